Source: an optimization exercise on an open RTL-to-GDS flow (aim: small area, a short achievable clock period and few clock cycles per item). Production flows keep margins and buffers that such runs may drop. RTL that was checked went through simulation tests only; none was proved equivalent to the original. The runs stand in the order in which they began. Some may have run side by side, so a run need not build on the results above it, and the first need not be the original design. The series may have gaps, and a smaller design here may also do less where the tests do not look. No functional check of the RTL was part of runs 3 to 9, 28 to 30 and 33 to 38. Power is estimated from default activity; no workload was simulated.

`design/flow/config.mk`:
```
export PLATFORM = sky130hd
export DESIGN_NAME = SHA
export DESIGN_NICKNAME = SHA
export VERILOG_FILES = /design/flow/design.v
export SDC_FILE = /design/flow/constraint.sdc
export NUM_CORES = 8
export LEC_CHECK = 0
export CAP_MARGIN = 20
export CORE_MARGIN = 2
export CORE_UTILIZATION = 25
export PLACE_DENSITY = 0.45
export SLEW_MARGIN = 20
```
`design/flow/constraint.sdc`:
```
create_clock -name core_clock -period 11.0 [get_ports {PCLK_IN}]
set_input_delay 2.2000 -clock core_clock [delete_from_list [all_inputs] [get_ports {PCLK_IN}]]
set_output_delay 2.2000 -clock core_clock [all_outputs]
set_load 0.01 [all_outputs]
```
`design/flow/design.v`:
```
module SHA(
	input logic PCLK_IN,
	input logic [4:0] PADDR_IN,
	input logic PRESETn_IN,
	input logic PSEL_IN,
	input logic PENABLE_IN,
	input logic PWRITE_IN,
	input logic [31:0] PWDATA_IN,
	output logic PREADY_OUT,
	output logic [31:0] PRDATA_OUT);
	logic [31:0] M [16];    
	logic [15:0] zf;        
	logic [31:0] S [16];    
	logic [31:0] H [5];     
	logic [31:0] a, b, c, d, e;
	logic [6:0] p;          
	logic ok;               
	wire rst = !PRESETn_IN;
	wire rdy = PREADY_OUT;
	wire we = PSEL_IN & !PENABLE_IN & PWRITE_IN & rdy;
	wire st = PSEL_IN & PENABLE_IN & rdy;
	wire [3:0] k = PADDR_IN[4] ? 4'd15 : PADDR_IN[3:0];
	wire hazard = we & ({3'd0, k} <= p);
	wire restart = rdy & (!ok | hazard | (!st & p[4]));
	wire last = !rdy & (p == 7'd80);
	function automatic logic [31:0] mnext(input logic [3:0] j);
		if (we && k == j) mnext = PWDATA_IN;
		else mnext = zf[j] ? 32'd0 : M[j];
	endfunction
	wire [6:0] p1 = p + 7'd1;
	wire [31:0] wrec = S[13] ^ S[8] ^ S[2] ^ S[0];
	wire [31:0] wnew = restart ? mnext(4'd0) :
	                   (p1 < 7'd16) ? mnext(p1[3:0]) : {wrec[30:0], wrec[31]};
	logic [31:0] f, K;
	always_comb begin
		if (p < 7'd20)      begin f = (b & c) | (~b & d);          K = 32'h5a827999; end
		else if (p < 7'd40) begin f = b ^ c ^ d;                   K = 32'h6ed9eba1; end
		else if (p < 7'd60) begin f = (b & c) | (b & d) | (c & d); K = 32'h8f1bbcdc; end
		else                begin f = b ^ c ^ d;                   K = 32'hca62c1d6; end
	end
	wire [31:0] T = {a[26:0], a[31:27]} + f + e + K + S[15];
	wire ring = !rdy & (p >= 7'd76) & (p <= 7'd80);
	wire [31:0] X = (p <= 7'd78) ? {a[1:0], a[31:2]} : a;
	wire [31:0] hsum = H[4] + X;
	always_ff @(posedge PCLK_IN) begin
		for (int j = 0; j < 16; j++)
			if (we && k == j) M[j] <= PWDATA_IN;
		if (rst) zf <= 16'hffff;
		else for (int j = 0; j < 16; j++)
			if (we && k == j) zf[j] <= 1'b0;
		for (int j = 0; j < 15; j++) S[j] <= S[j+1];
		S[15] <= wnew;
		if (restart) begin
			a <= H[0]; b <= H[1]; c <= H[2]; d <= H[3]; e <= H[4];
		end else begin
			a <= T; b <= a; c <= {b[1:0], b[31:2]}; d <= c; e <= d;
		end
		if (rst) begin
			PREADY_OUT <= 1'b1;
			p <= 7'd0;
			ok <= 1'b0;
		end else begin
			if (restart || last) p <= 7'd0;
			else p <= p1;
			if (last) ok <= 1'b0;
			else if (restart) ok <= 1'b1;
			if (rdy) PREADY_OUT <= !st;
			else PREADY_OUT <= last;
		end
		if (rst) begin
			H[0] <= 32'h67452301;
			H[1] <= 32'hefcdab89;
			H[2] <= 32'h98badcfe;
			H[3] <= 32'h10325476;
			H[4] <= 32'hc3d2e1f0;
		end else if (ring) begin
			H[0] <= hsum; H[1] <= H[0]; H[2] <= H[1]; H[3] <= H[2]; H[4] <= H[3];
		end
		case (PADDR_IN)
			5'd16: PRDATA_OUT <= H[0];
			5'd17: PRDATA_OUT <= H[1];
			5'd18: PRDATA_OUT <= H[2];
			5'd19: PRDATA_OUT <= H[3];
			5'd20: PRDATA_OUT <= H[4];
			default: PRDATA_OUT <= 32'd0;
		endcase
	end
endmodule
```
`design/flow/run.sh`:
```
#!/bin/bash
# synth_recipe.tcl (not shown) runs the flow's synth.tcl, then flattens the netlist and writes it again
# the make line also repeats each setting of config.mk as NAME=value (left out here)
make -C /OpenROAD-flow-scripts/flow DESIGN_CONFIG=/design/flow/config.mk WORK_HOME=/design/flow/orfs CLKGATE_MAP_FILE= SYNTH_SCRIPT=/design/flow/synth_recipe.tcl finish
```
==> notes.md, run 1 <==
commonest cells after routing, fill and taps aside dfxtp_1, nand2_1, edfxtp_1, inv_1, a22oi_1; chip height 460 um; clock sink count 1401; Crit path buffers/inverters 6; Max-Cap Viols 0; CTS tree yes; synthesized area 52000 sq um; Crit. End Element flip-flop; Req. time, crit path 11.64 ns; Initial DRT Pass Iterations 6; gr usage total 14.9%; routability cong. 0.848; first-pass GRT wire length 231000 um; final count of pins violating max slew 0; XOR/XNOR Fraction of Synth Area 2.88%; relative slew slack 33.6%; Fin Setup TNS 0 ns; highest clock rate 0.147 GHz; worst reg2reg path depth 23; Seq/Total Area, Yosys 63.8%; Overflow after GRT 0; FF-to-FF End a[29]; Crit. path cell count 23; Non-Filler Instances 7158; CP Max Fanout 29; leakage 0.0231 uW; Placed Cells 6882; CP cell instances and3_1 -> a21oi_4 -> nand2_2 -> buf_4 -> inv_1 -> nor2_4 -> inv_2 -> fa_1 -> inv_1 -> fa_1 -> inv_1 -> fa_1 -> inv_1 -> ha_1 -> a21o_1 -> a21o_1 -> a21oi_1 -> o2111ai_1 -> a211oi_1 -> o21ai_0 -> a31oi_1 -> xor2_1 -> o21ai_0; Clock transition at path regs 0.07 ns; Tcrit/Tclk final 61.8%; DRT Wirelength 159000 um; CTS resizes 0; Seq. cell area 33200 sq um; fin crit period 6.80 ns; clk latency of the worst-skew pair 0.80 ns; Initial Utilization 25.1%; CP Launch Type flip-flop; number of nets in the layout 4567; mux cell area share after synthesis 0.992%; Die X 460 um; Final setup viols 0; Worst VDD drop 0.161 mV; DP HPWL 96300 um; critical path launch point p[3]; Top delay family on crit path adder cells; # IOs 75; critical path type reg -> reg; share of post-route cells with drive strength above 1 9.96%; Syn Nets 4504; multi-input logic area 17300 sq um; vias in the first global route 32.5k; Seq cells post-synth 1401; PwrDens 257 nW/um^2; CP peak stage delay 0.59 ns; post-synthesis adder-cell area fraction 6.45%; synthesized instance count 4263; compound-gate portion of the synthesized area 13.0%; Hold Vio Cnt, Final 0; most common cell after layout, fill and taps aside dfxtp_1; CP most frequent cell inv_1; largest family of logic cells by synthesized area compound AO/OA/AOI/OAI gates; vias 32.8k; Avg Inst Size Synth 12.2 sq um; postcts setup bufs 0; number of vias per cell 4.59; WP data arrival 7.44 ns; FFs w/ async S/R, synth 0%; CTS root buffer clkbuf_16; DRC 0; Synth Warn # 4; initial antenna violation count 13; clk_skew 0.0365 ns; Routed Antenna Nets 0; core area 207000 sq um; largest net degree at the start of global routing 100; Yosys cell types 82; hold_sp S[4][0]; # hold bufs at CTS 0; TritonCTS Buffers 146; r2r setup slk 4.20 ns; Synth Area in Simple Gates 9.24%; die area 212000 sq um; RSZ-0062 raised after global routing no; Worst Hold Class reg -> reg; EDFF count, synth 512; Max Root-Sink Buffers 3; Buffers on Ports 74; status timing/DRC/antenna clean; Synth Flop Type dfxtp_1; DR iter-0 viols 2892; Tightest Pin Transition 0.994 ns; Crit-path slowest cell dfxtp_1; H-tree depth 4; launch point of the worst reg-to-reg path p[3]; Worst Setup EP a[29]; Layout fillers 21.1k; row count 167; routed len/inst 22.3 um; area delta synth->final 17.4%
synth_stat cells, types with 35 or more instances:
master / instances / share of area [%]
dfxtp_1: 889 / 34
nand2_1: 724 / 5.2
edfxtp_1: 512 / 30
inv_1: 245 / 1.8
a22oi_1: 216 / 3.1
o21ai_0: 154 / 1.5
clkbuf_1: 150 / 1.1
nand3_1: 128 / 1.2
fa_1: 115 / 4.4
nor2_1: 101 / 0.73
xor2_1: 89 / 1.5
ha_1: 84 / 2.0
xnor2_1: 82 / 1.4
a21oi_1: 79 / 0.76
a21boi_0: 64 / 0.92
a222oi_1: 64 / 1.2
buf_2: 44 / 0.42
a211oi_1: 38 / 0.55
nand4_1: 37 / 0.45
a21o_1: 36 / 0.52
a211o_1: 35 / 0.59
nor3b_1: 35 / 0.51
per-stage QoR:
stage	setup WS (ns)	hold slack (ns)	util [%]	area (sq um)	power (uW)
6_report	4.20	0.296	29.5	61000	15700
4_1_cts	4.26	0.303	29.5	61000	15800
3_5_place_dp	4.30	0.312	27.0	55900	10600
3_3_place_gp	4.48	0.310	27.0	55900	10600
2_1_floorplan	5.97	0.310	-	52000	9160
5_1_grt	3.70	0.303	29.5	61000	16600
registers in the layout (all words and copies together), names as in the netlist:
signal	count
b	32
S	512
e	32
ok	1
d	32
M	512
a	32
zf	16
PREADY_OUT	1
H	160
p	7
c	32
PRDATA_OUT	32
how the worst min path moves through the flow:
stage	cells after the start	slack [ns]	endpoint
after global placement	0	0.31	S[2][8]
final	0	0.30	S[3][0]
after CTS	0	0.30	S[3][0]
after detailed placement	0	0.31	S[0][23]
after global routing	0	0.30	S[3][0]
after floorplan	0	0.31	S[0][0]
per-layer routing:
metal / vias up / share of wire (%) / global-route usage [%]
li1: 15200 / - / -
met1: 16500 / 47 / 20.8
met2: 860 / 46 / 23.6
met3: 206 / 5.4 / 2.81
met4: 4 / 1.9 / 3.34
met5: - / 0.014 / 0
area by class of cell:
| type | count | area share, % |
|---|---|---|
| diodes | 5 | 0.0205 |
| inverters | 248 | 1.53 |
| multi-input cells | 2397 | 28.3 |
| repair buffers | 132 | 1.92 |
| clock buffers | 217 | 7.06 |
| well taps | 2704 | 5.54 |
| flip-flops and latches | 1401 | 54.4 |
| clock inverters | 54 | 1.26 |
where the power goes:
part	switching (uW)	internal (uW)	leakage (uW)
logic	2740	1760	0.00870
clock network	2160	2970	0.00247
registers	295	5740	0.0120
cells by family (layout without fill, tap and decap cells):
| kind of cell | count (synthesis) | after routing |
|---|---|---|
| flops | 1401 | 1401 |
| simple gates | 1110 | 1110 |
| compound gates | 874 | 874 |
| buf+inv | 465 | 651 |
| fa+ha+maj | 199 | 199 |
| xor+xnor | 171 | 171 |
| mux | 43 | 43 |
| other cells | 0 | 5 |
Testbench counts, summed over its fixed seeds: cycles 33,698, blocks 397.
==> run 2: changes to the inputs <==
--- a/design/flow/config.mk
+++ b/design/flow/config.mk
@@ -7,6 +7,8 @@
 export LEC_CHECK = 0
+export ABC_CLOCK_PERIOD_IN_PS = 2500
 export CAP_MARGIN = 20
 export CORE_MARGIN = 2
-export CORE_UTILIZATION = 25
-export PLACE_DENSITY = 0.45
+export CORE_UTILIZATION = 50
+export PLACE_DENSITY = 0.6
+export SETUP_SLACK_MARGIN = 5
 export SLEW_MARGIN = 20
==> notes.md, run 2 <==
status timing/DRC/antenna clean; most common cell after layout, fill and taps aside dfxtp_1; Layout fillers 8500 (-60%); top post-synthesis cells by count dfxtp_1, nand2_1, edfxtp_1; Synth Warn # 4 (unchanged); PwrDens 260 nW/um^2 (+1.3%); FFs w/ async S/R, synth 0% (unchanged); clock sink count 1401 (unchanged); WHS Path Cells 0 (unchanged); Placed Cells 5555 (-19%); EDFF count, synth 512 (unchanged); Req. time, crit path 11.61 ns (-0.03 ns); final count of pins violating max slew 0 (unchanged); clk latency of the worst-skew pair 0.77 ns (-0.03 ns); Crit. End Element flip-flop; Non-Filler Instances 5827 (-19%); clock network fraction of total power 31.7% (-1.1 points); largest net degree at the start of global routing 221 (+120%); worst reg2reg path depth 22 (-4.3%); Final setup viols 0 (unchanged); commonest cells after routing, fill and taps aside dfxtp_1, nand2_1, edfxtp_1, inv_1, a22oi_1; Syn Nets 4504 (unchanged); cell taking the most area after synthesis dfxtp_1; gr usage total 26.3% (+11 points); Seq/Total Area, Yosys 63.8% (unchanged); TritonCTS Buffers 142 (-2.7%); Buffers on Ports 74 (unchanged); first-pass GRT wire length 210000 um (-9.4%); CTS root buffer clkbuf_16; largest registers M (512), S (512), H (160); DRC 0 (unchanged); synthesized area 52000 sq um (unchanged); Yosys cell types 82 (unchanged); leakage 0.0230 uW (-0.50%); Routed Antenna Nets 0 (unchanged); Reg power frac 39.1% (+0.6 points); Max-Cap Viols 0 (unchanged); row count 118 (-29%); core area 103000 sq um (-50%); top-area cell type share of the netlist area 34.2% (unchanged); hold_sp S[6][23]; vias 33.3k (+1.5%); NetSw 5090 uW (-2.1%); Finished Cell Area 59200 sq um (-3.0%); r2r setup slk 5.40 ns (+1.19 ns); share of post-route cells with drive strength above 1 9.91% (-0.050 points); Core Util, Final 57.3% (+28 points); clk_skew 0.0401 ns (+0.00363 ns); Worst VDD drop 0.191 mV (+18%); setup slack at placement 4.52 ns (+0.225 ns); WP data arrival 6.22 ns (-1.22 ns); H-tree depth 4 (unchanged); DP HPWL 85000 um (-12%); area delta synth->final 13.9%; FF-to-FF End a[31]; relative slew slack 18.3% (-15 points); count leader, synth dfxtp_1; critical path type reg -> reg; Overflow after GRT 0 (unchanged); Tightest Pin Transition 1.23 ns (+0.231 ns); number of nets in the layout 4563 (-0.088%); hold endpoint S[5][23]; Sw Ratio 33.1% (-0.11 points); number of vias per cell 5.72 (+25%); chip height 326 um (-29%); Initial DRT Pass Iterations 7 (+1); DRT Wirelength 141000 um (-12%); die area 107000 sq um (-50%); P_int 10300 uW (-1.6%); Clock transition at path regs 0.06 ns (about the same); fin crit period 5.60 ns (-1.19 ns); Tcrit/Tclk final 50.9% (-11 points); launch point of the worst reg-to-reg path p[3]; Worst Hold Class reg -> reg; Hold Vio Cnt, Final 0 (unchanged); Avg Inst Size Synth 12.2 sq um (unchanged); worst setup margin 5.40 ns (+1.19 ns); placed cell areas 54300 sq um (-2.9%); highest clock rate 0.178 GHz (+21%); CP Max Fanout 29 (unchanged); Die X 326 um (-29%); DR iter-0 viols 3441 (+19%); Max Root-Sink Buffers 3 (unchanged); vias in the first global route 32.5k (+0.11%); routed len/inst 24.2 um (+8.5%); Seq cells post-synth 1401 (unchanged); synthesized instance count 4263 (unchanged); Synth area leaders dfxtp_1, edfxtp_1, nand2_1; initial antenna violation count 14 (+1); CP Launch Type flip-flop; Initial Utilization 50.3% (+25 points); CTS tree yes; # IOs 75 (unchanged); Fin Setup TNS 0 ns (unchanged); Gate power share 29.2% (+0.5 points); RSZ-0062 raised after global routing no; routability cong. 0.877 (+3.5%); Synth Flop Type dfxtp_1
## run 2: repair_timing
item / CTS / global route
pin swaps: 0 / 1
hold endpoints to repair: 0 / 0
hold buffers: 0 / 0
gates resized for setup: 7 / 8
setup buffers: 1 / 2
endpoints found under the setup margin: 14 / 18
## run 2: layout make-up
cell class | instances | area [sq um] | share of cell area (%)
inverters | 248 | 937 | 1.58
clock buffers | 203 | 4060 | 6.85
flip-flops and latches | 1401 | 33200 | 56.1
multi-input cells | 2397 | 17300 | 29.2
clock inverters | 60 | 753 | 1.27
repair buffers | 132 | 1220 | 2.06
diodes | 6 | 15.0 | 0.0254
well taps | 1380 | 1730 | 2.92
## run 2: logic make-up (layout without fill, tap and decap cells)
group / count (synthesis) / in the layout / share of synthesized area (%)
adder cells (fa/ha/maj): 199 / 199 / 6.45
flip-flops: 1401 / 1401 / 63.8
AND/OR/NAND/NOR: 1110 / 1110 / 9.24
XOR/XNOR: 171 / 171 / 2.88
buffers and inverters: 465 / 643 / 3.58
other: 0 / 6 / 0
multiplexers: 43 / 43 / 0.992
AO/OA/AOI/OAI: 874 / 874 / 13.0
## run 2: critical path, stage by stage (launching register included)
cell and delay, ns:
dfxtp_2 0.46, and3_1 0.31, a21oi_4 0.14, nand2_2 0.09, buf_8 0.23, clkinvlp_4 0.20
buf_4 0.22, a221oi_2 0.43, fa_1 0.48, fa_1 0.44, inv_1 0.07, ha_1 0.19
inv_1 0.08, fa_1 0.45, nor2b_1 0.12, o21ai_0 0.12, a21oi_1 0.22, o211a_2 0.31
a21oi_2 0.12, o41ai_1 0.38, a21oi_1 0.14, xnor2_1 0.14, o21ai_1 0.07
## run 2: worst max-delay path by stage
stage                end  slack (ns)  cells past startpoint         from
4_1_cts            a[31]        5.01                     22         p[2]
3_5_place_dp       a[26]        4.52                     22         p[3]
2_1_floorplan      a[29]        5.97                     24         p[3]
3_3_place_gp   S[15][31]        4.70                     15  PADDR_IN[4]
6_report           a[31]        5.40                     22         p[3]
5_1_grt            a[31]        5.00                     22         p[3]
## run 2: power groups by stage
| stage | registers (uW) | clock network (uW) | logic [uW] |
|---|---|---|---|
| CTS | 6020 | 4960 | 4410 |
| global placement | 6120 | 0 | 4330 |
| global route | 6050 | 5180 | 4980 |
| floorplan | 5990 | 0 | 3160 |
| detailed placement | 6120 | 0 | 4360 |
| finish | 6010 | 4880 | 4490 |
## run 2: stage by stage
stage / hold slack (ns) / power (uW)
floorplan: 0.310 / 9160
global placement: 0.310 / 10500
detailed placement: 0.312 / 10500
CTS: 0.287 / 15400
global route: 0.294 / 16200
finish: 0.298 / 15400
## run 2: routing by layer
metal / wire, um / global-route usage (%) / up-vias
li1: - / - / 15200
met4: 4010 / 8.72 / 4
met3: 9560 / 3.77 / 243
met5: 27 / 0 / -
met1: 63000 / 38.1 / 16600
met2: 64200 / 41.0 / 1275
==> run 3: changes to the inputs <==
--- a/design/flow/design.v
+++ b/design/flow/design.v
@@ -14,7 +14,8 @@
 	logic [31:0] H [5];     
-	logic [31:0] a, b, c, d, e;
+	logic [31:0] a, b, c, d, eK;
 	logic [6:0] p;          
+	logic [1:0] ph;         
 	logic ok;               
+	logic rdy;              
 	wire rst = !PRESETn_IN;
-	wire rdy = PREADY_OUT;
 	wire we = PSEL_IN & !PENABLE_IN & PWRITE_IN & rdy;
@@ -33,12 +34,24 @@
 	                   (p1 < 7'd16) ? mnext(p1[3:0]) : {wrec[30:0], wrec[31]};
-	logic [31:0] f, K;
+	logic fch, fmaj;        
+	wire [31:0] f = fch ? ((b & c) | (~b & d)) :
+	                fmaj ? ((b & c) | (b & d) | (c & d)) : (b ^ c ^ d);
+	wire [31:0] a5 = {a[26:0], a[31:27]};
+	wire [31:0] w = S[15];
+	wire [31:0] s1 = eK ^ w ^ a5;
+	wire [31:0] c1 = (eK & w) | (eK & a5) | (w & a5);
+	wire [31:0] c1s = {c1[30:0], 1'b0};
+	wire [31:0] s2 = s1 ^ c1s ^ f;
+	wire [31:0] c2 = (s1 & c1s) | (s1 & f) | (c1s & f);
+	wire [31:0] T = s2 + {c2[30:0], 1'b0};
+	logic [31:0] Kn;
 	always_comb begin
-		if (p < 7'd20)      begin f = (b & c) | (~b & d);          K = 32'h5a827999; end
-		else if (p < 7'd40) begin f = b ^ c ^ d;                   K = 32'h6ed9eba1; end
-		else if (p < 7'd60) begin f = (b & c) | (b & d) | (c & d); K = 32'h8f1bbcdc; end
-		else                begin f = b ^ c ^ d;                   K = 32'hca62c1d6; end
+		case (ph)
+			2'd0: Kn = (p == 7'd19) ? 32'h6ed9eba1 : 32'h5a827999;
+			2'd1: Kn = (p == 7'd39) ? 32'h8f1bbcdc : 32'h6ed9eba1;
+			default: Kn = (p == 7'd59) ? 32'hca62c1d6 : (ph == 2'd2) ? 32'h8f1bbcdc : 32'hca62c1d6;
+		endcase
 	end
-	wire [31:0] T = {a[26:0], a[31:27]} + f + e + K + S[15];
-	wire ring = !rdy & (p >= 7'd76) & (p <= 7'd80);
-	wire [31:0] X = (p <= 7'd78) ? {a[1:0], a[31:2]} : a;
+	wire [31:0] dK = d + Kn;
+	wire ring = !rdy & (p >= 7'd76);
+	wire [31:0] X = rdy ? 32'h5a827999 : (p <= 7'd78) ? {a[1:0], a[31:2]} : a;
 	wire [31:0] hsum = H[4] + X;
@@ -53,5 +66,5 @@
 		if (restart) begin
-			a <= H[0]; b <= H[1]; c <= H[2]; d <= H[3]; e <= H[4];
+			a <= H[0]; b <= H[1]; c <= H[2]; d <= H[3]; eK <= hsum;
 		end else begin
-			a <= T; b <= a; c <= {b[1:0], b[31:2]}; d <= c; e <= d;
+			a <= T; b <= a; c <= {b[1:0], b[31:2]}; d <= c; eK <= dK;
 		end
@@ -59,11 +72,30 @@
 			PREADY_OUT <= 1'b1;
+			rdy <= 1'b1;
 			p <= 7'd0;
+			ph <= 2'd0;
+			fch <= 1'b1;
+			fmaj <= 1'b0;
 			ok <= 1'b0;
 		end else begin
-			if (restart || last) p <= 7'd0;
-			else p <= p1;
+			if (restart || last) begin
+				p <= 7'd0;
+				ph <= 2'd0;
+				fch <= 1'b1;
+				fmaj <= 1'b0;
+			end else begin
+				if (p == 7'd19) fch <= 1'b0;
+				if (p == 7'd39) fmaj <= 1'b1;
+				if (p == 7'd59) fmaj <= 1'b0;
+				p <= p1;
+				if (p == 7'd19 || p == 7'd39 || p == 7'd59) ph <= ph + 2'd1;
+			end
 			if (last) ok <= 1'b0;
 			else if (restart) ok <= 1'b1;
-			if (rdy) PREADY_OUT <= !st;
-			else PREADY_OUT <= last;
+			if (rdy) begin
+				PREADY_OUT <= !(PSEL_IN & PENABLE_IN);
+				rdy <= !st;
+			end else begin
+				PREADY_OUT <= last;
+				rdy <= last;
+			end
 		end
==> notes.md, run 3 <==
Syn Nets 4795 (+6.5%); Sw Ratio 31.6% (-1.5 points); vias in the first global route 33.3k (+2.4%); Synth Flop Type dfxtp_1; Crit. End Element flip-flop; # IOs 75 (unchanged); relative slew slack 26.5% (+8.2 points); Max-Cap Viols 0 (unchanged); Die X 329 um (+0.72%); Fin Hold WS 0.316 ns (+0.0182 ns); number of nets in the layout 4838 (+6.0%); final count of pins violating max slew 0 (unchanged); RSZ-0062 raised after global routing no; top-area cell type share of the netlist area 33.9% (-0.34 points); row count 119 (+0.85%); status timing/DRC/antenna clean; leakage 0.0231 uW (+0.20%); Hold Vio Cnt, Final 0 (unchanged); Tcrit/Tclk final 49.6% (-1.3 points); top post-synthesis cells by count dfxtp_1, nand2_1, edfxtp_1; Final setup viols 0 (unchanged); cell taking the most area after synthesis dfxtp_1; count leader, synth dfxtp_1; DRC 0 (unchanged); postcts setup bufs 0 (-1); initial antenna violation count 3 (-11); clock sink count 1405 (+0.29%); Synth area leaders dfxtp_1, edfxtp_1, nand2_1; area delta synth->final 13.6%; Tightest Pin Transition 1.10 ns (-0.123 ns); CP Max Fanout 66 (+130%); TritonCTS Buffers 146 (+2.8%); clk_skew 0.0235 ns (-0.0166 ns); die area 108000 sq um (+1.4%); most common cell after layout, fill and taps aside dfxtp_1; Worst VDD drop 0.169 mV (-11%); H-tree depth 4 (unchanged); Initial Utilization 50.2% (-0.050 points); Routed Antenna Nets 0 (unchanged); CTS tree yes; NetSw 4640 uW (-8.9%); commonest cells after routing, fill and taps aside dfxtp_1, nand2_1, edfxtp_1, a21oi_1, nor2_1; DR iter-0 viols 3604 (+4.7%); Req. time, crit path 11.60 ns (about the same); Fin Setup TNS 0 ns (unchanged); Avg Inst Size Synth 11.6 sq um (-5.0%); highest clock rate 0.183 GHz (+2.7%); EDFF count, synth 512 (unchanged); vias 34.7k (+4.1%); core area 105000 sq um (+1.6%); Seq cells post-synth 1405 (+0.29%); largest net degree at the start of global routing 183 (-17%); Clock transition at path regs 0.06 ns (about the same); Reg power frac 41.7% (+2.6 points); Initial DRT Pass Iterations 5 (-2); Max Root-Sink Buffers 3 (unchanged); Yosys cell types 83 (+1.2%); CP Launch Type input pin; Overflow after GRT 0 (unchanged); routability cong. 0.871 (-0.74%); clock network fraction of total power 33.7% (+2.0 points); DRT Wirelength 144000 um (+2.1%); gr usage total 26.6% (+0.28 points); FFs w/ async S/R, synth 0% (unchanged); Synth Warn # 4 (unchanged); share of post-route cells with drive strength above 1 8.02% (-1.9 points); fin crit period 5.46 ns (-0.145 ns); largest registers M (512), S (512), H (160); DP HPWL 88200 um (+3.7%); first-pass GRT wire length 214000 um (+2.2%); total power 14700 uW (-4.5%); Worst Hold Class reg -> reg; CTS root buffer clkbuf_16; routed len/inst 23.5 um (-2.6%); synthesized instance count 4552 (+6.8%); # hold bufs at CTS 0 (unchanged); Seq/Total Area, Yosys 63.0% (-0.77 points); synthesized area 52700 sq um (+1.5%); clk latency of the worst-skew pair 0.77 ns (about the same); chip height 329 um (+0.72%); number of vias per cell 5.68 (-0.70%); WP data arrival 6.06 ns (-0.16 ns); critical path type in -> reg; PwrDens 245 nW/um^2 (-5.6%); Gate power share 24.6% (-4.6 points); P_int 10100 uW (-2.3%); Buffers on Ports 74 (unchanged); CTS resizes 0 (-7)
run 3: metal layers:
layer,global-route usage (%),share of wire (%),up-vias
li1,-,-,16100
met1,39.1,46,17200
met2,41.1,45,1264
met3,4.06,6.8,187
met4,7.31,2.1,4
met5,0,0.017,-
run 3: critical path: stages:
cell,delay [ns]
clkdlybuf4s50_1,0.50
nor2_1,0.26
inv_1,0.09
ha_1,0.30
nor2b_1,0.13
o21ai_0,0.15
nand2b_1,0.08
a21oi_1,0.13
o21ai_0,0.08
nand3_1,0.16
and2_4,0.41
buf_4,0.64
buf_4,0.66
o21ai_0,0.21
run 3: worst paths after layout:
check	slack, ns	startpoint	endpoint	cells after the start
max	5.54	PADDR_IN[1]	eK[12]	14
min reg2reg	0.32	S[12][7]	S[11][7]	0
min	0.32	S[12][7]	S[11][7]	0
max reg2reg	5.65	p[0]	eK[31]	19
run 3: power groups by stage:
stage	registers (uW)	logic, uW	clock network, uW
floorplan	6070	2620	0
global placement	6240	3540	0
detailed placement	6250	3580	0
CTS	6140	3610	5020
global route	6170	4060	5230
finish	6130	3620	4940
run 3: cells by family after synthesis:
family | Yosys count | synth area share (%)
XOR/XNOR | 190 | 3.16
adder cells (fa/ha/maj) | 201 | 6.14
buffers and inverters | 398 | 2.85
multiplexers | 135 | 2.73
AO/OA/AOI/OAI | 892 | 11.1
flip-flops | 1405 | 63.0
AND/OR/NAND/NOR | 1331 | 11.0
run 3: layout make-up:
| class | count | area (sq um) |
|---|---|---|
| Sequential cell | 1405 | 33300 |
| Tap cell | 1391 | 1740 |
| Clock buffer | 208 | 4150 |
| Fill cell | 8749 | 45100 |
| Inverter | 162 | 608 |
| Multi-Input combinational cell | 2749 | 18200 |
| Clock inverter | 60 | 749 |
| Timing Repair Buffer | 131 | 1170 |
| Antenna cell | 3 | 7.51 |
run 3: stage by stage:
| step | instances | area, sq um | utilization (%) | setup WS (ns) |
|---|---|---|---|---|
| finish | 6109 | 59900 | 57.1 | 5.54 |
| global placement | 5838 | 55000 | 52.4 | 4.91 |
| CTS | 6106 | 59900 | 57.1 | 5.64 |
| floorplan | 4552 | 52700 | - | 5.97 |
| detailed placement | 5838 | 55000 | 52.4 | 4.83 |
| global route | 6107 | 59900 | 57.1 | 5.29 |
==> run 4: changes to the inputs <==
==> design/flow/flow/run.sh (new file) <==
#!/bin/bash
# The standard layout, with repair_timing aiming for a larger setup slack.
set -euo pipefail
bash standard.sh SETUP_SLACK_MARGIN=7.5 finish > standard.log 2>&1
==> design/flow/standard.sh (new file) <==
#!/bin/bash
# synth_recipe.tcl (not shown) runs the flow's synth.tcl, then flattens the netlist and writes it again
# the make line also repeats each setting of config.mk as NAME=value (left out here)
make -C /OpenROAD-flow-scripts/flow DESIGN_CONFIG=/design/flow/config.mk WORK_HOME=/design/flow/orfs CLKGATE_MAP_FILE= SYNTH_SCRIPT=/design/flow/synth_recipe.tcl "${@:-finish}"
--- a/design/flow/config.mk
+++ b/design/flow/config.mk
@@ -7,3 +7,2 @@
 export LEC_CHECK = 0
-export ABC_CLOCK_PERIOD_IN_PS = 2500
 export CAP_MARGIN = 20
@@ -12,3 +11,2 @@
 export PLACE_DENSITY = 0.6
-export SETUP_SLACK_MARGIN = 5
 export SLEW_MARGIN = 20
removed: design/flow/run.sh
==> notes.md, run 4 <==
status timing/DRC/antenna clean; count leader, synth dfxtp_1; leakage 0.0257 uW (+11%); Synth Flop Type dfxtp_1; Avg Inst Size Synth 11.6 sq um (unchanged); Seq cells post-synth 1405 (unchanged); clk latency of the worst-skew pair 0.77 ns (about the same); Core Util, Final 63.1% (+6.0 points); number of vias per cell 5.89 (+3.6%); top-area cell type share of the netlist area 33.9% (unchanged); Seq/Total Area, Yosys 63.0% (unchanged); Req. time, crit path 11.70 ns (+0.10 ns); most common cell after layout, fill and taps aside dfxtp_1; WHS Path Cells 0 (unchanged); vias 37.4k (+7.9%); share of post-route cells with drive strength above 1 23.2% (+15 points); final count of pins violating max slew 0 (unchanged); FFs w/ async S/R, synth 0% (unchanged); RSZ-0062 raised after global routing yes; Final setup viols 0 (unchanged); clk_skew 0.0238 ns (+0.000306 ns); top post-synthesis cells by count dfxtp_1, nand2_1, edfxtp_1; Fin Hold WS 0.317 ns (+0.000295 ns); setup slack at placement 4.87 ns (+0.0403 ns); CP Max Fanout 4 (-94%); cell taking the most area after synthesis dfxtp_1; Tcrit/Tclk final 39.8% (-9.8 points); routability cong. 0.894 (+2.7%); relative slew slack 32.0% (+5.5 points); commonest cells after routing, fill and taps aside dfxtp_1, nand2_1, edfxtp_1, a21oi_1, a22oi_1; Yosys cell types 83 (unchanged); launch point of the worst reg-to-reg path c[1]; Clock transition at path regs 0.06 ns (about the same); CTS tree yes; synthesized area 52700 sq um (unchanged); synthesized instance count 4552 (unchanged); gr usage total 30.1% (+3.5 points); Synth area leaders dfxtp_1, edfxtp_1, nand2_1; DRC 0 (unchanged); Worst VDD drop 0.183 mV (+8.2%); FF-to-FF End a[15]; Tightest Pin Transition 1.02 ns (-0.0829 ns); largest net degree at the start of global routing 84 (-54%); Fin Setup TNS 0 ns (unchanged); DR iter-0 viols 3820 (+6.0%); H-tree depth 4 (unchanged); Routed Antenna Nets 0 (unchanged); Initial DRT Pass Iterations 6 (+1); worst setup margin 6.62 ns (+1.08 ns); Buffers on Ports 74 (unchanged); total power 16000 uW (+8.9%); Hold Vio Cnt, Final 0 (unchanged); worst reg2reg path depth 19 (unchanged); area delta synth->final 25.6%; hold_sp S[12][22]; Worst Hold Class reg -> reg; TritonCTS Buffers 145 (-0.68%); highest clock rate 0.228 GHz (+25%); fin crit period 4.38 ns (-1.08 ns); Die X 329 um (unchanged); Max-Cap Viols 0 (unchanged); Initial Utilization 50.2% (unchanged); hold endpoint S[11][22]; initial antenna violation count 7 (+4); die area 108000 sq um (unchanged); Overflow after GRT 0 (unchanged); critical path type reg -> reg; core area 105000 sq um (unchanged); first-pass GRT wire length 238000 um (+11%); r2r setup slk 6.62 ns (+0.97 ns); routed len/inst 26.1 um (+11%); Syn Nets 4795 (unchanged); clock sink count 1405 (unchanged); number of nets in the layout 5095 (+5.3%); DRT Wirelength 166000 um (+16%); DP HPWL 87500 um (-0.77%); vias in the first global route 35.7k (+7.3%); Synth Warn # 4 (unchanged); PwrDens 242 nW/um^2 (-1.5%); CTS root buffer clkbuf_16; chip height 329 um (unchanged); row count 119 (unchanged); CP Launch Type flip-flop; largest registers M (512), S (512), H (160); Crit. End Element flip-flop; # IOs 75 (unchanged); EDFF count, synth 512 (unchanged); Max Root-Sink Buffers 3 (unchanged); WP data arrival 5.08 ns (-0.98 ns)
run 4: cell counts after synthesis:
No cell type changed its count.
run 4: kinds of logic after synthesis:
group | share of synthesized area, %
flops | 63.0
simple gates | 11.0
compound gates | 11.1
buf+inv | 2.85
fa+ha+maj | 6.14
xor+xnor | 3.16
mux | 2.73
run 4: how the worst max path moves through the flow:
stage	to	slack, ns	startpoint
after floorplan	S[15][26]	6.74	PADDR_IN[2]
after global placement	a[15]	4.94	PADDR_IN[1]
after detailed placement	a[15]	4.87	PADDR_IN[1]
after CTS	a[29]	6.61	c[1]
after global routing	a[28]	6.48	d[9]
final	a[15]	6.62	c[1]
run 4: layout make-up:
cell class                      count  area (sq um)
Tap cell                         1391          1740
Sequential cell                  1405         33300
Antenna cell                        2          5.00
Inverter                          162           616
Clock buffer                      204          4260
Multi-Input combinational cell   2764         21100
Clock inverter                     60           637
Timing Repair Buffer              374          4580
Fill cell                        8077         38800
run 4: timing repair:
item,4_1_cts,5_1_grt
pin swaps,177,195
endpoints found under the setup margin,778,314
hold buffers,0,0
setup buffers,131,61
cloned,59,6
resized for setup,601,312
run 4: report_power, final:
group	leakage (uW)	internal, uW	total [uW]	switching, uW
Combinational	0.0112	2090	4810	2730
Sequential	0.0120	5780	6180	405
Clock	0.00241	2930	5010	2080
Total	0.0257	10800	16000	5210
run 4: critical path: stages, from the launching register on:
cell and delay (ns):
dfxtp_2 0.33, fa_1 0.54, mux2i_1 0.07, nor2_1 0.14
a21oi_2 0.05, fa_1 0.47, inv_2 0.08, ha_4 0.14
inv_2 0.04, fa_2 0.36, nand2b_4 0.17, a21oi_4 0.18
o41a_1 0.34, o21ai_0 0.17, a21oi_1 0.22, o21ai_0 0.10
nand2b_1 0.13, a21oi_1 0.10, or4b_2 0.61, nand4_1 0.09
run 4: metal layers:
layer	vias up	wire length (um)	share of wire, %	GRT usage [%]
met4	8	8330	5.0	13.4
met1	18600	69100	42	40.8
met2	1695	76200	46	47.3
met5	-	54	0.032	0
li1	16700	-	-	-
met3	453	12600	7.6	5.65
run 4: stage by stage:
step	instance area (sq um)	instances
after global routing	66200	6361
after detailed placement	55300	5839
after CTS	64300	6293
final	66200	6362
after global placement	55300	5839
after floorplan	53500	4552
==> run 5: changes to the inputs <==
==> design/flow/design.v (replaced) <==
module SHA(
	input logic PCLK_IN,
	input logic [4:0] PADDR_IN,
	input logic PRESETn_IN,
	input logic PSEL_IN,
	input logic PENABLE_IN,
	input logic PWRITE_IN,
	input logic [31:0] PWDATA_IN,
	output logic PREADY_OUT,
	output logic [31:0] PRDATA_OUT);
	localparam logic [31:0] K0 = 32'h5a827999, K1 = 32'h6ed9eba1,
	                        K2 = 32'h8f1bbcdc, K3 = 32'hca62c1d6;
	logic [31:0] M [16];    
	logic [15:0] zf;        
	logic [31:0] S [16];    
	logic [31:0] H [5];     
	logic [31:0] a, b, c, d, eKW;
	logic [6:0] p;          
	logic [15:0] oh;        
	logic [15:0] th;        
	logic sch;              
	logic [1:0] kn;         
	logic fch, fmaj;        
	logic ok;               
	logic rdy;              
	wire rst = !PRESETn_IN;
	wire we = PSEL_IN & !PENABLE_IN & PWRITE_IN & rdy;
	wire st = PSEL_IN & PENABLE_IN & rdy;
	wire [3:0] k = PADDR_IN[4] ? 4'd15 : PADDR_IN[3:0];
	wire hazard = we & th[k];
	wire w0 = we & (k == 4'd0);
	wire need = !ok | hazard | (p[4] & !st);
	wire ld = rdy & need & !w0;       
	wire inv = rdy & need & w0;       
	wire last = !rdy & (p == 7'd80);
	wire [31:0] f = fch ? ((b & c) | (~b & d)) :
	                fmaj ? ((b & c) | (b & d) | (c & d)) : (b ^ c ^ d);
	wire [31:0] a5 = {a[26:0], a[31:27]};
	wire [31:0] T = a5 + f + eKW;
	logic [31:0] msel;
	always_comb begin
		msel = 32'd0;
		for (int j = 0; j < 16; j++)
			if (oh[j] && !zf[j]) msel = msel | M[j];
	end
	wire [31:0] wrec = S[13] ^ S[8] ^ S[2] ^ S[0];
	wire [31:0] wn = sch ? {wrec[30:0], wrec[31]} : msel;
	wire [31:0] kv = (kn == 2'd0) ? K0 : (kn == 2'd1) ? K1 : (kn == 2'd2) ? K2 : K3;
	wire [31:0] eKWn = d + kv + wn;
	wire [31:0] m0 = zf[0] ? 32'd0 : M[0];
	wire [31:0] X = rdy ? K0 : (p <= 7'd78) ? {a[1:0], a[31:2]} : a;
	wire [31:0] Y = rdy ? m0 : 32'd0;
	wire [31:0] hsum = H[4] + X + Y;
	wire ring = !rdy & (p >= 7'd76);
	always_ff @(posedge PCLK_IN) begin
		for (int j = 0; j < 16; j++)
			if (we && k == j) M[j] <= PWDATA_IN;
		if (rst) zf <= 16'hffff;
		else for (int j = 0; j < 16; j++)
			if (we && k == j) zf[j] <= 1'b0;
		for (int j = 0; j < 15; j++) S[j] <= S[j+1];
		if (ld) begin
			S[15] <= m0;
			a <= H[0]; b <= H[1]; c <= H[2]; d <= H[3]; eKW <= hsum;
		end else begin
			S[15] <= wn;
			a <= T; b <= a; c <= {b[1:0], b[31:2]}; d <= c; eKW <= eKWn;
		end
		if (rst || ld || last) begin
			p <= 7'd0;
			oh <= 16'h0002;
			th <= 16'h0003;
			sch <= 1'b0;
			kn <= 2'd0;
			fch <= 1'b1;
			fmaj <= 1'b0;
		end else begin
			p <= p + 7'd1;
			oh <= {oh[14:0], 1'b0};
			th <= {th[14:0], 1'b1};
			sch <= sch | oh[15];
			if (p == 7'd18) kn <= 2'd1;
			if (p == 7'd38) kn <= 2'd2;
			if (p == 7'd58) kn <= 2'd3;
			fch <= (kn == 2'd0);
			fmaj <= (kn == 2'd2);
		end
		if (rst) begin
			PREADY_OUT <= 1'b1;
			rdy <= 1'b1;
			ok <= 1'b0;
		end else begin
			if (last || inv) ok <= 1'b0;
			else if (ld) ok <= 1'b1;
			if (rdy) begin
				PREADY_OUT <= !(PSEL_IN & PENABLE_IN);
				rdy <= !(PSEL_IN & PENABLE_IN);
			end else begin
				PREADY_OUT <= last;
				rdy <= last;
			end
		end
		if (rst) begin
			H[0] <= 32'h67452301;
			H[1] <= 32'hefcdab89;
			H[2] <= 32'h98badcfe;
			H[3] <= 32'h10325476;
			H[4] <= 32'hc3d2e1f0;
		end else if (ring) begin
			H[0] <= hsum; H[1] <= H[0]; H[2] <= H[1]; H[3] <= H[2]; H[4] <= H[3];
		end
		case (PADDR_IN)
			5'd16: PRDATA_OUT <= H[0];
			5'd17: PRDATA_OUT <= H[1];
			5'd18: PRDATA_OUT <= H[2];
			5'd19: PRDATA_OUT <= H[3];
			5'd20: PRDATA_OUT <= H[4];
			default: PRDATA_OUT <= 32'd0;
		endcase
	end
endmodule
==> notes.md, run 5 <==
status timing/DRC/antenna clean; Synth area leaders dfxtp_1, edfxtp_1, nand2_1; Top delay family on crit path compound AO/OA/AOI/OAI gates; CTS root buffer clkbuf_16; CP Max Fanout 15 (+11); Synth Flop Type dfxtp_1; Crit path buffers/inverters 6 (+4); DRC 0 (unchanged); Crit. End Element flip-flop; # IOs 75 (unchanged); clock sink count 1435 (+2.1%); WP data arrival 5.50 ns (+0.42 ns); area delta synth->final 28.8%; die area 109000 sq um (+0.75%); Fin Setup TNS 0 ns (unchanged); Finished Cell Area 68500 sq um (+3.4%); routed len/inst 26.7 um (+2.1%); cell taking the most area after synthesis dfxtp_1; Worst VDD drop 0.192 mV (+4.9%); CP peak stage delay 0.46 ns (-0.15 ns); Worst Hold Class reg -> reg; P_int 10500 uW (-2.3%); largest registers M (512), S (512), H (160); Syn Nets 4787 (-0.17%); H-tree depth 4 (unchanged); Hold Vio Cnt, Final 0 (unchanged); EDFF count, synth 512 (unchanged); CP Launch Type flip-flop; Crit-path slowest cell a211oi_2; largest net degree at the start of global routing 174 (+110%); Seq. cell area 33900 sq um (+1.9%); Clock transition at path regs 0.06 ns (about the same); number of vias per cell 5.90 (+0.25%); placed cell areas 55900 sq um (+0.99%); synthesized area 53100 sq um (+0.76%); Buffers on Ports 74 (unchanged); Seq cells post-synth 1435 (+2.1%); CP most frequent cell buf_4; Avg Inst Size Synth 11.8 sq um (+1.5%); vias 37.8k (+0.95%); multi-input logic area 21100 sq um (+0.14%); critical path type reg -> reg; clock network fraction of total power 32.7% (+1.4 points); clk latency of the worst-skew pair 0.77 ns (about the same); Sw Ratio 30.4% (-2.1 points); Max-Cap Viols 0 (unchanged); Yosys cell types 71 (-14%); Overflow after GRT 0 (unchanged); CP cell instances inv_4 -> ha_4 -> and4b_2 -> o31a_1 -> buf_4 -> buf_4 -> bufbuf_16 -> nand2_1 -> a21oi_1 -> fa_1 -> ha_1 -> nand4_1 -> nor2_2 -> nand2_1 -> a211oi_2 -> a211o_1 -> a41o_1 -> buf_4 -> buf_6 -> nor2_4 -> xor2_2 -> mux2i_1; NetSw 4610 uW (-11%); most common cell after layout, fill and taps aside dfxtp_1; count leader, synth dfxtp_1; Seq/Total Area, Yosys 63.7% (+0.66 points); Die X 330 um (+0.37%); Synth Warn # 4 (unchanged); relative slew slack 19.7% (-12 points); row count 119 (unchanged); highest clock rate 0.205 GHz (-10%); vias in the first global route 35.6k (-0.29%); DRT Wirelength 171000 um (+2.8%); clk_skew 0.0378 ns (+0.0140 ns); Initial DRT Pass Iterations 19 (+13); leakage 0.0271 uW (+5.7%); commonest cells after routing, fill and taps aside dfxtp_1, nand2_1, edfxtp_1, a22oi_1, inv_1; Initial Utilization 50.4% (+0.17 points); Layout fillers 7695 (-4.7%); RSZ-0062 raised after global routing yes; first-pass GRT wire length 242000 um (+1.3%); final count of pins violating max slew 0 (unchanged); routability cong. 0.912 (+2.0%); Req. time, crit path 11.63 ns (-0.07 ns); # hold bufs at CTS 0 (unchanged); Reg power frac 39.0% (+0.4 points); top post-synthesis cells by count dfxtp_1, nand2_1, edfxtp_1; PwrDens 221 nW/um^2 (-8.4%); Final setup viols 0 (unchanged); TritonCTS Buffers 145 (unchanged); number of nets in the layout 5160 (+1.3%); Routed Antenna Nets 0 (unchanged); Tightest Pin Transition 1.19 ns (+0.172 ns); share of post-route cells with drive strength above 1 25.7% (+2.5 points); DP HPWL 89500 um (+2.3%); CTS tree yes; top-area cell type share of the netlist area 34.8% (+0.88 points); FFs w/ async S/R, synth 0% (unchanged); Max Root-Sink Buffers 3 (unchanged); core area 105000 sq um (+0.43%); chip height 330 um (+0.37%); gr usage total 30.7% (+0.55 points); Gate power share 28.3% (-1.8 points); initial antenna violation count 10 (+3); Tcrit/Tclk final 44.4% (+4.6 points); fin crit period 4.88 ns (+0.501 ns); synthesized instance count 4517 (-0.77%); DR iter-0 viols 4264 (+12%)
run 5: metal layers:
metal | vias up | global-route usage [%] | wire [um]
met3 | 438 | 7.13 | 17500
met2 | 1896 | 46.6 | 76000
met5 | - | 0 | 55
met4 | 8 | 12.1 | 7800
met1 | 18800 | 42.7 | 69700
li1 | 16700 | - | -
run 5: final timing paths:
path              depth (start not counted)    start       to  slack, ns
hold reg to reg                           0  S[1][6]  S[0][6]       0.31
setup / recovery                         22     p[0]  eKW[28]       6.12
hold / removal                            0  S[1][6]  S[0][6]       0.31
setup reg to reg                         22     p[0]  eKW[28]       6.12
run 5: cell type report:
class	count	area share, %
well taps	1391	2.54
diodes	5	0.0183
clock buffers	210	6.19
inverters	197	1.09
flip-flops and latches	1435	49.6
multi-input cells	2674	30.8
repair buffers	437	8.86
clock inverters	57	0.885
run 5: repair_timing:
action                                  in CTS  in global routing
pin swaps                                  266                166
setup buffers                              166                 61
gates cloned                                72                  8
resized for setup                          834                314
endpoints found under the setup margin     821                468
run 5: logic make-up (layout without fill, tap and decap cells):
group,count (synthesis),count (layout),synth area share [%]
DFF,1435,1435,63.7
xor gates and xnor gates,177,177,2.93
other,0,5,0
and+or+nand+nor,1294,1294,10.5
muxes,63,63,1.28
AOI/OAI and AO/OA,911,912,11.8
buffers and inverters,409,901,2.94
adders and majority gates,228,228,6.91
run 5: per-stage QoR:
step,util [%],std cells,power [uW],hold WS (ns),setup slack (ns)
5_1_grt,64.9,6405,15700,0.313,6.00
4_1_cts,63.2,6332,14600,0.305,6.21
6_report,64.9,6406,15200,0.314,6.12
3_3_place_gp,53.0,5827,8600,0.310,4.65
3_5_place_dp,53.0,5827,8640,0.312,4.57
2_1_floorplan,-,4517,7960,0.310,6.62
run 5: power groups by stage:
stage | combinational, uW | clock [uW] | sequential, uW
CTS | 3680 | 5030 | 5890
detailed placement | 2640 | 0 | 6000
global route | 4560 | 5240 | 5920
finish | 4290 | 4960 | 5900
floorplan | 2050 | 0 | 5910
global placement | 2610 | 0 | 6000
==> run 6: changes to the inputs <==
==> design/flow/run.sh (new file) <==
#!/bin/bash
# synth_recipe.tcl (not shown) runs the flow's synth.tcl, then flattens the netlist and writes it again
# the make line also repeats each setting of config.mk as NAME=value (left out here)
make -C /OpenROAD-flow-scripts/flow DESIGN_CONFIG=/design/flow/config.mk WORK_HOME=/design/flow/orfs CLKGATE_MAP_FILE= SYNTH_SCRIPT=/design/flow/synth_recipe.tcl finish
--- a/design/flow/config.mk
+++ b/design/flow/config.mk
@@ -7,2 +7,3 @@
 export LEC_CHECK = 0
+export ABC_CLOCK_PERIOD_IN_PS = 2500
 export CAP_MARGIN = 20
@@ -11,2 +12,3 @@
 export PLACE_DENSITY = 0.6
+export SETUP_SLACK_MARGIN = 5
 export SLEW_MARGIN = 20
removed: design/flow/flow/run.sh
removed: design/flow/standard.sh
==> notes.md, run 6 <==
# IOs 75 (unchanged); relative slew slack 27.4% (+7.7 points); Synth area leaders dfxtp_1, edfxtp_1, nand2_1; H-tree depth 4 (unchanged); Seq cells post-synth 1435 (unchanged); Yosys cell types 71 (unchanged); Tcrit/Tclk final 53.0% (+8.7 points); TritonCTS Buffers 147 (+1.4%); CTS tree yes; vias 34.6k (-8.4%); status timing/DRC/antenna clean; first-pass GRT wire length 213000 um (-12%); largest registers M (512), S (512), H (160); Worst Hold Class reg -> reg; fin crit period 5.83 ns (+0.955 ns); Synth Warn # 4 (unchanged); CTS root buffer clkbuf_16; RSZ-0062 raised after global routing no; Max-Cap Viols 0 (unchanged); number of vias per cell 5.67 (-3.9%); Seq/Total Area, Yosys 63.7% (unchanged); critical path type reg -> reg; row count 119 (unchanged); DRT Wirelength 144000 um (-16%); chip height 330 um (unchanged); DP HPWL 89600 um (about the same); top-area cell type share of the netlist area 34.8% (unchanged); multi-input logic area 18000 sq um (-15%); commonest cells after routing, fill and taps aside dfxtp_1, nand2_1, edfxtp_1, a21oi_1, inv_1; Hold Vio Cnt, Final 0 (unchanged); largest net degree at the start of global routing 195 (+12%); highest clock rate 0.171 GHz (-16%); leakage 0.0239 uW (-12%); Avg Inst Size Synth 11.8 sq um (unchanged); total power 13600 uW (-10%); Final setup viols 0 (unchanged); Placed Cells 5831 (+0.069%); area delta synth->final 14.1%; Non-Filler Instances 6101 (-4.8%); vias in the first global route 32.5k (-8.8%); synthesized instance count 4517 (unchanged); clock sink count 1435 (unchanged); Clock transition at path regs 0.07 ns (about the same); CP Launch Type flip-flop; Syn Nets 4787 (unchanged); Overflow after GRT 0 (unchanged); Buffers on Ports 74 (unchanged); Seq. cell area 33900 sq um (-0.24%); Crit. End Element flip-flop; core area 105000 sq um (unchanged); EDFF count, synth 512 (unchanged); Initial DRT Pass Iterations 19 (unchanged); clk_skew 0.0222 ns (-0.0155 ns); synthesized area 53100 sq um (unchanged); top post-synthesis cells by count dfxtp_1, nand2_1, edfxtp_1; Fin Setup TNS 0 ns (unchanged); DR iter-0 viols 3570 (-16%); initial antenna violation count 5 (-5); Initial Utilization 50.4% (unchanged); Max Root-Sink Buffers 3 (unchanged); CP Max Fanout 44 (+29); most common cell after layout, fill and taps aside dfxtp_1; Tightest Pin Transition 1.08 ns (-0.114 ns); count leader, synth dfxtp_1; routability cong. 0.935 (+2.5%); number of nets in the layout 4860 (-5.8%); final count of pins violating max slew 0 (unchanged); DRC 0 (unchanged); PwrDens 224 nW/um^2 (+1.1%); Req. time, crit path 11.65 ns (+0.02 ns); Core Util, Final 57.5% (-7.4 points); routed len/inst 23.7 um (-11%); clk latency of the worst-skew pair 0.77 ns (about the same); share of post-route cells with drive strength above 1 8.41% (-17 points); FFs w/ async S/R, synth 0% (unchanged); Synth Flop Type dfxtp_1; cell taking the most area after synthesis dfxtp_1; Routed Antenna Nets 0 (unchanged); Layout fillers 8636 (+12%); Worst VDD drop 0.160 mV (-17%); Die X 330 um (unchanged); gr usage total 26.6% (-4.0 points); die area 109000 sq um (unchanged); WP data arrival 6.48 ns (+0.98 ns)
==> run 6: final timing paths <==
check	slack, ns	cells past startpoint	to	startpoint
setup / recovery	5.17	17	a[31]	fch
hold / removal	0.31	0	S[10][26]	S[11][26]
hold reg to reg	0.31	0	S[10][26]	S[11][26]
setup reg to reg	5.17	17	a[31]	fch
==> run 6: power by group <==
part	internal, uW	switching [uW]	total (uW)
clock network	2970	2130	5100
logic	1050	1540	2600
registers	5690	191	5880
==> run 6: area by class of cell <==
cell class / instances / area share [%]
multi-input combinational: 2673 / 29.7
clock buffer: 200 / 7.07
timing repair buffer: 136 / 2.02
sequential: 1435 / 55.8
clock inverter: 68 / 1.25
tap: 1391 / 2.87
antenna: 1 / 0.00413
inverter: 197 / 1.22
==> run 6: critical path, cell delays in order, from the launching register on <==
cell and delay (ns):
dfxtp_2 0.66, buf_4 0.53, nor2_1 0.10, a21oi_1 0.18, fa_1 0.44, inv_1 0.07, ha_1 0.20, inv_1 0.08
fa_1 0.47, nand2b_1 0.19, a211oi_1 0.54, o21ai_0 0.43, a21o_1 0.33, a21bo_2 0.27, a311oi_1 0.60, o31ai_1 0.28
mux2i_1 0.21, nand3_1 0.10
==> run 6: repair_timing <==
action / 4_1_cts / 5_1_grt
gates resized for setup: 0 / 2
setup buffers: 0 / 1
hold buffers: 0 / 0
endpoints found under the setup margin: 0 / 5
==> run 6: kinds of logic (layout without fill, tap and decap cells) <==
kind of cell | count (synthesis) | after routing | share of synthesized area [%]
mux | 63 | 63 | 1.28
flops | 1435 | 1435 | 63.7
compound gates | 911 | 911 | 11.8
simple gates | 1294 | 1294 | 10.5
buf+inv | 409 | 601 | 2.94
xor+xnor | 177 | 177 | 2.93
other cells | 0 | 1 | 0
fa+ha+maj | 228 | 228 | 6.91
==> run 6: metal layers <==
layer  global-route usage [%]  part of all wire, %
met3                     5.06                  7.8
met1                     37.7                   44
met2                     41.5                   46
met5                        0                0.028
met4                     8.45                  2.7
==> run 6: metrics by stage <==
stage / hold slack [ns] / area [sq um] / worst slack (ns)
after floorplan: 0.310 / 53100 / 5.69
after global placement: 0.310 / 55600 / 4.53
after detailed placement: 0.312 / 55600 / 4.38
after CTS: 0.310 / 60600 / 5.20
after global routing: 0.316 / 60600 / 5.01
final: 0.313 / 60600 / 5.17
==> run 7: changes to the inputs <==
--- a/design/flow/design.v
+++ b/design/flow/design.v
@@ -23,2 +23,4 @@
 	logic fch, fmaj;        
+	logic xrot;             
+	logic yen;              
 	logic ok;               
@@ -27,9 +29,7 @@
 	wire we = PSEL_IN & !PENABLE_IN & PWRITE_IN & rdy;
-	wire st = PSEL_IN & PENABLE_IN & rdy;
 	wire [3:0] k = PADDR_IN[4] ? 4'd15 : PADDR_IN[3:0];
-	wire hazard = we & th[k];
-	wire w0 = we & (k == 4'd0);
-	wire need = !ok | hazard | (p[4] & !st);
-	wire ld = rdy & need & !w0;       
-	wire inv = rdy & need & w0;       
+	logic [15:0] wk;        
+	always_comb for (int j = 0; j < 16; j++) wk[j] = we && k == j;
+	wire ld = rdy & (!ok | p[4]);     
+	wire hazard = we & (ld ? (k == 4'd0) : th[k]);
 	wire last = !rdy & (p == 7'd80);
@@ -39,15 +39,20 @@
 	wire [31:0] T = a5 + f + eKW;
+	wire [31:0] kv = (kn == 2'd0) ? K0 : (kn == 2'd1) ? K1 : (kn == 2'd2) ? K2 : K3;
+	wire [31:0] eKWn = d + kv + S[15];
 	logic [31:0] msel;
+	logic wsel;
 	always_comb begin
 		msel = 32'd0;
+		wsel = 1'b0;
 		for (int j = 0; j < 16; j++)
-			if (oh[j] && !zf[j]) msel = msel | M[j];
+			if (ld ? (j == 1) : oh[j]) begin
+				if (!zf[j]) msel = msel | M[j];
+				wsel = wsel | wk[j];
+			end
 	end
 	wire [31:0] wrec = S[13] ^ S[8] ^ S[2] ^ S[0];
-	wire [31:0] wn = sch ? {wrec[30:0], wrec[31]} : msel;
-	wire [31:0] kv = (kn == 2'd0) ? K0 : (kn == 2'd1) ? K1 : (kn == 2'd2) ? K2 : K3;
-	wire [31:0] eKWn = d + kv + wn;
+	wire [31:0] wn = wsel ? PWDATA_IN : (sch & !ld) ? {wrec[30:0], wrec[31]} : msel;
 	wire [31:0] m0 = zf[0] ? 32'd0 : M[0];
-	wire [31:0] X = rdy ? K0 : (p <= 7'd78) ? {a[1:0], a[31:2]} : a;
-	wire [31:0] Y = rdy ? m0 : 32'd0;
+	wire [31:0] X = rdy ? K0 : xrot ? {a[1:0], a[31:2]} : a;
+	wire [31:0] Y = yen ? M[0] : 32'd0;
 	wire [31:0] hsum = H[4] + X + Y;
@@ -56,12 +61,11 @@
 		for (int j = 0; j < 16; j++)
-			if (we && k == j) M[j] <= PWDATA_IN;
+			if (wk[j]) M[j] <= PWDATA_IN;
 		if (rst) zf <= 16'hffff;
-		else for (int j = 0; j < 16; j++)
-			if (we && k == j) zf[j] <= 1'b0;
-		for (int j = 0; j < 15; j++) S[j] <= S[j+1];
+		else zf <= zf & ~wk;
+		for (int j = 0; j < 14; j++) S[j] <= S[j+1];
+		S[14] <= ld ? m0 : S[15];
+		S[15] <= wn;
 		if (ld) begin
-			S[15] <= m0;
 			a <= H[0]; b <= H[1]; c <= H[2]; d <= H[3]; eKW <= hsum;
 		end else begin
-			S[15] <= wn;
 			a <= T; b <= a; c <= {b[1:0], b[31:2]}; d <= c; eKW <= eKWn;
@@ -70,3 +74,3 @@
 			p <= 7'd0;
-			oh <= 16'h0002;
+			oh <= 16'h0004;
 			th <= 16'h0003;
@@ -87,2 +91,4 @@
 		end
+		xrot <= (p <= 7'd77);
+		yen <= rdy_n & !zf_n0;
 		if (rst) begin
@@ -92,11 +98,6 @@
 		end else begin
-			if (last || inv) ok <= 1'b0;
+			if (last || hazard) ok <= 1'b0;
 			else if (ld) ok <= 1'b1;
-			if (rdy) begin
-				PREADY_OUT <= !(PSEL_IN & PENABLE_IN);
-				rdy <= !(PSEL_IN & PENABLE_IN);
-			end else begin
-				PREADY_OUT <= last;
-				rdy <= last;
-			end
+			PREADY_OUT <= rdy_n;
+			rdy <= rdy_n;
 		end
@@ -120,2 +121,4 @@
 	end
+	wire rdy_n = rst | (rdy ? !(PSEL_IN & PENABLE_IN) : last);
+	wire zf_n0 = rst | (zf[0] & !wk[0]);
 endmodule
==> design/flow/flow/run.sh (new file) <==
#!/bin/bash
# The standard layout, with repair_timing aiming for a larger setup slack.
set -euo pipefail
bash standard.sh SETUP_SLACK_MARGIN=7.5 finish > standard.log 2>&1
==> design/flow/standard.sh (new file) <==
#!/bin/bash
# synth_recipe.tcl (not shown) runs the flow's synth.tcl, then flattens the netlist and writes it again
# the make line also repeats each setting of config.mk as NAME=value (left out here)
make -C /OpenROAD-flow-scripts/flow DESIGN_CONFIG=/design/flow/config.mk WORK_HOME=/design/flow/orfs CLKGATE_MAP_FILE= SYNTH_SCRIPT=/design/flow/synth_recipe.tcl "${@:-finish}"
--- a/design/flow/config.mk
+++ b/design/flow/config.mk
@@ -7,3 +7,2 @@
 export LEC_CHECK = 0
-export ABC_CLOCK_PERIOD_IN_PS = 2500
 export CAP_MARGIN = 20
@@ -11,4 +10,5 @@
 export CORE_UTILIZATION = 50
+export GPL_TIMING_DRIVEN = 1
 export PLACE_DENSITY = 0.6
-export SETUP_SLACK_MARGIN = 5
 export SLEW_MARGIN = 20
+export TNS_END_PERCENT = 5
removed: design/flow/run.sh
==> notes.md, run 7 <==
status timing/DRC/antenna clean; synthesized area 54300 sq um (+2.3%); Tightest Pin Transition 0.999 ns (-0.0790 ns); Synth Flop Type dfxtp_1; relative slew slack 33.2% (+5.8 points); area delta synth->final 17.4%; Hold Vio Cnt, Final 0 (unchanged); commonest cells after routing, fill and taps aside dfxtp_1, nand2_1, edfxtp_1, inv_1, o21ai_0; DRC 0 (unchanged); Fin Setup TNS 0 ns (unchanged); Finished Cell Area 63800 sq um (+5.2%); Tcrit/Tclk final 39.1% (-14 points); clk latency of the worst-skew pair 0.78 ns (about the same); Max Root-Sink Buffers 3 (unchanged); clock sink count 1436 (+0.070%); Reg power frac 40.8% (-2.5 points); CP peak stage delay 0.50 ns (-0.16 ns); leakage 0.0250 uW (+4.4%); RSZ-0062 raised after global routing yes; PwrDens 230 nW/um^2 (+2.9%); Top delay family on crit path compound AO/OA/AOI/OAI gates; placed cell areas 56600 sq um (+1.8%); Yosys cell types 92 (+30%); Clock transition at path regs 0.06 ns (about the same); CTS root buffer clkbuf_16; Initial DRT Pass Iterations 8 (-11); # hold bufs at CTS 0 (unchanged); routability cong. 0.894 (-4.3%); Overflow after GRT 0 (unchanged); CP Max Fanout 5 (-89%); Core Util, Final 59.3% (+1.8 points); initial antenna violation count 7 (+2); mux cell area share after synthesis 1.89% (+0.61 points); Initial Utilization 50.6% (+0.14 points); Worst Hold Class reg -> reg; Synth area leaders dfxtp_1, edfxtp_1, nand2_1; TritonCTS Buffers 147 (unchanged); number of vias per cell 5.72 (+0.82%); count leader, synth dfxtp_1; cell taking the most area after synthesis dfxtp_1; die area 111000 sq um (+2.2%); core area 108000 sq um (+2.0%); Buffers on Ports 74 (unchanged); synthesized instance count 4674 (+3.5%); chip height 334 um (+1.1%); first-pass GRT wire length 227000 um (+6.5%); clock network fraction of total power 35.1% (-2.5 points); Seq cells post-synth 1436 (+0.070%); CP cell instances fa_1 -> mux2i_1 -> nor2_1 -> a21oi_1 -> fa_1 -> inv_1 -> ha_1 -> a211oi_2 -> o21ai_1 -> a31oi_4 -> o21ai_4 -> a221o_2 -> a221oi_4 -> o21bai_2 -> nand4b_1 -> o311ai_1; Syn Nets 4943 (+3.3%); CP most frequent cell fa_1; share of post-route cells with drive strength above 1 12.8% (+4.4 points); FFs w/ async S/R, synth 0% (unchanged); Max-Cap Viols 0 (unchanged); Crit. End Element flip-flop; Routed Antenna Nets 0 (unchanged); CP Launch Type flip-flop; largest family of logic cells by synthesized area compound AO/OA/AOI/OAI gates; row count 120 (+0.84%); Avg Inst Size Synth 11.6 sq um (-1.2%); Die X 334 um (+1.1%); fin crit period 4.30 ns (-1.53 ns); DRT Wirelength 155000 um (+7.4%); clk_skew 0.0461 ns (+0.0239 ns); total power 14700 uW (+8.3%); Crit path buffers/inverters 1 (-2); top-area cell type share of the netlist area 34.0% (-0.73 points); compound-gate portion of the synthesized area 12.4% (+0.58 points); Req. time, crit path 11.60 ns (-0.05 ns); CTS tree yes; worst setup margin 6.70 ns (+1.53 ns); Worst VDD drop 0.170 mV (+6.6%); # IOs 75 (unchanged); XOR/XNOR Fraction of Synth Area 2.98% (+0.050 points); vias 36.2k (+4.6%); multi-input logic area 19400 sq um (+7.5%); post-synthesis adder-cell area fraction 6.94% (+0.031 points); vias in the first global route 34.7k (+6.7%); Seq/Total Area, Yosys 62.3% (-1.4 points); routed len/inst 24.5 um (+3.6%); number of nets in the layout 5072 (+4.4%); EDFF count, synth 512 (unchanged); DP HPWL 91200 um (+1.9%); largest registers M (512), S (512), H (160); Crit-path slowest cell a221o_2; gr usage total 27.6% (+0.94 points); NetSw 4430 uW (+15%); highest clock rate 0.232 GHz (+36%); critical path type reg -> reg; top post-synthesis cells by count dfxtp_1, nand2_1, edfxtp_1; Layout fillers 8778 (+1.6%); Synth Area in Simple Gates 9.72% (-0.74 points); P_int 10300 uW (+5.7%); Final setup viols 0 (unchanged); Sw Ratio 30.1% (+1.7 points); Gate power share 24.0% (+4.9 points); Synth Warn # 4 (unchanged); H-tree depth 4 (unchanged); setup slack at placement 5.09 ns (+0.706 ns); largest net degree at the start of global routing 165 (-15%); WP data arrival 4.91 ns (-1.57 ns); DR iter-0 viols 3799 (+6.4%); most common cell after layout, fill and taps aside dfxtp_1; final count of pins violating max slew 0 (unchanged); Seq. cell area 33900 sq um (+0.12%)
-- run 7: cell count changes after synthesis, sizes merged, moves of 36 or more --
cell,previous run,this run
o21ai,145,251
inv,196,301
a21oi,197,132
xnor2,71,115
a22oi,195,152
nor2,170,127
nand3,152,114
a22o,32,68
xor2,106,70
-- run 7: layout make-up --
class                   instances  share of cell area, %
flip-flops and latches       1436                   53.1
multi-input cells            2702                   30.4
clock buffers                 213                   6.76
repair buffers                214                   3.84
well taps                    1403                   2.75
inverters                     301                   1.78
clock inverters                56                   1.33
repair inverters                1                0.00981
diodes                          1                0.00392
-- run 7: logic make-up after synthesis --
| kind of cell | after synthesis |
|---|---|
| simple gates | 1224 |
| xor+xnor | 185 |
| fa+ha+maj | 227 |
| flops | 1436 |
| buf+inv | 537 |
| mux | 95 |
| compound gates | 970 |
-- run 7: what timing repair did --
action                     in CTS  in global routing
setup buffers                  44                 24
setup endpoints to repair     755                457
pin swaps                      40                 44
gates cloned                   16                  3
gates resized for setup       166                 99
-- run 7: power groups by stage --
stage | clock network [uW] | logic, uW | registers (uW)
6_report | 5160 | 3530 | 6000
4_1_cts | 5240 | 3320 | 6000
3_5_place_dp | 0 | 3110 | 6110
3_3_place_gp | 0 | 3080 | 6110
2_1_floorplan | 0 | 2320 | 6040
5_1_grt | 5460 | 3880 | 6030
-- run 7: metrics by stage --
stage                     hold WS (ns)  std cells
after global routing             0.321       6326
after global placement           0.310       5970
after CTS                        0.318       6299
final                            0.317       6327
after floorplan                  0.310       4674
after detailed placement         0.312       5970
-- run 7: final timing paths --
check / start / endpoint / slack, ns / cells after the start
setup reg to reg: d[2] / a[30] / 6.70 / 16
setup / recovery: d[2] / a[30] / 6.70 / 16
hold / removal: S[10][13] / S[9][13] / 0.32 / 0
hold reg to reg: S[10][13] / S[9][13] / 0.32 / 0
-- run 7: per-layer routing --
| metal | part of all wire, % | up-vias | track usage (%) |
|---|---|---|---|
| li1 | - | 16600 | - |
| met1 | 45 | 17900 | 40.3 |
| met2 | 44 | 1403 | 41.7 |
| met3 | 8.0 | 249 | 4.69 |
| met4 | 3.1 | 10 | 8.94 |
| met5 | 0.041 | - | 0 |
==> run 8: changes to the inputs <==
==> design/flow/flow/run.sh (replaced) <==
#!/bin/bash
# The standard layout, with repair_timing aiming for a larger setup slack.
set -euo pipefail
bash standard.sh SETUP_SLACK_MARGIN=8.0 finish > standard.log 2>&1
==> notes.md, run 8 <==
cell taking the most area after synthesis dfxtp_1; row count 120 (unchanged); Tightest Pin Transition 1.01 ns (+0.0140 ns); Top delay family on crit path compound AO/OA/AOI/OAI gates; chip height 334 um (unchanged); vias 36.2k (+0.13%); final count of pins violating max slew 0 (unchanged); routability cong. 0.894 (unchanged); Seq. cell area 33900 sq um (about the same); vias in the first global route 34.8k (+0.36%); Initial DRT Pass Iterations 8 (unchanged); DRC 0 (unchanged); Syn Nets 4943 (unchanged); launch point of the worst reg-to-reg path b[2]; clock sink count 1436 (unchanged); DR iter-0 viols 3740 (-1.6%); Final setup viols 0 (unchanged); FFs w/ async S/R, synth 0% (unchanged); CTS tree yes; clock network fraction of total power 34.9% (-0.2 points); CP Launch Type flip-flop; area delta synth->final 18.3%; count leader, synth dfxtp_1; DRT Wirelength 155000 um (+0.22%); PwrDens 231 nW/um^2 (about the same); H-tree depth 4 (unchanged); Buffers on Ports 74 (unchanged); CP cell instances fa_1 -> mux2i_1 -> nor2_1 -> a21oi_1 -> fa_1 -> inv_1 -> ha_1 -> a211oi_2 -> o21ai_1 -> a31oi_4 -> o21ai_4 -> a221o_2 -> a221oi_4 -> buf_4 -> xnor2_1 -> a21oi_1; CP peak stage delay 0.57 ns (+0.07 ns); Die X 334 um (unchanged); Avg Inst Size Synth 11.6 sq um (unchanged); # IOs 75 (unchanged); commonest cells after routing, fill and taps aside dfxtp_1, nand2_1, edfxtp_1, inv_1, o21ai_0; Yosys cell types 92 (unchanged); worst setup margin 6.72 ns (+0.0290 ns); Synth area leaders dfxtp_1, edfxtp_1, nand2_1; WP data arrival 4.90 ns (about the same); leakage 0.0252 uW (+0.87%); Max-Cap Viols 0 (unchanged); critical path launch point b[2]; # hold bufs at CTS 0 (unchanged); Tcrit/Tclk final 38.9% (-0.26 points); Worst Hold Class reg -> reg; Synth Flop Type dfxtp_1; clk latency of the worst-skew pair 0.78 ns (about the same); Finished Cell Area 64300 sq um (+0.77%); TritonCTS Buffers 147 (unchanged); largest registers M (512), S (512), H (160); first-pass GRT wire length 228000 um (+0.40%); Seq/Total Area, Yosys 62.3% (unchanged); Clock transition at path regs 0.06 ns (about the same); highest clock rate 0.234 GHz (+0.68%); core area 108000 sq um (unchanged); status timing/DRC/antenna clean; share of post-route cells with drive strength above 1 13.7% (+0.93 points); fin crit period 4.28 ns (-0.0290 ns); placed cell areas 56600 sq um (unchanged); Layout fillers 8727 (-0.58%); largest net degree at the start of global routing 165 (unchanged); Crit path buffers/inverters 2 (+1); Fin Setup TNS 0 ns (unchanged); Initial Utilization 50.6% (unchanged); DP HPWL 91200 um (unchanged); critical path type reg -> reg; setup slack at placement 5.09 ns (unchanged); initial antenna violation count 7 (unchanged); number of nets in the layout 5089 (+0.34%); Seq cells post-synth 1436 (unchanged); top post-synthesis cells by count dfxtp_1, nand2_1, edfxtp_1; Req. time, crit path 11.62 ns (+0.02 ns); Worst VDD drop 0.172 mV (+0.74%); most common cell after layout, fill and taps aside dfxtp_1; Hold Vio Cnt, Final 0 (unchanged); CTS root buffer clkbuf_16; Gate power share 24.6% (+0.6 points); Fin Hold WS 0.317 ns (+0.000284 ns); CP Max Fanout 5 (unchanged); Sw Ratio 30.2% (+0.082 points); EDFF count, synth 512 (unchanged); die area 111000 sq um (unchanged); Core Util, Final 59.8% (+0.46 points); Routed Antenna Nets 0 (unchanged); clk_skew 0.0541 ns (+0.00795 ns); relative slew slack 32.3% (-0.94 points); Overflow after GRT 0 (unchanged); P_int 10300 uW (+0.71%); RSZ-0062 raised after global routing yes; hold_sp S[10][13]; synthesized instance count 4674 (unchanged); synthesized area 54300 sq um (unchanged); Reg power frac 40.5% (-0.3 points); Crit. End Element flip-flop; gr usage total 27.7% (+0.12 points); Crit-path slowest cell fa_1; routed len/inst 24.5 um (about the same); multi-input logic area 19600 sq um (+1.2%); Synth Warn # 4 (unchanged); top-area cell type share of the netlist area 34.0% (unchanged); NetSw 4480 uW (+1.1%); number of vias per cell 5.71 (-0.14%); Max Root-Sink Buffers 3 (unchanged)
-- run 8: final timing paths --
path                            endpoint  slack, ns  depth (start not counted)
worst min-delay path            S[9][13]       0.32                          0
worst max register to register     a[28]       6.72                         16
worst max-delay path               a[28]       6.72                         16
worst min register to register  S[9][13]       0.32                          0
-- run 8: layout make-up --
type / count / share of cell area (%)
Clock inverter: 56 / 1.32
Sequential cell: 1436 / 52.8
Tap cell: 1403 / 2.73
Clock buffer: 213 / 6.71
Inverter: 301 / 1.80
Antenna cell: 1 / 0.00389
Timing Repair Buffer: 232 / 4.16
Multi-Input combinational cell: 2702 / 30.5
-- run 8: cells by family after synthesis --
family | count (synthesis) | share of synthesized area, %
flops | 1436 | 62.3
simple gates | 1224 | 9.72
compound gates | 970 | 12.4
buf+inv | 537 | 3.79
fa+ha+maj | 227 | 6.94
xor+xnor | 185 | 2.98
mux | 95 | 1.89
-- run 8: power by group through the flow --
stage	registers (uW)	clock network, uW	logic (uW)
2_1_floorplan	6040	0	2320
3_3_place_gp	6110	0	3080
3_5_place_dp	6110	0	3110
4_1_cts	6000	5240	3360
5_1_grt	6030	5460	4010
6_report	6000	5170	3650
-- run 8: metal layers --
layer,vias to the layer above,global-route usage [%],wire (um)
met5,-,0,63
met3,273,4.76,13200
met2,1476,42.0,68400
met4,10,9.11,5340
li1,16600,-,-
met1,17800,40.4,68500
-- run 8: worst register-to-register path: cells and delay by family, from the launching register on --
family | cells | cell delay [ns]
AOI/OAI and AO/OA | 8 | 1.89
xor gates and xnor gates | 1 | 0.11
adders and majority gates | 3 | 1.41
buffers and inverters | 2 | 0.23
DFF | 1 | 0.34
muxes | 1 | 0.06
and+or+nand+nor | 1 | 0.09
-- run 8: timing repair --
| item | in CTS | in global routing |
|---|---|---|
| endpoints found under the hold margin | 0 | 0 |
| resized for setup | 221 | 120 |
| endpoints found under the setup margin | 838 | 828 |
| buffers inserted | 54 | 32 |
| pin swaps | 53 | 76 |
| cloned | 17 | 1 |
-- run 8: through the flow --
stage | power (uW) | instances
global placement | 9190 | 5970
floorplan | 8360 | 4674
global route | 15500 | 6343
CTS | 14600 | 6310
finish | 14800 | 6344
detailed placement | 9220 | 5970
==> run 9: changes to the inputs <==
==> design/flow/flow/run.sh (replaced) <==
#!/bin/bash
# The standard layout, with repair_timing aiming for a larger setup slack and
# a clock tree without dummy loads.
set -euo pipefail
bash standard.sh SETUP_SLACK_MARGIN=8.0 "CTS_ARGS=-sink_clustering_enable -repair_clock_nets -dont_use_dummy_load" finish > standard.log 2>&1
==> notes.md, run 9 <==
clock sink count 1436 (unchanged); Worst Hold Class reg -> reg; met1 GRT Util 39.6% (-0.80 points); top post-synthesis cells by count dfxtp_1, nand2_1, edfxtp_1; Final setup viols 0 (unchanged); DR iter-0 viols 3691 (-1.3%); Syn Nets 4943 (unchanged); Max-Cap Viols 0 (unchanged); most common cell after layout, fill and taps aside dfxtp_1; Worst VDD drop 0.169 mV (-1.5%); area delta synth->final 15.4%; DRT Wirelength 154000 um (-1.1%); H-tree depth 4 (unchanged); Seq cells post-synth 1436 (unchanged); routed len/inst 24.7 um (+0.78%); Fin Setup TNS 0 ns (unchanged); share of post-route cells with drive strength above 1 12.3% (-1.5 points); CP peak stage delay 0.47 ns (-0.10 ns); Crit-path slowest cell fa_1; CP Launch Type flip-flop; top-area cell type share of the netlist area 34.0% (unchanged); synthesized instance count 4674 (unchanged); largest registers M (512), S (512), H (160); compound-gate portion of the synthesized area 12.4% (unchanged); Seq/Total Area, Yosys 62.3% (unchanged); chip height 334 um (unchanged); fin crit period 4.22 ns (-0.0542 ns); Hold Vio Cnt, Final 0 (unchanged); Buffers on Ports 74 (unchanged); Synth Warn # 4 (unchanged); leakage 0.0244 uW (-3.0%); post-synthesis adder-cell area fraction 6.94% (unchanged); clk_skew 0.0886 ns (+0.0345 ns); initial antenna violation count 10 (+3); Core Util, Final 58.3% (-1.5 points); routability cong. 0.894 (unchanged); Routed Antenna Nets 0 (unchanged); number of vias per cell 5.76 (+0.83%); TritonCTS Buffers 147 (unchanged); Initial Utilization 50.6% (unchanged); critical path type reg -> reg; largest family of logic cells by synthesized area compound AO/OA/AOI/OAI gates; Clock transition at path regs 0.06 ns (about the same); cell taking the most area after synthesis dfxtp_1; vias 35.8k (-1.1%); CP Max Fanout 5 (unchanged); Overflow after GRT 0 (unchanged); Crit path buffers/inverters 2 (unchanged); EDFF count, synth 512 (unchanged); Crit. End Element flip-flop; DP HPWL 91200 um (unchanged); WP data arrival 4.84 ns (-0.06 ns); final count of pins violating max slew 0 (unchanged); # IOs 75 (unchanged); Yosys cell types 92 (unchanged); die area 111000 sq um (unchanged); largest net degree at the start of global routing 165 (unchanged); highest clock rate 0.237 GHz (+1.3%); Avg Inst Size Synth 11.6 sq um (unchanged); PwrDens 222 nW/um^2 (-3.8%); XOR/XNOR Fraction of Synth Area 2.98% (unchanged); M2 GR Usage 41.6% (-0.36 points); Max Root-Sink Buffers 3 (unchanged); grt peak-use layer met2; Top delay family on crit path compound AO/OA/AOI/OAI gates; clk latency of the worst-skew pair 0.78 ns (about the same); core area 108000 sq um (unchanged); FFs w/ async S/R, synth 0% (unchanged); commonest cells after routing, fill and taps aside dfxtp_1, nand2_1, edfxtp_1, inv_1, o21ai_0; Initial DRT Pass Iterations 6 (-2); Synth Flop Type dfxtp_1; number of nets in the layout 5091 (+0.039%); count leader, synth dfxtp_1; CP cell instances fa_1 -> mux2i_1 -> nor2_1 -> a21oi_2 -> fa_1 -> inv_2 -> ha_4 -> inv_2 -> fa_2 -> and2b_1 -> o2111ai_2 -> a21boi_2 -> a41oi_4 -> o211ai_1 -> and2_4 -> a41oi_4 -> a2111o_1 -> o211ai_1; gr usage total 27.4% (-0.26 points); Synth Area in Simple Gates 9.72% (unchanged); mux cell area share after synthesis 1.89% (unchanged); row count 120 (unchanged); status timing/DRC/antenna clean; vias in the first global route 34.6k (-0.57%); Req. time, crit path 11.62 ns (about the same); Tcrit/Tclk final 38.4% (-0.49 points); RSZ-0062 raised after global routing yes; Tightest Pin Transition 1.05 ns (+0.0412 ns); relative slew slack 29.7% (-2.5 points); first-pass GRT wire length 226000 um (-1.0%); synthesized area 54300 sq um (unchanged); CTS root buffer clkbuf_16; Synth area leaders dfxtp_1, edfxtp_1, nand2_1; grt met3 use 5.10% (+0.34 points); Die X 334 um (unchanged); DRC 0 (unchanged); CTS tree yes
[run 9: cell types whose count changed in the layout (fill, tap and decap cells not counted), moves of 8 or more]
cell	change
clkbuf_8	-28
clkinv_1	-8
clkbuf_1	-33
buf_4	+10
clkinv_16	-10
nand2_2	-20
bufinv_16	-10
clkinv_2	-17
nand2_1	+18
[run 9: final cells by class]
type	count	area (sq um)
diodes	1	2.50
clock buffers	147	3680
fillers	8865	44800
inverters	301	1160
multi-input cells	2702	19700
flip-flops and latches	1436	33900
well taps	1403	1760
repair buffers	234	2540
[run 9: worst paths after layout]
check	from	to	slack, ns	cells past startpoint
worst max-delay path	c[1]	a[29]	6.78	18
worst min-delay path	S[7][23]	S[6][23]	0.28	0
worst max register to register	c[1]	a[29]	6.78	18
worst min register to register	S[7][23]	S[6][23]	0.28	0
[run 9: power by group]
part | internal, uW | switching [uW]
logic | 1590 | 2160
registers | 5810 | 199
clock network | 2330 | 1830
total | 9730 | 4190
[run 9: cell families (layout without fill, tap and decap cells)]
kind of cell,Yosys count,count (layout)
flops,1436,1436
simple gates,1224,1224
compound gates,970,971
buf+inv,537,682
fa+ha+maj,227,227
xor+xnor,185,185
mux,95,95
other cells,0,1
[run 9: layer usage]
metal / part of all wire [%] / vias up
li1: - / 16500
met1: 44 / 17700
met2: 44 / 1371
met3: 8.0 / 248
met4: 3.1 / 12
met5: 0.052 / -
[run 9: metrics by stage]
stage / instance area (sq um) / total power [uW] / hold slack, ns / setup slack [ns] / std cells
2_1_floorplan: 54500 / 8360 / 0.310 / 6.38 / 4674
3_3_place_gp: 56600 / 9190 / 0.310 / 5.22 / 5970
3_5_place_dp: 56600 / 9220 / 0.312 / 5.09 / 5970
4_1_cts: 61900 / 13700 / 0.291 / 6.75 / 6184
5_1_grt: 62700 / 14600 / 0.293 / 6.55 / 6223
6_report: 62700 / 13900 / 0.285 / 6.78 / 6224
[run 9: timing repair]
action | in CTS | in global routing
endpoints found under the setup margin | 838 | 830
setup buffers | 54 | 38
hold buffers | 0 | 0
gates cloned | 13 | 1
gates resized for setup | 213 | 124
pin swaps | 58 | 78
==> run 10: changes to the inputs <==
--- a/design/flow/design.v
+++ b/design/flow/design.v
@@ -21,4 +21,5 @@
 	logic sch;              
+	logic [3:0] tgt;        
 	logic [1:0] kn;         
-	logic fch, fmaj;        
+	logic [31:0] F1, F0;    
 	logic xrot;             
@@ -26,3 +27,4 @@
 	logic ok;               
-	logic rdy;              
+	logic busy;             
+	wire rdy = !busy;
 	wire rst = !PRESETn_IN;
@@ -35,6 +37,10 @@
 	wire last = !rdy & (p == 7'd80);
-	wire [31:0] f = fch ? ((b & c) | (~b & d)) :
-	                fmaj ? ((b & c) | (b & d) | (c & d)) : (b ^ c ^ d);
+	logic [31:0] f;
+	always_comb for (int i = 0; i < 32; i++) f[i] = b[i] ? F1[i] : F0[i];
 	wire [31:0] a5 = {a[26:0], a[31:27]};
 	wire [31:0] T = a5 + f + eKW;
+	wire [31:0] cn = {b[1:0], b[31:2]};
+	wire [31:0] cxd = cn ^ c;
+	wire [31:0] F1n = (kn == 2'd0) ? cn : (kn == 2'd2) ? (cn | c) : ~cxd;
+	wire [31:0] F0n = (kn == 2'd0) ? c : (kn == 2'd2) ? (cn & c) : cxd;
 	wire [31:0] kv = (kn == 2'd0) ? K0 : (kn == 2'd1) ? K1 : (kn == 2'd2) ? K2 : K3;
@@ -42,12 +48,9 @@
 	logic [31:0] msel;
-	logic wsel;
 	always_comb begin
 		msel = 32'd0;
-		wsel = 1'b0;
 		for (int j = 0; j < 16; j++)
-			if (ld ? (j == 1) : oh[j]) begin
-				if (!zf[j]) msel = msel | M[j];
-				wsel = wsel | wk[j];
-			end
+			if ((ld ? (j == 1) : oh[j]) && !zf[j]) msel = msel | M[j];
 	end
+	wire [3:0] tw = ld ? 4'd1 : tgt;   
+	wire wsel = we & (ld | !sch) & (k == tw);
 	wire [31:0] wrec = S[13] ^ S[8] ^ S[2] ^ S[0];
@@ -69,4 +72,6 @@
 			a <= H[0]; b <= H[1]; c <= H[2]; d <= H[3]; eKW <= hsum;
+			F1 <= H[2]; F0 <= H[3];
 		end else begin
-			a <= T; b <= a; c <= {b[1:0], b[31:2]}; d <= c; eKW <= eKWn;
+			a <= T; b <= a; c <= cn; d <= c; eKW <= eKWn;
+			F1 <= F1n; F0 <= F0n;
 		end
@@ -75,2 +80,3 @@
 			oh <= 16'h0004;
+			tgt <= 4'd2;
 			th <= 16'h0003;
@@ -78,4 +84,2 @@
 			kn <= 2'd0;
-			fch <= 1'b1;
-			fmaj <= 1'b0;
 		end else begin
@@ -83,2 +87,3 @@
 			oh <= {oh[14:0], 1'b0};
+			tgt <= tgt + 4'd1;
 			th <= {th[14:0], 1'b1};
@@ -88,4 +93,2 @@
 			if (p == 7'd58) kn <= 2'd3;
-			fch <= (kn == 2'd0);
-			fmaj <= (kn == 2'd2);
 		end
@@ -95,3 +98,3 @@
 			PREADY_OUT <= 1'b1;
-			rdy <= 1'b1;
+			busy <= 1'b0;
 			ok <= 1'b0;
@@ -101,3 +104,3 @@
 			PREADY_OUT <= rdy_n;
-			rdy <= rdy_n;
+			busy <= !rdy_n;
 		end
==> design/flow/flow/run.sh (replaced) <==
#!/bin/bash
# The standard layout, with repair_timing aiming for a larger setup slack.
set -euo pipefail
bash standard.sh SETUP_SLACK_MARGIN=8.0 finish > standard.log 2>&1
==> notes.md, run 10 <==
Initial DRT Pass Iterations 5 (-1); initial antenna violation count 10 (unchanged); Yosys cell types 88 (-4.3%); Synth Warn # 4 (unchanged); core area 113000 sq um (+4.8%); Tightest Pin Transition 1.02 ns (-0.0382 ns); clk_skew 0.0428 ns (-0.0458 ns); vias 37.4k (+4.2%); chip height 341 um (+2.3%); PwrDens 221 nW/um^2 (-0.31%); area delta synth->final 16.6%; CTS tree yes; final count of pins violating max slew 0 (unchanged); Overflow after GRT 0 (unchanged); Worst Hold Class reg -> reg; clk latency of the worst-skew pair 0.77 ns (about the same); CP Max Fanout 3 (-2); synthesized area 56900 sq um (+4.7%); top post-synthesis cells by count dfxtp_1, nand2_1, edfxtp_1; Max-Cap Viols 0 (unchanged); DR iter-0 viols 3438 (-6.9%); Crit. End Element flip-flop; fin crit period 3.91 ns (-0.314 ns); RSZ-0062 raised after global routing yes; placed cell areas 59200 sq um (+4.6%); Seq/Total Area, Yosys 61.9% (-0.46 points); critical path type reg -> reg; Req. time, crit path 11.60 ns (-0.02 ns); most common cell after layout, fill and taps aside dfxtp_1; top-area cell type share of the netlist area 34.9% (+0.82 points); DRC 0 (unchanged); WP data arrival 4.51 ns (-0.33 ns); TritonCTS Buffers 150 (+2.0%); Buffers on Ports 74 (unchanged); number of vias per cell 5.60 (-2.7%); Hold Vio Cnt, Final 0 (unchanged); DRT Wirelength 155000 um (+0.51%); synthesized instance count 4932 (+5.5%); routability cong. 0.882 (-1.4%); share of post-route cells with drive strength above 1 13.4% (+1.2 points); row count 123 (+2.5%); commonest cells after routing, fill and taps aside dfxtp_1, nand2_1, edfxtp_1, inv_1, a21oi_1; number of nets in the layout 5350 (+5.1%); Finished Cell Area 66400 sq um (+5.8%); count leader, synth dfxtp_1; Routed Antenna Nets 0 (unchanged); Seq cells post-synth 1503 (+4.7%); Initial Utilization 50.5% (about the same); FFs w/ async S/R, synth 0% (unchanged); Avg Inst Size Synth 11.5 sq um (-0.75%); CTS root buffer clkbuf_16; H-tree depth 4 (unchanged); Fin Setup TNS 0 ns (unchanged); first-pass GRT wire length 229000 um (+1.4%); Tcrit/Tclk final 35.5% (-2.9 points); cell taking the most area after synthesis dfxtp_1; # IOs 75 (unchanged); relative slew slack 32.3% (+2.5 points); CP Launch Type flip-flop; leakage 0.0263 uW (+7.5%); highest clock rate 0.256 GHz (+8.0%); Max Root-Sink Buffers 3 (unchanged); clock sink count 1503 (+4.7%); gr usage total 26.3% (-1.1 points); Synth area leaders dfxtp_1, edfxtp_1, nand2_1; largest registers M (512), S (512), H (160); vias in the first global route 36.0k (+4.1%); EDFF count, synth 512 (unchanged); routed len/inst 23.2 um (-6.2%); die area 117000 sq um (+4.7%); DP HPWL 93300 um (+2.3%); Die X 341 um (+2.3%); status timing/DRC/antenna clean; # hold bufs at CTS 0 (unchanged); Final setup viols 0 (unchanged); Syn Nets 5233 (+5.9%); Worst VDD drop 0.184 mV (+9.0%); Clock transition at path regs 0.06 ns (about the same); Synth Flop Type dfxtp_1; largest net degree at the start of global routing 91 (-45%)
## run 10: cell count changes in the layout (fill, tap and decap cells not counted), moves of 32 or more
cell,before,now
and3_1,50,18
dfxtp_1,904,953
ha_1,74,132
nand2_1,775,678
a22oi_1,151,96
a221o_1,2,35
fa_1,119,86
o221ai_1,0,33
nand3b_1,2,34
and2_1,11,45
nor2_1,109,171
a21oi_1,116,217
## run 10: area by class of cell
class / count / area (sq um)
fillers: 9274 / 46300
flip-flops and latches: 1503 / 35300
clock inverters: 57 / 671
diodes: 3 / 7.51
inverters: 288 / 1090
clock buffers: 211 / 4310
well taps: 1500 / 1880
repair buffers: 227 / 2290
multi-input cells: 2879 / 20900
## run 10: metrics by stage
step	hold WS (ns)	utilization [%]	std cells	worst slack, ns	total power (uW)
2_1_floorplan	0.310	-	4932	6.67	8350
5_1_grt	0.306	58.9	6666	7.04	15300
3_5_place_dp	0.312	52.5	6299	5.68	9130
4_1_cts	0.299	58.5	6653	7.01	14400
6_report	0.293	58.9	6668	7.09	14700
3_3_place_gp	0.310	52.5	6299	5.67	9100
## run 10: report_power, final
part	leakage (uW)	switching (uW)	internal (uW)	total, uW
logic	0.0111	1860	1490	3340
clock network	0.00244	2190	2910	5100
registers	0.0127	261	5980	6240
## run 10: critical path: stages, from the launching register on
cell,delay (ns)
dfxtp_2,0.35
mux2_4,0.30
fa_1,0.48
ha_2,0.20
inv_2,0.04
fa_2,0.41
nor2b_4,0.16
o31ai_4,0.08
a211oi_2,0.29
o22a_2,0.24
nand4_1,0.23
a311oi_2,0.31
buf_4,0.18
a311oi_2,0.12
xor2_1,0.23
a21oi_1,0.09
## run 10: logic make-up after synthesis
group	synth area share, %
muxes	1.94
buffers and inverters	3.77
adders and majority gates	6.91
AOI/OAI and AO/OA	12.8
and+or+nand+nor	9.73
DFF	61.9
xor gates and xnor gates	2.94
## run 10: timing repair
item                                    in CTS  in global routing
endpoints found under the setup margin     740                839
gates cloned                                 6                  0
pin swaps                                   96                 48
setup buffers                               80                 12
gates resized for setup                    236                176
## run 10: worst paths after layout
path | start | end | depth (start not counted) | slack (ns)
worst min register to register | S[11][20] | S[10][20] | 0 | 0.29
worst min-delay path | S[11][20] | S[10][20] | 0 | 0.29
worst max-delay path | b[1] | a[27] | 15 | 7.09
worst max register to register | b[1] | a[27] | 15 | 7.09
## run 10: routing by layer
layer | up-vias | wire, um | GRT usage, %
met5 | - | 0 | 0
met1 | 18400 | 67700 | 36.5
li1 | 17500 | - | -
met4 | 0 | 5100 | 9.16
met3 | 268 | 11000 | 4.91
met2 | 1226 | 70700 | 41.4
Testbench counts for the RTL of run 10, summed over its fixed seeds: cycles 34,095, blocks 397.
==> run 11: changes to the inputs <==
==> design/flow/flow/run.sh (replaced) <==
#!/bin/bash
# The standard layout, with repair_timing aiming for a larger setup slack,
# a clock tree of larger sink clusters without dummy loads, and buf_2 port buffers.
set -euo pipefail
bash standard.sh SETUP_SLACK_MARGIN=8.0 \
  "CTS_ARGS=-sink_clustering_enable -repair_clock_nets -dont_use_dummy_load -sink_clustering_size 24 -sink_clustering_max_diameter 100" \
  "BUFFER_PORTS_ARGS=-buffer_cell sky130_fd_sc_hd__buf_2" \
  finish > standard.log 2>&1
==> notes.md, run 11 <==
met2 wire length 73200 um (+3.5%); first-pass GRT wire length 228000 um (-0.55%); count leader, synth dfxtp_1; leakage 0.0249 uW (-5.0%); final count of pins violating max slew 0 (unchanged); Overflow after GRT 0 (unchanged); Seq. cell area 35300 sq um (about the same); row count 123 (unchanged); Hold Vio Cnt, Final 0 (unchanged); Finished Cell Area 63300 sq um (-4.6%); Clock transition at path regs 0.10 ns (+0.04 ns); Initial Utilization 50.5% (unchanged); Final setup viols 0 (unchanged); status timing/DRC/antenna clean; TritonCTS Buffers 74 (-51%); Req. time, crit path 11.53 ns (-0.07 ns); highest clock rate 0.263 GHz (+2.6%); WL met3 10600 um (-3.4%); DRC 0 (unchanged); EDFF count, synth 512 (unchanged); clk latency of the worst-skew pair 0.69 ns (-0.08 ns); largest registers M (512), S (512), H (160); share of post-route cells with drive strength above 1 12.1% (-1.3 points); Crit. End Element flip-flop; CP Launch Type flip-flop; Avg Inst Size Synth 11.5 sq um (unchanged); synthesized area 56900 sq um (unchanged); Fin Setup TNS 0 ns (unchanged); wl on met1 68700 um (+1.4%); Syn Nets 5233 (unchanged); Max Root-Sink Buffers 3 (unchanged); Seq cells post-synth 1503 (unchanged); RSZ-0062 raised after global routing yes; commonest cells after routing, fill and taps aside dfxtp_1, nand2_1, edfxtp_1, inv_1, a21oi_1; clk_skew 0.0592 ns (+0.0165 ns); number of nets in the layout 5298 (-0.97%); DRT Wirelength 158000 um (+2.1%); Layout fillers 9528 (+2.7%); Synth Flop Type dfxtp_1; synthesized instance count 4932 (unchanged); highest metal used met5; vias 37.3k (-0.23%); clock sink count 1503 (unchanged); H-tree depth 3 (-1); Synth Warn # 4 (unchanged); WHS Path Cells 0 (unchanged); Routed Antenna Nets 0 (unchanged); WP data arrival 4.34 ns (-0.17 ns); die area 117000 sq um (unchanged); top post-synthesis cells by count dfxtp_1, nand2_1, edfxtp_1; CTS tree yes; Seq/Total Area, Yosys 61.9% (unchanged); number of vias per cell 5.74 (+2.4%); PwrDens 199 nW/um^2 (-9.8%); Buffers on Ports 74 (unchanged); cell taking the most area after synthesis dfxtp_1; multi-input logic area 21000 sq um (+0.86%); area delta synth->final 11.3%; routed len/inst 24.3 um (+4.8%); Synth area leaders dfxtp_1, edfxtp_1, nand2_1; critical path type reg -> reg; Tightest Pin Transition 1.23 ns (+0.210 ns); FFs w/ async S/R, synth 0% (unchanged); Die X 341 um (unchanged); vias in the first global route 35.1k (-2.5%); most common cell after layout, fill and taps aside dfxtp_1; Worst Hold Class reg -> reg; top-area cell type share of the netlist area 34.9% (unchanged); placed cell areas 58800 sq um (-0.58%); Tcrit/Tclk final 34.6% (-0.89 points); core area 113000 sq um (unchanged); routability cong. 0.899 (+2.0%); relative slew slack 17.2% (-15 points); Initial DRT Pass Iterations 6 (+1); Yosys cell types 88 (unchanged); fin crit period 3.81 ns (-0.0984 ns); gr usage total 26.1% (-0.20 points); initial antenna violation count 10 (unchanged); worst reg2reg path depth 15 (unchanged); CP Max Fanout 3 (unchanged); # IOs 75 (unchanged); DP HPWL 93000 um (-0.42%); largest net degree at the start of global routing 182 (+100%); DR iter-0 viols 3222 (-6.3%); CTS root buffer clkbuf_16; Max-Cap Viols 0 (unchanged); Worst VDD drop 0.149 mV (-19%); chip height 341 um (unchanged)
## run 11: cell count changes in the layout (fill, tap and decap cells not counted), sizes merged
cell and delta:
buf +64, bufbuf -2, bufinv -6, clkbuf -133, clkdlybuf4s15 -1, clkdlybuf4s50 -40
clkinv -43, clkinvlp -1, diode -2, dlygate4sd2 -2, inv -7, o311a +1
## run 11: repair_timing
item	4_1_cts	5_1_grt
pin swaps	79	77
setup endpoints to repair	802	848
hold buffers	0	0
cloned	2	8
buffers inserted	73	41
gates resized for setup	169	159
## run 11: cell type report
cell class	instances	share of cell area, %
Antenna cell	1	0.00395
Clock buffer	74	2.92
Inverter	288	1.72
Multi-Input combinational cell	2880	33.2
Sequential cell	1503	55.7
Tap cell	1500	2.96
Timing Repair Buffer	250	3.50
## run 11: final timing paths
| check | slack (ns) | endpoint | startpoint |
|---|---|---|---|
| max reg2reg | 7.19 | a[27] | b[1] |
| max | 7.19 | a[27] | b[1] |
| min reg2reg | 0.32 | S[10][11] | S[11][11] |
| min | 0.32 | S[10][11] | S[11][11] |
## run 11: cells by family (layout without fill, tap and decap cells)
group | Yosys count | after routing | share of synthesized area [%]
buffers and inverters | 551 | 612 | 3.77
other | 0 | 1 | 0
multiplexers | 102 | 102 | 1.94
AO/OA/AOI/OAI | 1080 | 1081 | 12.8
flip-flops | 1503 | 1503 | 61.9
adder cells (fa/ha/maj) | 259 | 259 | 6.91
XOR/XNOR | 191 | 191 | 2.94
AND/OR/NAND/NOR | 1246 | 1247 | 9.73
## run 11: per-layer routing
layer	global-route usage [%]	up-vias
met5	0	-
met2	41.8	1221
met4	7.59	4
met3	3.77	248
met1	37.0	18500
li1	-	17300
## run 11: worst max-delay path, cell delays in order, from the launching register on
cell and delay, ns:
dfxtp_4 0.36, mux2_4 0.30, fa_1 0.49, ha_2 0.18, inv_2 0.04, fa_2 0.38
nor2b_4 0.17, o31ai_4 0.10, a211oi_2 0.30, o22a_2 0.23, nand4_1 0.24, a311oi_2 0.30
buf_4 0.18, a311oi_4 0.10, xor2_1 0.21, a21oi_1 0.09
## run 11: power by group
part | total [uW] | internal, uW | switching (uW) | leakage (uW)
logic | 3500 | 1590 | 1910 | 0.0113
registers | 6240 | 5970 | 269 | 0.0127
clock network | 2880 | 1210 | 1680 | 0.000912
## run 11: per-stage QoR
stage                     setup slack, ns  utilization (%)  std cells  hold slack (ns)  power, uW
after CTS                            7.12             55.2       6446            0.303      12200
after global routing                 7.10             56.2       6495            0.316      13200
after floorplan                      6.67                -       4932            0.310       8350
after detailed placement             6.02             52.2       6297            0.312       9100
after global placement               6.10             52.2       6297            0.310       9080
final                                7.19             56.2       6496            0.317      12600
==> run 12: changes to the inputs <==
==> design/flow/flow/run.sh (replaced) <==
#!/bin/bash
# The standard layout with: the standard synthesis script, its logic mapped
# by a delay-oriented ABC script; repair_timing aiming for a larger setup slack;
# a clock tree of larger sink clusters without dummy loads; buf_2 port buffers.
set -euo pipefail
here=$PWD
{ head -1 synth_recipe.tcl; sed "s|@ABC_SCRIPT@|$here/flow/delay.abc|" flow/abc_override.tcl; tail -n +2 synth_recipe.tcl; } > my_synth.tcl
bash standard.sh SYNTH_SCRIPT=$here/my_synth.tcl SETUP_SLACK_MARGIN=8.0 \
  "CTS_ARGS=-sink_clustering_enable -repair_clock_nets -dont_use_dummy_load -sink_clustering_size 24 -sink_clustering_max_diameter 100" \
  "BUFFER_PORTS_ARGS=-buffer_cell sky130_fd_sc_hd__buf_2" \
  finish > standard.log 2>&1
==> design/flow/flow/abc_override.tcl (new file) <==
# Map the logic with a delay-oriented ABC script (structural hashing, then a
# delay-driven cut mapping) that keeps the adders' prefix structure, instead of
# ORFS's abc_speed.script. Only the combinational mapping changes.
proc abc {args} {
  set i [lsearch -exact $args -script]
  if {$i >= 0} { set args [lreplace $args $i [expr {$i + 1}] -script @ABC_SCRIPT@] }
  yosys abc {*}$args
}
==> design/flow/flow/delay.abc (new file) <==
strash; map -D 1000; topo; buffer -c; upsize -c; dnsize -c
==> notes.md, run 12 <==
share of post-route cells with drive strength above 1 16.8% (+4.7 points); Synth Flop Type dfxtp_1; routed len/inst 22.5 um (-7.2%); Avg Inst Size Synth 10.6 sq um (-8.1%); CTS tree yes; hold_sp S[1][16]; # IOs 75 (unchanged); launch point of the worst reg-to-reg path kn[1]; clock sink count 1503 (unchanged); synthesized area 59300 sq um (+4.3%); H-tree depth 3 (unchanged); critical path launch point PADDR_IN[4]; Tcrit/Tclk final 31.7% (-2.9 points); vias in the first global route 37.4k (+6.4%); CP most frequent cell nor2_4; top-area cell type share of the netlist area 33.4% (-1.4 points); Layout fillers 10.1k (+6.2%); largest net degree at the start of global routing 221 (+21%); DR iter-0 viols 3881 (+20%); CP Max Fanout 17 (+14); Die X 348 um (+2.1%); leakage 0.0266 uW (+6.9%); highest clock rate 0.286 GHz (+9.1%); relative slew slack 28.9% (+12 points); status timing/DRC/antenna clean; Hold Vio Cnt, Final 0 (unchanged); number of nets in the layout 5992 (+13%); most common cell after layout, fill and taps aside dfxtp_1; Crit-path slowest cell nor2_4; Final setup viols 0 (unchanged); Placed Cells 7030 (+12%); Crit. End Element flip-flop; CTS root buffer clkbuf_16; top post-synthesis cells by count dfxtp_1, inv_1, nand2_1; initial antenna violation count 3 (-7); Synth Warn # 4 (unchanged); hold endpoint S[0][16]; vias 40.0k (+7.2%); Yosys cell types 49 (-44%); Overflow after GRT 0 (unchanged); fin crit period 3.49 ns (-0.317 ns); gr usage total 26.4% (+0.31 points); TritonCTS Buffers 75 (+1.4%); Req. time, crit path 11.32 ns (-0.21 ns); Non-Filler Instances 7226 (+11%); r2r setup slk 7.57 ns (+0.38 ns); Crit path buffers/inverters 2 (unchanged); CP peak stage delay 0.63 ns (+0.14 ns); critical path type in -> reg; die area 121000 sq um (+4.2%); Routed Antenna Nets 0 (unchanged); Crit. path cell count 6 (-9); largest registers M (512), S (512), H (160); Seq/Total Area, Yosys 59.3% (-2.5 points); Initial Utilization 50.3% (-0.20 points); Fin Hold WS 0.293 ns (-0.0236 ns); WHS Path Cells 0 (unchanged); row count 126 (+2.4%); routability cong. 0.982 (+9.2%); worst reg2reg path depth 12 (-3); Max Root-Sink Buffers 3 (unchanged); core area 118000 sq um (+4.7%); cell taking the most area after synthesis dfxtp_1; FFs w/ async S/R, synth 0% (unchanged); Synth area leaders dfxtp_1, edfxtp_1, inv_1; CP Launch Type input pin; CP cell instances buf_2 -> nor2_4 -> inv_2 -> nor2_1 -> nand2_1 -> nor2_4; number of vias per cell 5.53 (-3.6%); EDFF count, synth 512 (unchanged); commonest cells after routing, fill and taps aside dfxtp_1, inv_1, nand2_1, edfxtp_1, o21ai_0; synthesized instance count 5596 (+13%); chip height 348 um (+2.1%); Initial DRT Pass Iterations 6 (unchanged); Buffers on Ports 74 (unchanged); final count of pins violating max slew 0 (unchanged); clk_skew 0.103 ns (+0.0433 ns); Worst VDD drop 0.161 mV (+7.9%); WP data arrival 3.81 ns (-0.53 ns); Fin Setup TNS 0 ns (unchanged); RSZ-0062 raised after global routing yes; Seq cells post-synth 1503 (unchanged); Top delay family on crit path simple AND/OR/NAND/NOR gates; FF-to-FF End eKW[24]; first-pass GRT wire length 241000 um (+6.1%); PwrDens 177 nW/um^2 (-11%); count leader, synth dfxtp_1; Clock transition at path regs 0.10 ns (about the same); DRT Wirelength 163000 um (+3.2%); DP HPWL 112000 um (+21%); Tightest Pin Transition 1.07 ns (-0.160 ns); DRC 0 (unchanged); clk latency of the worst-skew pair 0.69 ns (about the same); area delta synth->final 13.4%; Worst Hold Class reg -> reg; Max-Cap Viols 0 (unchanged); Syn Nets 5897 (+13%)
==> run 12: changes by cell type in the layout (fill, tap and decap cells not counted), moves of 58 or more <==
cell and change:
o21ai_0 +116, a22o_1 -65, xnor2_1 -58, a221oi_2 +88, a21boi_0 -67, o221ai_1 +99
a21oi_1 +67, a22oi_1 -64, inv_1 +486, nor2_1 +143, a221oi_1 -60, o211ai_1 +65
==> run 12: layout make-up <==
class	count	area [sq um]	area share, %
timing repair buffer	245	2250	3.34
sequential	1503	35300	52.4
clock buffer	75	1880	2.79
multi-input combinational	3028	22800	33.8
tap	1536	1920	2.86
antenna	1	2.50	0.00372
timing repair inverter	1	7.51	0.0112
inverter	837	3190	4.74
==> run 12: how the worst max path moves through the flow <==
stage,slack (ns),end
3_3_place_gp,5.90,S[15][9]
5_1_grt,7.44,eKW[29]
2_1_floorplan,6.50,M[10][0]
3_5_place_dp,5.90,S[15][9]
6_report,7.51,M[0][0]
4_1_cts,7.49,PRDATA_OUT[10]
==> run 12: per-layer routing <==
| metal | GRT usage [%] | part of all wire (%) | vias to the layer above |
|---|---|---|---|
| li1 | - | - | 19000 |
| met1 | 40.1 | 47 | 19500 |
| met2 | 39.0 | 43 | 1305 |
| met3 | 4.13 | 7.1 | 193 |
| met4 | 7.32 | 3.1 | 0 |
| met5 | 0 | 0 | - |
==> run 12: what timing repair did <==
item,4_1_cts,5_1_grt
hold buffers,0,0
pin swaps,104,93
resized for setup,509,233
endpoints found under the setup margin,902,912
cloned,11,2
setup buffers,67,40
==> run 12: logic make-up (layout without fill, tap and decap cells) <==
group	count (synthesis)	in the layout	synth area share, %
mux	73	73	1.30
compound gates	1236	1237	14.5
other cells	0	1	0
fa+ha+maj	259	259	6.63
xor+xnor	193	193	2.85
simple gates	1264	1266	8.42
buf+inv	1068	1158	6.94
flops	1503	1503	59.3
==> run 12: stage by stage <==
step                setup slack (ns)  util (%)  power (uW)  instance area [sq um]
detailed placement              5.90      52.0        8590                  61400
CTS                             7.49      56.0       11600                  66000
floorplan                       6.50         -        7710                  59500
global route                    7.44      57.1       12400                  67300
global placement                5.90      52.0        8580                  61400
finish                          7.51      57.1       11900                  67300
==> run 12: worst register-to-register path, stage by stage (launching register included) <==
cell	delay, ns
dfxtp_4	0.39
inv_2	0.07
ha_4	0.22
nor2_4	0.22
fa_1	0.49
ha_1	0.20
a21oi_1	0.28
and2_2	0.28
inv_1	0.09
a21oi_2	0.28
o221ai_1	0.27
xnor2_2	0.29
mux2i_1	0.12
==> run 12: report_power, final <==
part | switching, uW | internal (uW) | leakage (uW)
clock | 1680 | 1220 | 0.000924
combinational | 1920 | 1010 | 0.0131
sequential | 188 | 5910 | 0.0127
total | 3780 | 8140 | 0.0266
==> run 13: changes to the inputs <==
==> design/flow/flow/run.sh (replaced) <==
#!/bin/bash
# The standard layout, with repair_timing aiming for a larger setup slack,
# a clock tree of larger sink clusters without dummy loads, and buf_2 port buffers.
set -euo pipefail
bash standard.sh SETUP_SLACK_MARGIN=7.6 \
  "CTS_ARGS=-sink_clustering_enable -repair_clock_nets -dont_use_dummy_load -sink_clustering_size 24 -sink_clustering_max_diameter 100" \
  "BUFFER_PORTS_ARGS=-buffer_cell sky130_fd_sc_hd__buf_2" \
  finish > standard.log 2>&1
removed: design/flow/flow/abc_override.tcl
removed: design/flow/flow/delay.abc
==> notes.md, run 13 <==
status timing/DRC/antenna clean; clk_skew 0.0664 ns (-0.0361 ns); Initial Utilization 50.5% (+0.20 points); Syn Nets 5233 (-11%); H-tree depth 3 (unchanged); commonest cells after routing, fill and taps aside dfxtp_1, nand2_1, edfxtp_1, inv_1, a21oi_1; DP HPWL 93900 um (-16%); highest clock rate 0.259 GHz (-9.5%); row count 123 (-2.4%); Final setup viols 0 (unchanged); Max Root-Sink Buffers 3 (unchanged); clk latency of the worst-skew pair 0.69 ns (about the same); Synth Flop Type dfxtp_1; DRC 0 (unchanged); area delta synth->final 10.2%; vias in the first global route 35.2k (-5.8%); first-pass GRT wire length 228000 um (-5.7%); Clock transition at path regs 0.09 ns (about the same); CP Max Fanout 35 (+18); routed len/inst 23.9 um (+6.0%); Seq cells post-synth 1503 (unchanged); Seq/Total Area, Yosys 61.9% (+2.5 points); number of nets in the layout 5270 (-12%); CTS root buffer clkbuf_16; Req. time, crit path 11.51 ns (+0.19 ns); fin crit period 3.86 ns (+0.368 ns); EDFF count, synth 512 (unchanged); routability cong. 0.906 (-7.7%); RSZ-0062 raised after global routing yes; Crit. End Element flip-flop; clock sink count 1503 (unchanged); FFs w/ async S/R, synth 0% (unchanged); CTS tree yes; Worst VDD drop 0.158 mV (-1.8%); Routed Antenna Nets 0 (unchanged); synthesized area 56900 sq um (-4.1%); gr usage total 26.0% (-0.44 points); PwrDens 200 nW/um^2 (+13%); Worst Hold Class reg -> reg; top-area cell type share of the netlist area 34.9% (+1.4 points); most common cell after layout, fill and taps aside dfxtp_1; top post-synthesis cells by count dfxtp_1, nand2_1, edfxtp_1; Overflow after GRT 0 (unchanged); DR iter-0 viols 3574 (-7.9%); cell taking the most area after synthesis dfxtp_1; Max-Cap Viols 0 (unchanged); synthesized instance count 4932 (-12%); number of vias per cell 5.73 (+3.7%); largest registers M (512), S (512), H (160); Non-Filler Instances 6474 (-10%); TritonCTS Buffers 74 (-1.3%); final count of pins violating max slew 0 (unchanged); chip height 341 um (-2.0%); # IOs 75 (unchanged); Initial DRT Pass Iterations 8 (+2); leakage 0.0246 uW (-7.6%); Fin Setup TNS 0 ns (unchanged); critical path type in -> reg; vias 37.1k (-7.1%); die area 117000 sq um (-4.0%); Placed Cells 6299 (-10%); DRT Wirelength 155000 um (-5.1%); initial antenna violation count 13 (+10); relative slew slack 29.8% (+0.92 points); Avg Inst Size Synth 11.5 sq um (+8.8%); Hold Vio Cnt, Final 0 (unchanged); Synth area leaders dfxtp_1, edfxtp_1, nand2_1; Tcrit/Tclk final 35.1% (+3.3 points); largest net degree at the start of global routing 178 (-19%); Synth Warn # 4 (unchanged); Tightest Pin Transition 1.05 ns (-0.0138 ns); Die X 341 um (-2.0%); Buffers on Ports 74 (unchanged); share of post-route cells with drive strength above 1 11.1% (-5.7 points); WP data arrival 4.37 ns (+0.56 ns); count leader, synth dfxtp_1; Yosys cell types 88 (+80%); core area 113000 sq um (-4.5%); CP Launch Type input pin
run 13: cell count changes after synthesis, moves of 66 or more:
cell and change:
a21boi_0 +70, a21oi_1 -106, a221oi_2 -87, inv_1 -546, nor2_1 -191, o21ai_0 -164
o221ai_1 -101, xor2_1 -66
run 13: worst paths after layout:
path	from	end	slack [ns]	cells after the start
max	PADDR_IN[2]	PRDATA_OUT[23]	7.14	7
max reg2reg	b[1]	a[27]	7.19	14
min reg2reg	S[12][8]	S[11][8]	0.28	0
min	S[12][8]	S[11][8]	0.28	0
run 13: layout make-up:
class                      instances  area (sq um)
antenna                            7          17.5
clock buffer                      74          1850
fill                            9638         50000
inverter                         288          1080
multi-input combinational       2878         20800
sequential                      1503         35300
tap                             1500          1880
timing repair buffer             224          1780
run 13: logic make-up after synthesis:
kind of cell             Yosys count  share of synthesized area, %
buffers and inverters            551                          3.77
multiplexers                     102                          1.94
XOR/XNOR                         191                          2.94
AND/OR/NAND/NOR                 1246                          9.73
adder cells (fa/ha/maj)          259                          6.91
AO/OA/AOI/OAI                   1080                          12.8
flip-flops                      1503                          61.9
run 13: per-stage QoR:
step	total power (uW)	setup WS (ns)	instance area, sq um	hold slack [ns]	util (%)
after floorplan	8350	6.67	57100	0.310	-
after global placement	9090	6.29	58800	0.310	52.2
after detailed placement	9120	6.12	58800	0.312	52.2
after CTS	12100	7.11	61900	0.279	55.0
after global routing	13100	7.08	62700	0.289	55.6
final	12600	7.14	62700	0.278	55.7
run 13: worst max-delay path, stage by stage:
cell and delay (ns):
buf_2 0.23, buf_4 0.80, nor2_1 0.08, nand3_1 0.23, nor2_4 0.04, buf_4 0.32, a221o_1 0.44
run 13: routing by layer:
metal	up-vias	GRT usage (%)	wire length, um
met4	0	7.83	5290
met1	18300	37.8	68500
met2	1326	40.7	70100
met5	-	0	0
li1	17200	-	-
met3	238	3.28	10800
run 13: power by group:
part	switching, uW	leakage [uW]	internal [uW]
clock	1680	0.000912	1210
combinational	1890	0.0110	1540
sequential	270	0.0127	5970
run 13: timing repair:
action | 4_1_cts | 5_1_grt
pin swaps | 67 | 61
gates resized for setup | 157 | 95
setup endpoints to repair | 514 | 613
gates cloned | 1 | 2
buffers inserted | 62 | 26
hold buffers | 0 | 0
==> run 14: changes to the inputs <==
==> design/flow/flow/run.sh (replaced) <==
#!/bin/bash
# The standard layout with: the standard synthesis script, its logic mapped
# by a delay-oriented ABC script; repair_timing aiming for a larger setup slack;
# a clock tree of larger sink clusters without dummy loads; buf_2 port buffers.
set -euo pipefail
here=$PWD
{ head -1 synth_recipe.tcl; sed "s|@ABC_SCRIPT@|$here/flow/delay.abc|" flow/abc_override.tcl; tail -n +2 synth_recipe.tcl; } > my_synth.tcl
bash standard.sh SYNTH_SCRIPT=$here/my_synth.tcl SETUP_SLACK_MARGIN=8.0 \
  "CTS_ARGS=-sink_clustering_enable -repair_clock_nets -dont_use_dummy_load -sink_clustering_size 24 -sink_clustering_max_diameter 100" \
  "BUFFER_PORTS_ARGS=-buffer_cell sky130_fd_sc_hd__buf_2" \
  finish > standard.log 2>&1
==> design/flow/flow/abc_override.tcl (new file) <==
# Map the logic with a delay-oriented ABC script (structural hashing, then a
# delay-driven cut mapping) that keeps the adders' prefix structure, instead of
# ORFS's abc_speed.script. Only the combinational mapping changes.
proc abc {args} {
  set i [lsearch -exact $args -script]
  if {$i >= 0} { set args [lreplace $args $i [expr {$i + 1}] -script @ABC_SCRIPT@] }
  yosys abc {*}$args
}
==> design/flow/flow/delay.abc (new file) <==
strash; map -D 1000; topo; buffer -c; upsize -c; dnsize -c
--- a/design/flow/config.mk
+++ b/design/flow/config.mk
@@ -9,5 +9,5 @@
 export CORE_MARGIN = 2
-export CORE_UTILIZATION = 50
+export CORE_UTILIZATION = 65
 export GPL_TIMING_DRIVEN = 1
-export PLACE_DENSITY = 0.6
+export PLACE_DENSITY = 0.75
 export SLEW_MARGIN = 20
==> notes.md, run 14 <==
commonest cells after routing, fill and taps aside dfxtp_1, inv_1, nand2_1, edfxtp_1, o21ai_0; leakage 0.0268 uW (+8.9%); top-area cell type share of the netlist area 33.4% (-1.4 points); Tcrit/Tclk final 32.9% (-2.2 points); Synth Flop Type dfxtp_1; DR iter-0 viols 4951 (+39%); worst setup margin 7.38 ns (+0.240 ns); row count 110 (-11%); share of post-route cells with drive strength above 1 16.2% (+5.0 points); core area 90300 sq um (-20%); Avg Inst Size Synth 10.6 sq um (-8.1%); clk_skew 0.0636 ns (-0.00278 ns); relative slew slack 32.2% (+2.4 points); CTS root buffer clkbuf_16; DRT Wirelength 164000 um (+6.0%); Placed Cells 6678 (+6.0%); Routed Antenna Nets 0 (unchanged); largest registers M (512), S (512), H (160); status timing/DRC/antenna clean; Non-Filler Instances 6884 (+6.3%); Initial DRT Pass Iterations 8 (unchanged); setup slack at placement 5.98 ns (-0.142 ns); Sw Ratio 31.8% (+1.2 points); Yosys cell types 49 (-44%); # IOs 75 (unchanged); Seq/Total Area, Yosys 59.3% (-2.5 points); Max-Cap Viols 0 (unchanged); Synth Warn # 4 (unchanged); vias in the first global route 39.0k (+11%); clock sink count 1503 (unchanged); PwrDens 177 nW/um^2 (-12%); top post-synthesis cells by count dfxtp_1, inv_1, nand2_1; Die X 306 um (-10%); number of vias per cell 6.03 (+5.2%); area delta synth->final 12.9%; CP Max Fanout 21 (-40%); RSZ-0062 raised after global routing yes; first-pass GRT wire length 245000 um (+7.6%); Synth area leaders dfxtp_1, edfxtp_1, inv_1; TritonCTS Buffers 74 (unchanged); DP HPWL 110000 um (+17%); Hold Vio Cnt, Final 0 (unchanged); clk latency of the worst-skew pair 0.68 ns (about the same); synthesized instance count 5596 (+13%); clock network fraction of total power 24.2% (+1.2 points); Req. time, crit path 11.58 ns (+0.07 ns); highest clock rate 0.276 GHz (+6.6%); Layout fillers 6112 (-37%); count leader, synth dfxtp_1; Crit. End Element flip-flop; routability cong. 1.02 (+13%); Fin Setup TNS 0 ns (unchanged); fin crit period 3.62 ns (-0.240 ns); final count of pins violating max slew 0 (unchanged); Worst Hold Class reg -> reg; P_int 8090 uW (-7.2%); vias 41.5k (+12%); Worst VDD drop 0.158 mV (+0.32%); gr usage total 34.7% (+8.7 points); Seq cells post-synth 1503 (unchanged); FFs w/ async S/R, synth 0% (unchanged); number of nets in the layout 6010 (+14%); EDFF count, synth 512 (unchanged); Fin Hold WS 0.313 ns (+0.0356 ns); Overflow after GRT 0 (unchanged); Reg power frac 51.5% (+1.8 points); Tightest Pin Transition 1.02 ns (-0.0369 ns); Clock transition at path regs 0.09 ns (about the same); WP data arrival 4.20 ns (-0.17 ns); NetSw 3760 uW (-1.9%); CP Launch Type input pin; largest net degree at the start of global routing 103 (-42%); Gate power share 24.3% (-3.0 points); most common cell after layout, fill and taps aside dfxtp_1; Syn Nets 5897 (+13%); Initial Utilization 65.7% (+15 points); H-tree depth 3 (unchanged); cell taking the most area after synthesis dfxtp_1; Max Root-Sink Buffers 3 (unchanged); die area 93700 sq um (-20%); Final setup viols 0 (unchanged); chip height 306 um (-10%); initial antenna violation count 4 (-9); # hold bufs at CTS 0 (unchanged); routed len/inst 23.8 um (-0.33%); critical path type in -> reg; Buffers on Ports 74 (unchanged); DRC 0 (unchanged); synthesized area 59300 sq um (+4.3%); CTS tree yes
## run 14: layout make-up
type	count	area [sq um]	share of cell area, %
repair inverters	1	7.51	0.0112
repair buffers	264	2630	3.93
diodes	1	2.50	0.00374
clock buffers	74	1850	2.76
flip-flops and latches	1503	35300	52.7
inverters	837	3210	4.79
well taps	1176	1470	2.20
multi-input cells	3028	22500	33.6
## run 14: per-layer routing
metal	GRT usage, %	wire [um]
met5	0	27
met3	6.35	16800
met4	13.9	7790
met2	51.5	70500
met1	50.7	68800
## run 14: power by group through the flow
stage / clock network (uW) / registers (uW) / logic, uW
after floorplan: 0 / 6130 / 1590
after global placement: 0 / 6220 / 2310
after detailed placement: 0 / 6220 / 2340
after CTS: 2890 / 6090 / 2470
after global routing: 3070 / 6120 / 3080
final: 2870 / 6110 / 2880
## run 14: worst paths after layout
kind	start	to	slack (ns)	cells past startpoint
worst max-delay path	PADDR_IN[3]	PRDATA_OUT[1]	7.38	9
worst min-delay path	S[7][17]	S[6][17]	0.31	0
worst max register to register	xrot	H[0][26]	7.50	15
worst min register to register	S[7][17]	S[6][17]	0.31	0
## run 14: stage by stage
stage	cell area, sq um	utilization (%)	power (uW)
after CTS	66000	73.1	11500
after global routing	67000	74.2	12300
after global placement	61000	67.5	8530
after detailed placement	61000	67.5	8560
after floorplan	59500	-	7710
final	67000	74.2	11900
## run 14: cell families after synthesis
group           share of synthesized area [%]
xor+xnor                                 2.85
fa+ha+maj                                6.63
buf+inv                                  6.94
mux                                      1.30
compound gates                           14.5
flops                                    59.3
simple gates                             8.42
## run 14: worst max-delay path, cell delays in order
cell and delay (ns):
buf_6 0.10, nor2_1 0.24, inv_1 0.10, nor4_2 0.18, bufbuf_16 0.41, nor2_1 0.06
nand4_1 0.37, buf_4 0.30, o21a_1 0.22
## run 14: repair_timing
action	in CTS	in global routing
pin swaps	114	76
resized for setup	484	208
setup endpoints to repair	965	838
gates cloned	19	0
buffers inserted	83	29
==> run 15: changes to the inputs <==
==> design/flow/flow/abc_override.tcl (replaced) <==
# Map the logic with a delay-oriented ABC script (structural hashing, then a
# choice computation and a delay-driven cut mapping), instead of
# ORFS's abc_speed.script. Only the combinational mapping changes.
proc abc {args} {
  set i [lsearch -exact $args -script]
  if {$i >= 0} { set args [lreplace $args $i [expr {$i + 1}] -script @ABC_SCRIPT@] }
  yosys abc {*}$args
}
==> design/flow/flow/delay.abc (replaced) <==
strash; dch; map -D 1500; topo; buffer -c; upsize -c; dnsize -c
--- a/design/flow/config.mk
+++ b/design/flow/config.mk
@@ -9,5 +9,5 @@
 export CORE_MARGIN = 2
-export CORE_UTILIZATION = 65
+export CORE_UTILIZATION = 50
 export GPL_TIMING_DRIVEN = 1
-export PLACE_DENSITY = 0.75
+export PLACE_DENSITY = 0.6
 export SLEW_MARGIN = 20
==> notes.md, run 15 <==
status timing/DRC/antenna clean; hold_sp S[7][13]; # IOs 75 (unchanged); FF-to-FF End eKW[25]; Seq/Total Area, Yosys 62.7% (+3.4 points); Final setup viols 0 (unchanged); fin crit period 3.41 ns (-0.213 ns); CTS root buffer clkbuf_16; highest clock rate 0.294 GHz (+6.3%); Yosys cell types 52 (+6.1%); number of vias per cell 5.68 (-5.8%); final count of pins violating max slew 0 (unchanged); critical path type in -> reg; Seq cells post-synth 1503 (unchanged); routed len/inst 24.5 um (+3.0%); H-tree depth 3 (unchanged); vias 38.7k (-6.8%); synthesized instance count 5204 (-7.0%); Clock transition at path regs 0.09 ns (about the same); Crit. End Element flip-flop; clk_skew 0.0701 ns (+0.00651 ns); EDFF count, synth 512 (unchanged); Max Root-Sink Buffers 3 (unchanged); CP Launch Type input pin; CP Max Fanout 33 (+57%); Syn Nets 5505 (-6.6%); row count 122 (+11%); number of nets in the layout 5616 (-6.6%); Initial DRT Pass Iterations 12 (+4); gr usage total 28.3% (-6.4 points); area delta synth->final 13.4%; Routed Antenna Nets 0 (unchanged); hold endpoint S[6][13]; Worst VDD drop 0.178 mV (+13%); relative slew slack 35.5% (+3.2 points); commonest cells after routing, fill and taps aside dfxtp_1, nand2_1, o21ai_0, edfxtp_1, inv_1; DR iter-0 viols 3617 (-27%); most common cell after layout, fill and taps aside dfxtp_1; r2r setup slk 7.65 ns (+0.15 ns); leakage 0.0245 uW (-8.6%); PwrDens 198 nW/um^2 (+12%); chip height 339 um (+11%); Synth Warn # 4 (unchanged); DP HPWL 106000 um (-3.0%); Tcrit/Tclk final 31.0% (-1.9 points); Finished Cell Area 63600 sq um (-5.0%); DRT Wirelength 167000 um (+1.8%); launch point of the worst reg-to-reg path xrot; FFs w/ async S/R, synth 0% (unchanged); Avg Inst Size Synth 10.8 sq um (+1.7%); CTS tree yes; Buffers on Ports 74 (unchanged); synthesized area 56100 sq um (-5.4%); RSZ-0062 raised after global routing yes; Fin Setup TNS 0 ns (unchanged); initial antenna violation count 11 (+7); core area 111000 sq um (+23%); worst reg2reg path depth 18 (+3); TritonCTS Buffers 74 (unchanged); total power 12600 uW (+6.3%); WHS Path Cells 0 (unchanged); Synth Flop Type dfxtp_1; top post-synthesis cells by count dfxtp_1, nand2_1, o21ai_0; DRC 0 (unchanged); Worst Hold Class reg -> reg; Hold Vio Cnt, Final 0 (unchanged); clock sink count 1503 (unchanged); first-pass GRT wire length 242000 um (-1.0%); largest net degree at the start of global routing 103 (unchanged); CP cell instances buf_4 -> nor2_2 -> inv_2 -> nor2_2 -> inv_4 -> nor3_4 -> buf_4; WP data arrival 3.73 ns (-0.47 ns); Max-Cap Viols 0 (unchanged); Tightest Pin Transition 0.968 ns (-0.0474 ns); share of post-route cells with drive strength above 1 13.9% (-2.3 points); placed cell areas 58200 sq um (-4.5%); largest registers M (512), S (512), H (160); Die X 339 um (+11%); Crit path buffers/inverters 4 (unchanged); routability cong. 0.946 (-7.3%); vias in the first global route 36.7k (-5.8%); Crit-path slowest cell buf_4; Initial Utilization 50.6% (-15 points); Req. time, crit path 11.32 ns (-0.26 ns); count leader, synth dfxtp_1; die area 115000 sq um (+23%); cell taking the most area after synthesis dfxtp_1; top-area cell type share of the netlist area 35.4% (+1.9 points); Top delay family on crit path buffers and inverters; clk latency of the worst-skew pair 0.69 ns (about the same); CP peak stage delay 0.52 ns (+0.11 ns); Overflow after GRT 0 (unchanged); Synth area leaders dfxtp_1, edfxtp_1, o21ai_0
==> run 15: logic make-up (layout without fill, tap and decap cells) <==
kind of cell	after synthesis	count (layout)	synth area share [%]
DFF	1503	1503	62.7
AOI/OAI and AO/OA	1345	1345	13.9
and+or+nand+nor	1165	1166	8.33
buffers and inverters	742	850	5.02
adders and majority gates	259	259	7.01
xor gates and xnor gates	183	183	2.86
muxes	7	7	0.127
other	0	5	0
==> run 15: how the worst max path moves through the flow <==
stage / cells past startpoint / from / end / slack, ns
after floorplan: 5 / PENABLE_IN / M[11][0] / 6.96
after global placement: 10 / PENABLE_IN / S[15][16] / 5.36
after detailed placement: 10 / PENABLE_IN / S[15][29] / 5.24
after CTS: 1 / PRDATA_OUT[20] / PRDATA_OUT[20] / 7.57
after global routing: 18 / xrot / eKW[25] / 7.48
final: 7 / PADDR_IN[4] / M[1][17] / 7.59
==> run 15: power breakdown <==
part / leakage (uW) / switching (uW) / internal, uW
clock network: 0.000912 / 1680 / 1210
logic: 0.0109 / 2220 / 1300
registers: 0.0127 / 225 / 5970
total: 0.0245 / 4130 / 8480
==> run 15: layer usage <==
layer,track usage (%),vias up,share of wire [%]
met1,42.0,19100,45
met5,0,-,0.017
met3,4.00,240,7.6
li1,-,17900,-
met2,43.0,1421,44
met4,8.56,6,3.4
==> run 15: final cells by class <==
type | instances | area (sq um)
Inverter | 522 | 2060
Sequential cell | 1503 | 35300
Clock buffer | 74 | 1850
Timing Repair inverter | 7 | 111
Tap cell | 1488 | 1860
Multi-Input combinational cell | 2960 | 20200
Timing Repair Buffer | 247 | 2230
Antenna cell | 5 | 12.5
Fill cell | 9507 | 47400
==> run 15: stage by stage <==
step / utilization [%] / worst slack, ns / hold WS (ns) / cells
5_1_grt: 57.3 / 7.48 / 0.316 / 6803
3_5_place_dp: 52.5 / 5.24 / 0.312 / 6603
3_3_place_gp: 52.5 / 5.36 / 0.310 / 6603
4_1_cts: 55.7 / 7.57 / 0.312 / 6742
2_1_floorplan: - / 6.96 / 0.310 / 5204
6_report: 57.3 / 7.59 / 0.313 / 6806
==> run 15: timing repair <==
action	CTS	global route
pin swaps	59	96
gates cloned	12	3
hold buffers	0	0
endpoints found under the setup margin	939	891
resized for setup	285	367
buffers inserted	53	56
==> run 16: changes to the inputs <==
--- a/design/flow/design.v
+++ b/design/flow/design.v
@@ -18,4 +18,2 @@
 	logic [6:0] p;          
-	logic [15:0] oh;        
-	logic [15:0] th;        
 	logic sch;              
@@ -35,3 +33,3 @@
 	wire ld = rdy & (!ok | p[4]);     
-	wire hazard = we & (ld ? (k == 4'd0) : th[k]);
+	wire hazard = we & (ld ? (k == 4'd0) : (sch | (k < tgt)));
 	wire last = !rdy & (p == 7'd80);
@@ -47,2 +45,4 @@
 	wire [31:0] eKWn = d + kv + S[15];
+	wire [3:0] tw = ld ? 4'd1 : tgt;   
+	wire tv = ld | !sch;
 	logic [31:0] msel;
@@ -51,6 +51,5 @@
 		for (int j = 0; j < 16; j++)
-			if ((ld ? (j == 1) : oh[j]) && !zf[j]) msel = msel | M[j];
+			if (tv && tw == j && !zf[j]) msel = msel | M[j];
 	end
-	wire [3:0] tw = ld ? 4'd1 : tgt;   
-	wire wsel = we & (ld | !sch) & (k == tw);
+	wire wsel = we & tv & (k == tw);   
 	wire [31:0] wrec = S[13] ^ S[8] ^ S[2] ^ S[0];
@@ -79,5 +78,3 @@
 			p <= 7'd0;
-			oh <= 16'h0004;
 			tgt <= 4'd2;
-			th <= 16'h0003;
 			sch <= 1'b0;
@@ -86,6 +83,4 @@
 			p <= p + 7'd1;
-			oh <= {oh[14:0], 1'b0};
 			tgt <= tgt + 4'd1;
-			th <= {th[14:0], 1'b1};
-			sch <= sch | oh[15];
+			sch <= sch | (tgt == 4'd15);
 			if (p == 7'd18) kn <= 2'd1;
--- a/design/flow/flow/run.sh
+++ b/design/flow/flow/run.sh
@@ -7,3 +7,3 @@
 { head -1 synth_recipe.tcl; sed "s|@ABC_SCRIPT@|$here/flow/delay.abc|" flow/abc_override.tcl; tail -n +2 synth_recipe.tcl; } > my_synth.tcl
-bash standard.sh SYNTH_SCRIPT=$here/my_synth.tcl SETUP_SLACK_MARGIN=8.0 \
+bash standard.sh SYNTH_SCRIPT=$here/my_synth.tcl SETUP_SLACK_MARGIN=7.6 \
   "CTS_ARGS=-sink_clustering_enable -repair_clock_nets -dont_use_dummy_load -sink_clustering_size 24 -sink_clustering_max_diameter 100" \
==> notes.md, run 16 <==
status timing/DRC/antenna clean; fin crit period 3.57 ns (+0.168 ns); Worst Hold Class reg -> reg; Layout fillers 9529 (+0.23%); H-tree depth 3 (unchanged); Syn Nets 5443 (-1.1%); PwrDens 200 nW/um^2 (+0.78%); Seq/Total Area, Yosys 62.3% (-0.45 points); cell taking the most area after synthesis dfxtp_1; vias 38.1k (-1.5%); row count 122 (unchanged); Max-Cap Viols 0 (unchanged); area delta synth->final 10.8%; Worst VDD drop 0.193 mV (+8.5%); share of post-route cells with drive strength above 1 10.7% (-3.1 points); Final setup viols 0 (unchanged); routed len/inst 24.6 um (+0.12%); TritonCTS Buffers 73 (-1.4%); multi-input logic area 19300 sq um (-4.6%); largest net degree at the start of global routing 223 (+120%); synthesized instance count 5139 (-1.2%); Tcrit/Tclk final 32.5% (+1.5 points); WP data arrival 3.87 ns (+0.14 ns); # hold bufs at CTS 0 (unchanged); worst reg2reg path depth 18 (unchanged); Die X 338 um (-0.44%); Clock transition at path regs 0.09 ns (about the same); Initial Utilization 50.3% (-0.24 points); DR iter-0 viols 4263 (+18%); top-area cell type share of the netlist area 34.7% (-0.69 points); final count of pins violating max slew 0 (unchanged); clk_skew 0.0708 ns (+0.000672 ns); relative slew slack 25.3% (-10 points); number of vias per cell 5.68 (about the same); CP Max Fanout 33 (unchanged); DP HPWL 109000 um (+2.2%); Routed Antenna Nets 0 (unchanged); Non-Filler Instances 6705 (-1.5%); Buffers on Ports 74 (unchanged); gr usage total 28.6% (+0.34 points); clock sink count 1475 (-1.9%); critical path type in -> reg; Tightest Pin Transition 1.11 ns (+0.143 ns); Overflow after GRT 0 (unchanged); initial antenna violation count 11 (unchanged); chip height 338 um (-0.44%); vias in the first global route 35.6k (-3.0%); Seq cells post-synth 1475 (-1.9%); RSZ-0062 raised after global routing yes; r2r setup slk 7.44 ns (-0.21 ns); Max Root-Sink Buffers 3 (unchanged); # IOs 75 (unchanged); launch point of the worst reg-to-reg path b[1]; FF-to-FF End a[29]; Yosys cell types 53 (+1.9%); Seq. cell area 34700 sq um (-1.6%); DRC 0 (unchanged); CTS root buffer clkbuf_16; top post-synthesis cells by count dfxtp_1, nand2_1, inv_1; Fin Setup TNS 0 ns (unchanged); Synth Flop Type dfxtp_1; EDFF count, synth 512 (unchanged); Hold Vio Cnt, Final 0 (unchanged); first-pass GRT wire length 237000 um (-2.1%); Initial DRT Pass Iterations 6 (-6); largest registers M (512), S (512), H (160); most common cell after layout, fill and taps aside dfxtp_1; Req. time, crit path 11.30 ns (-0.02 ns); Placed Cells 6535 (-1.0%); WHS Path Cells 0 (unchanged); Crit. End Element flip-flop; CTS tree yes; synthesized area 55600 sq um (-0.88%); hold endpoint S[13][14]; FFs w/ async S/R, synth 0% (unchanged); leakage 0.0242 uW (-1.1%); Avg Inst Size Synth 10.8 sq um (+0.37%); count leader, synth dfxtp_1; core area 111000 sq um (-0.41%); Synth Warn # 4 (unchanged); DRT Wirelength 165000 um (-1.4%); hold_sp S[14][14]; CP Launch Type input pin; highest clock rate 0.280 GHz (-4.7%); routability cong. 0.956 (+1.1%); clk latency of the worst-skew pair 0.69 ns (about the same); commonest cells after routing, fill and taps aside dfxtp_1, nand2_1, edfxtp_1, inv_1, o21ai_0; Synth area leaders dfxtp_1, edfxtp_1, o21ai_0; number of nets in the layout 5520 (-1.7%); die area 114000 sq um (-0.87%)
## run 16: cell type report
type,count,area share [%]
timing repair inverter,1,0.0264
clock buffer,73,2.96
antenna,3,0.0122
multi-input combinational,2894,31.3
sequential,1475,56.3
tap,1488,3.02
inverter,547,3.42
timing repair buffer,224,2.99
## run 16: worst max-delay path by stage
stage | start | end | slack [ns]
6_report | PADDR_IN[4] | M[8][30] | 7.43
3_5_place_dp | busy | eKW[27] | 6.00
3_3_place_gp | xrot | eKW[30] | 6.08
5_1_grt | b[1] | a[29] | 7.31
4_1_cts | PADDR_IN[4] | PRDATA_OUT[30] | 7.28
2_1_floorplan | PADDR_IN[4] | M[0][0] | 6.95
## run 16: timing repair
item	CTS	global route
resized for setup	157	170
setup buffers	44	45
pin swaps	48	66
setup endpoints to repair	818	567
cloned	5	0
hold endpoints to repair	0	0
## run 16: kinds of logic after synthesis
logic type	synth area share, %
buffers and inverters	5.25
muxes	0.126
adders and majority gates	7.13
AOI/OAI and AO/OA	14.5
xor gates and xnor gates	2.55
DFF	62.3
and+or+nand+nor	8.13
## run 16: report_power, final
group | total [uW] | internal (uW) | switching, uW | leakage (uW)
logic | 3290 | 1240 | 2060 | 0.0109
clock network | 2850 | 1190 | 1660 | 0.000900
registers | 6170 | 5880 | 287 | 0.0124
total | 12300 | 8310 | 4000 | 0.0242
## run 16: critical path: stages
cell	delay, ns
buf_2	0.14
nor2_1	0.42
inv_1	0.14
nor2_1	0.15
inv_1	0.18
nor2_4	0.11
buf_4	0.50
## run 16: per-layer routing
| layer | GRT usage (%) | share of wire [%] | up-vias |
|---|---|---|---|
| met3 | 6.32 | 9.6 | 276 |
| met2 | 41.3 | 42 | 1625 |
| met1 | 42.0 | 44 | 18500 |
| met4 | 11.0 | 4.0 | 6 |
| li1 | - | - | 17700 |
| met5 | 0 | 0.025 | - |
## run 16: through the flow
stage / total power, uW / util (%) / setup WS [ns] / hold slack (ns) / area, sq um
final: 12300 / 55.8 / 7.43 / 0.291 / 61600
after global routing: 12900 / 55.8 / 7.31 / 0.303 / 61600
after CTS: 11900 / 54.9 / 7.28 / 0.292 / 60700
after detailed placement: 8970 / 52.2 / 6.00 / 0.312 / 57700
after global placement: 8960 / 52.2 / 6.08 / 0.310 / 57700
after floorplan: 8060 / - / 6.95 / 0.310 / 55700
Testbench counts for the RTL of run 16, summed over its fixed seeds: cycles 34,095, blocks 397.
==> run 17: changes to the inputs <==
--- a/design/flow/flow/run.sh
+++ b/design/flow/flow/run.sh
@@ -7,3 +7,3 @@
 { head -1 synth_recipe.tcl; sed "s|@ABC_SCRIPT@|$here/flow/delay.abc|" flow/abc_override.tcl; tail -n +2 synth_recipe.tcl; } > my_synth.tcl
-bash standard.sh SYNTH_SCRIPT=$here/my_synth.tcl SETUP_SLACK_MARGIN=7.6 \
+bash standard.sh SYNTH_SCRIPT=$here/my_synth.tcl SETUP_SLACK_MARGIN=8.0 \
   "CTS_ARGS=-sink_clustering_enable -repair_clock_nets -dont_use_dummy_load -sink_clustering_size 24 -sink_clustering_max_diameter 100" \
==> notes.md, run 17 <==
status timing/DRC/antenna clean; core area 111000 sq um (unchanged); Hold Vio Cnt, Final 0 (unchanged); CTS tree yes; Sw Ratio 32.8% (+0.29 points); hold endpoint S[13][14]; final count of pins violating max slew 0 (unchanged); PwrDens 200 nW/um^2 (+0.41%); Synth Flop Type dfxtp_1; Final setup viols 0 (unchanged); Yosys cell types 53 (unchanged); Buffers on Ports 74 (unchanged); first-pass GRT wire length 243000 um (+2.4%); DRC 0 (unchanged); leakage 0.0248 uW (+2.4%); Syn Nets 5443 (unchanged); routability cong. 0.956 (unchanged); critical path launch point b[1]; Fin Hold WS 0.291 ns (-0.000151 ns); Core Util, Final 57.4% (+1.7 points); Req. time, crit path 11.52 ns (+0.22 ns); EDFF count, synth 512 (unchanged); NetSw 4170 uW (+4.3%); Die X 338 um (unchanged); TritonCTS Buffers 73 (unchanged); worst reg2reg path depth 18 (unchanged); launch point of the worst reg-to-reg path b[1]; number of nets in the layout 5590 (+1.3%); Max Root-Sink Buffers 3 (unchanged); Synth Warn # 4 (unchanged); Max-Cap Viols 0 (unchanged); largest registers M (512), S (512), H (160); die area 114000 sq um (unchanged); count leader, synth dfxtp_1; Clock transition at path regs 0.10 ns (about the same); P_int 8550 uW (+2.9%); synthesized area 55600 sq um (unchanged); # IOs 75 (unchanged); clock sink count 1475 (unchanged); CTS root buffer clkbuf_16; routed len/inst 25.2 um (+2.6%); WP data arrival 4.04 ns (+0.17 ns); Seq/Total Area, Yosys 62.3% (unchanged); RSZ-0062 raised after global routing yes; Tcrit/Tclk final 31.9% (-0.55 points); total power 12700 uW (+3.4%); top post-synthesis cells by count dfxtp_1, nand2_1, inv_1; DRT Wirelength 171000 um (+3.7%); hold_sp S[14][14]; Avg Inst Size Synth 10.8 sq um (unchanged); DR iter-0 viols 4543 (+6.6%); clk_skew 0.0664 ns (-0.00442 ns); share of post-route cells with drive strength above 1 14.2% (+3.5 points); largest net degree at the start of global routing 223 (unchanged); Crit. End Element flip-flop; initial antenna violation count 11 (unchanged); Placed Cells 6535 (unchanged); area delta synth->final 14.1%; vias in the first global route 35.9k (+1.0%); CP Launch Type flip-flop; row count 122 (unchanged); Initial Utilization 50.3% (unchanged); DP HPWL 109000 um (unchanged); WHS Path Cells 0 (unchanged); cell taking the most area after synthesis dfxtp_1; FF-to-FF End a[29]; Gate power share 29.0% (+2.3 points); top-area cell type share of the netlist area 34.7% (unchanged); Worst VDD drop 0.202 mV (+4.6%); Worst Hold Class reg -> reg; gr usage total 29.2% (+0.61 points); Layout fillers 9305 (-2.4%); # hold bufs at CTS 0 (unchanged); Initial DRT Pass Iterations 6 (unchanged); synthesized instance count 5139 (unchanged); Synth area leaders dfxtp_1, edfxtp_1, o21ai_0; relative slew slack 26.0% (+0.71 points); Reg power frac 48.5% (-1.6 points); CP Max Fanout 3 (-91%); Seq cells post-synth 1475 (unchanged); critical path type reg -> reg; r2r setup slk 7.49 ns (+0.05 ns); most common cell after layout, fill and taps aside dfxtp_1; fin crit period 3.51 ns (-0.0601 ns); vias 39.1k (+2.5%); chip height 338 um (unchanged); Non-Filler Instances 6776 (+1.1%); highest clock rate 0.285 GHz (+1.7%); clock network fraction of total power 22.4% (-0.7 points); commonest cells after routing, fill and taps aside dfxtp_1, nand2_1, edfxtp_1, inv_1, o21ai_0; Tightest Pin Transition 1.10 ns (-0.0106 ns); H-tree depth 3 (unchanged); Fin Setup TNS 0 ns (unchanged); number of vias per cell 5.77 (+1.4%); FFs w/ async S/R, synth 0% (unchanged); Routed Antenna Nets 0 (unchanged); clk latency of the worst-skew pair 0.69 ns (about the same); Overflow after GRT 0 (unchanged)
-- run 17: routing by layer --
metal,routed length [um],track usage (%)
met4,6390,10.4
met3,15700,4.71
met2,72300,42.5
met5,54,0
met1,76200,44.1
-- run 17: repair_timing --
action	in CTS	in global routing
pin swaps	84	79
resized for setup	350	254
cloned	11	7
endpoints found under the setup margin	1027	820
buffers inserted	83	63
-- run 17: worst max path at each step --
stage          slack (ns)      end  cells past startpoint
5_1_grt              7.41    a[29]                     18
6_report             7.49    a[29]                     18
2_1_floorplan        6.95  M[0][0]                      5
4_1_cts              7.51    a[29]                     18
3_3_place_gp         6.08  eKW[30]                     19
3_5_place_dp         6.00  eKW[27]                     17
-- run 17: cells by family after synthesis --
logic type               count (synthesis)  synth area share, %
AO/OA/AOI/OAI                         1353                 14.5
AND/OR/NAND/NOR                       1110                 8.13
adder cells (fa/ha/maj)                262                 7.13
XOR/XNOR                               162                 2.55
buffers and inverters                  770                 5.25
flip-flops                            1475                 62.3
multiplexers                             7                0.126
-- run 17: cell type report --
| type | count | area, sq um | share of cell area, % |
|---|---|---|---|
| sequential | 1475 | 34700 | 54.7 |
| antenna | 4 | 10.0 | 0.0158 |
| clock buffer | 73 | 1830 | 2.88 |
| timing repair buffer | 293 | 2780 | 4.38 |
| multi-input combinational | 2895 | 20100 | 31.6 |
| inverter | 547 | 2160 | 3.40 |
| timing repair inverter | 1 | 30.0 | 0.0473 |
| tap | 1488 | 1860 | 2.93 |
-- run 17: worst max-delay path: stages, from the launching register on --
cell and delay, ns:
dfxtp_4 0.39, inv_4 0.05, nand2_2 0.05, nand2_2 0.05
fa_1 0.57, ha_4 0.15, inv_2 0.04, fa_2 0.39
o21ai_4 0.20, a31oi_4 0.15, o31ai_4 0.21, nand2_1 0.08
o211ai_1 0.22, and3_4 0.34, nand2_4 0.08, nor2_4 0.09
nor2_2 0.05, xor2_1 0.16, o21ai_1 0.09
-- run 17: power groups by stage --
stage | sequential, uW | combinational [uW] | clock [uW]
after floorplan | 6140 | 1920 | 0
after global placement | 6280 | 2680 | 0
after detailed placement | 6280 | 2690 | 0
after CTS | 6160 | 3000 | 2910
after global routing | 6200 | 4000 | 3090
final | 6180 | 3700 | 2850
-- run 17: stage by stage --
stage	setup slack (ns)	cell area, sq um
2_1_floorplan	6.95	55700
3_3_place_gp	6.08	57700
3_5_place_dp	6.00	57700
4_1_cts	7.51	61900
5_1_grt	7.41	63500
6_report	7.49	63500
==> run 18: changes to the inputs <==
--- a/design/flow/flow/run.sh
+++ b/design/flow/flow/run.sh
@@ -7,3 +7,3 @@
 { head -1 synth_recipe.tcl; sed "s|@ABC_SCRIPT@|$here/flow/delay.abc|" flow/abc_override.tcl; tail -n +2 synth_recipe.tcl; } > my_synth.tcl
-bash standard.sh SYNTH_SCRIPT=$here/my_synth.tcl SETUP_SLACK_MARGIN=8.0 \
+bash standard.sh SYNTH_SCRIPT=$here/my_synth.tcl SETUP_SLACK_MARGIN=7.6 \
   "CTS_ARGS=-sink_clustering_enable -repair_clock_nets -dont_use_dummy_load -sink_clustering_size 24 -sink_clustering_max_diameter 100" \
==> design/flow/flow/delay.abc (replaced) <==
strash; dch; map -D 1500
==> notes.md, run 18 <==
status timing/DRC/antenna clean; largest net degree at the start of global routing 97 (-57%); CP Max Fanout 30 (+27); EDFF count, synth 512 (unchanged); relative slew slack 34.9% (+8.9 points); CTS root buffer clkbuf_16; Clock transition at path regs 0.10 ns (about the same); clk latency of the worst-skew pair 0.67 ns (-0.02 ns); Finished Cell Area 61600 sq um (-3.0%); CTS tree yes; Tcrit/Tclk final 33.7% (+1.8 points); PwrDens 200 nW/um^2 (about the same); initial antenna violation count 8 (-3); FFs w/ async S/R, synth 0% (unchanged); routed len/inst 24.3 um (-3.5%); Max-Cap Viols 0 (unchanged); Yosys cell types 40 (-25%); DR iter-0 viols 4259 (-6.3%); Seq cells post-synth 1475 (unchanged); RSZ-0062 raised after global routing yes; Max Root-Sink Buffers 3 (unchanged); Fin Hold WS 0.296 ns (+0.00527 ns); Layout fillers 9221 (-0.90%); Die X 335 um (-0.77%); Crit. End Element flip-flop; Fin Setup TNS 0 ns (unchanged); share of post-route cells with drive strength above 1 11.7% (-2.5 points); count leader, synth dfxtp_1; final count of pins violating max slew 0 (unchanged); Worst VDD drop 0.159 mV (-21%); Req. time, crit path 11.53 ns (about the same); Seq/Total Area, Yosys 63.3% (+0.98 points); CP Launch Type input pin; DRT Wirelength 162000 um (-5.3%); number of nets in the layout 5537 (-0.95%); die area 112000 sq um (-1.5%); r2r setup slk 7.38 ns (-0.11 ns); critical path type in -> reg; WP data arrival 4.23 ns (+0.19 ns); commonest cells after routing, fill and taps aside dfxtp_1, nand2_1, edfxtp_1, clkinv_1, o21ai_0; top post-synthesis cells by count dfxtp_1, nand2_1, clkinv_1; number of vias per cell 5.73 (-0.65%); met1 GRT Util 42.8% (-1.3 points); gr usage total 28.6% (-0.69 points); H-tree depth 3 (unchanged); # IOs 75 (unchanged); Syn Nets 5220 (-4.1%); Buffers on Ports 74 (unchanged); Overflow after GRT 0 (unchanged); placed cell areas 57600 sq um (-0.15%); vias in the first global route 35.7k (-0.58%); cell taking the most area after synthesis dfxtp_1; Synth Warn # 4 (unchanged); DRC 0 (unchanged); Initial Utilization 50.4% (about the same); clk_skew 0.0533 ns (-0.0131 ns); routability cong. 0.906 (-5.3%); chip height 335 um (-0.77%); Synth Flop Type dfxtp_1; Avg Inst Size Synth 11.1 sq um (+2.9%); core area 109000 sq um (-1.6%); synthesized instance count 4916 (-4.3%); first-pass GRT wire length 237000 um (-2.5%); Synth area leaders dfxtp_1, edfxtp_1, o21ai_0; TritonCTS Buffers 72 (-1.4%); grt met3 use 3.97% (-0.74 points); total power 12300 uW (-3.0%); Worst Hold Class reg -> reg; # hold bufs at CTS 0 (unchanged); area delta synth->final 12.4%; synthesized area 54800 sq um (-1.5%); fin crit period 3.71 ns (+0.193 ns); largest registers M (512), S (512), H (160); M2 GR Usage 42.9% (+0.40 points); Hold Vio Cnt, Final 0 (unchanged); row count 121 (-0.82%); highest clock rate 0.270 GHz (-5.2%); DP HPWL 106000 um (-2.6%); Tightest Pin Transition 0.976 ns (-0.125 ns); vias 38.1k (-2.5%); Initial DRT Pass Iterations 6 (unchanged); top-area cell type share of the netlist area 35.2% (+0.54 points); most common cell after layout, fill and taps aside dfxtp_1; Routed Antenna Nets 0 (unchanged); leakage 0.0225 uW (-9.4%); clock sink count 1475 (unchanged); grt peak-use layer met2; Final setup viols 0 (unchanged)
[run 18: area by class of cell]
cell class	count	area [sq um]	share of cell area, %
Sequential cell	1475	34700	56.4
Tap cell	1414	1770	2.87
Clock buffer	72	1800	2.93
Antenna cell	4	10.0	0.0163
Timing Repair Buffer	242	1930	3.13
Timing Repair inverter	1	16.3	0.0264
Multi-Input combinational cell	2894	19200	31.1
Inverter	547	2150	3.49
[run 18: worst max-delay path, cell delays in order]
cell and delay, ns:
buf_2 0.13, clkinv_1 0.20, nor4_2 0.37, buf_6 0.44
clkinv_1 0.39, o211ai_1 0.45
[run 18: through the flow]
step                      setup slack [ns]  util (%)  instances
after global routing                  7.26      56.6       6647
after detailed placement              5.96      53.0       6467
final                                 7.29      56.6       6649
after global placement                6.06      53.0       6467
after floorplan                       1.79         -       4916
after CTS                             7.16      56.1       6611
[run 18: kinds of logic after synthesis]
| kind of cell | after synthesis | synth area share [%] |
|---|---|---|
| xor gates and xnor gates | 162 | 2.59 |
| AOI/OAI and AO/OA | 1353 | 14.8 |
| muxes | 7 | 0.128 |
| DFF | 1475 | 63.3 |
| adders and majority gates | 262 | 7.25 |
| and+or+nand+nor | 1110 | 8.20 |
| buffers and inverters | 547 | 3.75 |
[run 18: routing by layer]
layer / wire (um) / vias to the layer above / share of wire [%]
met5: 27 / - / 0.017
met4: 5250 / 4 / 3.2
met3: 12500 / 251 / 7.7
met2: 70000 / 1482 / 43
met1: 73800 / 18500 / 46
li1: - / 17800 / -
[run 18: final timing paths]
check | from | end | depth (start not counted)
worst max-delay path | PADDR_IN[4] | PRDATA_OUT[30] | 6
worst min-delay path | S[14][11] | S[13][11] | 0
worst max register to register | busy | eKW[4] | 19
worst min register to register | S[14][11] | S[13][11] | 0
[run 18: where the power goes]
group | internal (uW) | switching [uW]
combinational | 1280 | 2100
clock | 1180 | 1640
sequential | 5890 | 259
total | 8340 | 4000
[run 18: repair_timing]
item | CTS | global route
pin swaps | 47 | 39
cloned | 3 | 0
setup buffers | 69 | 34
endpoints found under the hold margin | 0 | 0
gates resized for setup | 225 | 111
endpoints found under the setup margin | 547 | 621
==> run 19: changes to the inputs <==
==> design/flow/flow/run.sh (replaced) <==
#!/bin/bash
# The standard layout with: the standard synthesis script, its logic mapped
# by the ABC scripts in abc_override.tcl; repair_timing aiming for a larger setup
# slack; a clock tree of larger sink clusters without dummy loads; buf_2 port
# buffers.
set -euo pipefail
here=$PWD
{ head -1 synth_recipe.tcl; sed "s|@DIR@|$here/flow|g" flow/abc_override.tcl; tail -n +2 synth_recipe.tcl; } > my_synth.tcl
bash standard.sh SYNTH_SCRIPT=$here/my_synth.tcl SETUP_SLACK_MARGIN=7.8 \
  "CTS_ARGS=-sink_clustering_enable -repair_clock_nets -dont_use_dummy_load -sink_clustering_size 24 -sink_clustering_max_diameter 100" \
  "BUFFER_PORTS_ARGS=-buffer_cell sky130_fd_sc_hd__buf_2" \
  finish > standard.log 2>&1
==> design/flow/flow/abc_override.tcl (replaced) <==
# Logic mapping. ABC maps the input cones of the round datapath registers (a, eKW,
# F1, F0, H) with a delay-driven cut mapping that keeps the adders' prefix
# structure (fast.abc), and the rest of the logic with a choice computation and a
# delay-driven mapping (rest.abc), instead of ORFS's abc_speed.script. Only the
# combinational mapping changes; the registers are the standard synthesis's.
proc abc {args} {
  set i [lsearch -exact $args -script]
  set fast [lreplace $args $i [expr {$i + 1}] -script @DIR@/fast.abc]
  set rest [lreplace $args $i [expr {$i + 1}] -script @DIR@/rest.abc]
  yosys select -set dp {c:a*$_DFF_P_} {c:eKW*$_DFF_P_} {c:F1*$_DFF_P_} {c:F0*$_DFF_P_} {c:H*$_SDFF*} %u %u %u %u {%ci*:-sky130_fd_sc_hd__dfxtp_1[Q]:-sky130_fd_sc_hd__edfxtp_1[Q]} {t:$_*} %i
  yosys abc {*}$fast @dp
  yosys abc {*}$rest
}
==> design/flow/flow/fast.abc (new file) <==
strash; map -D 1000; topo; buffer -c; upsize -c; dnsize -c
==> design/flow/flow/rest.abc (new file) <==
strash; dch; map -D 1500; topo; buffer -c; upsize -c; dnsize -c
removed: design/flow/flow/delay.abc
==> notes.md, run 19 <==
die area 117000 sq um (+4.7%); Syn Nets 5762 (+10%); worst setup margin 7.44 ns (+0.152 ns); Die X 343 um (+2.3%); Crit. End Element flip-flop; Yosys cell types 62 (+55%); top-area cell type share of the netlist area 33.6% (-1.6 points); RSZ-0062 raised after global routing yes; FF-to-FF End H[0][26]; final count of pins violating max slew 0 (unchanged); status timing/DRC/antenna clean; CP Max Fanout 29 (-3.3%); chip height 343 um (+2.3%); routed len/inst 26.1 um (+7.4%); Max-Cap Viols 0 (unchanged); initial antenna violation count 3 (-5); DRT Wirelength 185000 um (+15%); TritonCTS Buffers 74 (+2.8%); cell taking the most area after synthesis dfxtp_1; Req. time, crit path 11.59 ns (+0.06 ns); clk latency of the worst-skew pair 0.70 ns (+0.03 ns); count leader, synth nand2_1; launch point of the worst reg-to-reg path xrot; vias in the first global route 37.9k (+6.1%); CP cell instances buf_2 -> inv_1 -> nor2_1 -> inv_1 -> nor3_2 -> buf_4 -> a22oi_1 -> nand3_1; highest clock rate 0.281 GHz (+4.3%); core area 114000 sq um (+4.9%); setup slack at placement 6.16 ns (+0.205 ns); Layout fillers 9738 (+5.6%); Initial DRT Pass Iterations 6 (unchanged); row count 124 (+2.5%); hold_sp S[3][5]; share of post-route cells with drive strength above 1 14.6% (+2.9 points); relative slew slack 25.3% (-9.6 points); number of nets in the layout 5894 (+6.4%); Seq cells post-synth 1475 (unchanged); CP peak stage delay 0.54 ns (+0.09 ns); Synth Warn # 4 (unchanged); diode count 0 (-4); leakage 0.0252 uW (+12%); top post-synthesis cells by count nand2_1, dfxtp_1, edfxtp_1; Worst Hold Class reg -> reg; Overflow after GRT 0 (unchanged); DP HPWL 127000 um (+20%); Clock transition at path regs 0.09 ns (about the same); CP most frequent cell inv_1; Seq/Total Area, Yosys 60.4% (-2.9 points); CTS root buffer clkbuf_16; DRC 0 (unchanged); H-tree depth 3 (unchanged); clk_skew 0.116 ns (+0.0629 ns); total power 12900 uW (+4.4%); Synth area leaders dfxtp_1, edfxtp_1, nand2_1; synthesized instance count 5458 (+11%); WP data arrival 4.14 ns (-0.09 ns); Final setup viols 0 (unchanged); # IOs 75 (unchanged); synthesized area 57400 sq um (+4.8%); most common cell after layout, fill and taps aside nand2_1; CP Launch Type input pin; PwrDens 198 nW/um^2 (-1.5%); hold endpoint S[2][5]; Crit-path slowest cell buf_4; Worst VDD drop 0.138 mV (-13%); Avg Inst Size Synth 10.5 sq um (-5.6%); Tcrit/Tclk final 32.3% (-1.4 points); critical path type in -> reg; clock sink count 1475 (unchanged); gr usage total 31.0% (+2.4 points); largest registers M (512), S (512), H (160); Fin Setup TNS 0 ns (unchanged); vias 41.2k (+8.1%); fin crit period 3.56 ns (-0.152 ns); r2r setup slk 7.58 ns (+0.20 ns); Synth Flop Type dfxtp_1; Routed Antenna Nets 0 (unchanged); Initial Utilization 50.3% (-0.063 points); commonest cells after routing, fill and taps aside nand2_1, dfxtp_1, edfxtp_1, inv_1, a21oi_1; worst reg2reg path depth 16 (-3); EDFF count, synth 512 (unchanged); area delta synth->final 13.6%; Tightest Pin Transition 1.12 ns (+0.144 ns); first-pass GRT wire length 265000 um (+12%); largest net degree at the start of global routing 214 (+120%); Hold Vio Cnt, Final 0 (unchanged); Max Root-Sink Buffers 3 (unchanged); WHS Path Cells 0 (unchanged); routability cong. 0.990 (+9.3%); CTS tree yes; Buffers on Ports 74 (unchanged); # hold bufs at CTS 0 (unchanged); FFs w/ async S/R, synth 0% (unchanged); DR iter-0 viols 4454 (+4.6%); number of vias per cell 5.80 (+1.2%)
[run 19: changes by cell type after synthesis, moves of 68 or more]
cell,change
clkinv_1,-546
nand2_1,+537
o21ai_0,-159
clkbuf_1,+142
o211ai_1,+75
buf_2,+68
inv_1,+421
a22oi_1,+94
[run 19: worst max-delay path: cells and delay by family]
kind,cells,cell delay [ns]
and+or+nand+nor,3,0.74
buffers and inverters,4,1.00
AOI/OAI and AO/OA,1,0.14
[run 19: metrics by stage]
| stage | util, % | area (sq um) | hold slack, ns | cells |
|---|---|---|---|---|
| after detailed placement | 52.0 | 59300 | 0.312 | 6863 |
| after global placement | 52.0 | 59300 | 0.310 | 6860 |
| after global routing | 57.2 | 65200 | 0.309 | 7100 |
| after floorplan | - | 57600 | 0.310 | 5458 |
| after CTS | 56.4 | 64300 | 0.302 | 7070 |
| final | 57.2 | 65200 | 0.309 | 7100 |
[run 19: cell families (layout without fill, tap and decap cells)]
group                    Yosys count  count (layout)  synth area share (%)
adder cells (fa/ha/maj)          262             262                  6.92
flip-flops                      1475            1475                  60.4
XOR/XNOR                         134             134                  2.09
buffers and inverters            660             777                  4.53
AND/OR/NAND/NOR                 1684            1697                  12.2
AO/OA/AOI/OAI                   1174            1174                  12.6
multiplexers                      69              69                  1.27
[run 19: power breakdown]
part	internal (uW)	leakage (uW)	switching, uW
Sequential	5860	0.0124	295
Clock	1210	0.000912	1650
Combinational	1360	0.0118	2510
Total	8420	0.0252	4460
[run 19: layout make-up]
type	count	area [sq um]	area share (%)
Clock buffer	74	1850	2.84
Inverter	437	1700	2.60
Multi-Input combinational cell	3336	22500	34.5
Sequential cell	1475	34700	53.2
Tap cell	1512	1890	2.90
Timing Repair Buffer	265	2570	3.94
Timing Repair inverter	1	7.51	0.0115
[run 19: metal layers]
metal | vias up | global-route usage [%] | part of all wire (%)
met5 | - | 0 | 0.011
met1 | 20200 | 47.6 | 46
met4 | 4 | 8.62 | 3.2
met2 | 1786 | 45.2 | 43
li1 | 18900 | - | -
met3 | 241 | 4.81 | 8.4
[run 19: repair_timing]
action	4_1_cts	5_1_grt
resized for setup	484	158
pin swaps	127	31
cloned	17	2
setup endpoints to repair	742	625
setup buffers	116	27
[run 19: how the worst max path moves through the flow]
stage / from / to / slack [ns] / cells past startpoint
floorplan: PENABLE_IN / M[10][0] / 7.25 / 5
finish: PADDR_IN[0] / PRDATA_OUT[23] / 7.44 / 8
CTS: PRDATA_OUT[6] / PRDATA_OUT[6] / 7.52 / 1
global route: xrot / H[0][25] / 7.44 / 18
global placement: PENABLE_IN / M[3][9] / 6.28 / 6
detailed placement: xrot / H[0][25] / 6.16 / 17
==> run 20: changes to the inputs <==
--- a/design/flow/design.v
+++ b/design/flow/design.v
@@ -18,2 +18,4 @@
 	logic [6:0] p;          
+	logic [15:0] oh;        
+	logic [15:0] th;        
 	logic sch;              
@@ -33,3 +35,3 @@
 	wire ld = rdy & (!ok | p[4]);     
-	wire hazard = we & (ld ? (k == 4'd0) : (sch | (k < tgt)));
+	wire hazard = we & (ld ? (k == 4'd0) : th[k]);
 	wire last = !rdy & (p == 7'd80);
@@ -45,4 +47,2 @@
 	wire [31:0] eKWn = d + kv + S[15];
-	wire [3:0] tw = ld ? 4'd1 : tgt;   
-	wire tv = ld | !sch;
 	logic [31:0] msel;
@@ -51,5 +51,6 @@
 		for (int j = 0; j < 16; j++)
-			if (tv && tw == j && !zf[j]) msel = msel | M[j];
+			if ((ld ? (j == 1) : oh[j]) && !zf[j]) msel = msel | M[j];
 	end
-	wire wsel = we & tv & (k == tw);   
+	wire [3:0] tw = ld ? 4'd1 : tgt;   
+	wire wsel = we & (ld | !sch) & (k == tw);
 	wire [31:0] wrec = S[13] ^ S[8] ^ S[2] ^ S[0];
@@ -78,3 +79,5 @@
 			p <= 7'd0;
+			oh <= 16'h0004;
 			tgt <= 4'd2;
+			th <= 16'h0003;
 			sch <= 1'b0;
@@ -83,4 +86,6 @@
 			p <= p + 7'd1;
+			oh <= {oh[14:0], 1'b0};
 			tgt <= tgt + 4'd1;
-			sch <= sch | (tgt == 4'd15);
+			th <= {th[14:0], 1'b1};
+			sch <= sch | oh[15];
 			if (p == 7'd18) kn <= 2'd1;
==> notes.md, run 20 <==
status timing/DRC/antenna clean; vias 40.4k (-1.9%); Clock transition at path regs 0.10 ns (about the same); hold endpoint S[4][0]; relative slew slack 27.0% (+1.6 points); CP cell instances buf_2; Hold Vio Cnt, Final 0 (unchanged); synthesized area 57900 sq um (+0.97%); Max Root-Sink Buffers 3 (unchanged); chip height 344 um (+0.48%); CTS tree yes; total power 12700 uW (-1.4%); r2r setup slk 7.61 ns (+0.03 ns); WP data arrival 1.26 ns (-2.88 ns); first-pass GRT wire length 262000 um (-1.0%); Finished Cell Area 64600 sq um (-1.0%); PwrDens 197 nW/um^2 (-0.36%); DRC 0 (unchanged); EDFF count, synth 512 (unchanged); launch point of the worst reg-to-reg path xrot; clk_skew 0.0647 ns (-0.0515 ns); Crit path buffers/inverters 1 (-3); DR iter-0 viols 3895 (-13%); row count 124 (unchanged); Worst Hold Class reg -> reg; CP peak stage delay 0.42 ns (-0.12 ns); worst reg2reg path depth 19 (+3); number of nets in the layout 5883 (-0.19%); setup slack at placement 6.37 ns (+0.211 ns); DRT Wirelength 180000 um (-3.0%); Overflow after GRT 0 (unchanged); # IOs 75 (unchanged); Worst VDD drop 0.146 mV (+5.8%); largest registers M (512), S (512), H (160); top post-synthesis cells by count nand2_1, dfxtp_1, edfxtp_1; Die X 344 um (+0.48%); M2 GR Usage 46.7% (+1.5 points); DP HPWL 122000 um (-4.3%); placed cell areas 60000 sq um (+1.2%); hold_sp S[5][0]; grt met3 use 3.72% (-1.1 points); CP Max Fanout 1 (-97%); clk latency of the worst-skew pair 0.69 ns (about the same); Routed Antenna Nets 0 (unchanged); initial antenna violation count 13 (+10); Seq/Total Area, Yosys 60.8% (+0.39 points); Tcrit/Tclk final 31.4% (-0.88 points); highest clock rate 0.289 GHz (+2.8%); Req. time, crit path 8.80 ns (-2.79 ns); # hold bufs at CTS 0 (unchanged); Fin Setup TNS 0 ns (unchanged); clock sink count 1503 (+1.9%); Seq cells post-synth 1503 (+1.9%); critical path type reg -> out; FF-to-FF End H[0][25]; final count of pins violating max slew 0 (unchanged); most common cell after layout, fill and taps aside nand2_1; share of post-route cells with drive strength above 1 11.7% (-2.9 points); FFs w/ async S/R, synth 0% (unchanged); area delta synth->final 11.4%; CP Launch Type flip-flop; cell taking the most area after synthesis dfxtp_1; Tightest Pin Transition 1.10 ns (-0.0244 ns); Initial DRT Pass Iterations 6 (unchanged); TritonCTS Buffers 75 (+1.4%); number of vias per cell 5.69 (-1.8%); Synth Warn # 4 (unchanged); Crit-path slowest cell dfxtp_2; Synth area leaders dfxtp_1, edfxtp_1, nand2_1; met1 GRT Util 44.1% (-3.5 points); routed len/inst 25.3 um (-2.9%); die area 119000 sq um (+0.96%); Avg Inst Size Synth 10.5 sq um (-0.20%); WHS Path Cells 0 (unchanged); worst setup margin 7.54 ns (+0.0972 ns); Yosys cell types 61 (-1.6%); Final setup viols 0 (unchanged); Crit. End Element primary output; largest net degree at the start of global routing 113 (-47%); core area 115000 sq um (+0.54%); Buffers on Ports 74 (unchanged); Syn Nets 5823 (+1.1%); routability cong. 0.993 (+0.30%); vias in the first global route 38.7k (+2.0%); count leader, synth nand2_1; top-area cell type share of the netlist area 34.2% (+0.65 points); fin crit period 3.46 ns (-0.0972 ns); grt peak-use layer met2; leakage 0.0252 uW (about the same); CTS root buffer clkbuf_16; Max-Cap Viols 0 (unchanged); H-tree depth 3 (unchanged); commonest cells after routing, fill and taps aside nand2_1, dfxtp_1, edfxtp_1, inv_1, a21oi_1; synthesized instance count 5522 (+1.2%); RSZ-0062 raised after global routing yes; Top delay family on crit path flip-flops; Initial Utilization 50.5% (+0.21 points); Synth Flop Type dfxtp_1; gr usage total 30.2% (-0.74 points)
## run 20: cell count changes after synthesis, moves of 25 or more
| cell | before | now |
|---|---|---|
| inv_1 | 421 | 488 |
| o22ai_1 | 0 | 40 |
| o211ai_1 | 86 | 111 |
| dfxtp_1 | 963 | 991 |
| a22oi_1 | 263 | 210 |
| a21oi_1 | 348 | 315 |
| xnor2_1 | 76 | 109 |
| o31ai_1 | 38 | 11 |
## run 20: layer usage
metal,up-vias,part of all wire (%)
met5,-,0.051
met4,14,3.5
met3,252,6.7
met2,1434,45
met1,19900,45
li1,18800,-
## run 20: power by group
group	switching [uW]	internal, uW	leakage [uW]
clock network	1690	1220	0.000924
logic	2330	1210	0.0116
registers	292	5960	0.0127
## run 20: repair_timing
action / 4_1_cts / 5_1_grt
buffers inserted: 63 / 6
gates cloned: 8 / 0
setup endpoints to repair: 858 / 741
pin swaps: 76 / 18
resized for setup: 409 / 80
## run 20: final cells by class
type,count,area (sq um)
fillers,9956,50100
flip-flops and latches,1503,35200
clock buffers,75,1880
well taps,1512,1890
repair inverters,3,25.0
diodes,1,2.50
repair buffers,210,1810
multi-input cells,3295,21800
inverters,494,1910
## run 20: worst register-to-register path, stage by stage (launching register included)
cell and delay, ns:
dfxtp_4 0.37, buf_12 0.14, clkinvlp_4 0.16, buf_12 0.15
nand2_1 0.05, nand2_1 0.07, nand2_1 0.06, fa_1 0.48
inv_1 0.05, ha_2 0.42, nand4_1 0.17, buf_4 0.18
buf_4 0.14, nor2_2 0.15, nand4_1 0.12, o211ai_1 0.11
buf_4 0.16, nor2_1 0.05, o21ai_0 0.16, o211ai_1 0.10
## run 20: how the worst max path moves through the flow
stage | slack [ns] | cells past startpoint | end | start
5_1_grt | 7.50 | 15 | eKW[19] | xrot
2_1_floorplan | 7.30 | 5 | M[4][0] | PENABLE_IN
6_report | 7.54 | 1 | PRDATA_OUT[23] | PRDATA_OUT[23]
3_5_place_dp | 6.37 | 17 | H[0][25] | xrot
3_3_place_gp | 6.43 | 17 | H[0][25] | xrot
4_1_cts | 7.48 | 13 | a[29] | a[27]
## run 20: metrics by stage
step	instances	utilization, %	hold WS (ns)
detailed placement	6940	52.4	0.312
CTS	7086	56.0	0.314
finish	7093	56.3	0.313
global route	7092	56.3	0.323
floorplan	5522	-	0.310
global placement	6940	52.4	0.310
## run 20: cell families after synthesis
| family | after synthesis | share of synthesized area [%] |
|---|---|---|
| buffers and inverters | 724 | 4.88 |
| muxes | 69 | 1.26 |
| adders and majority gates | 259 | 6.79 |
| and+or+nand+nor | 1655 | 11.6 |
| xor gates and xnor gates | 168 | 2.59 |
| DFF | 1503 | 60.8 |
| AOI/OAI and AO/OA | 1144 | 12.1 |
Testbench counts for the RTL of run 20, summed over its fixed seeds: cycles 34,095, blocks 397.
==> run 21: changes to the inputs <==
==> design/flow/flow/run.sh (replaced) <==
#!/bin/bash
# The standard layout with: the standard synthesis script, its logic mapped
# by a delay-oriented ABC script; repair_timing aiming for a larger setup slack;
# a clock tree of larger sink clusters without dummy loads; buf_2 port buffers.
set -euo pipefail
here=$PWD
{ head -1 synth_recipe.tcl; sed "s|@ABC_SCRIPT@|$here/flow/delay.abc|" flow/abc_override.tcl; tail -n +2 synth_recipe.tcl; } > my_synth.tcl
bash standard.sh SYNTH_SCRIPT=$here/my_synth.tcl SETUP_SLACK_MARGIN=8.0 \
  "CTS_ARGS=-sink_clustering_enable -repair_clock_nets -dont_use_dummy_load -sink_clustering_size 28 -sink_clustering_max_diameter 90" \
  "BUFFER_PORTS_ARGS=-buffer_cell sky130_fd_sc_hd__buf_2" \
  finish > standard.log 2>&1
==> design/flow/flow/abc_override.tcl (replaced) <==
# Map the logic with a delay-oriented ABC script (structural hashing, then a
# choice computation and a delay-driven cut mapping), instead of
# ORFS's abc_speed.script. Only the combinational mapping changes.
proc abc {args} {
  set i [lsearch -exact $args -script]
  if {$i >= 0} { set args [lreplace $args $i [expr {$i + 1}] -script @ABC_SCRIPT@] }
  yosys abc {*}$args
}
==> design/flow/flow/delay.abc (new file) <==
strash; dch; map -D 1500; topo; buffer -c; upsize -c; dnsize -c
removed: design/flow/flow/fast.abc
removed: design/flow/flow/rest.abc
==> notes.md, run 21 <==
status timing/DRC/antenna clean; PwrDens 197 nW/um^2 (+0.24%); relative slew slack 28.1% (+1.1 points); core area 111000 sq um (-3.2%); CTS root buffer clkbuf_16; Max-Cap Viols 0 (unchanged); clk latency of the worst-skew pair 0.69 ns (about the same); Worst Hold Class reg -> reg; CP Launch Type input pin; Routed Antenna Nets 0 (unchanged); clock sink count 1503 (unchanged); Req. time, crit path 11.46 ns (+2.66 ns); Tightest Pin Transition 1.07 ns (-0.0267 ns); row count 122 (-1.6%); DP HPWL 106000 um (-13%); top-area cell type share of the netlist area 35.4% (+1.1 points); Synth area leaders dfxtp_1, edfxtp_1, o21ai_0; RSZ-0062 raised after global routing yes; FFs w/ async S/R, synth 0% (unchanged); Seq. cell area 35300 sq um (about the same); vias in the first global route 36.6k (-5.4%); final count of pins violating max slew 0 (unchanged); worst setup margin 7.52 ns (-0.0221 ns); Worst VDD drop 0.189 mV (+30%); first-pass GRT wire length 241000 um (-8.0%); Seq/Total Area, Yosys 62.7% (+2.0 points); # hold bufs at CTS 0 (unchanged); vias 38.7k (-4.2%); Initial Utilization 50.6% (about the same); Initial DRT Pass Iterations 6 (unchanged); TritonCTS Buffers 66 (-12%); largest registers M (512), S (512), H (160); CTS tree yes; highest clock rate 0.287 GHz (-0.64%); Tcrit/Tclk final 31.6% (+0.20 points); Layout fillers 9479 (-4.8%); area delta synth->final 12.9%; Syn Nets 5505 (-5.5%); largest net degree at the start of global routing 103 (-8.8%); EDFF count, synth 512 (unchanged); initial antenna violation count 8 (-5); placed cell areas 58200 sq um (-3.0%); clk_skew 0.0722 ns (+0.00751 ns); Seq cells post-synth 1503 (unchanged); critical path type in -> reg; Fin Hold WS 0.302 ns (-0.0107 ns); setup slack at placement 5.24 ns (-1.13 ns); Hold Vio Cnt, Final 0 (unchanged); Buffers on Ports 74 (unchanged); commonest cells after routing, fill and taps aside dfxtp_1, nand2_1, o21ai_0, edfxtp_1, inv_1; most common cell after layout, fill and taps aside dfxtp_1; multi-input logic area 20200 sq um (-7.1%); count leader, synth dfxtp_1; Clock transition at path regs 0.11 ns (about the same); Synth Warn # 4 (unchanged); Yosys cell types 52 (-15%); H-tree depth 3 (unchanged); Finished Cell Area 63300 sq um (-1.9%); cell taking the most area after synthesis dfxtp_1; Die X 339 um (-1.6%); chip height 339 um (-1.6%); number of vias per cell 5.69 (about the same); Max Root-Sink Buffers 3 (unchanged); share of post-route cells with drive strength above 1 13.4% (+1.7 points); Overflow after GRT 0 (unchanged); CP Max Fanout 31 (+30); WP data arrival 3.94 ns (+2.68 ns); fin crit period 3.48 ns (+0.0221 ns); Avg Inst Size Synth 10.8 sq um (+2.8%); Fin Setup TNS 0 ns (unchanged); # IOs 75 (unchanged); Crit. End Element flip-flop; DR iter-0 viols 3879 (-0.41%); routed len/inst 24.4 um (-3.7%); synthesized area 56100 sq um (-3.1%); gr usage total 28.1% (-2.1 points); leakage 0.0244 uW (-3.2%); top post-synthesis cells by count dfxtp_1, nand2_1, o21ai_0; Final setup viols 0 (unchanged); synthesized instance count 5204 (-5.8%); number of nets in the layout 5605 (-4.7%); routability cong. 0.946 (-4.7%); die area 115000 sq um (-3.1%); DRC 0 (unchanged); Synth Flop Type dfxtp_1; total power 12500 uW (-1.6%); DRT Wirelength 166000 um (-7.7%)
## run 21: changes by cell type after synthesis, sizes merged, moves of 34 or more
cell    change
o21ai     +306
o22ai      -34
o211ai    -106
a22oi      -86
buf        -45
a21oi      +39
clkbuf     +35
a221oi     +47
nand2     -430
## run 21: critical path: stages
cell       delay, ns
buf_4           0.16
inv_1           0.14
nor2_2          0.08
nand3_1         0.07
buf_4           0.50
inv_1           0.28
a22oi_1         0.20
o2111ai_1       0.29
## run 21: cell type report
type	instances	share of cell area, %
inverters	522	3.24
repair inverters	7	0.184
repair buffers	244	3.41
multi-input cells	2960	31.9
flip-flops and latches	1503	55.7
clock buffers	66	2.61
diodes	3	0.0119
well taps	1488	2.94
## run 21: power breakdown
| group | switching (uW) | internal (uW) | leakage (uW) | total (uW) |
|---|---|---|---|---|
| Sequential | 224 | 5970 | 0.0127 | 6190 |
| Combinational | 2230 | 1340 | 0.0109 | 3580 |
| Clock | 1650 | 1080 | 0.000813 | 2730 |
| Total | 4100 | 8400 | 0.0244 | 12500 |
## run 21: cell families (layout without fill, tap and decap cells)
logic type / count (synthesis) / in the layout / synth area share (%)
AOI/OAI and AO/OA: 1345 / 1345 / 13.9
buffers and inverters: 742 / 839 / 5.02
adders and majority gates: 259 / 259 / 7.01
other: 0 / 3 / 0
xor gates and xnor gates: 183 / 183 / 2.86
muxes: 7 / 7 / 0.127
DFF: 1503 / 1503 / 62.7
and+or+nand+nor: 1165 / 1166 / 8.33
## run 21: repair_timing
item                                    CTS  global route
gates cloned                             11             3
resized for setup                       261           347
endpoints found under the setup margin  939           913
buffers inserted                         51            56
pin swaps                                48            81
## run 21: routing by layer
| layer | wire length (um) | GRT usage (%) |
|---|---|---|
| met1 | 74300 | 41.8 |
| met2 | 72800 | 42.5 |
| met3 | 12800 | 3.90 |
| met4 | 5890 | 9.14 |
| met5 | 29 | 0 |
## run 21: final timing paths
kind,from,endpoint,slack [ns],cells after the start
setup / recovery,PADDR_IN[4],PRDATA_OUT[31],7.52,8
hold / removal,S[5][29],S[4][29],0.30,0
setup reg to reg,xrot,eKW[25],7.64,17
hold reg to reg,S[5][29],S[4][29],0.30,0
## run 21: through the flow
step                std cells  util (%)
floorplan                5204         -
global placement         6603      52.5
detailed placement       6603      52.5
CTS                      6731      55.4
global route             6792      57.1
finish                   6793      57.1
==> run 22: changes to the inputs <==
--- a/design/flow/flow/run.sh
+++ b/design/flow/flow/run.sh
@@ -7,4 +7,4 @@
 { head -1 synth_recipe.tcl; sed "s|@ABC_SCRIPT@|$here/flow/delay.abc|" flow/abc_override.tcl; tail -n +2 synth_recipe.tcl; } > my_synth.tcl
-bash standard.sh SYNTH_SCRIPT=$here/my_synth.tcl SETUP_SLACK_MARGIN=8.0 \
-  "CTS_ARGS=-sink_clustering_enable -repair_clock_nets -dont_use_dummy_load -sink_clustering_size 28 -sink_clustering_max_diameter 90" \
+bash standard.sh SYNTH_SCRIPT=$here/my_synth.tcl SETUP_SLACK_MARGIN=7.8 \
+  "CTS_ARGS=-sink_clustering_enable -repair_clock_nets -dont_use_dummy_load -sink_clustering_size 24 -sink_clustering_max_diameter 100" \
   "BUFFER_PORTS_ARGS=-buffer_cell sky130_fd_sc_hd__buf_2" \
==> notes.md, run 22 <==
vias in the first global route 36.2k (-0.93%); met2 wire length 73700 um (+1.3%); DRC 0 (unchanged); WHS Path Cells 0 (unchanged); Initial DRT Pass Iterations 6 (unchanged); DRT Wirelength 167000 um (+0.95%); core area 111000 sq um (unchanged); Yosys cell types 52 (unchanged); Hold Vio Cnt, Final 0 (unchanged); count leader, synth dfxtp_1; EDFF count, synth 512 (unchanged); Initial Utilization 50.6% (unchanged); Synth Warn # 4 (unchanged); vias 38.7k (-0.026%); synthesized area 56100 sq um (unchanged); top post-synthesis cells by count dfxtp_1, nand2_1, o21ai_0; Avg Inst Size Synth 10.8 sq um (unchanged); initial antenna violation count 11 (+3); Worst Hold Class reg -> reg; chip height 339 um (unchanged); worst reg2reg path depth 18 (+1); Buffers on Ports 74 (unchanged); Syn Nets 5505 (unchanged); cell taking the most area after synthesis dfxtp_1; highest metal used met5; Placed Cells 6600 (-0.045%); highest clock rate 0.293 GHz (+2.1%); final count of pins violating max slew 0 (unchanged); PwrDens 198 nW/um^2 (+0.15%); Routed Antenna Nets 0 (unchanged); Layout fillers 9476 (-0.032%); Tcrit/Tclk final 31.0% (-0.65 points); leakage 0.0244 uW (+0.38%); Seq/Total Area, Yosys 62.7% (unchanged); WP data arrival 3.70 ns (-0.24 ns); # IOs 75 (unchanged); Clock transition at path regs 0.09 ns (-0.02 ns); Die X 339 um (unchanged); Synth area leaders dfxtp_1, edfxtp_1, o21ai_0; Final setup viols 0 (unchanged); Worst VDD drop 0.154 mV (-19%); multi-input logic area 20100 sq um (-0.58%); TritonCTS Buffers 74 (+12%); CP Launch Type input pin; fin crit period 3.41 ns (-0.0718 ns); first-pass GRT wire length 243000 um (+0.55%); commonest cells after routing, fill and taps aside dfxtp_1, nand2_1, o21ai_0, edfxtp_1, inv_1; row count 122 (unchanged); # hold bufs at CTS 0 (unchanged); Seq cells post-synth 1503 (unchanged); RSZ-0062 raised after global routing yes; largest net degree at the start of global routing 158 (+53%); Max-Cap Viols 0 (unchanged); top-area cell type share of the netlist area 35.4% (unchanged); number of nets in the layout 5622 (+0.30%); CTS root buffer clkbuf_16; most common cell after layout, fill and taps aside dfxtp_1; gr usage total 28.4% (+0.30 points); DR iter-0 viols 4169 (+7.5%); routed len/inst 24.6 um (+0.71%); Tightest Pin Transition 0.908 ns (-0.161 ns); status timing/DRC/antenna clean; clock sink count 1503 (unchanged); relative slew slack 37.9% (+9.8 points); worst setup margin 7.59 ns (+0.0718 ns); Fin Setup TNS 0 ns (unchanged); CTS tree yes; H-tree depth 3 (unchanged); Max Root-Sink Buffers 3 (unchanged); WL met3 11700 um (-8.6%); routability cong. 0.941 (-0.50%); clk latency of the worst-skew pair 0.69 ns (about the same); Overflow after GRT 0 (unchanged); area delta synth->final 13.1%; setup slack at placement 5.16 ns (-0.0855 ns); CP Max Fanout 32 (+3.2%); Crit. End Element flip-flop; clk_skew 0.0544 ns (-0.0178 ns); number of vias per cell 5.68 (-0.26%); Seq. cell area 35300 sq um (about the same); wl on met1 76400 um (+2.7%); Non-Filler Instances 6809 (+0.24%); Synth Flop Type dfxtp_1; critical path type in -> reg; synthesized instance count 5204 (unchanged); Req. time, crit path 11.30 ns (-0.16 ns); share of post-route cells with drive strength above 1 13.3% (-0.16 points); die area 115000 sq um (unchanged); DP HPWL 108000 um (+1.1%); FFs w/ async S/R, synth 0% (unchanged); largest registers M (512), S (512), H (160)
[run 22: cell count changes in the layout (fill, tap and decap cells not counted), sizes merged]
cell    previous run  this run
a21oi            354       355
buf              239       252
bufbuf             1         2
clkbuf            70        76
clkinv             4         5
diode              3         2
inv              524       519
[run 22: cell families after synthesis]
| group | after synthesis | share of synthesized area [%] |
|---|---|---|
| mux | 7 | 0.127 |
| flops | 1503 | 62.7 |
| buf+inv | 742 | 5.02 |
| xor+xnor | 183 | 2.86 |
| compound gates | 1345 | 13.9 |
| fa+ha+maj | 259 | 7.01 |
| simple gates | 1165 | 8.33 |
[run 22: layer usage]
| metal | up-vias | track usage, % |
|---|---|---|
| li1 | 17900 | - |
| met1 | 19100 | 42.5 |
| met2 | 1427 | 42.9 |
| met3 | 230 | 3.41 |
| met4 | 10 | 9.33 |
| met5 | - | 0 |
[run 22: critical path, stage by stage]
cell and delay, ns:
buf_2 0.21, nor2_4 0.10, nor2_1 0.28, nand2_4 0.12, nor3_4 0.19, buf_4 0.56
[run 22: metrics by stage]
| step | instance area, sq um | hold WS [ns] | power, uW | util, % |
|---|---|---|---|---|
| after detailed placement | 58200 | 0.312 | 8980 | 52.4 |
| after global routing | 63500 | 0.298 | 13100 | 57.2 |
| after global placement | 58200 | 0.310 | 8960 | 52.4 |
| after CTS | 62100 | 0.295 | 12100 | 56.0 |
| after floorplan | 56300 | 0.310 | 8040 | - |
| final | 63500 | 0.293 | 12500 | 57.2 |
[run 22: report_power, final]
group | switching [uW] | internal, uW
sequential | 230 | 5970
clock | 1700 | 1210
combinational | 2180 | 1260
total | 4110 | 8440
[run 22: area by class of cell]
class,instances,area share [%]
diodes,2,0.00788
clock buffers,74,2.92
inverters,522,3.24
multi-input cells,2961,31.7
flip-flops and latches,1503,55.5
well taps,1488,2.93
repair buffers,256,3.61
repair inverters,3,0.0650
[run 22: repair_timing]
item / in CTS / in global routing
gates cloned: 10 / 1
gates resized for setup: 296 / 254
endpoints found under the setup margin: 817 / 727
pin swaps: 72 / 88
buffers inserted: 71 / 51
[run 22: final timing paths]
check                   start        end  slack [ns]
hold reg to reg      S[9][24]   S[8][24]        0.29
hold / removal       S[9][24]   S[8][24]        0.29
setup / recovery  PADDR_IN[4]  M[11][28]        7.59
setup reg to reg        kn[0]    eKW[28]        7.60
==> run 23: changes to the inputs <==
--- a/design/flow/design.v
+++ b/design/flow/design.v
@@ -18,4 +18,2 @@
 	logic [6:0] p;          
-	logic [15:0] oh;        
-	logic [15:0] th;        
 	logic sch;              
@@ -35,3 +33,3 @@
 	wire ld = rdy & (!ok | p[4]);     
-	wire hazard = we & (ld ? (k == 4'd0) : th[k]);
+	wire hazard = we & (ld ? (k == 4'd0) : (sch | (k < tgt)));
 	wire last = !rdy & (p == 7'd80);
@@ -47,2 +45,4 @@
 	wire [31:0] eKWn = d + kv + S[15];
+	wire [3:0] tw = ld ? 4'd1 : tgt;   
+	wire tv = ld | !sch;
 	logic [31:0] msel;
@@ -51,6 +51,5 @@
 		for (int j = 0; j < 16; j++)
-			if ((ld ? (j == 1) : oh[j]) && !zf[j]) msel = msel | M[j];
+			if (tv && tw == j && !zf[j]) msel = msel | M[j];
 	end
-	wire [3:0] tw = ld ? 4'd1 : tgt;   
-	wire wsel = we & (ld | !sch) & (k == tw);
+	wire wsel = we & tv & (k == tw);   
 	wire [31:0] wrec = S[13] ^ S[8] ^ S[2] ^ S[0];
@@ -79,5 +78,3 @@
 			p <= 7'd0;
-			oh <= 16'h0004;
 			tgt <= 4'd2;
-			th <= 16'h0003;
 			sch <= 1'b0;
@@ -86,6 +83,4 @@
 			p <= p + 7'd1;
-			oh <= {oh[14:0], 1'b0};
 			tgt <= tgt + 4'd1;
-			th <= {th[14:0], 1'b1};
-			sch <= sch | oh[15];
+			sch <= sch | (tgt == 4'd15);
 			if (p == 7'd18) kn <= 2'd1;
--- a/design/flow/config.mk
+++ b/design/flow/config.mk
@@ -9,5 +9,5 @@
 export CORE_MARGIN = 2
-export CORE_UTILIZATION = 50
+export CORE_UTILIZATION = 55
 export GPL_TIMING_DRIVEN = 1
-export PLACE_DENSITY = 0.6
+export PLACE_DENSITY = 0.65
 export SLEW_MARGIN = 20
==> notes.md, run 23 <==
status timing/DRC/antenna clean; leakage 0.0244 uW (-0.13%); WP data arrival 4.07 ns (+0.37 ns); highest clock rate 0.283 GHz (-3.7%); most common cell after layout, fill and taps aside dfxtp_1; CP Max Fanout 18 (-44%); Initial DRT Pass Iterations 9 (+3); synthesized area 55600 sq um (-0.88%); Seq cells post-synth 1475 (-1.9%); Overflow after GRT 0 (unchanged); setup slack at placement 6.17 ns (+1.01 ns); Finished Cell Area 62100 sq um (-2.2%); synthesized instance count 5139 (-1.2%); placed cell areas 57400 sq um (-1.4%); CP most frequent cell inv_1; Clock transition at path regs 0.10 ns (about the same); row count 116 (-4.9%); DRT Wirelength 163000 um (-2.6%); Synth Flop Type dfxtp_1; Avg Inst Size Synth 10.8 sq um (+0.37%); largest registers M (512), S (512), H (160); H-tree depth 3 (unchanged); initial antenna violation count 9 (-2); wl on met1 71600 um (-6.2%); vias in the first global route 35.8k (-1.1%); Crit. End Element flip-flop; vias 38.8k (+0.26%); DRC 0 (unchanged); CP Launch Type input pin; clock sink count 1475 (-1.9%); Req. time, crit path 11.53 ns (+0.23 ns); Final setup viols 0 (unchanged); DP HPWL 105000 um (-1.9%); WL met3 16900 um (+45%); critical path type in -> reg; CP peak stage delay 0.34 ns (-0.22 ns); highest metal used met5; PwrDens 203 nW/um^2 (+2.8%); chip height 322 um (-5.0%); number of nets in the layout 5532 (-1.6%); EDFF count, synth 512 (unchanged); routed len/inst 25.0 um (+1.6%); Fin Hold WS 0.308 ns (+0.0151 ns); Syn Nets 5443 (-1.1%); Routed Antenna Nets 0 (unchanged); share of post-route cells with drive strength above 1 12.2% (-1.0 points); final count of pins violating max slew 0 (unchanged); Seq/Total Area, Yosys 62.3% (-0.45 points); Layout fillers 8070 (-15%); Crit-path slowest cell o211ai_1; worst setup margin 7.46 ns (-0.131 ns); die area 104000 sq um (-9.8%); Synth Warn # 4 (unchanged); Top delay family on crit path buffers and inverters; top-area cell type share of the netlist area 34.7% (-0.69 points); number of vias per cell 5.94 (+4.6%); CP cell instances buf_2 -> inv_1 -> nor4_2 -> buf_6 -> buf_4 -> inv_1 -> o211ai_1; clk_skew 0.0675 ns (+0.0131 ns); core area 100000 sq um (-9.8%); Yosys cell types 53 (+1.9%); RSZ-0062 raised after global routing yes; Max Root-Sink Buffers 3 (unchanged); Worst Hold Class reg -> reg; relative slew slack 32.9% (-5.0 points); DR iter-0 viols 4625 (+11%); top post-synthesis cells by count dfxtp_1, nand2_1, inv_1; Max-Cap Viols 0 (unchanged); Buffers on Ports 74 (unchanged); Hold Vio Cnt, Final 0 (unchanged); Tcrit/Tclk final 32.2% (+1.2 points); # hold bufs at CTS 0 (unchanged); Synth area leaders dfxtp_1, edfxtp_1, o21ai_0; r2r setup slk 7.51 ns (-0.09 ns); Fin Setup TNS 0 ns (unchanged); area delta synth->final 11.6%; first-pass GRT wire length 235000 um (-3.0%); clk latency of the worst-skew pair 0.68 ns (about the same); commonest cells after routing, fill and taps aside dfxtp_1, nand2_1, edfxtp_1, inv_1, o21ai_0; fin crit period 3.54 ns (+0.131 ns); Tightest Pin Transition 0.998 ns (+0.0904 ns); CTS tree yes; cell taking the most area after synthesis dfxtp_1; count leader, synth dfxtp_1; Initial Utilization 55.5% (+5.0 points); Crit path buffers/inverters 5 (+3); # IOs 75 (unchanged); FFs w/ async S/R, synth 0% (unchanged); Die X 322 um (-5.0%); TritonCTS Buffers 73 (-1.4%); CTS root buffer clkbuf_16; largest net degree at the start of global routing 103 (-35%); met2 wire length 69700 um (-5.5%); Worst VDD drop 0.158 mV (+2.7%); routability cong. 0.979 (+4.0%); gr usage total 30.9% (+2.4 points)
run 23: changes by cell type after synthesis, sizes merged, moves of 28 or more:
cell / previous run / this run
a21oi: 354 / 407
a22oi: 125 / 169
dfxtp: 991 / 963
nand2: 694 / 587
nor2: 280 / 330
o21ai: 639 / 474
o22ai: 6 / 65
run 23: worst paths after layout:
kind,depth (start not counted),end,from
setup / recovery,7,PRDATA_OUT[25],PADDR_IN[4]
hold / removal,0,S[13][4],S[14][4]
setup reg to reg,18,a[29],b[1]
hold reg to reg,0,S[13][4],S[14][4]
run 23: cell type report:
class | instances | area (sq um) | share of cell area [%]
diodes | 3 | 7.51 | 0.0121
clock buffers | 73 | 1830 | 2.94
inverters | 547 | 2150 | 3.46
multi-input cells | 2894 | 19700 | 31.7
flip-flops and latches | 1475 | 34700 | 55.9
well taps | 1298 | 1620 | 2.62
repair buffers | 236 | 2090 | 3.37
repair inverters | 1 | 16.3 | 0.0262
run 23: layer usage:
layer	up-vias	GRT usage, %
met5	-	0
met4	6	9.38
met3	273	6.14
met2	1867	44.9
met1	18900	46.5
li1	17800	-
run 23: report_power, final:
part	leakage (uW)	switching [uW]	internal, uW
registers	0.0124	268	5890
logic	0.0111	2170	1430
clock network	0.000900	1660	1190
total	0.0244	4100	8510
run 23: cell families (layout without fill, tap and decap cells):
group / after synthesis / after routing / share of synthesized area, %
and+or+nand+nor: 1110 / 1110 / 8.13
muxes: 7 / 7 / 0.126
DFF: 1475 / 1475 / 62.3
adders and majority gates: 262 / 262 / 7.13
buffers and inverters: 770 / 857 / 5.25
xor gates and xnor gates: 162 / 162 / 2.55
AOI/OAI and AO/OA: 1353 / 1353 / 14.5
other: 0 / 3 / 0
run 23: through the flow:
step | utilization (%) | instances | power (uW)
finish | 62.0 | 6527 | 12600
global route | 62.0 | 6525 | 13200
CTS | 60.6 | 6476 | 12000
detailed placement | 57.3 | 6344 | 8940
global placement | 57.3 | 6344 | 8920
floorplan | - | 5139 | 8060
run 23: what timing repair did:
| action | CTS | global route |
|---|---|---|
| pin swaps | 47 | 100 |
| resized for setup | 219 | 263 |
| gates cloned | 7 | 2 |
| buffers inserted | 52 | 46 |
| setup endpoints to repair | 858 | 715 |
run 23: worst register-to-register path, delay by kind of cell (launching register included):
family | cells | cell delay, ns
AO/OA/AOI/OAI | 5 | 0.86
XOR/XNOR | 1 | 0.16
adder cells (fa/ha/maj) | 3 | 1.07
buffers and inverters | 2 | 0.09
flip-flops | 1 | 0.39
AND/OR/NAND/NOR | 7 | 0.80
Testbench counts for the RTL of run 23, summed over its fixed seeds: cycles 34,095, blocks 397.
==> run 24: changes to the inputs <==
--- a/design/flow/config.mk
+++ b/design/flow/config.mk
@@ -9,5 +9,5 @@
 export CORE_MARGIN = 2
-export CORE_UTILIZATION = 55
+export CORE_UTILIZATION = 45
 export GPL_TIMING_DRIVEN = 1
-export PLACE_DENSITY = 0.65
+export PLACE_DENSITY = 0.55
 export SLEW_MARGIN = 20
==> notes.md, run 24 <==
status timing/DRC/antenna clean; Crit. End Element flip-flop; share of post-route cells with drive strength above 1 11.8% (-0.45 points); gr usage total 26.2% (-4.6 points); post-synthesis adder-cell area fraction 7.13% (unchanged); H-tree depth 3 (unchanged); Synth Flop Type dfxtp_1; Die X 356 um (+10%); commonest cells after routing, fill and taps aside dfxtp_1, nand2_1, edfxtp_1, inv_1, o21ai_0; TritonCTS Buffers 73 (unchanged); Avg Inst Size Synth 10.8 sq um (unchanged); relative slew slack 35.3% (+2.4 points); leakage 0.0243 uW (-0.48%); Seq/Total Area, Yosys 62.3% (unchanged); synthesized area 55600 sq um (unchanged); CP Launch Type input pin; chip height 356 um (+10%); EDFF count, synth 512 (unchanged); first-pass GRT wire length 244000 um (+3.8%); DRC 0 (unchanged); # IOs 75 (unchanged); largest net degree at the start of global routing 202 (+96%); Seq. cell area 34700 sq um (about the same); critical path type in -> reg; Clock transition at path regs 0.10 ns (about the same); multi-input logic area 19500 sq um (-0.73%); Fin Hold WS 0.296 ns (-0.0114 ns); CTS tree yes; core area 122000 sq um (+22%); most common cell after layout, fill and taps aside dfxtp_1; Final setup viols 0 (unchanged); final count of pins violating max slew 0 (unchanged); Tcrit/Tclk final 32.1% (-0.047 points); Initial DRT Pass Iterations 6 (-3); RSZ-0062 raised after global routing yes; Worst VDD drop 0.167 mV (+6.1%); PwrDens 202 nW/um^2 (-0.68%); Core Util, Final 50.8% (-11 points); fin crit period 3.53 ns (-0.00522 ns); count leader, synth dfxtp_1; clock sink count 1475 (unchanged); Worst Hold Class reg -> reg; routability cong. 0.953 (-2.6%); clk latency of the worst-skew pair 0.69 ns (about the same); Max-Cap Viols 0 (unchanged); WHS Path Cells 0 (unchanged); Routed Antenna Nets 0 (unchanged); Buffers on Ports 74 (unchanged); area delta synth->final 11.7% (about the same); Overflow after GRT 0 (unchanged); XOR/XNOR Fraction of Synth Area 2.55% (unchanged); FFs w/ async S/R, synth 0% (unchanged); Req. time, crit path 11.56 ns (+0.03 ns); DR iter-0 viols 4362 (-5.7%); top-area cell type share of the netlist area 34.7% (unchanged); Synth Warn # 4 (unchanged); CP Max Fanout 22 (+4); highest clock rate 0.283 GHz (+0.15%); clk_skew 0.0686 ns (+0.00107 ns); Yosys cell types 53 (unchanged); DRT Wirelength 169000 um (+3.4%); WP data arrival 4.09 ns (+0.02 ns); cell taking the most area after synthesis dfxtp_1; Layout fillers 10.9k (+35%); DP HPWL 113000 um (+6.8%); FF-to-FF End a[29]; compound-gate portion of the synthesized area 14.5% (unchanged); CTS root buffer clkbuf_16; routed len/inst 24.6 um (-1.4%); synthesized instance count 5139 (unchanged); number of vias per cell 5.56 (-6.3%); Hold Vio Cnt, Final 0 (unchanged); Max Root-Sink Buffers 3 (unchanged); total power 12500 uW (-0.65%); largest family of logic cells by synthesized area compound AO/OA/AOI/OAI gates; row count 128 (+10%); Tightest Pin Transition 0.970 ns (-0.0278 ns); Fin Setup TNS 0 ns (unchanged); hold_sp S[12][15]; number of nets in the layout 5527 (-0.090%); largest registers M (512), S (512), H (160); vias 38.1k (-1.7%); launch point of the worst reg-to-reg path b[1]; die area 126000 sq um (+22%); vias in the first global route 35.4k (-1.0%); initial antenna violation count 8 (-1); hold endpoint S[11][15]; Initial Utilization 45.5% (-10 points); Syn Nets 5443 (unchanged); Seq cells post-synth 1475 (unchanged); worst reg2reg path depth 18 (unchanged); top post-synthesis cells by count dfxtp_1, nand2_1, inv_1; mux cell area share after synthesis 0.126% (unchanged); Synth area leaders dfxtp_1, edfxtp_1, o21ai_0; Synth Area in Simple Gates 8.13% (unchanged); r2r setup slk 7.50 ns (about the same)
[run 24: power by group]
group	internal, uW	switching, uW	total, uW
Clock	1190	1680	2870
Sequential	5890	284	6170
Combinational	1340	2150	3490
Total	8420	4110	12500
[run 24: how the worst max path moves through the flow]
stage	slack, ns	endpoint	startpoint
final	7.47	PRDATA_OUT[30]	PADDR_IN[4]
after global placement	6.15	eKW[30]	xrot
after global routing	7.36	H[0][23]	xrot
after detailed placement	6.03	eKW[30]	xrot
after floorplan	6.95	M[0][0]	PADDR_IN[4]
after CTS	7.52	a[29]	b[1]
[run 24: cell type report]
class / instances / area share (%)
diodes: 3 / 0.0121
repair buffers: 232 / 3.04
inverters: 547 / 3.42
well taps: 1625 / 3.27
clock buffers: 73 / 2.94
flip-flops and latches: 1475 / 55.9
multi-input cells: 2894 / 31.4
[run 24: stage by stage]
stage | setup WS [ns] | std cells | area [sq um]
global placement | 6.15 | 6674 | 57900
global route | 7.36 | 6846 | 62100
detailed placement | 6.03 | 6674 | 57900
floorplan | 6.95 | 5139 | 55700
finish | 7.47 | 6849 | 62100
CTS | 7.52 | 6808 | 61300
[run 24: critical path, stage by stage]
cell,delay [ns]
buf_2,0.15
inv_1,0.14
nor4_2,0.28
buf_4,0.31
buf_6,0.33
inv_1,0.28
o211ai_1,0.34
[run 24: timing repair]
action,in CTS,in global routing
resized for setup,255,154
buffers inserted,57,38
setup endpoints to repair,857,684
hold buffers,0,0
cloned,4,0
pin swaps,65,70
[run 24: logic make-up (layout without fill, tap and decap cells)]
kind of cell	count (synthesis)	after routing
other	0	3
adders and majority gates	262	262
muxes	7	7
DFF	1475	1475
xor gates and xnor gates	162	162
AOI/OAI and AO/OA	1353	1353
and+or+nand+nor	1110	1110
buffers and inverters	770	852
[run 24: layer usage]
layer  vias to the layer above  part of all wire [%]  global-route usage [%]
met2                      1510                    43                    38.9
met5                         -                 0.047                       0
met1                     18700                    47                    40.3
met4                        12                   2.0                    5.94
met3                       185                   8.3                    3.89
li1                      17700                     -                       -
==> run 25: changes to the inputs <==
--- a/design/flow/flow/run.sh
+++ b/design/flow/flow/run.sh
@@ -8,3 +8,3 @@
 bash standard.sh SYNTH_SCRIPT=$here/my_synth.tcl SETUP_SLACK_MARGIN=7.8 \
-  "CTS_ARGS=-sink_clustering_enable -repair_clock_nets -dont_use_dummy_load -sink_clustering_size 24 -sink_clustering_max_diameter 100" \
+  "CTS_ARGS=-sink_clustering_enable -repair_clock_nets -dont_use_dummy_load -sink_clustering_size 14 -sink_clustering_max_diameter 70 -buf_list sky130_fd_sc_hd__clkbuf_8 -root_buf sky130_fd_sc_hd__clkbuf_16" \
   "BUFFER_PORTS_ARGS=-buffer_cell sky130_fd_sc_hd__buf_2" \
--- a/design/flow/config.mk
+++ b/design/flow/config.mk
@@ -9,5 +9,5 @@
 export CORE_MARGIN = 2
-export CORE_UTILIZATION = 45
+export CORE_UTILIZATION = 50
 export GPL_TIMING_DRIVEN = 1
-export PLACE_DENSITY = 0.55
+export PLACE_DENSITY = 0.6
 export SLEW_MARGIN = 20
==> notes.md, run 25 <==
FFs w/ async S/R, synth 0% (unchanged); vias in the first global route 36.3k (+2.5%); Req. time, crit path 11.54 ns (-0.02 ns); number of nets in the layout 5612 (+1.5%); clk latency of the worst-skew pair 0.73 ns (+0.04 ns); relative slew slack 22.5% (-13 points); DRC 0 (unchanged); vias 38.8k (+1.9%); initial antenna violation count 11 (+3); TritonCTS Buffers 130 (+78%); largest net degree at the start of global routing 223 (+10%); top-area cell type share of the netlist area 34.7% (unchanged); share of post-route cells with drive strength above 1 13.6% (+1.8 points); launch point of the worst reg-to-reg path b[1]; core area 111000 sq um (-9.6%); count leader, synth dfxtp_1; Initial DRT Pass Iterations 6 (unchanged); Final setup viols 0 (unchanged); placed cell areas 57700 sq um (-0.30%); leakage 0.0246 uW (+1.1%); Max Root-Sink Buffers 3 (unchanged); RSZ-0062 raised after global routing yes; gr usage total 29.3% (+3.0 points); Non-Filler Instances 6796 (-0.77%); Buffers on Ports 74 (unchanged); highest clock rate 0.280 GHz (-0.99%); Synth area leaders dfxtp_1, edfxtp_1, o21ai_0; CTS tree yes; # hold bufs at CTS 0 (unchanged); fin crit period 3.57 ns (+0.0354 ns); H-tree depth 4 (+1); hold_sp S[14][14]; Tightest Pin Transition 1.15 ns (+0.182 ns); setup slack at placement 6.00 ns (-0.0355 ns); EDFF count, synth 512 (unchanged); Seq cells post-synth 1475 (unchanged); # IOs 75 (unchanged); routability cong. 0.956 (+0.31%); first-pass GRT wire length 243000 um (-0.72%); critical path launch point b[1]; CP Max Fanout 3 (-86%); Synth Warn # 4 (unchanged); DR iter-0 viols 4373 (+0.25%); Synth Flop Type dfxtp_1; Routed Antenna Nets 0 (unchanged); Fin Setup TNS 0 ns (unchanged); largest registers M (512), S (512), H (160); worst reg2reg path depth 18 (unchanged); status timing/DRC/antenna clean; clock sink count 1475 (unchanged); die area 114000 sq um (-9.9%); DP HPWL 109000 um (-3.5%); most common cell after layout, fill and taps aside dfxtp_1; Overflow after GRT 0 (unchanged); cell taking the most area after synthesis dfxtp_1; routed len/inst 24.7 um (+0.34%); top post-synthesis cells by count dfxtp_1, nand2_1, inv_1; Placed Cells 6535 (-2.1%); number of vias per cell 5.72 (+2.7%); WP data arrival 4.11 ns (+0.02 ns); area delta synth->final 12.2%; final count of pins violating max slew 0 (unchanged); WHS Path Cells 0 (unchanged); DRT Wirelength 168000 um (-0.44%); Crit. End Element flip-flop; Seq/Total Area, Yosys 62.3% (unchanged); CP Launch Type flip-flop; Avg Inst Size Synth 10.8 sq um (unchanged); Fin Hold WS 0.285 ns (-0.0113 ns); Tcrit/Tclk final 32.4% (+0.32 points); Clock transition at path regs 0.10 ns (about the same); row count 122 (-4.7%); PwrDens 199 nW/um^2 (-1.4%); Syn Nets 5443 (unchanged); Die X 338 um (-5.1%); Yosys cell types 53 (unchanged); synthesized instance count 5139 (unchanged); Initial Utilization 50.3% (+4.8 points); Max-Cap Viols 0 (unchanged); Worst Hold Class reg -> reg; Worst VDD drop 0.203 mV (+21%); commonest cells after routing, fill and taps aside dfxtp_1, nand2_1, edfxtp_1, inv_1, o21ai_0; worst setup margin 7.43 ns (-0.0354 ns); synthesized area 55600 sq um (unchanged); Finished Cell Area 62400 sq um (+0.49%); chip height 338 um (-5.1%); critical path type reg -> reg; Hold Vio Cnt, Final 0 (unchanged); clk_skew 0.101 ns (+0.0322 ns); CTS root buffer clkbuf_16
==> run 25: cell counts after synthesis <==
No cell type changed its count.
==> run 25: worst max-delay path, cell delays in order, from the launching register on <==
cell and delay [ns]:
dfxtp_4 0.39, inv_4 0.05, nand2_2 0.05, nand2_2 0.05, fa_1 0.58, ha_4 0.16
inv_2 0.04, fa_2 0.39, o21ai_4 0.21, a31oi_4 0.14, o31ai_4 0.21, nand2_1 0.09
o211ai_1 0.24, and3_4 0.35, nand2_4 0.07, nor2_4 0.09, nor2_2 0.05, xor2_1 0.16
o21ai_1 0.08
==> run 25: cells by family after synthesis <==
group	Yosys count	share of synthesized area, %
buffers and inverters	770	5.25
and+or+nand+nor	1110	8.13
xor gates and xnor gates	162	2.55
muxes	7	0.126
AOI/OAI and AO/OA	1353	14.5
DFF	1475	62.3
adders and majority gates	262	7.13
==> run 25: what timing repair did <==
action,CTS,global route
resized for setup,271,181
buffers inserted,75,45
cloned,6,3
pin swaps,78,82
endpoints found under the setup margin,906,653
==> run 25: per-stage QoR <==
step | power, uW | util, %
final | 12400 | 56.5
after global routing | 13000 | 56.5
after CTS | 12000 | 55.5
after detailed placement | 8970 | 52.2
after global placement | 8960 | 52.2
after floorplan | 8060 | -
==> run 25: power breakdown <==
group          leakage (uW)  internal (uW)  switching [uW]  total, uW
clock              0.000940           1070            1710       2780
sequential           0.0124           5880             286       6170
combinational        0.0112           1350            2120       3470
total                0.0246           8300            4120      12400
==> run 25: final cells by class <==
type                    instances  area (sq um)
diodes                          2          5.00
clock buffers                 130          1800
fillers                      9490         48100
inverters                     547          2130
multi-input cells            2895         19700
flip-flops and latches       1475         34700
well taps                    1488          1860
repair buffers                257          2190
repair inverters                2          32.5
==> run 25: final timing paths <==
| path | endpoint | slack, ns |
|---|---|---|
| worst min-delay path | S[13][14] | 0.28 |
| worst max register to register | a[29] | 7.43 |
| worst min register to register | S[13][14] | 0.28 |
| worst max-delay path | a[29] | 7.43 |
==> run 25: metal layers <==
layer,vias to the layer above,GRT usage [%],share of wire [%]
met5,-,0,0.033
met4,8,11.3,3.9
met3,313,5.70,9.1
met2,1711,42.6,42
met1,18900,43.1,44
li1,17900,-,-
==> run 26: changes to the inputs <==
--- a/design/flow/flow/run.sh
+++ b/design/flow/flow/run.sh
@@ -8,3 +8,3 @@
 bash standard.sh SYNTH_SCRIPT=$here/my_synth.tcl SETUP_SLACK_MARGIN=7.8 \
-  "CTS_ARGS=-sink_clustering_enable -repair_clock_nets -dont_use_dummy_load -sink_clustering_size 14 -sink_clustering_max_diameter 70 -buf_list sky130_fd_sc_hd__clkbuf_8 -root_buf sky130_fd_sc_hd__clkbuf_16" \
+  "CTS_ARGS=-sink_clustering_enable -repair_clock_nets -dont_use_dummy_load -sink_clustering_size 24 -sink_clustering_max_diameter 100" \
   "BUFFER_PORTS_ARGS=-buffer_cell sky130_fd_sc_hd__buf_2" \
--- a/design/flow/config.mk
+++ b/design/flow/config.mk
@@ -13,2 +13,2 @@
 export SLEW_MARGIN = 20
-export TNS_END_PERCENT = 5
+export TNS_END_PERCENT = 20
==> notes.md, run 26 <==
Routed Antenna Nets 0 (unchanged); largest registers M (512), S (512), H (160); commonest cells after routing, fill and taps aside dfxtp_1, nand2_1, edfxtp_1, inv_1, o21ai_0; core area 111000 sq um (unchanged); status timing/DRC/antenna clean; clk latency of the worst-skew pair 0.68 ns (-0.05 ns); Overflow after GRT 0 (unchanged); TritonCTS Buffers 72 (-45%); Synth area leaders dfxtp_1, edfxtp_1, o21ai_0; critical path type reg -> reg; Placed Cells 6537 (+0.031%); synthesized area 55600 sq um (unchanged); Clock transition at path regs 0.10 ns (about the same); Worst Hold Class reg -> reg; Worst VDD drop 0.150 mV (-26%); Avg Inst Size Synth 10.8 sq um (unchanged); number of vias per cell 5.75 (+0.57%); CP Launch Type flip-flop; Tcrit/Tclk final 31.6% (-0.81 points); Req. time, crit path 11.52 ns (-0.02 ns); H-tree depth 3 (-1); clk_skew 0.0479 ns (-0.0528 ns); final count of pins violating max slew 0 (unchanged); die area 114000 sq um (unchanged); Buffers on Ports 74 (unchanged); CP Max Fanout 3 (unchanged); Core Util, Final 57.2% (+0.68 points); Synth Flop Type dfxtp_1; Fin Hold WS 0.310 ns (+0.0253 ns); # IOs 75 (unchanged); routability cong. 0.966 (+1.0%); most common cell after layout, fill and taps aside dfxtp_1; DRC 0 (unchanged); Syn Nets 5443 (unchanged); FFs w/ async S/R, synth 0% (unchanged); # hold bufs at CTS 0 (unchanged); DP HPWL 107000 um (-1.4%); Die X 338 um (unchanged); fin crit period 3.48 ns (-0.0894 ns); WP data arrival 4.00 ns (-0.11 ns); first-pass GRT wire length 238000 um (-1.7%); CTS tree yes; count leader, synth dfxtp_1; synthesized instance count 5139 (unchanged); DRT Wirelength 168000 um (+0.20%); CTS root buffer clkbuf_16; hold_sp S[4][1]; top post-synthesis cells by count dfxtp_1, nand2_1, inv_1; Fin Setup TNS 0 ns (unchanged); Yosys cell types 53 (unchanged); Seq/Total Area, Yosys 62.3% (unchanged); Hold Vio Cnt, Final 0 (unchanged); Initial DRT Pass Iterations 6 (unchanged); RSZ-0062 raised after global routing yes; routed len/inst 24.9 um (+0.95%); Tightest Pin Transition 1.03 ns (-0.124 ns); share of post-route cells with drive strength above 1 13.8% (+0.15 points); Initial Utilization 50.3% (unchanged); vias 38.8k (-0.18%); clock sink count 1475 (unchanged); highest clock rate 0.287 GHz (+2.6%); Synth Warn # 4 (unchanged); Seq cells post-synth 1475 (unchanged); total power 12600 uW (+1.8%); largest net degree at the start of global routing 189 (-15%); EDFF count, synth 512 (unchanged); leakage 0.0247 uW (+0.59%); initial antenna violation count 11 (unchanged); hold endpoint S[3][1]; gr usage total 28.7% (-0.61 points); top-area cell type share of the netlist area 34.7% (unchanged); vias in the first global route 35.1k (-3.5%); number of nets in the layout 5561 (-0.91%); cell taking the most area after synthesis dfxtp_1; Crit. End Element flip-flop; PwrDens 200 nW/um^2 (+0.57%); Non-Filler Instances 6745 (-0.75%); Max Root-Sink Buffers 3 (unchanged); FF-to-FF End a[29]; r2r setup slk 7.52 ns (+0.09 ns); Max-Cap Viols 0 (unchanged); row count 122 (unchanged); launch point of the worst reg-to-reg path a[27]; area delta synth->final 13.6%; Final setup viols 0 (unchanged); DR iter-0 viols 4725 (+8.0%); relative slew slack 31.5% (+8.9 points); chip height 338 um (unchanged); worst reg2reg path depth 17 (-1); WHS Path Cells 0 (unchanged)
run 26: cell type report:
type	count	area, sq um
diodes	2	5.00
multi-input cells	2894	20100
repair buffers	264	2510
clock buffers	72	1800
well taps	1488	1860
flip-flops and latches	1475	34700
repair inverters	3	36.3
fillers	9264	47400
inverters	547	2150
run 26: per-layer routing:
layer  track usage, %  wire length (um)  vias to the layer above
met1             44.2             75500                    19000
met4             7.73              5570                        8
met3             4.32             15700                      260
li1                 -                 -                    17800
met5                0                46                        -
met2             42.0             71500                     1739
run 26: power by group:
part / switching [uW] / leakage (uW) / internal [uW]
sequential: 280 / 0.0125 / 5890
combinational: 2200 / 0.0114 / 1440
clock: 1650 / 0.000887 / 1180
run 26: what timing repair did:
action / in CTS / in global routing
buffers inserted: 76 / 45
endpoints found under the setup margin: 709 / 698
resized for setup: 298 / 313
cloned: 7 / 6
pin swaps: 64 / 96
run 26: logic make-up after synthesis:
group	after synthesis	share of synthesized area, %
buffers and inverters	770	5.25
XOR/XNOR	162	2.55
AND/OR/NAND/NOR	1110	8.13
multiplexers	7	0.126
AO/OA/AOI/OAI	1353	14.5
flip-flops	1475	62.3
adder cells (fa/ha/maj)	262	7.13
run 26: stage by stage:
stage	setup WS (ns)	area [sq um]
after detailed placement	6.10	57700
after floorplan	6.95	55700
after global routing	7.39	63200
after CTS	7.50	61400
after global placement	6.11	57700
final	7.52	63200
run 26: how the worst max path moves through the flow:
stage | start | endpoint | depth (start not counted)
2_1_floorplan | PADDR_IN[4] | M[0][0] | 5
3_3_place_gp | xrot | eKW[30] | 19
3_5_place_dp | xrot | eKW[30] | 19
4_1_cts | a[28] | a[29] | 15
5_1_grt | kn[0] | eKW[27] | 20
6_report | a[27] | a[29] | 17
run 26: critical path, stage by stage (launching register included):
cell,delay (ns)
dfxtp_1,0.38
inv_2,0.14
fa_1,0.44
inv_1,0.07
ha_2,0.19
inv_2,0.04
fa_2,0.36
o21ai_4,0.18
a31oi_4,0.13
o31ai_4,0.22
nand2_1,0.09
o211ai_1,0.23
and3_4,0.31
nand2_4,0.07
nor2_4,0.09
nor2_2,0.05
xor2_2,0.23
o21ai_1,0.09
==> run 27: changes to the inputs <==
--- a/design/flow/config.mk
+++ b/design/flow/config.mk
@@ -13,2 +13,2 @@
 export SLEW_MARGIN = 20
-export TNS_END_PERCENT = 20
+export TNS_END_PERCENT = 5
==> notes.md, run 27 <==
share of post-route cells with drive strength above 1 12.7% (-1.1 points); clk latency of the worst-skew pair 0.69 ns (about the same); chip height 338 um (unchanged); Clock transition at path regs 0.10 ns (about the same); RSZ-0062 raised after global routing yes; Syn Nets 5443 (unchanged); Max-Cap Viols 0 (unchanged); EDFF count, synth 512 (unchanged); clk_skew 0.0733 ns (+0.0254 ns); # IOs 75 (unchanged); DRC 0 (unchanged); Crit. End Element flip-flop; Hold Vio Cnt, Final 0 (unchanged); fin crit period 3.45 ns (-0.0321 ns); WP data arrival 3.98 ns (-0.02 ns); commonest cells after routing, fill and taps aside dfxtp_1, nand2_1, edfxtp_1, inv_1, o21ai_0; most common cell after layout, fill and taps aside dfxtp_1; # hold bufs at CTS 0 (unchanged); Reg power frac 49.1% (+0.3 points); Synth Warn # 4 (unchanged); final count of pins violating max slew 0 (unchanged); Worst VDD drop 0.191 mV (+27%); CP Launch Type flip-flop; Worst Hold Class reg -> reg; largest registers M (512), S (512), H (160); Avg Inst Size Synth 10.8 sq um (unchanged); FFs w/ async S/R, synth 0% (unchanged); Yosys cell types 53 (unchanged); top-area cell type share of the netlist area 34.7% (unchanged); CP Max Fanout 3 (unchanged); DRT Wirelength 167000 um (-0.71%); highest clock rate 0.290 GHz (+0.93%); launch point of the worst reg-to-reg path b[1]; clock sink count 1475 (unchanged); P_int 8480 uW (-0.33%); Routed Antenna Nets 0 (unchanged); Tightest Pin Transition 1.16 ns (+0.129 ns); critical path type reg -> reg; DR iter-0 viols 4340 (-8.1%); Synth Flop Type dfxtp_1; count leader, synth dfxtp_1; Seq cells post-synth 1475 (unchanged); leakage 0.0245 uW (-0.75%); TritonCTS Buffers 73 (+1.4%); top post-synthesis cells by count dfxtp_1, nand2_1, inv_1; Req. time, crit path 11.54 ns (+0.02 ns); vias 38.5k (-0.77%); number of nets in the layout 5554 (-0.13%); clock network fraction of total power 22.7% (+0.3 points); Initial Utilization 50.3% (unchanged); synthesized instance count 5139 (unchanged); status timing/DRC/antenna clean; NetSw 4110 uW (-0.63%); synthesized area 55600 sq um (unchanged); CTS root buffer clkbuf_16; largest net degree at the start of global routing 223 (+18%); Sw Ratio 32.6% (-0.067 points); row count 122 (unchanged); area delta synth->final 12.3%; H-tree depth 3 (unchanged); Max Root-Sink Buffers 3 (unchanged); Initial DRT Pass Iterations 6 (unchanged); cell taking the most area after synthesis dfxtp_1; hold_sp S[14][14]; Seq/Total Area, Yosys 62.3% (unchanged); Gate power share 28.3% (-0.6 points); first-pass GRT wire length 240000 um (+0.58%); initial antenna violation count 9 (-2); Core Util, Final 56.5% (-0.61 points); Buffers on Ports 74 (unchanged); Overflow after GRT 0 (unchanged); DP HPWL 109000 um (+1.4%); Final setup viols 0 (unchanged); Synth area leaders dfxtp_1, edfxtp_1, o21ai_0; PwrDens 201 nW/um^2 (+0.65%); CTS tree yes; gr usage total 28.8% (+0.15 points); Fin Setup TNS 0 ns (unchanged); routed len/inst 24.8 um (-0.61%); Tcrit/Tclk final 31.3% (-0.29 points); Layout fillers 9419 (+1.7%); core area 111000 sq um (unchanged); vias in the first global route 35.9k (+2.3%); Die X 338 um (unchanged); die area 114000 sq um (unchanged); number of vias per cell 5.71 (-0.66%); routability cong. 0.956 (-1.0%); critical path launch point b[1]; relative slew slack 22.2% (-9.3 points)
==> run 27: cell counts after synthesis <==
Identical to the previous run, type by type.
==> run 27: worst max-delay path: stages, from the launching register on <==
cell      delay [ns]
dfxtp_4         0.39
inv_4           0.05
nand2_2         0.05
nand2_2         0.05
fa_1            0.57
ha_4            0.15
inv_2           0.04
fa_2            0.39
o21ai_4         0.20
a31oi_4         0.14
o31ai_4         0.21
nand2_1         0.09
o211ai_1        0.20
and3_4          0.33
nand2_4         0.07
nor2_4          0.09
nor2_2          0.05
xor2_1          0.16
o21ai_1         0.08
==> run 27: cell families after synthesis <==
group | count (synthesis) | share of synthesized area (%)
DFF | 1475 | 62.3
xor gates and xnor gates | 162 | 2.55
buffers and inverters | 770 | 5.25
muxes | 7 | 0.126
AOI/OAI and AO/OA | 1353 | 14.5
adders and majority gates | 262 | 7.13
and+or+nand+nor | 1110 | 8.13
==> run 27: final timing paths <==
kind               endpoint  slack (ns)  depth (start not counted)
hold / removal    S[13][14]        0.29                          0
setup / recovery      a[29]        7.55                         18
hold reg to reg   S[13][14]        0.29                          0
setup reg to reg      a[29]        7.55                         18
==> run 27: area by class of cell <==
| type | instances | area, sq um | share of cell area [%] |
|---|---|---|---|
| Clock buffer | 73 | 1830 | 2.92 |
| Timing Repair Buffer | 258 | 2250 | 3.60 |
| Multi-Input combinational cell | 2894 | 19700 | 31.5 |
| Timing Repair inverter | 1 | 30.0 | 0.0481 |
| Tap cell | 1488 | 1860 | 2.98 |
| Inverter | 547 | 2120 | 3.40 |
| Sequential cell | 1475 | 34700 | 55.6 |
| Antenna cell | 2 | 5.00 | 0.00801 |
==> run 27: layer usage <==
metal	share of wire, %	vias to the layer above	global-route usage [%]
met4	3.5	8	9.97
met2	42	1607	42.2
met5	0.032	-	0
met1	45	18800	42.8
met3	9.2	262	5.38
li1	-	17800	-
==> run 27: repair_timing <==
| action | 4_1_cts | 5_1_grt |
|---|---|---|
| pin swaps | 76 | 81 |
| buffers inserted | 71 | 48 |
| cloned | 4 | 5 |
| endpoints found under the hold margin | 0 | 0 |
| endpoints found under the setup margin | 933 | 668 |
| resized for setup | 274 | 196 |
==> run 27: power by group through the flow <==
stage          Sequential (uW)  Combinational, uW  Clock [uW]
2_1_floorplan             6140               1920           0
3_3_place_gp              6280               2680           0
3_5_place_dp              6280               2690           0
4_1_cts                   6160               2980        2910
5_1_grt                   6200               3870        3090
6_report                  6170               3560        2850
==> run 27: per-stage QoR <==
stage	instances	total power (uW)	area [sq um]	hold WS (ns)	worst slack [ns]
floorplan	5139	8060	55700	0.310	6.95
global placement	6534	8960	57700	0.310	6.08
detailed placement	6535	8970	57700	0.312	6.00
CTS	6683	12000	61300	0.292	7.51
global route	6736	13200	62500	0.303	7.43
finish	6738	12600	62500	0.293	7.55
==> run 28: changes to the inputs <==
--- a/design/flow/design.v
+++ b/design/flow/design.v
@@ -14,2 +14,5 @@
 	logic [15:0] zf;        
+	logic wv;               
+	logic [3:0] wa;
+	logic [31:0] wd;
 	logic [31:0] S [16];    
@@ -24,2 +27,3 @@
 	logic yen;              
+	logic ysel;             
 	logic ok;               
@@ -31,3 +35,3 @@
 	logic [15:0] wk;        
-	always_comb for (int j = 0; j < 16; j++) wk[j] = we && k == j;
+	always_comb for (int j = 0; j < 16; j++) wk[j] = wv && wa == j;
 	wire ld = rdy & (!ok | p[4]);     
@@ -55,6 +59,7 @@
 	wire [31:0] wrec = S[13] ^ S[8] ^ S[2] ^ S[0];
-	wire [31:0] wn = wsel ? PWDATA_IN : (sch & !ld) ? {wrec[30:0], wrec[31]} : msel;
-	wire [31:0] m0 = zf[0] ? 32'd0 : M[0];
+	wire [31:0] mseln = (wv && tv && wa == tw) ? wd : msel;
+	wire [31:0] wn = wsel ? PWDATA_IN : (sch & !ld) ? {wrec[30:0], wrec[31]} : mseln;
+	wire [31:0] m0 = wk[0] ? wd : zf[0] ? 32'd0 : M[0];
 	wire [31:0] X = rdy ? K0 : xrot ? {a[1:0], a[31:2]} : a;
-	wire [31:0] Y = yen ? M[0] : 32'd0;
+	wire [31:0] Y = ysel ? wd : yen ? M[0] : 32'd0;
 	wire [31:0] hsum = H[4] + X + Y;
@@ -63,3 +68,6 @@
 		for (int j = 0; j < 16; j++)
-			if (wk[j]) M[j] <= PWDATA_IN;
+			if (wk[j]) M[j] <= wd;
+		wv <= we & !rst;
+		wa <= k;
+		wd <= PWDATA_IN;
 		if (rst) zf <= 16'hffff;
@@ -91,2 +99,3 @@
 		yen <= rdy_n & !zf_n0;
+		ysel <= rdy_n & we & !rst & (k == 4'd0);
 		if (rst) begin
==> notes.md, run 28 <==
largest registers M (512), S (512), H (160); Synth Warn # 4 (unchanged); CTS tree yes; Die X 341 um (+1.1%); Hold Vio Cnt, Final 0 (unchanged); Worst VDD drop 0.118 mV (-38%); TritonCTS Buffers 74 (+1.4%); gr usage total 28.5% (-0.27 points); Fin Hold WS 0.305 ns (+0.0119 ns); Clock transition at path regs 0.10 ns (about the same); row count 123 (+0.82%); Max Root-Sink Buffers 3 (unchanged); Placed Cells 6657 (+1.9%); Tcrit/Tclk final 34.5% (+3.2 points); most common cell after layout, fill and taps aside dfxtp_1; clock sink count 1513 (+2.6%); Crit. End Element flip-flop; Initial Utilization 50.5% (+0.14 points); Non-Filler Instances 6799 (+0.91%); share of post-route cells with drive strength above 1 9.12% (-3.6 points); CP Launch Type flip-flop; top post-synthesis cells by count dfxtp_1, nand2_1, o21ai_0; largest net degree at the start of global routing 103 (-54%); vias in the first global route 37.6k (+4.9%); CTS root buffer clkbuf_16; first-pass GRT wire length 247000 um (+3.1%); count leader, synth dfxtp_1; # IOs 75 (unchanged); Avg Inst Size Synth 10.8 sq um (+0.19%); Synth area leaders dfxtp_1, edfxtp_1, o21ai_0; Tightest Pin Transition 1.13 ns (-0.0309 ns); Finished Cell Area 62200 sq um (-0.42%); area delta synth->final 9.44%; Fin Setup TNS 0 ns (unchanged); Synth Flop Type dfxtp_1; synthesized instance count 5243 (+2.0%); DRT Wirelength 168000 um (+0.43%); Overflow after GRT 0 (unchanged); Req. time, crit path 11.55 ns (about the same); number of vias per cell 5.74 (+0.54%); clk_skew 0.0786 ns (+0.00531 ns); H-tree depth 3 (unchanged); DP HPWL 110000 um (+1.4%); cell taking the most area after synthesis dfxtp_1; relative slew slack 24.1% (+1.9 points); critical path type reg -> reg; status timing/DRC/antenna clean; placed cell areas 59000 sq um (+2.3%); Syn Nets 5547 (+1.9%); Seq/Total Area, Yosys 62.3% (about the same); Max-Cap Viols 0 (unchanged); vias 39.0k (+1.4%); PwrDens 189 nW/um^2 (-6.1%); EDFF count, synth 512 (unchanged); initial antenna violation count 5 (-4); highest clock rate 0.263 GHz (-9.3%); top-area cell type share of the netlist area 35.2% (+0.59 points); commonest cells after routing, fill and taps aside dfxtp_1, nand2_1, o21ai_0, edfxtp_1, inv_1; final count of pins violating max slew 0 (unchanged); Buffers on Ports 74 (unchanged); core area 113000 sq um (+1.9%); die area 116000 sq um (+2.2%); routability cong. 0.929 (-2.8%); routed len/inst 24.7 um (-0.47%); WP data arrival 4.35 ns (+0.37 ns); number of nets in the layout 5604 (+0.90%); DR iter-0 viols 3910 (-9.9%); Final setup viols 0 (unchanged); Layout fillers 9794 (+4.0%); # hold bufs at CTS 0 (unchanged); fin crit period 3.80 ns (+0.352 ns); CP Max Fanout 7 (+4); Routed Antenna Nets 0 (unchanged); chip height 341 um (+1.1%); clk latency of the worst-skew pair 0.71 ns (+0.02 ns); Seq cells post-synth 1513 (+2.6%); leakage 0.0242 uW (-1.2%); Initial DRT Pass Iterations 6 (unchanged); synthesized area 56900 sq um (+2.2%); Worst Hold Class reg -> reg; Yosys cell types 57 (+7.5%); FFs w/ async S/R, synth 0% (unchanged); RSZ-0062 raised after global routing yes; DRC 0 (unchanged)
==> run 28: cell count changes after synthesis, sizes merged, moves of 33 or more <==
cell    delta
o221ai    +33
a21oi     -67
inv       -35
o22ai     -39
o211ai    +37
o21ai     +82
a22o      -39
nand2     +49
dfxtp     +38
==> run 28: per-stage QoR <==
step,power (uW),utilization [%],setup slack [ns]
6_report,11800,55.2,7.20
5_1_grt,12300,55.2,7.07
4_1_cts,11700,54.8,7.24
3_5_place_dp,8800,52.4,6.11
3_3_place_gp,8790,52.4,6.26
2_1_floorplan,7980,-,7.38
==> run 28: logic make-up (layout without fill, tap and decap cells) <==
| logic type | Yosys count | count (layout) | synth area share (%) |
|---|---|---|---|
| simple gates | 1179 | 1181 | 8.66 |
| other cells | 0 | 1 | 0 |
| xor+xnor | 156 | 156 | 2.40 |
| flops | 1513 | 1513 | 62.3 |
| mux | 4 | 4 | 0.0704 |
| fa+ha+maj | 262 | 262 | 6.98 |
| compound gates | 1385 | 1386 | 14.6 |
| buf+inv | 744 | 796 | 5.01 |
==> run 28: worst max-delay path: stages (launching register included) <==
cell	delay (ns)
dfxtp_4	0.37
buf_12	0.11
clkinvlp_4	0.14
nand2_8	0.16
clkinv_8	0.09
a22oi_2	0.30
fa_1	0.47
inv_1	0.06
ha_1	0.28
a21o_1	0.22
a31oi_2	0.20
o21ai_4	0.10
a221oi_4	0.31
o211ai_1	0.14
buf_4	0.16
a21oi_4	0.17
o21ai_2	0.09
xor2_1	0.22
a21oi_1	0.08
==> run 28: what timing repair did <==
action	4_1_cts	5_1_grt
resized for setup	114	80
cloned	6	1
endpoints found under the setup margin	184	191
setup buffers	40	19
pin swaps	29	36
==> run 28: final cells by class <==
cell class | instances | area, sq um | share of cell area, %
timing repair buffer | 211 | 1590 | 2.55
inverter | 510 | 1960 | 3.14
multi-input combinational | 2989 | 19500 | 31.3
timing repair inverter | 1 | 8.76 | 0.0141
clock buffer | 74 | 1850 | 2.98
tap | 1500 | 1880 | 3.02
antenna | 1 | 2.50 | 0.00402
sequential | 1513 | 35400 | 57.0
==> run 28: where the power goes <==
group	total [uW]	internal, uW	leakage, uW	switching (uW)
sequential	6240	6000	0.0128	238
combinational	2620	933	0.0105	1690
clock	2910	1210	0.000912	1700
total	11800	8140	0.0242	3630
==> run 28: per-layer routing <==
| layer | share of wire (%) | vias to the layer above | track usage (%) |
|---|---|---|---|
| met3 | 7.4 | 287 | 4.14 |
| met5 | 0.0077 | - | 0 |
| li1 | - | 18100 | - |
| met1 | 42 | 19100 | 38.4 |
| met2 | 47 | 1533 | 47.1 |
| met4 | 3.7 | 2 | 10.3 |
==> run 28: final timing paths <==
| check | from | end | slack (ns) | cells past startpoint |
|---|---|---|---|---|
| hold / removal | S[10][31] | S[9][31] | 0.31 | 0 |
| hold reg to reg | S[10][31] | S[9][31] | 0.31 | 0 |
| setup reg to reg | ysel | H[0][31] | 7.20 | 18 |
| setup / recovery | ysel | H[0][31] | 7.20 | 18 |
==> run 29: changes to the inputs <==
--- a/design/flow/design.v
+++ b/design/flow/design.v
@@ -14,5 +14,2 @@
 	logic [15:0] zf;        
-	logic wv;               
-	logic [3:0] wa;
-	logic [31:0] wd;
 	logic [31:0] S [16];    
@@ -26,5 +23,4 @@
 	logic xrot;             
-	logic yen;              
-	logic ysel;             
 	logic ok;               
+	logic ld2;              
 	logic busy;             
@@ -35,5 +31,5 @@
 	logic [15:0] wk;        
-	always_comb for (int j = 0; j < 16; j++) wk[j] = wv && wa == j;
-	wire ld = rdy & (!ok | p[4]);     
-	wire hazard = we & (ld ? (k == 4'd0) : (sch | (k < tgt)));
+	always_comb for (int j = 0; j < 16; j++) wk[j] = we && k == j;
+	wire ld1 = rdy & !ld2 & (!ok | p[4]);
+	wire hazard = we & (ld1 ? 1'b0 : ld2 ? (k == 4'd0) : (sch | (k < tgt)));
 	wire last = !rdy & (p == 7'd80);
@@ -48,5 +44,5 @@
 	wire [31:0] kv = (kn == 2'd0) ? K0 : (kn == 2'd1) ? K1 : (kn == 2'd2) ? K2 : K3;
-	wire [31:0] eKWn = d + kv + S[15];
-	wire [3:0] tw = ld ? 4'd1 : tgt;   
-	wire tv = ld | !sch;
+	wire [31:0] eKW_n = d + kv + S[15];
+	wire [3:0] tw = ld1 ? 4'd0 : ld2 ? 4'd1 : tgt;
+	wire tv = ld1 | ld2 | !sch;
 	logic [31:0] msel;
@@ -59,8 +55,5 @@
 	wire [31:0] wrec = S[13] ^ S[8] ^ S[2] ^ S[0];
-	wire [31:0] mseln = (wv && tv && wa == tw) ? wd : msel;
-	wire [31:0] wn = wsel ? PWDATA_IN : (sch & !ld) ? {wrec[30:0], wrec[31]} : mseln;
-	wire [31:0] m0 = wk[0] ? wd : zf[0] ? 32'd0 : M[0];
-	wire [31:0] X = rdy ? K0 : xrot ? {a[1:0], a[31:2]} : a;
-	wire [31:0] Y = ysel ? wd : yen ? M[0] : 32'd0;
-	wire [31:0] hsum = H[4] + X + Y;
+	wire [31:0] wn = wsel ? PWDATA_IN : tv ? msel : {wrec[30:0], wrec[31]};
+	wire [31:0] X = xrot ? {a[1:0], a[31:2]} : a;
+	wire [31:0] hsum = H[4] + X;
 	wire ring = !rdy & (p >= 7'd76);
@@ -68,19 +61,15 @@
 		for (int j = 0; j < 16; j++)
-			if (wk[j]) M[j] <= wd;
-		wv <= we & !rst;
-		wa <= k;
-		wd <= PWDATA_IN;
+			if (wk[j]) M[j] <= PWDATA_IN;
 		if (rst) zf <= 16'hffff;
 		else zf <= zf & ~wk;
-		for (int j = 0; j < 14; j++) S[j] <= S[j+1];
-		S[14] <= ld ? m0 : S[15];
+		for (int j = 0; j < 15; j++) S[j] <= S[j+1];
 		S[15] <= wn;
-		if (ld) begin
-			a <= H[0]; b <= H[1]; c <= H[2]; d <= H[3]; eKW <= hsum;
-			F1 <= H[2]; F0 <= H[3];
+		eKW <= eKW_n;
+		F1 <= F1n; F0 <= F0n;
+		if (ld1) begin
+			a <= H[1]; b <= {H[2][29:0], H[2][31:30]}; c <= H[3]; d <= H[4];
 		end else begin
-			a <= T; b <= a; c <= cn; d <= c; eKW <= eKWn;
-			F1 <= F1n; F0 <= F0n;
+			a <= ld2 ? H[0] : T; b <= a; c <= cn; d <= c;
 		end
-		if (rst || ld || last) begin
+		if (rst || ld1 || ld2 || last) begin
 			p <= 7'd0;
@@ -98,4 +87,2 @@
 		xrot <= (p <= 7'd77);
-		yen <= rdy_n & !zf_n0;
-		ysel <= rdy_n & we & !rst & (k == 4'd0);
 		if (rst) begin
@@ -104,5 +91,7 @@
 			ok <= 1'b0;
+			ld2 <= 1'b0;
 		end else begin
 			if (last || hazard) ok <= 1'b0;
-			else if (ld) ok <= 1'b1;
+			else if (ld2) ok <= 1'b1;
+			ld2 <= ld1;
 			PREADY_OUT <= rdy_n;
@@ -129,3 +118,2 @@
 	wire rdy_n = rst | (rdy ? !(PSEL_IN & PENABLE_IN) : last);
-	wire zf_n0 = rst | (zf[0] & !wk[0]);
 endmodule
==> notes.md, run 29 <==
status timing/DRC/antenna clean; DR iter-0 viols 4031 (+3.1%); Finished Cell Area 59200 sq um (-4.9%); Sw Ratio 35.1% (+4.3 points); clock network fraction of total power 20.5% (-4.2 points); routed len/inst 24.9 um (+0.75%); commonest cells after routing, fill and taps aside dfxtp_1, edfxtp_1, nand2_1, a21oi_1, nor2_1; grt peak-use layer met2; CTS root buffer clkbuf_16; Fin Setup TNS 0 ns (unchanged); Initial Utilization 50.6% (+0.11 points); vias 35.8k (-8.3%); Gate power share 33.9% (+12 points); relative slew slack 20.0% (-4.1 points); chip height 331 um (-3.0%); critical path type in -> reg; routability cong. 0.933 (+0.37%); RSZ-0062 raised after global routing yes; core area 106000 sq um (-6.2%); H-tree depth 3 (unchanged); Worst Hold Class reg -> reg; multi-input logic area 17800 sq um (-8.6%); Reg power frac 45.5% (-7.5 points); placed cell areas 55400 sq um (-6.1%); Synth Warn # 4 (unchanged); Tcrit/Tclk final 33.0% (-1.5 points); Crit-path slowest cell nand3_1; Die X 331 um (-3.0%); EDFF count, synth 512 (unchanged); met1 GRT Util 40.3% (+1.9 points); Seq. cell area 34700 sq um (-2.1%); share of post-route cells with drive strength above 1 11.0% (+1.9 points); total power 13600 uW (+16%); die area 110000 sq um (-5.9%); Final setup viols 0 (unchanged); gr usage total 27.4% (-1.1 points); cell taking the most area after synthesis dfxtp_1; highest clock rate 0.275 GHz (+4.6%); Yosys cell types 64 (+12%); first-pass GRT wire length 220000 um (-11%); Worst VDD drop 0.241 mV (+110%); row count 119 (-3.3%); Overflow after GRT 0 (unchanged); Clock transition at path regs 0.09 ns (about the same); Initial DRT Pass Iterations 6 (unchanged); Seq/Total Area, Yosys 64.8% (+2.5 points); top post-synthesis cells by count dfxtp_1, nand2_1, edfxtp_1; number of nets in the layout 5041 (-10%); count leader, synth dfxtp_1; CP Max Fanout 26 (+19); P_int 8850 uW (+8.8%); Buffers on Ports 74 (unchanged); final count of pins violating max slew 0 (unchanged); Tightest Pin Transition 1.20 ns (+0.0694 ns); CP peak stage delay 0.60 ns (+0.13 ns); initial antenna violation count 12 (+7); Hold Vio Cnt, Final 0 (unchanged); CP cell instances buf_2 -> inv_1 -> nor2_1 -> nand3_1 -> clkinv_1 -> buf_4 -> a22oi_1 -> o211ai_1; Layout fillers 9030 (-7.8%); CP Launch Type input pin; CTS tree yes; DP HPWL 95100 um (-14%); most common cell after layout, fill and taps aside dfxtp_1; Synth Flop Type dfxtp_1; Seq cells post-synth 1475 (-2.5%); Routed Antenna Nets 0 (unchanged); M2 GR Usage 42.4% (-4.8 points); Req. time, crit path 11.57 ns (+0.02 ns); fin crit period 3.63 ns (-0.169 ns); DRC 0 (unchanged); clock sink count 1475 (-2.5%); Syn Nets 4940 (-11%); Max-Cap Viols 0 (unchanged); FFs w/ async S/R, synth 0% (unchanged); synthesized area 53500 sq um (-6.0%); PwrDens 231 nW/um^2 (+22%); Max Root-Sink Buffers 3 (unchanged); largest registers M (512), S (512), H (160); Synth area leaders dfxtp_1, edfxtp_1, ha_1; leakage 0.0230 uW (-5.1%); Avg Inst Size Synth 11.5 sq um (+5.7%); synthesized instance count 4666 (-11%); largest net degree at the start of global routing 176 (+71%); clk_skew 0.0422 ns (-0.0364 ns); vias in the first global route 32.9k (-13%); WP data arrival 4.20 ns (-0.15 ns); number of vias per cell 5.81 (+1.2%); area delta synth->final 10.7%; # IOs 75 (unchanged); grt met3 use 4.44% (+0.30 points); TritonCTS Buffers 72 (-2.7%); DRT Wirelength 153000 um (-8.7%); NetSw 4790 uW (+32%); top-area cell type share of the netlist area 36.1% (+0.81 points); clk latency of the worst-skew pair 0.68 ns (-0.03 ns); Crit. End Element flip-flop
==> run 29: repair_timing <==
| action | CTS | global route |
|---|---|---|
| endpoints found under the setup margin | 650 | 678 |
| buffers inserted | 44 | 33 |
| hold buffers | 0 | 0 |
| gates resized for setup | 125 | 153 |
| pin swaps | 35 | 63 |
| cloned | 10 | 4 |
==> run 29: critical path: cells and delay by family <==
family          cells  cell delay (ns)
compound gates      2             0.31
buf+inv             4             0.88
simple gates        2             0.75
==> run 29: stage by stage <==
step                util [%]  instances  worst slack, ns  hold slack [ns]
floorplan                  -       4666             7.10            0.310
global placement        52.4       5993             6.06            0.310
detailed placement      52.4       5993             6.00            0.312
CTS                     55.1       6119             7.45            0.274
global route            56.0       6157             7.34            0.271
finish                  56.0       6158             7.37            0.274
==> run 29: area by class of cell <==
class / instances / area share, %
Clock buffer: 72 / 3.04
Sequential cell: 1475 / 58.6
Timing Repair Buffer: 209 / 2.94
Inverter: 348 / 2.31
Multi-Input combinational cell: 2661 / 30.1
Tap cell: 1391 / 2.94
Antenna cell: 2 / 0.00846
==> run 29: path summary, 6_finish.rpt <==
check,start,end,slack (ns),cells past startpoint
worst max-delay path,PADDR_IN[4],PRDATA_OUT[1],7.37,8
worst max register to register,b[1],a[25],7.45,19
worst min register to register,S[3][26],S[2][26],0.27,0
worst min-delay path,S[3][26],S[2][26],0.27,0
==> run 29: layer usage <==
layer,vias to the layer above,wire [um]
li1,16500,-
met1,17500,67700
met2,1547,68600
met3,225,12700
met4,8,4030
met5,-,49
==> run 29: logic make-up after synthesis <==
| logic type | Yosys count | share of synthesized area (%) |
|---|---|---|
| xor+xnor | 172 | 2.82 |
| buf+inv | 535 | 3.89 |
| mux | 2 | 0.0374 |
| compound gates | 1209 | 14.1 |
| flops | 1475 | 64.8 |
| fa+ha+maj | 232 | 6.29 |
| simple gates | 1041 | 8.08 |
==> run 29: power groups by stage <==
stage	clock network (uW)	registers (uW)	logic, uW
finish	2800	6210	4620
detailed placement	0	6330	3530
global placement	0	6330	3520
CTS	2870	6210	3780
global route	3050	6240	5010
floorplan	0	6190	2460
==> run 30: changes to the inputs <==
--- a/design/flow/flow/run.sh
+++ b/design/flow/flow/run.sh
@@ -7,3 +7,3 @@
 { head -1 synth_recipe.tcl; sed "s|@ABC_SCRIPT@|$here/flow/delay.abc|" flow/abc_override.tcl; tail -n +2 synth_recipe.tcl; } > my_synth.tcl
-bash standard.sh SYNTH_SCRIPT=$here/my_synth.tcl SETUP_SLACK_MARGIN=7.8 \
+bash standard.sh SYNTH_SCRIPT=$here/my_synth.tcl SETUP_SLACK_MARGIN=7.6 \
   "CTS_ARGS=-sink_clustering_enable -repair_clock_nets -dont_use_dummy_load -sink_clustering_size 24 -sink_clustering_max_diameter 100" \
--- a/design/flow/config.mk
+++ b/design/flow/config.mk
@@ -13,2 +13,2 @@
 export SLEW_MARGIN = 20
-export TNS_END_PERCENT = 5
+export TNS_END_PERCENT = 100
==> notes.md, run 30 <==
EDFF count, synth 512 (unchanged); CP Max Fanout 7 (-73%); Max-Cap Viols 0 (unchanged); TritonCTS Buffers 72 (unchanged); Syn Nets 4940 (unchanged); routability cong. 0.924 (-0.97%); Non-Filler Instances 6145 (-0.21%); Die X 331 um (unchanged); leakage 0.0229 uW (-0.45%); clk_skew 0.0480 ns (+0.00573 ns); Seq/Total Area, Yosys 64.8% (unchanged); most common cell after layout, fill and taps aside dfxtp_1; # hold bufs at CTS 0 (unchanged); Synth Flop Type dfxtp_1; cell taking the most area after synthesis dfxtp_1; Gate power share 32.4% (-1.5 points); NetSw 4660 uW (-2.7%); Worst VDD drop 0.218 mV (-9.6%); Reg power frac 46.6% (+1.1 points); area delta synth->final 10.4%; Hold Vio Cnt, Final 0 (unchanged); chip height 331 um (unchanged); Crit. End Element flip-flop; CP cell instances inv_4 -> ha_4 -> buf_12 -> nor2_4 -> buf_12 -> buf_4 -> fa_1 -> ha_1 -> a21oi_1 -> o221ai_2 -> nand2_1 -> o211ai_1 -> nand2_1 -> o2111ai_2 -> a21o_1 -> nand2_1 -> nand2_2 -> a221oi_2 -> xor2_1; Routed Antenna Nets 0 (unchanged); highest clock rate 0.279 GHz (+1.1%); CP peak stage delay 0.41 ns (-0.19 ns); largest registers M (512), S (512), H (160); FFs w/ async S/R, synth 0% (unchanged); commonest cells after routing, fill and taps aside dfxtp_1, edfxtp_1, nand2_1, a21oi_1, nor2_1; Initial DRT Pass Iterations 5 (-1); Max Root-Sink Buffers 3 (unchanged); vias 35.2k (-1.6%); Seq cells post-synth 1475 (unchanged); initial antenna violation count 19 (+7); r2r setup slk 7.41 ns (-0.04 ns); Crit-path slowest cell ha_1; Synth Warn # 4 (unchanged); CP most frequent cell nand2_1; clock network fraction of total power 21.0% (+0.5 points); DRT Wirelength 149000 um (-3.0%); Sw Ratio 34.9% (-0.20 points); Initial Utilization 50.6% (unchanged); top-area cell type share of the netlist area 36.1% (unchanged); Req. time, crit path 11.57 ns (about the same); FF-to-FF End eKW[30]; critical path launch point kn[1]; Worst Hold Class reg -> reg; final count of pins violating max slew 0 (unchanged); Clock transition at path regs 0.10 ns (about the same); PwrDens 226 nW/um^2 (-1.9%); share of post-route cells with drive strength above 1 10.9% (-0.066 points); DP HPWL 94800 um (-0.27%); DRC 0 (unchanged); launch point of the worst reg-to-reg path kn[1]; routed len/inst 24.2 um (-2.8%); CTS tree yes; Tightest Pin Transition 1.14 ns (-0.0600 ns); row count 119 (unchanged); relative slew slack 23.8% (+3.7 points); CP Launch Type flip-flop; vias in the first global route 33.1k (+0.78%); synthesized instance count 4666 (unchanged); Fin Setup TNS 0 ns (unchanged); first-pass GRT wire length 216000 um (-1.9%); largest net degree at the start of global routing 100 (-43%); fin crit period 3.59 ns (-0.0404 ns); clock sink count 1475 (unchanged); core area 106000 sq um (unchanged); RSZ-0062 raised after global routing yes; Worst Setup EP eKW[30]; Overflow after GRT 0 (unchanged); DR iter-0 viols 3921 (-2.7%); number of nets in the layout 5024 (-0.34%); Final setup viols 0 (unchanged); Buffers on Ports 74 (unchanged); synthesized area 53500 sq um (unchanged); top post-synthesis cells by count dfxtp_1, nand2_1, edfxtp_1; critical path type reg -> reg; clk latency of the worst-skew pair 0.68 ns (about the same); Avg Inst Size Synth 11.5 sq um (unchanged); # IOs 75 (unchanged); die area 110000 sq um (unchanged); Placed Cells 5997 (+0.067%); gr usage total 26.8% (-0.59 points); P_int 8690 uW (-1.8%); CTS root buffer clkbuf_16; H-tree depth 3 (unchanged); WP data arrival 4.16 ns (-0.04 ns); Tcrit/Tclk final 32.6% (-0.37 points); Synth area leaders dfxtp_1, edfxtp_1, ha_1; status timing/DRC/antenna clean; number of vias per cell 5.73 (-1.4%); worst reg2reg path depth 19 (unchanged); Yosys cell types 64 (unchanged); count leader, synth dfxtp_1
run 30: worst min path at each step:
| stage | startpoint | to | depth (start not counted) |
|---|---|---|---|
| 6_report | S[12][3] | S[11][3] | 0 |
| 5_1_grt | S[14][21] | S[13][21] | 0 |
| 2_1_floorplan | S[1][0] | S[0][0] | 0 |
| 3_5_place_dp | S[12][30] | S[11][30] | 0 |
| 3_3_place_gp | S[4][14] | S[3][14] | 0 |
| 4_1_cts | S[14][21] | S[13][21] | 0 |
run 30: layout make-up:
cell class,count,area (sq um)
Antenna cell,6,15.0
Clock buffer,72,1800
Fill cell,8955,46700
Inverter,348,1380
Multi-Input combinational cell,2657,17700
Sequential cell,1475,34700
Tap cell,1391,1740
Timing Repair Buffer,195,1650
Timing Repair inverter,1,5.00
run 30: logic make-up after synthesis:
| logic type | after synthesis | share of synthesized area [%] |
|---|---|---|
| AND/OR/NAND/NOR | 1041 | 8.08 |
| multiplexers | 2 | 0.0374 |
| buffers and inverters | 535 | 3.89 |
| XOR/XNOR | 172 | 2.82 |
| flip-flops | 1475 | 64.8 |
| adder cells (fa/ha/maj) | 232 | 6.29 |
| AO/OA/AOI/OAI | 1209 | 14.1 |
run 30: critical path: cells and delay by family, from the launching register on:
family	cells	cell delay, ns
AOI/OAI and AO/OA	6	1.20
xor gates and xnor gates	1	0.19
adders and majority gates	3	0.91
buffers and inverters	4	0.43
DFF	1	0.37
and+or+nand+nor	5	0.38
run 30: repair_timing:
action	in CTS	in global routing
pin swaps	35	55
resized for setup	156	127
cloned	3	3
buffers inserted	28	36
endpoints found under the setup margin	600	364
run 30: stage by stage:
step / hold slack, ns / setup slack (ns) / instance area [sq um] / power [uW] / util (%)
floorplan: 0.310 / 7.11 / 53800 / 8650 / -
global placement: 0.310 / 6.03 / 55600 / 9860 / 52.6
detailed placement: 0.312 / 5.97 / 55600 / 9880 / 52.6
CTS: 0.310 / 7.42 / 58300 / 13000 / 55.1
global route: 0.319 / 7.26 / 59000 / 14100 / 55.8
finish: 0.308 / 7.41 / 59000 / 13300 / 55.8
run 30: power groups by stage:
stage	Combinational [uW]	Clock, uW	Sequential, uW
floorplan	2460	0	6190
global placement	3530	0	6340
detailed placement	3550	0	6340
CTS	3870	2870	6220
global route	4760	3050	6250
finish	4330	2800	6220
run 30: metal layers:
layer	track usage [%]	vias up	wire length, um
met3	5.98	253	13500
li1	-	16400	-
met4	9.80	14	5570
met2	39.3	1460	64000
met1	39.1	17100	65400
met5	0	-	72
==> run 31: changes to the inputs <==
--- a/design/flow/design.v
+++ b/design/flow/design.v
@@ -67,7 +67,8 @@
 		eKW <= eKW_n;
-		F1 <= F1n; F0 <= F0n;
-		if (ld1) begin
-			a <= H[1]; b <= {H[2][29:0], H[2][31:30]}; c <= H[3]; d <= H[4];
+		if (ld2) begin
+			a <= H[0]; b <= H[1]; c <= H[2]; d <= H[3];
+			F1 <= H[2]; F0 <= H[3];
 		end else begin
-			a <= ld2 ? H[0] : T; b <= a; c <= cn; d <= c;
+			a <= T; b <= a; c <= cn; d <= ld1 ? H[4] : c;
+			F1 <= F1n; F0 <= F0n;
 		end
==> notes.md, run 31 <==
Synth Flop Type dfxtp_1; Tightest Pin Transition 1.04 ns (-0.0940 ns); Layout fillers 9169 (+2.4%); vias in the first global route 34.8k (+5.2%); # IOs 75 (unchanged); Die X 333 um (+0.46%); clock sink count 1475 (unchanged); first-pass GRT wire length 225000 um (+4.1%); gr usage total 27.1% (+0.29 points); commonest cells after routing, fill and taps aside dfxtp_1, nand2_1, edfxtp_1, o21ai_0, inv_1; wl on met1 65500 um (+0.16%); EDFF count, synth 512 (unchanged); synthesized instance count 4871 (+4.4%); relative slew slack 30.6% (+6.8 points); CTS tree yes; Seq/Total Area, Yosys 64.2% (-0.60 points); Worst VDD drop 0.192 mV (-12%); placed cell areas 56100 sq um (+0.88%); chip height 333 um (+0.46%); Buffers on Ports 74 (unchanged); CP Launch Type flip-flop; Final setup viols 0 (unchanged); Crit. End Element flip-flop; largest net degree at the start of global routing 94 (-6.0%); CP Max Fanout 5 (-2); WHS Path Cells 0 (unchanged); fin crit period 3.49 ns (-0.104 ns); H-tree depth 3 (unchanged); cell taking the most area after synthesis dfxtp_1; Hold Vio Cnt, Final 0 (unchanged); routability cong. 0.910 (-1.4%); highest metal used met5; Seq cells post-synth 1475 (unchanged); status timing/DRC/antenna clean; Core Util, Final 55.4% (-0.41 points); initial antenna violation count 12 (-7); Tcrit/Tclk final 31.7% (-0.95 points); hold_sp S[4][14]; core area 107000 sq um (+1.3%); PwrDens 224 nW/um^2 (-1.1%); DP HPWL 96300 um (+1.5%); Syn Nets 5145 (+4.1%); critical path type reg -> reg; largest registers M (512), S (512), H (160); FFs w/ async S/R, synth 0% (unchanged); number of nets in the layout 5235 (+4.2%); WL met3 10600 um (-22%); Initial DRT Pass Iterations 6 (+1); critical path launch point kn[0]; launch point of the worst reg-to-reg path kn[0]; met2 wire length 70600 um (+10%); vias 36.5k (+3.6%); Synth area leaders dfxtp_1, edfxtp_1, nand2_1; Avg Inst Size Synth 11.1 sq um (-3.3%); synthesized area 54000 sq um (+0.93%); FF-to-FF End eKW[31]; final count of pins violating max slew 0 (unchanged); routed len/inst 23.9 um (-1.0%); Max Root-Sink Buffers 3 (unchanged); TritonCTS Buffers 72 (unchanged); highest clock rate 0.287 GHz (+3.0%); row count 120 (+0.84%); Overflow after GRT 0 (unchanged); CTS root buffer clkbuf_16; Yosys cell types 57 (-11%); most common cell after layout, fill and taps aside dfxtp_1; WP data arrival 4.07 ns (-0.09 ns); RSZ-0062 raised after global routing yes; Synth Warn # 4 (unchanged); Max-Cap Viols 0 (unchanged); number of vias per cell 5.72 (about the same); count leader, synth dfxtp_1; worst reg2reg path depth 18 (-1); Fin Setup TNS 0 ns (unchanged); area delta synth->final 9.91%; Req. time, crit path 11.59 ns (+0.02 ns); multi-input logic area 18000 sq um (+1.7%); Finished Cell Area 59300 sq um (+0.53%); clk_skew 0.0583 ns (+0.0103 ns); top-area cell type share of the netlist area 35.7% (-0.33 points); hold endpoint S[3][14]; die area 111000 sq um (+0.92%); share of post-route cells with drive strength above 1 9.84% (-1.1 points); leakage 0.0231 uW (+0.85%); Clock transition at path regs 0.10 ns (about the same); r2r setup slk 7.51 ns (+0.10 ns); DR iter-0 viols 3906 (-0.38%); Initial Utilization 50.4% (-0.17 points); clk latency of the worst-skew pair 0.69 ns (about the same); DRC 0 (unchanged); top post-synthesis cells by count dfxtp_1, nand2_1, edfxtp_1; Worst Hold Class reg -> reg; Routed Antenna Nets 0 (unchanged); Seq. cell area 34700 sq um (about the same); DRT Wirelength 152000 um (+2.6%)
[run 31: worst max-delay path by stage]
stage	end	slack, ns	cells past startpoint
2_1_floorplan	ok	7.03	6
3_3_place_gp	S[15][7]	5.58	11
3_5_place_dp	S[15][30]	5.51	11
4_1_cts	eKW[30]	7.56	18
5_1_grt	eKW[30]	7.37	18
6_report	eKW[31]	7.51	18
[run 31: final cells by class]
| class | count | share of cell area [%] |
|---|---|---|
| flip-flops and latches | 1475 | 58.5 |
| multi-input cells | 2842 | 30.4 |
| clock buffers | 72 | 3.04 |
| well taps | 1403 | 2.96 |
| repair buffers | 209 | 2.74 |
| inverters | 361 | 2.37 |
| diodes | 8 | 0.0337 |
[run 31: cells by family after synthesis]
group	Yosys count	synth area share, %
AOI/OAI and AO/OA	1093	12.4
and+or+nand+nor	1340	10.3
muxes	2	0.0371
buffers and inverters	556	4.00
xor gates and xnor gates	173	2.81
adders and majority gates	232	6.23
DFF	1475	64.2
[run 31: metrics by stage]
stage	hold slack, ns	setup slack, ns	std cells	power (uW)
2_1_floorplan	0.310	7.03	4871	8900
3_3_place_gp	0.310	5.58	6207	9970
3_5_place_dp	0.312	5.51	6207	10000
4_1_cts	0.285	7.56	6327	13000
5_1_grt	0.297	7.37	6365	14000
6_report	0.294	7.51	6370	13300
[run 31: report_power, final]
group	total, uW	switching [uW]	internal [uW]
clock network	2820	1640	1180
registers	6290	307	5990
logic	4150	2630	1520
total	13300	4580	8680
[run 31: worst max-delay path, stage by stage, from the launching register on]
cell and delay [ns]:
dfxtp_4 0.38, buf_6 0.12, ha_4 0.18, buf_4 0.14
buf_12 0.12, fa_1 0.48, inv_1 0.07, ha_4 0.24
a21oi_2 0.20, o21ai_4 0.10, nand4_1 0.09, nand3_2 0.09
nand2_1 0.07, o211ai_1 0.16, a31o_2 0.28, a21oi_4 0.18
o21ai_4 0.08, a221oi_2 0.27, xor2_1 0.17
[run 31: what timing repair did]
action / CTS / global route
gates resized for setup: 123 / 65
pin swaps: 44 / 50
endpoints found under the setup margin: 625 / 474
buffers inserted: 44 / 34
cloned: 4 / 1
hold buffers: 0 / 0
[run 31: layer usage]
layer	GRT usage, %	vias up
li1	-	16900
met1	38.1	17900
met2	43.7	1383
met3	3.44	293
met4	9.03	2
met5	0	-
Testbench counts for the RTL of run 31, summed over its fixed seeds: cycles 34,095, blocks 397.
==> run 32: changes to the inputs <==
--- a/design/flow/flow/run.sh
+++ b/design/flow/flow/run.sh
@@ -7,3 +7,3 @@
 { head -1 synth_recipe.tcl; sed "s|@ABC_SCRIPT@|$here/flow/delay.abc|" flow/abc_override.tcl; tail -n +2 synth_recipe.tcl; } > my_synth.tcl
-bash standard.sh SYNTH_SCRIPT=$here/my_synth.tcl SETUP_SLACK_MARGIN=7.6 \
+bash standard.sh SYNTH_SCRIPT=$here/my_synth.tcl SETUP_SLACK_MARGIN=7.8 \
   "CTS_ARGS=-sink_clustering_enable -repair_clock_nets -dont_use_dummy_load -sink_clustering_size 24 -sink_clustering_max_diameter 100" \
--- a/design/flow/config.mk
+++ b/design/flow/config.mk
@@ -13,2 +13,2 @@
 export SLEW_MARGIN = 20
-export TNS_END_PERCENT = 100
+export TNS_END_PERCENT = 5
==> notes.md, run 32 <==
status timing/DRC/antenna clean; vias 36.3k (-0.38%); EDFF count, synth 512 (unchanged); Seq/Total Area, Yosys 64.2% (unchanged); synthesized area 54000 sq um (unchanged); final count of pins violating max slew 0 (unchanged); critical path type in -> reg; CP cell instances buf_4 -> nor2_2 -> inv_1 -> nand3_1 -> nor2_4 -> buf_6; commonest cells after routing, fill and taps aside dfxtp_1, nand2_1, edfxtp_1, o21ai_0, inv_1; PwrDens 225 nW/um^2 (+0.77%); chip height 333 um (unchanged); CP Max Fanout 32 (+27); number of nets in the layout 5247 (+0.23%); Crit path buffers/inverters 3 (-1); highest clock rate 0.294 GHz (+2.6%); cell taking the most area after synthesis dfxtp_1; fin crit period 3.40 ns (-0.0880 ns); area delta synth->final 10.3%; Finished Cell Area 59500 sq um (+0.35%); DRC 0 (unchanged); CP Launch Type input pin; DR iter-0 viols 3735 (-4.4%); Max-Cap Viols 0 (unchanged); Overflow after GRT 0 (unchanged); Crit. path cell count 6 (-12); critical path launch point PADDR_IN[4]; FF-to-FF End eKW[31]; Crit. End Element flip-flop; r2r setup slk 7.65 ns (+0.14 ns); synthesized instance count 4871 (unchanged); RSZ-0062 raised after global routing yes; initial antenna violation count 13 (+1); Avg Inst Size Synth 11.1 sq um (unchanged); Crit-path slowest cell nand3_1; DP HPWL 95400 um (-0.94%); Fin Hold WS 0.289 ns (-0.00429 ns); Buffers on Ports 74 (unchanged); CP peak stage delay 0.43 ns (-0.05 ns); # hold bufs at CTS 0 (unchanged); worst setup margin 7.60 ns (+0.0880 ns); TritonCTS Buffers 71 (-1.4%); count leader, synth dfxtp_1; Routed Antenna Nets 0 (unchanged); routed len/inst 23.9 um (-0.28%); Die X 333 um (unchanged); Worst VDD drop 0.221 mV (+15%); FFs w/ async S/R, synth 0% (unchanged); DRT Wirelength 152000 um (-0.15%); worst reg2reg path depth 16 (-2); Tcrit/Tclk final 30.9% (-0.80 points); clock sink count 1475 (unchanged); launch point of the worst reg-to-reg path kn[0]; Top delay family on crit path buffers and inverters; Hold Vio Cnt, Final 0 (unchanged); gr usage total 27.1% (-0.054 points); Initial Utilization 50.4% (unchanged); Initial DRT Pass Iterations 6 (unchanged); Synth Flop Type dfxtp_1; Worst Hold Class reg -> reg; top-area cell type share of the netlist area 35.7% (unchanged); CTS tree yes; share of post-route cells with drive strength above 1 10.4% (+0.52 points); Max Root-Sink Buffers 3 (unchanged); routability cong. 0.917 (+0.78%); first-pass GRT wire length 223000 um (-0.63%); clk_skew 0.0541 ns (-0.00417 ns); Placed Cells 6207 (unchanged); WP data arrival 3.71 ns (-0.36 ns); leakage 0.0232 uW (+0.47%); number of vias per cell 5.70 (-0.51%); relative slew slack 32.5% (+1.9 points); largest registers M (512), S (512), H (160); placed cell areas 55900 sq um (-0.25%); Synth area leaders dfxtp_1, edfxtp_1, nand2_1; Worst Setup EP M[14][3]; Layout fillers 9082 (-0.95%); die area 111000 sq um (unchanged); H-tree depth 3 (unchanged); top post-synthesis cells by count dfxtp_1, nand2_1, edfxtp_1; CTS root buffer clkbuf_16; Seq cells post-synth 1475 (unchanged); Req. time, crit path 11.32 ns (-0.27 ns); clk latency of the worst-skew pair 0.68 ns (about the same); Clock transition at path regs 0.09 ns (about the same); row count 120 (unchanged); Syn Nets 5145 (unchanged); # IOs 75 (unchanged); setup slack at placement 6.08 ns (+0.564 ns); Final setup viols 0 (unchanged); core area 107000 sq um (unchanged); vias in the first global route 34.6k (-0.66%); largest net degree at the start of global routing 89 (-5.3%); Tightest Pin Transition 1.01 ns (-0.0305 ns); most common cell after layout, fill and taps aside dfxtp_1; Synth Warn # 4 (unchanged); Fin Setup TNS 0 ns (unchanged); Non-Filler Instances 6378 (+0.13%); Yosys cell types 57 (unchanged)
==> run 32: changes by cell type in the layout (fill, tap and decap cells not counted), sizes merged <==
cell,change
buf,+11
diode,-4
clkbuf,+2
bufbuf,-1
==> run 32: logic make-up (layout without fill, tap and decap cells) <==
family                   after synthesis  count (layout)  synth area share (%)
adder cells (fa/ha/maj)              232             232                  6.23
multiplexers                           2               2                0.0371
AO/OA/AOI/OAI                       1093            1093                  12.4
XOR/XNOR                             173             173                  2.81
AND/OR/NAND/NOR                     1340            1342                  10.3
other                                  0               4                     0
buffers and inverters                556             654                  4.00
flip-flops                          1475            1475                  64.2
==> run 32: metal layers <==
metal	track usage, %	part of all wire, %
met2	44.5	47
met3	4.10	7.0
met1	36.8	42
met4	8.83	3.7
met5	0	0.021
==> run 32: power by group <==
group          switching (uW)  total, uW  internal [uW]
clock network            1620       2780           1160
registers                 307       6300           5990
logic                    2700       4330           1630
total                    4630      13400           8780
==> run 32: layout make-up <==
cell class | count | area, sq um | area share, %
antenna | 4 | 10.0 | 0.0168
clock buffer | 71 | 1780 | 2.98
inverter | 361 | 1390 | 2.34
multi-input combinational | 2842 | 18100 | 30.4
sequential | 1475 | 34700 | 58.3
tap | 1403 | 1760 | 2.95
timing repair buffer | 222 | 1790 | 3.00
==> run 32: what timing repair did <==
action,CTS,global route
gates cloned,5,2
setup buffers,57,32
endpoints found under the setup margin,714,699
pin swaps,48,61
gates resized for setup,144,112
==> run 32: metrics by stage <==
| step | utilization [%] | total power, uW |
|---|---|---|
| after floorplan | - | 8900 |
| after global placement | 52.3 | 9990 |
| after detailed placement | 52.3 | 10000 |
| after CTS | 54.9 | 13000 |
| after global routing | 55.6 | 14100 |
| final | 55.6 | 13400 |
==> run 32: worst min path at each step <==
stage / depth (start not counted) / slack (ns) / to / start
6_report: 0 / 0.29 / S[8][13] / S[9][13]
5_1_grt: 0 / 0.32 / S[8][13] / S[9][13]
4_1_cts: 0 / 0.30 / S[8][13] / S[9][13]
3_5_place_dp: 0 / 0.31 / S[13][15] / S[14][15]
3_3_place_gp: 0 / 0.31 / S[2][14] / S[3][14]
2_1_floorplan: 0 / 0.31 / S[0][0] / S[1][0]
==> run 33: changes to the inputs <==
--- a/design/flow/design.v
+++ b/design/flow/design.v
@@ -21,2 +21,3 @@
 	logic [1:0] kn;         
+	logic [31:0] kv;        
 	logic [31:0] F1, F0;    
@@ -43,3 +44,2 @@
 	wire [31:0] F0n = (kn == 2'd0) ? c : (kn == 2'd2) ? (cn & c) : cxd;
-	wire [31:0] kv = (kn == 2'd0) ? K0 : (kn == 2'd1) ? K1 : (kn == 2'd2) ? K2 : K3;
 	wire [31:0] eKW_n = d + kv + S[15];
@@ -79,2 +79,3 @@
 			kn <= 2'd0;
+			kv <= K0;
 		end else begin
@@ -83,5 +84,5 @@
 			sch <= sch | (tgt == 4'd15);
-			if (p == 7'd18) kn <= 2'd1;
-			if (p == 7'd38) kn <= 2'd2;
-			if (p == 7'd58) kn <= 2'd3;
+			if (p == 7'd18) begin kn <= 2'd1; kv <= K1; end
+			if (p == 7'd38) begin kn <= 2'd2; kv <= K2; end
+			if (p == 7'd58) begin kn <= 2'd3; kv <= K3; end
 		end
==> notes.md, run 33 <==
clock sink count 1487 (+0.81%); highest metal used met5; Synth Flop Type dfxtp_1; Synth Warn # 4 (unchanged); DP HPWL 97900 um (+2.7%); placed cell areas 56000 sq um (about the same); number of vias per cell 5.76 (+1.1%); DRC 0 (unchanged); row count 120 (unchanged); top post-synthesis cells by count dfxtp_1, nand2_1, edfxtp_1; WP data arrival 3.96 ns (+0.25 ns); # IOs 75 (unchanged); EDFF count, synth 512 (unchanged); number of nets in the layout 5104 (-2.7%); vias in the first global route 34.1k (-1.6%); wl on met1 64800 um (+0.88%); final count of pins violating max slew 0 (unchanged); status timing/DRC/antenna clean; Syn Nets 5001 (-2.8%); DR iter-0 viols 3724 (-0.29%); share of post-route cells with drive strength above 1 10.6% (+0.26 points); Crit. End Element flip-flop; Req. time, crit path 11.49 ns (+0.17 ns); Die X 332 um (about the same); count leader, synth dfxtp_1; Worst Hold Class reg -> reg; Finished Cell Area 59400 sq um (-0.28%); first-pass GRT wire length 223000 um (-0.28%); Buffers on Ports 74 (unchanged); relative slew slack 26.5% (-6.1 points); PwrDens 231 nW/um^2 (+2.5%); highest clock rate 0.288 GHz (-2.1%); gr usage total 27.1% (about the same); Yosys cell types 60 (+5.3%); Overflow after GRT 0 (unchanged); clk latency of the worst-skew pair 0.66 ns (-0.02 ns); vias 35.9k (-1.1%); RSZ-0062 raised after global routing yes; # hold bufs at CTS 0 (unchanged); Tcrit/Tclk final 31.5% (+0.65 points); largest registers M (512), S (512), H (160); CP Launch Type input pin; Layout fillers 9105 (+0.25%); TritonCTS Buffers 72 (+1.4%); WL met3 11300 um (+6.1%); Initial Utilization 50.3% (-0.069 points); Synth area leaders dfxtp_1, edfxtp_1, nand2_1; Tightest Pin Transition 1.10 ns (+0.0924 ns); area delta synth->final 10.1%; largest net degree at the start of global routing 94 (+5.6%); die area 110000 sq um (-0.14%); Routed Antenna Nets 0 (unchanged); routed len/inst 24.5 um (+2.5%); clk_skew 0.0662 ns (+0.0121 ns); Fin Hold WS 0.322 ns (+0.0328 ns); core area 107000 sq um (unchanged); Initial DRT Pass Iterations 6 (unchanged); Hold Vio Cnt, Final 0 (unchanged); DRT Wirelength 153000 um (+0.26%); top-area cell type share of the netlist area 36.2% (+0.49 points); CTS tree yes; FFs w/ async S/R, synth 0% (unchanged); Fin Setup TNS 0 ns (unchanged); H-tree depth 3 (unchanged); most common cell after layout, fill and taps aside dfxtp_1; synthesized area 53900 sq um (-0.14%); Max Root-Sink Buffers 3 (unchanged); cell taking the most area after synthesis dfxtp_1; synthesized instance count 4731 (-2.9%); Max-Cap Viols 0 (unchanged); Final setup viols 0 (unchanged); leakage 0.0228 uW (-1.7%); routability cong. 0.918 (about the same); Worst VDD drop 0.187 mV (-15%); met2 wire length 70300 um (-1.7%); CP Max Fanout 32 (unchanged); CTS root buffer clkbuf_16; fin crit period 3.47 ns (+0.0719 ns); commonest cells after routing, fill and taps aside dfxtp_1, nand2_1, edfxtp_1, inv_1, o21ai_0; Avg Inst Size Synth 11.4 sq um (+2.8%); initial antenna violation count 11 (-2); Seq/Total Area, Yosys 64.7% (+0.53 points); Clock transition at path regs 0.09 ns (about the same); Seq cells post-synth 1487 (+0.81%); critical path type in -> reg; chip height 332 um (about the same)
[run 33: logic make-up (layout without fill, tap and decap cells)]
family,Yosys count,after routing,share of synthesized area (%)
flops,1487,1487,64.7
simple gates,1170,1172,9.09
compound gates,1131,1131,13.3
buf+inv,547,646,3.94
fa+ha+maj,228,228,6.14
xor+xnor,166,166,2.70
mux,2,2,0.0371
other cells,0,4,0
[run 33: worst paths after layout]
check | startpoint | depth (start not counted) | slack, ns | endpoint
max | PADDR_IN[4] | 6 | 7.53 | PRDATA_OUT[1]
min reg2reg | S[14][1] | 0 | 0.32 | S[13][1]
min | S[14][1] | 0 | 0.32 | S[13][1]
max reg2reg | a[27] | 18 | 7.65 | a[27]
[run 33: per-stage QoR]
step                instances  total power [uW]  util (%)  setup slack (ns)
detailed placement       6080             10200      52.3              6.19
finish                   6239             13700      55.4              7.53
global placement         6079             10100      52.3              6.10
CTS                      6199             13300      54.9              7.56
global route             6236             14500      55.4              7.49
floorplan                4731              9060         -              6.97
[run 33: layout make-up]
class / instances / area [sq um] / area share [%]
Sequential cell: 1487 / 35000 / 58.9
Multi-Input combinational cell: 2699 / 17700 / 29.8
Clock buffer: 72 / 1800 / 3.04
Tap cell: 1403 / 1760 / 2.96
Timing Repair Buffer: 211 / 1730 / 2.91
Inverter: 363 / 1400 / 2.36
Antenna cell: 4 / 10.0 / 0.0169
[run 33: worst max-delay path: stages]
cell,delay [ns]
buf_2,0.20
inv_1,0.14
nor4_2,0.40
buf_8,0.39
a22oi_2,0.19
o211ai_1,0.38
[run 33: metal layers]
metal | global-route usage, % | up-vias
li1 | - | 16700
met2 | 43.6 | 1414
met3 | 4.59 | 269
met1 | 36.9 | 17600
met4 | 9.86 | 6
met5 | 0 | -
[run 33: repair_timing]
action,4_1_cts,5_1_grt
gates cloned,7,1
endpoints found under the setup margin,728,637
setup buffers,40,35
resized for setup,143,104
pin swaps,40,53
[run 33: report_power, final]
group          switching [uW]  leakage (uW)  internal, uW
Sequential                312        0.0126          6040
Clock                    1640      0.000887          1180
Combinational            2780       0.00933          1760
Total                    4730        0.0228          8980
==> run 34: changes to the inputs <==
--- a/design/flow/design.v
+++ b/design/flow/design.v
@@ -14,2 +14,5 @@
 	logic [15:0] zf;        
+	logic wv;               
+	logic [3:0] wa;
+	logic [31:0] wd;
 	logic [31:0] S [16];    
@@ -32,3 +35,3 @@
 	logic [15:0] wk;        
-	always_comb for (int j = 0; j < 16; j++) wk[j] = we && k == j;
+	always_comb for (int j = 0; j < 16; j++) wk[j] = wv && wa == j;
 	wire ld1 = rdy & !ld2 & (!ok | p[4]);
@@ -55,3 +58,4 @@
 	wire [31:0] wrec = S[13] ^ S[8] ^ S[2] ^ S[0];
-	wire [31:0] wn = wsel ? PWDATA_IN : tv ? msel : {wrec[30:0], wrec[31]};
+	wire [31:0] mseln = (wv && wa == tw) ? wd : msel;
+	wire [31:0] wn = wsel ? PWDATA_IN : tv ? mseln : {wrec[30:0], wrec[31]};
 	wire [31:0] X = xrot ? {a[1:0], a[31:2]} : a;
@@ -61,3 +65,6 @@
 		for (int j = 0; j < 16; j++)
-			if (wk[j]) M[j] <= PWDATA_IN;
+			if (wk[j]) M[j] <= wd;
+		wv <= we & !rst;
+		wa <= k;
+		wd <= PWDATA_IN;
 		if (rst) zf <= 16'hffff;
==> notes.md, run 34 <==
DRC 0 (unchanged); chip height 335 um (+0.89%); FF-to-FF End S[15][8]; status timing/DRC/antenna clean; Synth Flop Type dfxtp_1; Syn Nets 5089 (+1.8%); Yosys cell types 70 (+17%); Max Root-Sink Buffers 3 (unchanged); Crit. End Element flip-flop; synthesized instance count 4819 (+1.9%); fin crit period 3.40 ns (-0.0741 ns); WP data arrival 3.99 ns (+0.03 ns); most common cell after layout, fill and taps aside dfxtp_1; share of post-route cells with drive strength above 1 9.33% (-1.3 points); largest registers M (512), S (512), H (160); Avg Inst Size Synth 11.4 sq um (about the same); CTS root buffer clkbuf_16; NetSw 4450 uW (-6.0%); Worst VDD drop 0.157 mV (-16%); RSZ-0062 raised after global routing yes; row count 121 (+0.83%); routed len/inst 24.6 um (+0.57%); CP Max Fanout 41 (+28%); Fin Setup TNS 0 ns (unchanged); PwrDens 223 nW/um^2 (-3.5%); clk_skew 0.0594 ns (-0.00680 ns); count leader, synth dfxtp_1; P_int 8960 uW (-0.27%); Fin Hold WS 0.298 ns (-0.0242 ns); Req. time, crit path 11.60 ns (+0.11 ns); Non-Filler Instances 6308 (+1.1%); Reg power frac 48.5% (+2.1 points); total power 13400 uW (-2.3%); Crit-path slowest cell dfxtp_4; clock sink count 1524 (+2.5%); cell taking the most area after synthesis dfxtp_1; vias in the first global route 35.3k (+3.6%); Sw Ratio 33.2% (-1.3 points); Hold Vio Cnt, Final 0 (unchanged); number of nets in the layout 5162 (+1.1%); CP Launch Type flip-flop; vias 36.6k (+1.7%); CTS tree yes; Routed Antenna Nets 0 (unchanged); Gate power share 29.9% (-3.2 points); TritonCTS Buffers 74 (+2.8%); r2r setup slk 7.60 ns (-0.05 ns); DR iter-0 viols 3907 (+4.9%); synthesized area 54900 sq um (+1.8%); critical path type reg -> reg; Overflow after GRT 0 (unchanged); Synth Warn # 4 (unchanged); Tcrit/Tclk final 30.9% (-0.67 points); hold_sp S[6][24]; routability cong. 0.902 (-1.7%); initial antenna violation count 6 (-5); DP HPWL 96200 um (-1.8%); Max-Cap Viols 0 (unchanged); Die X 335 um (+0.89%); CP peak stage delay 0.55 ns (+0.15 ns); relative slew slack 31.5% (+5.1 points); die area 112000 sq um (+1.8%); EDFF count, synth 512 (unchanged); top post-synthesis cells by count dfxtp_1, nand2_1, edfxtp_1; number of vias per cell 5.80 (+0.63%); Seq cells post-synth 1524 (+2.5%); first-pass GRT wire length 227000 um (+1.8%); highest clock rate 0.294 GHz (+2.2%); H-tree depth 3 (unchanged); core area 109000 sq um (+1.7%); Tightest Pin Transition 1.03 ns (-0.0773 ns); launch point of the worst reg-to-reg path ld2; Initial Utilization 50.4% (+0.066 points); commonest cells after routing, fill and taps aside dfxtp_1, nand2_1, edfxtp_1, nor2_1, inv_1; hold endpoint S[5][24]; Seq/Total Area, Yosys 64.9% (+0.20 points); area delta synth->final 9.52%; gr usage total 27.3% (+0.20 points); Clock transition at path regs 0.09 ns (about the same); clock network fraction of total power 21.6% (+1.1 points); Worst Hold Class reg -> reg; worst reg2reg path depth 16 (-2); FFs w/ async S/R, synth 0% (unchanged); Buffers on Ports 74 (unchanged); Layout fillers 9284 (+2.0%); CP cell instances inv_2 -> buf_12 -> nand2_2 -> buf_12 -> nor2_8 -> inv_12 -> nand3_2 -> inv_2 -> buf_6 -> nand2_1 -> bufinv_8 -> a22oi_1 -> nand4_1 -> a2111o_1 -> o211ai_1 -> a21oi_1; top-area cell type share of the netlist area 36.9% (+0.70 points); final count of pins violating max slew 0 (unchanged); leakage 0.0234 uW (+2.7%); Synth area leaders dfxtp_1, edfxtp_1, nand2_1; WHS Path Cells 0 (unchanged); # IOs 75 (unchanged); clk latency of the worst-skew pair 0.70 ns (+0.04 ns); Final setup viols 0 (unchanged); Initial DRT Pass Iterations 6 (unchanged); DRT Wirelength 155000 um (+1.7%); Placed Cells 6170 (+1.5%); largest net degree at the start of global routing 93 (-1.1%)
run 34: worst max-delay path: cells and delay by family, from the launching register on:
kind,cells,cell delay [ns]
flip-flops,1,0.55
buffers and inverters,7,1.57
AND/OR/NAND/NOR,5,0.68
AO/OA/AOI/OAI,4,0.48
run 34: metrics by stage:
stage          util [%]  worst slack (ns)  area, sq um
5_1_grt            55.2              7.49        60100
2_1_floorplan         -              7.68        54900
6_report           55.2              7.60        60100
3_3_place_gp       52.3              6.02        56900
4_1_cts            54.8              7.64        59700
3_5_place_dp       52.3              6.10        57000
run 34: cell families after synthesis:
logic type	share of synthesized area, %
buffers and inverters	3.94
multiplexers	0.0365
flip-flops	64.9
XOR/XNOR	2.75
AO/OA/AOI/OAI	12.7
AND/OR/NAND/NOR	9.64
adder cells (fa/ha/maj)	6.03
run 34: cell type report:
class / instances / area (sq um) / share of cell area (%)
clock buffer: 74 / 1850 / 3.08
multi-input combinational: 2739 / 17700 / 29.5
inverter: 359 / 1420 / 2.36
sequential: 1524 / 35700 / 59.4
timing repair buffer: 194 / 1650 / 2.74
tap: 1414 / 1770 / 2.94
antenna: 4 / 10.0 / 0.0167
run 34: repair_timing:
item,CTS,global route
gates resized for setup,139,66
gates cloned,6,0
endpoints found under the setup margin,174,192
pin swaps,25,35
hold buffers,0,0
buffers inserted,35,19
run 34: how the worst max path moves through the flow:
| stage | startpoint | to | cells past startpoint | slack (ns) |
|---|---|---|---|---|
| floorplan | PADDR_IN[4] | S[15][10] | 8 | 7.68 |
| global placement | ld2 | S[15][26] | 15 | 6.02 |
| finish | ld2 | S[15][8] | 16 | 7.60 |
| global route | a[27] | a[29] | 19 | 7.49 |
| CTS | a[27] | a[29] | 19 | 7.64 |
| detailed placement | ld2 | S[15][27] | 15 | 6.10 |
run 34: metal layers:
metal	GRT usage (%)	vias to the layer above	share of wire (%)
li1	-	16900	-
met1	37.2	17800	42
met2	44.4	1492	46
met3	4.80	265	8.3
met4	8.56	6	3.5
met5	0	-	0.079
run 34: power groups by stage:
stage	Combinational [uW]	Clock (uW)	Sequential, uW
after floorplan	2570	0	6480
after global placement	3420	0	6630
after detailed placement	3450	0	6630
after CTS	3760	2960	6500
after global routing	4490	3130	6540
final	4010	2890	6500
==> run 35: changes to the inputs <==
--- a/design/flow/flow/run.sh
+++ b/design/flow/flow/run.sh
@@ -3,3 +3,4 @@
 # by a delay-oriented ABC script; repair_timing aiming for a larger setup slack;
-# a clock tree of larger sink clusters without dummy loads; buf_2 port buffers.
+# a clock tree of larger sink clusters without dummy loads; buf_2 port buffers;
+# the pin assignment in io.tcl.
 set -euo pipefail
@@ -10,2 +11,3 @@
   "BUFFER_PORTS_ARGS=-buffer_cell sky130_fd_sc_hd__buf_2" \
+  IO_CONSTRAINTS=$here/flow/io.tcl \
   finish > standard.log 2>&1
==> design/flow/flow/io.tcl (new file) <==
# Pin assignment: the bus control, address and read data on one edge, next to
# each other, so the read path from PADDR_IN to PRDATA_OUT stays short; the
# write data on the neighbouring edge.
set_io_pin_constraint -pin_names {PADDR_IN[*] PSEL_IN PENABLE_IN PWRITE_IN PREADY_OUT PRDATA_OUT[*]} -region right:*
set_io_pin_constraint -pin_names {PWDATA_IN[*]} -region top:*
==> notes.md, run 35 <==
status timing/DRC/antenna clean; setup slack at placement 6.04 ns (-0.0553 ns); Worst Setup EP kv[9]; CP most frequent cell nor2_1; worst setup margin 7.53 ns (-0.0709 ns); Final setup viols 0 (unchanged); synthesized instance count 4819 (unchanged); CP Max Fanout 17 (-59%); CTS tree yes; Max-Cap Viols 0 (unchanged); top post-synthesis cells by count dfxtp_1, nand2_1, edfxtp_1; Tcrit/Tclk final 31.5% (+0.65 points); Initial DRT Pass Iterations 6 (unchanged); DP HPWL 103000 um (+7.2%); # IOs 75 (unchanged); Finished Cell Area 60600 sq um (+0.84%); critical path type in -> reg; final count of pins violating max slew 0 (unchanged); FFs w/ async S/R, synth 0% (unchanged); Synth Warn # 4 (unchanged); critical path launch point PRESETn_IN; Syn Nets 5089 (unchanged); RSZ-0062 raised after global routing yes; launch point of the worst reg-to-reg path S[15][3]; commonest cells after routing, fill and taps aside dfxtp_1, nand2_1, edfxtp_1, nor2_1, inv_1; Req. time, crit path 11.61 ns (about the same); largest net degree at the start of global routing 96 (+3.2%); routability cong. 0.896 (-0.69%); core area 109000 sq um (unchanged); leakage 0.0236 uW (+0.73%); Crit path buffers/inverters 3 (-4); relative slew slack 32.7% (+1.2 points); Hold Vio Cnt, Final 0 (unchanged); Synth Flop Type dfxtp_1; Top delay family on crit path simple AND/OR/NAND/NOR gates; H-tree depth 3 (unchanged); placed cell areas 57000 sq um (about the same); Yosys cell types 70 (unchanged); met2 wire length 74500 um (+3.7%); largest registers M (512), S (512), H (160); highest metal used met5; WL met3 12000 um (-6.9%); Non-Filler Instances 6329 (+0.33%); Max Root-Sink Buffers 3 (unchanged); Routed Antenna Nets 0 (unchanged); PwrDens 227 nW/um^2 (+2.0%); Seq/Total Area, Yosys 64.9% (unchanged); Overflow after GRT 0 (unchanged); CP cell instances buf_4 -> o21ai_0 -> nor2_1 -> inv_2 -> nor2_1 -> inv_1 -> nor2_1 -> o21a_1; initial antenna violation count 14 (+8); routed len/inst 25.7 um (+4.4%); fin crit period 3.47 ns (+0.0709 ns); worst reg2reg path depth 13 (-3); first-pass GRT wire length 235000 um (+3.7%); area delta synth->final 10.4%; DRC 0 (unchanged); clk latency of the worst-skew pair 0.68 ns (-0.02 ns); highest clock rate 0.288 GHz (-2.0%); vias in the first global route 34.7k (-1.6%); Initial Utilization 50.4% (unchanged); number of nets in the layout 5180 (+0.35%); CP peak stage delay 0.58 ns (+0.03 ns); # hold bufs at CTS 0 (unchanged); synthesized area 54900 sq um (unchanged); gr usage total 28.6% (+1.3 points); Clock transition at path regs 0.10 ns (about the same); Buffers on Ports 74 (unchanged); Avg Inst Size Synth 11.4 sq um (unchanged); DRT Wirelength 163000 um (+4.8%); Synth area leaders dfxtp_1, edfxtp_1, nand2_1; Worst VDD drop 0.194 mV (+24%); chip height 335 um (unchanged); clk_skew 0.0557 ns (-0.00371 ns); Crit-path slowest cell nor2_1; r2r setup slk 7.65 ns (+0.05 ns); clock sink count 1524 (unchanged); most common cell after layout, fill and taps aside dfxtp_1; Tightest Pin Transition 1.00 ns (-0.0238 ns); TritonCTS Buffers 73 (-1.4%); Crit. path cell count 8 (-8); DR iter-0 viols 3640 (-6.8%); CP Launch Type input pin; row count 121 (unchanged); wl on met1 68900 um (+6.2%); number of vias per cell 5.86 (+1.1%); top-area cell type share of the netlist area 36.9% (unchanged); count leader, synth dfxtp_1; hold_sp S[3][5]; FF-to-FF End eKW[28]; Seq cells post-synth 1524 (unchanged); Die X 335 um (unchanged); EDFF count, synth 512 (unchanged); Crit. End Element flip-flop; Fin Setup TNS 0 ns (unchanged); Placed Cells 6173 (+0.049%); die area 112000 sq um (unchanged); share of post-route cells with drive strength above 1 10.3% (+0.94 points); CTS root buffer clkbuf_16; WP data arrival 4.08 ns (+0.09 ns); Worst Hold Class reg -> reg; vias 37.1k (+1.4%); cell taking the most area after synthesis dfxtp_1
[run 35: cell count changes in the layout (fill, tap and decap cells not counted), moves of 6 or more]
| cell | delta |
|---|---|
| buf_4 | +15 |
| dfxtp_2 | -7 |
| ha_1 | -6 |
| nand2_1 | -9 |
| buf_2 | -6 |
[run 35: cell type report]
| cell class | count | area, sq um |
|---|---|---|
| fillers | 9114 | 48300 |
| flip-flops and latches | 1524 | 35700 |
| multi-input cells | 2739 | 17900 |
| repair buffers | 213 | 1970 |
| clock buffers | 73 | 1830 |
| well taps | 1414 | 1770 |
| inverters | 359 | 1410 |
| diodes | 7 | 17.5 |
[run 35: metrics by stage]
step / util (%) / hold WS [ns] / total power [uW]
final: 55.7 / 0.309 / 13800
after global routing: 55.7 / 0.316 / 14500
after CTS: 55.1 / 0.311 / 13300
after detailed placement: 52.4 / 0.312 / 10100
after global placement: 52.3 / 0.310 / 10100
after floorplan: - / 0.310 / 9050
[run 35: worst min path at each step]
stage | depth (start not counted) | to
final | 0 | S[2][5]
after global routing | 0 | S[2][5]
after CTS | 0 | S[2][5]
after detailed placement | 0 | S[2][1]
after global placement | 0 | S[4][22]
after floorplan | 0 | S[0][0]
[run 35: cells by family after synthesis]
| logic type | synth area share (%) |
|---|---|
| AOI/OAI and AO/OA | 12.7 |
| xor gates and xnor gates | 2.75 |
| adders and majority gates | 6.03 |
| buffers and inverters | 3.94 |
| DFF | 64.9 |
| muxes | 0.0365 |
| and+or+nand+nor | 9.64 |
[run 35: routing by layer]
layer / vias up / track usage [%]
li1: 17000 / -
met1: 18400 / 39.1
met2: 1461 / 45.8
met3: 291 / 4.57
met4: 4 / 11.2
met5: - / 0
[run 35: what timing repair did]
action / 4_1_cts / 5_1_grt
pin swaps: 32 / 47
resized for setup: 168 / 107
buffers inserted: 36 / 29
setup endpoints to repair: 240 / 201
cloned: 11 / 0
[run 35: power breakdown]
| group | total, uW | leakage (uW) | internal [uW] | switching [uW] |
|---|---|---|---|---|
| Sequential | 6510 | 0.0129 | 6170 | 332 |
| Combinational | 4400 | 0.00980 | 1800 | 2590 |
| Clock | 2880 | 0.000900 | 1190 | 1690 |
==> run 36: changes to the inputs <==
--- a/design/flow/design.v
+++ b/design/flow/design.v
@@ -23,2 +23,3 @@
 	logic [3:0] tgt;        
+	logic [15:0] oh;        
 	logic [1:0] kn;         
@@ -50,2 +51,3 @@
 	wire tv = ld1 | ld2 | !sch;
+	wire [15:0] ts = ld1 ? 16'h0001 : ld2 ? 16'h0002 : oh;   
 	logic [31:0] msel;
@@ -54,3 +56,3 @@
 		for (int j = 0; j < 16; j++)
-			if (tv && tw == j && !zf[j]) msel = msel | M[j];
+			if (ts[j] && !zf[j]) msel = msel | M[j];
 	end
@@ -81,5 +83,6 @@
 		end
-		if (rst || ld1 || ld2 || last) begin
+		if (ld1 || ld2 || last) begin
 			p <= 7'd0;
 			tgt <= 4'd2;
+			oh <= 16'h0004;
 			sch <= 1'b0;
@@ -90,2 +93,3 @@
 			tgt <= tgt + 4'd1;
+			oh <= {oh[14:0], 1'b0};
 			sch <= sch | (tgt == 4'd15);
==> notes.md, run 36 <==
# IOs 75 (unchanged); Routed Antenna Nets 0 (unchanged); EDFF count, synth 512 (unchanged); first-pass GRT wire length 230000 um (-2.1%); number of vias per cell 5.69 (-2.9%); Die X 338 um (+0.69%); largest net degree at the start of global routing 97 (+1.0%); CP cell instances buf_2; row count 122 (+0.83%); synthesized instance count 4968 (+3.1%); hold_sp S[12][29]; highest clock rate 0.293 GHz (+1.5%); CTS tree yes; total power 13700 uW (-0.43%); chip height 338 um (+0.69%); Tcrit/Tclk final 31.0% (-0.48 points); Crit-path slowest cell dfxtp_4; Seq cells post-synth 1538 (+0.92%); Req. time, crit path 8.80 ns (-2.81 ns); Worst Hold Class reg -> reg; vias in the first global route 34.6k (-0.38%); routed len/inst 24.5 um (-4.7%); routability cong. 0.920 (+2.7%); NetSw 4680 uW (+1.5%); number of nets in the layout 5279 (+1.9%); largest registers M (512), S (512), H (160); initial antenna violation count 11 (-3); leakage 0.0234 uW (-0.52%); Clock transition at path regs 0.10 ns (about the same); top-area cell type share of the netlist area 36.9% (about the same); Crit path buffers/inverters 1 (-2); Sw Ratio 34.1% (+0.65 points); Buffers on Ports 74 (unchanged); Synth area leaders dfxtp_1, edfxtp_1, nand2_1; CP Max Fanout 2 (-15); clk latency of the worst-skew pair 0.68 ns (about the same); clk_skew 0.101 ns (+0.0453 ns); Avg Inst Size Synth 11.2 sq um (-1.6%); Top delay family on crit path flip-flops; Gate power share 30.7% (-1.2 points); CP Launch Type flip-flop; top post-synthesis cells by count dfxtp_1, nand2_1, edfxtp_1; hold endpoint S[11][29]; Overflow after GRT 0 (unchanged); Hold Vio Cnt, Final 0 (unchanged); count leader, synth dfxtp_1; final count of pins violating max slew 0 (unchanged); FFs w/ async S/R, synth 0% (unchanged); r2r setup slk 7.65 ns (about the same); DRT Wirelength 159000 um (-2.1%); # hold bufs at CTS 0 (unchanged); core area 111000 sq um (+1.5%); Finished Cell Area 60700 sq um (+0.17%); CTS root buffer clkbuf_16; Yosys cell types 66 (-5.7%); setup slack at placement 6.33 ns (+0.282 ns); PwrDens 226 nW/um^2 (-0.61%); Syn Nets 5238 (+2.9%); Max-Cap Viols 0 (unchanged); status timing/DRC/antenna clean; Worst VDD drop 0.155 mV (-20%); cell taking the most area after synthesis dfxtp_1; synthesized area 55600 sq um (+1.4%); Final setup viols 0 (unchanged); vias 37.0k (-0.29%); DP HPWL 101000 um (-1.6%); Fin Setup TNS 0 ns (unchanged); Crit. path cell count 1 (-7); Synth Flop Type dfxtp_1; TritonCTS Buffers 75 (+2.7%); area delta synth->final 9.10%; DR iter-0 viols 3536 (-2.9%); critical path type reg -> out; fin crit period 3.41 ns (-0.0523 ns); most common cell after layout, fill and taps aside dfxtp_1; Crit. End Element primary output; H-tree depth 3 (unchanged); Synth Warn # 4 (unchanged); die area 114000 sq um (+1.4%); launch point of the worst reg-to-reg path a[29]; Seq/Total Area, Yosys 64.5% (-0.39 points); share of post-route cells with drive strength above 1 8.89% (-1.4 points); commonest cells after routing, fill and taps aside dfxtp_1, nand2_1, edfxtp_1, nor2_1, inv_1; WHS Path Cells 0 (unchanged); placed cell areas 57700 sq um (+1.3%); worst setup margin 7.59 ns (+0.0523 ns); Initial Utilization 50.3% (-0.062 points); Reg power frac 47.9% (+0.7 points); Tightest Pin Transition 1.06 ns (+0.0593 ns); clock sink count 1538 (+0.92%); Initial DRT Pass Iterations 6 (unchanged); worst reg2reg path depth 15 (+2); CP peak stage delay 0.42 ns (-0.16 ns); clock network fraction of total power 21.4% (+0.5 points); relative slew slack 29.2% (-3.5 points); WP data arrival 1.21 ns (-2.87 ns); gr usage total 27.6% (-1.0 points); critical path launch point PRDATA_OUT[30]; DRC 0 (unchanged); RSZ-0062 raised after global routing yes; Max Root-Sink Buffers 3 (unchanged); P_int 9040 uW (-1.4%); FF-to-FF End a[26]
-- run 36: cell types whose count changed in the layout (fill, tap and decap cells not counted), moves of 16 or more --
cell / previous run / this run
o221ai_1: 68 / 39
nand2_1: 625 / 676
a221oi_1: 61 / 14
nand4_1: 57 / 32
a32o_1: 23 / 0
nand3b_1: 1 / 17
nand3_1: 90 / 169
dfxtp_1: 977 / 995
o21ai_0: 297 / 318
a21oi_1: 262 / 279
buf_4: 105 / 81
a2111oi_0: 1 / 23
-- run 36: repair_timing --
action,in CTS,in global routing
buffers inserted,17,17
setup endpoints to repair,209,243
resized for setup,91,100
pin swaps,19,38
cloned,7,0
-- run 36: layout make-up --
type | count | area (sq um)
multi-input combinational | 2873 | 18200
tap | 1488 | 1860
timing repair buffer | 174 | 1420
sequential | 1538 | 36000
antenna | 4 | 10.0
fill | 9564 | 49800
clock buffer | 75 | 1880
timing repair inverter | 1 | 7.51
inverter | 346 | 1320
-- run 36: how the worst max path moves through the flow --
stage                           to
finish              PRDATA_OUT[30]
detailed placement        S[15][0]
CTS                 PRDATA_OUT[29]
floorplan                S[15][10]
global placement          S[15][0]
global route                 a[31]
-- run 36: stage by stage --
step	util, %	std cells	hold WS [ns]
after floorplan	-	4968	0.310
after global placement	52.2	6379	0.310
after detailed placement	52.2	6379	0.312
after CTS	54.5	6478	0.253
after global routing	54.9	6495	0.259
final	54.9	6499	0.248
-- run 36: logic make-up (layout without fill, tap and decap cells) --
| group | Yosys count | in the layout | share of synthesized area [%] |
|---|---|---|---|
| buffers and inverters | 557 | 596 | 3.95 |
| other | 0 | 4 | 0 |
| and+or+nand+nor | 1391 | 1391 | 10.6 |
| AOI/OAI and AO/OA | 1079 | 1079 | 12.2 |
| adders and majority gates | 228 | 228 | 5.95 |
| muxes | 1 | 1 | 0.0180 |
| DFF | 1538 | 1538 | 64.5 |
| xor gates and xnor gates | 174 | 174 | 2.74 |
-- run 36: power groups by stage --
| stage | Combinational [uW] | Clock (uW) | Sequential (uW) |
|---|---|---|---|
| after floorplan | 2690 | 0 | 6540 |
| after global routing | 4690 | 3180 | 6610 |
| final | 4220 | 2930 | 6570 |
| after CTS | 3760 | 2990 | 6570 |
| after global placement | 3610 | 0 | 6690 |
| after detailed placement | 3640 | 0 | 6690 |
-- run 36: per-layer routing --
layer  share of wire, %  global-route usage [%]
met1                 43                    38.6
met2                 46                    44.6
met3                7.3                    3.79
met4                3.4                    8.88
met5              0.026                       0
==> run 37: changes to the inputs <==
--- a/design/flow/design.v
+++ b/design/flow/design.v
@@ -14,5 +14,2 @@
 	logic [15:0] zf;        
-	logic wv;               
-	logic [3:0] wa;
-	logic [31:0] wd;
 	logic [31:0] S [16];    
@@ -23,3 +20,2 @@
 	logic [3:0] tgt;        
-	logic [15:0] oh;        
 	logic [1:0] kn;         
@@ -36,3 +32,3 @@
 	logic [15:0] wk;        
-	always_comb for (int j = 0; j < 16; j++) wk[j] = wv && wa == j;
+	always_comb for (int j = 0; j < 16; j++) wk[j] = we && k == j;
 	wire ld1 = rdy & !ld2 & (!ok | p[4]);
@@ -51,3 +47,2 @@
 	wire tv = ld1 | ld2 | !sch;
-	wire [15:0] ts = ld1 ? 16'h0001 : ld2 ? 16'h0002 : oh;   
 	logic [31:0] msel;
@@ -56,3 +51,3 @@
 		for (int j = 0; j < 16; j++)
-			if (ts[j] && !zf[j]) msel = msel | M[j];
+			if (tv && tw == j && !zf[j]) msel = msel | M[j];
 	end
@@ -60,4 +55,3 @@
 	wire [31:0] wrec = S[13] ^ S[8] ^ S[2] ^ S[0];
-	wire [31:0] mseln = (wv && wa == tw) ? wd : msel;
-	wire [31:0] wn = wsel ? PWDATA_IN : tv ? mseln : {wrec[30:0], wrec[31]};
+	wire [31:0] wn = wsel ? PWDATA_IN : tv ? msel : {wrec[30:0], wrec[31]};
 	wire [31:0] X = xrot ? {a[1:0], a[31:2]} : a;
@@ -67,6 +61,3 @@
 		for (int j = 0; j < 16; j++)
-			if (wk[j]) M[j] <= wd;
-		wv <= we & !rst;
-		wa <= k;
-		wd <= PWDATA_IN;
+			if (wk[j]) M[j] <= PWDATA_IN;
 		if (rst) zf <= 16'hffff;
@@ -86,3 +77,2 @@
 			tgt <= 4'd2;
-			oh <= 16'h0004;
 			sch <= 1'b0;
@@ -93,3 +83,2 @@
 			tgt <= tgt + 4'd1;
-			oh <= {oh[14:0], 1'b0};
 			sch <= sch | (tgt == 4'd15);
==> notes.md, run 37 <==
status timing/DRC/antenna clean; Initial Utilization 50.4% (+0.076 points); multi-input logic area 17900 sq um (-1.9%); setup slack at placement 5.64 ns (-0.683 ns); Crit-path slowest cell buf_4; Hold Vio Cnt, Final 0 (unchanged); vias in the first global route 33.5k (-3.1%); largest net degree at the start of global routing 198 (+100%); top post-synthesis cells by count dfxtp_1, nand2_1, edfxtp_1; total power 13700 uW (-0.39%); CP Max Fanout 32 (+30); CTS tree yes; grt peak-use layer met1; area delta synth->final 10.1%; Max-Cap Viols 0 (unchanged); Crit. End Element flip-flop; synthesized area 54000 sq um (-3.0%); CTS root buffer clkbuf_16; fin crit period 3.43 ns (+0.0196 ns); Synth Flop Type dfxtp_1; number of vias per cell 5.76 (+1.2%); leakage 0.0229 uW (-2.2%); core area 107000 sq um (-3.1%); clk latency of the worst-skew pair 0.67 ns (about the same); final count of pins violating max slew 0 (unchanged); Non-Filler Instances 6324 (-2.7%); Clock transition at path regs 0.09 ns (about the same); die area 111000 sq um (-3.0%); critical path type in -> reg; Routed Antenna Nets 0 (unchanged); M2 GR Usage 39.3% (-5.3 points); CP cell instances buf_2 -> nor2_1 -> inv_1 -> nor3_2 -> buf_4 -> a22oi_1 -> nand3_1; Placed Cells 6178 (-3.2%); top-area cell type share of the netlist area 36.2% (-0.75 points); CP Launch Type input pin; row count 120 (-1.6%); worst setup margin 7.57 ns (-0.0196 ns); Seq cells post-synth 1487 (-3.3%); TritonCTS Buffers 73 (-2.7%); most common cell after layout, fill and taps aside dfxtp_1; DR iter-0 viols 4262 (+21%); clk_skew 0.0875 ns (-0.0134 ns); commonest cells after routing, fill and taps aside dfxtp_1, nand2_1, edfxtp_1, nor2_1, inv_1; routability cong. 0.960 (+4.3%); DRT Wirelength 155000 um (-2.4%); Synth area leaders dfxtp_1, edfxtp_1, nand2_1; Fin Setup TNS 0 ns (unchanged); share of post-route cells with drive strength above 1 10.1% (+1.2 points); synthesized instance count 4828 (-2.8%); Buffers on Ports 74 (unchanged); Tcrit/Tclk final 31.2% (+0.18 points); number of nets in the layout 5186 (-1.8%); Overflow after GRT 0 (unchanged); FFs w/ async S/R, synth 0% (unchanged); Worst VDD drop 0.195 mV (+26%); Worst Hold Class reg -> reg; Seq. cell area 35000 sq um (-2.8%); Syn Nets 5098 (-2.7%); Top delay family on crit path buffers and inverters; DRC 0 (unchanged); largest registers M (512), S (512), H (160); highest clock rate 0.291 GHz (-0.57%); grt met3 use 5.78% (+2.0 points); Fin Hold WS 0.297 ns (+0.0490 ns); Synth Warn # 4 (unchanged); Initial DRT Pass Iterations 5 (-1); gr usage total 27.6% (-0.051 points); Tightest Pin Transition 1.08 ns (+0.0201 ns); first-pass GRT wire length 225000 um (-2.0%); routed len/inst 24.5 um (+0.29%); clock sink count 1487 (-3.3%); Seq/Total Area, Yosys 64.6% (+0.097 points); Max Root-Sink Buffers 3 (unchanged); count leader, synth dfxtp_1; Final setup viols 0 (unchanged); WP data arrival 3.92 ns (+2.71 ns); CP peak stage delay 0.56 ns (+0.14 ns); initial antenna violation count 32 (+21); PwrDens 230 nW/um^2 (+1.8%); DP HPWL 103000 um (+1.2%); Avg Inst Size Synth 11.2 sq um (-0.18%); Layout fillers 9100 (-4.9%); Req. time, crit path 11.49 ns (+2.69 ns); # hold bufs at CTS 0 (unchanged); H-tree depth 3 (unchanged); cell taking the most area after synthesis dfxtp_1; Yosys cell types 61 (-7.6%); EDFF count, synth 512 (unchanged); met1 GRT Util 42.3% (+3.7 points); # IOs 75 (unchanged); chip height 333 um (-1.5%); RSZ-0062 raised after global routing yes; vias 36.4k (-1.5%); Crit path buffers/inverters 3 (+2); Die X 333 um (-1.5%); relative slew slack 27.8% (-1.3 points)
run 37: cell types whose count changed after synthesis, moves of 17 or more:
cell,delta
nand2_1,+27
nor3_1,+26
nor4_1,-29
xnor2_1,+22
xor2_1,-30
a22oi_1,+22
a221oi_1,+31
nand3b_1,-17
o221ai_1,-30
a21oi_1,-92
dfxtp_1,-51
nor2_1,+23
a2111oi_0,-17
nand3_1,-41
run 37: cells by family (layout without fill, tap and decap cells):
group | count (synthesis) | count (layout) | share of synthesized area, %
flops | 1487 | 1487 | 64.6
simple gates | 1381 | 1383 | 10.6
compound gates | 1019 | 1019 | 12.0
buf+inv | 546 | 630 | 3.93
fa+ha+maj | 228 | 228 | 6.13
xor+xnor | 166 | 166 | 2.69
mux | 1 | 1 | 0.0185
other cells | 0 | 7 | 0
run 37: final cells by class:
cell class | count | share of cell area (%)
multi-input cells | 2797 | 30.1
well taps | 1403 | 2.95
inverters | 363 | 2.35
flip-flops and latches | 1487 | 58.9
clock buffers | 73 | 3.07
diodes | 7 | 0.0295
repair buffers | 194 | 2.65
run 37: final timing paths:
kind	start	end	slack, ns	cells after the start
hold reg to reg	S[14][28]	S[13][28]	0.30	0
setup / recovery	PADDR_IN[3]	PRDATA_OUT[6]	7.57	7
hold / removal	S[14][28]	S[13][28]	0.30	0
setup reg to reg	busy	S[15][15]	7.62	10
run 37: repair_timing:
item / CTS / global route
pin swaps: 21 / 48
gates cloned: 4 / 1
buffers inserted: 19 / 42
endpoints found under the setup margin: 667 / 678
gates resized for setup: 128 / 138
run 37: through the flow:
stage / instance area [sq um] / util (%)
2_1_floorplan: 54100 / -
3_3_place_gp: 56000 / 52.3
3_5_place_dp: 56100 / 52.4
4_1_cts: 58500 / 54.7
5_1_grt: 59400 / 55.5
6_report: 59400 / 55.5
run 37: where the power goes:
| part | switching (uW) | internal, uW |
|---|---|---|
| Combinational | 2800 | 1690 |
| Clock | 1650 | 1190 |
| Sequential | 310 | 6030 |
run 37: layer usage:
| metal | share of wire, % | vias to the layer above |
|---|---|---|
| met1 | 45 | 17800 |
| met4 | 3.1 | 2 |
| met5 | 0.0084 | - |
| met3 | 11 | 246 |
| li1 | - | 16800 |
| met2 | 41 | 1620 |
==> run 38: changes to the inputs <==
--- a/design/flow/design.v
+++ b/design/flow/design.v
@@ -67,8 +67,7 @@
 		eKW <= eKW_n;
-		if (ld2) begin
-			a <= H[0]; b <= H[1]; c <= H[2]; d <= H[3];
-			F1 <= H[2]; F0 <= H[3];
+		F1 <= F1n; F0 <= F0n;
+		if (ld1) begin
+			a <= H[1]; b <= {H[2][29:0], H[2][31:30]}; c <= H[3]; d <= H[4];
 		end else begin
-			a <= T; b <= a; c <= cn; d <= ld1 ? H[4] : c;
-			F1 <= F1n; F0 <= F0n;
+			a <= ld2 ? H[0] : T; b <= a; c <= cn; d <= c;
 		end
==> notes.md, run 38 <==
Syn Nets 4955 (-2.8%); placed cell areas 55600 sq um (-0.77%); commonest cells after routing, fill and taps aside dfxtp_1, nand2_1, edfxtp_1, o21ai_0, inv_1; die area 110000 sq um (-0.44%); clk latency of the worst-skew pair 0.68 ns (about the same); highest clock rate 0.284 GHz (-2.6%); Hold Vio Cnt, Final 0 (unchanged); Die X 332 um (-0.22%); CP Max Fanout 32 (unchanged); Worst Hold Class reg -> reg; TritonCTS Buffers 73 (unchanged); H-tree depth 3 (unchanged); DRC 0 (unchanged); compound-gate portion of the synthesized area 13.2% (+1.2 points); synthesized area 53700 sq um (-0.45%); # hold bufs at CTS 0 (unchanged); Crit. End Element flip-flop; FFs w/ async S/R, synth 0% (unchanged); largest net degree at the start of global routing 114 (-42%); clk_skew 0.0673 ns (-0.0203 ns); Tightest Pin Transition 1.30 ns (+0.223 ns); CP Launch Type input pin; Seq/Total Area, Yosys 64.9% (+0.29 points); number of nets in the layout 5030 (-3.0%); Overflow after GRT 0 (unchanged); EDFF count, synth 512 (unchanged); fin crit period 3.52 ns (+0.0900 ns); mux cell area share after synthesis 0.0186% (+0.000083 points); largest family of logic cells by synthesized area compound AO/OA/AOI/OAI gates; hold_sp S[5][8]; worst reg2reg path depth 18 (+8); first-pass GRT wire length 228000 um (+1.2%); Synth area leaders dfxtp_1, edfxtp_1, nand2_1; Synth Area in Simple Gates 9.37% (-1.2 points); XOR/XNOR Fraction of Synth Area 2.66% (-0.037 points); clock sink count 1487 (unchanged); count leader, synth dfxtp_1; vias in the first global route 33.8k (+1.0%); final count of pins violating max slew 0 (unchanged); Routed Antenna Nets 0 (unchanged); leakage 0.0224 uW (-2.4%); row count 120 (unchanged); area delta synth->final 10.5%; Synth Flop Type dfxtp_1; share of post-route cells with drive strength above 1 10.7% (+0.58 points); Yosys cell types 69 (+13%); most common cell after layout, fill and taps aside dfxtp_1; vias 35.9k (-1.4%); DP HPWL 102000 um (-0.40%); initial antenna violation count 24 (-25%); Max Root-Sink Buffers 3 (unchanged); Finished Cell Area 59400 sq um (about the same); CTS root buffer clkbuf_16; Initial Utilization 50.3% (-0.15 points); number of vias per cell 5.82 (+1.1%); Core Util, Final 55.6% (+0.060 points); Avg Inst Size Synth 11.5 sq um (+2.6%); routability cong. 0.908 (-5.4%); PwrDens 230 nW/um^2 (about the same); launch point of the worst reg-to-reg path a[27]; CTS tree yes; r2r setup slk 7.52 ns (-0.10 ns); synthesized instance count 4685 (-3.0%); Synth Warn # 4 (unchanged); Worst VDD drop 0.171 mV (-12%); top post-synthesis cells by count dfxtp_1, nand2_1, edfxtp_1; RSZ-0062 raised after global routing yes; # IOs 75 (unchanged); WHS Path Cells 0 (unchanged); core area 107000 sq um (-0.14%); largest registers M (512), S (512), H (160); cell taking the most area after synthesis dfxtp_1; Placed Cells 6017 (-2.6%); relative slew slack 11.9% (-16 points); Non-Filler Instances 6168 (-2.5%); critical path type in -> reg; gr usage total 28.0% (+0.48 points); Initial DRT Pass Iterations 6 (+1); chip height 332 um (-0.22%); DRT Wirelength 158000 um (+1.7%); Max-Cap Viols 0 (unchanged); Seq cells post-synth 1487 (unchanged); Fin Hold WS 0.290 ns (-0.00712 ns); routed len/inst 25.6 um (+4.3%); Buffers on Ports 74 (unchanged); DR iter-0 viols 3622 (-15%); top-area cell type share of the netlist area 36.3% (+0.16 points); Clock transition at path regs 0.09 ns (about the same); Fin Setup TNS 0 ns (unchanged); post-synthesis adder-cell area fraction 6.16% (+0.027 points); hold endpoint S[4][8]; Tcrit/Tclk final 32.0% (+0.82 points); FF-to-FF End a[25]; status timing/DRC/antenna clean; Final setup viols 0 (unchanged); Req. time, crit path 11.45 ns (-0.04 ns); WP data arrival 3.97 ns (+0.05 ns); Layout fillers 9026 (-0.81%)
==> run 38: final cells by class <==
class	count	area, sq um	share of cell area (%)
Sequential cell	1487	35000	58.8
Timing Repair Buffer	192	1670	2.82
Inverter	298	1200	2.02
Clock buffer	73	1830	3.08
Tap cell	1403	1760	2.96
Antenna cell	7	17.5	0.0295
Multi-Input combinational cell	2707	18000	30.2
Timing Repair inverter	1	8.76	0.0147
==> run 38: metal layers <==
layer	up-vias	global-route usage, %	part of all wire [%]
li1	16500	-	-
met1	17800	38.1	42
met2	1294	45.8	47
met3	287	3.94	6.5
met4	8	10.5	4.1
met5	-	0	0.025
==> run 38: how the worst max path moves through the flow <==
stage           startpoint             end
3_3_place_gp    PENABLE_IN       S[15][27]
4_1_cts               b[1]           a[27]
6_report       PADDR_IN[3]  PRDATA_OUT[11]
5_1_grt               b[1]           a[25]
2_1_floorplan   PENABLE_IN         M[7][0]
3_5_place_dp    PENABLE_IN        S[15][0]
==> run 38: timing repair <==
item                                    in CTS  in global routing
endpoints found under the setup margin     781                725
setup buffers                               34                 27
resized for setup                          145                175
cloned                                       6                  4
pin swaps                                   35                 49
hold endpoints to repair                     0                  0
==> run 38: kinds of logic (layout without fill, tap and decap cells) <==
group | Yosys count | after routing
and+or+nand+nor | 1190 | 1192
xor gates and xnor gates | 163 | 163
AOI/OAI and AO/OA | 1123 | 1123
buffers and inverters | 493 | 564
adders and majority gates | 228 | 228
other | 0 | 7
DFF | 1487 | 1487
muxes | 1 | 1
==> run 38: critical path: stages <==
cell and delay [ns]:
buf_2 0.19, nor2_1 0.17, inv_1 0.11, nor3_2 0.11
buf_4 0.58, a22oi_1 0.20, o2111ai_1 0.41
==> run 38: stage by stage <==
step           setup slack, ns  power [uW]
3_5_place_dp              5.99        9940
6_report                  7.48       13700
4_1_cts                   7.57       13100
3_3_place_gp              5.98        9930
5_1_grt                   7.47       14300
2_1_floorplan             7.04        8730
==> run 38: power breakdown <==
part           internal [uW]  switching [uW]  total (uW)  leakage (uW)
registers               5970             267        6240        0.0125
clock network           1190            1640        2830      0.000900
logic                   1700            2890        4590       0.00893
total                   8860            4800       13700        0.0224
==> run 39: changes to the inputs <==
--- a/design/flow/design.v
+++ b/design/flow/design.v
@@ -21,3 +21,2 @@
 	logic [1:0] kn;         
-	logic [31:0] kv;        
 	logic [31:0] F1, F0;    
@@ -44,2 +43,3 @@
 	wire [31:0] F0n = (kn == 2'd0) ? c : (kn == 2'd2) ? (cn & c) : cxd;
+	wire [31:0] kv = (kn == 2'd0) ? K0 : (kn == 2'd1) ? K1 : (kn == 2'd2) ? K2 : K3;
 	wire [31:0] eKW_n = d + kv + S[15];
@@ -67,9 +67,10 @@
 		eKW <= eKW_n;
-		F1 <= F1n; F0 <= F0n;
-		if (ld1) begin
-			a <= H[1]; b <= {H[2][29:0], H[2][31:30]}; c <= H[3]; d <= H[4];
+		if (ld2) begin
+			a <= H[0]; b <= H[1]; c <= H[2]; d <= H[3];
+			F1 <= H[2]; F0 <= H[3];
 		end else begin
-			a <= ld2 ? H[0] : T; b <= a; c <= cn; d <= c;
+			a <= T; b <= a; c <= cn; d <= ld1 ? H[4] : c;
+			F1 <= F1n; F0 <= F0n;
 		end
-		if (ld1 || ld2 || last) begin
+		if (rst || ld1 || ld2 || last) begin
 			p <= 7'd0;
@@ -78,3 +79,2 @@
 			kn <= 2'd0;
-			kv <= K0;
 		end else begin
@@ -83,5 +83,5 @@
 			sch <= sch | (tgt == 4'd15);
-			if (p == 7'd18) begin kn <= 2'd1; kv <= K1; end
-			if (p == 7'd38) begin kn <= 2'd2; kv <= K2; end
-			if (p == 7'd58) begin kn <= 2'd3; kv <= K3; end
+			if (p == 7'd18) kn <= 2'd1;
+			if (p == 7'd38) kn <= 2'd2;
+			if (p == 7'd58) kn <= 2'd3;
 		end
==> notes.md, run 39 <==
status timing/DRC/antenna clean; routed len/inst 25.0 um (-2.2%); WP data arrival 3.80 ns (-0.17 ns); FFs w/ async S/R, synth 0% (unchanged); number of vias per cell 5.77 (-0.89%); Fin Setup TNS 0 ns (unchanged); clk latency of the worst-skew pair 0.69 ns (about the same); WHS Path Cells 0 (unchanged); PwrDens 229 nW/um^2 (-0.62%); launch point of the worst reg-to-reg path kn[0]; vias 37.0k (+3.0%); worst reg2reg path depth 15 (-3); H-tree depth 3 (unchanged); Initial Utilization 50.4% (+0.14 points); DRC 0 (unchanged); largest registers M (512), S (512), H (160); Layout fillers 9089 (+0.70%); critical path type in -> reg; routability cong. 0.952 (+4.8%); Crit-path slowest cell nand3_1; Final setup viols 0 (unchanged); Synth Flop Type dfxtp_1; clock sink count 1475 (-0.81%); CP most frequent cell nor2_4; synthesized instance count 4871 (+4.0%); Max Root-Sink Buffers 3 (unchanged); cell taking the most area after synthesis dfxtp_1; CP Max Fanout 20 (-38%); DR iter-0 viols 4228 (+17%); TritonCTS Buffers 72 (-1.4%); vias in the first global route 34.5k (+2.0%); r2r setup slk 7.57 ns (+0.05 ns); gr usage total 28.3% (+0.30 points); Hold Vio Cnt, Final 0 (unchanged); Avg Inst Size Synth 11.1 sq um (-3.4%); RSZ-0062 raised after global routing yes; top post-synthesis cells by count dfxtp_1, nand2_1, edfxtp_1; leakage 0.0233 uW (+4.2%); Seq cells post-synth 1475 (-0.81%); # IOs 75 (unchanged); Placed Cells 6210 (+3.2%); fin crit period 3.48 ns (-0.0438 ns); Max-Cap Viols 0 (unchanged); DRT Wirelength 160000 um (+1.6%); Req. time, crit path 11.32 ns (-0.13 ns); FF-to-FF End eKW[31]; die area 111000 sq um (+0.42%); hold endpoint S[0][23]; CTS root buffer clkbuf_16; area delta synth->final 11.1%; core area 107000 sq um (+0.14%); Yosys cell types 57 (-17%); Tcrit/Tclk final 31.6% (-0.40 points); CP Launch Type input pin; final count of pins violating max slew 0 (unchanged); commonest cells after routing, fill and taps aside dfxtp_1, nand2_1, edfxtp_1, o21ai_0, inv_1; relative slew slack 26.6% (+15 points); share of post-route cells with drive strength above 1 11.3% (+0.57 points); top-area cell type share of the netlist area 35.7% (-0.60 points); Tightest Pin Transition 1.09 ns (-0.212 ns); EDFF count, synth 512 (unchanged); Crit. End Element flip-flop; chip height 333 um (+0.21%); CP cell instances buf_2 -> nor2_4 -> inv_1 -> nand3_1 -> nor2_4 -> buf_6; number of nets in the layout 5265 (+4.7%); initial antenna violation count 35 (+46%); Worst VDD drop 0.246 mV (+44%); synthesized area 54000 sq um (+0.43%); Die X 333 um (+0.21%); # hold bufs at CTS 0 (unchanged); Overflow after GRT 0 (unchanged); Worst Hold Class reg -> reg; Clock transition at path regs 0.09 ns (about the same); Syn Nets 5145 (+3.8%); Non-Filler Instances 6408 (+3.9%); most common cell after layout, fill and taps aside dfxtp_1; first-pass GRT wire length 230000 um (+0.96%); largest net degree at the start of global routing 90 (-21%); Synth area leaders dfxtp_1, edfxtp_1, nand2_1; Seq/Total Area, Yosys 64.2% (-0.72 points); count leader, synth dfxtp_1; Initial DRT Pass Iterations 6 (unchanged); CTS tree yes; CP peak stage delay 0.43 ns (-0.15 ns); Buffers on Ports 74 (unchanged); Synth Warn # 4 (unchanged); DP HPWL 104000 um (+1.4%); highest clock rate 0.287 GHz (+1.3%); clk_skew 0.0791 ns (+0.0118 ns); row count 120 (unchanged); Routed Antenna Nets 0 (unchanged); hold_sp S[1][23]
==> run 39: routing by layer <==
layer	part of all wire [%]	GRT usage [%]
met2	41	39.8
met4	3.8	10.1
met1	44	41.0
met5	0.20	1.43
met3	11	8.77
==> run 39: cell type report <==
cell class              instances  area (sq um)  share of cell area (%)
flip-flops and latches       1475         34700                    57.8
multi-input cells            2842         18300                    30.5
repair buffers                238          2000                    3.33
clock buffers                  72          1800                    3.00
well taps                    1403          1760                    2.93
inverters                     361          1400                    2.34
diodes                         16          40.0                  0.0668
repair inverters                1          5.00                 0.00834
==> run 39: worst max path at each step <==
stage | start | to | slack (ns) | depth (start not counted)
6_report | PADDR_IN[1] | M[11][11] | 7.52 | 6
5_1_grt | kn[0] | eKW[30] | 7.42 | 17
4_1_cts | kn[0] | eKW[30] | 7.56 | 17
3_5_place_dp | ld2 | S[15][20] | 5.93 | 13
3_3_place_gp | ld2 | S[15][9] | 6.05 | 13
2_1_floorplan | PADDR_IN[0] | ok | 7.02 | 6
==> run 39: through the flow <==
stage                     area [sq um]  setup slack (ns)  hold WS (ns)  util [%]  power [uW]
final                            60000              7.52         0.265      56.0       13700
after global routing             60000              7.42         0.275      56.0       14400
after CTS                        59000              7.56         0.264      55.1       13000
after detailed placement         56000              5.93         0.312      52.3       10100
after global placement           56000              6.05         0.310      52.3       10000
after floorplan                  54100              7.02         0.310         -        8900
==> run 39: power by group <==
part           total, uW  internal, uW  leakage (uW)  switching [uW]
registers           6300          5990        0.0125             306
logic               4590          1750       0.00998            2840
clock network       2820          1180      0.000887            1650
total              13700          8920        0.0233            4790
==> run 39: cells by family after synthesis <==
group	Yosys count	synth area share, %
xor+xnor	173	2.81
mux	2	0.0371
simple gates	1340	10.3
compound gates	1093	12.4
flops	1475	64.2
buf+inv	556	4.00
fa+ha+maj	232	6.23
==> run 39: timing repair <==
item,4_1_cts,5_1_grt
cloned,8,2
setup buffers,58,42
pin swaps,56,69
resized for setup,170,147
setup endpoints to repair,666,673
==> run 39: worst max-delay path: cells and delay by family <==
family	cells	cell delay, ns
buffers and inverters	3	0.70
and+or+nand+nor	3	0.88
Testbench counts for the RTL of run 39, summed over its fixed seeds: cycles 34,095, blocks 397.
==> run 40: changes to the inputs <==
==> design/flow/flow/run.sh (replaced) <==
#!/bin/bash
# The standard layout with: the standard synthesis script, its logic mapped
# by a delay-oriented ABC script; repair_timing aiming for a larger setup slack;
# a clock tree of larger sink clusters without dummy loads; buf_2 port buffers.
set -euo pipefail
here=$PWD
{ head -1 synth_recipe.tcl; sed "s|@ABC_SCRIPT@|$here/flow/delay.abc|" flow/abc_override.tcl; tail -n +2 synth_recipe.tcl; } > my_synth.tcl
bash standard.sh SYNTH_SCRIPT=$here/my_synth.tcl SETUP_SLACK_MARGIN=7.7 \
  "CTS_ARGS=-sink_clustering_enable -repair_clock_nets -dont_use_dummy_load -sink_clustering_size 24 -sink_clustering_max_diameter 100" \
  "BUFFER_PORTS_ARGS=-buffer_cell sky130_fd_sc_hd__buf_2" \
  finish > standard.log 2>&1
removed: design/flow/flow/io.tcl
==> notes.md, run 40 <==
highest clock rate 0.292 GHz (+1.5%); worst setup margin 7.57 ns (+0.0504 ns); multi-input logic area 17900 sq um (-2.0%); PwrDens 224 nW/um^2 (-1.8%); Seq/Total Area, Yosys 64.2% (unchanged); largest net degree at the start of global routing 89 (-1.1%); Worst Hold Class reg -> reg; commonest cells after routing, fill and taps aside dfxtp_1, nand2_1, edfxtp_1, o21ai_0, inv_1; largest registers M (512), S (512), H (160); DRT Wirelength 151000 um (-5.8%); Layout fillers 9105 (+0.18%); Tcrit/Tclk final 31.2% (-0.46 points); Hold Vio Cnt, Final 0 (unchanged); setup slack at placement 6.08 ns (+0.143 ns); EDFF count, synth 512 (unchanged); share of post-route cells with drive strength above 1 9.55% (-1.7 points); number of vias per cell 5.67 (-1.7%); gr usage total 27.0% (-1.4 points); Reg power frac 47.4% (+1.5 points); RSZ-0062 raised after global routing yes; Seq cells post-synth 1475 (unchanged); leakage 0.0231 uW (-1.0%); relative slew slack 32.5% (+5.9 points); critical path type in -> reg; DP HPWL 95400 um (-8.0%); TritonCTS Buffers 71 (-1.4%); CP Launch Type input pin; # IOs 75 (unchanged); die area 111000 sq um (unchanged); Clock transition at path regs 0.09 ns (about the same); CTS root buffer clkbuf_16; Initial DRT Pass Iterations 6 (unchanged); final count of pins violating max slew 0 (unchanged); chip height 333 um (unchanged); initial antenna violation count 15 (-57%); vias 36.1k (-2.3%); status timing/DRC/antenna clean; area delta synth->final 9.73%; CP Max Fanout 32 (+60%); Req. time, crit path 11.30 ns (-0.02 ns); DRC 0 (unchanged); Initial Utilization 50.4% (unchanged); Non-Filler Instances 6370 (-0.59%); Overflow after GRT 0 (unchanged); fin crit period 3.43 ns (-0.0504 ns); row count 120 (unchanged); Placed Cells 6207 (-0.048%); Worst Setup EP M[7][17]; clk_skew 0.0547 ns (-0.0244 ns); NetSw 4560 uW (-4.7%); DR iter-0 viols 3613 (-15%); P_int 8720 uW (-2.2%); Fin Setup TNS 0 ns (unchanged); first-pass GRT wire length 223000 um (-3.4%); H-tree depth 3 (unchanged); Final setup viols 0 (unchanged); Synth Flop Type dfxtp_1; Max-Cap Viols 0 (unchanged); count leader, synth dfxtp_1; routed len/inst 23.7 um (-5.2%); clock network fraction of total power 20.9% (+0.3 points); Synth area leaders dfxtp_1, edfxtp_1, nand2_1; top-area cell type share of the netlist area 35.7% (unchanged); r2r setup slk 7.65 ns (+0.08 ns); vias in the first global route 34.6k (+0.35%); Worst VDD drop 0.229 mV (-7.1%); Max Root-Sink Buffers 3 (unchanged); Tightest Pin Transition 1.01 ns (-0.0815 ns); synthesized area 54000 sq um (unchanged); critical path launch point PADDR_IN[4]; Synth Warn # 4 (unchanged); top post-synthesis cells by count dfxtp_1, nand2_1, edfxtp_1; Yosys cell types 57 (unchanged); Die X 333 um (unchanged); worst reg2reg path depth 18 (+3); Seq. cell area 34700 sq um (unchanged); Sw Ratio 34.4% (-0.59 points); clk latency of the worst-skew pair 0.69 ns (about the same); Buffers on Ports 74 (unchanged); WP data arrival 3.73 ns (-0.07 ns); # hold bufs at CTS 0 (unchanged); core area 107000 sq um (unchanged); hold_sp S[9][13]; Gate power share 31.7% (-1.8 points); FFs w/ async S/R, synth 0% (unchanged); Syn Nets 5145 (unchanged); routability cong. 0.917 (-3.6%); Avg Inst Size Synth 11.1 sq um (unchanged); launch point of the worst reg-to-reg path kn[0]; cell taking the most area after synthesis dfxtp_1; Crit. End Element flip-flop; Routed Antenna Nets 0 (unchanged); clock sink count 1475 (unchanged); most common cell after layout, fill and taps aside dfxtp_1; CTS tree yes; FF-to-FF End eKW[29]; synthesized instance count 4871 (unchanged); WHS Path Cells 0 (unchanged); number of nets in the layout 5238 (-0.51%)
## run 40: cell counts after synthesis
No cell type changed its count.
## run 40: cell type report
cell class | instances | share of cell area, %
multi-input cells | 2841 | 30.3
well taps | 1403 | 2.96
repair buffers | 214 | 2.83
flip-flops and latches | 1475 | 58.6
diodes | 5 | 0.0211
inverters | 361 | 2.34
clock buffers | 71 | 3.00
## run 40: what timing repair did
| item | in CTS | in global routing |
|---|---|---|
| pin swaps | 48 | 55 |
| endpoints found under the setup margin | 690 | 696 |
| buffers inserted | 55 | 28 |
| resized for setup | 116 | 85 |
| cloned | 3 | 1 |
## run 40: critical path: stages
cell,delay [ns]
buf_2,0.14
nor2_1,0.14
inv_1,0.10
nor2_1,0.18
nand2_2,0.15
nor3_4,0.15
buf_4,0.62
## run 40: routing by layer
layer / global-route usage [%] / share of wire (%) / up-vias
met2: 44.3 / 47 / 1291
li1: - / - / 16900
met1: 36.4 / 42 / 17600
met4: 9.06 / 3.8 / 8
met3: 4.34 / 6.9 / 278
met5: 0 / 0.033 / -
## run 40: worst min path at each step
stage / slack (ns) / end
5_1_grt: 0.32 / S[8][13]
6_report: 0.29 / S[8][13]
3_3_place_gp: 0.31 / S[2][14]
2_1_floorplan: 0.31 / S[0][0]
4_1_cts: 0.30 / S[8][13]
3_5_place_dp: 0.31 / S[13][15]
## run 40: kinds of logic (layout without fill, tap and decap cells)
| logic type | count (synthesis) | after routing | share of synthesized area, % |
|---|---|---|---|
| AO/OA/AOI/OAI | 1093 | 1093 | 12.4 |
| XOR/XNOR | 173 | 173 | 2.81 |
| adder cells (fa/ha/maj) | 232 | 232 | 6.23 |
| buffers and inverters | 556 | 646 | 4.00 |
| flip-flops | 1475 | 1475 | 64.2 |
| multiplexers | 2 | 2 | 0.0371 |
| other | 0 | 5 | 0 |
| AND/OR/NAND/NOR | 1340 | 1341 | 10.3 |
## run 40: power groups by stage
stage / registers, uW / clock network [uW] / logic, uW
3_3_place_gp: 6410 / 0 / 3570
6_report: 6300 / 2780 / 4210
3_5_place_dp: 6410 / 0 / 3610
5_1_grt: 6330 / 3010 / 4690
2_1_floorplan: 6270 / 0 / 2620
4_1_cts: 6290 / 2850 / 3850
## run 40: metrics by stage
stage / area, sq um / total power, uW / utilization (%) / hold slack [ns]
6_report: 59200 / 13300 / 55.3 / 0.291
2_1_floorplan: 54100 / 8900 / - / 0.310
3_3_place_gp: 55900 / 9990 / 52.3 / 0.310
5_1_grt: 59200 / 14000 / 55.3 / 0.317
3_5_place_dp: 55900 / 10000 / 52.3 / 0.312
4_1_cts: 58600 / 13000 / 54.8 / 0.298
==> run 41: changes to the inputs <==
--- a/design/flow/flow/run.sh
+++ b/design/flow/flow/run.sh
@@ -7,3 +7,3 @@
 { head -1 synth_recipe.tcl; sed "s|@ABC_SCRIPT@|$here/flow/delay.abc|" flow/abc_override.tcl; tail -n +2 synth_recipe.tcl; } > my_synth.tcl
-bash standard.sh SYNTH_SCRIPT=$here/my_synth.tcl SETUP_SLACK_MARGIN=7.7 \
+bash standard.sh SYNTH_SCRIPT=$here/my_synth.tcl SETUP_SLACK_MARGIN=7.9 \
   "CTS_ARGS=-sink_clustering_enable -repair_clock_nets -dont_use_dummy_load -sink_clustering_size 24 -sink_clustering_max_diameter 100" \
==> notes.md, run 41 <==
status timing/DRC/antenna clean; row count 120 (unchanged); Initial Utilization 50.4% (unchanged); share of post-route cells with drive strength above 1 11.8% (+2.2 points); FFs w/ async S/R, synth 0% (unchanged); top post-synthesis cells by count dfxtp_1, nand2_1, edfxtp_1; Worst Hold Class reg -> reg; fin crit period 3.42 ns (-0.0142 ns); DR iter-0 viols 3592 (-0.58%); Synth Flop Type dfxtp_1; mux cell area share after synthesis 0.0371% (unchanged); RSZ-0062 raised after global routing yes; Overflow after GRT 0 (unchanged); most common cell after layout, fill and taps aside dfxtp_1; worst setup margin 7.58 ns (+0.0142 ns); number of nets in the layout 5271 (+0.63%); Max-Cap Viols 0 (unchanged); XOR/XNOR Fraction of Synth Area 2.81% (unchanged); Finished Cell Area 60100 sq um (+1.4%); clk_skew 0.0525 ns (-0.00223 ns); PwrDens 226 nW/um^2 (+0.74%); clock sink count 1475 (unchanged); Syn Nets 5145 (unchanged); post-synthesis adder-cell area fraction 6.23% (unchanged); # hold bufs at CTS 0 (unchanged); routability cong. 0.917 (unchanged); vias in the first global route 34.7k (+0.25%); multi-input logic area 18400 sq um (+2.6%); Routed Antenna Nets 0 (unchanged); Synth area leaders dfxtp_1, edfxtp_1, nand2_1; compound-gate portion of the synthesized area 12.4% (unchanged); Final setup viols 0 (unchanged); Seq/Total Area, Yosys 64.2% (unchanged); routed len/inst 23.9 um (+0.57%); Crit-path slowest cell nand3_1; core area 107000 sq um (unchanged); TritonCTS Buffers 71 (unchanged); Die X 333 um (unchanged); # IOs 75 (unchanged); Synth Warn # 4 (unchanged); H-tree depth 3 (unchanged); CP peak stage delay 0.43 ns (-0.19 ns); Top delay family on crit path simple AND/OR/NAND/NOR gates; die area 111000 sq um (unchanged); DRC 0 (unchanged); WL met3 10600 um (+1.3%); Yosys cell types 57 (unchanged); largest net degree at the start of global routing 89 (unchanged); met2 wire length 72100 um (+1.5%); gr usage total 27.1% (+0.16 points); placed cell areas 55900 sq um (unchanged); highest metal used met5; Crit path buffers/inverters 3 (unchanged); CTS tree yes; largest registers M (512), S (512), H (160); chip height 333 um (unchanged); commonest cells after routing, fill and taps aside dfxtp_1, nand2_1, edfxtp_1, o21ai_0, inv_1; critical path type in -> reg; CTS root buffer clkbuf_16; Tcrit/Tclk final 31.1% (-0.13 points); CP Launch Type input pin; Max Root-Sink Buffers 3 (unchanged); initial antenna violation count 13 (-2); Tightest Pin Transition 1.02 ns (+0.00391 ns); Initial DRT Pass Iterations 5 (-1); Synth Area in Simple Gates 10.3% (unchanged); Avg Inst Size Synth 11.1 sq um (unchanged); Crit. End Element flip-flop; wl on met1 64200 um (+0.47%); Clock transition at path regs 0.09 ns (about the same); Buffers on Ports 74 (unchanged); Seq cells post-synth 1475 (unchanged); EDFF count, synth 512 (unchanged); synthesized instance count 4871 (unchanged); number of vias per cell 5.70 (+0.42%); Hold Vio Cnt, Final 0 (unchanged); final count of pins violating max slew 0 (unchanged); CP cell instances buf_4 -> nor2_2 -> inv_1 -> nand3_1 -> nor2_4 -> buf_8; synthesized area 54000 sq um (unchanged); setup slack at placement 6.08 ns (unchanged); clk latency of the worst-skew pair 0.68 ns (about the same); Seq. cell area 34700 sq um (about the same); Fin Setup TNS 0 ns (unchanged); top-area cell type share of the netlist area 35.7% (unchanged); Layout fillers 9030 (-0.82%); count leader, synth dfxtp_1; DRT Wirelength 153000 um (+1.1%); vias 36.5k (+0.91%); WP data arrival 3.74 ns (about the same); CP Max Fanout 33 (+3.1%); Req. time, crit path 11.33 ns (+0.03 ns); Fin Hold WS 0.288 ns (-0.00309 ns); largest family of logic cells by synthesized area compound AO/OA/AOI/OAI gates; DP HPWL 95400 um (unchanged); area delta synth->final 11.3%; leakage 0.0234 uW (+1.2%); Worst VDD drop 0.231 mV (+0.75%); highest clock rate 0.293 GHz (+0.42%); first-pass GRT wire length 224000 um (+0.55%); cell taking the most area after synthesis dfxtp_1; relative slew slack 32.2% (-0.26 points)
## run 41: cell counts after synthesis
No cell type changed its count.
## run 41: layout make-up
cell class,count,share of cell area [%]
Timing Repair Buffer,246,3.43
Tap cell,1403,2.92
Multi-Input combinational cell,2842,30.6
Sequential cell,1475,57.8
Antenna cell,3,0.0125
Inverter,361,2.32
Clock buffer,71,2.96
## run 41: kinds of logic after synthesis
kind of cell             count (synthesis)
XOR/XNOR                               173
multiplexers                             2
AND/OR/NAND/NOR                       1340
adder cells (fa/ha/maj)                232
flip-flops                            1475
buffers and inverters                  556
AO/OA/AOI/OAI                         1093
## run 41: final timing paths
path | from | endpoint | slack, ns | cells after the start
hold / removal | S[9][13] | S[8][13] | 0.29 | 0
setup reg to reg | kn[0] | eKW[31] | 7.66 | 16
setup / recovery | PADDR_IN[4] | M[10][20] | 7.58 | 6
hold reg to reg | S[9][13] | S[8][13] | 0.29 | 0
## run 41: through the flow
step | std cells | total power [uW] | util [%]
after floorplan | 4871 | 8900 | -
after global placement | 6207 | 9990 | 52.3
after detailed placement | 6207 | 10000 | 52.3
after CTS | 6343 | 13000 | 55.1
after global routing | 6399 | 14300 | 56.1
final | 6401 | 13600 | 56.1
## run 41: routing by layer
| metal | vias up | track usage (%) |
|---|---|---|
| li1 | 17000 | - |
| met1 | 17900 | 36.9 |
| met2 | 1342 | 44.7 |
| met3 | 283 | 4.03 |
| met4 | 6 | 8.73 |
| met5 | - | 0 |
## run 41: worst register-to-register path, delay by kind of cell (launching register included)
kind / cells / cell delay [ns]
AOI/OAI and AO/OA: 6 / 0.97
xor gates and xnor gates: 1 / 0.17
adders and majority gates: 4 / 1.22
buffers and inverters: 2 / 0.20
DFF: 1 / 0.39
and+or+nand+nor: 3 / 0.27
## run 41: where the power goes
part,total [uW],leakage [uW],internal (uW),switching [uW]
Combinational,4490,0.0100,1730,2770
Clock,2780,0.000875,1160,1620
Sequential,6300,0.0125,5990,311
## run 41: timing repair
item / in CTS / in global routing
cloned: 7 / 2
resized for setup: 176 / 181
setup buffers: 58 / 53
setup endpoints to repair: 766 / 781
pin swaps: 52 / 85
==> run 42: changes to the inputs <==
--- a/design/flow/flow/run.sh
+++ b/design/flow/flow/run.sh
@@ -7,3 +7,3 @@
 { head -1 synth_recipe.tcl; sed "s|@ABC_SCRIPT@|$here/flow/delay.abc|" flow/abc_override.tcl; tail -n +2 synth_recipe.tcl; } > my_synth.tcl
-bash standard.sh SYNTH_SCRIPT=$here/my_synth.tcl SETUP_SLACK_MARGIN=7.9 \
+bash standard.sh SYNTH_SCRIPT=$here/my_synth.tcl SETUP_SLACK_MARGIN=7.8 \
   "CTS_ARGS=-sink_clustering_enable -repair_clock_nets -dont_use_dummy_load -sink_clustering_size 24 -sink_clustering_max_diameter 100" \
--- a/design/flow/config.mk
+++ b/design/flow/config.mk
@@ -10,3 +10,3 @@
 export CORE_UTILIZATION = 50
-export GPL_TIMING_DRIVEN = 1
+export GPL_TIMING_DRIVEN = 0
 export PLACE_DENSITY = 0.6
==> notes.md, run 42 <==
first-pass GRT wire length 249000 um (+11%); critical path type in -> reg; Crit-path slowest cell clkbuf_1; routability cong. 0.998 (+8.8%); CTS tree yes; Core Util, Final 56.8% (+0.70 points); vias in the first global route 36.5k (+5.1%); Synth area leaders dfxtp_1, edfxtp_1, nand2_1; RSZ-0062 raised after global routing yes; Layout fillers 9145 (+1.3%); placed cell areas 56900 sq um (+1.7%); Yosys cell types 57 (unchanged); Worst Hold Class reg -> reg; initial antenna violation count 9 (-4); Buffers on Ports 74 (unchanged); clock network fraction of total power 20.6% (about the same); Seq/Total Area, Yosys 64.2% (unchanged); highest clock rate 0.265 GHz (-9.4%); multi-input logic area 18200 sq um (-0.83%); synthesized area 54000 sq um (unchanged); Crit. End Element flip-flop; WP data arrival 4.29 ns (+0.55 ns); relative slew slack 30.4% (-1.8 points); Avg Inst Size Synth 11.1 sq um (unchanged); Initial DRT Pass Iterations 6 (+1); DRC 0 (unchanged); status timing/DRC/antenna clean; Sw Ratio 35.9% (+1.3 points); core area 107000 sq um (unchanged); Seq. cell area 34700 sq um (about the same); clock sink count 1475 (unchanged); CP Max Fanout 10 (-70%); Initial Utilization 50.4% (unchanged); Max Root-Sink Buffers 3 (unchanged); top post-synthesis cells by count dfxtp_1, nand2_1, edfxtp_1; DP HPWL 128000 um (+34%); Worst VDD drop 0.145 mV (-37%); share of post-route cells with drive strength above 1 11.5% (-0.25 points); Gate power share 33.4% (+0.3 points); Finished Cell Area 60800 sq um (+1.2%); Top delay family on crit path buffers and inverters; EDFF count, synth 512 (unchanged); Fin Setup TNS 0 ns (unchanged); Crit path buffers/inverters 3 (unchanged); Routed Antenna Nets 0 (unchanged); H-tree depth 3 (unchanged); number of nets in the layout 5422 (+2.9%); NetSw 4940 uW (+5.1%); Synth Flop Type dfxtp_1; final count of pins violating max slew 0 (unchanged); Tcrit/Tclk final 34.3% (+3.2 points); largest registers M (512), S (512), H (160); largest net degree at the start of global routing 25 (-72%); Reg power frac 46.0% (-0.4 points); area delta synth->final 12.7%; clk_skew 0.0537 ns (+0.00122 ns); Seq cells post-synth 1475 (unchanged); TritonCTS Buffers 72 (+1.4%); clk latency of the worst-skew pair 0.69 ns (about the same); row count 120 (unchanged); CP peak stage delay 0.84 ns (+0.41 ns); CP most frequent cell clkbuf_1; Synth Warn # 4 (unchanged); top-area cell type share of the netlist area 35.7% (unchanged); synthesized instance count 4871 (unchanged); commonest cells after routing, fill and taps aside dfxtp_1, nand2_1, edfxtp_1, o21ai_0, inv_1; CP cell instances buf_2 -> clkbuf_1 -> clkbuf_1 -> nand3_1; routed len/inst 26.6 um (+11%); DRT Wirelength 174000 um (+14%); number of vias per cell 5.81 (+2.1%); Overflow after GRT 0 (unchanged); # IOs 75 (unchanged); FFs w/ async S/R, synth 0% (unchanged); Max-Cap Viols 0 (unchanged); cell taking the most area after synthesis dfxtp_1; vias 38.1k (+4.5%); leakage 0.0237 uW (+1.6%); most common cell after layout, fill and taps aside dfxtp_1; Syn Nets 5145 (unchanged); fin crit period 3.77 ns (+0.354 ns); Die X 333 um (unchanged); count leader, synth dfxtp_1; Req. time, crit path 11.52 ns (+0.19 ns); Hold Vio Cnt, Final 0 (unchanged); PwrDens 226 nW/um^2 (+0.11%); CTS root buffer clkbuf_16; Final setup viols 0 (unchanged); P_int 8820 uW (-0.66%); # hold bufs at CTS 0 (unchanged); die area 111000 sq um (unchanged); chip height 333 um (unchanged); gr usage total 31.0% (+3.9 points); DR iter-0 viols 4250 (+18%); CP Launch Type input pin; Tightest Pin Transition 1.04 ns (+0.0284 ns); Clock transition at path regs 0.10 ns (about the same)
==> run 42: cell counts after synthesis <==
Identical to the previous run, type by type.
==> run 42: final cells by class <==
cell class              count  area share (%)
plain buffers             195            1.70
inverters                 361            2.28
well taps                1403            2.89
multi-input cells        2840            30.0
clock buffers              72            2.96
flip-flops and latches   1475            57.0
repair buffers            203            3.17
diodes                      3          0.0123
==> run 42: worst paths after layout <==
| kind | start | endpoint | slack [ns] | cells after the start |
|---|---|---|---|---|
| worst min register to register | S[14][22] | S[13][22] | 0.30 | 0 |
| worst min-delay path | S[14][22] | S[13][22] | 0.30 | 0 |
| worst max-delay path | PRESETn_IN | H[4][30] | 7.23 | 4 |
| worst max register to register | kn[1] | eKW[30] | 7.41 | 18 |
==> run 42: metrics by stage <==
stage	cells	setup WS [ns]	power [uW]	hold WS (ns)
final	6552	7.23	13800	0.304
after global routing	6549	7.23	14400	0.310
after CTS	6521	7.35	13400	0.296
after detailed placement	6377	5.31	10200	0.312
after global placement	6348	5.37	10200	0.310
after floorplan	4871	7.02	8900	0.310
==> run 42: cells by family after synthesis <==
family          synth area share (%)
buf+inv                         4.00
compound gates                  12.4
fa+ha+maj                       6.23
mux                           0.0371
flops                           64.2
simple gates                    10.3
xor+xnor                        2.81
==> run 42: power by group through the flow <==
| stage | registers, uW | clock network (uW) | logic (uW) |
|---|---|---|---|
| floorplan | 6270 | 0 | 2620 |
| global placement | 6430 | 0 | 3760 |
| detailed placement | 6430 | 0 | 3780 |
| CTS | 6310 | 2890 | 4170 |
| global route | 6350 | 3050 | 5040 |
| finish | 6320 | 2840 | 4600 |
==> run 42: layer usage <==
layer,GRT usage [%],wire length (um),vias up
met2,49.3,79400,1738
met1,41.0,70400,18600
li1,-,-,17300
met4,17.9,11600,6
met3,3.90,12800,448
met5,0,38,-
==> run 42: what timing repair did <==
action                                  in CTS  in global routing
cloned                                       0                  1
pin swaps                                   76                 42
buffers inserted                            72                 27
endpoints found under the setup margin     799                678
gates resized for setup                    219                187

[port drivers added, routing unchanged]
Ports are ideal in the flow. The routed layouts listed here were re-timed in OpenROAD. Step 1 assumes that a clkbuf_16 drives the clock port and a buf_2 every other input. Step 2 also shifts input and output timing later by t, the mid clock arrival at the registers, as if the neighbouring blocks saw the same clock. Slacks: no drivers / after step 1 / after step 2; pairs: no drivers / after step 1.
run	shift t [ns]	slack for setup (ns)	worst setup path after step 2	worst data-port slew with drivers (ns)	pins driven straight from the clock port
run 1	0.855	4.204 / 4.204 / 4.204	register to register	0.19	1
run 2	0.823	5.397 / 5.397 / 4.712	input to register	0.14	1
run 3	0.825	5.542 / 5.573 / 4.749	input to register	0.17	1
run 4	0.827	6.621 / 6.621 / 6.363	input to register	0.17	1
run 5	0.816	6.121 / 6.121 / 6.121	register to register	0.21	1
run 6	0.835	5.166 / 5.166 / 4.577	input to register	0.17	1
run 7	0.838	6.695 / 6.696 / 6.471	input to register	0.17	1
run 8	0.835	6.725 / 6.725 / 6.479	input to register	0.17	1
run 9	0.815	6.779 / 6.779 / 6.468	input to register	0.18	1
run 10	0.829	7.093 / 7.093 / 6.817	input to register	0.15	1
run 11	0.732	7.191 / 7.191 / 6.686	input to register	0.13	1
run 12	0.714	7.509 / 7.446 / 6.847	input to register	0.10	1
run 13	0.728	7.140 / 7.191 / 6.464	input to register	0.16	1
run 14	0.723	7.380 / 7.422 / 6.699	input to register	0.13	1
run 15	0.734	7.593 / 7.524 / 6.874	input to register	0.15	1
run 16	0.730	7.426 / 7.434 / 6.704	input to register	0.13	1
run 17	0.736	7.486 / 7.486 / 6.987	input to register	0.13	1
run 18	0.721	7.293 / 7.323 / 6.602	input to register	0.15	1
run 19	0.715	7.445 / 7.452 / 6.737	input to register	0.07	1
run 20	0.734	7.542 / 7.466 / 6.883	input to register	0.13	1
run 21	0.734	7.520 / 7.506 / 6.804	input to register	0.15	1
run 22	0.741	7.592 / 7.520 / 6.833	input to register	0.13	1
run 23	0.727	7.461 / 7.499 / 6.772	input to register	0.11	1
run 24	0.736	7.466 / 7.446 / 6.710	input to register	0.14	1
run 25	0.750	7.431 / 7.431 / 6.859	input to register	0.13	1
run 26	0.739	7.520 / 7.520 / 6.975	input to register	0.14	1
run 27	0.726	7.552 / 7.552 / 6.892	input to register	0.13	1
run 28	0.746	7.200 / 7.200 / 6.948	input to register	0.05	1
run 29	0.736	7.369 / 7.362 / 6.626	input to register	0.13	1
run 30	0.719	7.410 / 7.410 / 6.898	input to register	0.16	1
run 31	0.732	7.514 / 7.514 / 6.885	input to register	0.15	1
run 32	0.733	7.602 / 7.513 / 6.780	input to register	0.17	1
run 33	0.705	7.530 / 7.527 / 6.823	input to register	0.17	1
run 34	0.725	7.604 / 7.604 / 6.942	input to register	0.09	1
run 35	0.726	7.533 / 7.489 / 6.764	input to register	0.18	1
run 36	0.705	7.586 / 7.516 / 6.970	input to register	0.17	1
run 37	0.719	7.566 / 7.542 / 6.823	input to register	0.21	1
run 38	0.730	7.476 / 7.495 / 6.765	input to register	0.22	1
run 39	0.711	7.520 / 7.560 / 6.849	input to register	0.17	1
run 40	0.730	7.570 / 7.547 / 6.818	input to register	0.17	1
run 41	0.734	7.584 / 7.507 / 6.772	input to register	0.16	1
run 42	0.734	7.231 / 7.282 / 6.548	input to register	0.15	1
After both steps every run listed still meets setup and hold. For run 32, which loses most, drivers alone change the setup slack by -0.089 ns; drivers and shift together by -0.822 ns.
